This is an optimization exercise on Yosys and OpenROAD, whose aim is small area, a short achievable clock period and few clock cycles per item, not a production implementation. At most, simulation tests tie the RTL to the original design; equivalence was not proved. Runs are listed by start time; runs that overlapped did not see each other's results, and the first one shown may already differ from the original design. The series may have gaps, and a smaller design here may also do less where the tests do not look. Only the layout flow was run in runs 18, 19, 22, 23 and 27 to 29; the RTL was not checked for function there.

==> design/flow/design.v <==
module cas (divisor, dividend, quotient, cin, cout, remainder);
input wire divisor, dividend, quotient, cin;
output wire cout, remainder;
assign remainder = (quotient ^ divisor) ^ dividend ^ cin;
assign cout = ((quotient ^ divisor)&dividend) | ((quotient ^ divisor)&cin) | (cin&dividend);
endmodule
module Divider_row(divisor, dividend, quotient, q_out, remainder);
input [15:0]divisor;
input [15:0]dividend;
input quotient;
output [15:0]remainder;
output q_out;
wire [15:0]cout;
assign q_out = ~remainder[15];
cas cas_15 (
	.divisor	(divisor[15]),
	.dividend	(dividend[15]),
	.quotient	(quotient),
	.cin		(cout[14]),
	.cout		(cout[15]),
	.remainder  (remainder[15])
);
cas cas_14 (
	.divisor	(divisor[14]),
	.dividend	(dividend[14]),
	.quotient	(quotient),
	.cin		(cout[13]),
	.cout		(cout[14]),
	.remainder  (remainder[14])
);
cas cas_13 (
	.divisor	(divisor[13]),
	.dividend	(dividend[13]),
	.quotient	(quotient),
	.cin		(cout[12]),
	.cout		(cout[13]),
	.remainder  (remainder[13])
);
cas cas_12 (
	.divisor	(divisor[12]),
	.dividend	(dividend[12]),
	.quotient	(quotient),
	.cin		(cout[11]),
	.cout		(cout[12]),
	.remainder  (remainder[12])
);
cas cas_11 (
	.divisor	(divisor[11]),
	.dividend	(dividend[11]),
	.quotient	(quotient),
	.cin		(cout[10]),
	.cout		(cout[11]),
	.remainder  (remainder[11])
);
cas cas_10 (
	.divisor	(divisor[10]),
	.dividend	(dividend[10]),
	.quotient	(quotient),
	.cin		(cout[9]),
	.cout		(cout[10]),
	.remainder  (remainder[10])
);
cas cas_9 (
	.divisor	(divisor[9]),
	.dividend	(dividend[9]),
	.quotient	(quotient),
	.cin		(cout[8]),
	.cout		(cout[9]),
	.remainder  (remainder[9])
);
cas cas_8 (
	.divisor	(divisor[8]),
	.dividend	(dividend[8]),
	.quotient	(quotient),
	.cin		(cout[7]),
	.cout		(cout[8]),
	.remainder  (remainder[8])
);
cas cas_7 (
	.divisor	(divisor[7]),
	.dividend	(dividend[7]),
	.quotient	(quotient),
	.cin		(cout[6]),
	.cout		(cout[7]),
	.remainder  (remainder[7])
);
cas cas_6 (
	.divisor	(divisor[6]),
	.dividend	(dividend[6]),
	.quotient	(quotient),
	.cin		(cout[5]),
	.cout		(cout[6]),
	.remainder  (remainder[6])
);
cas cas_5 (
	.divisor	(divisor[5]),
	.dividend	(dividend[5]),
	.quotient	(quotient),
	.cin		(cout[4]),
	.cout		(cout[5]),
	.remainder  (remainder[5])
);
cas cas_4 (
	.divisor	(divisor[4]),
	.dividend	(dividend[4]),
	.quotient	(quotient),
	.cin		(cout[3]),
	.cout		(cout[4]),
	.remainder  (remainder[4])
);
cas cas_3 (
	.divisor	(divisor[3]),
	.dividend	(dividend[3]),
	.quotient	(quotient),
	.cin		(cout[2]),
	.cout		(cout[3]),
	.remainder  (remainder[3])
);
cas cas_2 (
	.divisor	(divisor[2]),
	.dividend	(dividend[2]),
	.quotient	(quotient),
	.cin		(cout[1]),
	.cout		(cout[2]),
	.remainder  (remainder[2])
);
cas cas_1 (
	.divisor	(divisor[1]),
	.dividend	(dividend[1]),
	.quotient	(quotient),
	.cin		(cout[0]),
	.cout		(cout[1]),
	.remainder  (remainder[1])
);
cas cas_0 (
	.divisor	(divisor[0]),
	.dividend	(dividend[0]),
	.quotient	(quotient),
	.cin		(quotient),
	.cout		(cout[0]),
	.remainder  (remainder[0])
);
endmodule
module Divider_Modulo (clk , reset, mode, valid_in, divisor, dividend, result, valid_out);
input wire clk, reset, mode,valid_in;
input wire [31:0]dividend;
input wire [15:0]divisor;
output reg valid_out;
output wire [31:0]result;
reg [4:0]clk_counter;
reg [0:0]v_out_p[3:0];
reg [0:0]mode_p[4:0];
reg [31:0]dividend_p[4:0];	 
reg [15:0]divisor_p[4:0];	 
wire [15:0]temp_remainder[11:0];	 
reg  [15:0]remainder_p[3:0];	 
wire [15:0]remainder_p_w[3:0];	 
wire [15:0]remainder_final;		 
wire [15:0]remainder_out;		 
reg  [16:0]quotient_p[3:0];	 
wire [16:0]quotient_w;			 
wire [16:0]quotient_out;		 
assign quotient_out = {quotient_p[3][16:1], quotient_w[0]};
assign remainder_out = (remainder_final[15] == 1) ? divisor_p[4] + remainder_final : remainder_final;
assign result = (mode_p[4] == 0) ?  quotient_out : remainder_out;
Divider_row Divider_row_16 (
	.divisor	(divisor_p[0]),
	.dividend	(dividend_p[0][31:16]),
	.quotient	(1'b1),
	.q_out		(quotient_w[16]),
	.remainder	(temp_remainder[11])
);
Divider_row Divider_row_15 (
	.divisor	(divisor_p[0]),
	.dividend	({temp_remainder[11][14:0], dividend_p[0][15]}),
	.quotient	(~temp_remainder[11][15]),
	.q_out		(quotient_w[15]),
	.remainder	(temp_remainder[10])
);
Divider_row Divider_row_14 (
	.divisor	(divisor_p[0]),
	.dividend	({temp_remainder[10][14:0], dividend_p[0][14]}),
	.quotient	(~temp_remainder[10][15]),
	.q_out		(quotient_w[14]),
	.remainder	(temp_remainder[9])
);
Divider_row Divider_row_13 (
	.divisor	(divisor_p[0]),
	.dividend	({temp_remainder[9][14:0], dividend_p[0][13]}),
	.quotient	(~temp_remainder[9][15]),
	.q_out		(quotient_w[13]),
	.remainder	(remainder_p_w[3])
);
Divider_row Divider_row_12 (
	.divisor	(divisor_p[1]),
	.dividend	({remainder_p[3][14:0], dividend_p[1][12]}),
	.quotient	(~remainder_p[3][15]),
	.q_out		(quotient_w[12]),
	.remainder	(temp_remainder[8])
);
Divider_row Divider_row_11 (
	.divisor	(divisor_p[1]),
	.dividend	({temp_remainder[8][14:0], dividend_p[1][11]}),
	.quotient	(~temp_remainder[8][15]),
	.q_out		(quotient_w[11]),
	.remainder	(temp_remainder[7])
);
Divider_row Divider_row_10 (
	.divisor	(divisor_p[1]),
	.dividend	({temp_remainder[7][14:0], dividend_p[1][10]}),
	.quotient	(~temp_remainder[7][15]),
	.q_out		(quotient_w[10]),
	.remainder	(temp_remainder[6])
);
Divider_row Divider_row_9 (
	.divisor	(divisor_p[1]),
	.dividend	({temp_remainder[6][14:0], dividend_p[1][9]}),
	.quotient	(~temp_remainder[6][15]),
	.q_out		(quotient_w[9]),
	.remainder	(remainder_p_w[2])
);
Divider_row Divider_row_8 (
	.divisor	(divisor_p[2]),
	.dividend	({remainder_p[2][14:0], dividend_p[2][8]}),
	.quotient	(~remainder_p[2][15]),
	.q_out		(quotient_w[8]),
	.remainder	(temp_remainder[5])
);
Divider_row Divider_row_7 (
	.divisor	(divisor_p[2]),
	.dividend	({temp_remainder[5][14:0], dividend_p[2][7]}),
	.quotient	(~temp_remainder[5][15]),
	.q_out		(quotient_w[7]),
	.remainder	(temp_remainder[4])
);
Divider_row Divider_row_6 (
	.divisor	(divisor_p[2]),
	.dividend	({temp_remainder[4][14:0], dividend_p[2][6]}),
	.quotient	(~temp_remainder[4][15]),
	.q_out		(quotient_w[6]),
	.remainder	(temp_remainder[3])
);
Divider_row Divider_row_5 (
	.divisor	(divisor_p[2]),
	.dividend	({temp_remainder[3][14:0], dividend_p[2][5]}),
	.quotient	(~temp_remainder[3][15]),
	.q_out		(quotient_w[5]),
	.remainder	(remainder_p_w[1])
);
Divider_row Divider_row_4 (
	.divisor	(divisor_p[3]),
	.dividend	({remainder_p[1][14:0], dividend_p[3][4]}),
	.quotient	(~remainder_p[1][15]),
	.q_out		(quotient_w[4]),
	.remainder	(temp_remainder[2])
);
Divider_row Divider_row_3 (
	.divisor	(divisor_p[3]),
	.dividend	({temp_remainder[2][14:0], dividend_p[3][3]}),
	.quotient	(~temp_remainder[2][15]),
	.q_out		(quotient_w[3]),
	.remainder	(temp_remainder[1])
);
Divider_row Divider_row_2 (
	.divisor	(divisor_p[3]),
	.dividend	({temp_remainder[1][14:0], dividend_p[3][2]}),
	.quotient	(~temp_remainder[1][15]),
	.q_out		(quotient_w[2]),
	.remainder	(temp_remainder[0])
);
Divider_row Divider_row_1 (
	.divisor	(divisor_p[3]),
	.dividend	({temp_remainder[0][14:0], dividend_p[3][1]}),
	.quotient	(~temp_remainder[0][15]),
	.q_out		(quotient_w[1]),
	.remainder	(remainder_p_w[0])
);
Divider_row Divider_row_0 (
	.divisor	(divisor_p[4]),
	.dividend	({remainder_p[0][14:0], dividend_p[4][0]}),
	.quotient	(~remainder_p[0][15]),
	.q_out		(quotient_w[0]),
	.remainder	(remainder_final)
);
always @ ( posedge clk or posedge reset ) begin
	if (reset == 1'b1) begin
		clk_counter <= 5'b0;
		v_out_p[0]				<= 1'b0;
		v_out_p[1]				<= 1'b0;
		v_out_p[2]				<= 1'b0;
		v_out_p[3]				<= 1'b0;
		valid_out				<= 1'b0;
		dividend_p[0]			<= 32'b0;
		dividend_p[1]			<= 32'b0;
		dividend_p[2]			<= 32'b0;
		dividend_p[3]			<= 32'b0;
		dividend_p[4]			<= 32'b0;
		divisor_p[0]			<= 16'b0;
		divisor_p[1]			<= 16'b0;
		divisor_p[2]			<= 16'b0;
		divisor_p[3]			<= 16'b0;
		divisor_p[4]			<= 16'b0;
		remainder_p[0]			<= 16'b0;
		remainder_p[1]			<= 16'b0;
		remainder_p[2]			<= 16'b0;
		remainder_p[3]			<= 16'b0;
		mode_p[0]				<= 1'b0;
		mode_p[1]				<= 1'b0;
		mode_p[2]				<= 1'b0;
		mode_p[3]				<= 1'b0;
		quotient_p[0]			<= 17'b0;
		quotient_p[1]			<= 17'b0;
		quotient_p[2]			<= 17'b0;
		quotient_p[3]			<= 17'b0;
	end
	else begin
		clk_counter <= clk_counter + 5'd1;
		v_out_p[0]				<= valid_in;
		v_out_p[1]				<= v_out_p[0];
		v_out_p[2]				<= v_out_p[1];
		v_out_p[3]				<= v_out_p[2];
		valid_out				<= v_out_p[3];
		mode_p[0]				<= mode;
		mode_p[1]				<= mode_p[0];
		mode_p[2]				<= mode_p[1];
		mode_p[3]				<= mode_p[2];
		mode_p[4]				<= mode_p[3];
		dividend_p[0]			<= dividend;
		dividend_p[1]			<= dividend_p[0];
		dividend_p[2]			<= dividend_p[1];
		dividend_p[3]			<= dividend_p[2];
		dividend_p[4]			<= dividend_p[3];
		divisor_p[0]			<= divisor;
		divisor_p[1]			<= divisor_p[0];
		divisor_p[2]			<= divisor_p[1];
		divisor_p[3]			<= divisor_p[2];
		divisor_p[4]			<= divisor_p[3];
		remainder_p[0]			<= remainder_p_w[0];
		remainder_p[1]			<= remainder_p_w[1];
		remainder_p[2]			<= remainder_p_w[2];
		remainder_p[3]			<= remainder_p_w[3];
		quotient_p[0][16:13]	<= quotient_w[16:13];
		quotient_p[1][16:9]		<= {quotient_p[0][16:13], quotient_w[12:9]};
		quotient_p[2][16:5]		<= {quotient_p[1][16:9], quotient_w[8:5]};
		quotient_p[3][16:1]		<= {quotient_p[2][16:5], quotient_w[4:1]};
	end
end
endmodule
==> design/flow/run.sh <==
#!/bin/bash
# synth_recipe.tcl (not shown) runs the flow's synth.tcl, then flattens the netlist and writes it again
# the make line also repeats each setting of config.mk as NAME=value (left out here)
make -C /OpenROAD-flow-scripts/flow DESIGN_CONFIG=/design/flow/config.mk WORK_HOME=/design/flow/orfs CLKGATE_MAP_FILE= SYNTH_SCRIPT=/design/flow/synth_recipe.tcl finish
==> design/flow/config.mk <==
export PLATFORM = sky130hd
export DESIGN_NAME = Divider_Modulo
export DESIGN_NICKNAME = Divider_Modulo
export VERILOG_FILES = /design/flow/design.v
export SDC_FILE = /design/flow/constraint.sdc
export NUM_CORES = 4
export LEC_CHECK = 0
export CAP_MARGIN = 20
export CORE_MARGIN = 2
export CORE_UTILIZATION = 40
export SLEW_MARGIN = 20
==> design/flow/constraint.sdc <==
create_clock -name core_clock -period 25.0 [get_ports {clk}]
set_input_delay 5.0000 -clock core_clock [delete_from_list [all_inputs] [get_ports {clk}]]
set_output_delay 5.0000 -clock core_clock [all_outputs]
set_load 0.01 [all_outputs]
==> results of run 1 <==
==> critical path: cells and delay by family, from the launching register on <==
kind / cells / cell delay (ns)
buffers and inverters: 10 / 0.88
DFF: 1 / 0.36
muxes: 2 / 0.48
adders and majority gates: 57 / 20.59
xor gates and xnor gates: 10 / 1.68
==> state kept, by name, summed over array words and instances (netlist names) <==
register	cells
valid_out	1
divisor_p	80
remainder_p	64
quotient_p	40
v_out_p	4
dividend_p	60
mode_p	5
==> metrics by stage <==
stage               TNS, ns  hold slack [ns]  setup WS [ns]  cells
finish                    0            0.345          0.863   1837
global route        -0.0848            0.355        -0.0526   1837
CTS                       0            0.349        0.00899   1812
global placement      -1.01            0.333         -0.551   1757
detailed placement    -1.19            0.335         -0.575   1757
floorplan                 0            0.331         0.0165   1179
==> layout make-up <==
| class | count | share of cell area, % |
|---|---|---|
| clock buffers | 34 | 4.01 |
| clock inverters | 19 | 1.33 |
| inverters | 158 | 3.15 |
| multi-input cells | 717 | 48.4 |
| flip-flops and latches | 254 | 33.4 |
| well taps | 525 | 3.45 |
| repair buffers | 130 | 6.26 |
==> worst paths after layout <==
| check | slack [ns] | end | cells after the start | from |
|---|---|---|---|---|
| worst min register to register | 0.34 | dividend_p[2][7] | 0 | dividend_p[1][7] |
| worst max-delay path | 0.86 | quotient_p[0][13] | 79 | dividend_p[0][16] |
| worst max register to register | 0.86 | quotient_p[0][13] | 79 | dividend_p[0][16] |
| max in group asynchronous | 17.83 | dividend_p[1][1] | 4 | reset |
| worst min-delay path | 0.34 | dividend_p[2][7] | 0 | dividend_p[1][7] |
| min in group asynchronous | 5.00 | valid_out | 2 | reset |
==> cell families after synthesis <==
logic type      Yosys count  share of synthesized area, %
simple gates             75                          2.33
flops                   254                          39.7
xor+xnor                288                          17.6
fa+ha+maj               255                          31.1
mux                       9                         0.609
other cells               1                        0.0234
compound gates           75                          3.07
buf+inv                 208                          5.51
==> repair_timing <==
action                     CTS  global route
resized for setup            9            67
pin swaps                    7            24
setup endpoints to repair    5            12
buffers inserted             2            25
==> placed cells by master, fill, tap and decap left out, types with 3 or more instances in the layout <==
cell type        count
xnor2_2             37
nand2_1             20
nand3_1              7
o21ai_0             15
nor3_1               6
bufinv_16            5
inv_1              157
clkbuf_16           29
a211oi_1             6
nand3b_1             3
buf_4               56
a21o_1               4
dfrtp_2              3
o221ai_1             3
o31ai_1              3
xnor2_1            180
clkinv_2             5
o21a_1               6
fa_1               181
clkdlybuf4s50_1     69
buf_12               3
clkbuf_1             3
ha_1                16
xor2_2               3
a31oi_1              6
dfrtp_1            250
nor2_1              18
xnor2_4              8
conb_1              15
a21oi_1             13
nor2b_1              8
xor2_1              55
mux2_2               5
fa_2                58
o21bai_1             3
clkinv_4             7
==> layer usage <==
layer	wire, um	up-vias	track usage (%)
met5	0	-	0
met4	874	0	4.92
met3	765	47	1.64
met2	14400	116	24.9
met1	10400	4254	16.2
li1	-	3744	-
==> impl_metrics.env, run 1 <==
export IMPL_rows=73
export IMPL_drcViolationCount=0
export IMPL_cts_buffers=29
export IMPL_clockRootBuffer="clkbuf_16"
export IMPL_critPathSlowestCell="fa_1"
export IMPL_finClkSkew_ns=0.00945
export IMPL_num_antenna_cells=0
export IMPL_ys_flop_type="dfrtp_1"
export IMPL_postSynth_asyncResetShare_pct=99.6
export IMPL_dieArea_um2=41700
export IMPL_fillCellCount=3562
export IMPL_critical_path_arrival_ns=24.58
export IMPL_end_kind="flip-flop"
export IMPL_drtIter0Drc=189
export IMPL_fin_crit_sh_pct=96.5
export IMPL_place_congestion=0.815
export IMPL_start_util_pct=40.4
export IMPL_final_area_um2=19100
export IMPL_cts_tree="built"
export IMPL_grt_max_degree=127
export IMPL_grt_overflow_total=0
export IMPL_multi_input_area_um2=9220
export IMPL_slew_headroom_pct=41.6
export IMPL_clock_sinks=254
export IMPL_fmax_ghz=0.0414
export IMPL_postCtsHoldBufs=0
export IMPL_synth_most_common_cell="dfrtp_1"
export IMPL_synth_largest_area_cell="dfrtp_1"
export IMPL_synth_commonest_cells="253 x dfrtp_1, 239 x fa_1, 199 x xnor2_1"
export IMPL_grt_usage_pct=13.5
export IMPL_max_cap_violations=0
export IMPL_yosysSeqAreaShare_pct=39.7
export IMPL_syn_area_per_cell_um2=13.8
export IMPL_fin_crit_ns=24.14
export IMPL_totalWireLength_mm=26.4
export IMPL_cts_max_path_buffers=3
export IMPL_synthDistinctLibCells=52
export IMPL_grt_pass1_wl_mm=44.7
export IMPL_grt_pass1_vias=9169
export IMPL_dp_hpwl_mm=21.6
export IMPL_synth_warnings=13
export IMPL_htreeDepth=1
export IMPL_vias=8161
export IMPL_place_area_um2=17500
export IMPL_pin_count=85
export IMPL_final_layout_size_suffix_gt1_share_pct=18.1
export IMPL_viasPerCell=4.44
export IMPL_die_h_um=204
export IMPL_detail_route_antenna_nets=0
export IMPL_status="complete, no violations"
export IMPL_areaGrowthSynthToFinish_pct=18.9
export IMPL_yosysTopAreaCellShare_pct=39.5
export IMPL_drv_slew=0
export IMPL_hp_class="reg2reg"
export IMPL_critPathKind="reg2reg"
export IMPL_post_route_util_pct=48.1
export IMPL_startpoint_type="flip-flop"
export IMPL_die_w_um=204
export IMPL_drtPass1Iterations=4
export IMPL_nets=1597
export IMPL_synth_edf_count=1
export IMPL_critPathMaxFanout=10
export IMPL_required_ns=25.44
export IMPL_cp_common_cell="fa_1"
export IMPL_syn_inst=1165
export IMPL_finalSetupViolCount=0
export IMPL_hold_viol=0
export IMPL_ys_ff_latch=254
export IMPL_seq_area_um2=6360
export IMPL_syn_area_um2=16000
export IMPL_core_um2=39600
export IMPL_antenna_found_initial=1
export IMPL_yosys_top_cells_area="dfrtp_1 40%, fa_1 30%, xnor2_1 11%"
export IMPL_critPathMaxStageDelay_ns=0.47
export IMPL_wire_per_inst_um=14.4
export IMPL_clock_latency_ns=0.55
export IMPL_worst_pin_slew_ns=0.876
export IMPL_port_buffers=69
export IMPL_clkTransAtPathRegs_ns=0.06
Testbench counts, summed over its fixed seeds: cycles 20,000, items 4,000.
Power of run 1 is left out: the tool's default activity adds up to more than one toggle a clock period on the data nets, which glitch-free logic cannot reach.
==> run 2: changes to the inputs <==
==> design/flow/design.v (replaced) <==
module Divider_Modulo (clk, reset, mode, valid_in, divisor, dividend, result, valid_out);
input wire clk, reset, mode, valid_in;
input wire [31:0] dividend;
input wire [15:0] divisor;
output reg valid_out;
output wire [31:0] result;
localparam K1 = 6;
localparam K2 = 12;
function [15:0] step;    
	input [15:0] a;
	input [14:0] d;
	reg [15:0] diff;
	reg q;
	begin
		diff = {1'b0, a[14:0]} - {1'b0, d};
		q = a[15] | ~diff[15];
		step = {q, q ? diff[14:0] : a[14:0]};
	end
endfunction
wire [14:0] r  [0:17];
wire [16:0] sh [0:17];
wire [15:0] a16 = dividend[31:16];
wire [15:0] s16 = step(a16, divisor[14:0]);
assign r[1]  = s16[14:0];
assign sh[1] = {dividend[15:0], s16[15]};
reg [14:0] rA, rB;
reg [16:0] shA, shB;
reg [14:0] dA, dB;
reg mA, mB, vA;
genvar i;
generate
	for (i = 1; i < 17; i = i + 1) begin : row
		wire [14:0] rin  = (i == K1) ? rA  : (i == K2) ? rB  : r[i];
		wire [16:0] shin = (i == K1) ? shA : (i == K2) ? shB : sh[i];
		wire [14:0] d    = (i < K1) ? divisor[14:0] : (i < K2) ? dA : dB;
		wire [15:0] s    = step({rin, shin[16]}, d);
		assign r[i+1]  = s[14:0];
		assign sh[i+1] = {shin[15:0], s[15]};
	end
endgenerate
always @(posedge clk) begin
	rA <= r[K1]; shA <= sh[K1]; dA <= divisor[14:0]; mA <= mode;
	rB <= r[K2]; shB <= sh[K2]; dB <= dA; mB <= mA;
end
always @(posedge clk or posedge reset) begin
	if (reset) begin
		vA <= 1'b0;
		valid_out <= 1'b0;
	end else begin
		vA <= valid_in;
		valid_out <= vA;
	end
end
assign result = mB ? {17'b0, r[17]} : {15'b0, sh[17]};
endmodule
==> run 2 against run 1 <==
- routed wire length rose by 76%
- critical path depth fell by 12
- worst setup slack improved by 0.82 ns
==> impl_metrics.env, run 2 <==
export IMPL_synth_commonest_cells="255 x ha_1, 216 x nor2_1, 184 x a21oi_1"
export IMPL_critPathKind="in2reg"
export IMPL_fmax_ghz=0.0429
export IMPL_critPathMaxFanout=25
export IMPL_syn_area_per_cell_um2=7.62
export IMPL_post_route_util_pct=44.2
export IMPL_yosysSeqAreaShare_pct=11.9
export IMPL_clockRootBuffer="clkbuf_16"
export IMPL_hold_viol=0
export IMPL_vias=15500
export IMPL_syn_area_um2=16500
export IMPL_rsz0062_at_grt="false"
export IMPL_seq_area_um2=1970
export IMPL_synth_largest_area_cell="ha_1"
export IMPL_hp_class="reg2reg"
export IMPL_totalWireLength_mm=46.5
export IMPL_yosys_area_share_simple_pct=16.7
export IMPL_ys_ff_latch=98
export IMPL_detail_route_antenna_nets=0
export IMPL_multi_input_area_um2=13800
export IMPL_rows=74
export IMPL_final_cell_mix="255 x ha_1, 215 x nor2_1, 184 x a21oi_1, 167 x nand2_1, 149 x o21ai_0"
export IMPL_pin_count=85
export IMPL_dieArea_um2=43000
export IMPL_synth_most_common_cell="ha_1"
export IMPL_postCtsHoldBufs=0
export IMPL_port_buffers=68
export IMPL_yosysTopAreaCellShare_pct=19.3
export IMPL_areaGrowthSynthToFinish_pct=8.99
export IMPL_drtIter0Drc=1061
export IMPL_critPathBufInv=6
export IMPL_drtPass1Iterations=5
export IMPL_critPathSlowestCell="clkdlybuf4s50_1"
export IMPL_start_util_pct=40.5
export IMPL_core_um2=40800
export IMPL_ys_flop_type="dfxtp_1"
export IMPL_synth_area_mux_share_pct=7.56
export IMPL_viasPerCell=5.63
export IMPL_antenna_found_initial=0
export IMPL_end_kind="flip-flop"
export IMPL_synth_xor_area_share_pct=8.84
export IMPL_clock_sinks=98
export IMPL_fin_crit_sh_pct=93.3
export IMPL_synthDistinctLibCells=98
export IMPL_slew_headroom_pct=27.6
export IMPL_finalSetupViolCount=0
export IMPL_synth_edf_count=0
export IMPL_fillCellCount=4123
export IMPL_clock_latency_ns=0.38
export IMPL_dp_hpwl_mm=37.8
export IMPL_htreeDepth=3
export IMPL_synth_top_family_by_area="compound AO/OA/AOI/OAI gates"
export IMPL_die_h_um=207
export IMPL_fin_tns_setup_ns=0
export IMPL_drcViolationCount=0
export IMPL_syn_inst=2172
export IMPL_postCtsSetupBuffers=0
export IMPL_clkTransAtPathRegs_ns=0.09
export IMPL_finClkSkew_ns=0.0256
export IMPL_status="complete, no violations"
export IMPL_place_congestion=0.912
export IMPL_crit_family="compound AO/OA/AOI/OAI gates"
export IMPL_reg_largest_list="shA x17, shB x17"
export IMPL_cts_buffers=9
export IMPL_rrSetupSlack_ns=4.63
export IMPL_die_w_um=207
export IMPL_wire_per_inst_um=16.9
export IMPL_postSynth_asyncResetShare_pct=2.04
export IMPL_grt_pass1_vias=14900
export IMPL_synth_warnings=1
export IMPL_grt_pass1_wl_mm=75.4
export IMPL_layout_commonest_cell="ha_1"
export IMPL_required_ns=25.23
export IMPL_grt_max_degree=30
export IMPL_fin_crit_ns=23.31
export IMPL_worst_pin_slew_ns=1.08
export IMPL_final_layout_size_suffix_gt1_share_pct=5.71
export IMPL_max_cap_violations=0
export IMPL_ctsResizeCount=0
export IMPL_yosys_top_cells_area="ha_1 19%, dfxtp_1 12%, xnor2_1 5.9%"
export IMPL_nets=2545
export IMPL_critPathMaxStageDelay_ns=0.71
export IMPL_critical_path_arrival_ns=23.54
export IMPL_drv_slew=0
export IMPL_synth_compound_area_share_pct=28.3
export IMPL_grt_overflow_total=0
export IMPL_cts_tree="built"
export IMPL_startpoint_type="primary input"
export IMPL_cts_max_path_buffers=2
export IMPL_grt_usage_pct=21.1
export IMPL_num_antenna_cells=0
export IMPL_yosys_area_share_adder_pct=21.3
run 2: logic make-up after synthesis:
family | after synthesis
XOR/XNOR | 167
AND/OR/NAND/NOR | 597
multiplexers | 114
flip-flops | 98
adder cells (fa/ha/maj) | 272
other | 1
buffers and inverters | 207
AO/OA/AOI/OAI | 716
run 2: layout make-up:
cell class	count	share of cell area, %
Sequential cell	98	10.9
Timing Repair Buffer	78	4.23
Inverter	153	3.18
Clock buffer	10	1.27
Tap cell	532	3.69
Clock inverter	6	0.395
Multi-Input combinational cell	1881	76.3
run 2: worst paths after layout:
kind | startpoint | endpoint | cells past startpoint
min in group asynchronous | reset | vA | 2
min reg2reg | shA[3] | shB[9] | 0
max | divisor[1] | rA[13] | 67
max reg2reg | dA[1] | rB[7] | 71
max in group asynchronous | reset | valid_out | 2
min | shA[3] | shB[9] | 0
run 2: per-layer routing:
| layer | GRT usage (%) | wire length (um) |
|---|---|---|
| met5 | 0 | 0 |
| met3 | 1.82 | 1340 |
| met4 | 6.50 | 1180 |
| met1 | 28.0 | 22200 |
| met2 | 36.3 | 21800 |
run 2: per-stage QoR:
step	hold slack, ns	area [um2]	setup WS [ns]	std cells
after floorplan	0.310	16600	4.92	2186
after global placement	0.312	17700	1.45	2741
after detailed placement	0.312	17700	1.19	2742
after CTS	0.300	18000	1.47	2758
after global routing	0.310	18000	0.0618	2758
final	0.299	18000	1.69	2758
Testbench counts for the RTL of run 2, summed over its fixed seeds: cycles 8,000, items 4,000.
Power of run 2 is left out for the same reason.
==> run 3: too many edits to list; what changed since run 2 <==
design/flow/design.v: 55 -> 1586 lines; modules unchanged: 0
  Divider_Modulo: edited, 55 -> 31 lines
  div_stage0: new, 368 lines, not shown
  div_stage1: new, 819 lines, shown in part
  div_stage2: new, 368 lines, not shown
==> module Divider_Modulo as of run 3 <==
module Divider_Modulo (clk, reset, mode, valid_in, divisor, dividend, result, valid_out);
input wire clk, reset, mode, valid_in;
input wire [31:0] dividend;
input wire [15:0] divisor;
output reg valid_out;
output wire [31:0] result;
reg [14:0] rA, rB;    
reg [16:0] shA, shB;  
reg [14:0] dA, dB;    
reg mA, mB, vA;       
wire [14:0] r0, r1;
wire [16:0] sh0, sh1;
wire [16:0] res;
div_stage0 u_stage0 (.dividend(dividend), .d(divisor[14:0]), .r_out(r0), .sh_out(sh0));
div_stage1 u_stage1 (.r_in(rA), .sh_in(shA), .d(dA), .r_out(r1), .sh_out(sh1));
div_stage2 u_stage2 (.r_in(rB), .sh_in(shB), .d(dB), .mode(mB), .result(res));
always @(posedge clk) begin
	rA <= r0; shA <= sh0; dA <= divisor[14:0]; mA <= mode;
	rB <= r1; shB <= sh1; dB <= dA; mB <= mA;
end
always @(posedge clk or posedge reset) begin
	if (reset) begin
		vA <= 1'b0;
		valid_out <= 1'b0;
	end else begin
		vA <= valid_in;
		valid_out <= vA;
	end
end
assign result = {15'b0, res};
endmodule
==> module div_stage1 as of run 3, first 50 of 819 lines <==
module div_stage1 (r_in, sh_in, d, r_out, sh_out);
input wire [14:0] r_in;
input wire [16:0] sh_in;
input wire [14:0] d;
output wire [14:0] r_out;
output wire [16:0] sh_out;
wire [15:0] a_1a = {r_in, sh_in[16:16]};
wire [0:0] q_1a;
wire [14:0] r_1a;
wire s1a_1_g0 = a_1a[0] | ~d[0];
wire s1a_1_g1 = a_1a[1] & ~d[1];
wire s1a_1_p1 = a_1a[1] | ~d[1];
wire s1a_1_g2 = a_1a[2] & ~d[2];
wire s1a_1_p2 = a_1a[2] | ~d[2];
wire s1a_1_g3 = a_1a[3] & ~d[3];
wire s1a_1_p3 = a_1a[3] | ~d[3];
wire s1a_1_g4 = a_1a[4] & ~d[4];
wire s1a_1_p4 = a_1a[4] | ~d[4];
wire s1a_1_g5 = a_1a[5] & ~d[5];
wire s1a_1_p5 = a_1a[5] | ~d[5];
wire s1a_1_g6 = a_1a[6] & ~d[6];
wire s1a_1_p6 = a_1a[6] | ~d[6];
wire s1a_1_g7 = a_1a[7] & ~d[7];
wire s1a_1_p7 = a_1a[7] | ~d[7];
wire s1a_1_g8 = a_1a[8] & ~d[8];
wire s1a_1_p8 = a_1a[8] | ~d[8];
wire s1a_1_g9 = a_1a[9] & ~d[9];
wire s1a_1_p9 = a_1a[9] | ~d[9];
wire s1a_1_g10 = a_1a[10] & ~d[10];
wire s1a_1_p10 = a_1a[10] | ~d[10];
wire s1a_1_g11 = a_1a[11] & ~d[11];
wire s1a_1_p11 = a_1a[11] | ~d[11];
wire s1a_1_g12 = a_1a[12] & ~d[12];
wire s1a_1_p12 = a_1a[12] | ~d[12];
wire s1a_1_g13 = a_1a[13] & ~d[13];
wire s1a_1_p13 = a_1a[13] | ~d[13];
wire s1a_1_g14 = a_1a[14] & ~d[14];
wire s1a_1_p14 = a_1a[14] | ~d[14];
wire s1a_1_g15 = a_1a[15] & ~1'b0;
wire s1a_1_p15 = a_1a[15] | ~1'b0;
wire s1a_1_G0_1 = s1a_1_g1 | (s1a_1_p1 & s1a_1_g0);
wire s1a_1_G0_3 = s1a_1_g3 | (s1a_1_p3 & s1a_1_g2);
wire s1a_1_P0_3 = s1a_1_p3 & s1a_1_p2;
wire s1a_1_G0_5 = s1a_1_g5 | (s1a_1_p5 & s1a_1_g4);
wire s1a_1_P0_5 = s1a_1_p5 & s1a_1_p4;
wire s1a_1_G0_7 = s1a_1_g7 | (s1a_1_p7 & s1a_1_g6);
wire s1a_1_P0_7 = s1a_1_p7 & s1a_1_p6;
wire s1a_1_G0_9 = s1a_1_g9 | (s1a_1_p9 & s1a_1_g8);
wire s1a_1_P0_9 = s1a_1_p9 & s1a_1_p8;
wire s1a_1_G0_11 = s1a_1_g11 | (s1a_1_p11 & s1a_1_g10);
--- a/design/flow/config.mk
+++ b/design/flow/config.mk
@@ -5,7 +5,9 @@
 export SDC_FILE = /design/flow/constraint.sdc
 export NUM_CORES = 4
 export LEC_CHECK = 0
+export ABC_AREA = 1
 export CAP_MARGIN = 20
 export CORE_MARGIN = 2
 export CORE_UTILIZATION = 40
 export SLEW_MARGIN = 20
+export SYNTH_HIERARCHICAL = 1
==> run 3 against run 2 <==
- still clean on timing, DRC and antenna
- register-to-register slack improved by 7.2 ns
- sequential cell count did not move
- via count rose by 31%
- die area up 12%
- sequential share of layout area fell by 0.65 points
- non-clock buffer count down 6
- first-iteration DRC count fell by 33%
- final cell count rose by 52%
- hold slack gained 0.030 ns
- core utilization fell by 2.1 points
- critical path type is now reg2reg
- highest routed layer unchanged
==> impl_metrics.env, run 3 <==
export IMPL_start_util_pct=40.7
export IMPL_drtPass1Iterations=5
export IMPL_seq_area_um2=1970
export IMPL_core_um2=45600
export IMPL_layout_commonest_cell="nand2_1"
export IMPL_fin_tns_setup_ns=0
export IMPL_reg_largest_list="shA x17, shB x17"
export IMPL_synth_warnings=7
export IMPL_yosys_top_cells_area="nand2_1 32%, nand3_1 18%, dfxtp_1 10%"
export IMPL_hp_class="reg2reg"
export IMPL_drtIter0Drc=707
export IMPL_grt_usage_pct=18.7
export IMPL_finClkSkew_ns=0.0118
export IMPL_viasPerCell=4.88
export IMPL_end_kind="flip-flop"
export IMPL_synth_largest_area_cell="nand2_1"
export IMPL_critPathBufInv=3
export IMPL_ys_flop_type="dfxtp_1"
export IMPL_postCtsSetupBuffers=0
export IMPL_detail_route_antenna_nets=0
export IMPL_cts_buffers=9
export IMPL_multi_input_area_um2=13500
export IMPL_critPathSlowestCell="dfxtp_1"
export IMPL_hold_path_endpoint="shB[15]"
export IMPL_synth_commonest_cells="1,576 x nand2_1, 679 x nand3_1, 436 x inv_1"
export IMPL_dieArea_um2=48100
export IMPL_rsz0062_at_grt="false"
export IMPL_die_h_um=219
export IMPL_drv_slew=0
export IMPL_totalWireLength_mm=43.5
export IMPL_clkTransAtPathRegs_ns=0.08
export IMPL_clockRootBuffer="clkbuf_16"
export IMPL_htreeDepth=3
export IMPL_final_area_um2=19200
export IMPL_final_layout_size_suffix_gt1_share_pct=7.07
export IMPL_yosysTopAreaCellShare_pct=31.9
export IMPL_clock_latency_ns=0.37
export IMPL_required_ns=25.30
export IMPL_ys_ff_latch=98
export IMPL_status="complete, no violations"
export IMPL_clock_sinks=98
export IMPL_r2r_end="rB[6]"
export IMPL_crit_family="simple AND/OR/NAND/NOR gates"
export IMPL_worst_hold_startpoint="shA[6]"
export IMPL_vias=20400
export IMPL_drcViolationCount=0
export IMPL_slew_headroom_pct=29.7
export IMPL_yosysSeqAreaShare_pct=10.6
export IMPL_cp_common_cell="nand2_1"
export IMPL_grt_pass1_vias=18700
export IMPL_postCtsHoldBufs=0
export IMPL_critPathMaxStageDelay_ns=0.80
export IMPL_reg2reg_depth=89
export IMPL_grt_pass1_wl_mm=78.0
export IMPL_fin_crit_ns=13.17
export IMPL_max_cap_violations=0
export IMPL_syn_inst=3651
export IMPL_place_area_um2=18900
export IMPL_dp_hpwl_mm=37.1
export IMPL_hold_path_depth=0
export IMPL_final_cell_mix="1,576 x nand2_1, 679 x nand3_1, 436 x inv_1, 121 x nor2_1, 110 x nand4_1"
export IMPL_critical_path_arrival_ns=13.46
export IMPL_synthDistinctLibCells=43
export IMPL_fin_crit_sh_pct=52.7
export IMPL_cts_max_path_buffers=2
export IMPL_pin_count=85
export IMPL_synth_edf_count=0
export IMPL_cts_tree="built"
export IMPL_antenna_found_initial=0
export IMPL_num_antenna_cells=0
export IMPL_port_buffers=68
export IMPL_hold_viol=0
export IMPL_finalSetupViolCount=0
export IMPL_areaGrowthSynthToFinish_pct=3.34
export IMPL_wire_per_inst_um=10.4
export IMPL_r2r_start="dA[8]"
export IMPL_rrSetupSlack_ns=11.83
export IMPL_worst_pin_slew_ns=1.05
export IMPL_startpoint_type="flip-flop"
export IMPL_grt_max_degree=36
export IMPL_ctsResizeCount=0
export IMPL_synth_most_common_cell="nand2_1"
export IMPL_rows=78
export IMPL_die_w_um=219
export IMPL_grt_overflow_total=0
export IMPL_postSynth_asyncResetShare_pct=2.04
export IMPL_syn_area_um2=18600
export IMPL_place_congestion=0.854
export IMPL_critPathKind="reg2reg"
export IMPL_fmax_ghz=0.0759
export IMPL_fillCellCount=5250
export IMPL_critPathMaxFanout=35
export IMPL_nets=3628
export IMPL_syn_area_per_cell_um2=5.08
==> run 3: changes by cell type in the layout (fill, tap and decap cells not counted), sizes merged, moves of 105 or more <==
cell,previous run,this run
nand2,167,1668
o21ai,185,39
inv,155,495
nand3,14,723
ha,255,0
nand4,4,110
a21oi,185,42
xnor2,111,6
==> run 3: modules after synthesis, one instance, submodules excluded <==
module / copies in the design / cell area [um2] / flops+latches / cells
div_stage1: 1 / 8620 / 0 / 1875
div_stage0: 1 / 3970 / 0 / 821
div_stage2: 1 / 3880 / 0 / 840
Divider_Modulo: 1 / 2090 / 98 / 115
==> run 3: worst max-delay path by stage <==
| stage | to | start | cells past startpoint |
|---|---|---|---|
| floorplan | result[6] | dB[7] | 41 |
| global placement | rB[6] | dA[8] | 89 |
| detailed placement | rB[6] | dA[8] | 87 |
| CTS | rB[6] | dA[8] | 87 |
| global route | rB[3] | dA[8] | 87 |
| finish | rB[6] | dA[8] | 89 |
==> run 3: area by class of cell <==
type,count,share of cell area [%]
Clock buffer,10,1.19
Inverter,500,9.82
Timing Repair Buffer,72,3.71
Multi-Input combinational cell,2895,70.6
Sequential cell,98,10.3
Clock inverter,6,0.437
Tap cell,600,3.91
==> run 3: per-stage QoR <==
step                worst slack [ns]  instances  util [%]  hold slack [ns]
floorplan                      15.79       3665         -            0.310
global placement               11.95       4165      41.4            0.310
detailed placement             11.79       4165      41.4            0.312
CTS                            11.71       4181      42.1            0.329
global route                    9.85       4181      42.1            0.336
finish                         11.83       4181      42.1            0.328
==> run 3: cells by family (layout without fill, tap and decap cells) <==
group                  after synthesis  count (layout)  synth area share (%)
AND/OR/NAND/NOR                   2691            2691                  65.0
buffers and inverters              672             588                  16.7
XOR/XNOR                           101             101                  5.09
flip-flops                          98              98                  10.6
AO/OA/AOI/OAI                       88              88                  2.64
other                                1              15                0.0202
==> run 3: routing by layer <==
layer	global-route usage, %	wire, um
met5	0	0
met4	4.77	707
met3	1.52	847
met2	36.4	21800
met1	21.6	20100
Testbench counts for the RTL of run 3, summed over its fixed seeds: cycles 8,000, items 4,000.
Power of run 3 is left out for the same reason.
==> run 4: changes to the inputs <==
--- a/design/flow/design.v
+++ b/design/flow/design.v
@@ -394,8 +394,188 @@
 assign r_0d[13] = a_0d[13] ^ ((h0d_1 & ~(d[13] ^ s0d_1_G6_12)));
 assign r_0d[14] = a_0d[14] ^ ((h0d_1 & ~(d[14] ^ s0d_1_G5_13)));
 wire [16:0] sh_0d = {sh_0c[15:0], q_0d};
-assign r_out = r_0d;
-assign sh_out = sh_0d[16:0];
+wire [15:0] a_0e = {r_0d, sh_0d[16:16]};
+wire [0:0] q_0e;
+wire [14:0] r_0e;
+wire s0e_1_g0 = a_0e[0] | ~d[0];
+wire s0e_1_g1 = a_0e[1] & ~d[1];
+wire s0e_1_p1 = a_0e[1] | ~d[1];
+wire s0e_1_g2 = a_0e[2] & ~d[2];
+wire s0e_1_p2 = a_0e[2] | ~d[2];
+wire s0e_1_g3 = a_0e[3] & ~d[3];
+wire s0e_1_p3 = a_0e[3] | ~d[3];
+wire s0e_1_g4 = a_0e[4] & ~d[4];
+wire s0e_1_p4 = a_0e[4] | ~d[4];
+wire s0e_1_g5 = a_0e[5] & ~d[5];
+wire s0e_1_p5 = a_0e[5] | ~d[5];
+wire s0e_1_g6 = a_0e[6] & ~d[6];
+wire s0e_1_p6 = a_0e[6] | ~d[6];
+wire s0e_1_g7 = a_0e[7] & ~d[7];
+wire s0e_1_p7 = a_0e[7] | ~d[7];
+wire s0e_1_g8 = a_0e[8] & ~d[8];
+wire s0e_1_p8 = a_0e[8] | ~d[8];
+wire s0e_1_g9 = a_0e[9] & ~d[9];
+wire s0e_1_p9 = a_0e[9] | ~d[9];
+wire s0e_1_g10 = a_0e[10] & ~d[10];
+wire s0e_1_p10 = a_0e[10] | ~d[10];
+wire s0e_1_g11 = a_0e[11] & ~d[11];
+wire s0e_1_p11 = a_0e[11] | ~d[11];
+wire s0e_1_g12 = a_0e[12] & ~d[12];
+wire s0e_1_p12 = a_0e[12] | ~d[12];
+wire s0e_1_g13 = a_0e[13] & ~d[13];
+wire s0e_1_p13 = a_0e[13] | ~d[13];
+wire s0e_1_g14 = a_0e[14] & ~d[14];
+wire s0e_1_p14 = a_0e[14] | ~d[14];
+wire s0e_1_g15 = a_0e[15] & ~1'b0;
+wire s0e_1_p15 = a_0e[15] | ~1'b0;
+wire s0e_1_G0_1 = s0e_1_g1 | (s0e_1_p1 & s0e_1_g0);
+wire s0e_1_G0_3 = s0e_1_g3 | (s0e_1_p3 & s0e_1_g2);
+wire s0e_1_P0_3 = s0e_1_p3 & s0e_1_p2;
+wire s0e_1_G0_5 = s0e_1_g5 | (s0e_1_p5 & s0e_1_g4);
+wire s0e_1_P0_5 = s0e_1_p5 & s0e_1_p4;
+wire s0e_1_G0_7 = s0e_1_g7 | (s0e_1_p7 & s0e_1_g6);
+wire s0e_1_P0_7 = s0e_1_p7 & s0e_1_p6;
+wire s0e_1_G0_9 = s0e_1_g9 | (s0e_1_p9 & s0e_1_g8);
+wire s0e_1_P0_9 = s0e_1_p9 & s0e_1_p8;
+wire s0e_1_G0_11 = s0e_1_g11 | (s0e_1_p11 & s0e_1_g10);
+wire s0e_1_P0_11 = s0e_1_p11 & s0e_1_p10;
+wire s0e_1_G0_13 = s0e_1_g13 | (s0e_1_p13 & s0e_1_g12);
+wire s0e_1_P0_13 = s0e_1_p13 & s0e_1_p12;
+wire s0e_1_G0_15 = s0e_1_g15 | (s0e_1_p15 & s0e_1_g14);
+wire s0e_1_P0_15 = s0e_1_p15 & s0e_1_p14;
+wire s0e_1_G1_3 = s0e_1_G0_3 | (s0e_1_P0_3 & s0e_1_G0_1);
+wire s0e_1_G1_7 = s0e_1_G0_7 | (s0e_1_P0_7 & s0e_1_G0_5);
+wire s0e_1_P1_7 = s0e_1_P0_7 & s0e_1_P0_5;
+wire s0e_1_G1_11 = s0e_1_G0_11 | (s0e_1_P0_11 & s0e_1_G0_9);
+wire s0e_1_P1_11 = s0e_1_P0_11 & s0e_1_P0_9;
+wire s0e_1_G1_15 = s0e_1_G0_15 | (s0e_1_P0_15 & s0e_1_G0_13);
+wire s0e_1_P1_15 = s0e_1_P0_15 & s0e_1_P0_13;
+wire s0e_1_G2_7 = s0e_1_G1_7 | (s0e_1_P1_7 & s0e_1_G1_3);
+wire s0e_1_G2_15 = s0e_1_G1_15 | (s0e_1_P1_15 & s0e_1_G1_11);
+wire s0e_1_P2_15 = s0e_1_P1_15 & s0e_1_P1_11;
+wire s0e_1_G3_15 = s0e_1_G2_15 | (s0e_1_P2_15 & s0e_1_G2_7);
+wire s0e_1_G4_11 = s0e_1_G1_11 | (s0e_1_P1_11 & s0e_1_G2_7);
+wire s0e_1_G5_5 = s0e_1_G0_5 | (s0e_1_P0_5 & s0e_1_G1_3);
+wire s0e_1_G5_9 = s0e_1_G0_9 | (s0e_1_P0_9 & s0e_1_G2_7);
+wire s0e_1_G5_13 = s0e_1_G0_13 | (s0e_1_P0_13 & s0e_1_G4_11);
+wire s0e_1_G6_2 = s0e_1_g2 | (s0e_1_p2 & s0e_1_G0_1);
+wire s0e_1_G6_4 = s0e_1_g4 | (s0e_1_p4 & s0e_1_G1_3);
+wire s0e_1_G6_6 = s0e_1_g6 | (s0e_1_p6 & s0e_1_G5_5);
+wire s0e_1_G6_8 = s0e_1_g8 | (s0e_1_p8 & s0e_1_G2_7);
+wire s0e_1_G6_10 = s0e_1_g10 | (s0e_1_p10 & s0e_1_G5_9);
+wire s0e_1_G6_12 = s0e_1_g12 | (s0e_1_p12 & s0e_1_G4_11);
+wire s0e_1_G6_14 = s0e_1_g14 | (s0e_1_p14 & s0e_1_G5_13);
+wire ge0e_1 = s0e_1_G3_15;
+wire h0e_1 = ge0e_1;
+assign q_0e[0] = h0e_1;
+assign r_0e[0] = a_0e[0] ^ ((h0e_1 & ~(d[0] ^ 1'b1)));
+assign r_0e[1] = a_0e[1] ^ ((h0e_1 & ~(d[1] ^ s0e_1_g0)));
+assign r_0e[2] = a_0e[2] ^ ((h0e_1 & ~(d[2] ^ s0e_1_G0_1)));
+assign r_0e[3] = a_0e[3] ^ ((h0e_1 & ~(d[3] ^ s0e_1_G6_2)));
+assign r_0e[4] = a_0e[4] ^ ((h0e_1 & ~(d[4] ^ s0e_1_G1_3)));
+assign r_0e[5] = a_0e[5] ^ ((h0e_1 & ~(d[5] ^ s0e_1_G6_4)));
+assign r_0e[6] = a_0e[6] ^ ((h0e_1 & ~(d[6] ^ s0e_1_G5_5)));
+assign r_0e[7] = a_0e[7] ^ ((h0e_1 & ~(d[7] ^ s0e_1_G6_6)));
+assign r_0e[8] = a_0e[8] ^ ((h0e_1 & ~(d[8] ^ s0e_1_G2_7)));
+assign r_0e[9] = a_0e[9] ^ ((h0e_1 & ~(d[9] ^ s0e_1_G6_8)));
+assign r_0e[10] = a_0e[10] ^ ((h0e_1 & ~(d[10] ^ s0e_1_G5_9)));
+assign r_0e[11] = a_0e[11] ^ ((h0e_1 & ~(d[11] ^ s0e_1_G6_10)));
+assign r_0e[12] = a_0e[12] ^ ((h0e_1 & ~(d[12] ^ s0e_1_G4_11)));
+assign r_0e[13] = a_0e[13] ^ ((h0e_1 & ~(d[13] ^ s0e_1_G6_12)));
+assign r_0e[14] = a_0e[14] ^ ((h0e_1 & ~(d[14] ^ s0e_1_G5_13)));
+wire [16:0] sh_0e = {sh_0d[15:0], q_0e};
+wire [15:0] a_0f = {r_0e, sh_0e[16:16]};
+wire [0:0] q_0f;
+wire [14:0] r_0f;
+wire s0f_1_g0 = a_0f[0] | ~d[0];
+wire s0f_1_g1 = a_0f[1] & ~d[1];
+wire s0f_1_p1 = a_0f[1] | ~d[1];
+wire s0f_1_g2 = a_0f[2] & ~d[2];
+wire s0f_1_p2 = a_0f[2] | ~d[2];
+wire s0f_1_g3 = a_0f[3] & ~d[3];
+wire s0f_1_p3 = a_0f[3] | ~d[3];
+wire s0f_1_g4 = a_0f[4] & ~d[4];
+wire s0f_1_p4 = a_0f[4] | ~d[4];
+wire s0f_1_g5 = a_0f[5] & ~d[5];
+wire s0f_1_p5 = a_0f[5] | ~d[5];
+wire s0f_1_g6 = a_0f[6] & ~d[6];
+wire s0f_1_p6 = a_0f[6] | ~d[6];
+wire s0f_1_g7 = a_0f[7] & ~d[7];
+wire s0f_1_p7 = a_0f[7] | ~d[7];
+wire s0f_1_g8 = a_0f[8] & ~d[8];
+wire s0f_1_p8 = a_0f[8] | ~d[8];
+wire s0f_1_g9 = a_0f[9] & ~d[9];
+wire s0f_1_p9 = a_0f[9] | ~d[9];
+wire s0f_1_g10 = a_0f[10] & ~d[10];
+wire s0f_1_p10 = a_0f[10] | ~d[10];
+wire s0f_1_g11 = a_0f[11] & ~d[11];
+wire s0f_1_p11 = a_0f[11] | ~d[11];
+wire s0f_1_g12 = a_0f[12] & ~d[12];
+wire s0f_1_p12 = a_0f[12] | ~d[12];
+wire s0f_1_g13 = a_0f[13] & ~d[13];
+wire s0f_1_p13 = a_0f[13] | ~d[13];
+wire s0f_1_g14 = a_0f[14] & ~d[14];
+wire s0f_1_p14 = a_0f[14] | ~d[14];
+wire s0f_1_g15 = a_0f[15] & ~1'b0;
+wire s0f_1_p15 = a_0f[15] | ~1'b0;
+wire s0f_1_G0_1 = s0f_1_g1 | (s0f_1_p1 & s0f_1_g0);
+wire s0f_1_G0_3 = s0f_1_g3 | (s0f_1_p3 & s0f_1_g2);
+wire s0f_1_P0_3 = s0f_1_p3 & s0f_1_p2;
+wire s0f_1_G0_5 = s0f_1_g5 | (s0f_1_p5 & s0f_1_g4);
+wire s0f_1_P0_5 = s0f_1_p5 & s0f_1_p4;
+wire s0f_1_G0_7 = s0f_1_g7 | (s0f_1_p7 & s0f_1_g6);
+wire s0f_1_P0_7 = s0f_1_p7 & s0f_1_p6;
+wire s0f_1_G0_9 = s0f_1_g9 | (s0f_1_p9 & s0f_1_g8);
+wire s0f_1_P0_9 = s0f_1_p9 & s0f_1_p8;
+wire s0f_1_G0_11 = s0f_1_g11 | (s0f_1_p11 & s0f_1_g10);
+wire s0f_1_P0_11 = s0f_1_p11 & s0f_1_p10;
+wire s0f_1_G0_13 = s0f_1_g13 | (s0f_1_p13 & s0f_1_g12);
+wire s0f_1_P0_13 = s0f_1_p13 & s0f_1_p12;
+wire s0f_1_G0_15 = s0f_1_g15 | (s0f_1_p15 & s0f_1_g14);
+wire s0f_1_P0_15 = s0f_1_p15 & s0f_1_p14;
+wire s0f_1_G1_3 = s0f_1_G0_3 | (s0f_1_P0_3 & s0f_1_G0_1);
+wire s0f_1_G1_7 = s0f_1_G0_7 | (s0f_1_P0_7 & s0f_1_G0_5);
+wire s0f_1_P1_7 = s0f_1_P0_7 & s0f_1_P0_5;
+wire s0f_1_G1_11 = s0f_1_G0_11 | (s0f_1_P0_11 & s0f_1_G0_9);
+wire s0f_1_P1_11 = s0f_1_P0_11 & s0f_1_P0_9;
+wire s0f_1_G1_15 = s0f_1_G0_15 | (s0f_1_P0_15 & s0f_1_G0_13);
+wire s0f_1_P1_15 = s0f_1_P0_15 & s0f_1_P0_13;
+wire s0f_1_G2_7 = s0f_1_G1_7 | (s0f_1_P1_7 & s0f_1_G1_3);
+wire s0f_1_G2_15 = s0f_1_G1_15 | (s0f_1_P1_15 & s0f_1_G1_11);
+wire s0f_1_P2_15 = s0f_1_P1_15 & s0f_1_P1_11;
+wire s0f_1_G3_15 = s0f_1_G2_15 | (s0f_1_P2_15 & s0f_1_G2_7);
+wire s0f_1_G4_11 = s0f_1_G1_11 | (s0f_1_P1_11 & s0f_1_G2_7);
+wire s0f_1_G5_5 = s0f_1_G0_5 | (s0f_1_P0_5 & s0f_1_G1_3);
+wire s0f_1_G5_9 = s0f_1_G0_9 | (s0f_1_P0_9 & s0f_1_G2_7);
+wire s0f_1_G5_13 = s0f_1_G0_13 | (s0f_1_P0_13 & s0f_1_G4_11);
+wire s0f_1_G6_2 = s0f_1_g2 | (s0f_1_p2 & s0f_1_G0_1);
+wire s0f_1_G6_4 = s0f_1_g4 | (s0f_1_p4 & s0f_1_G1_3);
+wire s0f_1_G6_6 = s0f_1_g6 | (s0f_1_p6 & s0f_1_G5_5);
+wire s0f_1_G6_8 = s0f_1_g8 | (s0f_1_p8 & s0f_1_G2_7);
+wire s0f_1_G6_10 = s0f_1_g10 | (s0f_1_p10 & s0f_1_G5_9);
+wire s0f_1_G6_12 = s0f_1_g12 | (s0f_1_p12 & s0f_1_G4_11);
+wire s0f_1_G6_14 = s0f_1_g14 | (s0f_1_p14 & s0f_1_G5_13);
+wire ge0f_1 = s0f_1_G3_15;
+wire h0f_1 = ge0f_1;
+assign q_0f[0] = h0f_1;
+assign r_0f[0] = a_0f[0] ^ ((h0f_1 & ~(d[0] ^ 1'b1)));
+assign r_0f[1] = a_0f[1] ^ ((h0f_1 & ~(d[1] ^ s0f_1_g0)));
+assign r_0f[2] = a_0f[2] ^ ((h0f_1 & ~(d[2] ^ s0f_1_G0_1)));
+assign r_0f[3] = a_0f[3] ^ ((h0f_1 & ~(d[3] ^ s0f_1_G6_2)));
+assign r_0f[4] = a_0f[4] ^ ((h0f_1 & ~(d[4] ^ s0f_1_G1_3)));
+assign r_0f[5] = a_0f[5] ^ ((h0f_1 & ~(d[5] ^ s0f_1_G6_4)));
+assign r_0f[6] = a_0f[6] ^ ((h0f_1 & ~(d[6] ^ s0f_1_G5_5)));
+assign r_0f[7] = a_0f[7] ^ ((h0f_1 & ~(d[7] ^ s0f_1_G6_6)));
+assign r_0f[8] = a_0f[8] ^ ((h0f_1 & ~(d[8] ^ s0f_1_G2_7)));
+assign r_0f[9] = a_0f[9] ^ ((h0f_1 & ~(d[9] ^ s0f_1_G6_8)));
+assign r_0f[10] = a_0f[10] ^ ((h0f_1 & ~(d[10] ^ s0f_1_G5_9)));
+assign r_0f[11] = a_0f[11] ^ ((h0f_1 & ~(d[11] ^ s0f_1_G6_10)));
+assign r_0f[12] = a_0f[12] ^ ((h0f_1 & ~(d[12] ^ s0f_1_G4_11)));
+assign r_0f[13] = a_0f[13] ^ ((h0f_1 & ~(d[13] ^ s0f_1_G6_12)));
+assign r_0f[14] = a_0f[14] ^ ((h0f_1 & ~(d[14] ^ s0f_1_G5_13)));
+wire [16:0] sh_0f = {sh_0e[15:0], q_0f};
+assign r_out = r_0f;
+assign sh_out = sh_0f[16:0];
 endmodule
 module div_stage1 (r_in, sh_in, d, r_out, sh_out);
 input wire [14:0] r_in;
@@ -943,278 +1123,8 @@
 assign r_1f[13] = a_1f[13] ^ ((h1f_1 & ~(d[13] ^ s1f_1_G6_12)));
 assign r_1f[14] = a_1f[14] ^ ((h1f_1 & ~(d[14] ^ s1f_1_G5_13)));
 wire [16:0] sh_1f = {sh_1e[15:0], q_1f};
-wire [15:0] a_1g = {r_1f, sh_1f[16:16]};
-wire [0:0] q_1g;
-wire [14:0] r_1g;
-wire s1g_1_g0 = a_1g[0] | ~d[0];
-wire s1g_1_g1 = a_1g[1] & ~d[1];
-wire s1g_1_p1 = a_1g[1] | ~d[1];
-wire s1g_1_g2 = a_1g[2] & ~d[2];
-wire s1g_1_p2 = a_1g[2] | ~d[2];
-wire s1g_1_g3 = a_1g[3] & ~d[3];
-wire s1g_1_p3 = a_1g[3] | ~d[3];
-wire s1g_1_g4 = a_1g[4] & ~d[4];
-wire s1g_1_p4 = a_1g[4] | ~d[4];
-wire s1g_1_g5 = a_1g[5] & ~d[5];
-wire s1g_1_p5 = a_1g[5] | ~d[5];
-wire s1g_1_g6 = a_1g[6] & ~d[6];
-wire s1g_1_p6 = a_1g[6] | ~d[6];
-wire s1g_1_g7 = a_1g[7] & ~d[7];
-wire s1g_1_p7 = a_1g[7] | ~d[7];
-wire s1g_1_g8 = a_1g[8] & ~d[8];
-wire s1g_1_p8 = a_1g[8] | ~d[8];
-wire s1g_1_g9 = a_1g[9] & ~d[9];
-wire s1g_1_p9 = a_1g[9] | ~d[9];
-wire s1g_1_g10 = a_1g[10] & ~d[10];
-wire s1g_1_p10 = a_1g[10] | ~d[10];
-wire s1g_1_g11 = a_1g[11] & ~d[11];
-wire s1g_1_p11 = a_1g[11] | ~d[11];
-wire s1g_1_g12 = a_1g[12] & ~d[12];
-wire s1g_1_p12 = a_1g[12] | ~d[12];
-wire s1g_1_g13 = a_1g[13] & ~d[13];
-wire s1g_1_p13 = a_1g[13] | ~d[13];
-wire s1g_1_g14 = a_1g[14] & ~d[14];
-wire s1g_1_p14 = a_1g[14] | ~d[14];
-wire s1g_1_g15 = a_1g[15] & ~1'b0;
-wire s1g_1_p15 = a_1g[15] | ~1'b0;
-wire s1g_1_G0_1 = s1g_1_g1 | (s1g_1_p1 & s1g_1_g0);
-wire s1g_1_G0_3 = s1g_1_g3 | (s1g_1_p3 & s1g_1_g2);
-wire s1g_1_P0_3 = s1g_1_p3 & s1g_1_p2;
-wire s1g_1_G0_5 = s1g_1_g5 | (s1g_1_p5 & s1g_1_g4);
-wire s1g_1_P0_5 = s1g_1_p5 & s1g_1_p4;
-wire s1g_1_G0_7 = s1g_1_g7 | (s1g_1_p7 & s1g_1_g6);
-wire s1g_1_P0_7 = s1g_1_p7 & s1g_1_p6;
-wire s1g_1_G0_9 = s1g_1_g9 | (s1g_1_p9 & s1g_1_g8);
-wire s1g_1_P0_9 = s1g_1_p9 & s1g_1_p8;
-wire s1g_1_G0_11 = s1g_1_g11 | (s1g_1_p11 & s1g_1_g10);
-wire s1g_1_P0_11 = s1g_1_p11 & s1g_1_p10;
-wire s1g_1_G0_13 = s1g_1_g13 | (s1g_1_p13 & s1g_1_g12);
-wire s1g_1_P0_13 = s1g_1_p13 & s1g_1_p12;
-wire s1g_1_G0_15 = s1g_1_g15 | (s1g_1_p15 & s1g_1_g14);
-wire s1g_1_P0_15 = s1g_1_p15 & s1g_1_p14;
-wire s1g_1_G1_3 = s1g_1_G0_3 | (s1g_1_P0_3 & s1g_1_G0_1);
-wire s1g_1_G1_7 = s1g_1_G0_7 | (s1g_1_P0_7 & s1g_1_G0_5);
-wire s1g_1_P1_7 = s1g_1_P0_7 & s1g_1_P0_5;
-wire s1g_1_G1_11 = s1g_1_G0_11 | (s1g_1_P0_11 & s1g_1_G0_9);
-wire s1g_1_P1_11 = s1g_1_P0_11 & s1g_1_P0_9;
-wire s1g_1_G1_15 = s1g_1_G0_15 | (s1g_1_P0_15 & s1g_1_G0_13);
-wire s1g_1_P1_15 = s1g_1_P0_15 & s1g_1_P0_13;
-wire s1g_1_G2_7 = s1g_1_G1_7 | (s1g_1_P1_7 & s1g_1_G1_3);
-wire s1g_1_G2_15 = s1g_1_G1_15 | (s1g_1_P1_15 & s1g_1_G1_11);
-wire s1g_1_P2_15 = s1g_1_P1_15 & s1g_1_P1_11;
-wire s1g_1_G3_15 = s1g_1_G2_15 | (s1g_1_P2_15 & s1g_1_G2_7);
-wire s1g_1_G4_11 = s1g_1_G1_11 | (s1g_1_P1_11 & s1g_1_G2_7);
-wire s1g_1_G5_5 = s1g_1_G0_5 | (s1g_1_P0_5 & s1g_1_G1_3);
-wire s1g_1_G5_9 = s1g_1_G0_9 | (s1g_1_P0_9 & s1g_1_G2_7);
-wire s1g_1_G5_13 = s1g_1_G0_13 | (s1g_1_P0_13 & s1g_1_G4_11);
-wire s1g_1_G6_2 = s1g_1_g2 | (s1g_1_p2 & s1g_1_G0_1);
-wire s1g_1_G6_4 = s1g_1_g4 | (s1g_1_p4 & s1g_1_G1_3);
-wire s1g_1_G6_6 = s1g_1_g6 | (s1g_1_p6 & s1g_1_G5_5);
-wire s1g_1_G6_8 = s1g_1_g8 | (s1g_1_p8 & s1g_1_G2_7);
-wire s1g_1_G6_10 = s1g_1_g10 | (s1g_1_p10 & s1g_1_G5_9);
-wire s1g_1_G6_12 = s1g_1_g12 | (s1g_1_p12 & s1g_1_G4_11);
-wire s1g_1_G6_14 = s1g_1_g14 | (s1g_1_p14 & s1g_1_G5_13);
-wire ge1g_1 = s1g_1_G3_15;
-wire h1g_1 = ge1g_1;
-assign q_1g[0] = h1g_1;
-assign r_1g[0] = a_1g[0] ^ ((h1g_1 & ~(d[0] ^ 1'b1)));
-assign r_1g[1] = a_1g[1] ^ ((h1g_1 & ~(d[1] ^ s1g_1_g0)));
-assign r_1g[2] = a_1g[2] ^ ((h1g_1 & ~(d[2] ^ s1g_1_G0_1)));
-assign r_1g[3] = a_1g[3] ^ ((h1g_1 & ~(d[3] ^ s1g_1_G6_2)));
-assign r_1g[4] = a_1g[4] ^ ((h1g_1 & ~(d[4] ^ s1g_1_G1_3)));
-assign r_1g[5] = a_1g[5] ^ ((h1g_1 & ~(d[5] ^ s1g_1_G6_4)));
-assign r_1g[6] = a_1g[6] ^ ((h1g_1 & ~(d[6] ^ s1g_1_G5_5)));
-assign r_1g[7] = a_1g[7] ^ ((h1g_1 & ~(d[7] ^ s1g_1_G6_6)));
-assign r_1g[8] = a_1g[8] ^ ((h1g_1 & ~(d[8] ^ s1g_1_G2_7)));
-assign r_1g[9] = a_1g[9] ^ ((h1g_1 & ~(d[9] ^ s1g_1_G6_8)));
-assign r_1g[10] = a_1g[10] ^ ((h1g_1 & ~(d[10] ^ s1g_1_G5_9)));
-assign r_1g[11] = a_1g[11] ^ ((h1g_1 & ~(d[11] ^ s1g_1_G6_10)));
-assign r_1g[12] = a_1g[12] ^ ((h1g_1 & ~(d[12] ^ s1g_1_G4_11)));
-assign r_1g[13] = a_1g[13] ^ ((h1g_1 & ~(d[13] ^ s1g_1_G6_12)));
-assign r_1g[14] = a_1g[14] ^ ((h1g_1 & ~(d[14] ^ s1g_1_G5_13)));
-wire [16:0] sh_1g = {sh_1f[15:0], q_1g};
-wire [15:0] a_1h = {r_1g, sh_1g[16:16]};
-wire [0:0] q_1h;
-wire [14:0] r_1h;
-wire s1h_1_g0 = a_1h[0] | ~d[0];
-wire s1h_1_g1 = a_1h[1] & ~d[1];
-wire s1h_1_p1 = a_1h[1] | ~d[1];
-wire s1h_1_g2 = a_1h[2] & ~d[2];
-wire s1h_1_p2 = a_1h[2] | ~d[2];
-wire s1h_1_g3 = a_1h[3] & ~d[3];
-wire s1h_1_p3 = a_1h[3] | ~d[3];
-wire s1h_1_g4 = a_1h[4] & ~d[4];
-wire s1h_1_p4 = a_1h[4] | ~d[4];
-wire s1h_1_g5 = a_1h[5] & ~d[5];
-wire s1h_1_p5 = a_1h[5] | ~d[5];
-wire s1h_1_g6 = a_1h[6] & ~d[6];
-wire s1h_1_p6 = a_1h[6] | ~d[6];
-wire s1h_1_g7 = a_1h[7] & ~d[7];
-wire s1h_1_p7 = a_1h[7] | ~d[7];
-wire s1h_1_g8 = a_1h[8] & ~d[8];
-wire s1h_1_p8 = a_1h[8] | ~d[8];
-wire s1h_1_g9 = a_1h[9] & ~d[9];
-wire s1h_1_p9 = a_1h[9] | ~d[9];
-wire s1h_1_g10 = a_1h[10] & ~d[10];
-wire s1h_1_p10 = a_1h[10] | ~d[10];
-wire s1h_1_g11 = a_1h[11] & ~d[11];
-wire s1h_1_p11 = a_1h[11] | ~d[11];
-wire s1h_1_g12 = a_1h[12] & ~d[12];
-wire s1h_1_p12 = a_1h[12] | ~d[12];
-wire s1h_1_g13 = a_1h[13] & ~d[13];
-wire s1h_1_p13 = a_1h[13] | ~d[13];
-wire s1h_1_g14 = a_1h[14] & ~d[14];
-wire s1h_1_p14 = a_1h[14] | ~d[14];
-wire s1h_1_g15 = a_1h[15] & ~1'b0;
-wire s1h_1_p15 = a_1h[15] | ~1'b0;
-wire s1h_1_G0_1 = s1h_1_g1 | (s1h_1_p1 & s1h_1_g0);
-wire s1h_1_G0_3 = s1h_1_g3 | (s1h_1_p3 & s1h_1_g2);
-wire s1h_1_P0_3 = s1h_1_p3 & s1h_1_p2;
-wire s1h_1_G0_5 = s1h_1_g5 | (s1h_1_p5 & s1h_1_g4);
-wire s1h_1_P0_5 = s1h_1_p5 & s1h_1_p4;
-wire s1h_1_G0_7 = s1h_1_g7 | (s1h_1_p7 & s1h_1_g6);
-wire s1h_1_P0_7 = s1h_1_p7 & s1h_1_p6;
-wire s1h_1_G0_9 = s1h_1_g9 | (s1h_1_p9 & s1h_1_g8);
-wire s1h_1_P0_9 = s1h_1_p9 & s1h_1_p8;
-wire s1h_1_G0_11 = s1h_1_g11 | (s1h_1_p11 & s1h_1_g10);
-wire s1h_1_P0_11 = s1h_1_p11 & s1h_1_p10;
-wire s1h_1_G0_13 = s1h_1_g13 | (s1h_1_p13 & s1h_1_g12);
-wire s1h_1_P0_13 = s1h_1_p13 & s1h_1_p12;
-wire s1h_1_G0_15 = s1h_1_g15 | (s1h_1_p15 & s1h_1_g14);
-wire s1h_1_P0_15 = s1h_1_p15 & s1h_1_p14;
-wire s1h_1_G1_3 = s1h_1_G0_3 | (s1h_1_P0_3 & s1h_1_G0_1);
-wire s1h_1_G1_7 = s1h_1_G0_7 | (s1h_1_P0_7 & s1h_1_G0_5);
-wire s1h_1_P1_7 = s1h_1_P0_7 & s1h_1_P0_5;
-wire s1h_1_G1_11 = s1h_1_G0_11 | (s1h_1_P0_11 & s1h_1_G0_9);
-wire s1h_1_P1_11 = s1h_1_P0_11 & s1h_1_P0_9;
-wire s1h_1_G1_15 = s1h_1_G0_15 | (s1h_1_P0_15 & s1h_1_G0_13);
-wire s1h_1_P1_15 = s1h_1_P0_15 & s1h_1_P0_13;
-wire s1h_1_G2_7 = s1h_1_G1_7 | (s1h_1_P1_7 & s1h_1_G1_3);
-wire s1h_1_G2_15 = s1h_1_G1_15 | (s1h_1_P1_15 & s1h_1_G1_11);
-wire s1h_1_P2_15 = s1h_1_P1_15 & s1h_1_P1_11;
-wire s1h_1_G3_15 = s1h_1_G2_15 | (s1h_1_P2_15 & s1h_1_G2_7);
-wire s1h_1_G4_11 = s1h_1_G1_11 | (s1h_1_P1_11 & s1h_1_G2_7);
-wire s1h_1_G5_5 = s1h_1_G0_5 | (s1h_1_P0_5 & s1h_1_G1_3);
-wire s1h_1_G5_9 = s1h_1_G0_9 | (s1h_1_P0_9 & s1h_1_G2_7);
-wire s1h_1_G5_13 = s1h_1_G0_13 | (s1h_1_P0_13 & s1h_1_G4_11);
-wire s1h_1_G6_2 = s1h_1_g2 | (s1h_1_p2 & s1h_1_G0_1);
-wire s1h_1_G6_4 = s1h_1_g4 | (s1h_1_p4 & s1h_1_G1_3);
-wire s1h_1_G6_6 = s1h_1_g6 | (s1h_1_p6 & s1h_1_G5_5);
-wire s1h_1_G6_8 = s1h_1_g8 | (s1h_1_p8 & s1h_1_G2_7);
-wire s1h_1_G6_10 = s1h_1_g10 | (s1h_1_p10 & s1h_1_G5_9);
-wire s1h_1_G6_12 = s1h_1_g12 | (s1h_1_p12 & s1h_1_G4_11);
-wire s1h_1_G6_14 = s1h_1_g14 | (s1h_1_p14 & s1h_1_G5_13);
-wire ge1h_1 = s1h_1_G3_15;
-wire h1h_1 = ge1h_1;
-assign q_1h[0] = h1h_1;
-assign r_1h[0] = a_1h[0] ^ ((h1h_1 & ~(d[0] ^ 1'b1)));
-assign r_1h[1] = a_1h[1] ^ ((h1h_1 & ~(d[1] ^ s1h_1_g0)));
-assign r_1h[2] = a_1h[2] ^ ((h1h_1 & ~(d[2] ^ s1h_1_G0_1)));
-assign r_1h[3] = a_1h[3] ^ ((h1h_1 & ~(d[3] ^ s1h_1_G6_2)));
-assign r_1h[4] = a_1h[4] ^ ((h1h_1 & ~(d[4] ^ s1h_1_G1_3)));
-assign r_1h[5] = a_1h[5] ^ ((h1h_1 & ~(d[5] ^ s1h_1_G6_4)));
-assign r_1h[6] = a_1h[6] ^ ((h1h_1 & ~(d[6] ^ s1h_1_G5_5)));
-assign r_1h[7] = a_1h[7] ^ ((h1h_1 & ~(d[7] ^ s1h_1_G6_6)));
-assign r_1h[8] = a_1h[8] ^ ((h1h_1 & ~(d[8] ^ s1h_1_G2_7)));
-assign r_1h[9] = a_1h[9] ^ ((h1h_1 & ~(d[9] ^ s1h_1_G6_8)));
-assign r_1h[10] = a_1h[10] ^ ((h1h_1 & ~(d[10] ^ s1h_1_G5_9)));
-assign r_1h[11] = a_1h[11] ^ ((h1h_1 & ~(d[11] ^ s1h_1_G6_10)));
-assign r_1h[12] = a_1h[12] ^ ((h1h_1 & ~(d[12] ^ s1h_1_G4_11)));
-assign r_1h[13] = a_1h[13] ^ ((h1h_1 & ~(d[13] ^ s1h_1_G6_12)));
-assign r_1h[14] = a_1h[14] ^ ((h1h_1 & ~(d[14] ^ s1h_1_G5_13)));
-wire [16:0] sh_1h = {sh_1g[15:0], q_1h};
-wire [15:0] a_1i = {r_1h, sh_1h[16:16]};
-wire [0:0] q_1i;
-wire [14:0] r_1i;
-wire s1i_1_g0 = a_1i[0] | ~d[0];
-wire s1i_1_g1 = a_1i[1] & ~d[1];
-wire s1i_1_p1 = a_1i[1] | ~d[1];
-wire s1i_1_g2 = a_1i[2] & ~d[2];
-wire s1i_1_p2 = a_1i[2] | ~d[2];
-wire s1i_1_g3 = a_1i[3] & ~d[3];
-wire s1i_1_p3 = a_1i[3] | ~d[3];
-wire s1i_1_g4 = a_1i[4] & ~d[4];
-wire s1i_1_p4 = a_1i[4] | ~d[4];
-wire s1i_1_g5 = a_1i[5] & ~d[5];
-wire s1i_1_p5 = a_1i[5] | ~d[5];
-wire s1i_1_g6 = a_1i[6] & ~d[6];
-wire s1i_1_p6 = a_1i[6] | ~d[6];
-wire s1i_1_g7 = a_1i[7] & ~d[7];
-wire s1i_1_p7 = a_1i[7] | ~d[7];
-wire s1i_1_g8 = a_1i[8] & ~d[8];
-wire s1i_1_p8 = a_1i[8] | ~d[8];
-wire s1i_1_g9 = a_1i[9] & ~d[9];
-wire s1i_1_p9 = a_1i[9] | ~d[9];
-wire s1i_1_g10 = a_1i[10] & ~d[10];
-wire s1i_1_p10 = a_1i[10] | ~d[10];
-wire s1i_1_g11 = a_1i[11] & ~d[11];
-wire s1i_1_p11 = a_1i[11] | ~d[11];
-wire s1i_1_g12 = a_1i[12] & ~d[12];
-wire s1i_1_p12 = a_1i[12] | ~d[12];
-wire s1i_1_g13 = a_1i[13] & ~d[13];
-wire s1i_1_p13 = a_1i[13] | ~d[13];
-wire s1i_1_g14 = a_1i[14] & ~d[14];
-wire s1i_1_p14 = a_1i[14] | ~d[14];
-wire s1i_1_g15 = a_1i[15] & ~1'b0;
-wire s1i_1_p15 = a_1i[15] | ~1'b0;
-wire s1i_1_G0_1 = s1i_1_g1 | (s1i_1_p1 & s1i_1_g0);
-wire s1i_1_G0_3 = s1i_1_g3 | (s1i_1_p3 & s1i_1_g2);
-wire s1i_1_P0_3 = s1i_1_p3 & s1i_1_p2;
-wire s1i_1_G0_5 = s1i_1_g5 | (s1i_1_p5 & s1i_1_g4);
-wire s1i_1_P0_5 = s1i_1_p5 & s1i_1_p4;
-wire s1i_1_G0_7 = s1i_1_g7 | (s1i_1_p7 & s1i_1_g6);
-wire s1i_1_P0_7 = s1i_1_p7 & s1i_1_p6;
-wire s1i_1_G0_9 = s1i_1_g9 | (s1i_1_p9 & s1i_1_g8);
-wire s1i_1_P0_9 = s1i_1_p9 & s1i_1_p8;
-wire s1i_1_G0_11 = s1i_1_g11 | (s1i_1_p11 & s1i_1_g10);
-wire s1i_1_P0_11 = s1i_1_p11 & s1i_1_p10;
-wire s1i_1_G0_13 = s1i_1_g13 | (s1i_1_p13 & s1i_1_g12);
-wire s1i_1_P0_13 = s1i_1_p13 & s1i_1_p12;
-wire s1i_1_G0_15 = s1i_1_g15 | (s1i_1_p15 & s1i_1_g14);
-wire s1i_1_P0_15 = s1i_1_p15 & s1i_1_p14;
-wire s1i_1_G1_3 = s1i_1_G0_3 | (s1i_1_P0_3 & s1i_1_G0_1);
-wire s1i_1_G1_7 = s1i_1_G0_7 | (s1i_1_P0_7 & s1i_1_G0_5);
-wire s1i_1_P1_7 = s1i_1_P0_7 & s1i_1_P0_5;
-wire s1i_1_G1_11 = s1i_1_G0_11 | (s1i_1_P0_11 & s1i_1_G0_9);
-wire s1i_1_P1_11 = s1i_1_P0_11 & s1i_1_P0_9;
-wire s1i_1_G1_15 = s1i_1_G0_15 | (s1i_1_P0_15 & s1i_1_G0_13);
-wire s1i_1_P1_15 = s1i_1_P0_15 & s1i_1_P0_13;
-wire s1i_1_G2_7 = s1i_1_G1_7 | (s1i_1_P1_7 & s1i_1_G1_3);
-wire s1i_1_G2_15 = s1i_1_G1_15 | (s1i_1_P1_15 & s1i_1_G1_11);
-wire s1i_1_P2_15 = s1i_1_P1_15 & s1i_1_P1_11;
-wire s1i_1_G3_15 = s1i_1_G2_15 | (s1i_1_P2_15 & s1i_1_G2_7);
-wire s1i_1_G4_11 = s1i_1_G1_11 | (s1i_1_P1_11 & s1i_1_G2_7);
-wire s1i_1_G5_5 = s1i_1_G0_5 | (s1i_1_P0_5 & s1i_1_G1_3);
-wire s1i_1_G5_9 = s1i_1_G0_9 | (s1i_1_P0_9 & s1i_1_G2_7);
-wire s1i_1_G5_13 = s1i_1_G0_13 | (s1i_1_P0_13 & s1i_1_G4_11);
-wire s1i_1_G6_2 = s1i_1_g2 | (s1i_1_p2 & s1i_1_G0_1);
-wire s1i_1_G6_4 = s1i_1_g4 | (s1i_1_p4 & s1i_1_G1_3);
-wire s1i_1_G6_6 = s1i_1_g6 | (s1i_1_p6 & s1i_1_G5_5);
-wire s1i_1_G6_8 = s1i_1_g8 | (s1i_1_p8 & s1i_1_G2_7);
-wire s1i_1_G6_10 = s1i_1_g10 | (s1i_1_p10 & s1i_1_G5_9);
-wire s1i_1_G6_12 = s1i_1_g12 | (s1i_1_p12 & s1i_1_G4_11);
-wire s1i_1_G6_14 = s1i_1_g14 | (s1i_1_p14 & s1i_1_G5_13);
-wire ge1i_1 = s1i_1_G3_15;
-wire h1i_1 = ge1i_1;
-assign q_1i[0] = h1i_1;
-assign r_1i[0] = a_1i[0] ^ ((h1i_1 & ~(d[0] ^ 1'b1)));
-assign r_1i[1] = a_1i[1] ^ ((h1i_1 & ~(d[1] ^ s1i_1_g0)));
-assign r_1i[2] = a_1i[2] ^ ((h1i_1 & ~(d[2] ^ s1i_1_G0_1)));
-assign r_1i[3] = a_1i[3] ^ ((h1i_1 & ~(d[3] ^ s1i_1_G6_2)));
-assign r_1i[4] = a_1i[4] ^ ((h1i_1 & ~(d[4] ^ s1i_1_G1_3)));
-assign r_1i[5] = a_1i[5] ^ ((h1i_1 & ~(d[5] ^ s1i_1_G6_4)));
-assign r_1i[6] = a_1i[6] ^ ((h1i_1 & ~(d[6] ^ s1i_1_G5_5)));
-assign r_1i[7] = a_1i[7] ^ ((h1i_1 & ~(d[7] ^ s1i_1_G6_6)));
-assign r_1i[8] = a_1i[8] ^ ((h1i_1 & ~(d[8] ^ s1i_1_G2_7)));
-assign r_1i[9] = a_1i[9] ^ ((h1i_1 & ~(d[9] ^ s1i_1_G6_8)));
-assign r_1i[10] = a_1i[10] ^ ((h1i_1 & ~(d[10] ^ s1i_1_G5_9)));
-assign r_1i[11] = a_1i[11] ^ ((h1i_1 & ~(d[11] ^ s1i_1_G6_10)));
-assign r_1i[12] = a_1i[12] ^ ((h1i_1 & ~(d[12] ^ s1i_1_G4_11)));
-assign r_1i[13] = a_1i[13] ^ ((h1i_1 & ~(d[13] ^ s1i_1_G6_12)));
-assign r_1i[14] = a_1i[14] ^ ((h1i_1 & ~(d[14] ^ s1i_1_G5_13)));
-wire [16:0] sh_1i = {sh_1h[15:0], q_1i};
-assign r_out = r_1i;
-assign sh_out = sh_1i[16:0];
+assign r_out = r_1f;
+assign sh_out = sh_1f[16:0];
 endmodule
 module div_stage2 (r_in, sh_in, d, mode, result);
 input wire [14:0] r_in;
@@ -1582,5 +1492,95 @@
 assign r_2d[13] = a_2d[13] ^ ((h2d_1 & ~(d[13] ^ s2d_1_G6_12)));
 assign r_2d[14] = a_2d[14] ^ ((h2d_1 & ~(d[14] ^ s2d_1_G5_13)));
 wire [16:0] sh_2d = {sh_2c[15:0], q_2d};
-assign result = mode ? {2'b0, r_2d} : sh_2d[16:0];
+wire [15:0] a_2e = {r_2d, sh_2d[16:16]};
+wire [0:0] q_2e;
+wire [14:0] r_2e;
+wire s2e_1_g0 = a_2e[0] | ~d[0];
+wire s2e_1_g1 = a_2e[1] & ~d[1];
+wire s2e_1_p1 = a_2e[1] | ~d[1];
+wire s2e_1_g2 = a_2e[2] & ~d[2];
+wire s2e_1_p2 = a_2e[2] | ~d[2];
+wire s2e_1_g3 = a_2e[3] & ~d[3];
+wire s2e_1_p3 = a_2e[3] | ~d[3];
+wire s2e_1_g4 = a_2e[4] & ~d[4];
+wire s2e_1_p4 = a_2e[4] | ~d[4];
+wire s2e_1_g5 = a_2e[5] & ~d[5];
+wire s2e_1_p5 = a_2e[5] | ~d[5];
+wire s2e_1_g6 = a_2e[6] & ~d[6];
+wire s2e_1_p6 = a_2e[6] | ~d[6];
+wire s2e_1_g7 = a_2e[7] & ~d[7];
+wire s2e_1_p7 = a_2e[7] | ~d[7];
+wire s2e_1_g8 = a_2e[8] & ~d[8];
+wire s2e_1_p8 = a_2e[8] | ~d[8];
+wire s2e_1_g9 = a_2e[9] & ~d[9];
+wire s2e_1_p9 = a_2e[9] | ~d[9];
+wire s2e_1_g10 = a_2e[10] & ~d[10];
+wire s2e_1_p10 = a_2e[10] | ~d[10];
+wire s2e_1_g11 = a_2e[11] & ~d[11];
+wire s2e_1_p11 = a_2e[11] | ~d[11];
+wire s2e_1_g12 = a_2e[12] & ~d[12];
+wire s2e_1_p12 = a_2e[12] | ~d[12];
+wire s2e_1_g13 = a_2e[13] & ~d[13];
+wire s2e_1_p13 = a_2e[13] | ~d[13];
+wire s2e_1_g14 = a_2e[14] & ~d[14];
+wire s2e_1_p14 = a_2e[14] | ~d[14];
+wire s2e_1_g15 = a_2e[15] & ~1'b0;
+wire s2e_1_p15 = a_2e[15] | ~1'b0;
+wire s2e_1_G0_1 = s2e_1_g1 | (s2e_1_p1 & s2e_1_g0);
+wire s2e_1_G0_3 = s2e_1_g3 | (s2e_1_p3 & s2e_1_g2);
+wire s2e_1_P0_3 = s2e_1_p3 & s2e_1_p2;
+wire s2e_1_G0_5 = s2e_1_g5 | (s2e_1_p5 & s2e_1_g4);
+wire s2e_1_P0_5 = s2e_1_p5 & s2e_1_p4;
+wire s2e_1_G0_7 = s2e_1_g7 | (s2e_1_p7 & s2e_1_g6);
+wire s2e_1_P0_7 = s2e_1_p7 & s2e_1_p6;
+wire s2e_1_G0_9 = s2e_1_g9 | (s2e_1_p9 & s2e_1_g8);
+wire s2e_1_P0_9 = s2e_1_p9 & s2e_1_p8;
+wire s2e_1_G0_11 = s2e_1_g11 | (s2e_1_p11 & s2e_1_g10);
+wire s2e_1_P0_11 = s2e_1_p11 & s2e_1_p10;
+wire s2e_1_G0_13 = s2e_1_g13 | (s2e_1_p13 & s2e_1_g12);
+wire s2e_1_P0_13 = s2e_1_p13 & s2e_1_p12;
+wire s2e_1_G0_15 = s2e_1_g15 | (s2e_1_p15 & s2e_1_g14);
+wire s2e_1_P0_15 = s2e_1_p15 & s2e_1_p14;
+wire s2e_1_G1_3 = s2e_1_G0_3 | (s2e_1_P0_3 & s2e_1_G0_1);
+wire s2e_1_G1_7 = s2e_1_G0_7 | (s2e_1_P0_7 & s2e_1_G0_5);
+wire s2e_1_P1_7 = s2e_1_P0_7 & s2e_1_P0_5;
+wire s2e_1_G1_11 = s2e_1_G0_11 | (s2e_1_P0_11 & s2e_1_G0_9);
+wire s2e_1_P1_11 = s2e_1_P0_11 & s2e_1_P0_9;
+wire s2e_1_G1_15 = s2e_1_G0_15 | (s2e_1_P0_15 & s2e_1_G0_13);
+wire s2e_1_P1_15 = s2e_1_P0_15 & s2e_1_P0_13;
+wire s2e_1_G2_7 = s2e_1_G1_7 | (s2e_1_P1_7 & s2e_1_G1_3);
+wire s2e_1_G2_15 = s2e_1_G1_15 | (s2e_1_P1_15 & s2e_1_G1_11);
+wire s2e_1_P2_15 = s2e_1_P1_15 & s2e_1_P1_11;
+wire s2e_1_G3_15 = s2e_1_G2_15 | (s2e_1_P2_15 & s2e_1_G2_7);
+wire s2e_1_G4_11 = s2e_1_G1_11 | (s2e_1_P1_11 & s2e_1_G2_7);
+wire s2e_1_G5_5 = s2e_1_G0_5 | (s2e_1_P0_5 & s2e_1_G1_3);
+wire s2e_1_G5_9 = s2e_1_G0_9 | (s2e_1_P0_9 & s2e_1_G2_7);
+wire s2e_1_G5_13 = s2e_1_G0_13 | (s2e_1_P0_13 & s2e_1_G4_11);
+wire s2e_1_G6_2 = s2e_1_g2 | (s2e_1_p2 & s2e_1_G0_1);
+wire s2e_1_G6_4 = s2e_1_g4 | (s2e_1_p4 & s2e_1_G1_3);
+wire s2e_1_G6_6 = s2e_1_g6 | (s2e_1_p6 & s2e_1_G5_5);
+wire s2e_1_G6_8 = s2e_1_g8 | (s2e_1_p8 & s2e_1_G2_7);
+wire s2e_1_G6_10 = s2e_1_g10 | (s2e_1_p10 & s2e_1_G5_9);
+wire s2e_1_G6_12 = s2e_1_g12 | (s2e_1_p12 & s2e_1_G4_11);
+wire s2e_1_G6_14 = s2e_1_g14 | (s2e_1_p14 & s2e_1_G5_13);
+wire ge2e_1 = s2e_1_G3_15;
+wire h2e_1 = ge2e_1;
+assign q_2e[0] = h2e_1;
+assign r_2e[0] = a_2e[0] ^ ((h2e_1 & ~(d[0] ^ 1'b1)));
+assign r_2e[1] = a_2e[1] ^ ((h2e_1 & ~(d[1] ^ s2e_1_g0)));
+assign r_2e[2] = a_2e[2] ^ ((h2e_1 & ~(d[2] ^ s2e_1_G0_1)));
+assign r_2e[3] = a_2e[3] ^ ((h2e_1 & ~(d[3] ^ s2e_1_G6_2)));
+assign r_2e[4] = a_2e[4] ^ ((h2e_1 & ~(d[4] ^ s2e_1_G1_3)));
+assign r_2e[5] = a_2e[5] ^ ((h2e_1 & ~(d[5] ^ s2e_1_G6_4)));
+assign r_2e[6] = a_2e[6] ^ ((h2e_1 & ~(d[6] ^ s2e_1_G5_5)));
+assign r_2e[7] = a_2e[7] ^ ((h2e_1 & ~(d[7] ^ s2e_1_G6_6)));
+assign r_2e[8] = a_2e[8] ^ ((h2e_1 & ~(d[8] ^ s2e_1_G2_7)));
+assign r_2e[9] = a_2e[9] ^ ((h2e_1 & ~(d[9] ^ s2e_1_G6_8)));
+assign r_2e[10] = a_2e[10] ^ ((h2e_1 & ~(d[10] ^ s2e_1_G5_9)));
+assign r_2e[11] = a_2e[11] ^ ((h2e_1 & ~(d[11] ^ s2e_1_G6_10)));
+assign r_2e[12] = a_2e[12] ^ ((h2e_1 & ~(d[12] ^ s2e_1_G4_11)));
+assign r_2e[13] = a_2e[13] ^ ((h2e_1 & ~(d[13] ^ s2e_1_G6_12)));
+assign r_2e[14] = a_2e[14] ^ ((h2e_1 & ~(d[14] ^ s2e_1_G5_13)));
+wire [16:0] sh_2e = {sh_2d[15:0], q_2e};
+assign result = mode ? {2'b0, r_2e} : sh_2e[16:0];
 endmodule
--- a/design/flow/config.mk
+++ b/design/flow/config.mk
@@ -10,4 +10,3 @@
 export CORE_MARGIN = 2
 export CORE_UTILIZATION = 40
 export SLEW_MARGIN = 20
-export SYNTH_HIERARCHICAL = 1
==> run 4 against run 3 <==
- global-route usage up 0.52 points
- worst setup slack worse by 1.6 ns
- sequential share of layout area up 0.30 points
- area after synthesis down 4.4%
- highest routed layer unchanged
==> impl_metrics.env, run 4 <==
export IMPL_required_ns=25.30
export IMPL_core_um2=44000
export IMPL_port_buffers=68
export IMPL_final_cell_mix="1,556 x nand2_1, 694 x nand3_1, 445 x inv_1, 149 x nor2_1, 107 x nand4_1"
export IMPL_grt_overflow_total=0
export IMPL_yosysTopAreaCellShare_pct=32.9
export IMPL_cts_tree="built"
export IMPL_postCtsHoldBufs=0
export IMPL_fmax_ghz=0.0677
export IMPL_reg_largest_list="shA x17, shB x17"
export IMPL_die_h_um=215
export IMPL_postSynth_asyncResetShare_pct=2.04
export IMPL_grt_pass1_vias=18700
export IMPL_drtIter0Drc=682
export IMPL_synth_edf_count=0
export IMPL_synth_largest_area_cell="nand2_1"
export IMPL_cts_buffers=9
export IMPL_htreeDepth=3
export IMPL_end_kind="flip-flop"
export IMPL_layout_commonest_cell="nand2_1"
export IMPL_ys_ff_latch=98
export IMPL_synth_warnings=1
export IMPL_postCtsSetupBuffers=0
export IMPL_critPathKind="in2reg"
export IMPL_ctsResizeCount=0
export IMPL_syn_area_per_cell_um2=4.99
export IMPL_synth_most_common_cell="nand2_1"
export IMPL_antenna_found_initial=0
export IMPL_fin_crit_sh_pct=59.1
export IMPL_drv_slew=0
export IMPL_finClkSkew_ns=0.0121
export IMPL_status="complete, no violations"
export IMPL_clockRootBuffer="clkbuf_16"
export IMPL_clkTransAtPathRegs_ns=0.07
export IMPL_critical_path_arrival_ns=15.07
export IMPL_drtPass1Iterations=6
export IMPL_critPathBufInv=5
export IMPL_ys_flop_type="dfxtp_1"
export IMPL_areaGrowthSynthToFinish_pct=5.11
export IMPL_viasPerCell=4.91
export IMPL_startpoint_type="primary input"
export IMPL_clock_sinks=98
export IMPL_die_w_um=215
export IMPL_rows=77
export IMPL_syn_area_um2=17700
export IMPL_grt_max_degree=35
export IMPL_syn_inst=3556
export IMPL_final_layout_size_suffix_gt1_share_pct=3.77
export IMPL_cts_max_path_buffers=2
export IMPL_crit_family="simple AND/OR/NAND/NOR gates"
export IMPL_hold_viol=0
export IMPL_detail_route_antenna_nets=0
export IMPL_fin_crit_ns=14.77
export IMPL_start_util_pct=40.3
export IMPL_dp_hpwl_mm=36.1
export IMPL_slew_headroom_pct=52.9
export IMPL_critPathSlowestCell="clkdlybuf4s50_1"
export IMPL_hp_class="reg2reg"
export IMPL_worst_pin_slew_ns=0.705
export IMPL_totalWireLength_mm=42.9
export IMPL_grt_pass1_wl_mm=78.1
export IMPL_num_antenna_cells=0
export IMPL_clock_latency_ns=0.37
export IMPL_fin_tns_setup_ns=0
export IMPL_cp_common_cell="nand2_1"
export IMPL_drcViolationCount=0
export IMPL_synthDistinctLibCells=47
export IMPL_wire_per_inst_um=10.4
export IMPL_vias=20200
export IMPL_yosysSeqAreaShare_pct=11.1
export IMPL_synth_commonest_cells="1,556 x nand2_1, 694 x nand3_1, 445 x inv_1"
export IMPL_dieArea_um2=46000
export IMPL_place_congestion=0.848
export IMPL_finalSetupViolCount=0
export IMPL_rsz0062_at_grt="false"
export IMPL_max_cap_violations=0
export IMPL_critPathMaxStageDelay_ns=0.85
export IMPL_yosys_top_cells_area="nand2_1 33%, nand3_1 20%, dfxtp_1 11%"
export IMPL_nets=3574
export IMPL_pin_count=85
export IMPL_grt_usage_pct=19.2
export IMPL_hold_slack_ns=0.328
export IMPL_critPathMaxFanout=34
## run 4: cell types whose count changed in the layout (fill, tap and decap cells not counted), sizes merged, moves of 4 or more
cell    previous run  this run
and2               3         7
xor2              95       100
o21ai             39        49
a21oi             42        36
inv              495       477
nor2             143       158
xnor2              6        11
clkinv            10        14
nand3            723       713
a21boi             1         6
nand2           1668      1597
## run 4: path summary, 6_finish.rpt
check / slack [ns] / endpoint / cells after the start / start
min reg2reg: 0.33 / shB[16] / 0 / shA[10]
min: 0.33 / shB[16] / 0 / shA[10]
max in group asynchronous: 20.12 / vA / 2 / reset
min in group asynchronous: 4.77 / vA / 2 / reset
max reg2reg: 16.17 / rB[3] / 62 / dA[7]
max: 10.23 / rA[3] / 58 / divisor[14]
## run 4: kinds of logic (layout without fill, tap and decap cells)
family          after synthesis  after routing  synth area share [%]
simple gates               2628           2628                  64.6
buf+inv                     618            575                  15.4
other cells                   1             15                0.0211
compound gates              100            100                  3.13
xor+xnor                    111            111                  5.69
flops                        98             98                  11.1
## run 4: metal layers
layer	up-vias	track usage [%]	routed length, um
li1	11100	-	-
met5	-	0	0
met1	8825	21.7	19700
met2	206	38.5	21800
met4	0	4.58	646
met3	44	1.46	824
## run 4: final cells by class
class                   count  area [um2]
clock buffers              10         239
clock inverters             6        57.6
fillers                  5075       25400
inverters                 485        1830
multi-input cells        2854       13100
flip-flops and latches     98        1970
well taps                 592         741
repair buffers             74         726
## run 4: per-stage QoR
step | cells | instance area [um2] | worst slack (ns) | utilization (%)
floorplan | 3570 | 17800 | 13.98 | -
global placement | 4103 | 18300 | 9.80 | 41.7
detailed placement | 4103 | 18300 | 9.67 | 41.7
CTS | 4119 | 18600 | 10.06 | 42.3
global route | 4119 | 18600 | 8.63 | 42.3
finish | 4119 | 18600 | 10.23 | 42.3
Testbench counts for the RTL of run 4, summed over its fixed seeds: cycles 8,000, items 4,000.
Power of run 4 is left out for the same reason.
==> run 5: changes to the inputs <==
==> design/flow/design.v: back to that of run 3 <==
==> design/flow/flow/run.sh (new file) <==
#!/bin/bash
set -euo pipefail
MARGIN=${MARGIN:-16}
bash standard.sh synth > synth.log 2>&1
bash standard.sh SETUP_SLACK_MARGIN=$MARGIN finish > layout.log 2>&1
==> design/flow/standard.sh (new file) <==
#!/bin/bash
# synth_recipe.tcl (not shown) runs the flow's synth.tcl, then flattens the netlist and writes it again
# the make line also repeats each setting of config.mk as NAME=value (left out here)
make -C /OpenROAD-flow-scripts/flow DESIGN_CONFIG=/design/flow/config.mk WORK_HOME=/design/flow/orfs CLKGATE_MAP_FILE= SYNTH_SCRIPT=/design/flow/synth_recipe.tcl "${@:-finish}"
--- a/design/flow/config.mk
+++ b/design/flow/config.mk
@@ -10,3 +10,4 @@
 export CORE_MARGIN = 2
 export CORE_UTILIZATION = 40
 export SLEW_MARGIN = 20
+export SYNTH_HIERARCHICAL = 1
removed: design/flow/run.sh
==> run 5 against run 4 <==
- hold slack is essentially flat
- clock skew decreased by 0.00072 ns
- sequential share of layout area fell by 3.7 points
- first-iteration DRC count grew to 4.3 times the previous value
==> impl_metrics.env, run 5 <==
export IMPL_grt_usage_pct=28.9
export IMPL_place_congestion=0.858
export IMPL_nets=4252
export IMPL_dp_hpwl_mm=37.3
export IMPL_drcViolationCount=0
export IMPL_critical_path_arrival_ns=6.51
export IMPL_finClkSkew_ns=0.0114
export IMPL_grt_pass1_vias=24500
export IMPL_postSynth_asyncResetShare_pct=2.04
export IMPL_syn_area_per_cell_um2=5.08
export IMPL_totalWireLength_mm=86.3
export IMPL_hp_class="reg2reg"
export IMPL_rrSetupSlack_ns=13.60
export IMPL_detail_route_antenna_nets=0
export IMPL_rows=78
export IMPL_seq_area_um2=2110
export IMPL_required_ns=20.00
export IMPL_grt_overflow_total=0
export IMPL_areaGrowthSynthToFinish_pct=65.6
export IMPL_drtIter0Drc=2923
export IMPL_synthDistinctLibCells=43
export IMPL_core_um2=45600
export IMPL_critPathBufInv=7
export IMPL_worst_pin_slew_ns=0.581
export IMPL_cts_max_path_buffers=2
export IMPL_fillCellCount=3338
export IMPL_die_w_um=219
export IMPL_finalSetupViolCount=0
export IMPL_cp_common_cell="nand2_2"
export IMPL_pin_count=85
export IMPL_clock_latency_ns=0.39
export IMPL_grt_pass1_wl_mm=114
export IMPL_multi_input_area_um2=19700
export IMPL_reg2reg_depth=89
export IMPL_critPathMaxFanout=8
export IMPL_yosys_top_cells_area="nand2_1 32%, nand3_1 18%, dfxtp_1 10%"
export IMPL_end_kind="output pin"
export IMPL_synth_commonest_cells="1,576 x nand2_1, 679 x nand3_1, 436 x inv_1"
export IMPL_grt_max_degree=21
export IMPL_crit_cells=42
export IMPL_antenna_found_initial=5
export IMPL_dieArea_um2=48100
export IMPL_yosysSeqAreaShare_pct=10.6
export IMPL_crit_family="simple AND/OR/NAND/NOR gates"
export IMPL_synth_largest_area_cell="nand2_1"
export IMPL_critPathKind="reg2out"
export IMPL_status="complete, no violations"
export IMPL_htreeDepth=3
export IMPL_endpoint="result[3]"
export IMPL_synth_most_common_cell="nand2_1"
export IMPL_fin_crit_ns=11.51
export IMPL_rsz0062_at_grt="true"
export IMPL_cts_tree="built"
export IMPL_clock_sinks=98
export IMPL_synth_warnings=7
export IMPL_layout_commonest_cell="nand2_1"
export IMPL_stdcell_count=4810
export IMPL_r2r_start="dA[9]"
export IMPL_syn_area_um2=18600
export IMPL_synth_edf_count=0
export IMPL_slew_headroom_pct=61.2
export IMPL_reg_largest_list="shA x17, shB x17"
export IMPL_final_layout_size_suffix_gt1_share_pct=47.9
export IMPL_post_place_cells=4165
export IMPL_critPathSlowestCell="dfxtp_4"
export IMPL_port_buffers=68
export IMPL_crit_start="dB[8]"
export IMPL_viasPerCell=5.73
export IMPL_cts_buffers=9
export IMPL_wire_per_inst_um=17.9
export IMPL_clockRootBuffer="clkbuf_16"
export IMPL_yosysTopAreaCellShare_pct=31.9
export IMPL_max_cap_violations=0
export IMPL_drtPass1Iterations=10
export IMPL_final_cell_mix="1,013 x nand2_1, 495 x nand2_2, 465 x buf_4, 418 x nand3_1, 361 x inv_1"
export IMPL_die_h_um=219
export IMPL_fin_tns_setup_ns=0
export IMPL_clkTransAtPathRegs_ns=0.07
export IMPL_startpoint_type="flip-flop"
export IMPL_fin_crit_sh_pct=46.0
export IMPL_critPathMaxStageDelay_ns=0.37
export IMPL_ys_ff_latch=98
export IMPL_fmax_ghz=0.0869
export IMPL_drv_slew=0
export IMPL_r2r_end="rB[8]"
export IMPL_syn_inst=3651
export IMPL_hold_viol=0
export IMPL_start_util_pct=40.7
export IMPL_postCtsHoldBufs=0
export IMPL_vias=27600
export IMPL_ys_flop_type="dfxtp_1"
-- run 5: worst reg2reg max path: cells and delay by family, from the launching register on --
family / cells / cell delay (ns)
simple gates: 74 / 8.90
flops: 1 / 0.34
compound gates: 3 / 0.34
xor+xnor: 1 / 0.15
buf+inv: 11 / 1.55
-- run 5: repair_timing --
item	4_1_cts	5_1_grt
endpoints found under the setup margin	51	48
gates resized for setup	1215	684
pin swaps	457	434
setup buffers	420	146
gates cloned	57	1
-- run 5: per-module statistics from Yosys, one instance, submodules excluded --
module / times used / area (um2) / cells / flops+latches
div_stage1: 1 / 8620 / 1875 / 0
div_stage0: 1 / 3970 / 821 / 0
div_stage2: 1 / 3880 / 840 / 0
Divider_Modulo: 1 / 2090 / 115 / 98
-- run 5: worst min path at each step --
stage	start	endpoint	slack, ns	cells past startpoint
6_report	shA[0]	shB[9]	0.33	0
5_1_grt	shA[6]	shB[15]	0.34	0
4_1_cts	shA[0]	shB[9]	0.33	0
3_5_place_dp	shA[0]	shB[9]	0.31	0
3_3_place_gp	shA[0]	shB[9]	0.31	0
2_1_floorplan	mA	mB	0.31	0
-- run 5: logic make-up (layout without fill, tap and decap cells) --
family          Yosys count  count (layout)  share of synthesized area [%]
simple gates           2691            2744                           65.0
compound gates           88              88                           2.64
buf+inv                 672            1159                           16.7
flops                    98              98                           10.6
xor+xnor                101             101                           5.09
other cells               1              20                         0.0202
-- run 5: layer usage --
layer / track usage [%] / part of all wire, %
met5: 0 / 0.11
met4: 20.3 / 10
met3: 3.95 / 8.8
met2: 55.2 / 48
met1: 28.6 / 33
-- run 5: stage by stage --
step / hold WS [ns] / utilization, % / area [um2] / setup slack (ns)
after floorplan: 0.310 / - / 18700 / 15.85
after global placement: 0.310 / 41.6 / 19000 / 11.90
after detailed placement: 0.312 / 41.6 / 19000 / 11.68
after CTS: 0.328 / 59.4 / 27100 / 14.52
after global routing: 0.338 / 67.4 / 30700 / 13.00
final: 0.328 / 67.4 / 30700 / 13.49
-- run 5: final cells by class --
type,count,area share (%)
repair inverters,3,0.0611
multi-input cells,2948,64.1
inverters,500,6.61
diodes,5,0.0407
clock buffers,10,0.745
repair buffers,640,18.9
well taps,600,2.44
flip-flops and latches,98,6.87
clock inverters,6,0.220
Testbench counts for the RTL of run 5, summed over its fixed seeds: cycles 8,000, items 4,000.
Power of run 5 is left out for the same reason.
==> run 6: changes to the inputs <==
--- a/design/flow/design.v
+++ b/design/flow/design.v
@@ -394,8 +394,98 @@
 assign r_0d[13] = a_0d[13] ^ ((h0d_1 & ~(d[13] ^ s0d_1_G6_12)));
 assign r_0d[14] = a_0d[14] ^ ((h0d_1 & ~(d[14] ^ s0d_1_G5_13)));
 wire [16:0] sh_0d = {sh_0c[15:0], q_0d};
-assign r_out = r_0d;
-assign sh_out = sh_0d[16:0];
+wire [15:0] a_0e = {r_0d, sh_0d[16:16]};
+wire [0:0] q_0e;
+wire [14:0] r_0e;
+wire s0e_1_g0 = a_0e[0] | ~d[0];
+wire s0e_1_g1 = a_0e[1] & ~d[1];
+wire s0e_1_p1 = a_0e[1] | ~d[1];
+wire s0e_1_g2 = a_0e[2] & ~d[2];
+wire s0e_1_p2 = a_0e[2] | ~d[2];
+wire s0e_1_g3 = a_0e[3] & ~d[3];
+wire s0e_1_p3 = a_0e[3] | ~d[3];
+wire s0e_1_g4 = a_0e[4] & ~d[4];
+wire s0e_1_p4 = a_0e[4] | ~d[4];
+wire s0e_1_g5 = a_0e[5] & ~d[5];
+wire s0e_1_p5 = a_0e[5] | ~d[5];
+wire s0e_1_g6 = a_0e[6] & ~d[6];
+wire s0e_1_p6 = a_0e[6] | ~d[6];
+wire s0e_1_g7 = a_0e[7] & ~d[7];
+wire s0e_1_p7 = a_0e[7] | ~d[7];
+wire s0e_1_g8 = a_0e[8] & ~d[8];
+wire s0e_1_p8 = a_0e[8] | ~d[8];
+wire s0e_1_g9 = a_0e[9] & ~d[9];
+wire s0e_1_p9 = a_0e[9] | ~d[9];
+wire s0e_1_g10 = a_0e[10] & ~d[10];
+wire s0e_1_p10 = a_0e[10] | ~d[10];
+wire s0e_1_g11 = a_0e[11] & ~d[11];
+wire s0e_1_p11 = a_0e[11] | ~d[11];
+wire s0e_1_g12 = a_0e[12] & ~d[12];
+wire s0e_1_p12 = a_0e[12] | ~d[12];
+wire s0e_1_g13 = a_0e[13] & ~d[13];
+wire s0e_1_p13 = a_0e[13] | ~d[13];
+wire s0e_1_g14 = a_0e[14] & ~d[14];
+wire s0e_1_p14 = a_0e[14] | ~d[14];
+wire s0e_1_g15 = a_0e[15] & ~1'b0;
+wire s0e_1_p15 = a_0e[15] | ~1'b0;
+wire s0e_1_G0_1 = s0e_1_g1 | (s0e_1_p1 & s0e_1_g0);
+wire s0e_1_G0_3 = s0e_1_g3 | (s0e_1_p3 & s0e_1_g2);
+wire s0e_1_P0_3 = s0e_1_p3 & s0e_1_p2;
+wire s0e_1_G0_5 = s0e_1_g5 | (s0e_1_p5 & s0e_1_g4);
+wire s0e_1_P0_5 = s0e_1_p5 & s0e_1_p4;
+wire s0e_1_G0_7 = s0e_1_g7 | (s0e_1_p7 & s0e_1_g6);
+wire s0e_1_P0_7 = s0e_1_p7 & s0e_1_p6;
+wire s0e_1_G0_9 = s0e_1_g9 | (s0e_1_p9 & s0e_1_g8);
+wire s0e_1_P0_9 = s0e_1_p9 & s0e_1_p8;
+wire s0e_1_G0_11 = s0e_1_g11 | (s0e_1_p11 & s0e_1_g10);
+wire s0e_1_P0_11 = s0e_1_p11 & s0e_1_p10;
+wire s0e_1_G0_13 = s0e_1_g13 | (s0e_1_p13 & s0e_1_g12);
+wire s0e_1_P0_13 = s0e_1_p13 & s0e_1_p12;
+wire s0e_1_G0_15 = s0e_1_g15 | (s0e_1_p15 & s0e_1_g14);
+wire s0e_1_P0_15 = s0e_1_p15 & s0e_1_p14;
+wire s0e_1_G1_3 = s0e_1_G0_3 | (s0e_1_P0_3 & s0e_1_G0_1);
+wire s0e_1_G1_7 = s0e_1_G0_7 | (s0e_1_P0_7 & s0e_1_G0_5);
+wire s0e_1_P1_7 = s0e_1_P0_7 & s0e_1_P0_5;
+wire s0e_1_G1_11 = s0e_1_G0_11 | (s0e_1_P0_11 & s0e_1_G0_9);
+wire s0e_1_P1_11 = s0e_1_P0_11 & s0e_1_P0_9;
+wire s0e_1_G1_15 = s0e_1_G0_15 | (s0e_1_P0_15 & s0e_1_G0_13);
+wire s0e_1_P1_15 = s0e_1_P0_15 & s0e_1_P0_13;
+wire s0e_1_G2_7 = s0e_1_G1_7 | (s0e_1_P1_7 & s0e_1_G1_3);
+wire s0e_1_G2_15 = s0e_1_G1_15 | (s0e_1_P1_15 & s0e_1_G1_11);
+wire s0e_1_P2_15 = s0e_1_P1_15 & s0e_1_P1_11;
+wire s0e_1_G3_15 = s0e_1_G2_15 | (s0e_1_P2_15 & s0e_1_G2_7);
+wire s0e_1_G4_11 = s0e_1_G1_11 | (s0e_1_P1_11 & s0e_1_G2_7);
+wire s0e_1_G5_5 = s0e_1_G0_5 | (s0e_1_P0_5 & s0e_1_G1_3);
+wire s0e_1_G5_9 = s0e_1_G0_9 | (s0e_1_P0_9 & s0e_1_G2_7);
+wire s0e_1_G5_13 = s0e_1_G0_13 | (s0e_1_P0_13 & s0e_1_G4_11);
+wire s0e_1_G6_2 = s0e_1_g2 | (s0e_1_p2 & s0e_1_G0_1);
+wire s0e_1_G6_4 = s0e_1_g4 | (s0e_1_p4 & s0e_1_G1_3);
+wire s0e_1_G6_6 = s0e_1_g6 | (s0e_1_p6 & s0e_1_G5_5);
+wire s0e_1_G6_8 = s0e_1_g8 | (s0e_1_p8 & s0e_1_G2_7);
+wire s0e_1_G6_10 = s0e_1_g10 | (s0e_1_p10 & s0e_1_G5_9);
+wire s0e_1_G6_12 = s0e_1_g12 | (s0e_1_p12 & s0e_1_G4_11);
+wire s0e_1_G6_14 = s0e_1_g14 | (s0e_1_p14 & s0e_1_G5_13);
+wire ge0e_1 = s0e_1_G3_15;
+wire h0e_1 = ge0e_1;
+assign q_0e[0] = h0e_1;
+assign r_0e[0] = a_0e[0] ^ ((h0e_1 & ~(d[0] ^ 1'b1)));
+assign r_0e[1] = a_0e[1] ^ ((h0e_1 & ~(d[1] ^ s0e_1_g0)));
+assign r_0e[2] = a_0e[2] ^ ((h0e_1 & ~(d[2] ^ s0e_1_G0_1)));
+assign r_0e[3] = a_0e[3] ^ ((h0e_1 & ~(d[3] ^ s0e_1_G6_2)));
+assign r_0e[4] = a_0e[4] ^ ((h0e_1 & ~(d[4] ^ s0e_1_G1_3)));
+assign r_0e[5] = a_0e[5] ^ ((h0e_1 & ~(d[5] ^ s0e_1_G6_4)));
+assign r_0e[6] = a_0e[6] ^ ((h0e_1 & ~(d[6] ^ s0e_1_G5_5)));
+assign r_0e[7] = a_0e[7] ^ ((h0e_1 & ~(d[7] ^ s0e_1_G6_6)));
+assign r_0e[8] = a_0e[8] ^ ((h0e_1 & ~(d[8] ^ s0e_1_G2_7)));
+assign r_0e[9] = a_0e[9] ^ ((h0e_1 & ~(d[9] ^ s0e_1_G6_8)));
+assign r_0e[10] = a_0e[10] ^ ((h0e_1 & ~(d[10] ^ s0e_1_G5_9)));
+assign r_0e[11] = a_0e[11] ^ ((h0e_1 & ~(d[11] ^ s0e_1_G6_10)));
+assign r_0e[12] = a_0e[12] ^ ((h0e_1 & ~(d[12] ^ s0e_1_G4_11)));
+assign r_0e[13] = a_0e[13] ^ ((h0e_1 & ~(d[13] ^ s0e_1_G6_12)));
+assign r_0e[14] = a_0e[14] ^ ((h0e_1 & ~(d[14] ^ s0e_1_G5_13)));
+wire [16:0] sh_0e = {sh_0d[15:0], q_0e};
+assign r_out = r_0e;
+assign sh_out = sh_0e[16:0];
 endmodule
 module div_stage1 (r_in, sh_in, d, r_out, sh_out);
 input wire [14:0] r_in;
@@ -1123,98 +1213,8 @@
 assign r_1h[13] = a_1h[13] ^ ((h1h_1 & ~(d[13] ^ s1h_1_G6_12)));
 assign r_1h[14] = a_1h[14] ^ ((h1h_1 & ~(d[14] ^ s1h_1_G5_13)));
 wire [16:0] sh_1h = {sh_1g[15:0], q_1h};
-wire [15:0] a_1i = {r_1h, sh_1h[16:16]};
-wire [0:0] q_1i;
-wire [14:0] r_1i;
-wire s1i_1_g0 = a_1i[0] | ~d[0];
-wire s1i_1_g1 = a_1i[1] & ~d[1];
-wire s1i_1_p1 = a_1i[1] | ~d[1];
-wire s1i_1_g2 = a_1i[2] & ~d[2];
-wire s1i_1_p2 = a_1i[2] | ~d[2];
-wire s1i_1_g3 = a_1i[3] & ~d[3];
-wire s1i_1_p3 = a_1i[3] | ~d[3];
-wire s1i_1_g4 = a_1i[4] & ~d[4];
-wire s1i_1_p4 = a_1i[4] | ~d[4];
-wire s1i_1_g5 = a_1i[5] & ~d[5];
-wire s1i_1_p5 = a_1i[5] | ~d[5];
-wire s1i_1_g6 = a_1i[6] & ~d[6];
-wire s1i_1_p6 = a_1i[6] | ~d[6];
-wire s1i_1_g7 = a_1i[7] & ~d[7];
-wire s1i_1_p7 = a_1i[7] | ~d[7];
-wire s1i_1_g8 = a_1i[8] & ~d[8];
-wire s1i_1_p8 = a_1i[8] | ~d[8];
-wire s1i_1_g9 = a_1i[9] & ~d[9];
-wire s1i_1_p9 = a_1i[9] | ~d[9];
-wire s1i_1_g10 = a_1i[10] & ~d[10];
-wire s1i_1_p10 = a_1i[10] | ~d[10];
-wire s1i_1_g11 = a_1i[11] & ~d[11];
-wire s1i_1_p11 = a_1i[11] | ~d[11];
-wire s1i_1_g12 = a_1i[12] & ~d[12];
-wire s1i_1_p12 = a_1i[12] | ~d[12];
-wire s1i_1_g13 = a_1i[13] & ~d[13];
-wire s1i_1_p13 = a_1i[13] | ~d[13];
-wire s1i_1_g14 = a_1i[14] & ~d[14];
-wire s1i_1_p14 = a_1i[14] | ~d[14];
-wire s1i_1_g15 = a_1i[15] & ~1'b0;
-wire s1i_1_p15 = a_1i[15] | ~1'b0;
-wire s1i_1_G0_1 = s1i_1_g1 | (s1i_1_p1 & s1i_1_g0);
-wire s1i_1_G0_3 = s1i_1_g3 | (s1i_1_p3 & s1i_1_g2);
-wire s1i_1_P0_3 = s1i_1_p3 & s1i_1_p2;
-wire s1i_1_G0_5 = s1i_1_g5 | (s1i_1_p5 & s1i_1_g4);
-wire s1i_1_P0_5 = s1i_1_p5 & s1i_1_p4;
-wire s1i_1_G0_7 = s1i_1_g7 | (s1i_1_p7 & s1i_1_g6);
-wire s1i_1_P0_7 = s1i_1_p7 & s1i_1_p6;
-wire s1i_1_G0_9 = s1i_1_g9 | (s1i_1_p9 & s1i_1_g8);
-wire s1i_1_P0_9 = s1i_1_p9 & s1i_1_p8;
-wire s1i_1_G0_11 = s1i_1_g11 | (s1i_1_p11 & s1i_1_g10);
-wire s1i_1_P0_11 = s1i_1_p11 & s1i_1_p10;
-wire s1i_1_G0_13 = s1i_1_g13 | (s1i_1_p13 & s1i_1_g12);
-wire s1i_1_P0_13 = s1i_1_p13 & s1i_1_p12;
-wire s1i_1_G0_15 = s1i_1_g15 | (s1i_1_p15 & s1i_1_g14);
-wire s1i_1_P0_15 = s1i_1_p15 & s1i_1_p14;
-wire s1i_1_G1_3 = s1i_1_G0_3 | (s1i_1_P0_3 & s1i_1_G0_1);
-wire s1i_1_G1_7 = s1i_1_G0_7 | (s1i_1_P0_7 & s1i_1_G0_5);
-wire s1i_1_P1_7 = s1i_1_P0_7 & s1i_1_P0_5;
-wire s1i_1_G1_11 = s1i_1_G0_11 | (s1i_1_P0_11 & s1i_1_G0_9);
-wire s1i_1_P1_11 = s1i_1_P0_11 & s1i_1_P0_9;
-wire s1i_1_G1_15 = s1i_1_G0_15 | (s1i_1_P0_15 & s1i_1_G0_13);
-wire s1i_1_P1_15 = s1i_1_P0_15 & s1i_1_P0_13;
-wire s1i_1_G2_7 = s1i_1_G1_7 | (s1i_1_P1_7 & s1i_1_G1_3);
-wire s1i_1_G2_15 = s1i_1_G1_15 | (s1i_1_P1_15 & s1i_1_G1_11);
-wire s1i_1_P2_15 = s1i_1_P1_15 & s1i_1_P1_11;
-wire s1i_1_G3_15 = s1i_1_G2_15 | (s1i_1_P2_15 & s1i_1_G2_7);
-wire s1i_1_G4_11 = s1i_1_G1_11 | (s1i_1_P1_11 & s1i_1_G2_7);
-wire s1i_1_G5_5 = s1i_1_G0_5 | (s1i_1_P0_5 & s1i_1_G1_3);
-wire s1i_1_G5_9 = s1i_1_G0_9 | (s1i_1_P0_9 & s1i_1_G2_7);
-wire s1i_1_G5_13 = s1i_1_G0_13 | (s1i_1_P0_13 & s1i_1_G4_11);
-wire s1i_1_G6_2 = s1i_1_g2 | (s1i_1_p2 & s1i_1_G0_1);
-wire s1i_1_G6_4 = s1i_1_g4 | (s1i_1_p4 & s1i_1_G1_3);
-wire s1i_1_G6_6 = s1i_1_g6 | (s1i_1_p6 & s1i_1_G5_5);
-wire s1i_1_G6_8 = s1i_1_g8 | (s1i_1_p8 & s1i_1_G2_7);
-wire s1i_1_G6_10 = s1i_1_g10 | (s1i_1_p10 & s1i_1_G5_9);
-wire s1i_1_G6_12 = s1i_1_g12 | (s1i_1_p12 & s1i_1_G4_11);
-wire s1i_1_G6_14 = s1i_1_g14 | (s1i_1_p14 & s1i_1_G5_13);
-wire ge1i_1 = s1i_1_G3_15;
-wire h1i_1 = ge1i_1;
-assign q_1i[0] = h1i_1;
-assign r_1i[0] = a_1i[0] ^ ((h1i_1 & ~(d[0] ^ 1'b1)));
-assign r_1i[1] = a_1i[1] ^ ((h1i_1 & ~(d[1] ^ s1i_1_g0)));
-assign r_1i[2] = a_1i[2] ^ ((h1i_1 & ~(d[2] ^ s1i_1_G0_1)));
-assign r_1i[3] = a_1i[3] ^ ((h1i_1 & ~(d[3] ^ s1i_1_G6_2)));
-assign r_1i[4] = a_1i[4] ^ ((h1i_1 & ~(d[4] ^ s1i_1_G1_3)));
-assign r_1i[5] = a_1i[5] ^ ((h1i_1 & ~(d[5] ^ s1i_1_G6_4)));
-assign r_1i[6] = a_1i[6] ^ ((h1i_1 & ~(d[6] ^ s1i_1_G5_5)));
-assign r_1i[7] = a_1i[7] ^ ((h1i_1 & ~(d[7] ^ s1i_1_G6_6)));
-assign r_1i[8] = a_1i[8] ^ ((h1i_1 & ~(d[8] ^ s1i_1_G2_7)));
-assign r_1i[9] = a_1i[9] ^ ((h1i_1 & ~(d[9] ^ s1i_1_G6_8)));
-assign r_1i[10] = a_1i[10] ^ ((h1i_1 & ~(d[10] ^ s1i_1_G5_9)));
-assign r_1i[11] = a_1i[11] ^ ((h1i_1 & ~(d[11] ^ s1i_1_G6_10)));
-assign r_1i[12] = a_1i[12] ^ ((h1i_1 & ~(d[12] ^ s1i_1_G4_11)));
-assign r_1i[13] = a_1i[13] ^ ((h1i_1 & ~(d[13] ^ s1i_1_G6_12)));
-assign r_1i[14] = a_1i[14] ^ ((h1i_1 & ~(d[14] ^ s1i_1_G5_13)));
-wire [16:0] sh_1i = {sh_1h[15:0], q_1i};
-assign r_out = r_1i;
-assign sh_out = sh_1i[16:0];
+assign r_out = r_1h;
+assign sh_out = sh_1h[16:0];
 endmodule
 module div_stage2 (r_in, sh_in, d, mode, result);
 input wire [14:0] r_in;
==> design/flow/run.sh (new file) <==
#!/bin/bash
# synth_recipe.tcl (not shown) runs the flow's synth.tcl, then flattens the netlist and writes it again
# the make line also repeats each setting of config.mk as NAME=value (left out here)
make -C /OpenROAD-flow-scripts/flow DESIGN_CONFIG=/design/flow/config.mk WORK_HOME=/design/flow/orfs CLKGATE_MAP_FILE= SYNTH_SCRIPT=/design/flow/synth_recipe.tcl finish
removed: design/flow/flow/run.sh
removed: design/flow/standard.sh
==> run 6 against run 5 <==
- fmax decreased by 6.5%
- die area decreased by 0.71%
- critical path depth increased by 8
- global-route usage decreased by 10 points
- area after synthesis decreased by 0.73%
- synthesized cell count about the same
- routed wire length decreased by 51%
- core utilization decreased by 25 points
==> impl_metrics.env, run 6 <==
export IMPL_rrSetupSlack_ns=13.09
export IMPL_areaGrowthSynthToFinish_pct=3.32
export IMPL_critPathMaxFanout=34
export IMPL_rsz0062_at_grt="false"
export IMPL_finClkSkew_ns=0.0217
export IMPL_core_um2=45400
export IMPL_top_layer="met4"
export IMPL_fillCellCount=5189
export IMPL_cts_max_path_buffers=2
export IMPL_seq_area_um2=1970
export IMPL_ys_flop_type="dfxtp_1"
export IMPL_clock_sinks=98
export IMPL_synth_largest_area_cell="nand2_1"
export IMPL_wire_per_inst_um=10.2
export IMPL_met1Wirelength_mm=19.5
export IMPL_wl_met3_um=866
export IMPL_layout_commonest_cell="nand2_1"
export IMPL_drtPass1Iterations=8
export IMPL_cts_buffers=9
export IMPL_fin_crit_sh_pct=49.2
export IMPL_slew_headroom_pct=36.0
export IMPL_yosysTopAreaCellShare_pct=31.7
export IMPL_status="complete, no violations"
export IMPL_fin_crit_ns=12.31
export IMPL_clockRootBuffer="clkbuf_16"
export IMPL_worst_hold_startpoint="shA[6]"
export IMPL_cts_tree="built"
export IMPL_postCtsSetupBuffers=0
export IMPL_postSynth_asyncResetShare_pct=2.04
export IMPL_startpoint_type="primary input"
export IMPL_grt_overflow_total=0
export IMPL_hold_viol=0
export IMPL_synthDistinctLibCells=39
export IMPL_final_cell_mix="1,555 x nand2_1, 725 x nand3_1, 438 x inv_1, 126 x nor2_1, 106 x nand4_1"
export IMPL_dieArea_um2=47800
export IMPL_place_congestion=0.844
export IMPL_synth_commonest_cells="1,555 x nand2_1, 725 x nand3_1, 438 x inv_1"
export IMPL_grt_max_degree=36
export IMPL_die_w_um=219
export IMPL_end_kind="flip-flop"
export IMPL_finalSetupViolCount=0
export IMPL_critical_path_arrival_ns=12.62
export IMPL_r2r_start="dA[0]"
export IMPL_cp_common_cell="nand2_1"
export IMPL_hold_path_endpoint="shB[14]"
export IMPL_reg_largest_list="shA x17, shB x17"
export IMPL_synth_most_common_cell="nand2_1"
export IMPL_grt_pass1_vias=19100
export IMPL_critPathMaxStageDelay_ns=0.81
export IMPL_antenna_found_initial=0
export IMPL_nets=3627
export IMPL_drtIter0Drc=778
export IMPL_clkTransAtPathRegs_ns=0.07
export IMPL_r2r_end="rB[10]"
export IMPL_pin_count=85
export IMPL_start_util_pct=40.6
export IMPL_worst_pin_slew_ns=0.959
export IMPL_ctsResizeCount=0
export IMPL_synth_warnings=7
export IMPL_grt_pass1_wl_mm=78.2
export IMPL_hp_class="reg2reg"
export IMPL_required_ns=25.31
export IMPL_hold_path_depth=0
export IMPL_critPathKind="in2reg"
export IMPL_synth_edf_count=0
export IMPL_reg2reg_depth=83
export IMPL_syn_inst=3650
export IMPL_port_buffers=68
export IMPL_yosys_area_share_adder_pct=0
export IMPL_grt_usage_pct=18.9
export IMPL_synth_area_mux_share_pct=0
export IMPL_postCtsHoldBufs=0
export IMPL_critPathSlowestCell="clkdlybuf4s50_1"
export IMPL_drv_slew=0
export IMPL_synth_compound_area_share_pct=2.87
export IMPL_fin_tns_setup_ns=0
export IMPL_yosys_top_cells_area="nand2_1 32%, nand3_1 20%, dfxtp_1 10%"
export IMPL_ys_ff_latch=98
export IMPL_dp_hpwl_mm=35.9
export IMPL_clock_latency_ns=0.40
export IMPL_totalWireLength_mm=42.6
export IMPL_multi_input_area_um2=13400
export IMPL_detail_route_antenna_nets=0
export IMPL_synth_xor_area_share_pct=5.17
export IMPL_vias=20400
export IMPL_drcViolationCount=0
export IMPL_rows=78
export IMPL_die_h_um=219
export IMPL_viasPerCell=4.89
export IMPL_max_cap_violations=0
export IMPL_synth_top_family_by_area="simple AND/OR/NAND/NOR gates"
export IMPL_htreeDepth=3
export IMPL_final_layout_size_suffix_gt1_share_pct=5.61
export IMPL_yosysSeqAreaShare_pct=10.7
export IMPL_wl_met2_mm=21.5
export IMPL_syn_area_per_cell_um2=5.05
export IMPL_fmax_ghz=0.0812
export IMPL_syn_area_um2=18400
export IMPL_yosys_area_share_simple_pct=64.2
## run 6: per-layer routing
| layer | vias to the layer above | GRT usage (%) |
|---|---|---|
| met2 | 173 | 37.0 |
| met4 | 0 | 5.49 |
| met1 | 8897 | 21.2 |
| met3 | 55 | 1.81 |
| li1 | 11300 | - |
| met5 | - | 0 |
## run 6: through the flow
step | setup WS [ns] | hold WS [ns] | area, um2 | std cells | utilization, %
final | 12.69 | 0.330 | 19000 | 4181 | 41.9
after global routing | 11.22 | 0.338 | 19000 | 4180 | 41.9
after floorplan | 15.18 | 0.310 | 18500 | 3664 | -
after detailed placement | 12.11 | 0.314 | 18700 | 4164 | 41.3
after global placement | 12.18 | 0.311 | 18700 | 4164 | 41.3
after CTS | 12.52 | 0.333 | 19000 | 4180 | 41.9
## run 6: final cells by class
type	instances	area share, %
clock inverter	7	0.427
timing repair buffer	72	3.73
inverter	511	10.1
tap	600	3.94
sequential	98	10.4
antenna	1	0.0131
multi-input combinational	2883	70.2
clock buffer	9	1.18
## run 6: critical path, delay by kind of cell
kind	cells	cell delay [ns]
buf+inv	4	1.26
simple gates	43	5.81
xor+xnor	1	0.16
compound gates	2	0.33
## run 6: worst max-delay path by stage
stage | from | end | slack, ns | depth (start not counted)
global placement | divisor[12] | rA[6] | 12.18 | 50
CTS | divisor[12] | rA[8] | 12.52 | 50
global route | dA[0] | rB[10] | 11.22 | 87
detailed placement | divisor[12] | rA[8] | 12.11 | 50
floorplan | divisor[0] | rA[3] | 15.18 | 51
finish | divisor[12] | rA[8] | 12.69 | 50
## run 6: logic make-up (layout without fill, tap and decap cells)
family                 Yosys count  count (layout)
AO/OA/AOI/OAI                   95              95
XOR/XNOR                       108             108
buffers and inverters          683             599
flip-flops                      98              98
other                            1              16
AND/OR/NAND/NOR               2665            2665
## run 6: modules after synthesis, one instance, submodules excluded
module | cells | copies in the design | area [um2] | flip-flops and latches
Divider_Modulo | 115 | 1 | 2090 | 98
div_stage0 | 1030 | 1 | 4840 | 0
div_stage1 | 1665 | 1 | 7610 | 0
div_stage2 | 840 | 1 | 3880 | 0
Testbench counts for the RTL of run 6, summed over its fixed seeds: cycles 8,000, items 4,000.
Power of run 6 is left out for the same reason.
==> run 7: changes to the inputs <==
--- a/design/flow/config.mk
+++ b/design/flow/config.mk
@@ -8,6 +8,7 @@
 export ABC_AREA = 1
 export CAP_MARGIN = 20
 export CORE_MARGIN = 2
-export CORE_UTILIZATION = 40
+export CORE_UTILIZATION = 65
+export PLACE_DENSITY = 0.8
 export SLEW_MARGIN = 20
 export SYNTH_HIERARCHICAL = 1
==> run 7 against run 6 <==
- still clean on timing, DRC and antenna
- fmax shrank 1.1%
- sequential share of layout area grew 0.14 points
- via count grew 6.3%
- first-iteration DRC count grew 55%
==> impl_metrics.env, run 7 <==
export IMPL_hp_class="reg2reg"
export IMPL_htreeDepth=3
export IMPL_rrSetupSlack_ns=12.93
export IMPL_postSynth_asyncResetShare_pct=2.04
export IMPL_max_cap_violations=0
export IMPL_start_util_pct=66.1
export IMPL_fin_crit_sh_pct=49.8
export IMPL_finalSetupViolCount=0
export IMPL_ys_ff_latch=98
export IMPL_fmax_ghz=0.0803
export IMPL_critPathBufInv=3
export IMPL_clock_sinks=98
export IMPL_antenna_found_initial=0
export IMPL_fin_crit_ns=12.45
export IMPL_grt_overflow_total=0
export IMPL_grt_max_degree=36
export IMPL_grt_usage_pct=31.3
export IMPL_port_buffers=68
export IMPL_die_w_um=172
export IMPL_r2r_end="rB[10]"
export IMPL_final_layout_size_suffix_gt1_share_pct=5.69
export IMPL_syn_area_per_cell_um2=5.05
export IMPL_required_ns=20.00
export IMPL_status="complete, no violations"
export IMPL_place_congestion=0.904
export IMPL_critPathMaxFanout=34
export IMPL_reg_largest_list="shA x17, shB x17"
export IMPL_cts_buffers=9
export IMPL_synthDistinctLibCells=39
export IMPL_synth_edf_count=0
export IMPL_ys_flop_type="dfxtp_1"
export IMPL_syn_area_um2=18400
export IMPL_postCtsSetupBuffers=0
export IMPL_hold_viol=0
export IMPL_ctsResizeCount=0
export IMPL_critical_path_arrival_ns=7.45
export IMPL_drtPass1Iterations=7
export IMPL_totalWireLength_mm=45.4
export IMPL_dp_hpwl_mm=36.9
export IMPL_clockRootBuffer="clkbuf_16"
export IMPL_endpoint="result[8]"
export IMPL_drtIter0Drc=1203
export IMPL_finClkSkew_ns=0.00865
export IMPL_rsz0062_at_grt="false"
export IMPL_worst_pin_slew_ns=0.909
export IMPL_crit_cells=39
export IMPL_critPathKind="reg2out"
export IMPL_slew_headroom_pct=39.3
export IMPL_syn_inst=3650
export IMPL_rows=61
export IMPL_r2r_start="dA[0]"
export IMPL_crit_family="simple AND/OR/NAND/NOR gates"
export IMPL_wire_per_inst_um=11.5
export IMPL_cts_max_path_buffers=2
export IMPL_synth_commonest_cells="1,555 x nand2_1, 725 x nand3_1, 438 x inv_1"
export IMPL_worst_slack_ns=12.55
export IMPL_cp_common_cell="nand2_1"
export IMPL_layout_commonest_cell="nand2_1"
export IMPL_critPathMaxStageDelay_ns=0.67
export IMPL_grt_pass1_wl_mm=80.2
export IMPL_clkTransAtPathRegs_ns=0.08
export IMPL_detail_route_antenna_nets=0
export IMPL_synth_largest_area_cell="nand2_1"
export IMPL_synth_most_common_cell="nand2_1"
export IMPL_final_cell_mix="1,555 x nand2_1, 725 x nand3_1, 438 x inv_1, 126 x nor2_1, 106 x nand4_1"
export IMPL_pin_count=85
export IMPL_grt_pass1_vias=20200
export IMPL_postCtsHoldBufs=0
export IMPL_worst_hold_startpoint="mA"
export IMPL_num_antenna_cells=0
export IMPL_hold_slack_ns=0.330
export IMPL_vias=21700
export IMPL_viasPerCell=5.48
export IMPL_fin_tns_setup_ns=0
export IMPL_clock_latency_ns=0.37
export IMPL_end_kind="output pin"
export IMPL_yosysTopAreaCellShare_pct=31.7
export IMPL_critPathSlowestCell="clkdlybuf4s50_1"
export IMPL_nets=3630
export IMPL_drv_slew=0
export IMPL_yosysSeqAreaShare_pct=10.7
export IMPL_reg2reg_depth=83
export IMPL_die_h_um=172
export IMPL_startpoint_type="flip-flop"
export IMPL_cts_tree="built"
export IMPL_crit_start="dB[7]"
export IMPL_dpl_worst_slack_ns=12.20
export IMPL_drcViolationCount=0
export IMPL_dieArea_um2=29700
export IMPL_core_um2=27900
export IMPL_yosys_top_cells_area="nand2_1 32%, nand3_1 20%, dfxtp_1 10%"
export IMPL_synth_warnings=7
export IMPL_areaGrowthSynthToFinish_pct=1.92
[run 7: worst min path at each step]
stage | to | slack (ns) | depth (start not counted)
floorplan | mB | 0.31 | 0
global placement | shB[11] | 0.31 | 0
detailed placement | mB | 0.31 | 0
CTS | mB | 0.33 | 0
global route | shB[9] | 0.34 | 0
finish | mB | 0.33 | 0
[run 7: layout make-up]
| type | instances | area [um2] |
|---|---|---|
| Multi-Input combinational cell | 2883 | 13400 |
| Fill cell | 2731 | 9080 |
| Sequential cell | 98 | 1970 |
| Inverter | 511 | 1930 |
| Timing Repair Buffer | 75 | 733 |
| Tap cell | 378 | 473 |
| Clock buffer | 9 | 225 |
| Clock inverter | 7 | 81.3 |
[run 7: metal layers]
| metal | wire length, um | vias to the layer above | share of wire [%] | global-route usage, % |
|---|---|---|---|---|
| met5 | 0 | - | 0 | 0 |
| met4 | 1390 | 0 | 3.1 | 15.6 |
| met3 | 1960 | 118 | 4.3 | 3.59 |
| met2 | 23500 | 547 | 52 | 61.0 |
| met1 | 18500 | 9709 | 41 | 32.8 |
| li1 | - | 11300 | - | - |
[run 7: logic make-up (layout without fill, tap and decap cells)]
group | after synthesis | in the layout | synth area share [%]
xor gates and xnor gates | 108 | 108 | 5.17
AOI/OAI and AO/OA | 95 | 95 | 2.87
and+or+nand+nor | 2665 | 2665 | 64.2
other | 1 | 15 | 0.0204
DFF | 98 | 98 | 10.7
buffers and inverters | 683 | 602 | 17.0
[run 7: modules after synthesis (local to each module, per instance)]
module | flops+latches | cells | times used | cell area (um2)
Divider_Modulo | 98 | 115 | 1 | 2090
div_stage0 | 0 | 1030 | 1 | 4840
div_stage1 | 0 | 1665 | 1 | 7610
div_stage2 | 0 | 840 | 1 | 3880
[run 7: per-stage QoR]
stage | std cells | utilization, % | instance area, um2
floorplan | 3664 | - | 18500
global placement | 3945 | 66.3 | 18500
detailed placement | 3945 | 66.3 | 18500
CTS | 3961 | 67.4 | 18800
global route | 3961 | 67.4 | 18800
finish | 3961 | 67.4 | 18800
Power of run 7 is left out for the same reason.
==> run 8: changes to the inputs <==
==> design/flow/flow/run.sh (new file) <==
#!/bin/bash
set -euo pipefail
bash standard.sh synth > synth.log 2>&1
bash standard.sh SETUP_SLACK_MARGIN=14 TNS_END_PERCENT=0 finish > layout.log 2>&1
==> design/flow/standard.sh (new file) <==
#!/bin/bash
# synth_recipe.tcl (not shown) runs the flow's synth.tcl, then flattens the netlist and writes it again
# the make line also repeats each setting of config.mk as NAME=value (left out here)
make -C /OpenROAD-flow-scripts/flow DESIGN_CONFIG=/design/flow/config.mk WORK_HOME=/design/flow/orfs CLKGATE_MAP_FILE= SYNTH_SCRIPT=/design/flow/synth_recipe.tcl "${@:-finish}"
--- a/design/flow/config.mk
+++ b/design/flow/config.mk
@@ -8,7 +8,6 @@
 export ABC_AREA = 1
 export CAP_MARGIN = 20
 export CORE_MARGIN = 2
-export CORE_UTILIZATION = 65
-export PLACE_DENSITY = 0.8
+export CORE_UTILIZATION = 40
 export SLEW_MARGIN = 20
 export SYNTH_HIERARCHICAL = 1
removed: design/flow/run.sh
==> run 8 against run 7 <==
- non-clock buffer count grew 83
- largest cell class unchanged
- first-iteration DRC count shrank 10%
- register-to-register slack gained 1.8 ns
- routed wire length grew 18%
- still clean
- via count is the same
- sequential cell count is the same
- final cell count grew 8.7%
- fmax grew 15%
==> impl_metrics.env, run 8 <==
export IMPL_hold_viol=0
export IMPL_grt_pass1_wl_mm=83.6
export IMPL_status="complete, no violations"
export IMPL_cp_common_cell="nand2_1"
export IMPL_startpoint_type="primary input"
export IMPL_fmax_ghz=0.0920
export IMPL_final_area_um2=21200
export IMPL_stdcell_count=4307
export IMPL_grt_overflow_total=0
export IMPL_rrSetupSlack_ns=14.78
export IMPL_clock_latency_ns=0.40
export IMPL_final_cell_mix="1,510 x nand2_1, 712 x nand3_1, 424 x inv_1, 106 x nor2_1, 106 x nand4_1"
export IMPL_viasPerCell=5.04
export IMPL_ys_ff_latch=98
export IMPL_pin_count=85
export IMPL_vias=21700
export IMPL_synth_xor_area_share_pct=5.17
export IMPL_clkTransAtPathRegs_ns=0.09
export IMPL_areaGrowthSynthToFinish_pct=15.1
export IMPL_clock_sinks=98
export IMPL_yosys_area_share_adder_pct=0
export IMPL_drtPass1Iterations=6
export IMPL_grt_pass1_vias=19700
export IMPL_die_h_um=219
export IMPL_synth_warnings=7
export IMPL_postCtsHoldBufs=0
export IMPL_nets=3754
export IMPL_synthDistinctLibCells=39
export IMPL_syn_inst=3650
export IMPL_synth_edf_count=0
export IMPL_place_congestion=0.844
export IMPL_worst_pin_slew_ns=0.562
export IMPL_clockRootBuffer="clkbuf_16"
export IMPL_grt_usage_pct=20.5
export IMPL_drcViolationCount=0
export IMPL_critPathSlowestCell="clkdlybuf4s50_1"
export IMPL_critical_path_arrival_ns=11.21
export IMPL_synth_most_common_cell="nand2_1"
export IMPL_slew_headroom_pct=62.5
export IMPL_detail_route_antenna_nets=0
export IMPL_wire_per_inst_um=12.4
export IMPL_max_cap_violations=0
export IMPL_finClkSkew_ns=0.0232
export IMPL_rsz0062_at_grt="true"
export IMPL_synth_commonest_cells="1,555 x nand2_1, 725 x nand3_1, 438 x inv_1"
export IMPL_final_layout_size_suffix_gt1_share_pct=12.9
export IMPL_critPathMaxFanout=17
export IMPL_end_kind="flip-flop"
export IMPL_place_area_um2=18700
export IMPL_yosysTopAreaCellShare_pct=31.7
export IMPL_dp_hpwl_mm=35.9
export IMPL_cts_buffers=9
export IMPL_fin_tns_setup_ns=0
export IMPL_start_util_pct=40.6
export IMPL_critPathKind="in2reg"
export IMPL_synth_top_family_by_area="simple AND/OR/NAND/NOR gates"
export IMPL_antenna_found_initial=0
export IMPL_totalWireLength_mm=53.5
export IMPL_fillCellCount=5007
export IMPL_grt_max_degree=35
export IMPL_cts_max_path_buffers=2
export IMPL_cts_tree="built"
export IMPL_syn_area_per_cell_um2=5.05
export IMPL_yosys_area_share_simple_pct=64.2
export IMPL_reg_largest_list="shA x17, shB x17"
export IMPL_layout_commonest_cell="nand2_1"
export IMPL_num_antenna_cells=0
export IMPL_synth_compound_area_share_pct=2.87
export IMPL_synth_largest_area_cell="nand2_1"
export IMPL_fin_crit_ns=10.87
export IMPL_core_um2=45400
export IMPL_syn_area_um2=18400
export IMPL_htreeDepth=3
export IMPL_drv_slew=0
export IMPL_yosysSeqAreaShare_pct=10.7
export IMPL_hp_class="reg2reg"
export IMPL_finalSetupViolCount=0
export IMPL_die_w_um=219
export IMPL_fin_crit_sh_pct=43.5
export IMPL_critPathMaxStageDelay_ns=0.45
export IMPL_postSynth_asyncResetShare_pct=2.04
export IMPL_drtIter0Drc=1081
export IMPL_yosys_top_cells_area="nand2_1 32%, nand3_1 20%, dfxtp_1 10%"
export IMPL_post_place_cells=4164
export IMPL_dieArea_um2=47800
export IMPL_required_ns=25.34
export IMPL_synth_area_mux_share_pct=0
export IMPL_port_buffers=68
export IMPL_rows=78
export IMPL_ys_flop_type="dfxtp_1"
==> run 8: cell counts after synthesis <==
Identical to the previous run, type by type.
==> run 8: final timing paths <==
| kind | from | to | depth (start not counted) |
|---|---|---|---|
| min in group asynchronous | reset | vA | 2 |
| worst min-delay path | shA[6] | shB[14] | 0 |
| worst max register to register | dA[12] | rB[6] | 76 |
| worst min register to register | shA[6] | shB[14] | 0 |
| max in group asynchronous | reset | valid_out | 2 |
| worst max-delay path | dividend[27] | rA[0] | 53 |
==> run 8: layer usage <==
layer	share of wire [%]	GRT usage, %	vias to the layer above	wire (um)
li1	-	-	11700	-
met1	39	21.8	9563	21000
met2	54	41.1	352	28800
met3	2.6	2.03	127	1370
met4	4.3	6.96	0	2310
met5	0	0	-	0
==> run 8: metrics by stage <==
stage	hold slack (ns)	utilization [%]	setup slack, ns
floorplan	0.310	-	15.18
global placement	0.311	41.3	12.18
detailed placement	0.314	41.3	12.11
CTS	0.333	43.3	13.97
global route	0.337	46.7	13.57
finish	0.329	46.7	14.13
==> run 8: cells by family (layout without fill, tap and decap cells) <==
family                    count (synthesis)  count (layout)
xor gates and xnor gates                108             108
DFF                                      98              98
other                                     1              15
buffers and inverters                   683             685
and+or+nand+nor                        2665            2706
AOI/OAI and AO/OA                        95              95
==> run 8: cell type report <==
| cell class | instances | area, um2 | area share (%) |
|---|---|---|---|
| multi-input cells | 2924 | 14700 | 69.1 |
| flip-flops and latches | 98 | 2050 | 9.69 |
| inverters | 511 | 1970 | 9.28 |
| repair buffers | 158 | 1470 | 6.91 |
| well taps | 600 | 751 | 3.54 |
| clock buffers | 9 | 225 | 1.06 |
| clock inverters | 7 | 81.3 | 0.384 |
==> run 8: worst max-delay path, delay by kind of cell <==
family | cells | cell delay (ns)
AOI/OAI and AO/OA | 3 | 0.51
xor gates and xnor gates | 1 | 0.13
buffers and inverters | 11 | 1.79
and+or+nand+nor | 38 | 3.80
==> run 8: modules after synthesis, one instance, submodules excluded <==
module	flops+latches	cells
Divider_Modulo	98	115
div_stage2	0	840
div_stage1	0	1665
div_stage0	0	1030
==> run 8: timing repair <==
item	in CTS	in global routing
cloned	17	24
buffers inserted	11	75
pin swaps	9	54
resized for setup	107	216
setup endpoints to repair	47	47
Power of run 8 is left out for the same reason.
==> run 9: changes to the inputs <==
==> design/flow/flow/run.sh (replaced) <==
#!/bin/bash
set -euo pipefail
bash standard.sh synth > synth.log 2>&1
bash standard.sh SETUP_SLACK_MARGIN=15 TNS_END_PERCENT=0 SKIP_INCREMENTAL_REPAIR=1 finish > layout.log 2>&1
==> run 9 against run 8 <==
- critical path depth fell by 1
- hold slack improved by 0.00069 ns
- sequential cell count stayed put
- clock skew is 0.0013 ns lower
- highest routed layer unchanged
- still clean on timing, DRC and antenna
- worst setup slack gained 0.40 ns
- via count up 2.4%
- sequential share of layout area fell by 0.34 points
- synthesized cell count did not move
- cell area grew 4.9%
- core utilization grew 2.3 points
==> impl_metrics.env, run 9 <==
export IMPL_status="complete, no violations"
export IMPL_drtPass1Iterations=7
export IMPL_grt_max_degree=33
export IMPL_dieArea_um2=47800
export IMPL_clock_latency_ns=0.40
export IMPL_die_h_um=219
export IMPL_syn_area_per_cell_um2=5.05
export IMPL_num_antenna_cells=0
export IMPL_drv_slew=0
export IMPL_cts_max_path_buffers=2
export IMPL_cp_common_cell="nand2_1"
export IMPL_die_w_um=219
export IMPL_synthDistinctLibCells=39
export IMPL_synth_top_family_by_area="simple AND/OR/NAND/NOR gates"
export IMPL_critPathMaxStageDelay_ns=0.28
export IMPL_required_ns=25.30
export IMPL_ys_ff_latch=98
export IMPL_antenna_found_initial=0
export IMPL_met1_usage_pct=23.9
export IMPL_clkTransAtPathRegs_ns=0.08
export IMPL_syn_area_um2=18400
export IMPL_detail_route_antenna_nets=0
export IMPL_met2_usage_pct=46.7
export IMPL_max_cap_violations=0
export IMPL_fin_crit_ns=10.47
export IMPL_synth_commonest_cells="1,555 x nand2_1, 725 x nand3_1, 438 x inv_1"
export IMPL_synth_largest_area_cell="nand2_1"
export IMPL_ctsResizeCount=577
export IMPL_wire_per_inst_um=12.6
export IMPL_critPathBufInv=11
export IMPL_layout_commonest_cell="nand2_1"
export IMPL_nets=3823
export IMPL_grt_busiest_layer="met2"
export IMPL_core_um2=45400
export IMPL_final_layout_size_suffix_gt1_share_pct=17.8
export IMPL_clockRootBuffer="clkbuf_16"
export IMPL_grt_overflow_total=0
export IMPL_crit_family="simple AND/OR/NAND/NOR gates"
export IMPL_critical_path_arrival_ns=10.77
export IMPL_vias=22200
export IMPL_reg_largest_list="shA x17, shB x17"
export IMPL_synth_warnings=7
export IMPL_fmax_ghz=0.0955
export IMPL_drcViolationCount=0
export IMPL_dp_hpwl_mm=35.9
export IMPL_place_congestion=0.844
export IMPL_grt_usage_pct=24.1
export IMPL_use_met3_pct=2.49
export IMPL_hold_viol=0
export IMPL_htreeDepth=3
export IMPL_critPathKind="in2reg"
export IMPL_synth_edf_count=0
export IMPL_grt_pass1_vias=21500
export IMPL_post_route_util_pct=49.0
export IMPL_fillCellCount=4878
export IMPL_start_util_pct=40.6
export IMPL_finalSetupViolCount=0
export IMPL_synth_compound_area_share_pct=2.87
export IMPL_viasPerCell=5.08
export IMPL_startpoint_type="primary input"
export IMPL_fin_crit_sh_pct=41.9
export IMPL_synth_area_mux_share_pct=0
export IMPL_pin_count=85
export IMPL_slew_headroom_pct=61.7
export IMPL_postSynth_asyncResetShare_pct=2.04
export IMPL_critPathSlowestCell="dlygate4sd2_1"
export IMPL_port_buffers=68
export IMPL_totalWireLength_mm=55.0
export IMPL_areaGrowthSynthToFinish_pct=20.7
export IMPL_yosys_area_share_adder_pct=0
export IMPL_postCtsSetupBuffers=153
export IMPL_clock_sinks=98
export IMPL_yosysSeqAreaShare_pct=10.7
export IMPL_cts_tree="built"
export IMPL_rows=78
export IMPL_synth_most_common_cell="nand2_1"
export IMPL_hp_class="reg2reg"
export IMPL_yosys_top_cells_area="nand2_1 32%, nand3_1 20%, dfxtp_1 10%"
export IMPL_ys_flop_type="dfxtp_1"
export IMPL_cts_buffers=9
export IMPL_dpl_worst_slack_ns=12.11
export IMPL_synth_xor_area_share_pct=5.17
export IMPL_yosys_area_share_simple_pct=64.2
export IMPL_fin_tns_setup_ns=0
export IMPL_drtIter0Drc=1071
export IMPL_worst_pin_slew_ns=0.574
export IMPL_end_kind="flip-flop"
export IMPL_final_cell_mix="1,453 x nand2_1, 693 x nand3_1, 411 x inv_1, 136 x buf_4, 135 x nand2_2"
export IMPL_worst_slack_ns=14.53
export IMPL_syn_inst=3650
export IMPL_critPathMaxFanout=8
export IMPL_yosysTopAreaCellShare_pct=31.7
export IMPL_grt_pass1_wl_mm=95.7
export IMPL_finClkSkew_ns=0.0220
export IMPL_postCtsHoldBufs=0
==> run 9: metal layers <==
layer | wire length [um] | vias up
li1 | - | 11800
met2 | 28600 | 424
met1 | 21100 | 9804
met4 | 3750 | 0
met3 | 1470 | 198
met5 | 0 | -
==> run 9: logic make-up after synthesis <==
family                    Yosys count
other                               1
buffers and inverters             683
and+or+nand+nor                  2665
xor gates and xnor gates          108
DFF                                98
AOI/OAI and AO/OA                  95
==> run 9: final timing paths <==
kind | from | end | slack [ns] | cells after the start
setup reg to reg | dA[13] | rB[7] | 14.84 | 76
hold reg to reg | shA[6] | shB[14] | 0.33 | 0
hold / removal | shA[6] | shB[14] | 0.33 | 0
min in group asynchronous | reset | vA | 4.74 | 2
setup / recovery | dividend[27] | rA[14] | 14.53 | 52
max in group asynchronous | reset | valid_out | 20.16 | 2
==> run 9: area by class of cell <==
cell class	instances	area (um2)	share of cell area, %
clock buffers	9	225	1.01
repair buffers	225	1940	8.72
inverters	511	1980	8.91
multi-input cells	2926	15200	68.3
well taps	600	751	3.38
flip-flops and latches	98	2080	9.35
clock inverters	7	81.3	0.366
==> run 9: Yosys stat by module (local to each module, per instance) <==
module,copies in the design,flip-flops and latches
Divider_Modulo,1,98
div_stage0,1,0
div_stage1,1,0
div_stage2,1,0
==> run 9: stage by stage <==
step | hold WS [ns] | area (um2) | cells
final | 0.330 | 22200 | 4376
after global routing | 0.335 | 22200 | 4376
after CTS | 0.332 | 22200 | 4376
after detailed placement | 0.314 | 18700 | 4164
after global placement | 0.311 | 18700 | 4164
after floorplan | 0.310 | 18500 | 3664
==> run 9: worst register-to-register path: cells and delay by family (launching register included) <==
kind	cells	cell delay, ns
simple gates	61	7.25
xor+xnor	1	0.21
buf+inv	10	0.99
compound gates	4	1.01
flops	1	0.58
Power of run 9 is left out for the same reason.
==> run 10: changes to the inputs <==
==> design/flow/flow/run.sh (replaced) <==
#!/bin/bash
set -euo pipefail
bash standard.sh synth > synth.log 2>&1
bash standard.sh SETUP_SLACK_MARGIN=14 TNS_END_PERCENT=0 SKIP_INCREMENTAL_REPAIR=1 finish > layout.log 2>&1
==> run 10 against run 9 <==
- sequential share of layout area up 0.88 points
- highest routed layer unchanged
- via count down 6.5%
- critical endpoint is now rA[12]
- die area unchanged
- core utilization down 5.7 points
- non-clock buffer count down 142
- final cell count down 3.8%
- still clean
==> impl_metrics.env, run 10 <==
export IMPL_status="complete, no violations"
export IMPL_syn_inst=3650
export IMPL_viasPerCell=4.94
export IMPL_critPathMaxStageDelay_ns=0.50
export IMPL_critPathSlowestCell="clkdlybuf4s15_1"
export IMPL_wire_per_inst_um=11.0
export IMPL_grt_pass1_vias=19700
export IMPL_postCtsSetupBuffers=11
export IMPL_top_layer="met4"
export IMPL_post_route_util_pct=43.3
export IMPL_rrSetupSlack_ns=14.29
export IMPL_hold_path_endpoint="shB[14]"
export IMPL_met1Wirelength_mm=20.1
export IMPL_reg_largest_list="shA x17, shB x17"
export IMPL_finClkSkew_ns=0.0218
export IMPL_detail_route_antenna_nets=0
export IMPL_post_place_cells=4164
export IMPL_final_layout_size_suffix_gt1_share_pct=7.71
export IMPL_slew_headroom_pct=60.8
export IMPL_fmax_ghz=0.0907
export IMPL_antenna_found_initial=0
export IMPL_crit_family="simple AND/OR/NAND/NOR gates"
export IMPL_cts_tree="built"
export IMPL_die_h_um=219
export IMPL_synth_compound_area_share_pct=2.87
export IMPL_synth_largest_area_cell="nand2_1"
export IMPL_reg2reg_depth=84
export IMPL_layout_commonest_cell="nand2_1"
export IMPL_ys_ff_latch=98
export IMPL_end_kind="flip-flop"
export IMPL_fin_crit_ns=11.03
export IMPL_port_buffers=68
export IMPL_drtPass1Iterations=5
export IMPL_grt_pass1_wl_mm=83.6
export IMPL_max_cap_violations=0
export IMPL_synth_warnings=7
export IMPL_cp_common_cell="nand2_1"
export IMPL_num_antenna_cells=0
export IMPL_postSynth_asyncResetShare_pct=2.04
export IMPL_critical_path_arrival_ns=11.32
export IMPL_critPathMaxFanout=17
export IMPL_start_util_pct=40.6
export IMPL_cts_max_path_buffers=2
export IMPL_startpoint_type="primary input"
export IMPL_worst_pin_slew_ns=0.588
export IMPL_clock_sinks=98
export IMPL_ys_flop_type="dfxtp_1"
export IMPL_stdcell_count=4208
export IMPL_critPathKind="in2reg"
export IMPL_drcViolationCount=0
export IMPL_clkTransAtPathRegs_ns=0.08
export IMPL_htreeDepth=3
export IMPL_wl_met3_um=839
export IMPL_grt_overflow_total=0
export IMPL_yosys_area_share_adder_pct=0
export IMPL_rows=78
export IMPL_final_cell_mix="1,550 x nand2_1, 723 x nand3_1, 434 x inv_1, 124 x nor2_1, 106 x nand4_1"
export IMPL_r2r_start="dA[5]"
export IMPL_critPathBufInv=6
export IMPL_postCtsHoldBufs=0
export IMPL_hold_path_depth=0
export IMPL_yosysSeqAreaShare_pct=10.7
export IMPL_worst_hold_startpoint="shA[6]"
export IMPL_hold_viol=0
export IMPL_synth_area_mux_share_pct=0
export IMPL_pin_count=85
export IMPL_fin_crit_sh_pct=44.1
export IMPL_r2r_end="rB[3]"
export IMPL_areaGrowthSynthToFinish_pct=6.60
export IMPL_synth_top_family_by_area="simple AND/OR/NAND/NOR gates"
export IMPL_drv_slew=0
export IMPL_hold_slack_ns=0.329
export IMPL_required_ns=25.29
export IMPL_nets=3655
export IMPL_clock_latency_ns=0.40
export IMPL_clockRootBuffer="clkbuf_16"
export IMPL_fin_tns_setup_ns=0
export IMPL_yosys_top_cells_area="nand2_1 32%, nand3_1 20%, dfxtp_1 10%"
export IMPL_synthDistinctLibCells=39
export IMPL_yosysTopAreaCellShare_pct=31.7
export IMPL_synth_most_common_cell="nand2_1"
export IMPL_totalWireLength_mm=46.3
export IMPL_hp_class="reg2reg"
export IMPL_dieArea_um2=47800
export IMPL_synth_commonest_cells="1,555 x nand2_1, 725 x nand3_1, 438 x inv_1"
export IMPL_syn_area_um2=18400
export IMPL_yosys_area_share_simple_pct=64.2
export IMPL_die_w_um=219
export IMPL_fillCellCount=5167
export IMPL_core_um2=45400
export IMPL_finalSetupViolCount=0
export IMPL_grt_usage_pct=20.5
export IMPL_syn_area_per_cell_um2=5.05
export IMPL_vias=20800
export IMPL_cts_buffers=9
export IMPL_place_congestion=0.844
export IMPL_ctsResizeCount=107
export IMPL_dp_hpwl_mm=35.9
export IMPL_wl_met2_mm=24.4
export IMPL_synth_edf_count=0
export IMPL_grt_max_degree=35
export IMPL_drtIter0Drc=866
export IMPL_synth_xor_area_share_pct=5.17
run 10: changes by cell type in the layout (fill, tap and decap cells not counted), sizes merged:
cell / delta
clkdlybuf4s50: +30
nand3: -17
nand2: -9
inv: +4
clkdlybuf4s15: +2
buf: -169
dlygate4sd2: -5
clkinvlp: -4
run 10: worst max path at each step:
stage	endpoint	startpoint	slack [ns]	cells past startpoint
final	rA[12]	divisor[5]	13.97	52
after global routing	rB[14]	dA[8]	12.63	87
after CTS	rA[8]	dividend[17]	13.97	53
after detailed placement	rA[8]	divisor[12]	12.11	50
after global placement	rA[6]	divisor[12]	12.18	50
after floorplan	rA[3]	divisor[0]	15.18	51
run 10: logic make-up (layout without fill, tap and decap cells):
logic type,after synthesis,after routing
AND/OR/NAND/NOR,2665,2682
flip-flops,98,98
other,1,15
XOR/XNOR,108,108
AO/OA/AOI/OAI,95,95
buffers and inverters,683,610
run 10: final cells by class:
type / instances / area, um2 / area share (%)
clock buffers: 9 / 225 / 1.15
well taps: 600 / 751 / 3.82
clock inverters: 7 / 81.3 / 0.414
flip-flops and latches: 98 / 2010 / 10.2
repair buffers: 83 / 801 / 4.08
inverters: 511 / 1930 / 9.82
multi-input cells: 2900 / 13800 / 70.5
run 10: worst reg2reg max path, delay by kind of cell, from the launching register on:
family | cells | cell delay (ns)
simple gates | 75 | 9.17
flops | 1 | 0.56
buf+inv | 7 | 0.53
compound gates | 1 | 0.18
xor+xnor | 1 | 0.15
run 10: stage by stage:
stage	instance area (um2)	setup WS, ns
finish	19600	13.97
global route	19600	12.63
CTS	19600	13.97
detailed placement	18700	12.11
global placement	18700	12.18
floorplan	18500	15.18
run 10: Yosys stat by module (local to each module, per instance):
module	cell area, um2	flops+latches	times used
Divider_Modulo	2090	98	1
div_stage0	4840	0	1
div_stage1	7610	0	1
div_stage2	3880	0	1
run 10: metal layers:
layer | vias to the layer above | track usage (%)
met5 | - | 0
met4 | 0 | 6.96
met3 | 67 | 2.03
met2 | 196 | 41.1
met1 | 9108 | 21.8
li1 | 11400 | -
Power of run 10 is left out for the same reason.
==> run 11: changes to the inputs <==
==> design/flow/flow/run.sh (replaced) <==
#!/bin/bash
set -euo pipefail
bash standard.sh synth > synth.log 2>&1
bash standard.sh SETUP_SLACK_MARGIN=13.5 TNS_END_PERCENT=0 SKIP_INCREMENTAL_REPAIR=1 finish > layout.log 2>&1
==> run 11 against run 10 <==
- synthesized cell count is the same
- largest cell class unchanged
- fmax shrank 3.5%
- via count shrank 1.3%
- still clean on timing, DRC and antenna
- routed wire length shrank 6.1%
- non-clock buffer count shrank 11
- final cell count shrank 0.59%
- sequential share of layout area grew 0.12 points
- die area is the same
==> impl_metrics.env, run 11 <==
export IMPL_status="complete, no violations"
export IMPL_clock_latency_ns=0.40
export IMPL_drv_slew=0
export IMPL_rows=78
export IMPL_r2r_start="dA[5]"
export IMPL_syn_area_um2=18400
export IMPL_drcViolationCount=0
export IMPL_syn_inst=3650
export IMPL_critPathMaxStageDelay_ns=0.79
export IMPL_finalSetupViolCount=0
export IMPL_critPathKind="in2reg"
export IMPL_postSynth_asyncResetShare_pct=2.04
export IMPL_grt_pass1_vias=19200
export IMPL_cts_tree="built"
export IMPL_layout_commonest_cell="nand2_1"
export IMPL_antenna_found_initial=0
export IMPL_required_ns=25.27
export IMPL_endpoint="rA[8]"
export IMPL_vias=20500
export IMPL_critPathMaxFanout=34
export IMPL_drtPass1Iterations=5
export IMPL_fmax_ghz=0.0875
export IMPL_die_w_um=219
export IMPL_startpoint_type="primary input"
export IMPL_post_place_cells=4164
export IMPL_dieArea_um2=47800
export IMPL_fin_tns_setup_ns=0
export IMPL_dp_hpwl_mm=35.9
export IMPL_htreeDepth=3
export IMPL_ctsResizeCount=33
export IMPL_place_congestion=0.844
export IMPL_reg2reg_depth=83
export IMPL_hp_class="reg2reg"
export IMPL_dpl_worst_slack_ns=12.11
export IMPL_slew_headroom_pct=44.2
export IMPL_clock_sinks=98
export IMPL_r2r_end="rB[10]"
export IMPL_crit_start="divisor[10]"
export IMPL_final_cell_mix="1,555 x nand2_1, 725 x nand3_1, 437 x inv_1, 126 x nor2_1, 106 x nand4_1"
export IMPL_ys_ff_latch=98
export IMPL_grt_pass1_wl_mm=79.4
export IMPL_grt_max_degree=36
export IMPL_synth_warnings=7
export IMPL_finClkSkew_ns=0.0215
export IMPL_critPathSlowestCell="clkdlybuf4s50_1"
export IMPL_core_um2=45400
export IMPL_critical_path_arrival_ns=11.70
export IMPL_pin_count=85
export IMPL_worst_slack_ns=13.57
export IMPL_fin_crit_sh_pct=45.7
export IMPL_areaGrowthSynthToFinish_pct=3.88
export IMPL_stdcell_count=4183
export IMPL_port_buffers=68
export IMPL_crit_family="simple AND/OR/NAND/NOR gates"
export IMPL_final_area_um2=19100
export IMPL_cts_buffers=9
export IMPL_start_util_pct=40.6
export IMPL_crit_cells=51
export IMPL_clkTransAtPathRegs_ns=0.07
export IMPL_synthDistinctLibCells=39
export IMPL_reg_largest_list="shA x17, shB x17"
export IMPL_yosys_top_cells_area="nand2_1 32%, nand3_1 20%, dfxtp_1 10%"
export IMPL_cts_max_path_buffers=2
export IMPL_worst_pin_slew_ns=0.836
export IMPL_wire_per_inst_um=10.4
export IMPL_postCtsHoldBufs=0
export IMPL_synth_commonest_cells="1,555 x nand2_1, 725 x nand3_1, 438 x inv_1"
export IMPL_yosysTopAreaCellShare_pct=31.7
export IMPL_place_area_um2=18700
export IMPL_nets=3630
export IMPL_viasPerCell=4.91
export IMPL_clockRootBuffer="clkbuf_16"
export IMPL_totalWireLength_mm=43.5
export IMPL_postCtsSetupBuffers=0
export IMPL_synth_largest_area_cell="nand2_1"
export IMPL_synth_most_common_cell="nand2_1"
export IMPL_yosysSeqAreaShare_pct=10.7
export IMPL_ys_flop_type="dfxtp_1"
export IMPL_grt_overflow_total=0
export IMPL_max_cap_violations=0
export IMPL_critPathBufInv=4
export IMPL_cp_common_cell="nand2_1"
export IMPL_fin_crit_ns=11.43
export IMPL_rrSetupSlack_ns=13.68
export IMPL_die_h_um=219
export IMPL_synth_edf_count=0
export IMPL_final_layout_size_suffix_gt1_share_pct=6.00
export IMPL_hold_viol=0
export IMPL_grt_usage_pct=19.2
export IMPL_syn_area_per_cell_um2=5.05
export IMPL_num_antenna_cells=0
export IMPL_drtIter0Drc=834
export IMPL_detail_route_antenna_nets=0
export IMPL_end_kind="flip-flop"
[run 11: cell counts after synthesis]
No cell type changed its count.
[run 11: worst min-delay path by stage]
stage	start	to	slack (ns)	cells after the start
after CTS	shA[6]	shB[14]	0.33	0
after global routing	shA[3]	shB[11]	0.34	0
after floorplan	mA	mB	0.31	0
final	shA[6]	shB[14]	0.33	0
after global placement	shA[4]	shB[12]	0.31	0
after detailed placement	shA[4]	shB[12]	0.31	0
[run 11: cells by family after synthesis]
kind of cell,Yosys count,synth area share (%)
flops,98,10.7
other cells,1,0.0204
xor+xnor,108,5.17
compound gates,95,2.87
buf+inv,683,17.0
simple gates,2665,64.2
[run 11: per-stage QoR]
step / hold WS [ns] / utilization [%]
2_1_floorplan: 0.310 / -
3_5_place_dp: 0.314 / 41.3
6_report: 0.330 / 42.2
5_1_grt: 0.337 / 42.2
4_1_cts: 0.333 / 42.2
3_3_place_gp: 0.311 / 41.3
[run 11: Yosys stat by module (local to each module, per instance)]
module	cells	times used	flops+latches
Divider_Modulo	115	1	98
div_stage0	1030	1	0
div_stage1	1665	1	0
div_stage2	840	1	0
[run 11: worst reg2reg max path: cells and delay by family, from the launching register on]
| kind | cells | cell delay, ns |
|---|---|---|
| AO/OA/AOI/OAI | 2 | 0.40 |
| buffers and inverters | 6 | 0.59 |
| flip-flops | 1 | 0.76 |
| AND/OR/NAND/NOR | 75 | 9.46 |
[run 11: final cells by class]
type / count / area, um2
Fill cell: 5193 / 26200
Tap cell: 600 / 751
Timing Repair Buffer: 72 / 699
Clock inverter: 7 / 81.3
Sequential cell: 98 / 1980
Clock buffer: 9 / 225
Inverter: 511 / 1930
Multi-Input combinational cell: 2886 / 13500
[run 11: metal layers]
metal	vias to the layer above	wire (um)	GRT usage (%)
li1	11300	-	-
met1	8969	19800	21.4
met2	178	22200	37.9
met3	58	699	1.78
met4	0	794	5.62
met5	-	0	0
Power of run 11 is left out for the same reason.
==> run 12: changes to the inputs <==
==> design/flow/flow/run.sh (replaced) <==
#!/bin/bash
set -euo pipefail
bash standard.sh synth > synth.log 2>&1
bash standard.sh SETUP_SLACK_MARGIN=14.5 TNS_END_PERCENT=0 SKIP_INCREMENTAL_REPAIR=1 finish > layout.log 2>&1
==> run 12 against run 11 <==
- still clean on timing, DRC and antenna
- area after synthesis unchanged
- clock-buffer cell count unchanged
- via count increased by 5.6%
- critical path depth unchanged
- critical path type unchanged
- critical endpoint is now rA[14]
==> impl_metrics.env, run 12 <==
export IMPL_dieArea_um2=47800
export IMPL_start_util_pct=40.6
export IMPL_startpoint_type="primary input"
export IMPL_synth_warnings=7
export IMPL_clock_latency_ns=0.40
export IMPL_met1Wirelength_mm=20.5
export IMPL_place_area_um2=18700
export IMPL_worst_hold_startpoint="shA[6]"
export IMPL_grt_pass1_vias=20800
export IMPL_clkTransAtPathRegs_ns=0.08
export IMPL_core_um2=45400
export IMPL_yosys_area_share_adder_pct=0
export IMPL_fmax_ghz=0.0944
export IMPL_yosysTopAreaCellShare_pct=31.7
export IMPL_antenna_found_initial=0
export IMPL_vias=21700
export IMPL_status="complete, no violations"
export IMPL_clockRootBuffer="clkbuf_16"
export IMPL_yosys_top_cells_area="nand2_1 32%, nand3_1 20%, dfxtp_1 10%"
export IMPL_postCtsHoldBufs=0
export IMPL_htreeDepth=3
export IMPL_grt_max_degree=33
export IMPL_fin_tns_setup_ns=0
export IMPL_yosysSeqAreaShare_pct=10.7
export IMPL_r2r_start="dA[12]"
export IMPL_pin_count=85
export IMPL_final_layout_size_suffix_gt1_share_pct=13.2
export IMPL_critical_path_arrival_ns=10.89
export IMPL_grt_usage_pct=22.8
export IMPL_dp_hpwl_mm=35.9
export IMPL_drcViolationCount=0
export IMPL_rows=78
export IMPL_wl_met2_mm=27.5
export IMPL_synth_area_mux_share_pct=0
export IMPL_critPathMaxFanout=8
export IMPL_num_antenna_cells=0
export IMPL_ctsResizeCount=356
export IMPL_final_area_um2=21300
export IMPL_critPathMaxStageDelay_ns=0.46
export IMPL_synth_commonest_cells="1,555 x nand2_1, 725 x nand3_1, 438 x inv_1"
export IMPL_end_kind="flip-flop"
export IMPL_wire_per_inst_um=12.1
export IMPL_crit_start="dividend[27]"
export IMPL_required_ns=25.30
export IMPL_synth_largest_area_cell="nand2_1"
export IMPL_synth_most_common_cell="nand2_1"
export IMPL_max_cap_violations=0
export IMPL_worst_pin_slew_ns=0.559
export IMPL_viasPerCell=5.04
export IMPL_syn_area_um2=18400
export IMPL_grt_pass1_wl_mm=91.1
export IMPL_areaGrowthSynthToFinish_pct=15.7
export IMPL_syn_area_per_cell_um2=5.05
export IMPL_nets=3749
export IMPL_postSynth_asyncResetShare_pct=2.04
export IMPL_finClkSkew_ns=0.0214
export IMPL_port_buffers=68
export IMPL_critPathBufInv=11
export IMPL_synthDistinctLibCells=39
export IMPL_grt_overflow_total=0
export IMPL_synth_xor_area_share_pct=5.17
export IMPL_die_h_um=219
export IMPL_yosys_area_share_simple_pct=64.2
export IMPL_place_congestion=0.844
export IMPL_critPathSlowestCell="clkdlybuf4s50_1"
export IMPL_fin_crit_sh_pct=42.4
export IMPL_drtIter0Drc=985
export IMPL_crit_family="simple AND/OR/NAND/NOR gates"
export IMPL_hold_viol=0
export IMPL_clock_sinks=98
export IMPL_cts_buffers=9
export IMPL_ys_ff_latch=98
export IMPL_drv_slew=0
export IMPL_postCtsSetupBuffers=85
export IMPL_critPathKind="in2reg"
export IMPL_cp_common_cell="nand2_1"
export IMPL_final_cell_mix="1,504 x nand2_1, 706 x nand3_1, 427 x inv_1, 109 x nor2_1, 106 x nand4_1"
export IMPL_cts_tree="built"
export IMPL_top_layer="met4"
export IMPL_drtPass1Iterations=7
export IMPL_synth_top_family_by_area="simple AND/OR/NAND/NOR gates"
export IMPL_slew_headroom_pct=62.7
export IMPL_hold_slack_ns=0.329
export IMPL_synth_edf_count=0
export IMPL_syn_inst=3650
export IMPL_reg_largest_list="shA x17, shB x17"
export IMPL_finalSetupViolCount=0
export IMPL_fin_crit_ns=10.59
export IMPL_layout_commonest_cell="nand2_1"
export IMPL_die_w_um=219
export IMPL_wl_met3_mm=1.48
export IMPL_synth_compound_area_share_pct=2.87
export IMPL_detail_route_antenna_nets=0
export IMPL_totalWireLength_mm=52.0
export IMPL_hp_class="reg2reg"
export IMPL_ys_flop_type="dfxtp_1"
export IMPL_cts_max_path_buffers=2
==> run 12: changes by cell type in the layout (fill, tap and decap cells not counted), sizes merged <==
cell | before | now
dlygate4sd2 | 10 | 16
clkdlybuf4s15 | 1 | 16
inv | 497 | 493
clkinvlp | 0 | 4
clkdlybuf4s50 | 57 | 33
buf | 4 | 91
nand2 | 1616 | 1626
nand3 | 764 | 788
clkdlybuf4s18 | 0 | 1
==> run 12: logic make-up (layout without fill, tap and decap cells) <==
logic type | Yosys count | count (layout)
compound gates | 95 | 95
xor+xnor | 108 | 108
buf+inv | 683 | 684
flops | 98 | 98
other cells | 1 | 15
simple gates | 2665 | 2702
==> run 12: path summary, 6_finish.rpt <==
path,to,slack (ns),cells after the start
setup reg to reg,rB[7],14.68,78
hold / removal,shB[14],0.33,0
hold reg to reg,shB[14],0.33,0
setup / recovery,rA[14],14.41,51
max in group asynchronous,valid_out,20.15,2
min in group asynchronous,vA,4.74,2
==> run 12: per-module statistics from Yosys, one instance, submodules excluded <==
module	cells	area, um2
div_stage1	1665	7610
div_stage0	1030	4840
div_stage2	840	3880
Divider_Modulo	115	2090
==> run 12: layer usage <==
layer | vias up | global-route usage [%]
li1 | 11700 | -
met1 | 9510 | 22.9
met2 | 374 | 45.2
met3 | 141 | 2.31
met4 | 0 | 12.5
met5 | - | 0
==> run 12: area by class of cell <==
type	count	area [um2]
Inverter	511	1950
Timing Repair Buffer	157	1480
Clock inverter	7	81.3
Multi-Input combinational cell	2920	14800
Fill cell	4986	24100
Clock buffer	9	225
Sequential cell	98	2050
Tap cell	600	751
==> run 12: worst register-to-register path, delay by kind of cell (launching register included) <==
| family | cells | cell delay, ns |
|---|---|---|
| AND/OR/NAND/NOR | 62 | 7.62 |
| flip-flops | 1 | 0.31 |
| XOR/XNOR | 1 | 0.20 |
| AO/OA/AOI/OAI | 5 | 0.98 |
| buffers and inverters | 10 | 1.10 |
==> run 12: stage by stage <==
| step | setup slack, ns | utilization (%) | instances |
|---|---|---|---|
| floorplan | 15.18 | - | 3664 |
| detailed placement | 12.11 | 41.3 | 4164 |
| global route | 13.23 | 47.0 | 4302 |
| CTS | 14.50 | 47.0 | 4302 |
| global placement | 12.18 | 41.3 | 4164 |
| finish | 14.41 | 47.0 | 4302 |
Power of run 12 is left out for the same reason.
==> run 13: changes to the inputs <==
==> design/flow/flow/run.sh (replaced) <==
#!/bin/bash
# Own layout flow: the standard synthesis unchanged, then the standard
# layout with these changes:
#  - ports are buffered with buf_4 cells instead of the slow delay buffers the
#    default port buffering picks;
#  - repair may resize a cell to any cell of the same function;
set -euo pipefail
bash standard.sh synth > synth.log 2>&1
bash standard.sh "BUFFER_PORTS_ARGS=-buffer_cell sky130_fd_sc_hd__buf_4" MATCH_CELL_FOOTPRINT=0 \
  SETUP_SLACK_MARGIN=14 TNS_END_PERCENT=0 SKIP_INCREMENTAL_REPAIR=1 finish > layout.log 2>&1
==> run 13 against run 12 <==
- clock-buffer cell count grew 1
- sequential cell count unchanged
- clock skew decreased by 0.0045 ns
- cell area decreased by 11%
- global-route usage is 3.5 points lower
- synthesized cell count is the same
- final cell count down 2.7%
- critical path depth decreased by 7
- non-clock buffer count decreased by 85
- highest routed layer unchanged
==> impl_metrics.env, run 13 <==
export IMPL_cts_buffers=9
export IMPL_synth_edf_count=0
export IMPL_clockRootBuffer="clkbuf_16"
export IMPL_drtPass1Iterations=5
export IMPL_areaGrowthSynthToFinish_pct=3.30
export IMPL_status="complete, no violations"
export IMPL_detail_route_antenna_nets=0
export IMPL_drv_slew=0
export IMPL_layout_commonest_cell="nand2_1"
export IMPL_final_cell_mix="1,555 x nand2_1, 725 x nand3_1, 438 x inv_1, 126 x nor2_1, 106 x nand4_1"
export IMPL_fin_tns_setup_ns=0
export IMPL_critical_path_arrival_ns=5.93
export IMPL_ctsResizeCount=27
export IMPL_fin_crit_ns=10.93
export IMPL_wire_per_inst_um=10.5
export IMPL_dieArea_um2=47800
export IMPL_reg_largest_list="shA x17, shB x17"
export IMPL_totalWireLength_mm=44.0
export IMPL_end_kind="output pin"
export IMPL_clock_latency_ns=0.40
export IMPL_yosysSeqAreaShare_pct=10.7
export IMPL_synthDistinctLibCells=39
export IMPL_worst_slack_ns=14.07
export IMPL_grt_pass1_vias=19200
export IMPL_ys_flop_type="dfxtp_1"
export IMPL_cts_tree="built"
export IMPL_port_buffers=68
export IMPL_die_w_um=219
export IMPL_critPathSlowestCell="dfxtp_1"
export IMPL_postSynth_asyncResetShare_pct=2.04
export IMPL_clkTransAtPathRegs_ns=0.07
export IMPL_vias=20500
export IMPL_pin_count=85
export IMPL_final_layout_size_suffix_gt1_share_pct=8.09
export IMPL_rows=78
export IMPL_synth_commonest_cells="1,555 x nand2_1, 725 x nand3_1, 438 x inv_1"
export IMPL_syn_area_per_cell_um2=5.05
export IMPL_htreeDepth=3
export IMPL_critPathMaxFanout=30
export IMPL_max_cap_violations=0
export IMPL_worst_pin_slew_ns=0.569
export IMPL_grt_overflow_total=0
export IMPL_cts_max_path_buffers=2
export IMPL_dpl_worst_slack_ns=12.93
export IMPL_die_h_um=219
export IMPL_ys_ff_latch=98
export IMPL_fin_crit_sh_pct=43.7
export IMPL_dp_hpwl_mm=35.9
export IMPL_place_congestion=0.845
export IMPL_fmax_ghz=0.0915
export IMPL_clock_sinks=98
export IMPL_synth_largest_area_cell="nand2_1"
export IMPL_finalSetupViolCount=0
export IMPL_antenna_found_initial=2
export IMPL_grt_usage_pct=19.2
export IMPL_yosysTopAreaCellShare_pct=31.7
export IMPL_start_util_pct=40.6
export IMPL_grt_pass1_wl_mm=79.3
export IMPL_startpoint_type="flip-flop"
export IMPL_slew_headroom_pct=62.0
export IMPL_synth_warnings=7
export IMPL_postCtsSetupBuffers=0
export IMPL_grt_max_degree=35
export IMPL_finClkSkew_ns=0.0169
export IMPL_viasPerCell=4.89
export IMPL_drtIter0Drc=803
export IMPL_syn_inst=3650
export IMPL_nets=3632
export IMPL_core_um2=45400
export IMPL_num_antenna_cells=0
export IMPL_synth_most_common_cell="nand2_1"
export IMPL_syn_area_um2=18400
export IMPL_drcViolationCount=0
export IMPL_required_ns=20.00
export IMPL_postCtsHoldBufs=0
export IMPL_yosys_top_cells_area="nand2_1 32%, nand3_1 20%, dfxtp_1 10%"
export IMPL_cp_common_cell="nand2_1"
export IMPL_hp_class="reg2reg"
export IMPL_critPathKind="reg2out"
export IMPL_critPathMaxStageDelay_ns=0.56
export IMPL_hold_viol=0
run 13: cells by family (layout without fill, tap and decap cells):
| logic type | after synthesis | after routing | synth area share (%) |
|---|---|---|---|
| DFF | 98 | 98 | 10.7 |
| xor gates and xnor gates | 108 | 108 | 5.17 |
| other | 1 | 15 | 0.0204 |
| AOI/OAI and AO/OA | 95 | 95 | 2.87 |
| and+or+nand+nor | 2665 | 2670 | 64.2 |
| buffers and inverters | 683 | 599 | 17.0 |
run 13: routing by layer:
layer	global-route usage [%]	part of all wire, %	wire length [um]	vias to the layer above
li1	-	-	-	11300
met3	1.67	1.6	715	36
met1	21.4	45	20000	8994
met4	5.92	1.4	610	0
met2	38.0	52	22700	128
met5	0	0	0	-
run 13: final cells by class:
| cell class | count | area (um2) |
|---|---|---|
| clock buffer | 10 | 239 |
| clock inverter | 6 | 82.6 |
| fill | 5235 | 26300 |
| inverter | 511 | 1930 |
| multi-input combinational | 2888 | 13500 |
| sequential | 98 | 1990 |
| tap | 600 | 751 |
| timing repair buffer | 72 | 541 |
run 13: metrics by stage:
stage | hold slack, ns | std cells | utilization (%) | area, um2
2_1_floorplan | 0.310 | 3664 | - | 18500
5_1_grt | 0.334 | 4185 | 41.9 | 19000
4_1_cts | 0.330 | 4185 | 41.9 | 19000
3_5_place_dp | 0.312 | 4164 | 40.9 | 18600
6_report | 0.329 | 4185 | 41.9 | 19000
3_3_place_gp | 0.311 | 4164 | 40.9 | 18600
run 13: per-module statistics from Yosys (local to each module, per instance):
module / cells inside / copies in the design / flip-flops and latches / cell area, um2
Divider_Modulo: 115 / 1 / 98 / 2090
div_stage0: 1030 / 1 / 0 / 4840
div_stage1: 1665 / 1 / 0 / 7610
div_stage2: 840 / 1 / 0 / 3880
run 13: path summary, 6_finish.rpt:
kind	slack, ns	end	cells after the start	from
min in group asynchronous	4.44	vA	2	reset
setup reg to reg	14.27	rB[0]	82	dA[0]
hold / removal	0.33	shB[13]	0	shA[5]
setup / recovery	14.07	result[3]	44	dB[4]
max in group asynchronous	20.45	vA	2	reset
hold reg to reg	0.33	shB[13]	0	shA[5]
run 13: worst max-delay path: cells and delay by family, from the launching register on:
family	cells	cell delay (ns)
AND/OR/NAND/NOR	40	4.51
XOR/XNOR	1	0.16
flip-flops	1	0.56
buffers and inverters	3	0.27
Power of run 13 is left out for the same reason.
==> run 14: changes to the inputs <==
--- a/design/flow/flow/run.sh
+++ b/design/flow/flow/run.sh
@@ -6,5 +6,5 @@
 #  - repair may resize a cell to any cell of the same function;
 set -euo pipefail
 bash standard.sh synth > synth.log 2>&1
-bash standard.sh "BUFFER_PORTS_ARGS=-buffer_cell sky130_fd_sc_hd__buf_4" MATCH_CELL_FOOTPRINT=0 \
+bash standard.sh "BUFFER_PORTS_ARGS=-buffer_cell sky130_fd_sc_hd__buf_4" \
   SETUP_SLACK_MARGIN=14 TNS_END_PERCENT=0 SKIP_INCREMENTAL_REPAIR=1 finish > layout.log 2>&1
==> run 14 against run 13 <==
- still clean
- via count stayed put
- global-route usage unchanged
- die area did not move
- hold slack did not move
- clock skew did not move
- sequential share of layout area unchanged
- first-iteration DRC count is the same
- critical path type unchanged
- critical endpoint unchanged
==> impl_metrics.env, run 14 <==
export IMPL_stdcell_count=4185
export IMPL_postCtsSetupBuffers=0
export IMPL_grt_overflow_total=0
export IMPL_clock_sinks=98
export IMPL_postSynth_asyncResetShare_pct=2.04
export IMPL_ctsResizeCount=27
export IMPL_synth_most_common_cell="nand2_1"
export IMPL_end_kind="output pin"
export IMPL_dieArea_um2=47800
export IMPL_core_um2=45400
export IMPL_startpoint_type="flip-flop"
export IMPL_grt_pass1_wl_mm=79.3
export IMPL_start_util_pct=40.6
export IMPL_final_cell_mix="1,555 x nand2_1, 725 x nand3_1, 438 x inv_1, 126 x nor2_1, 106 x nand4_1"
export IMPL_ys_flop_type="dfxtp_1"
export IMPL_wire_per_inst_um=10.5
export IMPL_place_congestion=0.845
export IMPL_fmax_ghz=0.0915
export IMPL_synth_commonest_cells="1,555 x nand2_1, 725 x nand3_1, 438 x inv_1"
export IMPL_finClkSkew_ns=0.0169
export IMPL_clkTransAtPathRegs_ns=0.07
export IMPL_drv_slew=0
export IMPL_reg_largest_list="shA x17, shB x17"
export IMPL_num_antenna_cells=0
export IMPL_viasPerCell=4.89
export IMPL_cts_buffers=9
export IMPL_areaGrowthSynthToFinish_pct=3.30
export IMPL_rows=78
export IMPL_critPathSlowestCell="dfxtp_1"
export IMPL_required_ns=20.00
export IMPL_yosysSeqAreaShare_pct=10.7
export IMPL_yosys_area_share_adder_pct=0
export IMPL_slew_headroom_pct=62.0
export IMPL_status="complete, no violations"
export IMPL_htreeDepth=3
export IMPL_pin_count=85
export IMPL_clock_latency_ns=0.40
export IMPL_post_place_cells=4164
export IMPL_cp_common_cell="nand2_1"
export IMPL_fin_crit_ns=10.93
export IMPL_synth_top_family_by_area="simple AND/OR/NAND/NOR gates"
export IMPL_critPathMaxFanout=30
export IMPL_synth_warnings=7
export IMPL_port_buffers=68
export IMPL_synth_compound_area_share_pct=2.87
export IMPL_cts_max_path_buffers=2
export IMPL_yosys_top_cells_area="nand2_1 32%, nand3_1 20%, dfxtp_1 10%"
export IMPL_synth_xor_area_share_pct=5.17
export IMPL_hold_viol=0
export IMPL_synth_largest_area_cell="nand2_1"
export IMPL_clockRootBuffer="clkbuf_16"
export IMPL_die_w_um=219
export IMPL_critPathKind="reg2out"
export IMPL_antenna_found_initial=2
export IMPL_drcViolationCount=0
export IMPL_critical_path_arrival_ns=5.93
export IMPL_yosys_area_share_simple_pct=64.2
export IMPL_hp_class="reg2reg"
export IMPL_finalSetupViolCount=0
export IMPL_postCtsHoldBufs=0
export IMPL_totalWireLength_mm=44.0
export IMPL_syn_inst=3650
export IMPL_layout_commonest_cell="nand2_1"
export IMPL_die_h_um=219
export IMPL_grt_pass1_vias=19200
export IMPL_detail_route_antenna_nets=0
export IMPL_grt_max_degree=35
export IMPL_drtPass1Iterations=5
export IMPL_cts_tree="built"
export IMPL_synthDistinctLibCells=39
export IMPL_synth_edf_count=0
export IMPL_fin_crit_sh_pct=43.7
export IMPL_dp_hpwl_mm=35.9
export IMPL_max_cap_violations=0
export IMPL_final_area_um2=19000
export IMPL_fin_tns_setup_ns=0
export IMPL_critPathMaxStageDelay_ns=0.56
export IMPL_place_area_um2=18600
export IMPL_ys_ff_latch=98
export IMPL_yosysTopAreaCellShare_pct=31.7
export IMPL_syn_area_um2=18400
export IMPL_drtIter0Drc=803
export IMPL_synth_area_mux_share_pct=0
export IMPL_final_layout_size_suffix_gt1_share_pct=8.09
export IMPL_grt_usage_pct=19.2
export IMPL_syn_area_per_cell_um2=5.05
export IMPL_worst_pin_slew_ns=0.569
export IMPL_nets=3632
export IMPL_vias=20500
## run 14: cell counts after synthesis
Identical to the previous run, type by type.
## run 14: final timing paths
check / from / end / slack (ns) / depth (start not counted)
worst max register to register: dA[0] / rB[0] / 14.27 / 82
min in group asynchronous: reset / vA / 4.44 / 2
max in group asynchronous: reset / vA / 20.45 / 2
worst max-delay path: dB[4] / result[3] / 14.07 / 44
worst min register to register: shA[5] / shB[13] / 0.33 / 0
worst min-delay path: shA[5] / shB[13] / 0.33 / 0
## run 14: cell type report
type	instances	area, um2
Clock buffer	10	239
Timing Repair Buffer	72	541
Multi-Input combinational cell	2888	13500
Inverter	511	1930
Clock inverter	6	82.6
Sequential cell	98	1990
Fill cell	5235	26300
Tap cell	600	751
## run 14: cell families (layout without fill, tap and decap cells)
family          after synthesis  after routing
simple gates               2665           2670
buf+inv                     683            599
xor+xnor                    108            108
flops                        98             98
compound gates               95             95
other cells                   1             15
## run 14: stage by stage
step	utilization, %	hold slack [ns]	setup WS (ns)
6_report	41.9	0.329	14.07
2_1_floorplan	-	0.310	15.18
5_1_grt	41.9	0.334	12.48
3_3_place_gp	40.9	0.311	13.04
4_1_cts	41.9	0.330	13.99
3_5_place_dp	40.9	0.312	12.93
## run 14: critical path, delay by kind of cell, from the launching register on
family | cells | cell delay [ns]
simple gates | 40 | 4.51
flops | 1 | 0.56
xor+xnor | 1 | 0.16
buf+inv | 3 | 0.27
## run 14: routing by layer
metal / wire length, um / GRT usage (%) / share of wire (%)
met5: 0 / 0 / 0
met4: 610 / 5.92 / 1.4
met3: 715 / 1.67 / 1.6
met2: 22700 / 38.0 / 52
met1: 20000 / 21.4 / 45
## run 14: Yosys stat by module, one instance, submodules excluded
module	cells	times used	flops+latches	area, um2
Divider_Modulo	115	1	98	2090
div_stage2	840	1	0	3880
div_stage0	1030	1	0	4840
div_stage1	1665	1	0	7610
Power of run 14 is left out for the same reason.
==> run 15: changes to the inputs <==
--- a/design/flow/config.mk
+++ b/design/flow/config.mk
@@ -8,6 +8,7 @@
 export ABC_AREA = 1
 export CAP_MARGIN = 20
 export CORE_MARGIN = 2
-export CORE_UTILIZATION = 40
+export CORE_UTILIZATION = 60
+export PLACE_DENSITY = 0.75
 export SLEW_MARGIN = 20
 export SYNTH_HIERARCHICAL = 1
==> run 15 against run 14 <==
- still clean
- via count increased by 7.1%
- global-route usage increased by 12 points
- fmax decreased by 3.0%
- sequential share of layout area increased by 0.058 points
- core utilization increased by 21 points
- highest routed layer unchanged
==> impl_metrics.env, run 15 <==
export IMPL_grt_usage_pct=31.3
export IMPL_synth_warnings=7
export IMPL_postCtsSetupBuffers=12
export IMPL_grt_overflow_total=0
export IMPL_totalWireLength_mm=48.3
export IMPL_slew_headroom_pct=60.7
export IMPL_critPathMaxFanout=8
export IMPL_grt_pass1_wl_mm=85.4
export IMPL_port_buffers=68
export IMPL_synthDistinctLibCells=39
export IMPL_fillCellCount=2993
export IMPL_cts_buffers=9
export IMPL_ys_ff_latch=98
export IMPL_areaGrowthSynthToFinish_pct=3.77
export IMPL_fin_crit_ns=11.26
export IMPL_max_cap_violations=0
export IMPL_required_ns=20.00
export IMPL_synth_edf_count=0
export IMPL_critPathMaxStageDelay_ns=0.45
export IMPL_clockRootBuffer="clkbuf_16"
export IMPL_synth_largest_area_cell="nand2_1"
export IMPL_syn_area_um2=18400
export IMPL_vias=21900
export IMPL_start_util_pct=60.5
export IMPL_hp_class="reg2reg"
export IMPL_finalSetupViolCount=0
export IMPL_die_h_um=179
export IMPL_reg2reg_depth=83
export IMPL_worst_pin_slew_ns=0.589
export IMPL_postSynth_asyncResetShare_pct=2.04
export IMPL_ys_flop_type="dfxtp_1"
export IMPL_final_cell_mix="1,552 x nand2_1, 721 x nand3_1, 437 x inv_1, 125 x nor2_1, 106 x nand4_1"
export IMPL_die_w_um=179
export IMPL_cts_max_path_buffers=2
export IMPL_core_um2=30400
export IMPL_viasPerCell=5.48
export IMPL_fmax_ghz=0.0888
export IMPL_critPathKind="reg2out"
export IMPL_place_congestion=0.890
export IMPL_multi_input_area_um2=13700
export IMPL_dp_hpwl_mm=37.1
export IMPL_syn_area_per_cell_um2=5.05
export IMPL_detail_route_antenna_nets=0
export IMPL_final_layout_size_suffix_gt1_share_pct=9.12
export IMPL_cp_common_cell="nand2_1"
export IMPL_clkTransAtPathRegs_ns=0.07
export IMPL_critPathSlowestCell="dfxtp_2"
export IMPL_yosysSeqAreaShare_pct=10.7
export IMPL_clock_sinks=98
export IMPL_drcViolationCount=0
export IMPL_hold_viol=0
export IMPL_layout_commonest_cell="nand2_1"
export IMPL_synth_commonest_cells="1,555 x nand2_1, 725 x nand3_1, 438 x inv_1"
export IMPL_yosysTopAreaCellShare_pct=31.7
export IMPL_clock_latency_ns=0.36
export IMPL_syn_inst=3650
export IMPL_startpoint_type="flip-flop"
export IMPL_finClkSkew_ns=0.00813
export IMPL_fin_crit_sh_pct=45.1
export IMPL_grt_max_degree=36
export IMPL_wire_per_inst_um=12.1
export IMPL_critical_path_arrival_ns=6.26
export IMPL_reg_largest_list="shA x17, shB x17"
export IMPL_drv_slew=0
export IMPL_drtPass1Iterations=6
export IMPL_synth_most_common_cell="nand2_1"
export IMPL_status="complete, no violations"
export IMPL_dieArea_um2=32100
export IMPL_fin_tns_setup_ns=0
export IMPL_cts_tree="built"
export IMPL_grt_pass1_vias=20600
export IMPL_nets=3653
export IMPL_yosys_top_cells_area="nand2_1 32%, nand3_1 20%, dfxtp_1 10%"
export IMPL_rows=64
export IMPL_postCtsHoldBufs=0
export IMPL_drtIter0Drc=1171
export IMPL_htreeDepth=3
export IMPL_end_kind="output pin"
export IMPL_hold_path_depth=0
export IMPL_pin_count=85
export IMPL_seq_area_um2=2010
export IMPL_antenna_found_initial=0
export IMPL_ctsResizeCount=62
run 15: cell count changes in the layout (fill, tap and decap cells not counted), moves of 3 or more:
| cell | change |
|---|---|
| nand2_1 | -3 |
| dfxtp_4 | +4 |
| a21oi_4 | +3 |
| dfxtp_1 | -8 |
| a21oi_2 | -3 |
| nand3_1 | -4 |
| dfxtp_2 | +4 |
| buf_4 | +13 |
| inv_8 | +3 |
| nand3_2 | +4 |
| nand3_4 | +4 |
run 15: path summary, 6_finish.rpt:
path	from	to	slack, ns
worst max register to register	dA[2]	rB[10]	13.89
worst min register to register	shA[4]	shB[12]	0.33
max in group asynchronous	reset	valid_out	20.42
worst min-delay path	shA[4]	shB[12]	0.33
worst max-delay path	dB[2]	result[8]	13.74
min in group asynchronous	reset	vA	4.48
run 15: per-layer routing:
metal / share of wire, % / up-vias / wire [um] / track usage [%]
li1: - / 11400 / - / -
met1: 40 / 9791 / 19400 / 33.1
met2: 51 / 615 / 24800 / 60.7
met3: 5.1 / 135 / 2460 / 4.39
met4: 3.4 / 0 / 1640 / 14.3
met5: 0 / - / 0 / 0
run 15: stage by stage:
stage               std cells  utilization, %  hold WS [ns]  setup slack (ns)  area (um2)
global route             4002            62.8         0.338             12.34       19100
finish                   4003            62.8         0.329             13.74       19100
floorplan                3664               -         0.310             15.18       18500
CTS                      4002            62.8         0.332             13.99       19100
global placement         3963            60.2         0.310             13.24       18300
detailed placement       3963            60.2         0.313             13.05       18300
run 15: cell families after synthesis:
| group | count (synthesis) | synth area share [%] |
|---|---|---|
| AOI/OAI and AO/OA | 95 | 2.87 |
| xor gates and xnor gates | 108 | 5.17 |
| buffers and inverters | 683 | 17.0 |
| DFF | 98 | 10.7 |
| other | 1 | 0.0204 |
| and+or+nand+nor | 2665 | 64.2 |
run 15: cell type report:
| class | instances | share of cell area (%) |
|---|---|---|
| diodes | 1 | 0.0131 |
| clock buffers | 9 | 1.18 |
| clock inverters | 7 | 0.412 |
| inverters | 511 | 10.1 |
| multi-input cells | 2894 | 71.7 |
| flip-flops and latches | 98 | 10.5 |
| well taps | 396 | 2.59 |
| repair buffers | 87 | 3.55 |
run 15: Yosys stat by module, one instance, submodules excluded:
module          cell area (um2)  flops+latches
Divider_Modulo             2090             98
div_stage0                 4840              0
div_stage2                 3880              0
div_stage1                 7610              0
run 15: critical path: cells and delay by family (launching register included):
| kind | cells | cell delay, ns |
|---|---|---|
| buf+inv | 4 | 0.58 |
| simple gates | 35 | 4.25 |
| compound gates | 2 | 0.60 |
| flops | 1 | 0.45 |
Power of run 15 is left out for the same reason.
==> run 16: changes to the inputs <==
--- a/design/flow/flow/run.sh
+++ b/design/flow/flow/run.sh
@@ -7,4 +7,4 @@
 set -euo pipefail
 bash standard.sh synth > synth.log 2>&1
 bash standard.sh "BUFFER_PORTS_ARGS=-buffer_cell sky130_fd_sc_hd__buf_4" \
-  SETUP_SLACK_MARGIN=14 TNS_END_PERCENT=0 SKIP_INCREMENTAL_REPAIR=1 finish > layout.log 2>&1
+  SETUP_SLACK_MARGIN=14.5 TNS_END_PERCENT=0 SKIP_INCREMENTAL_REPAIR=1 finish > layout.log 2>&1
--- a/design/flow/config.mk
+++ b/design/flow/config.mk
@@ -8,7 +8,6 @@
 export ABC_AREA = 1
 export CAP_MARGIN = 20
 export CORE_MARGIN = 2
-export CORE_UTILIZATION = 60
-export PLACE_DENSITY = 0.75
+export CORE_UTILIZATION = 40
 export SLEW_MARGIN = 20
 export SYNTH_HIERARCHICAL = 1
==> run 16 against run 15 <==
- still clean on timing, DRC and antenna
- final cell count grew 5.8%
- critical path depth increased by 6
- sequential share of layout area decreased by 0.39 points
- die area is 49% higher
- global-route usage shrank 9.7 points
- cell area increased by 5.3%
- routed wire length is 2.8% higher
- area after synthesis is the same
- hold slack hardly changed
==> impl_metrics.env, run 16 <==
export IMPL_core_um2=45400
export IMPL_synth_largest_area_cell="nand2_1"
export IMPL_drv_slew=0
export IMPL_clkTransAtPathRegs_ns=0.07
export IMPL_detail_route_antenna_nets=0
export IMPL_hp_class="reg2reg"
export IMPL_nets=3683
export IMPL_rows=78
export IMPL_ys_flop_type="dfxtp_1"
export IMPL_ys_ff_latch=98
export IMPL_start_util_pct=40.6
export IMPL_cts_tree="built"
export IMPL_worst_slack_ns=14.46
export IMPL_dieArea_um2=47800
export IMPL_areaGrowthSynthToFinish_pct=9.29
export IMPL_rrSetupSlack_ns=14.72
export IMPL_critPathKind="in2reg"
export IMPL_yosysTopAreaCellShare_pct=31.7
export IMPL_grt_busiest_layer="met2"
export IMPL_clockRootBuffer="clkbuf_16"
export IMPL_grt_max_degree=33
export IMPL_fin_crit_sh_pct=42.1
export IMPL_reg2reg_depth=79
export IMPL_clock_sinks=98
export IMPL_startpoint_type="primary input"
export IMPL_use_met3_pct=2.00
export IMPL_die_h_um=219
export IMPL_grt_pass1_wl_mm=86.6
export IMPL_yosys_top_cells_area="nand2_1 32%, nand3_1 20%, dfxtp_1 10%"
export IMPL_met1_usage_pct=22.1
export IMPL_met2_usage_pct=43.6
export IMPL_grt_usage_pct=21.6
export IMPL_critPathSlowestCell="a21oi_4"
export IMPL_reg_largest_list="shA x17, shB x17"
export IMPL_synth_most_common_cell="nand2_1"
export IMPL_dp_hpwl_mm=35.9
export IMPL_postSynth_asyncResetShare_pct=2.04
export IMPL_viasPerCell=5.00
export IMPL_dpl_worst_slack_ns=12.93
export IMPL_fin_tns_setup_ns=0
export IMPL_final_layout_size_suffix_gt1_share_pct=10.7
export IMPL_synth_warnings=7
export IMPL_hold_path_depth=0
export IMPL_fin_crit_ns=10.54
export IMPL_htreeDepth=3
export IMPL_die_w_um=219
export IMPL_critPathMaxFanout=19
export IMPL_required_ns=25.31
export IMPL_drtIter0Drc=878
export IMPL_critical_path_arrival_ns=10.85
export IMPL_yosysSeqAreaShare_pct=10.7
export IMPL_hold_viol=0
export IMPL_cts_buffers=9
export IMPL_port_buffers=68
export IMPL_drtPass1Iterations=8
export IMPL_fmax_ghz=0.0949
export IMPL_max_cap_violations=0
export IMPL_synthDistinctLibCells=39
export IMPL_cp_common_cell="nand2_1"
export IMPL_syn_area_um2=18400
export IMPL_critPathMaxStageDelay_ns=0.31
export IMPL_vias=21200
export IMPL_crit_cells=47
export IMPL_pin_count=85
export IMPL_grt_overflow_total=0
export IMPL_cts_max_path_buffers=2
export IMPL_grt_pass1_vias=20000
export IMPL_drcViolationCount=0
export IMPL_ctsResizeCount=146
export IMPL_place_congestion=0.845
export IMPL_postCtsHoldBufs=0
export IMPL_critPathBufInv=5
export IMPL_layout_commonest_cell="nand2_1"
export IMPL_slew_headroom_pct=65.3
export IMPL_syn_area_per_cell_um2=5.05
export IMPL_final_cell_mix="1,547 x nand2_1, 721 x nand3_1, 432 x inv_1, 121 x nor2_1, 106 x nand4_1"
export IMPL_finClkSkew_ns=0.0175
export IMPL_totalWireLength_mm=49.6
export IMPL_clock_latency_ns=0.40
export IMPL_syn_inst=3650
export IMPL_finalSetupViolCount=0
export IMPL_synth_commonest_cells="1,555 x nand2_1, 725 x nand3_1, 438 x inv_1"
export IMPL_status="complete, no violations"
export IMPL_synth_edf_count=0
export IMPL_worst_pin_slew_ns=0.520
export IMPL_crit_family="simple AND/OR/NAND/NOR gates"
export IMPL_wire_per_inst_um=11.7
export IMPL_antenna_found_initial=1
export IMPL_postCtsSetupBuffers=25
export IMPL_end_kind="flip-flop"
==> run 16: cell count changes in the layout (fill, tap and decap cells not counted), moves of 6 or more <==
cell / previous run / this run
nand3_4: 20 / 38
a21oi_1: 33 / 26
a21oi_4: 3 / 9
dfxtp_2: 18 / 11
nand2_8: 3 / 9
nand2_4: 7 / 14
dfxtp_4: 4 / 14
==> run 16: cells by family (layout without fill, tap and decap cells) <==
kind of cell	count (synthesis)	count (layout)	share of synthesized area, %
buffers and inverters	683	624	17.0
AO/OA/AOI/OAI	95	95	2.87
flip-flops	98	98	10.7
AND/OR/NAND/NOR	2665	2696	64.2
XOR/XNOR	108	108	5.17
other	1	16	0.0204
==> run 16: final timing paths <==
kind                            start      end
max reg2reg                     dA[8]    rB[1]
max in group asynchronous       reset       vA
min in group asynchronous       reset       vA
max                        divisor[0]    rA[8]
min                            shA[5]  shB[13]
min reg2reg                    shA[5]  shB[13]
==> run 16: cell type report <==
| class | instances | area [um2] |
|---|---|---|
| fill | 5091 | 25200 |
| multi-input combinational | 2914 | 14300 |
| sequential | 98 | 2040 |
| inverter | 511 | 1950 |
| timing repair buffer | 97 | 816 |
| tap | 600 | 751 |
| clock buffer | 10 | 239 |
| clock inverter | 6 | 82.6 |
| antenna | 1 | 2.50 |
==> run 16: layer usage <==
| layer | wire length [um] | share of wire (%) |
|---|---|---|
| met5 | 0 | 0 |
| met4 | 1690 | 3.4 |
| met3 | 1080 | 2.2 |
| met2 | 26600 | 54 |
| met1 | 20300 | 41 |
==> run 16: worst reg2reg max path: cells and delay by family, from the launching register on <==
family | cells | cell delay [ns]
and+or+nand+nor | 70 | 8.72
AOI/OAI and AO/OA | 3 | 0.53
DFF | 1 | 0.46
buffers and inverters | 6 | 0.44
==> run 16: through the flow <==
stage | instances | hold WS [ns] | utilization, % | cell area [um2]
3_5_place_dp | 4164 | 0.312 | 40.9 | 18600
3_3_place_gp | 4164 | 0.311 | 40.9 | 18600
2_1_floorplan | 3664 | 0.310 | - | 18500
6_report | 4237 | 0.329 | 44.4 | 20100
4_1_cts | 4236 | 0.330 | 44.4 | 20100
5_1_grt | 4236 | 0.334 | 44.4 | 20100
==> run 16: Yosys stat by module, one instance, submodules excluded <==
module | cells | times used | flops+latches
div_stage1 | 1665 | 1 | 0
div_stage0 | 1030 | 1 | 0
div_stage2 | 840 | 1 | 0
Divider_Modulo | 115 | 1 | 98
Power of run 16 is left out for the same reason.
==> run 17: changes to the inputs <==
==> design/flow/design.v: back to that of run 3 <==
--- a/design/flow/flow/run.sh
+++ b/design/flow/flow/run.sh
@@ -7,4 +7,4 @@
 set -euo pipefail
 bash standard.sh synth > synth.log 2>&1
 bash standard.sh "BUFFER_PORTS_ARGS=-buffer_cell sky130_fd_sc_hd__buf_4" \
-  SETUP_SLACK_MARGIN=14.5 TNS_END_PERCENT=0 SKIP_INCREMENTAL_REPAIR=1 finish > layout.log 2>&1
+  SETUP_SLACK_MARGIN=14 TNS_END_PERCENT=0 SKIP_INCREMENTAL_REPAIR=1 finish > layout.log 2>&1
==> run 17 against run 16 <==
- die area rose by 0.72%
- routed wire length decreased by 1.4%
- critical endpoint is now rB[3]
- final cell count is 0.45% lower
==> impl_metrics.env, run 17 <==
export IMPL_syn_area_um2=18600
export IMPL_startpoint_type="flip-flop"
export IMPL_hp_class="reg2reg"
export IMPL_syn_inst=3651
export IMPL_hold_slack_ns=0.327
export IMPL_critPathMaxStageDelay_ns=0.47
export IMPL_drtIter0Drc=944
export IMPL_ys_flop_type="dfxtp_1"
export IMPL_synth_largest_area_cell="nand2_1"
export IMPL_reg2reg_depth=89
export IMPL_grt_pass1_wl_mm=85.0
export IMPL_worst_hold_startpoint="mA"
export IMPL_drtPass1Iterations=5
export IMPL_fin_crit_sh_pct=44.2
export IMPL_fillCellCount=5154
export IMPL_synth_commonest_cells="1,576 x nand2_1, 679 x nand3_1, 436 x inv_1"
export IMPL_hold_viol=0
export IMPL_fin_tns_setup_ns=0
export IMPL_cts_max_path_buffers=2
export IMPL_clockRootBuffer="clkbuf_16"
export IMPL_rows=78
export IMPL_core_um2=45600
export IMPL_wire_per_inst_um=11.6
export IMPL_required_ns=25.26
export IMPL_max_cap_violations=0
export IMPL_antenna_found_initial=0
export IMPL_r2r_end="rB[3]"
export IMPL_yosysSeqAreaShare_pct=10.6
export IMPL_worst_pin_slew_ns=0.510
export IMPL_syn_area_per_cell_um2=5.08
export IMPL_yosys_top_cells_area="nand2_1 32%, nand3_1 18%, dfxtp_1 10%"
export IMPL_pin_count=85
export IMPL_grt_max_degree=36
export IMPL_num_antenna_cells=0
export IMPL_clock_sinks=98
export IMPL_hold_path_endpoint="mB"
export IMPL_port_buffers=68
export IMPL_layout_commonest_cell="nand2_1"
export IMPL_fin_crit_ns=11.04
export IMPL_dp_hpwl_mm=37.0
export IMPL_final_cell_mix="1,568 x nand2_1, 678 x nand3_1, 433 x inv_1, 120 x nor2_1, 110 x nand4_1"
export IMPL_synthDistinctLibCells=43
export IMPL_cts_buffers=9
export IMPL_critical_path_arrival_ns=11.30
export IMPL_end_kind="flip-flop"
export IMPL_finalSetupViolCount=0
export IMPL_rrSetupSlack_ns=13.96
export IMPL_cp_common_cell="nand2_1"
export IMPL_postSynth_asyncResetShare_pct=2.04
export IMPL_grt_overflow_total=0
export IMPL_grt_pass1_vias=19400
export IMPL_critPathKind="reg2reg"
export IMPL_synth_edf_count=0
export IMPL_critPathMaxFanout=35
export IMPL_fmax_ghz=0.0906
export IMPL_finClkSkew_ns=0.00992
export IMPL_dieArea_um2=48100
export IMPL_status="complete, no violations"
export IMPL_place_congestion=0.844
export IMPL_reg_largest_list="shA x17, shB x17"
export IMPL_vias=21000
export IMPL_die_w_um=219
export IMPL_clkTransAtPathRegs_ns=0.07
export IMPL_ctsResizeCount=101
export IMPL_yosysTopAreaCellShare_pct=31.9
export IMPL_detail_route_antenna_nets=0
export IMPL_die_h_um=219
export IMPL_drcViolationCount=0
export IMPL_areaGrowthSynthToFinish_pct=6.62
export IMPL_postCtsSetupBuffers=12
export IMPL_critPathSlowestCell="dfxtp_4"
export IMPL_grt_usage_pct=20.9
export IMPL_viasPerCell=4.98
export IMPL_start_util_pct=40.7
export IMPL_ys_ff_latch=98
export IMPL_drv_slew=0
export IMPL_slew_headroom_pct=65.9
export IMPL_final_layout_size_suffix_gt1_share_pct=11.1
export IMPL_cts_tree="built"
export IMPL_hold_path_depth=0
export IMPL_synth_most_common_cell="nand2_1"
export IMPL_postCtsHoldBufs=0
export IMPL_totalWireLength_mm=48.9
export IMPL_nets=3665
export IMPL_htreeDepth=3
export IMPL_synth_warnings=7
export IMPL_clock_latency_ns=0.37
export IMPL_r2r_start="dA[4]"
-- run 17: cell count changes after synthesis, sizes merged, moves of 4 or more --
cell	delta
nand2	+52
nand3	-38
clkinv	-8
xor2	-7
o21ai	-5
nand3b	+4
-- run 17: per-layer routing --
metal	vias up	GRT usage [%]	routed length (um)
li1	11400	-	-
met1	9221	22.5	20800
met2	268	41.6	25400
met3	101	1.87	1110
met4	0	7.86	1560
met5	-	0	0
-- run 17: worst max-delay path: cells and delay by family, from the launching register on --
family / cells / cell delay [ns]
buf+inv: 10 / 0.72
flops: 1 / 0.47
simple gates: 76 / 8.92
xor+xnor: 1 / 0.14
compound gates: 2 / 0.60
-- run 17: how the worst max path moves through the flow --
stage,from,end,slack (ns),cells after the start
after floorplan,dB[7],result[6],15.79,41
after global placement,dA[8],rB[6],11.90,87
after detailed placement,dA[8],rB[11],11.80,89
after CTS,dA[4],rB[3],13.96,94
after global routing,dA[11],rB[12],12.49,93
final,dA[4],rB[3],13.96,89
-- run 17: cell type report --
| class | instances | area [um2] | area share, % |
|---|---|---|---|
| multi-input combinational | 2918 | 14100 | 71.4 |
| sequential | 98 | 2030 | 10.3 |
| inverter | 500 | 1900 | 9.61 |
| tap | 600 | 751 | 3.79 |
| timing repair buffer | 84 | 634 | 3.21 |
| clock buffer | 10 | 239 | 1.21 |
| clock inverter | 6 | 83.8 | 0.424 |
| timing repair inverter | 2 | 10.0 | 0.0506 |
-- run 17: per-module statistics from Yosys (local to each module, per instance) --
module          times used  flip-flops and latches  cells  cell area (um2)
div_stage2               1                       0    840             3880
div_stage1               1                       0   1875             8620
div_stage0               1                       0    821             3970
Divider_Modulo           1                      98    115             2090
-- run 17: cell families after synthesis --
group / count (synthesis) / synth area share (%)
AND/OR/NAND/NOR: 2691 / 65.0
buffers and inverters: 672 / 16.7
XOR/XNOR: 101 / 5.09
flip-flops: 98 / 10.6
AO/OA/AOI/OAI: 88 / 2.64
other: 1 / 0.0202
-- run 17: metrics by stage --
step	instances	setup slack, ns	area, um2	utilization, %
2_1_floorplan	3665	15.79	18600	-
3_3_place_gp	4165	11.90	18700	41.0
3_5_place_dp	4165	11.80	18700	41.0
4_1_cts	4218	13.96	19800	43.4
5_1_grt	4218	12.49	19800	43.4
6_report	4218	13.96	19800	43.4
Testbench counts for the RTL of run 17, summed over its fixed seeds: cycles 8,000, items 4,000.
Power of run 17 is left out for the same reason.
==> run 18: changes to the inputs <==
--- a/design/flow/design.v
+++ b/design/flow/design.v
@@ -394,8 +394,188 @@
 assign r_0d[13] = a_0d[13] ^ ((h0d_1 & ~(d[13] ^ s0d_1_G6_12)));
 assign r_0d[14] = a_0d[14] ^ ((h0d_1 & ~(d[14] ^ s0d_1_G5_13)));
 wire [16:0] sh_0d = {sh_0c[15:0], q_0d};
-assign r_out = r_0d;
-assign sh_out = sh_0d[16:0];
+wire [15:0] a_0e = {r_0d, sh_0d[16:16]};
+wire [0:0] q_0e;
+wire [14:0] r_0e;
+wire s0e_1_g0 = a_0e[0] | ~d[0];
+wire s0e_1_g1 = a_0e[1] & ~d[1];
+wire s0e_1_p1 = a_0e[1] | ~d[1];
+wire s0e_1_g2 = a_0e[2] & ~d[2];
+wire s0e_1_p2 = a_0e[2] | ~d[2];
+wire s0e_1_g3 = a_0e[3] & ~d[3];
+wire s0e_1_p3 = a_0e[3] | ~d[3];
+wire s0e_1_g4 = a_0e[4] & ~d[4];
+wire s0e_1_p4 = a_0e[4] | ~d[4];
+wire s0e_1_g5 = a_0e[5] & ~d[5];
+wire s0e_1_p5 = a_0e[5] | ~d[5];
+wire s0e_1_g6 = a_0e[6] & ~d[6];
+wire s0e_1_p6 = a_0e[6] | ~d[6];
+wire s0e_1_g7 = a_0e[7] & ~d[7];
+wire s0e_1_p7 = a_0e[7] | ~d[7];
+wire s0e_1_g8 = a_0e[8] & ~d[8];
+wire s0e_1_p8 = a_0e[8] | ~d[8];
+wire s0e_1_g9 = a_0e[9] & ~d[9];
+wire s0e_1_p9 = a_0e[9] | ~d[9];
+wire s0e_1_g10 = a_0e[10] & ~d[10];
+wire s0e_1_p10 = a_0e[10] | ~d[10];
+wire s0e_1_g11 = a_0e[11] & ~d[11];
+wire s0e_1_p11 = a_0e[11] | ~d[11];
+wire s0e_1_g12 = a_0e[12] & ~d[12];
+wire s0e_1_p12 = a_0e[12] | ~d[12];
+wire s0e_1_g13 = a_0e[13] & ~d[13];
+wire s0e_1_p13 = a_0e[13] | ~d[13];
+wire s0e_1_g14 = a_0e[14] & ~d[14];
+wire s0e_1_p14 = a_0e[14] | ~d[14];
+wire s0e_1_g15 = a_0e[15] & ~1'b0;
+wire s0e_1_p15 = a_0e[15] | ~1'b0;
+wire s0e_1_G0_1 = s0e_1_g1 | (s0e_1_p1 & s0e_1_g0);
+wire s0e_1_G0_3 = s0e_1_g3 | (s0e_1_p3 & s0e_1_g2);
+wire s0e_1_P0_3 = s0e_1_p3 & s0e_1_p2;
+wire s0e_1_G0_5 = s0e_1_g5 | (s0e_1_p5 & s0e_1_g4);
+wire s0e_1_P0_5 = s0e_1_p5 & s0e_1_p4;
+wire s0e_1_G0_7 = s0e_1_g7 | (s0e_1_p7 & s0e_1_g6);
+wire s0e_1_P0_7 = s0e_1_p7 & s0e_1_p6;
+wire s0e_1_G0_9 = s0e_1_g9 | (s0e_1_p9 & s0e_1_g8);
+wire s0e_1_P0_9 = s0e_1_p9 & s0e_1_p8;
+wire s0e_1_G0_11 = s0e_1_g11 | (s0e_1_p11 & s0e_1_g10);
+wire s0e_1_P0_11 = s0e_1_p11 & s0e_1_p10;
+wire s0e_1_G0_13 = s0e_1_g13 | (s0e_1_p13 & s0e_1_g12);
+wire s0e_1_P0_13 = s0e_1_p13 & s0e_1_p12;
+wire s0e_1_G0_15 = s0e_1_g15 | (s0e_1_p15 & s0e_1_g14);
+wire s0e_1_P0_15 = s0e_1_p15 & s0e_1_p14;
+wire s0e_1_G1_3 = s0e_1_G0_3 | (s0e_1_P0_3 & s0e_1_G0_1);
+wire s0e_1_G1_7 = s0e_1_G0_7 | (s0e_1_P0_7 & s0e_1_G0_5);
+wire s0e_1_P1_7 = s0e_1_P0_7 & s0e_1_P0_5;
+wire s0e_1_G1_11 = s0e_1_G0_11 | (s0e_1_P0_11 & s0e_1_G0_9);
+wire s0e_1_P1_11 = s0e_1_P0_11 & s0e_1_P0_9;
+wire s0e_1_G1_15 = s0e_1_G0_15 | (s0e_1_P0_15 & s0e_1_G0_13);
+wire s0e_1_P1_15 = s0e_1_P0_15 & s0e_1_P0_13;
+wire s0e_1_G2_7 = s0e_1_G1_7 | (s0e_1_P1_7 & s0e_1_G1_3);
+wire s0e_1_G2_15 = s0e_1_G1_15 | (s0e_1_P1_15 & s0e_1_G1_11);
+wire s0e_1_P2_15 = s0e_1_P1_15 & s0e_1_P1_11;
+wire s0e_1_G3_15 = s0e_1_G2_15 | (s0e_1_P2_15 & s0e_1_G2_7);
+wire s0e_1_G4_11 = s0e_1_G1_11 | (s0e_1_P1_11 & s0e_1_G2_7);
+wire s0e_1_G5_5 = s0e_1_G0_5 | (s0e_1_P0_5 & s0e_1_G1_3);
+wire s0e_1_G5_9 = s0e_1_G0_9 | (s0e_1_P0_9 & s0e_1_G2_7);
+wire s0e_1_G5_13 = s0e_1_G0_13 | (s0e_1_P0_13 & s0e_1_G4_11);
+wire s0e_1_G6_2 = s0e_1_g2 | (s0e_1_p2 & s0e_1_G0_1);
+wire s0e_1_G6_4 = s0e_1_g4 | (s0e_1_p4 & s0e_1_G1_3);
+wire s0e_1_G6_6 = s0e_1_g6 | (s0e_1_p6 & s0e_1_G5_5);
+wire s0e_1_G6_8 = s0e_1_g8 | (s0e_1_p8 & s0e_1_G2_7);
+wire s0e_1_G6_10 = s0e_1_g10 | (s0e_1_p10 & s0e_1_G5_9);
+wire s0e_1_G6_12 = s0e_1_g12 | (s0e_1_p12 & s0e_1_G4_11);
+wire s0e_1_G6_14 = s0e_1_g14 | (s0e_1_p14 & s0e_1_G5_13);
+wire ge0e_1 = s0e_1_G3_15;
+wire h0e_1 = ge0e_1;
+assign q_0e[0] = h0e_1;
+assign r_0e[0] = a_0e[0] ^ ((h0e_1 & ~(d[0] ^ 1'b1)));
+assign r_0e[1] = a_0e[1] ^ ((h0e_1 & ~(d[1] ^ s0e_1_g0)));
+assign r_0e[2] = a_0e[2] ^ ((h0e_1 & ~(d[2] ^ s0e_1_G0_1)));
+assign r_0e[3] = a_0e[3] ^ ((h0e_1 & ~(d[3] ^ s0e_1_G6_2)));
+assign r_0e[4] = a_0e[4] ^ ((h0e_1 & ~(d[4] ^ s0e_1_G1_3)));
+assign r_0e[5] = a_0e[5] ^ ((h0e_1 & ~(d[5] ^ s0e_1_G6_4)));
+assign r_0e[6] = a_0e[6] ^ ((h0e_1 & ~(d[6] ^ s0e_1_G5_5)));
+assign r_0e[7] = a_0e[7] ^ ((h0e_1 & ~(d[7] ^ s0e_1_G6_6)));
+assign r_0e[8] = a_0e[8] ^ ((h0e_1 & ~(d[8] ^ s0e_1_G2_7)));
+assign r_0e[9] = a_0e[9] ^ ((h0e_1 & ~(d[9] ^ s0e_1_G6_8)));
+assign r_0e[10] = a_0e[10] ^ ((h0e_1 & ~(d[10] ^ s0e_1_G5_9)));
+assign r_0e[11] = a_0e[11] ^ ((h0e_1 & ~(d[11] ^ s0e_1_G6_10)));
+assign r_0e[12] = a_0e[12] ^ ((h0e_1 & ~(d[12] ^ s0e_1_G4_11)));
+assign r_0e[13] = a_0e[13] ^ ((h0e_1 & ~(d[13] ^ s0e_1_G6_12)));
+assign r_0e[14] = a_0e[14] ^ ((h0e_1 & ~(d[14] ^ s0e_1_G5_13)));
+wire [16:0] sh_0e = {sh_0d[15:0], q_0e};
+wire [15:0] a_0f = {r_0e, sh_0e[16:16]};
+wire [0:0] q_0f;
+wire [14:0] r_0f;
+wire s0f_1_g0 = a_0f[0] | ~d[0];
+wire s0f_1_g1 = a_0f[1] & ~d[1];
+wire s0f_1_p1 = a_0f[1] | ~d[1];
+wire s0f_1_g2 = a_0f[2] & ~d[2];
+wire s0f_1_p2 = a_0f[2] | ~d[2];
+wire s0f_1_g3 = a_0f[3] & ~d[3];
+wire s0f_1_p3 = a_0f[3] | ~d[3];
+wire s0f_1_g4 = a_0f[4] & ~d[4];
+wire s0f_1_p4 = a_0f[4] | ~d[4];
+wire s0f_1_g5 = a_0f[5] & ~d[5];
+wire s0f_1_p5 = a_0f[5] | ~d[5];
+wire s0f_1_g6 = a_0f[6] & ~d[6];
+wire s0f_1_p6 = a_0f[6] | ~d[6];
+wire s0f_1_g7 = a_0f[7] & ~d[7];
+wire s0f_1_p7 = a_0f[7] | ~d[7];
+wire s0f_1_g8 = a_0f[8] & ~d[8];
+wire s0f_1_p8 = a_0f[8] | ~d[8];
+wire s0f_1_g9 = a_0f[9] & ~d[9];
+wire s0f_1_p9 = a_0f[9] | ~d[9];
+wire s0f_1_g10 = a_0f[10] & ~d[10];
+wire s0f_1_p10 = a_0f[10] | ~d[10];
+wire s0f_1_g11 = a_0f[11] & ~d[11];
+wire s0f_1_p11 = a_0f[11] | ~d[11];
+wire s0f_1_g12 = a_0f[12] & ~d[12];
+wire s0f_1_p12 = a_0f[12] | ~d[12];
+wire s0f_1_g13 = a_0f[13] & ~d[13];
+wire s0f_1_p13 = a_0f[13] | ~d[13];
+wire s0f_1_g14 = a_0f[14] & ~d[14];
+wire s0f_1_p14 = a_0f[14] | ~d[14];
+wire s0f_1_g15 = a_0f[15] & ~1'b0;
+wire s0f_1_p15 = a_0f[15] | ~1'b0;
+wire s0f_1_G0_1 = s0f_1_g1 | (s0f_1_p1 & s0f_1_g0);
+wire s0f_1_G0_3 = s0f_1_g3 | (s0f_1_p3 & s0f_1_g2);
+wire s0f_1_P0_3 = s0f_1_p3 & s0f_1_p2;
+wire s0f_1_G0_5 = s0f_1_g5 | (s0f_1_p5 & s0f_1_g4);
+wire s0f_1_P0_5 = s0f_1_p5 & s0f_1_p4;
+wire s0f_1_G0_7 = s0f_1_g7 | (s0f_1_p7 & s0f_1_g6);
+wire s0f_1_P0_7 = s0f_1_p7 & s0f_1_p6;
+wire s0f_1_G0_9 = s0f_1_g9 | (s0f_1_p9 & s0f_1_g8);
+wire s0f_1_P0_9 = s0f_1_p9 & s0f_1_p8;
+wire s0f_1_G0_11 = s0f_1_g11 | (s0f_1_p11 & s0f_1_g10);
+wire s0f_1_P0_11 = s0f_1_p11 & s0f_1_p10;
+wire s0f_1_G0_13 = s0f_1_g13 | (s0f_1_p13 & s0f_1_g12);
+wire s0f_1_P0_13 = s0f_1_p13 & s0f_1_p12;
+wire s0f_1_G0_15 = s0f_1_g15 | (s0f_1_p15 & s0f_1_g14);
+wire s0f_1_P0_15 = s0f_1_p15 & s0f_1_p14;
+wire s0f_1_G1_3 = s0f_1_G0_3 | (s0f_1_P0_3 & s0f_1_G0_1);
+wire s0f_1_G1_7 = s0f_1_G0_7 | (s0f_1_P0_7 & s0f_1_G0_5);
+wire s0f_1_P1_7 = s0f_1_P0_7 & s0f_1_P0_5;
+wire s0f_1_G1_11 = s0f_1_G0_11 | (s0f_1_P0_11 & s0f_1_G0_9);
+wire s0f_1_P1_11 = s0f_1_P0_11 & s0f_1_P0_9;
+wire s0f_1_G1_15 = s0f_1_G0_15 | (s0f_1_P0_15 & s0f_1_G0_13);
+wire s0f_1_P1_15 = s0f_1_P0_15 & s0f_1_P0_13;
+wire s0f_1_G2_7 = s0f_1_G1_7 | (s0f_1_P1_7 & s0f_1_G1_3);
+wire s0f_1_G2_15 = s0f_1_G1_15 | (s0f_1_P1_15 & s0f_1_G1_11);
+wire s0f_1_P2_15 = s0f_1_P1_15 & s0f_1_P1_11;
+wire s0f_1_G3_15 = s0f_1_G2_15 | (s0f_1_P2_15 & s0f_1_G2_7);
+wire s0f_1_G4_11 = s0f_1_G1_11 | (s0f_1_P1_11 & s0f_1_G2_7);
+wire s0f_1_G5_5 = s0f_1_G0_5 | (s0f_1_P0_5 & s0f_1_G1_3);
+wire s0f_1_G5_9 = s0f_1_G0_9 | (s0f_1_P0_9 & s0f_1_G2_7);
+wire s0f_1_G5_13 = s0f_1_G0_13 | (s0f_1_P0_13 & s0f_1_G4_11);
+wire s0f_1_G6_2 = s0f_1_g2 | (s0f_1_p2 & s0f_1_G0_1);
+wire s0f_1_G6_4 = s0f_1_g4 | (s0f_1_p4 & s0f_1_G1_3);
+wire s0f_1_G6_6 = s0f_1_g6 | (s0f_1_p6 & s0f_1_G5_5);
+wire s0f_1_G6_8 = s0f_1_g8 | (s0f_1_p8 & s0f_1_G2_7);
+wire s0f_1_G6_10 = s0f_1_g10 | (s0f_1_p10 & s0f_1_G5_9);
+wire s0f_1_G6_12 = s0f_1_g12 | (s0f_1_p12 & s0f_1_G4_11);
+wire s0f_1_G6_14 = s0f_1_g14 | (s0f_1_p14 & s0f_1_G5_13);
+wire ge0f_1 = s0f_1_G3_15;
+wire h0f_1 = ge0f_1;
+assign q_0f[0] = h0f_1;
+assign r_0f[0] = a_0f[0] ^ ((h0f_1 & ~(d[0] ^ 1'b1)));
+assign r_0f[1] = a_0f[1] ^ ((h0f_1 & ~(d[1] ^ s0f_1_g0)));
+assign r_0f[2] = a_0f[2] ^ ((h0f_1 & ~(d[2] ^ s0f_1_G0_1)));
+assign r_0f[3] = a_0f[3] ^ ((h0f_1 & ~(d[3] ^ s0f_1_G6_2)));
+assign r_0f[4] = a_0f[4] ^ ((h0f_1 & ~(d[4] ^ s0f_1_G1_3)));
+assign r_0f[5] = a_0f[5] ^ ((h0f_1 & ~(d[5] ^ s0f_1_G6_4)));
+assign r_0f[6] = a_0f[6] ^ ((h0f_1 & ~(d[6] ^ s0f_1_G5_5)));
+assign r_0f[7] = a_0f[7] ^ ((h0f_1 & ~(d[7] ^ s0f_1_G6_6)));
+assign r_0f[8] = a_0f[8] ^ ((h0f_1 & ~(d[8] ^ s0f_1_G2_7)));
+assign r_0f[9] = a_0f[9] ^ ((h0f_1 & ~(d[9] ^ s0f_1_G6_8)));
+assign r_0f[10] = a_0f[10] ^ ((h0f_1 & ~(d[10] ^ s0f_1_G5_9)));
+assign r_0f[11] = a_0f[11] ^ ((h0f_1 & ~(d[11] ^ s0f_1_G6_10)));
+assign r_0f[12] = a_0f[12] ^ ((h0f_1 & ~(d[12] ^ s0f_1_G4_11)));
+assign r_0f[13] = a_0f[13] ^ ((h0f_1 & ~(d[13] ^ s0f_1_G6_12)));
+assign r_0f[14] = a_0f[14] ^ ((h0f_1 & ~(d[14] ^ s0f_1_G5_13)));
+wire [16:0] sh_0f = {sh_0e[15:0], q_0f};
+assign r_out = r_0f;
+assign sh_out = sh_0f[16:0];
 endmodule
 module div_stage1 (r_in, sh_in, d, r_out, sh_out);
 input wire [14:0] r_in;
@@ -1033,188 +1213,8 @@
 assign r_1g[13] = a_1g[13] ^ ((h1g_1 & ~(d[13] ^ s1g_1_G6_12)));
 assign r_1g[14] = a_1g[14] ^ ((h1g_1 & ~(d[14] ^ s1g_1_G5_13)));
 wire [16:0] sh_1g = {sh_1f[15:0], q_1g};
-wire [15:0] a_1h = {r_1g, sh_1g[16:16]};
-wire [0:0] q_1h;
-wire [14:0] r_1h;
-wire s1h_1_g0 = a_1h[0] | ~d[0];
-wire s1h_1_g1 = a_1h[1] & ~d[1];
-wire s1h_1_p1 = a_1h[1] | ~d[1];
-wire s1h_1_g2 = a_1h[2] & ~d[2];
-wire s1h_1_p2 = a_1h[2] | ~d[2];
-wire s1h_1_g3 = a_1h[3] & ~d[3];
-wire s1h_1_p3 = a_1h[3] | ~d[3];
-wire s1h_1_g4 = a_1h[4] & ~d[4];
-wire s1h_1_p4 = a_1h[4] | ~d[4];
-wire s1h_1_g5 = a_1h[5] & ~d[5];
-wire s1h_1_p5 = a_1h[5] | ~d[5];
-wire s1h_1_g6 = a_1h[6] & ~d[6];
-wire s1h_1_p6 = a_1h[6] | ~d[6];
-wire s1h_1_g7 = a_1h[7] & ~d[7];
-wire s1h_1_p7 = a_1h[7] | ~d[7];
-wire s1h_1_g8 = a_1h[8] & ~d[8];
-wire s1h_1_p8 = a_1h[8] | ~d[8];
-wire s1h_1_g9 = a_1h[9] & ~d[9];
-wire s1h_1_p9 = a_1h[9] | ~d[9];
-wire s1h_1_g10 = a_1h[10] & ~d[10];
-wire s1h_1_p10 = a_1h[10] | ~d[10];
-wire s1h_1_g11 = a_1h[11] & ~d[11];
-wire s1h_1_p11 = a_1h[11] | ~d[11];
-wire s1h_1_g12 = a_1h[12] & ~d[12];
-wire s1h_1_p12 = a_1h[12] | ~d[12];
-wire s1h_1_g13 = a_1h[13] & ~d[13];
-wire s1h_1_p13 = a_1h[13] | ~d[13];
-wire s1h_1_g14 = a_1h[14] & ~d[14];
-wire s1h_1_p14 = a_1h[14] | ~d[14];
-wire s1h_1_g15 = a_1h[15] & ~1'b0;
-wire s1h_1_p15 = a_1h[15] | ~1'b0;
-wire s1h_1_G0_1 = s1h_1_g1 | (s1h_1_p1 & s1h_1_g0);
-wire s1h_1_G0_3 = s1h_1_g3 | (s1h_1_p3 & s1h_1_g2);
-wire s1h_1_P0_3 = s1h_1_p3 & s1h_1_p2;
-wire s1h_1_G0_5 = s1h_1_g5 | (s1h_1_p5 & s1h_1_g4);
-wire s1h_1_P0_5 = s1h_1_p5 & s1h_1_p4;
-wire s1h_1_G0_7 = s1h_1_g7 | (s1h_1_p7 & s1h_1_g6);
-wire s1h_1_P0_7 = s1h_1_p7 & s1h_1_p6;
-wire s1h_1_G0_9 = s1h_1_g9 | (s1h_1_p9 & s1h_1_g8);
-wire s1h_1_P0_9 = s1h_1_p9 & s1h_1_p8;
-wire s1h_1_G0_11 = s1h_1_g11 | (s1h_1_p11 & s1h_1_g10);
-wire s1h_1_P0_11 = s1h_1_p11 & s1h_1_p10;
-wire s1h_1_G0_13 = s1h_1_g13 | (s1h_1_p13 & s1h_1_g12);
-wire s1h_1_P0_13 = s1h_1_p13 & s1h_1_p12;
-wire s1h_1_G0_15 = s1h_1_g15 | (s1h_1_p15 & s1h_1_g14);
-wire s1h_1_P0_15 = s1h_1_p15 & s1h_1_p14;
-wire s1h_1_G1_3 = s1h_1_G0_3 | (s1h_1_P0_3 & s1h_1_G0_1);
-wire s1h_1_G1_7 = s1h_1_G0_7 | (s1h_1_P0_7 & s1h_1_G0_5);
-wire s1h_1_P1_7 = s1h_1_P0_7 & s1h_1_P0_5;
-wire s1h_1_G1_11 = s1h_1_G0_11 | (s1h_1_P0_11 & s1h_1_G0_9);
-wire s1h_1_P1_11 = s1h_1_P0_11 & s1h_1_P0_9;
-wire s1h_1_G1_15 = s1h_1_G0_15 | (s1h_1_P0_15 & s1h_1_G0_13);
-wire s1h_1_P1_15 = s1h_1_P0_15 & s1h_1_P0_13;
-wire s1h_1_G2_7 = s1h_1_G1_7 | (s1h_1_P1_7 & s1h_1_G1_3);
-wire s1h_1_G2_15 = s1h_1_G1_15 | (s1h_1_P1_15 & s1h_1_G1_11);
-wire s1h_1_P2_15 = s1h_1_P1_15 & s1h_1_P1_11;
-wire s1h_1_G3_15 = s1h_1_G2_15 | (s1h_1_P2_15 & s1h_1_G2_7);
-wire s1h_1_G4_11 = s1h_1_G1_11 | (s1h_1_P1_11 & s1h_1_G2_7);
-wire s1h_1_G5_5 = s1h_1_G0_5 | (s1h_1_P0_5 & s1h_1_G1_3);
-wire s1h_1_G5_9 = s1h_1_G0_9 | (s1h_1_P0_9 & s1h_1_G2_7);
-wire s1h_1_G5_13 = s1h_1_G0_13 | (s1h_1_P0_13 & s1h_1_G4_11);
-wire s1h_1_G6_2 = s1h_1_g2 | (s1h_1_p2 & s1h_1_G0_1);
-wire s1h_1_G6_4 = s1h_1_g4 | (s1h_1_p4 & s1h_1_G1_3);
-wire s1h_1_G6_6 = s1h_1_g6 | (s1h_1_p6 & s1h_1_G5_5);
-wire s1h_1_G6_8 = s1h_1_g8 | (s1h_1_p8 & s1h_1_G2_7);
-wire s1h_1_G6_10 = s1h_1_g10 | (s1h_1_p10 & s1h_1_G5_9);
-wire s1h_1_G6_12 = s1h_1_g12 | (s1h_1_p12 & s1h_1_G4_11);
-wire s1h_1_G6_14 = s1h_1_g14 | (s1h_1_p14 & s1h_1_G5_13);
-wire ge1h_1 = s1h_1_G3_15;
-wire h1h_1 = ge1h_1;
-assign q_1h[0] = h1h_1;
-assign r_1h[0] = a_1h[0] ^ ((h1h_1 & ~(d[0] ^ 1'b1)));
-assign r_1h[1] = a_1h[1] ^ ((h1h_1 & ~(d[1] ^ s1h_1_g0)));
-assign r_1h[2] = a_1h[2] ^ ((h1h_1 & ~(d[2] ^ s1h_1_G0_1)));
-assign r_1h[3] = a_1h[3] ^ ((h1h_1 & ~(d[3] ^ s1h_1_G6_2)));
-assign r_1h[4] = a_1h[4] ^ ((h1h_1 & ~(d[4] ^ s1h_1_G1_3)));
-assign r_1h[5] = a_1h[5] ^ ((h1h_1 & ~(d[5] ^ s1h_1_G6_4)));
-assign r_1h[6] = a_1h[6] ^ ((h1h_1 & ~(d[6] ^ s1h_1_G5_5)));
-assign r_1h[7] = a_1h[7] ^ ((h1h_1 & ~(d[7] ^ s1h_1_G6_6)));
-assign r_1h[8] = a_1h[8] ^ ((h1h_1 & ~(d[8] ^ s1h_1_G2_7)));
-assign r_1h[9] = a_1h[9] ^ ((h1h_1 & ~(d[9] ^ s1h_1_G6_8)));
-assign r_1h[10] = a_1h[10] ^ ((h1h_1 & ~(d[10] ^ s1h_1_G5_9)));
-assign r_1h[11] = a_1h[11] ^ ((h1h_1 & ~(d[11] ^ s1h_1_G6_10)));
-assign r_1h[12] = a_1h[12] ^ ((h1h_1 & ~(d[12] ^ s1h_1_G4_11)));
-assign r_1h[13] = a_1h[13] ^ ((h1h_1 & ~(d[13] ^ s1h_1_G6_12)));
-assign r_1h[14] = a_1h[14] ^ ((h1h_1 & ~(d[14] ^ s1h_1_G5_13)));
-wire [16:0] sh_1h = {sh_1g[15:0], q_1h};
-wire [15:0] a_1i = {r_1h, sh_1h[16:16]};
-wire [0:0] q_1i;
-wire [14:0] r_1i;
-wire s1i_1_g0 = a_1i[0] | ~d[0];
-wire s1i_1_g1 = a_1i[1] & ~d[1];
-wire s1i_1_p1 = a_1i[1] | ~d[1];
-wire s1i_1_g2 = a_1i[2] & ~d[2];
-wire s1i_1_p2 = a_1i[2] | ~d[2];
-wire s1i_1_g3 = a_1i[3] & ~d[3];
-wire s1i_1_p3 = a_1i[3] | ~d[3];
-wire s1i_1_g4 = a_1i[4] & ~d[4];
-wire s1i_1_p4 = a_1i[4] | ~d[4];
-wire s1i_1_g5 = a_1i[5] & ~d[5];
-wire s1i_1_p5 = a_1i[5] | ~d[5];
-wire s1i_1_g6 = a_1i[6] & ~d[6];
-wire s1i_1_p6 = a_1i[6] | ~d[6];
-wire s1i_1_g7 = a_1i[7] & ~d[7];
-wire s1i_1_p7 = a_1i[7] | ~d[7];
-wire s1i_1_g8 = a_1i[8] & ~d[8];
-wire s1i_1_p8 = a_1i[8] | ~d[8];
-wire s1i_1_g9 = a_1i[9] & ~d[9];
-wire s1i_1_p9 = a_1i[9] | ~d[9];
-wire s1i_1_g10 = a_1i[10] & ~d[10];
-wire s1i_1_p10 = a_1i[10] | ~d[10];
-wire s1i_1_g11 = a_1i[11] & ~d[11];
-wire s1i_1_p11 = a_1i[11] | ~d[11];
-wire s1i_1_g12 = a_1i[12] & ~d[12];
-wire s1i_1_p12 = a_1i[12] | ~d[12];
-wire s1i_1_g13 = a_1i[13] & ~d[13];
-wire s1i_1_p13 = a_1i[13] | ~d[13];
-wire s1i_1_g14 = a_1i[14] & ~d[14];
-wire s1i_1_p14 = a_1i[14] | ~d[14];
-wire s1i_1_g15 = a_1i[15] & ~1'b0;
-wire s1i_1_p15 = a_1i[15] | ~1'b0;
-wire s1i_1_G0_1 = s1i_1_g1 | (s1i_1_p1 & s1i_1_g0);
-wire s1i_1_G0_3 = s1i_1_g3 | (s1i_1_p3 & s1i_1_g2);
-wire s1i_1_P0_3 = s1i_1_p3 & s1i_1_p2;
-wire s1i_1_G0_5 = s1i_1_g5 | (s1i_1_p5 & s1i_1_g4);
-wire s1i_1_P0_5 = s1i_1_p5 & s1i_1_p4;
-wire s1i_1_G0_7 = s1i_1_g7 | (s1i_1_p7 & s1i_1_g6);
-wire s1i_1_P0_7 = s1i_1_p7 & s1i_1_p6;
-wire s1i_1_G0_9 = s1i_1_g9 | (s1i_1_p9 & s1i_1_g8);
-wire s1i_1_P0_9 = s1i_1_p9 & s1i_1_p8;
-wire s1i_1_G0_11 = s1i_1_g11 | (s1i_1_p11 & s1i_1_g10);
-wire s1i_1_P0_11 = s1i_1_p11 & s1i_1_p10;
-wire s1i_1_G0_13 = s1i_1_g13 | (s1i_1_p13 & s1i_1_g12);
-wire s1i_1_P0_13 = s1i_1_p13 & s1i_1_p12;
-wire s1i_1_G0_15 = s1i_1_g15 | (s1i_1_p15 & s1i_1_g14);
-wire s1i_1_P0_15 = s1i_1_p15 & s1i_1_p14;
-wire s1i_1_G1_3 = s1i_1_G0_3 | (s1i_1_P0_3 & s1i_1_G0_1);
-wire s1i_1_G1_7 = s1i_1_G0_7 | (s1i_1_P0_7 & s1i_1_G0_5);
-wire s1i_1_P1_7 = s1i_1_P0_7 & s1i_1_P0_5;
-wire s1i_1_G1_11 = s1i_1_G0_11 | (s1i_1_P0_11 & s1i_1_G0_9);
-wire s1i_1_P1_11 = s1i_1_P0_11 & s1i_1_P0_9;
-wire s1i_1_G1_15 = s1i_1_G0_15 | (s1i_1_P0_15 & s1i_1_G0_13);
-wire s1i_1_P1_15 = s1i_1_P0_15 & s1i_1_P0_13;
-wire s1i_1_G2_7 = s1i_1_G1_7 | (s1i_1_P1_7 & s1i_1_G1_3);
-wire s1i_1_G2_15 = s1i_1_G1_15 | (s1i_1_P1_15 & s1i_1_G1_11);
-wire s1i_1_P2_15 = s1i_1_P1_15 & s1i_1_P1_11;
-wire s1i_1_G3_15 = s1i_1_G2_15 | (s1i_1_P2_15 & s1i_1_G2_7);
-wire s1i_1_G4_11 = s1i_1_G1_11 | (s1i_1_P1_11 & s1i_1_G2_7);
-wire s1i_1_G5_5 = s1i_1_G0_5 | (s1i_1_P0_5 & s1i_1_G1_3);
-wire s1i_1_G5_9 = s1i_1_G0_9 | (s1i_1_P0_9 & s1i_1_G2_7);
-wire s1i_1_G5_13 = s1i_1_G0_13 | (s1i_1_P0_13 & s1i_1_G4_11);
-wire s1i_1_G6_2 = s1i_1_g2 | (s1i_1_p2 & s1i_1_G0_1);
-wire s1i_1_G6_4 = s1i_1_g4 | (s1i_1_p4 & s1i_1_G1_3);
-wire s1i_1_G6_6 = s1i_1_g6 | (s1i_1_p6 & s1i_1_G5_5);
-wire s1i_1_G6_8 = s1i_1_g8 | (s1i_1_p8 & s1i_1_G2_7);
-wire s1i_1_G6_10 = s1i_1_g10 | (s1i_1_p10 & s1i_1_G5_9);
-wire s1i_1_G6_12 = s1i_1_g12 | (s1i_1_p12 & s1i_1_G4_11);
-wire s1i_1_G6_14 = s1i_1_g14 | (s1i_1_p14 & s1i_1_G5_13);
-wire ge1i_1 = s1i_1_G3_15;
-wire h1i_1 = ge1i_1;
-assign q_1i[0] = h1i_1;
-assign r_1i[0] = a_1i[0] ^ ((h1i_1 & ~(d[0] ^ 1'b1)));
-assign r_1i[1] = a_1i[1] ^ ((h1i_1 & ~(d[1] ^ s1i_1_g0)));
-assign r_1i[2] = a_1i[2] ^ ((h1i_1 & ~(d[2] ^ s1i_1_G0_1)));
-assign r_1i[3] = a_1i[3] ^ ((h1i_1 & ~(d[3] ^ s1i_1_G6_2)));
-assign r_1i[4] = a_1i[4] ^ ((h1i_1 & ~(d[4] ^ s1i_1_G1_3)));
-assign r_1i[5] = a_1i[5] ^ ((h1i_1 & ~(d[5] ^ s1i_1_G6_4)));
-assign r_1i[6] = a_1i[6] ^ ((h1i_1 & ~(d[6] ^ s1i_1_G5_5)));
-assign r_1i[7] = a_1i[7] ^ ((h1i_1 & ~(d[7] ^ s1i_1_G6_6)));
-assign r_1i[8] = a_1i[8] ^ ((h1i_1 & ~(d[8] ^ s1i_1_G2_7)));
-assign r_1i[9] = a_1i[9] ^ ((h1i_1 & ~(d[9] ^ s1i_1_G6_8)));
-assign r_1i[10] = a_1i[10] ^ ((h1i_1 & ~(d[10] ^ s1i_1_G5_9)));
-assign r_1i[11] = a_1i[11] ^ ((h1i_1 & ~(d[11] ^ s1i_1_G6_10)));
-assign r_1i[12] = a_1i[12] ^ ((h1i_1 & ~(d[12] ^ s1i_1_G4_11)));
-assign r_1i[13] = a_1i[13] ^ ((h1i_1 & ~(d[13] ^ s1i_1_G6_12)));
-assign r_1i[14] = a_1i[14] ^ ((h1i_1 & ~(d[14] ^ s1i_1_G5_13)));
-wire [16:0] sh_1i = {sh_1h[15:0], q_1i};
-assign r_out = r_1i;
-assign sh_out = sh_1i[16:0];
+assign r_out = r_1g;
+assign sh_out = sh_1g[16:0];
 endmodule
 module div_stage2 (r_in, sh_in, d, mode, result);
 input wire [14:0] r_in;
==> run 18 against run 17 <==
- still clean on timing, DRC and antenna
- register-to-register slack improved by 0.60 ns
- via count rose by 1.1%
- routed wire length is 0.78% lower
- hold slack better by 0.0013 ns
- cell area rose by 3.6%
- non-clock buffer count increased by 56
- area after synthesis down 1.1%
- sequential cell count unchanged
- critical path depth decreased by 27
- first-iteration DRC count down 2.1%
- largest cell class unchanged
==> impl_metrics.env, run 18 <==
export IMPL_status="complete, no violations"
export IMPL_syn_inst=3649
export IMPL_cts_max_path_buffers=2
export IMPL_die_h_um=218
export IMPL_viasPerCell=4.98
export IMPL_drtPass1Iterations=5
export IMPL_hold_viol=0
export IMPL_max_cap_violations=0
export IMPL_areaGrowthSynthToFinish_pct=11.7
export IMPL_synthDistinctLibCells=43
export IMPL_rows=78
export IMPL_pin_count=85
export IMPL_antenna_found_initial=0
export IMPL_num_antenna_cells=0
export IMPL_clock_sinks=98
export IMPL_clkTransAtPathRegs_ns=0.07
export IMPL_clockRootBuffer="clkbuf_16"
export IMPL_rrSetupSlack_ns=14.56
export IMPL_synth_top_family_by_area="simple AND/OR/NAND/NOR gates"
export IMPL_grt_usage_pct=21.4
export IMPL_totalWireLength_mm=48.5
export IMPL_htreeDepth=3
export IMPL_postSynth_asyncResetShare_pct=2.04
export IMPL_synth_edf_count=0
export IMPL_finClkSkew_ns=0.0114
export IMPL_grt_max_degree=35
export IMPL_port_buffers=68
export IMPL_grt_overflow_total=0
export IMPL_core_um2=45400
export IMPL_nets=3712
export IMPL_synth_most_common_cell="nand2_1"
export IMPL_synth_compound_area_share_pct=2.90
export IMPL_place_congestion=0.840
export IMPL_hold_slack_ns=0.328
export IMPL_reg_largest_list="shA x17, shB x17"
export IMPL_drcViolationCount=0
export IMPL_clock_latency_ns=0.37
export IMPL_dieArea_um2=47600
export IMPL_vias=21200
export IMPL_synth_area_mux_share_pct=0
export IMPL_worst_pin_slew_ns=0.781
export IMPL_cts_buffers=9
export IMPL_grt_pass1_wl_mm=87.4
export IMPL_layout_commonest_cell="nand2_1"
export IMPL_die_w_um=218
export IMPL_critPathKind="in2reg"
export IMPL_start_util_pct=40.4
export IMPL_ctsResizeCount=234
export IMPL_end_kind="flip-flop"
export IMPL_fin_crit_ns=11.50
export IMPL_synth_xor_area_share_pct=5.10
export IMPL_yosysSeqAreaShare_pct=10.7
export IMPL_syn_area_um2=18400
export IMPL_fmax_ghz=0.0869
export IMPL_grt_pass1_vias=20500
export IMPL_postCtsSetupBuffers=68
export IMPL_synth_largest_area_cell="nand2_1"
export IMPL_final_layout_size_suffix_gt1_share_pct=13.2
export IMPL_drv_slew=0
export IMPL_startpoint_type="primary input"
export IMPL_synth_commonest_cells="1,576 x nand2_1, 707 x nand3_1, 460 x inv_1"
export IMPL_critPathMaxFanout=14
export IMPL_detail_route_antenna_nets=0
export IMPL_wire_per_inst_um=11.4
export IMPL_yosys_area_share_simple_pct=64.2
export IMPL_critical_path_arrival_ns=11.76
export IMPL_yosys_top_cells_area="nand2_1 32%, nand3_1 19%, dfxtp_1 10%"
export IMPL_hp_class="reg2reg"
export IMPL_fin_crit_sh_pct=46.0
export IMPL_fillCellCount=5018
export IMPL_final_cell_mix="1,508 x nand2_1, 675 x nand3_1, 450 x inv_1, 113 x nand2_2, 112 x buf_4"
export IMPL_cts_tree="built"
export IMPL_required_ns=25.26
export IMPL_critPathMaxStageDelay_ns=0.20
export IMPL_finalSetupViolCount=0
export IMPL_ys_flop_type="dfxtp_1"
export IMPL_dp_hpwl_mm=36.7
export IMPL_yosysTopAreaCellShare_pct=32.2
export IMPL_postCtsHoldBufs=0
export IMPL_drtIter0Drc=924
export IMPL_ys_ff_latch=98
export IMPL_critPathSlowestCell="buf_6"
export IMPL_syn_area_per_cell_um2=5.03
export IMPL_fin_tns_setup_ns=0
export IMPL_synth_warnings=7
export IMPL_slew_headroom_pct=47.9
export IMPL_yosys_area_share_adder_pct=0
run 18: cell count changes in the layout (fill, tap and decap cells not counted), sizes merged, moves of 4 or more:
cell    before   now
buf         84   140
nand3      745   751
xnor2        6    11
nand4      110   102
o21ai       39    45
nor2       143   139
nand3b      38    32
nand2     1669  1645
inv        492   505
run 18: path summary, 6_finish.rpt:
kind                             start   endpoint  cells after the start
setup / recovery           divisor[14]      rA[9]                     62
hold / removal                  shA[8]    shB[15]                      0
setup reg to reg                 dA[4]     rB[11]                     71
hold reg to reg                 shA[8]    shB[15]                      0
max in group asynchronous        reset         vA                      2
min in group asynchronous        reset  valid_out                      2
run 18: cell families after synthesis:
logic type                count (synthesis)
buffers and inverters                   683
xor gates and xnor gates                106
and+or+nand+nor                        2664
AOI/OAI and AO/OA                        97
other                                     1
DFF                                      98
run 18: worst max-delay path, delay by kind of cell:
kind | cells | cell delay (ns)
buffers and inverters | 10 | 1.45
AOI/OAI and AO/OA | 3 | 0.43
and+or+nand+nor | 48 | 4.66
xor gates and xnor gates | 1 | 0.14
run 18: layout make-up:
class | count | area (um2) | share of cell area [%]
Multi-Input combinational cell | 2895 | 14200 | 69.3
Inverter | 516 | 1980 | 9.64
Timing Repair Buffer | 140 | 1270 | 6.18
Clock buffer | 10 | 229 | 1.12
Clock inverter | 6 | 90.1 | 0.439
Tap cell | 600 | 751 | 3.66
Sequential cell | 98 | 1970 | 9.62
run 18: through the flow:
stage          setup slack [ns]  area (um2)  util (%)  std cells
6_report                  13.50       20500      45.2       4265
5_1_grt                   12.82       20500      45.2       4265
4_1_cts                   13.71       20500      45.2       4265
3_5_place_dp              11.30       18500      40.8       4167
3_3_place_gp              11.42       18500      40.8       4167
2_1_floorplan             14.24       18400         -       3663
run 18: per-layer routing:
metal / wire, um / GRT usage, %
met5: 0 / 0
met4: 1800 / 9.00
met3: 836 / 1.34
met2: 25100 / 42.7
met1: 20800 / 23.1
run 18: Yosys stat by module, one instance, submodules excluded:
module	flip-flops and latches	area, um2
div_stage2	0	3880
Divider_Modulo	98	2090
div_stage0	0	5660
div_stage1	0	6720
Power of run 18 is left out for the same reason.
==> run 19: changes to the inputs <==
--- a/design/flow/design.v
+++ b/design/flow/design.v
@@ -484,98 +484,8 @@
 assign r_0e[13] = a_0e[13] ^ ((h0e_1 & ~(d[13] ^ s0e_1_G6_12)));
 assign r_0e[14] = a_0e[14] ^ ((h0e_1 & ~(d[14] ^ s0e_1_G5_13)));
 wire [16:0] sh_0e = {sh_0d[15:0], q_0e};
-wire [15:0] a_0f = {r_0e, sh_0e[16:16]};
-wire [0:0] q_0f;
-wire [14:0] r_0f;
-wire s0f_1_g0 = a_0f[0] | ~d[0];
-wire s0f_1_g1 = a_0f[1] & ~d[1];
-wire s0f_1_p1 = a_0f[1] | ~d[1];
-wire s0f_1_g2 = a_0f[2] & ~d[2];
-wire s0f_1_p2 = a_0f[2] | ~d[2];
-wire s0f_1_g3 = a_0f[3] & ~d[3];
-wire s0f_1_p3 = a_0f[3] | ~d[3];
-wire s0f_1_g4 = a_0f[4] & ~d[4];
-wire s0f_1_p4 = a_0f[4] | ~d[4];
-wire s0f_1_g5 = a_0f[5] & ~d[5];
-wire s0f_1_p5 = a_0f[5] | ~d[5];
-wire s0f_1_g6 = a_0f[6] & ~d[6];
-wire s0f_1_p6 = a_0f[6] | ~d[6];
-wire s0f_1_g7 = a_0f[7] & ~d[7];
-wire s0f_1_p7 = a_0f[7] | ~d[7];
-wire s0f_1_g8 = a_0f[8] & ~d[8];
-wire s0f_1_p8 = a_0f[8] | ~d[8];
-wire s0f_1_g9 = a_0f[9] & ~d[9];
-wire s0f_1_p9 = a_0f[9] | ~d[9];
-wire s0f_1_g10 = a_0f[10] & ~d[10];
-wire s0f_1_p10 = a_0f[10] | ~d[10];
-wire s0f_1_g11 = a_0f[11] & ~d[11];
-wire s0f_1_p11 = a_0f[11] | ~d[11];
-wire s0f_1_g12 = a_0f[12] & ~d[12];
-wire s0f_1_p12 = a_0f[12] | ~d[12];
-wire s0f_1_g13 = a_0f[13] & ~d[13];
-wire s0f_1_p13 = a_0f[13] | ~d[13];
-wire s0f_1_g14 = a_0f[14] & ~d[14];
-wire s0f_1_p14 = a_0f[14] | ~d[14];
-wire s0f_1_g15 = a_0f[15] & ~1'b0;
-wire s0f_1_p15 = a_0f[15] | ~1'b0;
-wire s0f_1_G0_1 = s0f_1_g1 | (s0f_1_p1 & s0f_1_g0);
-wire s0f_1_G0_3 = s0f_1_g3 | (s0f_1_p3 & s0f_1_g2);
-wire s0f_1_P0_3 = s0f_1_p3 & s0f_1_p2;
-wire s0f_1_G0_5 = s0f_1_g5 | (s0f_1_p5 & s0f_1_g4);
-wire s0f_1_P0_5 = s0f_1_p5 & s0f_1_p4;
-wire s0f_1_G0_7 = s0f_1_g7 | (s0f_1_p7 & s0f_1_g6);
-wire s0f_1_P0_7 = s0f_1_p7 & s0f_1_p6;
-wire s0f_1_G0_9 = s0f_1_g9 | (s0f_1_p9 & s0f_1_g8);
-wire s0f_1_P0_9 = s0f_1_p9 & s0f_1_p8;
-wire s0f_1_G0_11 = s0f_1_g11 | (s0f_1_p11 & s0f_1_g10);
-wire s0f_1_P0_11 = s0f_1_p11 & s0f_1_p10;
-wire s0f_1_G0_13 = s0f_1_g13 | (s0f_1_p13 & s0f_1_g12);
-wire s0f_1_P0_13 = s0f_1_p13 & s0f_1_p12;
-wire s0f_1_G0_15 = s0f_1_g15 | (s0f_1_p15 & s0f_1_g14);
-wire s0f_1_P0_15 = s0f_1_p15 & s0f_1_p14;
-wire s0f_1_G1_3 = s0f_1_G0_3 | (s0f_1_P0_3 & s0f_1_G0_1);
-wire s0f_1_G1_7 = s0f_1_G0_7 | (s0f_1_P0_7 & s0f_1_G0_5);
-wire s0f_1_P1_7 = s0f_1_P0_7 & s0f_1_P0_5;
-wire s0f_1_G1_11 = s0f_1_G0_11 | (s0f_1_P0_11 & s0f_1_G0_9);
-wire s0f_1_P1_11 = s0f_1_P0_11 & s0f_1_P0_9;
-wire s0f_1_G1_15 = s0f_1_G0_15 | (s0f_1_P0_15 & s0f_1_G0_13);
-wire s0f_1_P1_15 = s0f_1_P0_15 & s0f_1_P0_13;
-wire s0f_1_G2_7 = s0f_1_G1_7 | (s0f_1_P1_7 & s0f_1_G1_3);
-wire s0f_1_G2_15 = s0f_1_G1_15 | (s0f_1_P1_15 & s0f_1_G1_11);
-wire s0f_1_P2_15 = s0f_1_P1_15 & s0f_1_P1_11;
-wire s0f_1_G3_15 = s0f_1_G2_15 | (s0f_1_P2_15 & s0f_1_G2_7);
-wire s0f_1_G4_11 = s0f_1_G1_11 | (s0f_1_P1_11 & s0f_1_G2_7);
-wire s0f_1_G5_5 = s0f_1_G0_5 | (s0f_1_P0_5 & s0f_1_G1_3);
-wire s0f_1_G5_9 = s0f_1_G0_9 | (s0f_1_P0_9 & s0f_1_G2_7);
-wire s0f_1_G5_13 = s0f_1_G0_13 | (s0f_1_P0_13 & s0f_1_G4_11);
-wire s0f_1_G6_2 = s0f_1_g2 | (s0f_1_p2 & s0f_1_G0_1);
-wire s0f_1_G6_4 = s0f_1_g4 | (s0f_1_p4 & s0f_1_G1_3);
-wire s0f_1_G6_6 = s0f_1_g6 | (s0f_1_p6 & s0f_1_G5_5);
-wire s0f_1_G6_8 = s0f_1_g8 | (s0f_1_p8 & s0f_1_G2_7);
-wire s0f_1_G6_10 = s0f_1_g10 | (s0f_1_p10 & s0f_1_G5_9);
-wire s0f_1_G6_12 = s0f_1_g12 | (s0f_1_p12 & s0f_1_G4_11);
-wire s0f_1_G6_14 = s0f_1_g14 | (s0f_1_p14 & s0f_1_G5_13);
-wire ge0f_1 = s0f_1_G3_15;
-wire h0f_1 = ge0f_1;
-assign q_0f[0] = h0f_1;
-assign r_0f[0] = a_0f[0] ^ ((h0f_1 & ~(d[0] ^ 1'b1)));
-assign r_0f[1] = a_0f[1] ^ ((h0f_1 & ~(d[1] ^ s0f_1_g0)));
-assign r_0f[2] = a_0f[2] ^ ((h0f_1 & ~(d[2] ^ s0f_1_G0_1)));
-assign r_0f[3] = a_0f[3] ^ ((h0f_1 & ~(d[3] ^ s0f_1_G6_2)));
-assign r_0f[4] = a_0f[4] ^ ((h0f_1 & ~(d[4] ^ s0f_1_G1_3)));
-assign r_0f[5] = a_0f[5] ^ ((h0f_1 & ~(d[5] ^ s0f_1_G6_4)));
-assign r_0f[6] = a_0f[6] ^ ((h0f_1 & ~(d[6] ^ s0f_1_G5_5)));
-assign r_0f[7] = a_0f[7] ^ ((h0f_1 & ~(d[7] ^ s0f_1_G6_6)));
-assign r_0f[8] = a_0f[8] ^ ((h0f_1 & ~(d[8] ^ s0f_1_G2_7)));
-assign r_0f[9] = a_0f[9] ^ ((h0f_1 & ~(d[9] ^ s0f_1_G6_8)));
-assign r_0f[10] = a_0f[10] ^ ((h0f_1 & ~(d[10] ^ s0f_1_G5_9)));
-assign r_0f[11] = a_0f[11] ^ ((h0f_1 & ~(d[11] ^ s0f_1_G6_10)));
-assign r_0f[12] = a_0f[12] ^ ((h0f_1 & ~(d[12] ^ s0f_1_G4_11)));
-assign r_0f[13] = a_0f[13] ^ ((h0f_1 & ~(d[13] ^ s0f_1_G6_12)));
-assign r_0f[14] = a_0f[14] ^ ((h0f_1 & ~(d[14] ^ s0f_1_G5_13)));
-wire [16:0] sh_0f = {sh_0e[15:0], q_0f};
-assign r_out = r_0f;
-assign sh_out = sh_0f[16:0];
+assign r_out = r_0e;
+assign sh_out = sh_0e[16:0];
 endmodule
 module div_stage1 (r_in, sh_in, d, r_out, sh_out);
 input wire [14:0] r_in;
@@ -1582,5 +1492,95 @@
 assign r_2d[13] = a_2d[13] ^ ((h2d_1 & ~(d[13] ^ s2d_1_G6_12)));
 assign r_2d[14] = a_2d[14] ^ ((h2d_1 & ~(d[14] ^ s2d_1_G5_13)));
 wire [16:0] sh_2d = {sh_2c[15:0], q_2d};
-assign result = mode ? {2'b0, r_2d} : sh_2d[16:0];
+wire [15:0] a_2e = {r_2d, sh_2d[16:16]};
+wire [0:0] q_2e;
+wire [14:0] r_2e;
+wire s2e_1_g0 = a_2e[0] | ~d[0];
+wire s2e_1_g1 = a_2e[1] & ~d[1];
+wire s2e_1_p1 = a_2e[1] | ~d[1];
+wire s2e_1_g2 = a_2e[2] & ~d[2];
+wire s2e_1_p2 = a_2e[2] | ~d[2];
+wire s2e_1_g3 = a_2e[3] & ~d[3];
+wire s2e_1_p3 = a_2e[3] | ~d[3];
+wire s2e_1_g4 = a_2e[4] & ~d[4];
+wire s2e_1_p4 = a_2e[4] | ~d[4];
+wire s2e_1_g5 = a_2e[5] & ~d[5];
+wire s2e_1_p5 = a_2e[5] | ~d[5];
+wire s2e_1_g6 = a_2e[6] & ~d[6];
+wire s2e_1_p6 = a_2e[6] | ~d[6];
+wire s2e_1_g7 = a_2e[7] & ~d[7];
+wire s2e_1_p7 = a_2e[7] | ~d[7];
+wire s2e_1_g8 = a_2e[8] & ~d[8];
+wire s2e_1_p8 = a_2e[8] | ~d[8];
+wire s2e_1_g9 = a_2e[9] & ~d[9];
+wire s2e_1_p9 = a_2e[9] | ~d[9];
+wire s2e_1_g10 = a_2e[10] & ~d[10];
+wire s2e_1_p10 = a_2e[10] | ~d[10];
+wire s2e_1_g11 = a_2e[11] & ~d[11];
+wire s2e_1_p11 = a_2e[11] | ~d[11];
+wire s2e_1_g12 = a_2e[12] & ~d[12];
+wire s2e_1_p12 = a_2e[12] | ~d[12];
+wire s2e_1_g13 = a_2e[13] & ~d[13];
+wire s2e_1_p13 = a_2e[13] | ~d[13];
+wire s2e_1_g14 = a_2e[14] & ~d[14];
+wire s2e_1_p14 = a_2e[14] | ~d[14];
+wire s2e_1_g15 = a_2e[15] & ~1'b0;
+wire s2e_1_p15 = a_2e[15] | ~1'b0;
+wire s2e_1_G0_1 = s2e_1_g1 | (s2e_1_p1 & s2e_1_g0);
+wire s2e_1_G0_3 = s2e_1_g3 | (s2e_1_p3 & s2e_1_g2);
+wire s2e_1_P0_3 = s2e_1_p3 & s2e_1_p2;
+wire s2e_1_G0_5 = s2e_1_g5 | (s2e_1_p5 & s2e_1_g4);
+wire s2e_1_P0_5 = s2e_1_p5 & s2e_1_p4;
+wire s2e_1_G0_7 = s2e_1_g7 | (s2e_1_p7 & s2e_1_g6);
+wire s2e_1_P0_7 = s2e_1_p7 & s2e_1_p6;
+wire s2e_1_G0_9 = s2e_1_g9 | (s2e_1_p9 & s2e_1_g8);
+wire s2e_1_P0_9 = s2e_1_p9 & s2e_1_p8;
+wire s2e_1_G0_11 = s2e_1_g11 | (s2e_1_p11 & s2e_1_g10);
+wire s2e_1_P0_11 = s2e_1_p11 & s2e_1_p10;
+wire s2e_1_G0_13 = s2e_1_g13 | (s2e_1_p13 & s2e_1_g12);
+wire s2e_1_P0_13 = s2e_1_p13 & s2e_1_p12;
+wire s2e_1_G0_15 = s2e_1_g15 | (s2e_1_p15 & s2e_1_g14);
+wire s2e_1_P0_15 = s2e_1_p15 & s2e_1_p14;
+wire s2e_1_G1_3 = s2e_1_G0_3 | (s2e_1_P0_3 & s2e_1_G0_1);
+wire s2e_1_G1_7 = s2e_1_G0_7 | (s2e_1_P0_7 & s2e_1_G0_5);
+wire s2e_1_P1_7 = s2e_1_P0_7 & s2e_1_P0_5;
+wire s2e_1_G1_11 = s2e_1_G0_11 | (s2e_1_P0_11 & s2e_1_G0_9);
+wire s2e_1_P1_11 = s2e_1_P0_11 & s2e_1_P0_9;
+wire s2e_1_G1_15 = s2e_1_G0_15 | (s2e_1_P0_15 & s2e_1_G0_13);
+wire s2e_1_P1_15 = s2e_1_P0_15 & s2e_1_P0_13;
+wire s2e_1_G2_7 = s2e_1_G1_7 | (s2e_1_P1_7 & s2e_1_G1_3);
+wire s2e_1_G2_15 = s2e_1_G1_15 | (s2e_1_P1_15 & s2e_1_G1_11);
+wire s2e_1_P2_15 = s2e_1_P1_15 & s2e_1_P1_11;
+wire s2e_1_G3_15 = s2e_1_G2_15 | (s2e_1_P2_15 & s2e_1_G2_7);
+wire s2e_1_G4_11 = s2e_1_G1_11 | (s2e_1_P1_11 & s2e_1_G2_7);
+wire s2e_1_G5_5 = s2e_1_G0_5 | (s2e_1_P0_5 & s2e_1_G1_3);
+wire s2e_1_G5_9 = s2e_1_G0_9 | (s2e_1_P0_9 & s2e_1_G2_7);
+wire s2e_1_G5_13 = s2e_1_G0_13 | (s2e_1_P0_13 & s2e_1_G4_11);
+wire s2e_1_G6_2 = s2e_1_g2 | (s2e_1_p2 & s2e_1_G0_1);
+wire s2e_1_G6_4 = s2e_1_g4 | (s2e_1_p4 & s2e_1_G1_3);
+wire s2e_1_G6_6 = s2e_1_g6 | (s2e_1_p6 & s2e_1_G5_5);
+wire s2e_1_G6_8 = s2e_1_g8 | (s2e_1_p8 & s2e_1_G2_7);
+wire s2e_1_G6_10 = s2e_1_g10 | (s2e_1_p10 & s2e_1_G5_9);
+wire s2e_1_G6_12 = s2e_1_g12 | (s2e_1_p12 & s2e_1_G4_11);
+wire s2e_1_G6_14 = s2e_1_g14 | (s2e_1_p14 & s2e_1_G5_13);
+wire ge2e_1 = s2e_1_G3_15;
+wire h2e_1 = ge2e_1;
+assign q_2e[0] = h2e_1;
+assign r_2e[0] = a_2e[0] ^ ((h2e_1 & ~(d[0] ^ 1'b1)));
+assign r_2e[1] = a_2e[1] ^ ((h2e_1 & ~(d[1] ^ s2e_1_g0)));
+assign r_2e[2] = a_2e[2] ^ ((h2e_1 & ~(d[2] ^ s2e_1_G0_1)));
+assign r_2e[3] = a_2e[3] ^ ((h2e_1 & ~(d[3] ^ s2e_1_G6_2)));
+assign r_2e[4] = a_2e[4] ^ ((h2e_1 & ~(d[4] ^ s2e_1_G1_3)));
+assign r_2e[5] = a_2e[5] ^ ((h2e_1 & ~(d[5] ^ s2e_1_G6_4)));
+assign r_2e[6] = a_2e[6] ^ ((h2e_1 & ~(d[6] ^ s2e_1_G5_5)));
+assign r_2e[7] = a_2e[7] ^ ((h2e_1 & ~(d[7] ^ s2e_1_G6_6)));
+assign r_2e[8] = a_2e[8] ^ ((h2e_1 & ~(d[8] ^ s2e_1_G2_7)));
+assign r_2e[9] = a_2e[9] ^ ((h2e_1 & ~(d[9] ^ s2e_1_G6_8)));
+assign r_2e[10] = a_2e[10] ^ ((h2e_1 & ~(d[10] ^ s2e_1_G5_9)));
+assign r_2e[11] = a_2e[11] ^ ((h2e_1 & ~(d[11] ^ s2e_1_G6_10)));
+assign r_2e[12] = a_2e[12] ^ ((h2e_1 & ~(d[12] ^ s2e_1_G4_11)));
+assign r_2e[13] = a_2e[13] ^ ((h2e_1 & ~(d[13] ^ s2e_1_G6_12)));
+assign r_2e[14] = a_2e[14] ^ ((h2e_1 & ~(d[14] ^ s2e_1_G5_13)));
+wire [16:0] sh_2e = {sh_2d[15:0], q_2e};
+assign result = mode ? {2'b0, r_2e} : sh_2e[16:0];
 endmodule
==> run 19 against run 18 <==
- still clean on timing, DRC and antenna
- non-clock buffer count is 8 higher
- final cell count is 0.42% higher
- routed wire length is 1.2% lower
- clock-buffer cell count stayed put
- hold slack worse by 0.00065 ns
- critical path type is now reg2out
==> impl_metrics.env, run 19 <==
export IMPL_vias=21400
export IMPL_max_cap_violations=0
export IMPL_cts_buffers=9
export IMPL_antenna_found_initial=0
export IMPL_grt_overflow_total=0
export IMPL_clock_latency_ns=0.40
export IMPL_critPathBufInv=9
export IMPL_layout_commonest_cell="nand2_1"
export IMPL_grt_pass1_vias=20200
export IMPL_cts_max_path_buffers=2
export IMPL_fin_crit_sh_pct=46.2
export IMPL_ys_flop_type="dfxtp_1"
export IMPL_clockRootBuffer="clkbuf_16"
export IMPL_hold_viol=0
export IMPL_dieArea_um2=48000
export IMPL_start_util_pct=40.7
export IMPL_crit_family="simple AND/OR/NAND/NOR gates"
export IMPL_areaGrowthSynthToFinish_pct=11.7
export IMPL_finalSetupViolCount=0
export IMPL_clock_sinks=98
export IMPL_syn_area_um2=18500
export IMPL_die_w_um=219
export IMPL_startpoint_type="flip-flop"
export IMPL_yosysSeqAreaShare_pct=10.7
export IMPL_dp_hpwl_mm=36.2
export IMPL_post_route_util_pct=45.5
export IMPL_cts_tree="built"
export IMPL_fin_tns_setup_ns=0
export IMPL_nets=3730
export IMPL_port_buffers=68
export IMPL_syn_area_per_cell_um2=5.05
export IMPL_viasPerCell=4.99
export IMPL_required_ns=20.00
export IMPL_detail_route_antenna_nets=0
export IMPL_hp_class="reg2reg"
export IMPL_critPathSlowestCell="dfxtp_4"
export IMPL_place_congestion=0.869
export IMPL_critPathKind="reg2out"
export IMPL_core_um2=45500
export IMPL_final_cell_mix="1,481 x nand2_1, 700 x nand3_1, 460 x inv_1, 136 x buf_4, 117 x nand2_2"
export IMPL_end_kind="output pin"
export IMPL_grt_pass1_wl_mm=85.4
export IMPL_drv_slew=0
export IMPL_critPathMaxFanout=8
export IMPL_worst_slack_ns=13.45
export IMPL_wire_per_inst_um=11.2
export IMPL_rows=78
export IMPL_synth_warnings=7
export IMPL_synth_commonest_cells="1,543 x nand2_1, 734 x nand3_1, 467 x inv_1"
export IMPL_synthDistinctLibCells=42
export IMPL_reg_largest_list="shA x17, shB x17"
export IMPL_ys_ff_latch=98
export IMPL_dpl_worst_slack_ns=12.32
export IMPL_ctsResizeCount=240
export IMPL_num_antenna_cells=0
export IMPL_postSynth_asyncResetShare_pct=2.04
export IMPL_pin_count=85
export IMPL_synth_edf_count=0
export IMPL_grt_usage_pct=20.8
export IMPL_critical_path_arrival_ns=6.55
export IMPL_critPathMaxStageDelay_ns=0.36
export IMPL_drtPass1Iterations=7
export IMPL_fin_crit_ns=11.55
export IMPL_cp_common_cell="nand2_1"
export IMPL_syn_inst=3661
export IMPL_drtIter0Drc=961
export IMPL_postCtsSetupBuffers=79
export IMPL_status="complete, no violations"
export IMPL_fmax_ghz=0.0866
export IMPL_yosys_top_cells_area="nand2_1 31%, nand3_1 20%, dfxtp_1 10%"
export IMPL_hold_slack_ns=0.328
export IMPL_clkTransAtPathRegs_ns=0.07
export IMPL_yosysTopAreaCellShare_pct=31.3
export IMPL_worst_pin_slew_ns=0.794
export IMPL_die_h_um=219
export IMPL_postCtsHoldBufs=0
export IMPL_synth_most_common_cell="nand2_1"
export IMPL_totalWireLength_mm=48.0
export IMPL_finClkSkew_ns=0.0170
export IMPL_htreeDepth=3
export IMPL_synth_largest_area_cell="nand2_1"
export IMPL_grt_max_degree=35
export IMPL_drcViolationCount=0
export IMPL_slew_headroom_pct=47.0
export IMPL_final_layout_size_suffix_gt1_share_pct=13.7
run 19: modules after synthesis, one instance, submodules excluded:
module          cells  flip-flops and latches
Divider_Modulo    115                      98
div_stage0       1030                       0
div_stage1       1454                       0
div_stage2       1062                       0
run 19: layer usage:
metal	GRT usage, %	vias to the layer above	wire length, um
met2	41.0	284	24700
met1	22.6	9417	20900
met5	0	-	0
li1	-	11600	-
met4	7.97	0	1410
met3	1.93	100	974
run 19: cell families after synthesis:
logic type / Yosys count / share of synthesized area (%)
and+or+nand+nor: 2677 / 64.4
buffers and inverters: 681 / 16.9
xor gates and xnor gates: 108 / 5.15
DFF: 98 / 10.7
AOI/OAI and AO/OA: 96 / 2.89
other: 1 / 0.0203
run 19: area by class of cell:
class,count,area (um2)
clock buffer,10,239
clock inverter,6,78.8
fill,5009,24800
inverter,511,1950
multi-input combinational,2910,14400
sequential,98,2040
tap,600,751
timing repair buffer,148,1230
run 19: worst reg2reg max path: cells and delay by family, from the launching register on:
family | cells | cell delay [ns]
flops | 1 | 0.62
buf+inv | 3 | 0.46
xor+xnor | 1 | 0.15
simple gates | 67 | 9.21
run 19: stage by stage:
stage | instance area [um2] | cells
floorplan | 18600 | 3675
global placement | 18600 | 4174
detailed placement | 18600 | 4174
CTS | 20700 | 4283
global route | 20700 | 4283
finish | 20700 | 4283
run 19: worst paths after layout:
| check | from | endpoint | slack [ns] | cells past startpoint |
|---|---|---|---|---|
| worst max register to register | dA[4] | rB[3] | 14.54 | 71 |
| min in group asynchronous | reset | vA | 4.45 | 2 |
| worst max-delay path | dB[12] | result[5] | 13.45 | 50 |
| max in group asynchronous | reset | valid_out | 20.44 | 2 |
| worst min-delay path | shA[5] | shB[12] | 0.33 | 0 |
| worst min register to register | shA[5] | shB[12] | 0.33 | 0 |
Power of run 19 is left out for the same reason.
==> run 20: changes to the inputs <==
==> design/flow/design.v: back to that of run 6 <==
--- a/design/flow/config.mk
+++ b/design/flow/config.mk
@@ -9,5 +9,6 @@
 export CAP_MARGIN = 20
 export CORE_MARGIN = 2
 export CORE_UTILIZATION = 40
+export GPL_TIMING_DRIVEN = 0
 export SLEW_MARGIN = 20
 export SYNTH_HIERARCHICAL = 1
==> run 20 against run 19 <==
- still clean on timing, DRC and antenna
- final cell count is 1.3% higher
- via count is 0.91% lower
- die area is 0.43% lower
- fmax is 5.5% higher
- largest cell class unchanged
==> impl_metrics.env, run 20 <==
export IMPL_status="complete, no violations"
export IMPL_nets=3783
export IMPL_wire_per_inst_um=11.3
export IMPL_htreeDepth=3
export IMPL_ctsResizeCount=1
export IMPL_place_congestion=0.860
export IMPL_synth_xor_area_share_pct=5.17
export IMPL_slew_headroom_pct=38.7
export IMPL_pin_count=85
export IMPL_hold_viol=0
export IMPL_syn_area_um2=18400
export IMPL_grt_max_degree=21
export IMPL_reg_largest_list="shA x17, shB x17"
export IMPL_die_w_um=219
export IMPL_wl_met2_mm=25.2
export IMPL_final_layout_size_suffix_gt1_share_pct=10.4
export IMPL_syn_inst=3650
export IMPL_cts_buffers=9
export IMPL_critPathMaxStageDelay_ns=0.24
export IMPL_end_kind="flip-flop"
export IMPL_totalWireLength_mm=49.2
export IMPL_cts_tree="built"
export IMPL_synth_commonest_cells="1,555 x nand2_1, 725 x nand3_1, 438 x inv_1"
export IMPL_finalSetupViolCount=0
export IMPL_vias=21200
export IMPL_grt_overflow_total=0
export IMPL_cts_max_path_buffers=2
export IMPL_worst_pin_slew_ns=0.920
export IMPL_syn_area_per_cell_um2=5.05
export IMPL_postSynth_asyncResetShare_pct=2.04
export IMPL_core_um2=45400
export IMPL_synth_warnings=7
export IMPL_grt_pass1_vias=19700
export IMPL_seq_area_um2=1970
export IMPL_synth_most_common_cell="nand2_1"
export IMPL_drtIter0Drc=910
export IMPL_grt_usage_pct=21.4
export IMPL_layout_commonest_cell="nand2_1"
export IMPL_antenna_found_initial=0
export IMPL_synth_largest_area_cell="nand2_1"
export IMPL_clkTransAtPathRegs_ns=0.08
export IMPL_critical_path_arrival_ns=11.23
export IMPL_clockRootBuffer="clkbuf_16"
export IMPL_wl_met3_um=816
export IMPL_clock_latency_ns=0.39
export IMPL_viasPerCell=4.88
export IMPL_multi_input_area_um2=13400
export IMPL_drv_slew=0
export IMPL_required_ns=25.28
export IMPL_dp_hpwl_mm=43.0
export IMPL_grt_pass1_wl_mm=85.5
export IMPL_cp_common_cell="nand2_1"
export IMPL_fin_crit_ns=10.95
export IMPL_postCtsSetupBuffers=0
export IMPL_fin_crit_sh_pct=43.8
export IMPL_synth_top_family_by_area="simple AND/OR/NAND/NOR gates"
export IMPL_rows=78
export IMPL_synth_compound_area_share_pct=2.87
export IMPL_detail_route_antenna_nets=0
export IMPL_met1Wirelength_mm=21.5
export IMPL_critPathSlowestCell="buf_4"
export IMPL_areaGrowthSynthToFinish_pct=8.32
export IMPL_port_buffers=56
export IMPL_fillCellCount=5181
export IMPL_drcViolationCount=0
export IMPL_yosysSeqAreaShare_pct=10.7
export IMPL_fmax_ghz=0.0913
export IMPL_critPathKind="in2reg"
export IMPL_max_cap_violations=0
export IMPL_fin_tns_setup_ns=0
export IMPL_critPathMaxFanout=10
export IMPL_ys_ff_latch=98
export IMPL_yosys_area_share_simple_pct=64.2
export IMPL_dieArea_um2=47800
export IMPL_finClkSkew_ns=0.0127
export IMPL_yosysTopAreaCellShare_pct=31.7
export IMPL_yosys_top_cells_area="nand2_1 32%, nand3_1 20%, dfxtp_1 10%"
export IMPL_hp_class="reg2reg"
export IMPL_startpoint_type="primary input"
export IMPL_postCtsHoldBufs=0
export IMPL_start_util_pct=40.6
export IMPL_ys_flop_type="dfxtp_1"
export IMPL_synthDistinctLibCells=39
export IMPL_yosys_area_share_adder_pct=0
export IMPL_drtPass1Iterations=5
export IMPL_final_cell_mix="1,555 x nand2_1, 725 x nand3_1, 438 x inv_1, 138 x buf_4, 126 x nor2_1"
export IMPL_die_h_um=219
export IMPL_synth_edf_count=0
export IMPL_clock_sinks=98
export IMPL_top_layer="met4"
export IMPL_synth_area_mux_share_pct=0
## run 20: cell count changes after synthesis, sizes merged, moves of 2 or more
cell	change
a21boi	-2
a21oi	-7
buf	+6
clkbuf	-4
clkinv	+4
inv	-4
nand2	-2
nand3	-9
nand3b	-5
nand4	+6
o21ai	+8
or2	-2
xnor2	-3
xor2	+3
## run 20: path summary, 6_finish.rpt
check                      startpoint        end  slack [ns]  cells past startpoint
hold / removal                     mA         mB        0.33                      0
hold reg to reg                    mA         mB        0.33                      0
max in group asynchronous       reset  valid_out       20.44                      2
min in group asynchronous       reset         vA        4.45                      2
setup reg to reg                dA[1]      rB[1]       15.01                     82
setup / recovery           divisor[0]     shA[0]       14.05                     53
## run 20: cells by family after synthesis
kind of cell,count (synthesis)
flip-flops,98
buffers and inverters,683
other,1
AO/OA/AOI/OAI,95
XOR/XNOR,108
AND/OR/NAND/NOR,2665
## run 20: critical path: cells and delay by family
family	cells	cell delay, ns
buffers and inverters	13	1.76
AOI/OAI and AO/OA	2	0.43
and+or+nand+nor	38	3.97
## run 20: area by class of cell
| cell class | instances | share of cell area [%] |
|---|---|---|
| clock buffers | 9 | 1.13 |
| repair buffers | 56 | 2.11 |
| inverters | 511 | 9.65 |
| diodes | 1 | 0.0125 |
| multi-input cells | 2883 | 67.0 |
| clock inverters | 7 | 0.395 |
| flip-flops and latches | 98 | 9.88 |
| well taps | 600 | 3.76 |
| plain buffers | 172 | 6.08 |
## run 20: metal layers
| layer | vias to the layer above | track usage (%) |
|---|---|---|
| li1 | 11600 | - |
| met1 | 9226 | 23.3 |
| met2 | 236 | 42.0 |
| met3 | 79 | 1.36 |
| met4 | 0 | 9.14 |
| met5 | - | 0 |
## run 20: per-module statistics from Yosys (local to each module, per instance)
| module | cells inside | times used | area, um2 | flip-flops and latches |
|---|---|---|---|---|
| Divider_Modulo | 115 | 1 | 2090 | 98 |
| div_stage0 | 1030 | 1 | 4840 | 0 |
| div_stage1 | 1665 | 1 | 7610 | 0 |
| div_stage2 | 840 | 1 | 3880 | 0 |
## run 20: stage by stage
stage / utilization, % / hold slack [ns] / setup slack, ns / instances / instance area (um2)
finish: 44.0 / 0.332 / 14.05 / 4337 / 20000
global route: 44.0 / 0.344 / 13.27 / 4336 / 20000
CTS: 44.0 / 0.335 / 14.03 / 4336 / 20000
detailed placement: 43.3 / 0.315 / 13.59 / 4320 / 19600
global placement: 43.3 / 0.314 / 13.61 / 4320 / 19600
floorplan: - / 0.310 / 15.18 / 3664 / 18500
Testbench counts for the RTL of run 20, summed over its fixed seeds: cycles 8,000, items 4,000.
Power of run 20 is left out for the same reason.
==> run 21: changes to the inputs <==
--- a/design/flow/config.mk
+++ b/design/flow/config.mk
@@ -9,6 +9,6 @@
 export CAP_MARGIN = 20
 export CORE_MARGIN = 2
 export CORE_UTILIZATION = 40
-export GPL_TIMING_DRIVEN = 0
+export CTS_BUF_LIST = sky130_fd_sc_hd__clkbuf_4 sky130_fd_sc_hd__clkbuf_8
 export SLEW_MARGIN = 20
 export SYNTH_HIERARCHICAL = 1
==> run 21 against run 20 <==
- fmax shrank 0.26%
- register-to-register slack lost 0.77 ns
- cell area down 5.1%
- sequential cell count is the same
- critical endpoint is now rA[8]
- largest cell class unchanged
==> impl_metrics.env, run 21 <==
export IMPL_start_util_pct=40.6
export IMPL_die_w_um=219
export IMPL_vias=20500
export IMPL_critPathMaxStageDelay_ns=0.29
export IMPL_synth_edf_count=0
export IMPL_fin_crit_ns=10.98
export IMPL_max_cap_violations=0
export IMPL_clkTransAtPathRegs_ns=0.10
export IMPL_crit_start="divisor[5]"
export IMPL_hold_path_endpoint="shB[12]"
export IMPL_final_area_um2=18900
export IMPL_yosysSeqAreaShare_pct=10.7
export IMPL_r2r_end="rB[4]"
export IMPL_ys_ff_latch=98
export IMPL_htreeDepth=3
export IMPL_syn_area_um2=18400
export IMPL_ctsResizeCount=34
export IMPL_finalSetupViolCount=0
export IMPL_grt_pass1_vias=19200
export IMPL_dp_hpwl_mm=35.9
export IMPL_worst_pin_slew_ns=0.518
export IMPL_fin_crit_sh_pct=43.9
export IMPL_synthDistinctLibCells=39
export IMPL_rows=78
export IMPL_critical_path_arrival_ns=11.31
export IMPL_cts_tree="built"
export IMPL_postCtsSetupBuffers=1
export IMPL_fmax_ghz=0.0911
export IMPL_reg_largest_list="shA x17, shB x17"
export IMPL_antenna_found_initial=2
export IMPL_critPathKind="in2reg"
export IMPL_layout_commonest_cell="nand2_1"
export IMPL_drtIter0Drc=820
export IMPL_place_area_um2=18600
export IMPL_hold_viol=0
export IMPL_clock_latency_ns=0.45
export IMPL_viasPerCell=4.89
export IMPL_yosys_top_cells_area="nand2_1 32%, nand3_1 20%, dfxtp_1 10%"
export IMPL_pin_count=85
export IMPL_wire_per_inst_um=10.5
export IMPL_critPathMaxFanout=34
export IMPL_postSynth_asyncResetShare_pct=2.04
export IMPL_slew_headroom_pct=65.4
export IMPL_worst_hold_startpoint="shA[4]"
export IMPL_yosysTopAreaCellShare_pct=31.7
export IMPL_cts_buffers=9
export IMPL_end_kind="flip-flop"
export IMPL_drcViolationCount=0
export IMPL_required_ns=25.33
export IMPL_critPathSlowestCell="nand3_4"
export IMPL_final_cell_mix="1,555 x nand2_1, 725 x nand3_1, 437 x inv_1, 126 x nor2_1, 106 x nand4_1"
export IMPL_synth_largest_area_cell="nand2_1"
export IMPL_final_layout_size_suffix_gt1_share_pct=8.26
export IMPL_hold_slack_ns=0.337
export IMPL_totalWireLength_mm=43.8
export IMPL_grt_pass1_wl_mm=79.2
export IMPL_clockRootBuffer="clkbuf_8"
export IMPL_rrSetupSlack_ns=14.24
export IMPL_synth_most_common_cell="nand2_1"
export IMPL_postCtsHoldBufs=0
export IMPL_startpoint_type="primary input"
export IMPL_grt_overflow_total=0
export IMPL_dieArea_um2=47800
export IMPL_status="complete, no violations"
export IMPL_reg2reg_depth=86
export IMPL_syn_area_per_cell_um2=5.05
export IMPL_ys_flop_type="dfxtp_1"
export IMPL_hold_path_depth=0
export IMPL_post_place_cells=4164
export IMPL_hp_class="reg2reg"
export IMPL_port_buffers=68
export IMPL_stdcell_count=4185
export IMPL_die_h_um=219
export IMPL_grt_usage_pct=19.2
export IMPL_nets=3632
export IMPL_drv_slew=0
export IMPL_areaGrowthSynthToFinish_pct=2.77
export IMPL_grt_max_degree=36
export IMPL_synth_warnings=7
export IMPL_cts_max_path_buffers=2
export IMPL_num_antenna_cells=0
export IMPL_cp_common_cell="nand2_1"
export IMPL_place_congestion=0.845
export IMPL_finClkSkew_ns=0.0270
export IMPL_clock_sinks=98
export IMPL_r2r_start="dA[5]"
export IMPL_syn_inst=3650
export IMPL_detail_route_antenna_nets=0
export IMPL_core_um2=45400
export IMPL_fin_tns_setup_ns=0
export IMPL_synth_commonest_cells="1,555 x nand2_1, 725 x nand3_1, 438 x inv_1"
export IMPL_drtPass1Iterations=5
==> run 21: changes by cell type in the layout (fill, tap and decap cells not counted), moves of 14 or more <==
cell,before,now
buf_4,138,73
buf_6,31,0
clkbuf_1,23,0
buf_2,22,0
dfxtp_1,96,77
dfxtp_2,0,17
buf_1,14,0
==> run 21: metrics by stage <==
stage,util [%],setup WS [ns]
global route,41.7,12.44
global placement,40.9,13.04
CTS,41.7,13.96
detailed placement,40.9,12.93
floorplan,-,15.18
finish,41.7,14.02
==> run 21: kinds of logic after synthesis <==
| logic type | count (synthesis) | share of synthesized area, % |
|---|---|---|
| XOR/XNOR | 108 | 5.17 |
| flip-flops | 98 | 10.7 |
| AO/OA/AOI/OAI | 95 | 2.87 |
| other | 1 | 0.0204 |
| buffers and inverters | 683 | 17.0 |
| AND/OR/NAND/NOR | 2665 | 64.2 |
==> run 21: critical path: cells and delay by family <==
kind | cells | cell delay, ns
simple gates | 48 | 5.53
buf+inv | 5 | 0.55
xor+xnor | 1 | 0.15
==> run 21: layout make-up <==
class	instances	area (um2)
inverters	511	1930
repair buffers	73	548
clock buffers	10	138
flip-flops and latches	98	2000
fillers	5244	26400
multi-input cells	2887	13500
clock inverters	6	82.6
well taps	600	751
==> run 21: worst max path at each step <==
stage | endpoint | cells past startpoint
2_1_floorplan | rA[3] | 51
3_3_place_gp | rA[6] | 53
3_5_place_dp | rA[8] | 53
4_1_cts | rA[8] | 53
5_1_grt | rB[10] | 84
6_report | rA[8] | 54
==> run 21: per-module statistics from Yosys, one instance, submodules excluded <==
module,times used,cells inside
div_stage1,1,1665
div_stage0,1,1030
div_stage2,1,840
Divider_Modulo,1,115
==> run 21: routing by layer <==
layer / vias to the layer above / share of wire, % / GRT usage (%)
met4: 0 / 1.3 / 5.35
met2: 155 / 51 / 37.9
met5: - / 0 / 0
li1: 11300 / - / -
met3: 34 / 2.1 / 1.99
met1: 8969 / 45 / 21.3
Power of run 21 is left out for the same reason.
## Run 22: large edit since run 21, in outline
design/flow/design.v: 1586 -> 2069 lines; modules unchanged: 1
  div_stage0: edited, 458 -> 489 lines, not shown
  div_stage1: edited, 729 -> 1060 lines, shown in part
  div_stage2: edited, 368 -> 489 lines, not shown
==> module div_stage1, changes in run 22, first 43 of 1199 lines <==
@@ -4,6 +4,7 @@
 input wire [14:0] d;
 output wire [14:0] r_out;
 output wire [16:0] sh_out;
+wire [16:0] d3 = {2'b0, d} + {1'b0, d, 1'b0};
 wire [15:0] a_1a = {r_in, sh_in[16:16]};
 wire [0:0] q_1a;
 wire [14:0] r_1a;
@@ -94,8 +95,8 @@
 assign r_1a[13] = a_1a[13] ^ ((h1a_1 & ~(d[13] ^ s1a_1_G6_12)));
 assign r_1a[14] = a_1a[14] ^ ((h1a_1 & ~(d[14] ^ s1a_1_G5_13)));
 wire [16:0] sh_1a = {sh_in[15:0], q_1a};
-wire [15:0] a_1b = {r_1a, sh_1a[16:16]};
-wire [0:0] q_1b;
+wire [16:0] a_1b = {r_1a, sh_1a[16:15]};
+wire [1:0] q_1b;
 wire [14:0] r_1b;
 wire s1b_1_g0 = a_1b[0] | ~d[0];
 wire s1b_1_g1 = a_1b[1] & ~d[1];
@@ -128,6 +129,8 @@
 wire s1b_1_p14 = a_1b[14] | ~d[14];
 wire s1b_1_g15 = a_1b[15] & ~1'b0;
 wire s1b_1_p15 = a_1b[15] | ~1'b0;
+wire s1b_1_g16 = a_1b[16] & ~1'b0;
+wire s1b_1_p16 = a_1b[16] | ~1'b0;
 wire s1b_1_G0_1 = s1b_1_g1 | (s1b_1_p1 & s1b_1_g0);
 wire s1b_1_G0_3 = s1b_1_g3 | (s1b_1_p3 & s1b_1_g2);
 wire s1b_1_P0_3 = s1b_1_p3 & s1b_1_p2;
@@ -154,38 +157,186 @@
 wire s1b_1_G2_15 = s1b_1_G1_15 | (s1b_1_P1_15 & s1b_1_G1_11);
 wire s1b_1_P2_15 = s1b_1_P1_15 & s1b_1_P1_11;
 wire s1b_1_G3_15 = s1b_1_G2_15 | (s1b_1_P2_15 & s1b_1_G2_7);
-wire s1b_1_G4_11 = s1b_1_G1_11 | (s1b_1_P1_11 & s1b_1_G2_7);
-wire s1b_1_G5_5 = s1b_1_G0_5 | (s1b_1_P0_5 & s1b_1_G1_3);
-wire s1b_1_G5_9 = s1b_1_G0_9 | (s1b_1_P0_9 & s1b_1_G2_7);
-wire s1b_1_G5_13 = s1b_1_G0_13 | (s1b_1_P0_13 & s1b_1_G4_11);
-wire s1b_1_G6_2 = s1b_1_g2 | (s1b_1_p2 & s1b_1_G0_1);
-wire s1b_1_G6_4 = s1b_1_g4 | (s1b_1_p4 & s1b_1_G1_3);
-wire s1b_1_G6_6 = s1b_1_g6 | (s1b_1_p6 & s1b_1_G5_5);
-wire s1b_1_G6_8 = s1b_1_g8 | (s1b_1_p8 & s1b_1_G2_7);
-wire s1b_1_G6_10 = s1b_1_g10 | (s1b_1_p10 & s1b_1_G5_9);
-wire s1b_1_G6_12 = s1b_1_g12 | (s1b_1_p12 & s1b_1_G4_11);
-wire s1b_1_G6_14 = s1b_1_g14 | (s1b_1_p14 & s1b_1_G5_13);
--- a/design/flow/config.mk
+++ b/design/flow/config.mk
@@ -9,6 +9,5 @@
 export CAP_MARGIN = 20
 export CORE_MARGIN = 2
 export CORE_UTILIZATION = 40
-export CTS_BUF_LIST = sky130_fd_sc_hd__clkbuf_4 sky130_fd_sc_hd__clkbuf_8
 export SLEW_MARGIN = 20
 export SYNTH_HIERARCHICAL = 1
==> run 22 against run 21 <==
- core utilization rose by 0.54 points
- area after synthesis rose by 35%
- routed wire length rose by 95%
- clock-buffer cell count did not move
- final cell count rose by 37%
- first-iteration DRC count rose to 2.8 times the previous value
- die area rose by 34%
- critical path type is now reg2out
- critical endpoint is now result[9]
- highest routed layer is now met5
==> impl_metrics.env, run 22 <==
export IMPL_status="complete, no violations"
export IMPL_r2r_start="dA[1]"
export IMPL_synth_warnings=7
export IMPL_critPathMaxStageDelay_ns=0.65
export IMPL_cts_buffers=9
export IMPL_grt_pass1_wl_mm=139
export IMPL_viasPerCell=5.29
export IMPL_syn_inst=4910
export IMPL_dp_hpwl_mm=70.0
export IMPL_rows=91
export IMPL_port_buffers=68
export IMPL_drv_slew=0
export IMPL_hold_path_depth=0
export IMPL_dieArea_um2=64300
export IMPL_antenna_found_initial=3
export IMPL_yosys_top_cells_area="nand2_1 28%, nand3_1 17%, inv_1 8.3%"
export IMPL_place_congestion=0.959
export IMPL_synth_area_mux_share_pct=0
export IMPL_totalWireLength_mm=85.5
export IMPL_synthDistinctLibCells=54
export IMPL_detail_route_antenna_nets=0
export IMPL_yosysSeqAreaShare_pct=7.92
export IMPL_crit_family="simple AND/OR/NAND/NOR gates"
export IMPL_synth_top_family_by_area="simple AND/OR/NAND/NOR gates"
export IMPL_grt_overflow_total=0
export IMPL_wire_per_inst_um=14.9
export IMPL_hold_path_endpoint="shB[16]"
export IMPL_critPathBufInv=4
export IMPL_critPathMaxFanout=15
export IMPL_yosysTopAreaCellShare_pct=28.4
export IMPL_required_ns=20.00
export IMPL_fin_crit_sh_pct=44.2
export IMPL_ctsResizeCount=4
export IMPL_layout_commonest_cell="nand2_1"
export IMPL_yosys_area_share_adder_pct=2.60
export IMPL_clock_sinks=98
export IMPL_fmax_ghz=0.0906
export IMPL_final_layout_size_suffix_gt1_share_pct=9.70
export IMPL_fillCellCount=6998
export IMPL_ys_flop_type="dfxtp_1"
export IMPL_critPathKind="reg2out"
export IMPL_critPathSlowestCell="dfxtp_1"
export IMPL_synth_commonest_cells="1,886 x nand2_1, 867 x nand3_1, 548 x inv_1"
export IMPL_drtPass1Iterations=9
export IMPL_htreeDepth=3
export IMPL_hp_class="reg2reg"
export IMPL_drcViolationCount=0
export IMPL_fin_crit_ns=11.04
export IMPL_synth_edf_count=0
export IMPL_die_w_um=253
export IMPL_slew_headroom_pct=24.4
export IMPL_synth_most_common_cell="nand2_1"
export IMPL_worst_hold_startpoint="shA[7]"
export IMPL_start_util_pct=40.4
export IMPL_die_h_um=253
export IMPL_max_cap_violations=0
export IMPL_postSynth_asyncResetShare_pct=2.04
export IMPL_yosys_area_share_simple_pct=64.0
export IMPL_fin_tns_setup_ns=0
export IMPL_finClkSkew_ns=0.0145
export IMPL_seq_area_um2=1970
export IMPL_synth_largest_area_cell="nand2_1"
export IMPL_cts_max_path_buffers=2
export IMPL_final_cell_mix="1,886 x nand2_1, 867 x nand3_1, 548 x inv_1, 359 x nor2_1, 139 x xor2_1"
export IMPL_finalSetupViolCount=0
export IMPL_worst_pin_slew_ns=1.13
export IMPL_syn_area_per_cell_um2=5.07
export IMPL_core_um2=61600
export IMPL_grt_usage_pct=26.6
export IMPL_grt_pass1_vias=28100
export IMPL_clkTransAtPathRegs_ns=0.08
export IMPL_cp_common_cell="nand2_1"
export IMPL_synth_compound_area_share_pct=6.95
export IMPL_nets=4983
export IMPL_end_kind="output pin"
export IMPL_clockRootBuffer="clkbuf_16"
export IMPL_multi_input_area_um2=19600
export IMPL_drtIter0Drc=2303
export IMPL_critical_path_arrival_ns=6.04
export IMPL_grt_max_degree=34
export IMPL_postCtsSetupBuffers=2
export IMPL_pin_count=85
export IMPL_clock_latency_ns=0.40
export IMPL_r2r_end="rB[3]"
export IMPL_reg2reg_depth=49
export IMPL_vias=30300
export IMPL_reg_largest_list="shA x17, shB x17"
export IMPL_ys_ff_latch=98
export IMPL_syn_area_um2=24900
export IMPL_cts_tree="built"
export IMPL_postCtsHoldBufs=0
export IMPL_hold_viol=0
export IMPL_synth_xor_area_share_pct=5.00
export IMPL_rrSetupSlack_ns=14.48
export IMPL_startpoint_type="flip-flop"
export IMPL_areaGrowthSynthToFinish_pct=4.57
run 22: cell types whose count changed after synthesis, sizes merged, moves of 6 or more:
cell,delta
a21oi,+99
and2,+6
buf,-36
clkbuf,+7
ha,+47
inv,+126
nand2,+403
nand3,+182
nand4,+15
nor2,+249
o21ai,+87
or2,+17
xor2,+37
run 22: modules after synthesis (local to each module, per instance):
module,cell area (um2),times used
div_stage0,5480,1
div_stage2,5650,1
Divider_Modulo,2090,1
div_stage1,11700,1
run 22: cell type report:
| type | instances | area share (%) |
|---|---|---|
| multi-input combinational | 4045 | 75.4 |
| inverter | 638 | 9.20 |
| sequential | 98 | 7.58 |
| tap | 837 | 4.02 |
| timing repair buffer | 89 | 2.61 |
| clock buffer | 10 | 0.918 |
| clock inverter | 6 | 0.298 |
| antenna | 1 | 0.00961 |
run 22: cells by family (layout without fill, tap and decap cells):
kind of cell,count (synthesis),in the layout
buffers and inverters,781,743
xor gates and xnor gates,142,142
DFF,98,98
AOI/OAI and AO/OA,302,302
other,1,16
adders and majority gates,50,50
and+or+nand+nor,3536,3536
run 22: worst max-delay path by stage:
| stage | start | endpoint | cells past startpoint |
|---|---|---|---|
| floorplan | dB[0] | result[5] | 35 |
| global placement | dB[1] | result[0] | 29 |
| detailed placement | dB[1] | result[0] | 29 |
| CTS | dB[1] | result[9] | 31 |
| global route | dA[1] | rB[5] | 53 |
| finish | dB[13] | result[9] | 33 |
run 22: metrics by stage:
stage | cells | util (%) | hold slack, ns | setup WS [ns] | instance area, um2
floorplan | 4924 | - | 0.310 | 16.23 | 25000
global placement | 5705 | 41.7 | 0.310 | 14.11 | 25700
detailed placement | 5705 | 41.7 | 0.313 | 14.06 | 25700
CTS | 5723 | 42.3 | 0.328 | 14.05 | 26000
global route | 5724 | 42.3 | 0.334 | 13.47 | 26000
finish | 5724 | 42.3 | 0.319 | 13.96 | 26000
run 22: worst reg2reg max path, delay by kind of cell (launching register included):
kind | cells | cell delay (ns)
AO/OA/AOI/OAI | 6 | 1.30
XOR/XNOR | 1 | 0.92
adder cells (fa/ha/maj) | 2 | 0.87
buffers and inverters | 1 | 0.22
flip-flops | 1 | 0.52
AND/OR/NAND/NOR | 39 | 6.61
run 22: per-layer routing:
layer  global-route usage (%)  up-vias  wire length, um
met1                     31.2    13600            35400
met4                     11.3        4             3550
met2                     49.1      886            42100
li1                         -    15600                -
met5                        0        -               28
met3                     2.40      198             4490
Power of run 22 is left out for the same reason.
==> run 23: changes to the inputs <==
--- a/design/flow/flow/run.sh
+++ b/design/flow/flow/run.sh
@@ -7,4 +7,4 @@
 set -euo pipefail
 bash standard.sh synth > synth.log 2>&1
 bash standard.sh "BUFFER_PORTS_ARGS=-buffer_cell sky130_fd_sc_hd__buf_4" \
-  SETUP_SLACK_MARGIN=14 TNS_END_PERCENT=0 SKIP_INCREMENTAL_REPAIR=1 finish > layout.log 2>&1
+  SETUP_SLACK_MARGIN=15.5 TNS_END_PERCENT=0 SKIP_INCREMENTAL_REPAIR=1 finish > layout.log 2>&1
==> run 23 against run 22 <==
- die area is the same
- routed wire length grew 3.3%
- clock skew is essentially flat
- still clean
- area after synthesis is the same
- clock-buffer cell count is the same
- sequential cell count is the same
- sequential share of layout area shrank 0.23 points
- critical endpoint is now result[14]
- synthesized cell count is the same
- via count grew 1.9%
- non-clock buffer count grew 62
- critical path type unchanged
- register-to-register slack gained 0.65 ns
- final cell count grew 1.1%
==> impl_metrics.env, run 23 <==
export IMPL_synth_most_common_cell="nand2_1"
export IMPL_multi_input_area_um2=20400
export IMPL_postCtsSetupBuffers=63
export IMPL_totalWireLength_mm=88.3
export IMPL_core_um2=61600
export IMPL_grt_pass1_vias=28900
export IMPL_critPathSlowestCell="fa_2"
export IMPL_grt_max_degree=34
export IMPL_rows=91
export IMPL_seq_area_um2=2020
export IMPL_cts_max_path_buffers=2
export IMPL_met2_usage_pct=50.4
export IMPL_required_ns=20.00
export IMPL_fin_tns_setup_ns=0
export IMPL_drtIter0Drc=2363
export IMPL_fillCellCount=6866
export IMPL_startpoint_type="flip-flop"
export IMPL_wire_per_inst_um=15.2
export IMPL_postSynth_asyncResetShare_pct=2.04
export IMPL_syn_area_per_cell_um2=5.07
export IMPL_grt_usage_pct=27.5
export IMPL_status="complete, no violations"
export IMPL_drtPass1Iterations=7
export IMPL_final_layout_size_suffix_gt1_share_pct=13.7
export IMPL_hold_slack_ns=0.318
export IMPL_antenna_found_initial=1
export IMPL_synth_commonest_cells="1,886 x nand2_1, 867 x nand3_1, 548 x inv_1"
export IMPL_dieArea_um2=64300
export IMPL_start_util_pct=40.4
export IMPL_critPathKind="reg2out"
export IMPL_end_kind="output pin"
export IMPL_dpl_worst_slack_ns=14.06
export IMPL_synth_largest_area_cell="nand2_1"
export IMPL_nets=5048
export IMPL_hold_path_depth=0
export IMPL_final_cell_mix="1,827 x nand2_1, 837 x nand3_1, 546 x inv_1, 345 x nor2_1, 165 x nand2_2"
export IMPL_yosysTopAreaCellShare_pct=28.4
export IMPL_grt_pass1_wl_mm=144
export IMPL_ctsResizeCount=208
export IMPL_detail_route_antenna_nets=0
export IMPL_finClkSkew_ns=0.0145
export IMPL_yosysSeqAreaShare_pct=7.92
export IMPL_hp_class="reg2reg"
export IMPL_dp_hpwl_mm=70.0
export IMPL_critical_path_arrival_ns=5.02
export IMPL_viasPerCell=5.33
export IMPL_areaGrowthSynthToFinish_pct=10.2
export IMPL_worst_pin_slew_ns=0.952
export IMPL_syn_inst=4910
export IMPL_fmax_ghz=0.0998
export IMPL_syn_area_um2=24900
export IMPL_grt_busiest_layer="met2"
export IMPL_port_buffers=68
export IMPL_synth_warnings=7
export IMPL_place_congestion=0.959
export IMPL_clock_latency_ns=0.40
export IMPL_yosys_top_cells_area="nand2_1 28%, nand3_1 17%, inv_1 8.3%"
export IMPL_clkTransAtPathRegs_ns=0.08
export IMPL_drv_slew=0
export IMPL_layout_commonest_cell="nand2_1"
export IMPL_cts_tree="built"
export IMPL_ys_ff_latch=98
export IMPL_pin_count=85
export IMPL_vias=30900
export IMPL_ys_flop_type="dfxtp_1"
export IMPL_met1_usage_pct=31.8
export IMPL_synthDistinctLibCells=54
export IMPL_hold_viol=0
export IMPL_clockRootBuffer="clkbuf_16"
export IMPL_fin_crit_ns=10.02
export IMPL_cts_buffers=9
export IMPL_postCtsHoldBufs=0
export IMPL_max_cap_violations=0
export IMPL_grt_overflow_total=0
export IMPL_use_met3_pct=2.61
export IMPL_finalSetupViolCount=0
export IMPL_reg_largest_list="shA x17, shB x17"
export IMPL_critPathMaxStageDelay_ns=0.44
export IMPL_reg2reg_depth=51
export IMPL_critPathMaxFanout=7
export IMPL_htreeDepth=3
export IMPL_worst_slack_ns=14.98
export IMPL_die_w_um=253
export IMPL_drcViolationCount=0
export IMPL_die_h_um=253
export IMPL_slew_headroom_pct=36.5
export IMPL_synth_edf_count=0
export IMPL_fin_crit_sh_pct=40.1
export IMPL_clock_sinks=98
## run 23: cell types whose count changed in the layout (fill, tap and decap cells not counted), sizes merged
cell,delta
clkinvlp,+1
buf,+62
nand2,+2
## run 23: final cells by class
class | count | share of cell area [%]
Timing Repair inverter | 1 | 0.0274
Timing Repair Buffer | 151 | 4.64
Multi-Input combinational cell | 4047 | 74.2
Clock buffer | 10 | 0.871
Sequential cell | 98 | 7.35
Tap cell | 837 | 3.82
Antenna cell | 1 | 0.00912
Inverter | 638 | 8.78
Clock inverter | 6 | 0.283
## run 23: critical path: cells and delay by family (launching register included)
kind / cells / cell delay, ns
simple gates: 26 / 2.66
flops: 1 / 0.37
fa+ha+maj: 2 / 0.62
buf+inv: 6 / 0.97
## run 23: layer usage
layer / vias up / part of all wire (%)
met5: - / 0
met4: 0 / 4.9
met3: 218 / 5.7
met2: 1012 / 49
met1: 13900 / 40
li1: 15700 / -
## run 23: worst paths after layout
check | startpoint | slack (ns) | end
min in group asynchronous | reset | 4.46 | valid_out
hold / removal | shA[7] | 0.32 | shB[16]
max in group asynchronous | reset | 20.44 | vA
setup / recovery | dB[1] | 14.98 | result[14]
hold reg to reg | shA[7] | 0.32 | shB[16]
setup reg to reg | dA[1] | 15.13 | rB[3]
## run 23: Yosys stat by module, one instance, submodules excluded
| module | cell area [um2] | flip-flops and latches | copies in the design | cells inside |
|---|---|---|---|---|
| div_stage1 | 11700 | 0 | 1 | 2480 |
| div_stage2 | 5650 | 0 | 1 | 1168 |
| div_stage0 | 5480 | 0 | 1 | 1147 |
| Divider_Modulo | 2090 | 98 | 1 | 115 |
## run 23: kinds of logic (layout without fill, tap and decap cells)
kind of cell             after synthesis  count (layout)  share of synthesized area (%)
AO/OA/AOI/OAI                        302             302                           6.95
adder cells (fa/ha/maj)               50              50                           2.60
other                                  1              16                         0.0151
AND/OR/NAND/NOR                     3536            3538                           64.0
flip-flops                            98              98                           7.92
buffers and inverters                781             806                           13.5
XOR/XNOR                             142             142                           5.00
## run 23: metrics by stage
| stage | utilization (%) | cell area, um2 | instances |
|---|---|---|---|
| 3_3_place_gp | 41.7 | 25700 | 5705 |
| 6_report | 44.6 | 27400 | 5789 |
| 3_5_place_dp | 41.7 | 25700 | 5705 |
| 2_1_floorplan | - | 25000 | 4924 |
| 4_1_cts | 44.6 | 27400 | 5788 |
| 5_1_grt | 44.6 | 27400 | 5789 |
Power of run 23 is left out for the same reason.
==> run 24: changes to the inputs <==
==> design/flow/design.v: back to that of run 6 <==
--- a/design/flow/flow/run.sh
+++ b/design/flow/flow/run.sh
@@ -7,4 +7,4 @@
 set -euo pipefail
 bash standard.sh synth > synth.log 2>&1
 bash standard.sh "BUFFER_PORTS_ARGS=-buffer_cell sky130_fd_sc_hd__buf_4" \
-  SETUP_SLACK_MARGIN=15.5 TNS_END_PERCENT=0 SKIP_INCREMENTAL_REPAIR=1 finish > layout.log 2>&1
+  SETUP_SLACK_MARGIN=14 TNS_END_PERCENT=0 SKIP_INCREMENTAL_REPAIR=1 finish > layout.log 2>&1
--- a/design/flow/config.mk
+++ b/design/flow/config.mk
@@ -9,5 +9,6 @@
 export CAP_MARGIN = 20
 export CORE_MARGIN = 2
 export CORE_UTILIZATION = 40
+export GPL_ROUTABILITY_DRIVEN = 0
 export SLEW_MARGIN = 20
 export SYNTH_HIERARCHICAL = 1
==> run 24 against run 23 <==
- sequential share of layout area increased by 3.1 points
- cell area decreased by 31%
- fmax decreased by 8.3%
- final cell count decreased by 28%
- critical endpoint is now result[3]
- global-route usage decreased by 8.3 points
- critical path type unchanged
==> impl_metrics.env, run 24 <==
export IMPL_dp_hpwl_mm=35.9
export IMPL_nets=3632
export IMPL_critPathBufInv=3
export IMPL_synth_top_family_by_area="simple AND/OR/NAND/NOR gates"
export IMPL_core_um2=45400
export IMPL_synth_largest_area_cell="nand2_1"
export IMPL_postSynth_asyncResetShare_pct=2.04
export IMPL_status="complete, no violations"
export IMPL_synth_commonest_cells="1,555 x nand2_1, 725 x nand3_1, 438 x inv_1"
export IMPL_die_h_um=219
export IMPL_die_w_um=219
export IMPL_port_buffers=68
export IMPL_crit_start="dB[4]"
export IMPL_hold_viol=0
export IMPL_yosysTopAreaCellShare_pct=31.7
export IMPL_synthDistinctLibCells=39
export IMPL_postCtsSetupBuffers=0
export IMPL_grt_pass1_wl_mm=79.3
export IMPL_grt_overflow_total=0
export IMPL_dieArea_um2=47800
export IMPL_viasPerCell=4.89
export IMPL_drv_slew=0
export IMPL_vias=20500
export IMPL_synth_xor_area_share_pct=5.17
export IMPL_synth_compound_area_share_pct=2.87
export IMPL_synth_area_mux_share_pct=0
export IMPL_clockRootBuffer="clkbuf_16"
export IMPL_wire_per_inst_um=10.5
export IMPL_grt_max_degree=35
export IMPL_rows=78
export IMPL_syn_inst=3650
export IMPL_yosysSeqAreaShare_pct=10.7
export IMPL_start_util_pct=40.6
export IMPL_yosys_top_cells_area="nand2_1 32%, nand3_1 20%, dfxtp_1 10%"
export IMPL_clkTransAtPathRegs_ns=0.07
export IMPL_drcViolationCount=0
export IMPL_syn_area_um2=18400
export IMPL_synth_edf_count=0
export IMPL_fin_crit_sh_pct=43.7
export IMPL_totalWireLength_mm=44.0
export IMPL_crit_family="simple AND/OR/NAND/NOR gates"
export IMPL_startpoint_type="flip-flop"
export IMPL_fin_tns_setup_ns=0
export IMPL_end_kind="output pin"
export IMPL_clock_latency_ns=0.40
export IMPL_final_layout_size_suffix_gt1_share_pct=8.09
export IMPL_ys_flop_type="dfxtp_1"
export IMPL_synth_most_common_cell="nand2_1"
export IMPL_drtPass1Iterations=5
export IMPL_slew_headroom_pct=62.0
export IMPL_max_cap_violations=0
export IMPL_grt_usage_pct=19.2
export IMPL_clock_sinks=98
export IMPL_final_cell_mix="1,555 x nand2_1, 725 x nand3_1, 438 x inv_1, 126 x nor2_1, 106 x nand4_1"
export IMPL_htreeDepth=3
export IMPL_required_ns=20.00
export IMPL_areaGrowthSynthToFinish_pct=3.30
export IMPL_ys_ff_latch=98
export IMPL_yosys_area_share_adder_pct=0
export IMPL_yosys_area_share_simple_pct=64.2
export IMPL_fin_crit_ns=10.93
export IMPL_critPathMaxFanout=30
export IMPL_syn_area_per_cell_um2=5.05
export IMPL_synth_warnings=7
export IMPL_cts_tree="built"
export IMPL_r2r_start="dA[0]"
export IMPL_critical_path_arrival_ns=5.93
export IMPL_rrSetupSlack_ns=14.27
export IMPL_pin_count=85
export IMPL_critPathSlowestCell="dfxtp_1"
export IMPL_critPathKind="reg2out"
export IMPL_seq_area_um2=1990
export IMPL_hold_slack_ns=0.329
export IMPL_grt_pass1_vias=19200
export IMPL_fmax_ghz=0.0915
export IMPL_layout_commonest_cell="nand2_1"
export IMPL_reg_largest_list="shA x17, shB x17"
export IMPL_multi_input_area_um2=13500
export IMPL_ctsResizeCount=27
export IMPL_hp_class="reg2reg"
export IMPL_finalSetupViolCount=0
export IMPL_detail_route_antenna_nets=0
export IMPL_cp_common_cell="nand2_1"
export IMPL_num_antenna_cells=0
export IMPL_postCtsHoldBufs=0
export IMPL_worst_pin_slew_ns=0.569
export IMPL_critPathMaxStageDelay_ns=0.56
export IMPL_drtIter0Drc=803
export IMPL_fillCellCount=5235
export IMPL_worst_hold_startpoint="shA[5]"
export IMPL_antenna_found_initial=2
export IMPL_cts_max_path_buffers=2
export IMPL_finClkSkew_ns=0.0169
export IMPL_cts_buffers=9
[run 24: layout make-up]
cell class / count / share of cell area [%]
multi-input combinational: 2888 / 71.0
tap: 600 / 3.94
clock inverter: 6 / 0.434
timing repair buffer: 72 / 2.84
inverter: 511 / 10.1
clock buffer: 10 / 1.26
sequential: 98 / 10.5
[run 24: cell families (layout without fill, tap and decap cells)]
| group | after synthesis | count (layout) |
|---|---|---|
| AND/OR/NAND/NOR | 2665 | 2670 |
| buffers and inverters | 683 | 599 |
| XOR/XNOR | 108 | 108 |
| flip-flops | 98 | 98 |
| AO/OA/AOI/OAI | 95 | 95 |
| other | 1 | 15 |
[run 24: path summary, 6_finish.rpt]
check	endpoint	depth (start not counted)
worst min-delay path	shB[13]	0
worst max-delay path	result[3]	44
worst max register to register	rB[0]	82
min in group asynchronous	vA	2
max in group asynchronous	vA	2
worst min register to register	shB[13]	0
[run 24: routing by layer]
layer	up-vias	routed length [um]	global-route usage (%)
li1	11300	-	-
met1	8994	20000	21.4
met2	128	22700	38.0
met3	36	715	1.67
met4	0	610	5.92
met5	-	0	0
[run 24: modules after synthesis, one instance, submodules excluded]
module	area [um2]	cells	copies in the design
div_stage2	3880	840	1
div_stage1	7610	1665	1
div_stage0	4840	1030	1
Divider_Modulo	2090	115	1
[run 24: worst register-to-register path, delay by kind of cell, from the launching register on]
kind / cells / cell delay [ns]
buffers and inverters: 6 / 0.30
AND/OR/NAND/NOR: 75 / 9.50
flip-flops: 1 / 0.66
XOR/XNOR: 1 / 0.15
[run 24: through the flow]
step | cell area, um2 | instances | util (%) | setup WS, ns
after global routing | 19000 | 4185 | 41.9 | 12.48
after global placement | 18600 | 4164 | 40.9 | 13.04
after floorplan | 18500 | 3664 | - | 15.18
final | 19000 | 4185 | 41.9 | 14.07
after CTS | 19000 | 4185 | 41.9 | 13.99
after detailed placement | 18600 | 4164 | 40.9 | 12.93
Testbench counts for the RTL of run 24, summed over its fixed seeds: cycles 8,000, items 4,000.
Power of run 24 is left out for the same reason.
==> run 25: changes to the inputs <==
--- a/design/flow/config.mk
+++ b/design/flow/config.mk
@@ -8,7 +8,7 @@
 export ABC_AREA = 1
 export CAP_MARGIN = 20
 export CORE_MARGIN = 2
-export CORE_UTILIZATION = 40
-export GPL_ROUTABILITY_DRIVEN = 0
+export CORE_UTILIZATION = 50
+export PLACE_DENSITY = 0.65
 export SLEW_MARGIN = 20
 export SYNTH_HIERARCHICAL = 1
==> run 25 against run 24 <==
- clock skew down 0.0036 ns
- still clean
- area after synthesis unchanged
- die area down 20%
- via count up 1.7%
- first-iteration DRC count up 18%
- synthesized cell count unchanged
- routed wire length up 3.4%
- final cell count down 2.9%
==> impl_metrics.env, run 25 <==
export IMPL_syn_area_um2=18400
export IMPL_detail_route_antenna_nets=0
export IMPL_fin_crit_sh_pct=44.4
export IMPL_viasPerCell=5.13
export IMPL_cts_max_path_buffers=2
export IMPL_max_cap_violations=0
export IMPL_end_kind="output pin"
export IMPL_syn_area_per_cell_um2=5.05
export IMPL_hp_class="reg2reg"
export IMPL_grt_pass1_wl_mm=81.1
export IMPL_top_layer="met4"
export IMPL_ys_ff_latch=98
export IMPL_num_antenna_cells=0
export IMPL_htreeDepth=3
export IMPL_fmax_ghz=0.0900
export IMPL_final_cell_mix="1,553 x nand2_1, 721 x nand3_1, 437 x inv_1, 126 x nor2_1, 106 x nand4_1"
export IMPL_worst_hold_startpoint="shA[0]"
export IMPL_ys_flop_type="dfxtp_1"
export IMPL_postCtsHoldBufs=0
export IMPL_slew_headroom_pct=61.0
export IMPL_antenna_found_initial=0
export IMPL_finClkSkew_ns=0.0133
export IMPL_dieArea_um2=38400
export IMPL_critPathMaxFanout=30
export IMPL_cp_common_cell="nand2_1"
export IMPL_critPathMaxStageDelay_ns=0.38
export IMPL_core_um2=36400
export IMPL_critical_path_arrival_ns=6.11
export IMPL_die_h_um=196
export IMPL_cts_buffers=9
export IMPL_yosysSeqAreaShare_pct=10.7
export IMPL_wl_met2_mm=23.2
export IMPL_wl_met3_mm=1.37
export IMPL_die_w_um=196
export IMPL_status="complete, no violations"
export IMPL_crit_start="shB[16]"
export IMPL_clock_sinks=98
export IMPL_post_route_util_pct=52.3
export IMPL_synth_commonest_cells="1,555 x nand2_1, 725 x nand3_1, 438 x inv_1"
export IMPL_reg_largest_list="shA x17, shB x17"
export IMPL_ctsResizeCount=50
export IMPL_postCtsSetupBuffers=5
export IMPL_nets=3642
export IMPL_areaGrowthSynthToFinish_pct=3.48
export IMPL_layout_commonest_cell="nand2_1"
export IMPL_synthDistinctLibCells=39
export IMPL_hold_path_endpoint="shB[8]"
export IMPL_synth_most_common_cell="nand2_1"
export IMPL_fin_crit_ns=11.11
export IMPL_yosys_top_cells_area="nand2_1 32%, nand3_1 20%, dfxtp_1 10%"
export IMPL_clkTransAtPathRegs_ns=0.07
export IMPL_grt_usage_pct=24.4
export IMPL_synth_warnings=7
export IMPL_grt_overflow_total=0
export IMPL_hold_viol=0
export IMPL_critPathKind="reg2out"
export IMPL_stdcell_count=4063
export IMPL_worst_pin_slew_ns=0.583
export IMPL_drcViolationCount=0
export IMPL_cts_tree="built"
export IMPL_synth_edf_count=0
export IMPL_final_layout_size_suffix_gt1_share_pct=8.68
export IMPL_drtIter0Drc=948
export IMPL_port_buffers=68
export IMPL_rrSetupSlack_ns=14.07
export IMPL_grt_pass1_vias=18900
export IMPL_dp_hpwl_mm=36.7
export IMPL_pin_count=85
export IMPL_reg2reg_depth=86
export IMPL_synth_largest_area_cell="nand2_1"
export IMPL_clock_latency_ns=0.36
export IMPL_post_place_cells=4034
export IMPL_place_congestion=0.855
export IMPL_start_util_pct=50.6
export IMPL_fin_tns_setup_ns=0
export IMPL_wire_per_inst_um=11.2
export IMPL_startpoint_type="flip-flop"
export IMPL_drtPass1Iterations=5
export IMPL_drv_slew=0
export IMPL_yosysTopAreaCellShare_pct=31.7
export IMPL_rows=70
export IMPL_syn_inst=3650
export IMPL_hold_path_depth=0
export IMPL_vias=20800
export IMPL_grt_max_degree=36
export IMPL_totalWireLength_mm=45.5
export IMPL_met1Wirelength_mm=20.0
export IMPL_r2r_end="rB[10]"
export IMPL_fillCellCount=4097
export IMPL_r2r_start="dA[4]"
export IMPL_required_ns=20.00
export IMPL_finalSetupViolCount=0
export IMPL_critPathSlowestCell="dfxtp_1"
export IMPL_clockRootBuffer="clkbuf_16"
export IMPL_postSynth_asyncResetShare_pct=2.04
==> run 25: cell types whose count changed in the layout (fill, tap and decap cells not counted), moves of 2 or more <==
cell	delta
dfxtp_1	-5
dfxtp_2	+3
dfxtp_4	+2
buf_4	+5
a21oi_4	+3
nand2_1	-2
nand3_2	+4
nand3_4	+3
nand3_1	-4
clkinv_4	+2
buf_12	+2
a21oi_2	-3
==> run 25: layout make-up <==
class	count	area (um2)	share of cell area (%)
multi-input combinational	2891	13600	71.5
sequential	98	2000	10.5
inverter	511	1930	10.1
timing repair buffer	79	618	3.24
tap	468	586	3.07
clock buffer	9	225	1.18
clock inverter	7	81.3	0.427
==> run 25: how the worst max path moves through the flow <==
| stage | end | cells after the start |
|---|---|---|
| finish | result[6] | 41 |
| global route | rB[10] | 85 |
| CTS | rA[6] | 53 |
| detailed placement | rA[6] | 53 |
| global placement | rA[6] | 53 |
| floorplan | rA[3] | 51 |
==> run 25: cells by family after synthesis <==
| logic type | after synthesis | share of synthesized area [%] |
|---|---|---|
| xor gates and xnor gates | 108 | 5.17 |
| and+or+nand+nor | 2665 | 64.2 |
| other | 1 | 0.0204 |
| buffers and inverters | 683 | 17.0 |
| AOI/OAI and AO/OA | 95 | 2.87 |
| DFF | 98 | 10.7 |
==> run 25: layer usage <==
layer  vias to the layer above  global-route usage (%)
met2                       300                    47.5
met5                         -                       0
met1                      9116                    28.5
met3                        65                    1.72
li1                      11300                       -
met4                         0                    6.71
==> run 25: critical path, delay by kind of cell, from the launching register on <==
kind / cells / cell delay [ns]
and+or+nand+nor: 34 / 4.25
DFF: 1 / 0.38
AOI/OAI and AO/OA: 3 / 0.71
buffers and inverters: 4 / 0.38
==> run 25: stage by stage <==
stage | worst slack [ns] | hold slack [ns] | instance area, um2
after floorplan | 15.18 | 0.310 | 18500
after global placement | 13.01 | 0.310 | 18400
after detailed placement | 12.96 | 0.312 | 18400
after CTS | 13.93 | 0.330 | 19100
after global routing | 12.35 | 0.337 | 19100
final | 13.89 | 0.330 | 19100
==> run 25: per-module statistics from Yosys, one instance, submodules excluded <==
module	cell area, um2	times used	flops+latches	cells inside
div_stage0	4840	1	0	1030
div_stage1	7610	1	0	1665
Divider_Modulo	2090	1	98	115
div_stage2	3880	1	0	840
Power of run 25 is left out for the same reason.
==> run 26: changes to the inputs <==
--- a/design/flow/flow/run.sh
+++ b/design/flow/flow/run.sh
@@ -3,7 +3,9 @@
 # layout with these changes:
 #  - ports are buffered with buf_4 cells instead of the slow delay buffers the
 #    default port buffering picks;
-#  - repair may resize a cell to any cell of the same function;
+#  - timing repair works to a setup slack margin of 14 ns (worst endpoint
+#    only), so that after clock tree synthesis it speeds up the critical paths
+#    although every path already meets the 25 ns clock;
 set -euo pipefail
 bash standard.sh synth > synth.log 2>&1
 bash standard.sh "BUFFER_PORTS_ARGS=-buffer_cell sky130_fd_sc_hd__buf_4" \
--- a/design/flow/config.mk
+++ b/design/flow/config.mk
@@ -8,7 +8,6 @@
 export ABC_AREA = 1
 export CAP_MARGIN = 20
 export CORE_MARGIN = 2
-export CORE_UTILIZATION = 50
-export PLACE_DENSITY = 0.65
+export CORE_UTILIZATION = 40
 export SLEW_MARGIN = 20
 export SYNTH_HIERARCHICAL = 1
==> run 26 against run 25 <==
- first-iteration DRC count shrank 15%
- clock-buffer cell count grew 1
- register-to-register slack gained 0.20 ns
- clock skew grew 0.0036 ns
- critical path depth grew 3
- hold slack lost 0.0016 ns
- worst setup slack gained 0.18 ns
- cell area shrank 0.18%
- synthesized cell count is the same
- via count shrank 1.7%
- largest cell class unchanged
==> impl_metrics.env, run 26 <==
export IMPL_status="complete, no violations"
export IMPL_final_area_um2=19000
export IMPL_hp_class="reg2reg"
export IMPL_dieArea_um2=47800
export IMPL_grt_overflow_total=0
export IMPL_finClkSkew_ns=0.0169
export IMPL_clock_sinks=98
export IMPL_synthDistinctLibCells=39
export IMPL_fin_tns_setup_ns=0
export IMPL_detail_route_antenna_nets=0
export IMPL_critPathMaxFanout=30
export IMPL_ys_flop_type="dfxtp_1"
export IMPL_rows=78
export IMPL_fin_crit_ns=10.93
export IMPL_finalSetupViolCount=0
export IMPL_critPathKind="reg2out"
export IMPL_drv_slew=0
export IMPL_worst_pin_slew_ns=0.569
export IMPL_crit_family="simple AND/OR/NAND/NOR gates"
export IMPL_cts_tree="built"
export IMPL_drtPass1Iterations=5
export IMPL_fillCellCount=5235
export IMPL_cts_buffers=9
export IMPL_die_h_um=219
export IMPL_fin_crit_sh_pct=43.7
export IMPL_r2r_start="dA[0]"
export IMPL_critPathMaxStageDelay_ns=0.56
export IMPL_syn_inst=3650
export IMPL_r2r_end="rB[0]"
export IMPL_postSynth_asyncResetShare_pct=2.04
export IMPL_startpoint_type="flip-flop"
export IMPL_critPathBufInv=3
export IMPL_drcViolationCount=0
export IMPL_crit_cells=44
export IMPL_drtIter0Drc=803
export IMPL_grt_max_degree=35
export IMPL_start_util_pct=40.6
export IMPL_yosysTopAreaCellShare_pct=31.7
export IMPL_ctsResizeCount=27
export IMPL_clkTransAtPathRegs_ns=0.07
export IMPL_totalWireLength_mm=44.0
export IMPL_required_ns=20.00
export IMPL_synth_edf_count=0
export IMPL_clockRootBuffer="clkbuf_16"
export IMPL_grt_pass1_vias=19200
export IMPL_syn_area_per_cell_um2=5.05
export IMPL_clock_latency_ns=0.40
export IMPL_cp_common_cell="nand2_1"
export IMPL_layout_commonest_cell="nand2_1"
export IMPL_pin_count=85
export IMPL_place_congestion=0.845
export IMPL_ys_ff_latch=98
export IMPL_critPathSlowestCell="dfxtp_1"
export IMPL_grt_usage_pct=19.2
export IMPL_viasPerCell=4.89
export IMPL_endpoint="result[3]"
export IMPL_cts_max_path_buffers=2
export IMPL_grt_pass1_wl_mm=79.3
export IMPL_antenna_found_initial=2
export IMPL_synth_commonest_cells="1,555 x nand2_1, 725 x nand3_1, 438 x inv_1"
export IMPL_critical_path_arrival_ns=5.93
export IMPL_port_buffers=68
export IMPL_core_um2=45400
export IMPL_synth_most_common_cell="nand2_1"
export IMPL_synth_warnings=7
export IMPL_hold_viol=0
export IMPL_die_w_um=219
export IMPL_crit_start="dB[4]"
export IMPL_slew_headroom_pct=62.0
export IMPL_rrSetupSlack_ns=14.27
export IMPL_synth_largest_area_cell="nand2_1"
export IMPL_max_cap_violations=0
export IMPL_fmax_ghz=0.0915
export IMPL_vias=20500
export IMPL_final_cell_mix="1,555 x nand2_1, 725 x nand3_1, 438 x inv_1, 126 x nor2_1, 106 x nand4_1"
export IMPL_postCtsHoldBufs=0
export IMPL_dp_hpwl_mm=35.9
export IMPL_wire_per_inst_um=10.5
export IMPL_end_kind="output pin"
export IMPL_areaGrowthSynthToFinish_pct=3.30
export IMPL_place_area_um2=18600
export IMPL_yosysSeqAreaShare_pct=10.7
export IMPL_reg_largest_list="shA x17, shB x17"
export IMPL_syn_area_um2=18400
export IMPL_final_layout_size_suffix_gt1_share_pct=8.09
export IMPL_num_antenna_cells=0
export IMPL_yosys_top_cells_area="nand2_1 32%, nand3_1 20%, dfxtp_1 10%"
export IMPL_nets=3632
export IMPL_postCtsSetupBuffers=0
export IMPL_reg2reg_depth=82
export IMPL_htreeDepth=3
## run 26: Yosys stat by module (local to each module, per instance)
module,area [um2],cells,flip-flops and latches,times used
div_stage1,7610,1665,0,1
div_stage0,4840,1030,0,1
div_stage2,3880,840,0,1
Divider_Modulo,2090,115,98,1
## run 26: worst min path at each step
stage | startpoint | endpoint | slack (ns) | depth (start not counted)
6_report | shA[5] | shB[13] | 0.33 | 0
5_1_grt | shA[3] | shB[11] | 0.33 | 0
4_1_cts | shA[4] | shB[12] | 0.33 | 0
3_5_place_dp | shA[4] | shB[12] | 0.31 | 0
3_3_place_gp | shA[4] | shB[12] | 0.31 | 0
2_1_floorplan | mA | mB | 0.31 | 0
## run 26: kinds of logic after synthesis
logic type	count (synthesis)	synth area share (%)
xor+xnor	108	5.17
other cells	1	0.0204
compound gates	95	2.87
simple gates	2665	64.2
buf+inv	683	17.0
flops	98	10.7
## run 26: layer usage
layer	up-vias	global-route usage [%]	wire, um
li1	11300	-	-
met1	8994	21.4	20000
met2	128	38.0	22700
met3	36	1.67	715
met4	0	5.92	610
met5	-	0	0
## run 26: area by class of cell
cell class | instances | area [um2] | area share [%]
multi-input cells | 2888 | 13500 | 71.0
flip-flops and latches | 98 | 1990 | 10.5
inverters | 511 | 1930 | 10.1
well taps | 600 | 751 | 3.94
repair buffers | 72 | 541 | 2.84
clock buffers | 10 | 239 | 1.26
clock inverters | 6 | 82.6 | 0.434
## run 26: metrics by stage
step	instances	setup slack (ns)	hold WS (ns)	utilization [%]
2_1_floorplan	3664	15.18	0.310	-
3_3_place_gp	4164	13.04	0.311	40.9
3_5_place_dp	4164	12.93	0.312	40.9
4_1_cts	4185	13.99	0.330	41.9
5_1_grt	4185	12.48	0.334	41.9
6_report	4185	14.07	0.329	41.9
Power of run 26 is left out for the same reason.
==> run 27: changes to the inputs <==
--- a/design/flow/design.v
+++ b/design/flow/design.v
@@ -1213,8 +1213,98 @@
 assign r_1h[13] = a_1h[13] ^ ((h1h_1 & ~(d[13] ^ s1h_1_G6_12)));
 assign r_1h[14] = a_1h[14] ^ ((h1h_1 & ~(d[14] ^ s1h_1_G5_13)));
 wire [16:0] sh_1h = {sh_1g[15:0], q_1h};
-assign r_out = r_1h;
-assign sh_out = sh_1h[16:0];
+wire [15:0] a_1i = {r_1h, sh_1h[16:16]};
+wire [0:0] q_1i;
+wire [14:0] r_1i;
+wire s1i_1_g0 = a_1i[0] | ~d[0];
+wire s1i_1_g1 = a_1i[1] & ~d[1];
+wire s1i_1_p1 = a_1i[1] | ~d[1];
+wire s1i_1_g2 = a_1i[2] & ~d[2];
+wire s1i_1_p2 = a_1i[2] | ~d[2];
+wire s1i_1_g3 = a_1i[3] & ~d[3];
+wire s1i_1_p3 = a_1i[3] | ~d[3];
+wire s1i_1_g4 = a_1i[4] & ~d[4];
+wire s1i_1_p4 = a_1i[4] | ~d[4];
+wire s1i_1_g5 = a_1i[5] & ~d[5];
+wire s1i_1_p5 = a_1i[5] | ~d[5];
+wire s1i_1_g6 = a_1i[6] & ~d[6];
+wire s1i_1_p6 = a_1i[6] | ~d[6];
+wire s1i_1_g7 = a_1i[7] & ~d[7];
+wire s1i_1_p7 = a_1i[7] | ~d[7];
+wire s1i_1_g8 = a_1i[8] & ~d[8];
+wire s1i_1_p8 = a_1i[8] | ~d[8];
+wire s1i_1_g9 = a_1i[9] & ~d[9];
+wire s1i_1_p9 = a_1i[9] | ~d[9];
+wire s1i_1_g10 = a_1i[10] & ~d[10];
+wire s1i_1_p10 = a_1i[10] | ~d[10];
+wire s1i_1_g11 = a_1i[11] & ~d[11];
+wire s1i_1_p11 = a_1i[11] | ~d[11];
+wire s1i_1_g12 = a_1i[12] & ~d[12];
+wire s1i_1_p12 = a_1i[12] | ~d[12];
+wire s1i_1_g13 = a_1i[13] & ~d[13];
+wire s1i_1_p13 = a_1i[13] | ~d[13];
+wire s1i_1_g14 = a_1i[14] & ~d[14];
+wire s1i_1_p14 = a_1i[14] | ~d[14];
+wire s1i_1_g15 = a_1i[15] & ~1'b0;
+wire s1i_1_p15 = a_1i[15] | ~1'b0;
+wire s1i_1_G0_1 = s1i_1_g1 | (s1i_1_p1 & s1i_1_g0);
+wire s1i_1_G0_3 = s1i_1_g3 | (s1i_1_p3 & s1i_1_g2);
+wire s1i_1_P0_3 = s1i_1_p3 & s1i_1_p2;
+wire s1i_1_G0_5 = s1i_1_g5 | (s1i_1_p5 & s1i_1_g4);
+wire s1i_1_P0_5 = s1i_1_p5 & s1i_1_p4;
+wire s1i_1_G0_7 = s1i_1_g7 | (s1i_1_p7 & s1i_1_g6);
+wire s1i_1_P0_7 = s1i_1_p7 & s1i_1_p6;
+wire s1i_1_G0_9 = s1i_1_g9 | (s1i_1_p9 & s1i_1_g8);
+wire s1i_1_P0_9 = s1i_1_p9 & s1i_1_p8;
+wire s1i_1_G0_11 = s1i_1_g11 | (s1i_1_p11 & s1i_1_g10);
+wire s1i_1_P0_11 = s1i_1_p11 & s1i_1_p10;
+wire s1i_1_G0_13 = s1i_1_g13 | (s1i_1_p13 & s1i_1_g12);
+wire s1i_1_P0_13 = s1i_1_p13 & s1i_1_p12;
+wire s1i_1_G0_15 = s1i_1_g15 | (s1i_1_p15 & s1i_1_g14);
+wire s1i_1_P0_15 = s1i_1_p15 & s1i_1_p14;
+wire s1i_1_G1_3 = s1i_1_G0_3 | (s1i_1_P0_3 & s1i_1_G0_1);
+wire s1i_1_G1_7 = s1i_1_G0_7 | (s1i_1_P0_7 & s1i_1_G0_5);
+wire s1i_1_P1_7 = s1i_1_P0_7 & s1i_1_P0_5;
+wire s1i_1_G1_11 = s1i_1_G0_11 | (s1i_1_P0_11 & s1i_1_G0_9);
+wire s1i_1_P1_11 = s1i_1_P0_11 & s1i_1_P0_9;
+wire s1i_1_G1_15 = s1i_1_G0_15 | (s1i_1_P0_15 & s1i_1_G0_13);
+wire s1i_1_P1_15 = s1i_1_P0_15 & s1i_1_P0_13;
+wire s1i_1_G2_7 = s1i_1_G1_7 | (s1i_1_P1_7 & s1i_1_G1_3);
+wire s1i_1_G2_15 = s1i_1_G1_15 | (s1i_1_P1_15 & s1i_1_G1_11);
+wire s1i_1_P2_15 = s1i_1_P1_15 & s1i_1_P1_11;
+wire s1i_1_G3_15 = s1i_1_G2_15 | (s1i_1_P2_15 & s1i_1_G2_7);
+wire s1i_1_G4_11 = s1i_1_G1_11 | (s1i_1_P1_11 & s1i_1_G2_7);
+wire s1i_1_G5_5 = s1i_1_G0_5 | (s1i_1_P0_5 & s1i_1_G1_3);
+wire s1i_1_G5_9 = s1i_1_G0_9 | (s1i_1_P0_9 & s1i_1_G2_7);
+wire s1i_1_G5_13 = s1i_1_G0_13 | (s1i_1_P0_13 & s1i_1_G4_11);
+wire s1i_1_G6_2 = s1i_1_g2 | (s1i_1_p2 & s1i_1_G0_1);
+wire s1i_1_G6_4 = s1i_1_g4 | (s1i_1_p4 & s1i_1_G1_3);
+wire s1i_1_G6_6 = s1i_1_g6 | (s1i_1_p6 & s1i_1_G5_5);
+wire s1i_1_G6_8 = s1i_1_g8 | (s1i_1_p8 & s1i_1_G2_7);
+wire s1i_1_G6_10 = s1i_1_g10 | (s1i_1_p10 & s1i_1_G5_9);
+wire s1i_1_G6_12 = s1i_1_g12 | (s1i_1_p12 & s1i_1_G4_11);
+wire s1i_1_G6_14 = s1i_1_g14 | (s1i_1_p14 & s1i_1_G5_13);
+wire ge1i_1 = s1i_1_G3_15;
+wire h1i_1 = ge1i_1;
+assign q_1i[0] = h1i_1;
+assign r_1i[0] = a_1i[0] ^ ((h1i_1 & ~(d[0] ^ 1'b1)));
+assign r_1i[1] = a_1i[1] ^ ((h1i_1 & ~(d[1] ^ s1i_1_g0)));
+assign r_1i[2] = a_1i[2] ^ ((h1i_1 & ~(d[2] ^ s1i_1_G0_1)));
+assign r_1i[3] = a_1i[3] ^ ((h1i_1 & ~(d[3] ^ s1i_1_G6_2)));
+assign r_1i[4] = a_1i[4] ^ ((h1i_1 & ~(d[4] ^ s1i_1_G1_3)));
+assign r_1i[5] = a_1i[5] ^ ((h1i_1 & ~(d[5] ^ s1i_1_G6_4)));
+assign r_1i[6] = a_1i[6] ^ ((h1i_1 & ~(d[6] ^ s1i_1_G5_5)));
+assign r_1i[7] = a_1i[7] ^ ((h1i_1 & ~(d[7] ^ s1i_1_G6_6)));
+assign r_1i[8] = a_1i[8] ^ ((h1i_1 & ~(d[8] ^ s1i_1_G2_7)));
+assign r_1i[9] = a_1i[9] ^ ((h1i_1 & ~(d[9] ^ s1i_1_G6_8)));
+assign r_1i[10] = a_1i[10] ^ ((h1i_1 & ~(d[10] ^ s1i_1_G5_9)));
+assign r_1i[11] = a_1i[11] ^ ((h1i_1 & ~(d[11] ^ s1i_1_G6_10)));
+assign r_1i[12] = a_1i[12] ^ ((h1i_1 & ~(d[12] ^ s1i_1_G4_11)));
+assign r_1i[13] = a_1i[13] ^ ((h1i_1 & ~(d[13] ^ s1i_1_G6_12)));
+assign r_1i[14] = a_1i[14] ^ ((h1i_1 & ~(d[14] ^ s1i_1_G5_13)));
+wire [16:0] sh_1i = {sh_1h[15:0], q_1i};
+assign r_out = r_1i;
+assign sh_out = sh_1i[16:0];
 endmodule
 module div_stage2 (r_in, sh_in, d, mode, result);
 input wire [14:0] r_in;
@@ -1492,95 +1582,5 @@
 assign r_2c[13] = a_2c[13] ^ ((h2c_1 & ~(d[13] ^ s2c_1_G6_12)));
 assign r_2c[14] = a_2c[14] ^ ((h2c_1 & ~(d[14] ^ s2c_1_G5_13)));
 wire [16:0] sh_2c = {sh_2b[15:0], q_2c};
-wire [15:0] a_2d = {r_2c, sh_2c[16:16]};
-wire [0:0] q_2d;
-wire [14:0] r_2d;
-wire s2d_1_g0 = a_2d[0] | ~d[0];
-wire s2d_1_g1 = a_2d[1] & ~d[1];
-wire s2d_1_p1 = a_2d[1] | ~d[1];
-wire s2d_1_g2 = a_2d[2] & ~d[2];
-wire s2d_1_p2 = a_2d[2] | ~d[2];
-wire s2d_1_g3 = a_2d[3] & ~d[3];
-wire s2d_1_p3 = a_2d[3] | ~d[3];
-wire s2d_1_g4 = a_2d[4] & ~d[4];
-wire s2d_1_p4 = a_2d[4] | ~d[4];
-wire s2d_1_g5 = a_2d[5] & ~d[5];
-wire s2d_1_p5 = a_2d[5] | ~d[5];
-wire s2d_1_g6 = a_2d[6] & ~d[6];
-wire s2d_1_p6 = a_2d[6] | ~d[6];
-wire s2d_1_g7 = a_2d[7] & ~d[7];
-wire s2d_1_p7 = a_2d[7] | ~d[7];
-wire s2d_1_g8 = a_2d[8] & ~d[8];
-wire s2d_1_p8 = a_2d[8] | ~d[8];
-wire s2d_1_g9 = a_2d[9] & ~d[9];
-wire s2d_1_p9 = a_2d[9] | ~d[9];
-wire s2d_1_g10 = a_2d[10] & ~d[10];
-wire s2d_1_p10 = a_2d[10] | ~d[10];
-wire s2d_1_g11 = a_2d[11] & ~d[11];
-wire s2d_1_p11 = a_2d[11] | ~d[11];
-wire s2d_1_g12 = a_2d[12] & ~d[12];
-wire s2d_1_p12 = a_2d[12] | ~d[12];
-wire s2d_1_g13 = a_2d[13] & ~d[13];
-wire s2d_1_p13 = a_2d[13] | ~d[13];
-wire s2d_1_g14 = a_2d[14] & ~d[14];
-wire s2d_1_p14 = a_2d[14] | ~d[14];
-wire s2d_1_g15 = a_2d[15] & ~1'b0;
-wire s2d_1_p15 = a_2d[15] | ~1'b0;
-wire s2d_1_G0_1 = s2d_1_g1 | (s2d_1_p1 & s2d_1_g0);
-wire s2d_1_G0_3 = s2d_1_g3 | (s2d_1_p3 & s2d_1_g2);
-wire s2d_1_P0_3 = s2d_1_p3 & s2d_1_p2;
-wire s2d_1_G0_5 = s2d_1_g5 | (s2d_1_p5 & s2d_1_g4);
-wire s2d_1_P0_5 = s2d_1_p5 & s2d_1_p4;
-wire s2d_1_G0_7 = s2d_1_g7 | (s2d_1_p7 & s2d_1_g6);
-wire s2d_1_P0_7 = s2d_1_p7 & s2d_1_p6;
-wire s2d_1_G0_9 = s2d_1_g9 | (s2d_1_p9 & s2d_1_g8);
-wire s2d_1_P0_9 = s2d_1_p9 & s2d_1_p8;
-wire s2d_1_G0_11 = s2d_1_g11 | (s2d_1_p11 & s2d_1_g10);
-wire s2d_1_P0_11 = s2d_1_p11 & s2d_1_p10;
-wire s2d_1_G0_13 = s2d_1_g13 | (s2d_1_p13 & s2d_1_g12);
-wire s2d_1_P0_13 = s2d_1_p13 & s2d_1_p12;
-wire s2d_1_G0_15 = s2d_1_g15 | (s2d_1_p15 & s2d_1_g14);
-wire s2d_1_P0_15 = s2d_1_p15 & s2d_1_p14;
-wire s2d_1_G1_3 = s2d_1_G0_3 | (s2d_1_P0_3 & s2d_1_G0_1);
-wire s2d_1_G1_7 = s2d_1_G0_7 | (s2d_1_P0_7 & s2d_1_G0_5);
-wire s2d_1_P1_7 = s2d_1_P0_7 & s2d_1_P0_5;
-wire s2d_1_G1_11 = s2d_1_G0_11 | (s2d_1_P0_11 & s2d_1_G0_9);
-wire s2d_1_P1_11 = s2d_1_P0_11 & s2d_1_P0_9;
-wire s2d_1_G1_15 = s2d_1_G0_15 | (s2d_1_P0_15 & s2d_1_G0_13);
-wire s2d_1_P1_15 = s2d_1_P0_15 & s2d_1_P0_13;
-wire s2d_1_G2_7 = s2d_1_G1_7 | (s2d_1_P1_7 & s2d_1_G1_3);
-wire s2d_1_G2_15 = s2d_1_G1_15 | (s2d_1_P1_15 & s2d_1_G1_11);
-wire s2d_1_P2_15 = s2d_1_P1_15 & s2d_1_P1_11;
-wire s2d_1_G3_15 = s2d_1_G2_15 | (s2d_1_P2_15 & s2d_1_G2_7);
-wire s2d_1_G4_11 = s2d_1_G1_11 | (s2d_1_P1_11 & s2d_1_G2_7);
-wire s2d_1_G5_5 = s2d_1_G0_5 | (s2d_1_P0_5 & s2d_1_G1_3);
-wire s2d_1_G5_9 = s2d_1_G0_9 | (s2d_1_P0_9 & s2d_1_G2_7);
-wire s2d_1_G5_13 = s2d_1_G0_13 | (s2d_1_P0_13 & s2d_1_G4_11);
-wire s2d_1_G6_2 = s2d_1_g2 | (s2d_1_p2 & s2d_1_G0_1);
-wire s2d_1_G6_4 = s2d_1_g4 | (s2d_1_p4 & s2d_1_G1_3);
-wire s2d_1_G6_6 = s2d_1_g6 | (s2d_1_p6 & s2d_1_G5_5);
-wire s2d_1_G6_8 = s2d_1_g8 | (s2d_1_p8 & s2d_1_G2_7);
-wire s2d_1_G6_10 = s2d_1_g10 | (s2d_1_p10 & s2d_1_G5_9);
-wire s2d_1_G6_12 = s2d_1_g12 | (s2d_1_p12 & s2d_1_G4_11);
-wire s2d_1_G6_14 = s2d_1_g14 | (s2d_1_p14 & s2d_1_G5_13);
-wire ge2d_1 = s2d_1_G3_15;
-wire h2d_1 = ge2d_1;
-assign q_2d[0] = h2d_1;
-assign r_2d[0] = a_2d[0] ^ ((h2d_1 & ~(d[0] ^ 1'b1)));
-assign r_2d[1] = a_2d[1] ^ ((h2d_1 & ~(d[1] ^ s2d_1_g0)));
-assign r_2d[2] = a_2d[2] ^ ((h2d_1 & ~(d[2] ^ s2d_1_G0_1)));
-assign r_2d[3] = a_2d[3] ^ ((h2d_1 & ~(d[3] ^ s2d_1_G6_2)));
-assign r_2d[4] = a_2d[4] ^ ((h2d_1 & ~(d[4] ^ s2d_1_G1_3)));
-assign r_2d[5] = a_2d[5] ^ ((h2d_1 & ~(d[5] ^ s2d_1_G6_4)));
-assign r_2d[6] = a_2d[6] ^ ((h2d_1 & ~(d[6] ^ s2d_1_G5_5)));
-assign r_2d[7] = a_2d[7] ^ ((h2d_1 & ~(d[7] ^ s2d_1_G6_6)));
-assign r_2d[8] = a_2d[8] ^ ((h2d_1 & ~(d[8] ^ s2d_1_G2_7)));
-assign r_2d[9] = a_2d[9] ^ ((h2d_1 & ~(d[9] ^ s2d_1_G6_8)));
-assign r_2d[10] = a_2d[10] ^ ((h2d_1 & ~(d[10] ^ s2d_1_G5_9)));
-assign r_2d[11] = a_2d[11] ^ ((h2d_1 & ~(d[11] ^ s2d_1_G6_10)));
-assign r_2d[12] = a_2d[12] ^ ((h2d_1 & ~(d[12] ^ s2d_1_G4_11)));
-assign r_2d[13] = a_2d[13] ^ ((h2d_1 & ~(d[13] ^ s2d_1_G6_12)));
-assign r_2d[14] = a_2d[14] ^ ((h2d_1 & ~(d[14] ^ s2d_1_G5_13)));
-wire [16:0] sh_2d = {sh_2c[15:0], q_2d};
-assign result = mode ? {2'b0, r_2d} : sh_2d[16:0];
+assign result = mode ? {2'b0, r_2c} : sh_2c[16:0];
 endmodule
==> run 27 against run 26 <==
- fmax is 0.41% lower
- cell area up 3.3%
- sequential share of layout area is 0.18 points lower
- routed wire length grew 9.3%
- area after synthesis is 0.50% higher
- register-to-register slack lost 0.25 ns
- sequential cell count unchanged
- core utilization is 1.2 points higher
- clock-buffer cell count down 1
- global-route usage up 1.6 points
- first-iteration DRC count rose by 18%
- critical path type is now reg2reg
- critical endpoint is now rB[3]
- highest routed layer is now met5
==> impl_metrics.env, run 27 <==
export IMPL_cp_common_cell="nand2_1"
export IMPL_synthDistinctLibCells=41
export IMPL_max_cap_violations=0
export IMPL_fin_crit_sh_pct=43.9
export IMPL_status="complete, no violations"
export IMPL_cts_buffers=9
export IMPL_synth_warnings=7
export IMPL_end_kind="flip-flop"
export IMPL_pin_count=85
export IMPL_htreeDepth=3
export IMPL_fmax_ghz=0.0911
export IMPL_yosysTopAreaCellShare_pct=31.3
export IMPL_core_um2=45600
export IMPL_hp_class="reg2reg"
export IMPL_synth_commonest_cells="1,542 x nand2_1, 706 x nand3_1, 437 x inv_1"
export IMPL_critPathBufInv=4
export IMPL_dp_hpwl_mm=37.1
export IMPL_seq_area_um2=2020
export IMPL_grt_max_degree=36
export IMPL_grt_overflow_total=0
export IMPL_rows=78
export IMPL_r2r_end="rB[3]"
export IMPL_multi_input_area_um2=14000
export IMPL_reg2reg_depth=82
export IMPL_final_cell_mix="1,537 x nand2_1, 705 x nand3_1, 435 x inv_1, 119 x nor2_1, 111 x nand4_1"
export IMPL_endpoint="rB[3]"
export IMPL_layout_commonest_cell="nand2_1"
export IMPL_vias=21100
export IMPL_fillCellCount=5107
export IMPL_drcViolationCount=0
export IMPL_crit_cells=82
export IMPL_crit_start="dA[4]"
export IMPL_worst_slack_ns=14.02
export IMPL_synth_largest_area_cell="nand2_1"
export IMPL_finClkSkew_ns=0.0177
export IMPL_ys_flop_type="dfxtp_1"
export IMPL_postCtsHoldBufs=0
export IMPL_critPathMaxFanout=35
export IMPL_slew_headroom_pct=65.5
export IMPL_final_layout_size_suffix_gt1_share_pct=10.1
export IMPL_yosysSeqAreaShare_pct=10.7
export IMPL_grt_pass1_vias=19800
export IMPL_critical_path_arrival_ns=11.25
export IMPL_required_ns=25.27
export IMPL_die_h_um=219
export IMPL_hold_viol=0
export IMPL_wire_per_inst_um=11.4
export IMPL_nets=3651
export IMPL_yosys_top_cells_area="nand2_1 31%, nand3_1 19%, dfxtp_1 10%"
export IMPL_port_buffers=68
export IMPL_syn_area_um2=18500
export IMPL_finalSetupViolCount=0
export IMPL_postCtsSetupBuffers=16
export IMPL_critPathKind="reg2reg"
export IMPL_detail_route_antenna_nets=0
export IMPL_clkTransAtPathRegs_ns=0.08
export IMPL_ys_ff_latch=98
export IMPL_r2r_start="dA[4]"
export IMPL_synth_edf_count=0
export IMPL_areaGrowthSynthToFinish_pct=6.23
export IMPL_grt_pass1_wl_mm=85.1
export IMPL_crit_family="simple AND/OR/NAND/NOR gates"
export IMPL_totalWireLength_mm=48.1
export IMPL_cts_tree="built"
export IMPL_drtIter0Drc=945
export IMPL_drtPass1Iterations=5
export IMPL_grt_usage_pct=20.8
export IMPL_ctsResizeCount=84
export IMPL_critPathMaxStageDelay_ns=0.42
export IMPL_drv_slew=0
export IMPL_syn_inst=3642
export IMPL_clock_sinks=98
export IMPL_startpoint_type="flip-flop"
export IMPL_reg_largest_list="shA x17, shB x17"
export IMPL_viasPerCell=5.00
export IMPL_critPathSlowestCell="dfxtp_4"
export IMPL_rrSetupSlack_ns=14.02
export IMPL_synth_most_common_cell="nand2_1"
export IMPL_place_congestion=0.842
export IMPL_cts_max_path_buffers=2
export IMPL_syn_area_per_cell_um2=5.08
export IMPL_dieArea_um2=48000
export IMPL_postSynth_asyncResetShare_pct=2.04
export IMPL_worst_pin_slew_ns=0.516
export IMPL_die_w_um=219
export IMPL_dpl_worst_slack_ns=11.79
export IMPL_post_route_util_pct=43.2
export IMPL_antenna_found_initial=4
export IMPL_fin_tns_setup_ns=0
export IMPL_clockRootBuffer="clkbuf_16"
export IMPL_fin_crit_ns=10.98
export IMPL_start_util_pct=40.6
export IMPL_clock_latency_ns=0.38
-- run 27: changes by cell type in the layout (fill, tap and decap cells not counted), moves of 7 or more --
cell      change
nand3_4      +11
dfxtp_2      -14
xor2_1        -7
inv_2        -12
o21ai_1       -7
nand2_1      -18
nor2_1        -7
buf_4        +13
nand3_1      -20
dfxtp_4      +13
nand2_2      +24
nor2_2        +7
nand3b_1     +11
-- run 27: kinds of logic (layout without fill, tap and decap cells) --
| group | Yosys count | after routing | synth area share, % |
|---|---|---|---|
| other | 1 | 18 | 0.0203 |
| flip-flops | 98 | 98 | 10.7 |
| buffers and inverters | 670 | 601 | 16.7 |
| AO/OA/AOI/OAI | 92 | 92 | 2.79 |
| AND/OR/NAND/NOR | 2678 | 2695 | 64.8 |
| XOR/XNOR | 103 | 103 | 5.08 |
-- run 27: worst min path at each step --
stage | startpoint | endpoint | slack [ns] | cells past startpoint
2_1_floorplan | mA | mB | 0.31 | 0
3_3_place_gp | shA[4] | shB[13] | 0.31 | 0
3_5_place_dp | shA[2] | shB[11] | 0.31 | 0
4_1_cts | shA[2] | shB[11] | 0.33 | 0
5_1_grt | shA[4] | shB[13] | 0.33 | 0
6_report | shA[4] | shB[13] | 0.33 | 0
-- run 27: metrics by stage --
stage	cell area (um2)	std cells	hold slack (ns)
after floorplan	18600	3656	0.310
after detailed placement	18600	4153	0.312
final	19700	4207	0.328
after global routing	19700	4204	0.327
after CTS	19700	4204	0.329
after global placement	18600	4153	0.311
-- run 27: worst register-to-register path, delay by kind of cell, from the launching register on --
kind,cells,cell delay [ns]
buffers and inverters,4,0.45
AOI/OAI and AO/OA,1,0.32
xor gates and xnor gates,1,0.14
and+or+nand+nor,76,9.53
DFF,1,0.42
-- run 27: cell type report --
| cell class | count | area share [%] |
|---|---|---|
| antenna | 3 | 0.0382 |
| clock buffer | 9 | 1.15 |
| clock inverter | 7 | 0.445 |
| inverter | 495 | 9.56 |
| multi-input combinational | 2905 | 71.2 |
| sequential | 98 | 10.3 |
| tap | 600 | 3.82 |
| timing repair buffer | 88 | 3.51 |
| timing repair inverter | 2 | 0.0509 |
-- run 27: layer usage --
| metal | share of wire (%) | up-vias | global-route usage (%) |
|---|---|---|---|
| met5 | 0.027 | - | 0 |
| met4 | 2.9 | 2 | 7.77 |
| met3 | 3.4 | 97 | 3.20 |
| met2 | 51 | 314 | 40.6 |
| met1 | 43 | 9219 | 22.3 |
| li1 | - | 11400 | - |
-- run 27: modules after synthesis (local to each module, per instance) --
module	times used	area [um2]
div_stage1	1	8620
div_stage0	1	4840
div_stage2	1	2960
Divider_Modulo	1	2090
Power of run 27 is left out for the same reason.
==> run 28: changes to the inputs <==
--- a/design/flow/design.v
+++ b/design/flow/design.v
@@ -394,98 +394,8 @@
 assign r_0d[13] = a_0d[13] ^ ((h0d_1 & ~(d[13] ^ s0d_1_G6_12)));
 assign r_0d[14] = a_0d[14] ^ ((h0d_1 & ~(d[14] ^ s0d_1_G5_13)));
 wire [16:0] sh_0d = {sh_0c[15:0], q_0d};
-wire [15:0] a_0e = {r_0d, sh_0d[16:16]};
-wire [0:0] q_0e;
-wire [14:0] r_0e;
-wire s0e_1_g0 = a_0e[0] | ~d[0];
-wire s0e_1_g1 = a_0e[1] & ~d[1];
-wire s0e_1_p1 = a_0e[1] | ~d[1];
-wire s0e_1_g2 = a_0e[2] & ~d[2];
-wire s0e_1_p2 = a_0e[2] | ~d[2];
-wire s0e_1_g3 = a_0e[3] & ~d[3];
-wire s0e_1_p3 = a_0e[3] | ~d[3];
-wire s0e_1_g4 = a_0e[4] & ~d[4];
-wire s0e_1_p4 = a_0e[4] | ~d[4];
-wire s0e_1_g5 = a_0e[5] & ~d[5];
-wire s0e_1_p5 = a_0e[5] | ~d[5];
-wire s0e_1_g6 = a_0e[6] & ~d[6];
-wire s0e_1_p6 = a_0e[6] | ~d[6];
-wire s0e_1_g7 = a_0e[7] & ~d[7];
-wire s0e_1_p7 = a_0e[7] | ~d[7];
-wire s0e_1_g8 = a_0e[8] & ~d[8];
-wire s0e_1_p8 = a_0e[8] | ~d[8];
-wire s0e_1_g9 = a_0e[9] & ~d[9];
-wire s0e_1_p9 = a_0e[9] | ~d[9];
-wire s0e_1_g10 = a_0e[10] & ~d[10];
-wire s0e_1_p10 = a_0e[10] | ~d[10];
-wire s0e_1_g11 = a_0e[11] & ~d[11];
-wire s0e_1_p11 = a_0e[11] | ~d[11];
-wire s0e_1_g12 = a_0e[12] & ~d[12];
-wire s0e_1_p12 = a_0e[12] | ~d[12];
-wire s0e_1_g13 = a_0e[13] & ~d[13];
-wire s0e_1_p13 = a_0e[13] | ~d[13];
-wire s0e_1_g14 = a_0e[14] & ~d[14];
-wire s0e_1_p14 = a_0e[14] | ~d[14];
-wire s0e_1_g15 = a_0e[15] & ~1'b0;
-wire s0e_1_p15 = a_0e[15] | ~1'b0;
-wire s0e_1_G0_1 = s0e_1_g1 | (s0e_1_p1 & s0e_1_g0);
-wire s0e_1_G0_3 = s0e_1_g3 | (s0e_1_p3 & s0e_1_g2);
-wire s0e_1_P0_3 = s0e_1_p3 & s0e_1_p2;
-wire s0e_1_G0_5 = s0e_1_g5 | (s0e_1_p5 & s0e_1_g4);
-wire s0e_1_P0_5 = s0e_1_p5 & s0e_1_p4;
-wire s0e_1_G0_7 = s0e_1_g7 | (s0e_1_p7 & s0e_1_g6);
-wire s0e_1_P0_7 = s0e_1_p7 & s0e_1_p6;
-wire s0e_1_G0_9 = s0e_1_g9 | (s0e_1_p9 & s0e_1_g8);
-wire s0e_1_P0_9 = s0e_1_p9 & s0e_1_p8;
-wire s0e_1_G0_11 = s0e_1_g11 | (s0e_1_p11 & s0e_1_g10);
-wire s0e_1_P0_11 = s0e_1_p11 & s0e_1_p10;
-wire s0e_1_G0_13 = s0e_1_g13 | (s0e_1_p13 & s0e_1_g12);
-wire s0e_1_P0_13 = s0e_1_p13 & s0e_1_p12;
-wire s0e_1_G0_15 = s0e_1_g15 | (s0e_1_p15 & s0e_1_g14);
-wire s0e_1_P0_15 = s0e_1_p15 & s0e_1_p14;
-wire s0e_1_G1_3 = s0e_1_G0_3 | (s0e_1_P0_3 & s0e_1_G0_1);
-wire s0e_1_G1_7 = s0e_1_G0_7 | (s0e_1_P0_7 & s0e_1_G0_5);
-wire s0e_1_P1_7 = s0e_1_P0_7 & s0e_1_P0_5;
-wire s0e_1_G1_11 = s0e_1_G0_11 | (s0e_1_P0_11 & s0e_1_G0_9);
-wire s0e_1_P1_11 = s0e_1_P0_11 & s0e_1_P0_9;
-wire s0e_1_G1_15 = s0e_1_G0_15 | (s0e_1_P0_15 & s0e_1_G0_13);
-wire s0e_1_P1_15 = s0e_1_P0_15 & s0e_1_P0_13;
-wire s0e_1_G2_7 = s0e_1_G1_7 | (s0e_1_P1_7 & s0e_1_G1_3);
-wire s0e_1_G2_15 = s0e_1_G1_15 | (s0e_1_P1_15 & s0e_1_G1_11);
-wire s0e_1_P2_15 = s0e_1_P1_15 & s0e_1_P1_11;
-wire s0e_1_G3_15 = s0e_1_G2_15 | (s0e_1_P2_15 & s0e_1_G2_7);
-wire s0e_1_G4_11 = s0e_1_G1_11 | (s0e_1_P1_11 & s0e_1_G2_7);
-wire s0e_1_G5_5 = s0e_1_G0_5 | (s0e_1_P0_5 & s0e_1_G1_3);
-wire s0e_1_G5_9 = s0e_1_G0_9 | (s0e_1_P0_9 & s0e_1_G2_7);
-wire s0e_1_G5_13 = s0e_1_G0_13 | (s0e_1_P0_13 & s0e_1_G4_11);
-wire s0e_1_G6_2 = s0e_1_g2 | (s0e_1_p2 & s0e_1_G0_1);
-wire s0e_1_G6_4 = s0e_1_g4 | (s0e_1_p4 & s0e_1_G1_3);
-wire s0e_1_G6_6 = s0e_1_g6 | (s0e_1_p6 & s0e_1_G5_5);
-wire s0e_1_G6_8 = s0e_1_g8 | (s0e_1_p8 & s0e_1_G2_7);
-wire s0e_1_G6_10 = s0e_1_g10 | (s0e_1_p10 & s0e_1_G5_9);
-wire s0e_1_G6_12 = s0e_1_g12 | (s0e_1_p12 & s0e_1_G4_11);
-wire s0e_1_G6_14 = s0e_1_g14 | (s0e_1_p14 & s0e_1_G5_13);
-wire ge0e_1 = s0e_1_G3_15;
-wire h0e_1 = ge0e_1;
-assign q_0e[0] = h0e_1;
-assign r_0e[0] = a_0e[0] ^ ((h0e_1 & ~(d[0] ^ 1'b1)));
-assign r_0e[1] = a_0e[1] ^ ((h0e_1 & ~(d[1] ^ s0e_1_g0)));
-assign r_0e[2] = a_0e[2] ^ ((h0e_1 & ~(d[2] ^ s0e_1_G0_1)));
-assign r_0e[3] = a_0e[3] ^ ((h0e_1 & ~(d[3] ^ s0e_1_G6_2)));
-assign r_0e[4] = a_0e[4] ^ ((h0e_1 & ~(d[4] ^ s0e_1_G1_3)));
-assign r_0e[5] = a_0e[5] ^ ((h0e_1 & ~(d[5] ^ s0e_1_G6_4)));
-assign r_0e[6] = a_0e[6] ^ ((h0e_1 & ~(d[6] ^ s0e_1_G5_5)));
-assign r_0e[7] = a_0e[7] ^ ((h0e_1 & ~(d[7] ^ s0e_1_G6_6)));
-assign r_0e[8] = a_0e[8] ^ ((h0e_1 & ~(d[8] ^ s0e_1_G2_7)));
-assign r_0e[9] = a_0e[9] ^ ((h0e_1 & ~(d[9] ^ s0e_1_G6_8)));
-assign r_0e[10] = a_0e[10] ^ ((h0e_1 & ~(d[10] ^ s0e_1_G5_9)));
-assign r_0e[11] = a_0e[11] ^ ((h0e_1 & ~(d[11] ^ s0e_1_G6_10)));
-assign r_0e[12] = a_0e[12] ^ ((h0e_1 & ~(d[12] ^ s0e_1_G4_11)));
-assign r_0e[13] = a_0e[13] ^ ((h0e_1 & ~(d[13] ^ s0e_1_G6_12)));
-assign r_0e[14] = a_0e[14] ^ ((h0e_1 & ~(d[14] ^ s0e_1_G5_13)));
-wire [16:0] sh_0e = {sh_0d[15:0], q_0e};
-assign r_out = r_0e;
-assign sh_out = sh_0e[16:0];
+assign r_out = r_0d;
+assign sh_out = sh_0d[16:0];
 endmodule
 module div_stage1 (r_in, sh_in, d, r_out, sh_out);
 input wire [14:0] r_in;
@@ -1213,98 +1123,8 @@
 assign r_1h[13] = a_1h[13] ^ ((h1h_1 & ~(d[13] ^ s1h_1_G6_12)));
 assign r_1h[14] = a_1h[14] ^ ((h1h_1 & ~(d[14] ^ s1h_1_G5_13)));
 wire [16:0] sh_1h = {sh_1g[15:0], q_1h};
-wire [15:0] a_1i = {r_1h, sh_1h[16:16]};
-wire [0:0] q_1i;
-wire [14:0] r_1i;
-wire s1i_1_g0 = a_1i[0] | ~d[0];
-wire s1i_1_g1 = a_1i[1] & ~d[1];
-wire s1i_1_p1 = a_1i[1] | ~d[1];
-wire s1i_1_g2 = a_1i[2] & ~d[2];
-wire s1i_1_p2 = a_1i[2] | ~d[2];
-wire s1i_1_g3 = a_1i[3] & ~d[3];
-wire s1i_1_p3 = a_1i[3] | ~d[3];
-wire s1i_1_g4 = a_1i[4] & ~d[4];
-wire s1i_1_p4 = a_1i[4] | ~d[4];
-wire s1i_1_g5 = a_1i[5] & ~d[5];
-wire s1i_1_p5 = a_1i[5] | ~d[5];
-wire s1i_1_g6 = a_1i[6] & ~d[6];
-wire s1i_1_p6 = a_1i[6] | ~d[6];
-wire s1i_1_g7 = a_1i[7] & ~d[7];
-wire s1i_1_p7 = a_1i[7] | ~d[7];
-wire s1i_1_g8 = a_1i[8] & ~d[8];
-wire s1i_1_p8 = a_1i[8] | ~d[8];
-wire s1i_1_g9 = a_1i[9] & ~d[9];
-wire s1i_1_p9 = a_1i[9] | ~d[9];
-wire s1i_1_g10 = a_1i[10] & ~d[10];
-wire s1i_1_p10 = a_1i[10] | ~d[10];
-wire s1i_1_g11 = a_1i[11] & ~d[11];
-wire s1i_1_p11 = a_1i[11] | ~d[11];
-wire s1i_1_g12 = a_1i[12] & ~d[12];
-wire s1i_1_p12 = a_1i[12] | ~d[12];
-wire s1i_1_g13 = a_1i[13] & ~d[13];
-wire s1i_1_p13 = a_1i[13] | ~d[13];
-wire s1i_1_g14 = a_1i[14] & ~d[14];
-wire s1i_1_p14 = a_1i[14] | ~d[14];
-wire s1i_1_g15 = a_1i[15] & ~1'b0;
-wire s1i_1_p15 = a_1i[15] | ~1'b0;
-wire s1i_1_G0_1 = s1i_1_g1 | (s1i_1_p1 & s1i_1_g0);
-wire s1i_1_G0_3 = s1i_1_g3 | (s1i_1_p3 & s1i_1_g2);
-wire s1i_1_P0_3 = s1i_1_p3 & s1i_1_p2;
-wire s1i_1_G0_5 = s1i_1_g5 | (s1i_1_p5 & s1i_1_g4);
-wire s1i_1_P0_5 = s1i_1_p5 & s1i_1_p4;
-wire s1i_1_G0_7 = s1i_1_g7 | (s1i_1_p7 & s1i_1_g6);
-wire s1i_1_P0_7 = s1i_1_p7 & s1i_1_p6;
-wire s1i_1_G0_9 = s1i_1_g9 | (s1i_1_p9 & s1i_1_g8);
-wire s1i_1_P0_9 = s1i_1_p9 & s1i_1_p8;
-wire s1i_1_G0_11 = s1i_1_g11 | (s1i_1_p11 & s1i_1_g10);
-wire s1i_1_P0_11 = s1i_1_p11 & s1i_1_p10;
-wire s1i_1_G0_13 = s1i_1_g13 | (s1i_1_p13 & s1i_1_g12);
-wire s1i_1_P0_13 = s1i_1_p13 & s1i_1_p12;
-wire s1i_1_G0_15 = s1i_1_g15 | (s1i_1_p15 & s1i_1_g14);
-wire s1i_1_P0_15 = s1i_1_p15 & s1i_1_p14;
-wire s1i_1_G1_3 = s1i_1_G0_3 | (s1i_1_P0_3 & s1i_1_G0_1);
-wire s1i_1_G1_7 = s1i_1_G0_7 | (s1i_1_P0_7 & s1i_1_G0_5);
-wire s1i_1_P1_7 = s1i_1_P0_7 & s1i_1_P0_5;
-wire s1i_1_G1_11 = s1i_1_G0_11 | (s1i_1_P0_11 & s1i_1_G0_9);
-wire s1i_1_P1_11 = s1i_1_P0_11 & s1i_1_P0_9;
-wire s1i_1_G1_15 = s1i_1_G0_15 | (s1i_1_P0_15 & s1i_1_G0_13);
-wire s1i_1_P1_15 = s1i_1_P0_15 & s1i_1_P0_13;
-wire s1i_1_G2_7 = s1i_1_G1_7 | (s1i_1_P1_7 & s1i_1_G1_3);
-wire s1i_1_G2_15 = s1i_1_G1_15 | (s1i_1_P1_15 & s1i_1_G1_11);
-wire s1i_1_P2_15 = s1i_1_P1_15 & s1i_1_P1_11;
-wire s1i_1_G3_15 = s1i_1_G2_15 | (s1i_1_P2_15 & s1i_1_G2_7);
-wire s1i_1_G4_11 = s1i_1_G1_11 | (s1i_1_P1_11 & s1i_1_G2_7);
-wire s1i_1_G5_5 = s1i_1_G0_5 | (s1i_1_P0_5 & s1i_1_G1_3);
-wire s1i_1_G5_9 = s1i_1_G0_9 | (s1i_1_P0_9 & s1i_1_G2_7);
-wire s1i_1_G5_13 = s1i_1_G0_13 | (s1i_1_P0_13 & s1i_1_G4_11);
-wire s1i_1_G6_2 = s1i_1_g2 | (s1i_1_p2 & s1i_1_G0_1);
-wire s1i_1_G6_4 = s1i_1_g4 | (s1i_1_p4 & s1i_1_G1_3);
-wire s1i_1_G6_6 = s1i_1_g6 | (s1i_1_p6 & s1i_1_G5_5);
-wire s1i_1_G6_8 = s1i_1_g8 | (s1i_1_p8 & s1i_1_G2_7);
-wire s1i_1_G6_10 = s1i_1_g10 | (s1i_1_p10 & s1i_1_G5_9);
-wire s1i_1_G6_12 = s1i_1_g12 | (s1i_1_p12 & s1i_1_G4_11);
-wire s1i_1_G6_14 = s1i_1_g14 | (s1i_1_p14 & s1i_1_G5_13);
-wire ge1i_1 = s1i_1_G3_15;
-wire h1i_1 = ge1i_1;
-assign q_1i[0] = h1i_1;
-assign r_1i[0] = a_1i[0] ^ ((h1i_1 & ~(d[0] ^ 1'b1)));
-assign r_1i[1] = a_1i[1] ^ ((h1i_1 & ~(d[1] ^ s1i_1_g0)));
-assign r_1i[2] = a_1i[2] ^ ((h1i_1 & ~(d[2] ^ s1i_1_G0_1)));
-assign r_1i[3] = a_1i[3] ^ ((h1i_1 & ~(d[3] ^ s1i_1_G6_2)));
-assign r_1i[4] = a_1i[4] ^ ((h1i_1 & ~(d[4] ^ s1i_1_G1_3)));
-assign r_1i[5] = a_1i[5] ^ ((h1i_1 & ~(d[5] ^ s1i_1_G6_4)));
-assign r_1i[6] = a_1i[6] ^ ((h1i_1 & ~(d[6] ^ s1i_1_G5_5)));
-assign r_1i[7] = a_1i[7] ^ ((h1i_1 & ~(d[7] ^ s1i_1_G6_6)));
-assign r_1i[8] = a_1i[8] ^ ((h1i_1 & ~(d[8] ^ s1i_1_G2_7)));
-assign r_1i[9] = a_1i[9] ^ ((h1i_1 & ~(d[9] ^ s1i_1_G6_8)));
-assign r_1i[10] = a_1i[10] ^ ((h1i_1 & ~(d[10] ^ s1i_1_G5_9)));
-assign r_1i[11] = a_1i[11] ^ ((h1i_1 & ~(d[11] ^ s1i_1_G6_10)));
-assign r_1i[12] = a_1i[12] ^ ((h1i_1 & ~(d[12] ^ s1i_1_G4_11)));
-assign r_1i[13] = a_1i[13] ^ ((h1i_1 & ~(d[13] ^ s1i_1_G6_12)));
-assign r_1i[14] = a_1i[14] ^ ((h1i_1 & ~(d[14] ^ s1i_1_G5_13)));
-wire [16:0] sh_1i = {sh_1h[15:0], q_1i};
-assign r_out = r_1i;
-assign sh_out = sh_1i[16:0];
+assign r_out = r_1h;
+assign sh_out = sh_1h[16:0];
 endmodule
 module div_stage2 (r_in, sh_in, d, mode, result);
 input wire [14:0] r_in;
@@ -1582,5 +1402,185 @@
 assign r_2c[13] = a_2c[13] ^ ((h2c_1 & ~(d[13] ^ s2c_1_G6_12)));
 assign r_2c[14] = a_2c[14] ^ ((h2c_1 & ~(d[14] ^ s2c_1_G5_13)));
 wire [16:0] sh_2c = {sh_2b[15:0], q_2c};
-assign result = mode ? {2'b0, r_2c} : sh_2c[16:0];
+wire [15:0] a_2d = {r_2c, sh_2c[16:16]};
+wire [0:0] q_2d;
+wire [14:0] r_2d;
+wire s2d_1_g0 = a_2d[0] | ~d[0];
+wire s2d_1_g1 = a_2d[1] & ~d[1];
+wire s2d_1_p1 = a_2d[1] | ~d[1];
+wire s2d_1_g2 = a_2d[2] & ~d[2];
+wire s2d_1_p2 = a_2d[2] | ~d[2];
+wire s2d_1_g3 = a_2d[3] & ~d[3];
+wire s2d_1_p3 = a_2d[3] | ~d[3];
+wire s2d_1_g4 = a_2d[4] & ~d[4];
+wire s2d_1_p4 = a_2d[4] | ~d[4];
+wire s2d_1_g5 = a_2d[5] & ~d[5];
+wire s2d_1_p5 = a_2d[5] | ~d[5];
+wire s2d_1_g6 = a_2d[6] & ~d[6];
+wire s2d_1_p6 = a_2d[6] | ~d[6];
+wire s2d_1_g7 = a_2d[7] & ~d[7];
+wire s2d_1_p7 = a_2d[7] | ~d[7];
+wire s2d_1_g8 = a_2d[8] & ~d[8];
+wire s2d_1_p8 = a_2d[8] | ~d[8];
+wire s2d_1_g9 = a_2d[9] & ~d[9];
+wire s2d_1_p9 = a_2d[9] | ~d[9];
+wire s2d_1_g10 = a_2d[10] & ~d[10];
+wire s2d_1_p10 = a_2d[10] | ~d[10];
+wire s2d_1_g11 = a_2d[11] & ~d[11];
+wire s2d_1_p11 = a_2d[11] | ~d[11];
+wire s2d_1_g12 = a_2d[12] & ~d[12];
+wire s2d_1_p12 = a_2d[12] | ~d[12];
+wire s2d_1_g13 = a_2d[13] & ~d[13];
+wire s2d_1_p13 = a_2d[13] | ~d[13];
+wire s2d_1_g14 = a_2d[14] & ~d[14];
+wire s2d_1_p14 = a_2d[14] | ~d[14];
+wire s2d_1_g15 = a_2d[15] & ~1'b0;
+wire s2d_1_p15 = a_2d[15] | ~1'b0;
+wire s2d_1_G0_1 = s2d_1_g1 | (s2d_1_p1 & s2d_1_g0);
+wire s2d_1_G0_3 = s2d_1_g3 | (s2d_1_p3 & s2d_1_g2);
+wire s2d_1_P0_3 = s2d_1_p3 & s2d_1_p2;
+wire s2d_1_G0_5 = s2d_1_g5 | (s2d_1_p5 & s2d_1_g4);
+wire s2d_1_P0_5 = s2d_1_p5 & s2d_1_p4;
+wire s2d_1_G0_7 = s2d_1_g7 | (s2d_1_p7 & s2d_1_g6);
+wire s2d_1_P0_7 = s2d_1_p7 & s2d_1_p6;
+wire s2d_1_G0_9 = s2d_1_g9 | (s2d_1_p9 & s2d_1_g8);
+wire s2d_1_P0_9 = s2d_1_p9 & s2d_1_p8;
+wire s2d_1_G0_11 = s2d_1_g11 | (s2d_1_p11 & s2d_1_g10);
+wire s2d_1_P0_11 = s2d_1_p11 & s2d_1_p10;
+wire s2d_1_G0_13 = s2d_1_g13 | (s2d_1_p13 & s2d_1_g12);
+wire s2d_1_P0_13 = s2d_1_p13 & s2d_1_p12;
+wire s2d_1_G0_15 = s2d_1_g15 | (s2d_1_p15 & s2d_1_g14);
+wire s2d_1_P0_15 = s2d_1_p15 & s2d_1_p14;
+wire s2d_1_G1_3 = s2d_1_G0_3 | (s2d_1_P0_3 & s2d_1_G0_1);
+wire s2d_1_G1_7 = s2d_1_G0_7 | (s2d_1_P0_7 & s2d_1_G0_5);
+wire s2d_1_P1_7 = s2d_1_P0_7 & s2d_1_P0_5;
+wire s2d_1_G1_11 = s2d_1_G0_11 | (s2d_1_P0_11 & s2d_1_G0_9);
+wire s2d_1_P1_11 = s2d_1_P0_11 & s2d_1_P0_9;
+wire s2d_1_G1_15 = s2d_1_G0_15 | (s2d_1_P0_15 & s2d_1_G0_13);
+wire s2d_1_P1_15 = s2d_1_P0_15 & s2d_1_P0_13;
+wire s2d_1_G2_7 = s2d_1_G1_7 | (s2d_1_P1_7 & s2d_1_G1_3);
+wire s2d_1_G2_15 = s2d_1_G1_15 | (s2d_1_P1_15 & s2d_1_G1_11);
+wire s2d_1_P2_15 = s2d_1_P1_15 & s2d_1_P1_11;
+wire s2d_1_G3_15 = s2d_1_G2_15 | (s2d_1_P2_15 & s2d_1_G2_7);
+wire s2d_1_G4_11 = s2d_1_G1_11 | (s2d_1_P1_11 & s2d_1_G2_7);
+wire s2d_1_G5_5 = s2d_1_G0_5 | (s2d_1_P0_5 & s2d_1_G1_3);
+wire s2d_1_G5_9 = s2d_1_G0_9 | (s2d_1_P0_9 & s2d_1_G2_7);
+wire s2d_1_G5_13 = s2d_1_G0_13 | (s2d_1_P0_13 & s2d_1_G4_11);
+wire s2d_1_G6_2 = s2d_1_g2 | (s2d_1_p2 & s2d_1_G0_1);
+wire s2d_1_G6_4 = s2d_1_g4 | (s2d_1_p4 & s2d_1_G1_3);
+wire s2d_1_G6_6 = s2d_1_g6 | (s2d_1_p6 & s2d_1_G5_5);
+wire s2d_1_G6_8 = s2d_1_g8 | (s2d_1_p8 & s2d_1_G2_7);
+wire s2d_1_G6_10 = s2d_1_g10 | (s2d_1_p10 & s2d_1_G5_9);
+wire s2d_1_G6_12 = s2d_1_g12 | (s2d_1_p12 & s2d_1_G4_11);
+wire s2d_1_G6_14 = s2d_1_g14 | (s2d_1_p14 & s2d_1_G5_13);
+wire ge2d_1 = s2d_1_G3_15;
+wire h2d_1 = ge2d_1;
+assign q_2d[0] = h2d_1;
+assign r_2d[0] = a_2d[0] ^ ((h2d_1 & ~(d[0] ^ 1'b1)));
+assign r_2d[1] = a_2d[1] ^ ((h2d_1 & ~(d[1] ^ s2d_1_g0)));
+assign r_2d[2] = a_2d[2] ^ ((h2d_1 & ~(d[2] ^ s2d_1_G0_1)));
+assign r_2d[3] = a_2d[3] ^ ((h2d_1 & ~(d[3] ^ s2d_1_G6_2)));
+assign r_2d[4] = a_2d[4] ^ ((h2d_1 & ~(d[4] ^ s2d_1_G1_3)));
+assign r_2d[5] = a_2d[5] ^ ((h2d_1 & ~(d[5] ^ s2d_1_G6_4)));
+assign r_2d[6] = a_2d[6] ^ ((h2d_1 & ~(d[6] ^ s2d_1_G5_5)));
+assign r_2d[7] = a_2d[7] ^ ((h2d_1 & ~(d[7] ^ s2d_1_G6_6)));
+assign r_2d[8] = a_2d[8] ^ ((h2d_1 & ~(d[8] ^ s2d_1_G2_7)));
+assign r_2d[9] = a_2d[9] ^ ((h2d_1 & ~(d[9] ^ s2d_1_G6_8)));
+assign r_2d[10] = a_2d[10] ^ ((h2d_1 & ~(d[10] ^ s2d_1_G5_9)));
+assign r_2d[11] = a_2d[11] ^ ((h2d_1 & ~(d[11] ^ s2d_1_G6_10)));
+assign r_2d[12] = a_2d[12] ^ ((h2d_1 & ~(d[12] ^ s2d_1_G4_11)));
+assign r_2d[13] = a_2d[13] ^ ((h2d_1 & ~(d[13] ^ s2d_1_G6_12)));
+assign r_2d[14] = a_2d[14] ^ ((h2d_1 & ~(d[14] ^ s2d_1_G5_13)));
+wire [16:0] sh_2d = {sh_2c[15:0], q_2d};
+wire [15:0] a_2e = {r_2d, sh_2d[16:16]};
+wire [0:0] q_2e;
+wire [14:0] r_2e;
+wire s2e_1_g0 = a_2e[0] | ~d[0];
+wire s2e_1_g1 = a_2e[1] & ~d[1];
+wire s2e_1_p1 = a_2e[1] | ~d[1];
+wire s2e_1_g2 = a_2e[2] & ~d[2];
+wire s2e_1_p2 = a_2e[2] | ~d[2];
+wire s2e_1_g3 = a_2e[3] & ~d[3];
+wire s2e_1_p3 = a_2e[3] | ~d[3];
+wire s2e_1_g4 = a_2e[4] & ~d[4];
+wire s2e_1_p4 = a_2e[4] | ~d[4];
+wire s2e_1_g5 = a_2e[5] & ~d[5];
+wire s2e_1_p5 = a_2e[5] | ~d[5];
+wire s2e_1_g6 = a_2e[6] & ~d[6];
+wire s2e_1_p6 = a_2e[6] | ~d[6];
+wire s2e_1_g7 = a_2e[7] & ~d[7];
+wire s2e_1_p7 = a_2e[7] | ~d[7];
+wire s2e_1_g8 = a_2e[8] & ~d[8];
+wire s2e_1_p8 = a_2e[8] | ~d[8];
+wire s2e_1_g9 = a_2e[9] & ~d[9];
+wire s2e_1_p9 = a_2e[9] | ~d[9];
+wire s2e_1_g10 = a_2e[10] & ~d[10];
+wire s2e_1_p10 = a_2e[10] | ~d[10];
+wire s2e_1_g11 = a_2e[11] & ~d[11];
+wire s2e_1_p11 = a_2e[11] | ~d[11];
+wire s2e_1_g12 = a_2e[12] & ~d[12];
+wire s2e_1_p12 = a_2e[12] | ~d[12];
+wire s2e_1_g13 = a_2e[13] & ~d[13];
+wire s2e_1_p13 = a_2e[13] | ~d[13];
+wire s2e_1_g14 = a_2e[14] & ~d[14];
+wire s2e_1_p14 = a_2e[14] | ~d[14];
+wire s2e_1_g15 = a_2e[15] & ~1'b0;
+wire s2e_1_p15 = a_2e[15] | ~1'b0;
+wire s2e_1_G0_1 = s2e_1_g1 | (s2e_1_p1 & s2e_1_g0);
+wire s2e_1_G0_3 = s2e_1_g3 | (s2e_1_p3 & s2e_1_g2);
+wire s2e_1_P0_3 = s2e_1_p3 & s2e_1_p2;
+wire s2e_1_G0_5 = s2e_1_g5 | (s2e_1_p5 & s2e_1_g4);
+wire s2e_1_P0_5 = s2e_1_p5 & s2e_1_p4;
+wire s2e_1_G0_7 = s2e_1_g7 | (s2e_1_p7 & s2e_1_g6);
+wire s2e_1_P0_7 = s2e_1_p7 & s2e_1_p6;
+wire s2e_1_G0_9 = s2e_1_g9 | (s2e_1_p9 & s2e_1_g8);
+wire s2e_1_P0_9 = s2e_1_p9 & s2e_1_p8;
+wire s2e_1_G0_11 = s2e_1_g11 | (s2e_1_p11 & s2e_1_g10);
+wire s2e_1_P0_11 = s2e_1_p11 & s2e_1_p10;
+wire s2e_1_G0_13 = s2e_1_g13 | (s2e_1_p13 & s2e_1_g12);
+wire s2e_1_P0_13 = s2e_1_p13 & s2e_1_p12;
+wire s2e_1_G0_15 = s2e_1_g15 | (s2e_1_p15 & s2e_1_g14);
+wire s2e_1_P0_15 = s2e_1_p15 & s2e_1_p14;
+wire s2e_1_G1_3 = s2e_1_G0_3 | (s2e_1_P0_3 & s2e_1_G0_1);
+wire s2e_1_G1_7 = s2e_1_G0_7 | (s2e_1_P0_7 & s2e_1_G0_5);
+wire s2e_1_P1_7 = s2e_1_P0_7 & s2e_1_P0_5;
+wire s2e_1_G1_11 = s2e_1_G0_11 | (s2e_1_P0_11 & s2e_1_G0_9);
+wire s2e_1_P1_11 = s2e_1_P0_11 & s2e_1_P0_9;
+wire s2e_1_G1_15 = s2e_1_G0_15 | (s2e_1_P0_15 & s2e_1_G0_13);
+wire s2e_1_P1_15 = s2e_1_P0_15 & s2e_1_P0_13;
+wire s2e_1_G2_7 = s2e_1_G1_7 | (s2e_1_P1_7 & s2e_1_G1_3);
+wire s2e_1_G2_15 = s2e_1_G1_15 | (s2e_1_P1_15 & s2e_1_G1_11);
+wire s2e_1_P2_15 = s2e_1_P1_15 & s2e_1_P1_11;
+wire s2e_1_G3_15 = s2e_1_G2_15 | (s2e_1_P2_15 & s2e_1_G2_7);
+wire s2e_1_G4_11 = s2e_1_G1_11 | (s2e_1_P1_11 & s2e_1_G2_7);
+wire s2e_1_G5_5 = s2e_1_G0_5 | (s2e_1_P0_5 & s2e_1_G1_3);
+wire s2e_1_G5_9 = s2e_1_G0_9 | (s2e_1_P0_9 & s2e_1_G2_7);
+wire s2e_1_G5_13 = s2e_1_G0_13 | (s2e_1_P0_13 & s2e_1_G4_11);
+wire s2e_1_G6_2 = s2e_1_g2 | (s2e_1_p2 & s2e_1_G0_1);
+wire s2e_1_G6_4 = s2e_1_g4 | (s2e_1_p4 & s2e_1_G1_3);
+wire s2e_1_G6_6 = s2e_1_g6 | (s2e_1_p6 & s2e_1_G5_5);
+wire s2e_1_G6_8 = s2e_1_g8 | (s2e_1_p8 & s2e_1_G2_7);
+wire s2e_1_G6_10 = s2e_1_g10 | (s2e_1_p10 & s2e_1_G5_9);
+wire s2e_1_G6_12 = s2e_1_g12 | (s2e_1_p12 & s2e_1_G4_11);
+wire s2e_1_G6_14 = s2e_1_g14 | (s2e_1_p14 & s2e_1_G5_13);
+wire ge2e_1 = s2e_1_G3_15;
+wire h2e_1 = ge2e_1;
+assign q_2e[0] = h2e_1;
+assign r_2e[0] = a_2e[0] ^ ((h2e_1 & ~(d[0] ^ 1'b1)));
+assign r_2e[1] = a_2e[1] ^ ((h2e_1 & ~(d[1] ^ s2e_1_g0)));
+assign r_2e[2] = a_2e[2] ^ ((h2e_1 & ~(d[2] ^ s2e_1_G0_1)));
+assign r_2e[3] = a_2e[3] ^ ((h2e_1 & ~(d[3] ^ s2e_1_G6_2)));
+assign r_2e[4] = a_2e[4] ^ ((h2e_1 & ~(d[4] ^ s2e_1_G1_3)));
+assign r_2e[5] = a_2e[5] ^ ((h2e_1 & ~(d[5] ^ s2e_1_G6_4)));
+assign r_2e[6] = a_2e[6] ^ ((h2e_1 & ~(d[6] ^ s2e_1_G5_5)));
+assign r_2e[7] = a_2e[7] ^ ((h2e_1 & ~(d[7] ^ s2e_1_G6_6)));
+assign r_2e[8] = a_2e[8] ^ ((h2e_1 & ~(d[8] ^ s2e_1_G2_7)));
+assign r_2e[9] = a_2e[9] ^ ((h2e_1 & ~(d[9] ^ s2e_1_G6_8)));
+assign r_2e[10] = a_2e[10] ^ ((h2e_1 & ~(d[10] ^ s2e_1_G5_9)));
+assign r_2e[11] = a_2e[11] ^ ((h2e_1 & ~(d[11] ^ s2e_1_G6_10)));
+assign r_2e[12] = a_2e[12] ^ ((h2e_1 & ~(d[12] ^ s2e_1_G4_11)));
+assign r_2e[13] = a_2e[13] ^ ((h2e_1 & ~(d[13] ^ s2e_1_G6_12)));
+assign r_2e[14] = a_2e[14] ^ ((h2e_1 & ~(d[14] ^ s2e_1_G5_13)));
+wire [16:0] sh_2e = {sh_2d[15:0], q_2e};
+assign result = mode ? {2'b0, r_2e} : sh_2e[16:0];
 endmodule
==> run 28 against run 27 <==
- die area is essentially flat
- critical endpoint is now result[4]
- first-iteration DRC count down 12%
- cell area up 7.2%
- still clean
- highest routed layer is now met4
- critical path type is now reg2out
- worst setup slack got worse by 0.50 ns
- register-to-register slack about the same
- hold slack about the same
- routed wire length up 0.74%
- area after synthesis about the same
==> impl_metrics.env, run 28 <==
export IMPL_status="complete, no violations"
export IMPL_fin_tns_setup_ns=0
export IMPL_synth_commonest_cells="1,568 x nand2_1, 722 x nand3_1, 428 x inv_1"
export IMPL_detail_route_antenna_nets=0
export IMPL_grt_overflow_total=0
export IMPL_clock_sinks=98
export IMPL_clockRootBuffer="clkbuf_16"
export IMPL_postCtsHoldBufs=0
export IMPL_viasPerCell=4.97
export IMPL_synthDistinctLibCells=43
export IMPL_drtPass1Iterations=6
export IMPL_yosysSeqAreaShare_pct=10.7
export IMPL_grt_pass1_vias=20200
export IMPL_clkTransAtPathRegs_ns=0.08
export IMPL_rows=78
export IMPL_htreeDepth=3
export IMPL_fin_crit_ns=11.47
export IMPL_yosys_area_share_adder_pct=0
export IMPL_layout_commonest_cell="nand2_1"
export IMPL_die_w_um=219
export IMPL_worst_pin_slew_ns=0.567
export IMPL_grt_max_degree=36
export IMPL_hp_class="reg2reg"
export IMPL_syn_area_per_cell_um2=5.05
export IMPL_slew_headroom_pct=62.1
export IMPL_core_um2=45600
export IMPL_final_cell_mix="1,501 x nand2_1, 675 x nand3_1, 423 x inv_1, 181 x buf_4, 122 x nand2_2"
export IMPL_place_area_um2=18700
export IMPL_drcViolationCount=0
export IMPL_synth_warnings=7
export IMPL_wire_per_inst_um=11.2
export IMPL_grt_usage_pct=21.0
export IMPL_syn_area_um2=18500
export IMPL_grt_pass1_wl_mm=86.2
export IMPL_cts_tree="built"
export IMPL_fmax_ghz=0.0872
export IMPL_pin_count=85
export IMPL_critPathMaxFanout=11
export IMPL_port_buffers=68
export IMPL_yosys_area_share_simple_pct=64.5
export IMPL_end_kind="output pin"
export IMPL_synth_compound_area_share_pct=2.65
export IMPL_cp_common_cell="nand2_1"
export IMPL_synth_top_family_by_area="simple AND/OR/NAND/NOR gates"
export IMPL_drtIter0Drc=833
export IMPL_dieArea_um2=48000
export IMPL_critPathMaxStageDelay_ns=0.36
export IMPL_ctsResizeCount=266
export IMPL_antenna_found_initial=0
export IMPL_start_util_pct=40.6
export IMPL_hold_viol=0
export IMPL_num_antenna_cells=0
export IMPL_critPathKind="reg2out"
export IMPL_vias=21500
export IMPL_clock_latency_ns=0.39
export IMPL_syn_inst=3663
export IMPL_die_h_um=219
export IMPL_synth_area_mux_share_pct=0
export IMPL_postSynth_asyncResetShare_pct=2.04
export IMPL_cts_max_path_buffers=2
export IMPL_fin_crit_sh_pct=45.9
export IMPL_startpoint_type="flip-flop"
export IMPL_synth_edf_count=0
export IMPL_synth_largest_area_cell="nand2_1"
export IMPL_ys_flop_type="dfxtp_1"
export IMPL_yosys_top_cells_area="nand2_1 32%, nand3_1 20%, dfxtp_1 10%"
export IMPL_ys_ff_latch=98
export IMPL_place_congestion=0.869
export IMPL_postCtsSetupBuffers=118
export IMPL_areaGrowthSynthToFinish_pct=13.9
export IMPL_yosysTopAreaCellShare_pct=31.8
export IMPL_critPathSlowestCell="dfxtp_4"
export IMPL_finalSetupViolCount=0
export IMPL_drv_slew=0
export IMPL_synth_most_common_cell="nand2_1"
export IMPL_reg_largest_list="shA x17, shB x17"
export IMPL_cts_buffers=9
export IMPL_max_cap_violations=0
export IMPL_finClkSkew_ns=0.0137
export IMPL_critical_path_arrival_ns=6.47
export IMPL_final_layout_size_suffix_gt1_share_pct=16.2
export IMPL_totalWireLength_mm=48.5
export IMPL_fillCellCount=4948
export IMPL_synth_xor_area_share_pct=5.48
export IMPL_nets=3774
export IMPL_final_area_um2=21100
export IMPL_dp_hpwl_mm=36.0
export IMPL_required_ns=20.00
-- run 28: per-layer routing --
layer / share of wire, % / GRT usage (%) / wire [um] / vias up
li1: - / - / - / 11600
met1: 43 / 22.9 / 20900 / 9459
met2: 52 / 41.3 / 25100 / 296
met3: 2.0 / 1.43 / 956 / 108
met4: 3.3 / 9.14 / 1590 / 0
met5: 0 / 0 / 0 / -
-- run 28: modules after synthesis (local to each module, per instance) --
module / flops+latches / cells inside / copies in the design / area (um2)
Divider_Modulo: 98 / 115 / 1 / 2090
div_stage2: 0 / 1062 / 1 / 4850
div_stage1: 0 / 1665 / 1 / 7610
div_stage0: 0 / 821 / 1 / 3970
-- run 28: cells by family after synthesis --
| logic type | Yosys count |
|---|---|
| AO/OA/AOI/OAI | 89 |
| flip-flops | 98 |
| buffers and inverters | 674 |
| XOR/XNOR | 109 |
| other | 1 |
| AND/OR/NAND/NOR | 2692 |
-- run 28: cell type report --
| cell class | count | area, um2 | share of cell area, % |
|---|---|---|---|
| clock buffers | 9 | 225 | 1.07 |
| repair buffers | 192 | 1540 | 7.30 |
| multi-input cells | 2919 | 14500 | 68.8 |
| flip-flops and latches | 98 | 2050 | 9.71 |
| inverters | 502 | 1920 | 9.09 |
| clock inverters | 6 | 98.8 | 0.469 |
| well taps | 600 | 751 | 3.56 |
-- run 28: path summary, 6_finish.rpt --
kind	from	to	cells past startpoint	slack, ns
min	shA[2]	shB[10]	0	0.33
max in group asynchronous	reset	valid_out	2	20.44
max	dB[7]	result[4]	48	13.53
min in group asynchronous	reset	vA	2	4.46
min reg2reg	shA[2]	shB[10]	0	0.33
max reg2reg	dA[1]	rB[10]	85	14.01
-- run 28: critical path: cells and delay by family, from the launching register on --
family | cells | cell delay (ns)
AO/OA/AOI/OAI | 4 | 0.78
buffers and inverters | 8 | 1.12
AND/OR/NAND/NOR | 36 | 3.82
flip-flops | 1 | 0.36
-- run 28: stage by stage --
| stage | worst slack [ns] | hold WS [ns] | cells | util (%) |
|---|---|---|---|---|
| final | 13.53 | 0.328 | 4326 | 46.3 |
| after CTS | 13.70 | 0.331 | 4326 | 46.3 |
| after detailed placement | 12.36 | 0.314 | 4179 | 41.0 |
| after global placement | 12.44 | 0.310 | 4179 | 41.0 |
| after global routing | 12.16 | 0.344 | 4326 | 46.3 |
| after floorplan | 14.80 | 0.310 | 3677 | - |
Power of run 28 is left out for the same reason.
==> run 29: changes to the inputs <==
--- a/design/flow/design.v
+++ b/design/flow/design.v
@@ -6,17 +6,18 @@
 output wire [31:0] result;
 reg [14:0] rA, rB;    
 reg [16:0] shA, shB;  
-reg [14:0] dA, dB;    
+reg [14:0] ndA, ndB;  
 reg mA, mB, vA;       
 wire [14:0] r0, r1;
 wire [16:0] sh0, sh1;
 wire [16:0] res;
-div_stage0 u_stage0 (.dividend(dividend), .d(divisor[14:0]), .r_out(r0), .sh_out(sh0));
-div_stage1 u_stage1 (.r_in(rA), .sh_in(shA), .d(dA), .r_out(r1), .sh_out(sh1));
-div_stage2 u_stage2 (.r_in(rB), .sh_in(shB), .d(dB), .mode(mB), .result(res));
+wire [14:0] nd0;
+div_stage0 u_stage0 (.dividend(dividend), .d(divisor[14:0]), .r_out(r0), .sh_out(sh0), .nd_out(nd0));
+div_stage1 u_stage1 (.r_in(rA), .sh_in(shA), .nd(ndA), .r_out(r1), .sh_out(sh1));
+div_stage2 u_stage2 (.r_in(rB), .sh_in(shB), .nd(ndB), .mode(mB), .result(res));
 always @(posedge clk) begin
-	rA <= r0; shA <= sh0; dA <= divisor[14:0]; mA <= mode;
-	rB <= r1; shB <= sh1; dB <= dA; mB <= mA;
+	rA <= r0; shA <= sh0; ndA <= nd0; mA <= mode;
+	rB <= r1; shB <= sh1; ndB <= ndA; mB <= mA;
 end
 always @(posedge clk or posedge reset) begin
 	if (reset) begin
@@ -29,9 +30,11 @@
 end
 assign result = {15'b0, res};
 endmodule
-module div_stage0 (dividend, d, r_out, sh_out);
+module div_stage0 (dividend, d, r_out, sh_out, nd_out);
 input wire [31:0] dividend;
 input wire [14:0] d;
+output wire [14:0] nd_out;   
+assign nd_out = ~d;
 output wire [14:0] r_out;
 output wire [16:0] sh_out;
 wire [15:0] a_0a = dividend[31:16];
@@ -394,13 +397,104 @@
 assign r_0d[13] = a_0d[13] ^ ((h0d_1 & ~(d[13] ^ s0d_1_G6_12)));
 assign r_0d[14] = a_0d[14] ^ ((h0d_1 & ~(d[14] ^ s0d_1_G5_13)));
 wire [16:0] sh_0d = {sh_0c[15:0], q_0d};
-assign r_out = r_0d;
-assign sh_out = sh_0d[16:0];
+wire [15:0] a_0e = {r_0d, sh_0d[16:16]};
+wire [0:0] q_0e;
+wire [14:0] r_0e;
+wire s0e_1_g0 = a_0e[0] | ~d[0];
+wire s0e_1_g1 = a_0e[1] & ~d[1];
+wire s0e_1_p1 = a_0e[1] | ~d[1];
+wire s0e_1_g2 = a_0e[2] & ~d[2];
+wire s0e_1_p2 = a_0e[2] | ~d[2];
+wire s0e_1_g3 = a_0e[3] & ~d[3];
+wire s0e_1_p3 = a_0e[3] | ~d[3];
+wire s0e_1_g4 = a_0e[4] & ~d[4];
+wire s0e_1_p4 = a_0e[4] | ~d[4];
+wire s0e_1_g5 = a_0e[5] & ~d[5];
+wire s0e_1_p5 = a_0e[5] | ~d[5];
+wire s0e_1_g6 = a_0e[6] & ~d[6];
+wire s0e_1_p6 = a_0e[6] | ~d[6];
+wire s0e_1_g7 = a_0e[7] & ~d[7];
+wire s0e_1_p7 = a_0e[7] | ~d[7];
+wire s0e_1_g8 = a_0e[8] & ~d[8];
+wire s0e_1_p8 = a_0e[8] | ~d[8];
+wire s0e_1_g9 = a_0e[9] & ~d[9];
+wire s0e_1_p9 = a_0e[9] | ~d[9];
+wire s0e_1_g10 = a_0e[10] & ~d[10];
+wire s0e_1_p10 = a_0e[10] | ~d[10];
+wire s0e_1_g11 = a_0e[11] & ~d[11];
+wire s0e_1_p11 = a_0e[11] | ~d[11];
+wire s0e_1_g12 = a_0e[12] & ~d[12];
+wire s0e_1_p12 = a_0e[12] | ~d[12];
+wire s0e_1_g13 = a_0e[13] & ~d[13];
+wire s0e_1_p13 = a_0e[13] | ~d[13];
+wire s0e_1_g14 = a_0e[14] & ~d[14];
+wire s0e_1_p14 = a_0e[14] | ~d[14];
+wire s0e_1_g15 = a_0e[15] & ~1'b0;
+wire s0e_1_p15 = a_0e[15] | ~1'b0;
+wire s0e_1_G0_1 = s0e_1_g1 | (s0e_1_p1 & s0e_1_g0);
+wire s0e_1_G0_3 = s0e_1_g3 | (s0e_1_p3 & s0e_1_g2);
+wire s0e_1_P0_3 = s0e_1_p3 & s0e_1_p2;
+wire s0e_1_G0_5 = s0e_1_g5 | (s0e_1_p5 & s0e_1_g4);
+wire s0e_1_P0_5 = s0e_1_p5 & s0e_1_p4;
+wire s0e_1_G0_7 = s0e_1_g7 | (s0e_1_p7 & s0e_1_g6);
+wire s0e_1_P0_7 = s0e_1_p7 & s0e_1_p6;
+wire s0e_1_G0_9 = s0e_1_g9 | (s0e_1_p9 & s0e_1_g8);
+wire s0e_1_P0_9 = s0e_1_p9 & s0e_1_p8;
+wire s0e_1_G0_11 = s0e_1_g11 | (s0e_1_p11 & s0e_1_g10);
+wire s0e_1_P0_11 = s0e_1_p11 & s0e_1_p10;
+wire s0e_1_G0_13 = s0e_1_g13 | (s0e_1_p13 & s0e_1_g12);
+wire s0e_1_P0_13 = s0e_1_p13 & s0e_1_p12;
+wire s0e_1_G0_15 = s0e_1_g15 | (s0e_1_p15 & s0e_1_g14);
+wire s0e_1_P0_15 = s0e_1_p15 & s0e_1_p14;
+wire s0e_1_G1_3 = s0e_1_G0_3 | (s0e_1_P0_3 & s0e_1_G0_1);
+wire s0e_1_G1_7 = s0e_1_G0_7 | (s0e_1_P0_7 & s0e_1_G0_5);
+wire s0e_1_P1_7 = s0e_1_P0_7 & s0e_1_P0_5;
+wire s0e_1_G1_11 = s0e_1_G0_11 | (s0e_1_P0_11 & s0e_1_G0_9);
+wire s0e_1_P1_11 = s0e_1_P0_11 & s0e_1_P0_9;
+wire s0e_1_G1_15 = s0e_1_G0_15 | (s0e_1_P0_15 & s0e_1_G0_13);
+wire s0e_1_P1_15 = s0e_1_P0_15 & s0e_1_P0_13;
+wire s0e_1_G2_7 = s0e_1_G1_7 | (s0e_1_P1_7 & s0e_1_G1_3);
+wire s0e_1_G2_15 = s0e_1_G1_15 | (s0e_1_P1_15 & s0e_1_G1_11);
+wire s0e_1_P2_15 = s0e_1_P1_15 & s0e_1_P1_11;
+wire s0e_1_G3_15 = s0e_1_G2_15 | (s0e_1_P2_15 & s0e_1_G2_7);
+wire s0e_1_G4_11 = s0e_1_G1_11 | (s0e_1_P1_11 & s0e_1_G2_7);
+wire s0e_1_G5_5 = s0e_1_G0_5 | (s0e_1_P0_5 & s0e_1_G1_3);
+wire s0e_1_G5_9 = s0e_1_G0_9 | (s0e_1_P0_9 & s0e_1_G2_7);
+wire s0e_1_G5_13 = s0e_1_G0_13 | (s0e_1_P0_13 & s0e_1_G4_11);
+wire s0e_1_G6_2 = s0e_1_g2 | (s0e_1_p2 & s0e_1_G0_1);
+wire s0e_1_G6_4 = s0e_1_g4 | (s0e_1_p4 & s0e_1_G1_3);
+wire s0e_1_G6_6 = s0e_1_g6 | (s0e_1_p6 & s0e_1_G5_5);
+wire s0e_1_G6_8 = s0e_1_g8 | (s0e_1_p8 & s0e_1_G2_7);
+wire s0e_1_G6_10 = s0e_1_g10 | (s0e_1_p10 & s0e_1_G5_9);
+wire s0e_1_G6_12 = s0e_1_g12 | (s0e_1_p12 & s0e_1_G4_11);
+wire s0e_1_G6_14 = s0e_1_g14 | (s0e_1_p14 & s0e_1_G5_13);
+wire ge0e_1 = s0e_1_G3_15;
+wire h0e_1 = ge0e_1;
+assign q_0e[0] = h0e_1;
+assign r_0e[0] = a_0e[0] ^ ((h0e_1 & ~(d[0] ^ 1'b1)));
+assign r_0e[1] = a_0e[1] ^ ((h0e_1 & ~(d[1] ^ s0e_1_g0)));
+assign r_0e[2] = a_0e[2] ^ ((h0e_1 & ~(d[2] ^ s0e_1_G0_1)));
+assign r_0e[3] = a_0e[3] ^ ((h0e_1 & ~(d[3] ^ s0e_1_G6_2)));
+assign r_0e[4] = a_0e[4] ^ ((h0e_1 & ~(d[4] ^ s0e_1_G1_3)));
+assign r_0e[5] = a_0e[5] ^ ((h0e_1 & ~(d[5] ^ s0e_1_G6_4)));
+assign r_0e[6] = a_0e[6] ^ ((h0e_1 & ~(d[6] ^ s0e_1_G5_5)));
+assign r_0e[7] = a_0e[7] ^ ((h0e_1 & ~(d[7] ^ s0e_1_G6_6)));
+assign r_0e[8] = a_0e[8] ^ ((h0e_1 & ~(d[8] ^ s0e_1_G2_7)));
+assign r_0e[9] = a_0e[9] ^ ((h0e_1 & ~(d[9] ^ s0e_1_G6_8)));
+assign r_0e[10] = a_0e[10] ^ ((h0e_1 & ~(d[10] ^ s0e_1_G5_9)));
+assign r_0e[11] = a_0e[11] ^ ((h0e_1 & ~(d[11] ^ s0e_1_G6_10)));
+assign r_0e[12] = a_0e[12] ^ ((h0e_1 & ~(d[12] ^ s0e_1_G4_11)));
+assign r_0e[13] = a_0e[13] ^ ((h0e_1 & ~(d[13] ^ s0e_1_G6_12)));
+assign r_0e[14] = a_0e[14] ^ ((h0e_1 & ~(d[14] ^ s0e_1_G5_13)));
+wire [16:0] sh_0e = {sh_0d[15:0], q_0e};
+assign r_out = r_0e;
+assign sh_out = sh_0e[16:0];
 endmodule
-module div_stage1 (r_in, sh_in, d, r_out, sh_out);
+module div_stage1 (r_in, sh_in, nd, r_out, sh_out);
 input wire [14:0] r_in;
 input wire [16:0] sh_in;
-input wire [14:0] d;
+input wire [14:0] nd;    
+wire [14:0] d = ~nd;
 output wire [14:0] r_out;
 output wire [16:0] sh_out;
 wire [15:0] a_1a = {r_in, sh_in[16:16]};
@@ -1126,10 +1220,11 @@
 assign r_out = r_1h;
 assign sh_out = sh_1h[16:0];
 endmodule
-module div_stage2 (r_in, sh_in, d, mode, result);
+module div_stage2 (r_in, sh_in, nd, mode, result);
 input wire [14:0] r_in;
 input wire [16:0] sh_in;
-input wire [14:0] d;
+input wire [14:0] nd;    
+wire [14:0] d = ~nd;
 input wire mode;
 output wire [16:0] result;
 wire [15:0] a_2a = {r_in, sh_in[16:16]};
@@ -1492,95 +1587,5 @@
 assign r_2d[13] = a_2d[13] ^ ((h2d_1 & ~(d[13] ^ s2d_1_G6_12)));
 assign r_2d[14] = a_2d[14] ^ ((h2d_1 & ~(d[14] ^ s2d_1_G5_13)));
 wire [16:0] sh_2d = {sh_2c[15:0], q_2d};
-wire [15:0] a_2e = {r_2d, sh_2d[16:16]};
-wire [0:0] q_2e;
-wire [14:0] r_2e;
-wire s2e_1_g0 = a_2e[0] | ~d[0];
-wire s2e_1_g1 = a_2e[1] & ~d[1];
-wire s2e_1_p1 = a_2e[1] | ~d[1];
-wire s2e_1_g2 = a_2e[2] & ~d[2];
-wire s2e_1_p2 = a_2e[2] | ~d[2];
-wire s2e_1_g3 = a_2e[3] & ~d[3];
-wire s2e_1_p3 = a_2e[3] | ~d[3];
-wire s2e_1_g4 = a_2e[4] & ~d[4];
-wire s2e_1_p4 = a_2e[4] | ~d[4];
-wire s2e_1_g5 = a_2e[5] & ~d[5];
-wire s2e_1_p5 = a_2e[5] | ~d[5];
-wire s2e_1_g6 = a_2e[6] & ~d[6];
-wire s2e_1_p6 = a_2e[6] | ~d[6];
-wire s2e_1_g7 = a_2e[7] & ~d[7];
-wire s2e_1_p7 = a_2e[7] | ~d[7];
-wire s2e_1_g8 = a_2e[8] & ~d[8];
-wire s2e_1_p8 = a_2e[8] | ~d[8];
-wire s2e_1_g9 = a_2e[9] & ~d[9];
-wire s2e_1_p9 = a_2e[9] | ~d[9];
-wire s2e_1_g10 = a_2e[10] & ~d[10];
-wire s2e_1_p10 = a_2e[10] | ~d[10];
-wire s2e_1_g11 = a_2e[11] & ~d[11];
-wire s2e_1_p11 = a_2e[11] | ~d[11];
-wire s2e_1_g12 = a_2e[12] & ~d[12];
-wire s2e_1_p12 = a_2e[12] | ~d[12];
-wire s2e_1_g13 = a_2e[13] & ~d[13];
-wire s2e_1_p13 = a_2e[13] | ~d[13];
-wire s2e_1_g14 = a_2e[14] & ~d[14];
-wire s2e_1_p14 = a_2e[14] | ~d[14];
-wire s2e_1_g15 = a_2e[15] & ~1'b0;
-wire s2e_1_p15 = a_2e[15] | ~1'b0;
-wire s2e_1_G0_1 = s2e_1_g1 | (s2e_1_p1 & s2e_1_g0);
-wire s2e_1_G0_3 = s2e_1_g3 | (s2e_1_p3 & s2e_1_g2);
-wire s2e_1_P0_3 = s2e_1_p3 & s2e_1_p2;
-wire s2e_1_G0_5 = s2e_1_g5 | (s2e_1_p5 & s2e_1_g4);
-wire s2e_1_P0_5 = s2e_1_p5 & s2e_1_p4;
-wire s2e_1_G0_7 = s2e_1_g7 | (s2e_1_p7 & s2e_1_g6);
-wire s2e_1_P0_7 = s2e_1_p7 & s2e_1_p6;
-wire s2e_1_G0_9 = s2e_1_g9 | (s2e_1_p9 & s2e_1_g8);
-wire s2e_1_P0_9 = s2e_1_p9 & s2e_1_p8;
-wire s2e_1_G0_11 = s2e_1_g11 | (s2e_1_p11 & s2e_1_g10);
-wire s2e_1_P0_11 = s2e_1_p11 & s2e_1_p10;
-wire s2e_1_G0_13 = s2e_1_g13 | (s2e_1_p13 & s2e_1_g12);
-wire s2e_1_P0_13 = s2e_1_p13 & s2e_1_p12;
-wire s2e_1_G0_15 = s2e_1_g15 | (s2e_1_p15 & s2e_1_g14);
-wire s2e_1_P0_15 = s2e_1_p15 & s2e_1_p14;
-wire s2e_1_G1_3 = s2e_1_G0_3 | (s2e_1_P0_3 & s2e_1_G0_1);
-wire s2e_1_G1_7 = s2e_1_G0_7 | (s2e_1_P0_7 & s2e_1_G0_5);
-wire s2e_1_P1_7 = s2e_1_P0_7 & s2e_1_P0_5;
-wire s2e_1_G1_11 = s2e_1_G0_11 | (s2e_1_P0_11 & s2e_1_G0_9);
-wire s2e_1_P1_11 = s2e_1_P0_11 & s2e_1_P0_9;
-wire s2e_1_G1_15 = s2e_1_G0_15 | (s2e_1_P0_15 & s2e_1_G0_13);
-wire s2e_1_P1_15 = s2e_1_P0_15 & s2e_1_P0_13;
-wire s2e_1_G2_7 = s2e_1_G1_7 | (s2e_1_P1_7 & s2e_1_G1_3);
-wire s2e_1_G2_15 = s2e_1_G1_15 | (s2e_1_P1_15 & s2e_1_G1_11);
-wire s2e_1_P2_15 = s2e_1_P1_15 & s2e_1_P1_11;
-wire s2e_1_G3_15 = s2e_1_G2_15 | (s2e_1_P2_15 & s2e_1_G2_7);
-wire s2e_1_G4_11 = s2e_1_G1_11 | (s2e_1_P1_11 & s2e_1_G2_7);
-wire s2e_1_G5_5 = s2e_1_G0_5 | (s2e_1_P0_5 & s2e_1_G1_3);
-wire s2e_1_G5_9 = s2e_1_G0_9 | (s2e_1_P0_9 & s2e_1_G2_7);
-wire s2e_1_G5_13 = s2e_1_G0_13 | (s2e_1_P0_13 & s2e_1_G4_11);
-wire s2e_1_G6_2 = s2e_1_g2 | (s2e_1_p2 & s2e_1_G0_1);
-wire s2e_1_G6_4 = s2e_1_g4 | (s2e_1_p4 & s2e_1_G1_3);
-wire s2e_1_G6_6 = s2e_1_g6 | (s2e_1_p6 & s2e_1_G5_5);
-wire s2e_1_G6_8 = s2e_1_g8 | (s2e_1_p8 & s2e_1_G2_7);
-wire s2e_1_G6_10 = s2e_1_g10 | (s2e_1_p10 & s2e_1_G5_9);
-wire s2e_1_G6_12 = s2e_1_g12 | (s2e_1_p12 & s2e_1_G4_11);
-wire s2e_1_G6_14 = s2e_1_g14 | (s2e_1_p14 & s2e_1_G5_13);
-wire ge2e_1 = s2e_1_G3_15;
-wire h2e_1 = ge2e_1;
-assign q_2e[0] = h2e_1;
-assign r_2e[0] = a_2e[0] ^ ((h2e_1 & ~(d[0] ^ 1'b1)));
-assign r_2e[1] = a_2e[1] ^ ((h2e_1 & ~(d[1] ^ s2e_1_g0)));
-assign r_2e[2] = a_2e[2] ^ ((h2e_1 & ~(d[2] ^ s2e_1_G0_1)));
-assign r_2e[3] = a_2e[3] ^ ((h2e_1 & ~(d[3] ^ s2e_1_G6_2)));
-assign r_2e[4] = a_2e[4] ^ ((h2e_1 & ~(d[4] ^ s2e_1_G1_3)));
-assign r_2e[5] = a_2e[5] ^ ((h2e_1 & ~(d[5] ^ s2e_1_G6_4)));
-assign r_2e[6] = a_2e[6] ^ ((h2e_1 & ~(d[6] ^ s2e_1_G5_5)));
-assign r_2e[7] = a_2e[7] ^ ((h2e_1 & ~(d[7] ^ s2e_1_G6_6)));
-assign r_2e[8] = a_2e[8] ^ ((h2e_1 & ~(d[8] ^ s2e_1_G2_7)));
-assign r_2e[9] = a_2e[9] ^ ((h2e_1 & ~(d[9] ^ s2e_1_G6_8)));
-assign r_2e[10] = a_2e[10] ^ ((h2e_1 & ~(d[10] ^ s2e_1_G5_9)));
-assign r_2e[11] = a_2e[11] ^ ((h2e_1 & ~(d[11] ^ s2e_1_G6_10)));
-assign r_2e[12] = a_2e[12] ^ ((h2e_1 & ~(d[12] ^ s2e_1_G4_11)));
-assign r_2e[13] = a_2e[13] ^ ((h2e_1 & ~(d[13] ^ s2e_1_G6_12)));
-assign r_2e[14] = a_2e[14] ^ ((h2e_1 & ~(d[14] ^ s2e_1_G5_13)));
-wire [16:0] sh_2e = {sh_2d[15:0], q_2e};
-assign result = mode ? {2'b0, r_2e} : sh_2e[16:0];
+assign result = mode ? {2'b0, r_2d} : sh_2d[16:0];
 endmodule
==> run 29 against run 28 <==
- still clean on timing, DRC and antenna
- clock skew is 0.0012 ns lower
- die area is 0.14% lower
- first-iteration DRC count is 20% higher
- hold slack better by 0.0034 ns
- sequential share of layout area is 0.68 points higher
==> impl_metrics.env, run 29 <==
export IMPL_status="complete, no violations"
export IMPL_hold_viol=0
export IMPL_yosys_top_cells_area="nand2_1 31%, nand3_1 19%, dfxtp_1 10%"
export IMPL_finalSetupViolCount=0
export IMPL_synth_warnings=7
export IMPL_htreeDepth=3
export IMPL_slew_headroom_pct=53.8
export IMPL_critPathMaxStageDelay_ns=0.48
export IMPL_max_cap_violations=0
export IMPL_multi_input_area_um2=13600
export IMPL_drcViolationCount=0
export IMPL_cp_common_cell="nand2_1"
export IMPL_syn_area_per_cell_um2=5.04
export IMPL_postCtsHoldBufs=0
export IMPL_clkTransAtPathRegs_ns=0.08
export IMPL_cts_max_path_buffers=2
export IMPL_reg_largest_list="shA x17, shB x17"
export IMPL_totalWireLength_mm=44.9
export IMPL_clock_sinks=98
export IMPL_nets=3656
export IMPL_num_antenna_cells=0
export IMPL_grt_overflow_total=0
export IMPL_grt_pass1_vias=19200
export IMPL_final_cell_mix="1,548 x nand2_1, 699 x nand3_1, 447 x inv_1, 170 x nor2_1, 114 x nand4_1"
export IMPL_clockRootBuffer="clkbuf_16"
export IMPL_hp_class="reg2reg"
export IMPL_synthDistinctLibCells=40
export IMPL_reg2reg_depth=82
export IMPL_crit_family="simple AND/OR/NAND/NOR gates"
export IMPL_syn_area_um2=18500
export IMPL_detail_route_antenna_nets=0
export IMPL_cts_buffers=9
export IMPL_postCtsSetupBuffers=0
export IMPL_die_h_um=219
export IMPL_fmax_ghz=0.0901
export IMPL_worst_pin_slew_ns=0.691
export IMPL_synth_largest_area_cell="nand2_1"
export IMPL_viasPerCell=4.93
export IMPL_critPathKind="reg2out"
export IMPL_critPathSlowestCell="dfxtp_1"
export IMPL_fin_tns_setup_ns=0
export IMPL_drv_slew=0
export IMPL_grt_max_degree=35
export IMPL_vias=20700
export IMPL_r2r_start="ndA[6]"
export IMPL_clock_latency_ns=0.36
export IMPL_grt_pass1_wl_mm=81.3
export IMPL_areaGrowthSynthToFinish_pct=3.51
export IMPL_startpoint_type="flip-flop"
export IMPL_die_w_um=219
export IMPL_postSynth_asyncResetShare_pct=2.04
export IMPL_pin_count=85
export IMPL_cts_tree="built"
export IMPL_hold_path_endpoint="shB[11]"
export IMPL_rrSetupSlack_ns=14.12
export IMPL_ys_flop_type="dfxtp_1"
export IMPL_critPathBufInv=3
export IMPL_antenna_found_initial=0
export IMPL_yosysTopAreaCellShare_pct=31.4
export IMPL_end_kind="output pin"
export IMPL_fin_crit_sh_pct=44.4
export IMPL_finClkSkew_ns=0.0125
export IMPL_core_um2=45500
export IMPL_fin_crit_ns=11.09
export IMPL_synth_most_common_cell="nand2_1"
export IMPL_grt_usage_pct=19.6
export IMPL_syn_inst=3669
export IMPL_final_layout_size_suffix_gt1_share_pct=7.79
export IMPL_start_util_pct=40.6
export IMPL_dieArea_um2=47900
export IMPL_required_ns=20.00
export IMPL_synth_commonest_cells="1,548 x nand2_1, 699 x nand3_1, 447 x inv_1"
export IMPL_port_buffers=68
export IMPL_yosysSeqAreaShare_pct=10.7
export IMPL_drtPass1Iterations=6
export IMPL_worst_hold_startpoint="shA[3]"
export IMPL_layout_commonest_cell="nand2_1"
export IMPL_place_congestion=0.827
export IMPL_seq_area_um2=1990
export IMPL_synth_edf_count=0
export IMPL_wire_per_inst_um=10.7
export IMPL_fillCellCount=5224
export IMPL_hold_path_depth=0
export IMPL_r2r_end="rB[0]"
export IMPL_ys_ff_latch=98
export IMPL_drtIter0Drc=999
export IMPL_ctsResizeCount=31
export IMPL_dp_hpwl_mm=37.1
export IMPL_critical_path_arrival_ns=6.09
export IMPL_critPathMaxFanout=34
export IMPL_rows=78
## run 29: cell types whose count changed after synthesis, moves of 12 or more
cell      delta
nand3b_1    +20
inv_1       +19
nand2_1     -20
nand2_2     -18
nand3_1     -23
nand4_1     +12
inv_2       -12
nor2_1      +36
## run 29: cell type report
type	count	share of cell area, %
Multi-Input combinational cell	2917	71.3
Clock inverter	7	0.360
Inverter	502	9.87
Timing Repair Buffer	76	2.98
Clock buffer	9	1.18
Sequential cell	98	10.4
Tap cell	600	3.92
## run 29: stage by stage
step           area (um2)  setup slack (ns)  std cells  hold slack (ns)  utilization, %
2_1_floorplan       18500             15.16       3683            0.310               -
3_5_place_dp        18700             12.64       4189            0.313            41.0
3_3_place_gp        18700             12.76       4189            0.311            41.0
5_1_grt             19100             12.23       4209            0.336            42.1
6_report            19100             13.91       4209            0.331            42.1
4_1_cts             19100             13.86       4209            0.331            42.1
## run 29: logic make-up after synthesis
family                    share of synthesized area (%)
AOI/OAI and AO/OA                                  2.66
xor gates and xnor gates                           4.74
buffers and inverters                              16.7
DFF                                                10.7
other                                            0.0203
and+or+nand+nor                                    65.2
## run 29: how the worst max path moves through the flow
stage,startpoint,endpoint,slack (ns),depth (start not counted)
2_1_floorplan,divisor[0],rA[0],15.16,55
3_3_place_gp,divisor[7],rA[13],12.76,52
3_5_place_dp,ndA[4],rB[13],12.64,79
4_1_cts,ndB[6],result[13],13.86,43
5_1_grt,ndA[3],rB[0],12.23,84
6_report,ndB[6],result[10],13.91,41
## run 29: layer usage
layer	wire length, um	global-route usage (%)	share of wire (%)	vias up
li1	-	-	-	11400
met1	20900	22.8	47	9118
met2	22600	38.5	50	177
met3	773	1.59	1.7	41
met4	546	3.90	1.2	0
met5	0	0	0	-
## run 29: modules after synthesis, one instance, submodules excluded
module | cell area [um2] | cells inside
div_stage1 | 7580 | 1662
Divider_Modulo | 2090 | 115
div_stage0 | 4840 | 1044
div_stage2 | 3980 | 848
Power of run 29 is left out for the same reason.
==> run 30: changes to the inputs <==
--- a/design/flow/design.v
+++ b/design/flow/design.v
@@ -6,18 +6,17 @@
 output wire [31:0] result;
 reg [14:0] rA, rB;    
 reg [16:0] shA, shB;  
-reg [14:0] ndA, ndB;  
+reg [14:0] dA, dB;    
 reg mA, mB, vA;       
 wire [14:0] r0, r1;
 wire [16:0] sh0, sh1;
 wire [16:0] res;
-wire [14:0] nd0;
-div_stage0 u_stage0 (.dividend(dividend), .d(divisor[14:0]), .r_out(r0), .sh_out(sh0), .nd_out(nd0));
-div_stage1 u_stage1 (.r_in(rA), .sh_in(shA), .nd(ndA), .r_out(r1), .sh_out(sh1));
-div_stage2 u_stage2 (.r_in(rB), .sh_in(shB), .nd(ndB), .mode(mB), .result(res));
+div_stage0 u_stage0 (.dividend(dividend), .d(divisor[14:0]), .r_out(r0), .sh_out(sh0));
+div_stage1 u_stage1 (.r_in(rA), .sh_in(shA), .d(dA), .r_out(r1), .sh_out(sh1));
+div_stage2 u_stage2 (.r_in(rB), .sh_in(shB), .d(dB), .mode(mB), .result(res));
 always @(posedge clk) begin
-	rA <= r0; shA <= sh0; ndA <= nd0; mA <= mode;
-	rB <= r1; shB <= sh1; ndB <= ndA; mB <= mA;
+	rA <= r0; shA <= sh0; dA <= divisor[14:0]; mA <= mode;
+	rB <= r1; shB <= sh1; dB <= dA; mB <= mA;
 end
 always @(posedge clk or posedge reset) begin
 	if (reset) begin
@@ -30,11 +29,9 @@
 end
 assign result = {15'b0, res};
 endmodule
-module div_stage0 (dividend, d, r_out, sh_out, nd_out);
+module div_stage0 (dividend, d, r_out, sh_out);
 input wire [31:0] dividend;
 input wire [14:0] d;
-output wire [14:0] nd_out;   
-assign nd_out = ~d;
 output wire [14:0] r_out;
 output wire [16:0] sh_out;
 wire [15:0] a_0a = dividend[31:16];
@@ -490,11 +487,10 @@
 assign r_out = r_0e;
 assign sh_out = sh_0e[16:0];
 endmodule
-module div_stage1 (r_in, sh_in, nd, r_out, sh_out);
+module div_stage1 (r_in, sh_in, d, r_out, sh_out);
 input wire [14:0] r_in;
 input wire [16:0] sh_in;
-input wire [14:0] nd;    
-wire [14:0] d = ~nd;
+input wire [14:0] d;
 output wire [14:0] r_out;
 output wire [16:0] sh_out;
 wire [15:0] a_1a = {r_in, sh_in[16:16]};
@@ -1220,11 +1216,10 @@
 assign r_out = r_1h;
 assign sh_out = sh_1h[16:0];
 endmodule
-module div_stage2 (r_in, sh_in, nd, mode, result);
+module div_stage2 (r_in, sh_in, d, mode, result);
 input wire [14:0] r_in;
 input wire [16:0] sh_in;
-input wire [14:0] nd;    
-wire [14:0] d = ~nd;
+input wire [14:0] d;
 input wire mode;
 output wire [16:0] result;
 wire [15:0] a_2a = {r_in, sh_in[16:16]};
==> design/flow/flow/run.sh (replaced) <==
#!/bin/bash
# Own layout flow: the standard synthesis unchanged, then the standard
# layout with these changes:
#  - ports are buffered with buf_2 cells instead of the slow delay buffers the
#    default port buffering picks;
#  - timing repair works to a setup slack margin of 14 ns (worst endpoint
#    only), so that after clock tree synthesis it speeds up the critical paths
#    although every path already meets the 25 ns clock;
set -euo pipefail
bash standard.sh synth > synth.log 2>&1
bash standard.sh "BUFFER_PORTS_ARGS=-buffer_cell sky130_fd_sc_hd__buf_2" \
  SETUP_SLACK_MARGIN=14 TNS_END_PERCENT=0 SKIP_INCREMENTAL_REPAIR=1 finish > layout.log 2>&1
==> run 30 against run 29 <==
- critical endpoint is now result[3]
- critical path type unchanged
- die area down 0.32%
- synthesized cell count decreased by 0.52%
- final cell count fell by 0.55%
- core utilization decreased by 0.47 points
- still clean
- register-to-register slack better by 0.06 ns
- clock-buffer cell count increased by 1
- non-clock buffer count is 2 lower
- fmax grew 1.2%
- global-route usage decreased by 0.44 points
- clock skew increased by 0.0042 ns
==> impl_metrics.env, run 30 <==
export IMPL_syn_area_per_cell_um2=5.05
export IMPL_clkTransAtPathRegs_ns=0.07
export IMPL_die_w_um=219
export IMPL_core_um2=45400
export IMPL_fin_crit_ns=10.96
export IMPL_max_cap_violations=0
export IMPL_synthDistinctLibCells=39
export IMPL_grt_usage_pct=19.1
export IMPL_die_h_um=219
export IMPL_critPathKind="reg2out"
export IMPL_viasPerCell=4.90
export IMPL_rrSetupSlack_ns=14.18
export IMPL_critPathSlowestCell="dfxtp_1"
export IMPL_cp_common_cell="nand2_1"
export IMPL_hold_viol=0
export IMPL_pin_count=85
export IMPL_worst_hold_startpoint="shA[4]"
export IMPL_layout_commonest_cell="nand2_1"
export IMPL_place_area_um2=18400
export IMPL_cts_buffers=9
export IMPL_totalWireLength_mm=43.3
export IMPL_postSynth_asyncResetShare_pct=2.04
export IMPL_postCtsHoldBufs=0
export IMPL_fin_crit_sh_pct=43.8
export IMPL_detail_route_antenna_nets=0
export IMPL_status="complete, no violations"
export IMPL_fmax_ghz=0.0913
export IMPL_hp_class="reg2reg"
export IMPL_port_buffers=68
export IMPL_seq_area_um2=1990
export IMPL_nets=3632
export IMPL_vias=20500
export IMPL_r2r_start="dA[8]"
export IMPL_synth_commonest_cells="1,555 x nand2_1, 725 x nand3_1, 438 x inv_1"
export IMPL_yosysSeqAreaShare_pct=10.7
export IMPL_critPathMaxFanout=33
export IMPL_final_layout_size_suffix_gt1_share_pct=8.23
export IMPL_startpoint_type="flip-flop"
export IMPL_yosysTopAreaCellShare_pct=31.7
export IMPL_drv_slew=0
export IMPL_synth_compound_area_share_pct=2.87
export IMPL_stdcell_count=4186
export IMPL_yosys_area_share_simple_pct=64.2
export IMPL_slew_headroom_pct=63.2
export IMPL_htreeDepth=3
export IMPL_clock_sinks=98
export IMPL_postCtsSetupBuffers=2
export IMPL_fin_tns_setup_ns=0
export IMPL_place_congestion=0.841
export IMPL_critical_path_arrival_ns=5.96
export IMPL_drtPass1Iterations=5
export IMPL_post_place_cells=4164
export IMPL_final_area_um2=18900
export IMPL_synth_largest_area_cell="nand2_1"
export IMPL_grt_overflow_total=0
export IMPL_dieArea_um2=47800
export IMPL_syn_inst=3650
export IMPL_multi_input_area_um2=13500
export IMPL_wire_per_inst_um=10.3
export IMPL_synth_warnings=7
export IMPL_worst_pin_slew_ns=0.551
export IMPL_critPathMaxStageDelay_ns=0.51
export IMPL_yosys_area_share_adder_pct=0
export IMPL_antenna_found_initial=0
export IMPL_required_ns=20.00
export IMPL_clock_latency_ns=0.39
export IMPL_r2r_end="rB[4]"
export IMPL_grt_pass1_vias=19200
export IMPL_dp_hpwl_mm=35.7
export IMPL_areaGrowthSynthToFinish_pct=2.47
export IMPL_end_kind="output pin"
export IMPL_final_cell_mix="1,555 x nand2_1, 725 x nand3_1, 436 x inv_1, 126 x nor2_1, 106 x nand4_1"
export IMPL_synth_area_mux_share_pct=0
export IMPL_cts_max_path_buffers=2
export IMPL_synth_xor_area_share_pct=5.17
export IMPL_finClkSkew_ns=0.0167
export IMPL_cts_tree="built"
export IMPL_grt_max_degree=36
export IMPL_reg2reg_depth=82
export IMPL_syn_area_um2=18400
export IMPL_yosys_top_cells_area="nand2_1 32%, nand3_1 20%, dfxtp_1 10%"
export IMPL_clockRootBuffer="clkbuf_16"
export IMPL_drtIter0Drc=859
export IMPL_fillCellCount=5197
export IMPL_ctsResizeCount=33
export IMPL_synth_top_family_by_area="simple AND/OR/NAND/NOR gates"
export IMPL_ys_flop_type="dfxtp_1"
export IMPL_synth_edf_count=0
export IMPL_grt_pass1_wl_mm=79.2
export IMPL_ys_ff_latch=98
export IMPL_finalSetupViolCount=0
export IMPL_start_util_pct=40.6
export IMPL_synth_most_common_cell="nand2_1"
export IMPL_hold_path_depth=0
export IMPL_reg_largest_list="shA x17, shB x17"
export IMPL_drcViolationCount=0
export IMPL_rows=78
export IMPL_hold_path_endpoint="shB[12]"
## run 30: changes by cell type in the layout (fill, tap and decap cells not counted), sizes merged, moves of 7 or more
| cell | previous run | this run |
|---|---|---|
| nand3 | 741 | 764 |
| xor2 | 92 | 102 |
| nor2 | 189 | 141 |
| o21ai | 35 | 44 |
| nand3b | 52 | 34 |
| clkinv | 9 | 19 |
| nand4 | 114 | 107 |
| nand2 | 1605 | 1616 |
## run 30: stage by stage
stage | hold slack [ns] | setup WS [ns] | util, %
after floorplan | 0.310 | 15.18 | -
after global placement | 0.311 | 12.94 | 40.5
after detailed placement | 0.314 | 12.77 | 40.5
after CTS | 0.332 | 13.98 | 41.6
after global routing | 0.337 | 12.36 | 41.6
final | 0.329 | 14.04 | 41.6
## run 30: kinds of logic (layout without fill, tap and decap cells)
logic type      after synthesis  in the layout
compound gates               95             95
buf+inv                     683            601
other cells                   1             16
xor+xnor                    108            108
simple gates               2665           2668
flops                        98             98
## run 30: critical path: cells and delay by family, from the launching register on
family / cells / cell delay [ns]
AO/OA/AOI/OAI: 1 / 0.18
buffers and inverters: 3 / 0.24
AND/OR/NAND/NOR: 39 / 4.46
XOR/XNOR: 1 / 0.16
flip-flops: 1 / 0.51
## run 30: how the worst max path moves through the flow
stage               depth (start not counted)        start        end  slack (ns)
floorplan                                  51   divisor[0]      rA[3]       15.18
detailed placement                         50  divisor[12]      rA[6]       12.77
finish                                     44        dB[2]  result[3]       14.04
global placement                           50  divisor[12]      rA[6]       12.94
global route                               87        dA[8]     rB[14]       12.36
CTS                                        53   divisor[0]      rA[6]       13.98
## run 30: metal layers
metal / global-route usage (%) / vias up / wire length [um]
met2: 37.2 / 189 / 21700
met4: 6.44 / 0 / 842
met1: 21.4 / 8950 / 19800
li1: - / 11300 / -
met3: 1.71 / 42 / 913
met5: 0 / - / 0
## run 30: final cells by class
cell class / count / area share, %
tap: 600 / 3.98
antenna: 1 / 0.0133
timing repair buffer: 74 / 2.04
clock inverter: 6 / 0.444
multi-input combinational: 2886 / 71.5
clock buffer: 10 / 1.27
sequential: 98 / 10.6
inverter: 511 / 10.2
## run 30: modules after synthesis (local to each module, per instance)
module / copies in the design / cells inside / cell area (um2)
Divider_Modulo: 1 / 115 / 2090
div_stage0: 1 / 1030 / 4840
div_stage1: 1 / 1665 / 7610
div_stage2: 1 / 840 / 3880
Testbench counts for the RTL of run 30, summed over its fixed seeds: cycles 8,000, items 4,000.
Power of run 30 is left out for the same reason.
==> run 31: changes to the inputs <==
==> design/flow/flow/run.sh (replaced) <==
#!/bin/bash
# Own layout flow: the standard synthesis unchanged, then the standard
# layout with these changes:
#  - ports are buffered with buf_2 cells instead of the slow delay buffers the
#    default port buffering picks;
#  - timing repair works to a setup slack margin of 14.3 ns (worst endpoint
#    only), so that after clock tree synthesis it speeds up the critical paths
#    although every path already meets the 25 ns clock;
set -euo pipefail
bash standard.sh synth > synth.log 2>&1
bash standard.sh "BUFFER_PORTS_ARGS=-buffer_cell sky130_fd_sc_hd__buf_2" \
  SETUP_SLACK_MARGIN=14.3 TNS_END_PERCENT=0 SKIP_INCREMENTAL_REPAIR=1 finish > layout.log 2>&1
==> run 31 against run 30 <==
- critical path depth rose by 10
- final cell count increased by 0.55%
- fmax up 2.3%
- die area is the same
- area after synthesis is the same
- synthesized cell count unchanged
- worst setup slack better by 0.25 ns
- register-to-register slack better by 0.32 ns
- sequential share of layout area shrank 0.15 points
- core utilization increased by 0.93 points
- clock skew hardly changed
- critical path type is now in2reg
- critical endpoint is now rA[12]
- largest cell class unchanged
==> impl_metrics.env, run 31 <==
export IMPL_ys_flop_type="dfxtp_1"
export IMPL_critPathSlowestCell="a21oi_2"
export IMPL_crit_family="simple AND/OR/NAND/NOR gates"
export IMPL_clock_sinks=98
export IMPL_status="complete, no violations"
export IMPL_worst_pin_slew_ns=0.553
export IMPL_detail_route_antenna_nets=0
export IMPL_synthDistinctLibCells=39
export IMPL_grt_max_degree=35
export IMPL_synth_commonest_cells="1,555 x nand2_1, 725 x nand3_1, 438 x inv_1"
export IMPL_ctsResizeCount=80
export IMPL_clockRootBuffer="clkbuf_16"
export IMPL_fin_tns_setup_ns=0
export IMPL_yosysSeqAreaShare_pct=10.7
export IMPL_finClkSkew_ns=0.0165
export IMPL_clkTransAtPathRegs_ns=0.07
export IMPL_hold_viol=0
export IMPL_yosysTopAreaCellShare_pct=31.7
export IMPL_core_um2=45400
export IMPL_antenna_found_initial=0
export IMPL_slew_headroom_pct=63.1
export IMPL_reg_largest_list="shA x17, shB x17"
export IMPL_drtPass1Iterations=5
export IMPL_critPathMaxStageDelay_ns=0.31
export IMPL_final_area_um2=19300
export IMPL_synth_edf_count=0
export IMPL_fin_crit_sh_pct=42.8
export IMPL_pin_count=85
export IMPL_rrSetupSlack_ns=14.50
export IMPL_wire_per_inst_um=11.2
export IMPL_grt_pass1_wl_mm=84.1
export IMPL_num_antenna_cells=0
export IMPL_die_h_um=219
export IMPL_drtIter0Drc=903
export IMPL_drv_slew=0
export IMPL_dieArea_um2=47800
export IMPL_totalWireLength_mm=47.0
export IMPL_max_cap_violations=0
export IMPL_postCtsHoldBufs=0
export IMPL_syn_area_per_cell_um2=5.05
export IMPL_grt_overflow_total=0
export IMPL_reg2reg_depth=84
export IMPL_yosys_top_cells_area="nand2_1 32%, nand3_1 20%, dfxtp_1 10%"
export IMPL_postCtsSetupBuffers=9
export IMPL_dp_hpwl_mm=35.7
export IMPL_rows=78
export IMPL_hold_path_endpoint="shB[12]"
export IMPL_multi_input_area_um2=13800
export IMPL_grt_usage_pct=20.7
export IMPL_critPathMaxFanout=17
export IMPL_critical_path_arrival_ns=10.99
export IMPL_place_congestion=0.841
export IMPL_grt_pass1_vias=19700
export IMPL_final_layout_size_suffix_gt1_share_pct=9.50
export IMPL_cts_buffers=9
export IMPL_fillCellCount=5159
export IMPL_synth_most_common_cell="nand2_1"
export IMPL_nets=3656
export IMPL_fin_crit_ns=10.71
export IMPL_drcViolationCount=0
export IMPL_hold_path_depth=0
export IMPL_crit_start="divisor[4]"
export IMPL_finalSetupViolCount=0
export IMPL_layout_commonest_cell="nand2_1"
export IMPL_syn_area_um2=18400
export IMPL_syn_inst=3650
export IMPL_areaGrowthSynthToFinish_pct=4.75
export IMPL_ys_ff_latch=98
export IMPL_final_cell_mix="1,550 x nand2_1, 723 x nand3_1, 433 x inv_1, 125 x nor2_1, 106 x nand4_1"
export IMPL_cp_common_cell="nand2_1"
export IMPL_postSynth_asyncResetShare_pct=2.04
export IMPL_cts_max_path_buffers=2
export IMPL_seq_area_um2=2010
export IMPL_critPathKind="in2reg"
export IMPL_die_w_um=219
export IMPL_r2r_end="rB[4]"
export IMPL_synth_largest_area_cell="nand2_1"
export IMPL_required_ns=25.28
export IMPL_viasPerCell=4.95
export IMPL_port_buffers=68
export IMPL_place_area_um2=18400
export IMPL_hold_slack_ns=0.328
export IMPL_hp_class="reg2reg"
export IMPL_worst_hold_startpoint="shA[4]"
export IMPL_synth_warnings=7
export IMPL_cts_tree="built"
export IMPL_post_route_util_pct=42.5
export IMPL_start_util_pct=40.6
export IMPL_startpoint_type="primary input"
export IMPL_vias=20800
export IMPL_end_kind="flip-flop"
export IMPL_r2r_start="dA[5]"
export IMPL_htreeDepth=3
export IMPL_fmax_ghz=0.0934
export IMPL_critPathBufInv=7
export IMPL_clock_latency_ns=0.39
-- run 31: how the worst max path moves through the flow --
stage / to / slack (ns) / cells past startpoint
floorplan: rA[3] / 15.18 / 51
global placement: rA[6] / 12.94 / 50
detailed placement: rA[6] / 12.77 / 50
CTS: rA[6] / 14.21 / 54
global route: rB[14] / 12.83 / 90
finish: rA[12] / 14.29 / 54
-- run 31: through the flow --
| stage | instances | setup WS (ns) |
|---|---|---|
| after floorplan | 3664 | 15.18 |
| after global placement | 4164 | 12.94 |
| after detailed placement | 4164 | 12.77 |
| after CTS | 4209 | 14.21 |
| after global routing | 4209 | 12.83 |
| final | 4209 | 14.29 |
-- run 31: final cells by class --
class | count | area share, %
Clock buffer | 10 | 1.24
Clock inverter | 6 | 0.434
Inverter | 511 | 10.1
Multi-Input combinational cell | 2903 | 71.6
Sequential cell | 98 | 10.4
Tap cell | 600 | 3.89
Timing Repair Buffer | 81 | 2.31
-- run 31: logic make-up (layout without fill, tap and decap cells) --
group	Yosys count	in the layout	share of synthesized area (%)
AOI/OAI and AO/OA	95	95	2.87
xor gates and xnor gates	108	108	5.17
DFF	98	98	10.7
and+or+nand+nor	2665	2685	64.2
other	1	15	0.0204
buffers and inverters	683	608	17.0
-- run 31: modules after synthesis, one instance, submodules excluded --
module / area, um2 / times used / flops+latches / cells inside
div_stage1: 7610 / 1 / 0 / 1665
div_stage2: 3880 / 1 / 0 / 840
Divider_Modulo: 2090 / 1 / 98 / 115
div_stage0: 4840 / 1 / 0 / 1030
-- run 31: per-layer routing --
layer,GRT usage [%],wire length (um)
met5,0,0
met4,8.00,1300
met3,1.95,945
met2,41.1,24400
met1,22.0,20300
Power of run 31 is left out for the same reason.
==> run 32: changes to the inputs <==
==> design/flow/flow/run.sh (replaced) <==
#!/bin/bash
# Own layout flow: the standard synthesis unchanged, then the standard
# layout with these changes:
#  - ports are buffered with buf_2 cells instead of the slow delay buffers the
#    default port buffering picks;
#  - timing repair works to a setup slack margin of 13.7 ns (worst endpoint
#    only), so that after clock tree synthesis it speeds up the critical paths
#    although every path already meets the 25 ns clock;
set -euo pipefail
bash standard.sh synth > synth.log 2>&1
bash standard.sh "BUFFER_PORTS_ARGS=-buffer_cell sky130_fd_sc_hd__buf_2" \
  SETUP_SLACK_MARGIN=13.7 TNS_END_PERCENT=0 SKIP_INCREMENTAL_REPAIR=1 finish > layout.log 2>&1
==> run 32 against run 31 <==
- fmax down 4.9%
- worst setup slack worse by 0.55 ns
- hold slack barely moved
- critical path depth down 10
- die area is the same
- routed wire length shrank 9.2%
==> impl_metrics.env, run 32 <==
export IMPL_totalWireLength_mm=42.6
export IMPL_ctsResizeCount=11
export IMPL_drtPass1Iterations=7
export IMPL_grt_pass1_wl_mm=78.3
export IMPL_stdcell_count=4180
export IMPL_drtIter0Drc=875
export IMPL_r2r_end="rB[3]"
export IMPL_dieArea_um2=47800
export IMPL_end_kind="output pin"
export IMPL_critPathMaxStageDelay_ns=0.57
export IMPL_grt_max_degree=36
export IMPL_synth_largest_area_cell="nand2_1"
export IMPL_reg2reg_depth=82
export IMPL_place_area_um2=18400
export IMPL_hp_class="reg2reg"
export IMPL_post_place_cells=4164
export IMPL_status="complete, no violations"
export IMPL_final_area_um2=18800
export IMPL_postSynth_asyncResetShare_pct=2.04
export IMPL_startpoint_type="flip-flop"
export IMPL_yosysSeqAreaShare_pct=10.7
export IMPL_viasPerCell=4.90
export IMPL_seq_area_um2=1980
export IMPL_rows=78
export IMPL_cts_buffers=9
export IMPL_max_cap_violations=0
export IMPL_hold_viol=0
export IMPL_final_cell_mix="1,555 x nand2_1, 725 x nand3_1, 438 x inv_1, 126 x nor2_1, 106 x nand4_1"
export IMPL_clockRootBuffer="clkbuf_16"
export IMPL_critical_path_arrival_ns=6.26
export IMPL_crit_start="dB[0]"
export IMPL_grt_pass1_vias=19100
export IMPL_antenna_found_initial=0
export IMPL_fmax_ghz=0.0888
export IMPL_fillCellCount=5211
export IMPL_start_util_pct=40.6
export IMPL_syn_area_per_cell_um2=5.05
export IMPL_slew_headroom_pct=43.4
export IMPL_cp_common_cell="nand2_1"
export IMPL_required_ns=20.00
export IMPL_postCtsHoldBufs=0
export IMPL_drv_slew=0
export IMPL_syn_area_um2=18400
export IMPL_final_layout_size_suffix_gt1_share_pct=7.68
export IMPL_wire_per_inst_um=10.2
export IMPL_place_congestion=0.841
export IMPL_num_antenna_cells=0
export IMPL_hold_slack_ns=0.328
export IMPL_synth_most_common_cell="nand2_1"
export IMPL_port_buffers=68
export IMPL_clock_latency_ns=0.39
export IMPL_yosys_top_cells_area="nand2_1 32%, nand3_1 20%, dfxtp_1 10%"
export IMPL_worst_pin_slew_ns=0.847
export IMPL_ys_flop_type="dfxtp_1"
export IMPL_endpoint="result[3]"
export IMPL_vias=20500
export IMPL_finalSetupViolCount=0
export IMPL_pin_count=85
export IMPL_cts_max_path_buffers=2
export IMPL_dp_hpwl_mm=35.7
export IMPL_fin_crit_sh_pct=45.0
export IMPL_drcViolationCount=0
export IMPL_die_h_um=219
export IMPL_die_w_um=219
export IMPL_syn_inst=3650
export IMPL_critPathMaxFanout=34
export IMPL_layout_commonest_cell="nand2_1"
export IMPL_clkTransAtPathRegs_ns=0.07
export IMPL_critPathSlowestCell="dfxtp_1"
export IMPL_areaGrowthSynthToFinish_pct=1.78
export IMPL_synth_warnings=7
export IMPL_rrSetupSlack_ns=13.86
export IMPL_multi_input_area_um2=13400
export IMPL_nets=3627
export IMPL_cts_tree="built"
export IMPL_detail_route_antenna_nets=0
export IMPL_core_um2=45400
export IMPL_htreeDepth=3
export IMPL_postCtsSetupBuffers=0
export IMPL_synthDistinctLibCells=39
export IMPL_grt_overflow_total=0
export IMPL_fin_crit_ns=11.26
export IMPL_r2r_start="dA[4]"
export IMPL_grt_usage_pct=18.8
export IMPL_critPathKind="reg2out"
export IMPL_clock_sinks=98
export IMPL_reg_largest_list="shA x17, shB x17"
export IMPL_ys_ff_latch=98
export IMPL_fin_tns_setup_ns=0
export IMPL_synth_edf_count=0
export IMPL_finClkSkew_ns=0.0162
export IMPL_yosysTopAreaCellShare_pct=31.7
export IMPL_synth_commonest_cells="1,555 x nand2_1, 725 x nand3_1, 438 x inv_1"
-- run 32: cell counts after synthesis --
Identical to the previous run, type by type.
-- run 32: metrics by stage --
stage / util (%) / setup slack, ns
after floorplan: - / 15.18
after global placement: 40.5 / 12.94
after detailed placement: 40.5 / 12.77
after CTS: 41.3 / 13.62
after global routing: 41.3 / 12.02
final: 41.3 / 13.74
-- run 32: area by class of cell --
class                           count  share of cell area [%]
Clock buffer                       10                    1.27
Clock inverter                      6                   0.447
Inverter                          511                    10.3
Multi-Input combinational cell   2883                    71.5
Sequential cell                    98                    10.6
Tap cell                          600                    4.00
Timing Repair Buffer               72                    1.98
-- run 32: cells by family after synthesis --
family	synth area share, %
AO/OA/AOI/OAI	2.87
XOR/XNOR	5.17
buffers and inverters	17.0
flip-flops	10.7
other	0.0204
AND/OR/NAND/NOR	64.2
-- run 32: how the worst min path moves through the flow --
stage	from	to	slack, ns	cells past startpoint
2_1_floorplan	mA	mB	0.31	0
3_3_place_gp	shA[3]	shB[11]	0.31	0
3_5_place_dp	shA[5]	shB[13]	0.31	0
4_1_cts	shA[4]	shB[12]	0.33	0
5_1_grt	shA[3]	shB[11]	0.34	0
6_report	shA[4]	shB[12]	0.33	0
-- run 32: Yosys stat by module, one instance, submodules excluded --
module          copies in the design  cells  cell area (um2)
div_stage0                         1   1030             4840
div_stage1                         1   1665             7610
Divider_Modulo                     1    115             2090
div_stage2                         1    840             3880
-- run 32: worst max-delay path, delay by kind of cell (launching register included) --
kind	cells	cell delay [ns]
XOR/XNOR	1	0.16
buffers and inverters	2	0.19
flip-flops	1	0.57
AND/OR/NAND/NOR	41	4.92
-- run 32: per-layer routing --
metal / vias to the layer above / part of all wire (%) / global-route usage (%)
met5: - / 0 / 0
li1: 11300 / - / -
met4: 0 / 1.6 / 5.80
met1: 8946 / 47 / 21.4
met2: 183 / 50 / 36.7
met3: 38 / 1.7 / 1.52
Power of run 32 is left out for the same reason.

==> re-timing with driven ports <==
In the flow no input, the clock included, has a driving cell. The finished layouts below were timed again as built, in two steps. Step 1 (the two cells are an assumption about what drives the block):
set clk [get_ports {clk}]
set_driving_cell -lib_cell sky130_fd_sc_hd__clkbuf_16 $clk
set_driving_cell -lib_cell sky130_fd_sc_hd__buf_2 [delete_from_list [all_inputs] $clk]
Step 2 also shifts input and output timing later by t, the mid clock arrival at the registers, as if the neighbouring blocks saw the same clock. Slacks: no drivers / after step 1 / after step 2; pairs: no drivers / after step 1.
run | t, ns | slack for setup (ns) | hold slack, ns
run 1 | 0.591 | 0.863 / 0.863 / 0.863 | 0.345 / 0.345 / 0.345
run 2 | 0.418 | 1.687 / 1.712 / 1.294 | 0.299 / 0.299 / 0.299
run 3 | 0.422 | 11.833 / 11.833 / 11.833 | 0.328 / 0.328 / 0.328
run 4 | 0.410 | 10.233 / 10.256 / 9.846 | 0.328 / 0.328 / 0.328
run 5 | 0.445 | 13.491 / 13.434 / 13.601 | 0.328 / 0.328 / 0.328
run 6 | 0.435 | 12.688 / 12.714 / 12.278 | 0.330 / 0.330 / 0.330
run 7 | 0.410 | 12.554 / 12.507 / 12.177 | 0.330 / 0.330 / 0.330
run 8 | 0.442 | 14.131 / 14.085 / 13.700 | 0.329 / 0.329 / 0.329
run 9 | 0.444 | 14.528 / 14.543 / 14.101 | 0.330 / 0.330 / 0.330
run 10 | 0.439 | 13.973 / 13.987 / 13.564 | 0.329 / 0.329 / 0.329
run 11 | 0.438 | 13.569 / 13.550 / 13.162 | 0.330 / 0.330 / 0.330
run 12 | 0.439 | 14.410 / 14.387 / 13.982 | 0.329 / 0.329 / 0.329
run 13 | 0.439 | 14.070 / 14.019 / 13.672 | 0.329 / 0.329 / 0.329
run 14 | 0.439 | 14.070 / 14.019 / 13.672 | 0.329 / 0.329 / 0.329
run 15 | 0.407 | 13.735 / 13.687 / 13.532 | 0.329 / 0.329 / 0.329
run 16 | 0.436 | 14.464 / 14.437 / 14.046 | 0.329 / 0.329 / 0.329
run 17 | 0.423 | 13.962 / 13.962 / 13.962 | 0.327 / 0.327 / 0.327
run 18 | 0.416 | 13.498 / 13.506 / 13.090 | 0.328 / 0.328 / 0.328
run 19 | 0.447 | 13.451 / 13.396 / 13.395 | 0.328 / 0.328 / 0.328
run 20 | 0.433 | 14.052 / 14.082 / 13.648 | 0.332 / 0.332 / 0.332
run 21 | 0.483 | 14.024 / 14.025 / 13.563 | 0.337 / 0.337 / 0.337
run 22 | 0.447 | 13.957 / 13.903 / 14.349 | 0.319 / 0.319 / 0.319
run 23 | 0.446 | 14.981 / 14.925 / 14.797 | 0.318 / 0.318 / 0.318
run 24 | 0.439 | 14.070 / 14.019 / 13.672 | 0.329 / 0.329 / 0.329
run 25 | 0.404 | 13.892 / 13.846 / 13.629 | 0.330 / 0.330 / 0.330
run 26 | 0.439 | 14.070 / 14.019 / 13.672 | 0.329 / 0.329 / 0.329
run 27 | 0.422 | 14.025 / 14.025 / 13.674 | 0.328 / 0.328 / 0.328
run 28 | 0.435 | 13.526 / 13.476 / 13.911 | 0.328 / 0.328 / 0.328
run 29 | 0.415 | 13.906 / 13.849 / 13.576 | 0.331 / 0.331 / 0.331
run 30 | 0.435 | 14.043 / 13.992 / 13.672 | 0.329 / 0.329 / 0.329
run 31 | 0.442 | 14.293 / 14.260 / 13.858 | 0.328 / 0.328 / 0.328
run 32 | 0.435 | 13.740 / 13.688 / 13.402 | 0.328 / 0.328 / 0.328
After both steps setup and hold are still met in every run listed. The setup slack of run 21, which loses most, moves by +0.001 ns with the drivers and by -0.461 ns with both steps.
